Context: an optimization exercise on an open-source flow, tuned for small area and a short achievable clock period. The choices shown serve that exercise and are no tape-out recipe. Where RTL was checked, it was by simulation tests only, not by an equivalence proof against the original. Order is by start time. A run may have started before the one above it ended, and the first run may already hold edits. Not every run is shown, and edits may drop behaviour that the tests do not exercise. Function not checked in runs 2, 3, 7, 9 to 14 and 18: the RTL went through the layout flow alone.

`run.sh`:
```
#!/bin/bash
# synth_recipe.tcl (not shown) runs the flow's synth.tcl, then flattens the netlist and writes it again
# the make line also repeats each setting of config.mk as NAME=value (left out here)
make -C /OpenROAD-flow-scripts/flow DESIGN_CONFIG=/design/flow/config.mk WORK_HOME=/design/flow/orfs CLKGATE_MAP_FILE= SYNTH_SCRIPT=/design/flow/synth_recipe.tcl finish
```
`config.mk`:
```
export PLATFORM = sky130hd
export DESIGN_NAME = kalman_range
export DESIGN_NICKNAME = kalman_range
export VERILOG_FILES = /design/flow/design.v
export SDC_FILE = /design/flow/constraint.sdc
export NUM_CORES = 4
export LEC_CHECK = 0
export CAP_MARGIN = 20
export CORE_MARGIN = 2
export CORE_UTILIZATION = 40
export PLACE_DENSITY = 0.6
export SLEW_MARGIN = 20
```
`constraint.sdc`:
```
create_clock -name core_clock -period 140.0 [get_ports {clk}]
set_input_delay 28.0000 -clock core_clock [delete_from_list [all_inputs] [get_ports {clk}]]
set_output_delay 28.0000 -clock core_clock [all_outputs]
set_load 0.01 [all_outputs]
```
`design.v`:
```
module kalman_filter(
input				clk,
input				rst_n,
input		[18:0]	data_in,
input		[13:0]	kg,
output	reg	[18:0]	data_out
);
wire	[19:0]	diff	= {1'b0, data_in} - {1'b0, data_out};
wire			neg		= diff[19];
wire signed	[14:0]	kg_s	= {1'b0, kg};
wire signed	[19:0]	diff_s	= diff;
wire signed	[34:0]	prod	= kg_s * diff_s;
wire	[34:0]	sum		= {data_out, 16'd0} + prod + {19'd0, {16{neg}}};
always @(posedge clk or negedge rst_n) begin
	if(~rst_n)
		data_out	<= 19'd0;
	else
		data_out	<= sum[34:16];
end
endmodule
module seg_driver(
		input	wire		clk		,
		input	wire		rst_n	,
		input	wire		alive	,	 
		input	wire [12:0]	q_in	,
		input	wire [6:0]	r_in	,
		output	wire [6:0]	hex1	,
		output	wire [6:0]	hex2	,
		output	wire [6:0]	hex3	,
		output	wire [6:0]	hex4	,
		output	wire [6:0]	hex5	,
		output	wire [6:0]	hex6	,
		output	wire [6:0]	hex7	,
		output	wire [6:0]	hex8
	);
		reg		[12:0]	q1;
		reg		[6:0]	r1;
		always @(posedge clk) begin
			q1 <= q_in;
			r1 <= r_in;
		end
		wire	[27:0]	q10_w	= q1 * 15'd3277;				 
		wire	[9:0]	q10		= q10_w[24:15];
		wire	[17:0]	q100_w	= q10 * 8'd205;				 
		wire	[6:0]	q100	= q100_w[17:11];
		wire	[14:0]	q1000_w	= q100 * 8'd205;
		wire	[2:0]	q1000	= q1000_w[13:11];
		wire	[3:0]	d_h		= q1 - q10 * 4'd10;
		wire	[3:0]	d_th	= q10 - q100 * 4'd10;
		wire	[3:0]	d_tth	= q100 - q1000 * 4'd10;
		wire	[14:0]	r10_w	= r1 * 8'd205;
		wire	[3:0]	r10		= r10_w[14:11];			 
		wire	[3:0]	d_o		= r1 - r10 * 4'd10;
		reg		[3:0]	point_3, point_2, point_1, cm_unit, cm_ten, cm_hund;
		always @(posedge clk or negedge rst_n) begin
			if(!rst_n)begin
				point_3	<= 4'd8;
				point_2	<= 4'd8;
				point_1	<= 4'd8;
				cm_unit	<= 4'd8;
				cm_ten	<= 4'd8;
				cm_hund	<= 4'd8;
			end
			else begin
				point_3	<= d_o;
				point_2	<= r10;
				point_1	<= d_h;
				cm_unit	<= d_th;
				cm_ten	<= d_tth;
				cm_hund	<= {1'b0, q1000};
			end
		end
		assign hex1 = hex_data(point_3);
		assign hex2 = hex_data(point_2);
		assign hex3 = hex_data(point_1);
		assign hex4 = {1'b0, {6{alive}}};
		assign hex5 = hex_data(cm_unit);
		assign hex6 = hex_data(cm_ten);
		assign hex7 = hex_data(cm_hund);
		assign hex8 = {7{alive}};
		function  [6:0]	hex_data;
			input   [3:0]	data_i;
			begin
				case(data_i)
					4'd0:hex_data = 7'b1000000;
					4'd1:hex_data = 7'b1111001;
					4'd2:hex_data = 7'b0100100;
					4'd3:hex_data = 7'b0110000;
					4'd4:hex_data = 7'b0011001;
					4'd5:hex_data = 7'b0010010;
					4'd6:hex_data = 7'b0000010;
					4'd7:hex_data = 7'b1111000;
					4'd9:hex_data = 7'b0010000;
					default:hex_data = 7'b0000000;
				endcase
			end
		endfunction
	endmodule
module kalman_range (
    input               clk,
    input               rst_n,
    input       [18:0]  f_data_in,
    input       [18:0]  b_data_in,
    output      [6:0]   hex1,
    output      [6:0]   hex2,
    output      [6:0]   hex3,
    output      [6:0]   hex4,
    output      [6:0]   hex5,
    output      [6:0]   hex6,
    output      [6:0]   hex7,
    output      [6:0]   hex8,
    output      [12:0]  distance_data_f,
    output      [12:0]  distance_data_b
);
    reg     [2:0]   step;
    always @(posedge clk or negedge rst_n) begin
        if (!rst_n)
            step <= 3'd0;
        else if (step != 3'd5)
            step <= step + 3'd1;
    end
    reg     [13:0]  kg;
    always @(*) begin
        case (step)
            3'd0:    kg = 14'd5538;
            3'd1:    kg = 14'd9485;
            3'd2:    kg = 14'd12288;
            3'd3:    kg = 14'd14212;
            3'd4:    kg = 14'd15420;
            default: kg = 14'd16002;
        endcase
    end
    wire    [18:0]  filter_data_f;
    wire    [18:0]  filter_data_b;
    kalman_filter   f_kalman_filter(
        .clk        (clk),
        .rst_n      (rst_n),
        .data_in    (f_data_in),
        .kg         (kg),
        .data_out   (filter_data_f)
    );
    kalman_filter   b_kalman_filter(
        .clk        (clk),
        .rst_n      (rst_n),
        .data_in    (b_data_in),
        .kg         (kg),
        .data_out   (filter_data_b)
    );
    wire    [34:0]  qf_w = filter_data_f * 35'd41943 + 35'd20968;
    wire    [34:0]  qb_w = filter_data_b * 35'd41943 + 35'd20968;
    assign distance_data_f = qf_w[34:22];
    assign distance_data_b = qb_w[34:22];
    wire    [6:0]   rf = filter_data_f[6:0] - distance_data_f[6:0] * 7'd100;
    seg_driver u_seg_driver(
        .clk        (clk),
        .rst_n      (rst_n),
        .alive      (step != 3'd0),
        .q_in       (distance_data_f),
        .r_in       (rf),
        .hex1       (hex1),
        .hex2       (hex2),
        .hex3       (hex3),
        .hex4       (hex4),
        .hex5       (hex5),
        .hex6       (hex6),
        .hex7       (hex7),
        .hex8       (hex8)
    );
endmodule
```
==> results.cfg, run 1 <==
[status]
outcome = timing/DRC/antenna clean

[sta]
tightest_slew_ps = 1120
max_freq_mhz = 27.1
clock-skew-final_ps = 19.8
slew_headroom = 0.251
report.final.slew_viol_count = 0
rsz0062_at_grt = no
tns_ps = 0
finalHoldViolations = 0
layout_min_cycle_time_ps = 36900
final-setup-viol-count = 0
period_share = 0.264

[setup_path]
startpoint_type = input port
crit_top_cell = fa_1
cp_num_cells = 27
cp_max_fo = 8
crit_buf_inv = 4
rr_worst_depth = 50
critPathKind = input port to register
cp_slowest_stage_delay_ps = 710
cp.required_ps = 140270
endpoint_kind = register
slowest_stage = a2111oi_0
cp_top_family = compound AO/OA/AOI/OAI gates
worst-endpoint-arrival_ps = 37170

[clock_network]
cts_tree = yes
clk_pin_slew_worst_paths_ps = 90
root_buffer = clkbuf_16
clk_path_buf_depth = 2
cts_max_level = 3
postCtsSetupBuffers = 0
clkLatencyLatePin_ps = 400
ctsResizeCount = 0
numCtsBuffers = 9
cts.sinks = 85
hold_buffers = 0

[drt]
vias = 29749
wire_per_inst_um = 17.4
drt_wl_total_um = 104000
vias_per_cell = 4.95
drt-pass1-iter-count = 5
post-route-drc-count = 0
ant_nets = 0
dr.first_iter.drc_count = 1425

[floorplan]
std_cell_rows = 120
fp.dieW_um = 332
die_area_um2 = 110000
fp.dieH_um = 332
io_pins = 122
core_um2 = 107000
initial_core_util = 0.403

[run]
drv_cap = 0

[global_routing]
track_usage = 0.197
grt_max_degree = 66
grt_pass1_wl_um = 172000
grt_pass1_vias = 31993
antenna_found_initial = 1
grt.overflow.total = 0

[cells_and_area]
syn_to_final_growth_pct = 7.51
multi_input_area_um2 = 36400
fillers = 10490
finalNonFillerCells = 6005
drive_gt1_frac = 0.0219
final_common_cell = inv_1
final_cell_mix = 1166 x inv_1, 889 x fa_1, 810 x ha_1
final-seq-area_um2 = 2030
nNetsFinal = 6336
antennaDiodeCount = 0

[logic_synthesis]
ys_types = 79
yosysSeqAreaShare = 0.0472
ys_seq_elements = 85
synth_top_family_by_area = adder cells
avgSynthCellArea_um2 = 9.55
synth_warnings = 3
synthesis.area_um2 = 43100
synth_flop_cell = dfrtp_1
synth_edf_count = 0
synth_xor_xnor_area_share = 0.0439
synth_compound_area_frac = 0.0661
synthArstFlopShare = 0.765
synth-simple-area-share = 0.0831
synthAdderAreaFrac = 0.647
muxShareOfSynthArea = 0.00235
synth_cells = 4515

[placement]
placed_cells = 5988
dp_hpwl_um = 89600
place.gp.congestion = 0.888
io_buffers = 120

[min_path]
hold_depth = 0
min_path_type = register to register
final cells by class:
cell class              count  share of cell area
multi-input cells        3183               0.786
inverters                1169              0.0946
flip-flops and latches     85              0.0439
well taps                1403              0.0378
repair buffers            149              0.0310
clock buffers               9             0.00486
clock inverters             7             0.00224
Yosys cell counts (50+ instances only):
cell type  number  share of area
a21o_1         71          0.012
a21oi_1       135          0.016
clkbuf_1       57         0.0050
dfrtp_1        59          0.034
fa_1          889           0.41
ha_1          810           0.23
inv_1        1166           0.10
nand2_1       282          0.025
nor2_1        377          0.033
o21ai_0        50         0.0058
xnor2_1       140          0.028
xor2_1         68          0.014
flip-flops by register name, summed over array words and instances, names as in the netlist:
signal                    cells
u_seg_driver.q1              13
b_kalman_filter.data_out     19
u_seg_driver.point_2          4
u_seg_driver.point_3          4
u_seg_driver.cm_unit          4
u_seg_driver.cm_ten           4
f_kalman_filter.data_out     19
u_seg_driver.point_1          4
u_seg_driver.cm_hund          4
u_seg_driver.r1               7
step                          3
stage by stage:
step           area (µm²)  setup slack [ps]  utilization  hold slack, ps
2_1_floorplan       43100            104120            -             399
3_3_place_gp        46000            102870        0.430             456
3_5_place_dp        46000            102820        0.430             463
4_1_cts             46300            103230        0.433             475
5_1_grt             46400            102610        0.433             484
6_report            46400            103100        0.433             463
logic make-up (layout without fill, tap and decap cells):
family,Yosys count,count (layout)
compound gates,423,423
xor+xnor,212,212
fa+ha+maj,1699,1699
buf+inv,1248,1334
flops,85,85
mux,10,10
other cells,1,2
simple gates,837,837
metal layers:
metal,GRT usage,vias to the layer above,share of wire
li1,-,14030,-
met1,0.274,14973,0.45
met2,0.324,631,0.47
met3,0.0315,113,0.059
met4,0.0413,2,0.020
met5,0,-,0.00012
path summary, 6_finish.rpt:
kind	from	endpoint	slack [ps]
max	b_data_in[6]	b_kalman_filter.data_out[12]$_DFF_PN0_	103100
min	u_seg_driver.r1[0]$_DFF_P_	u_seg_driver.point_3[0]$_DFF_PN0_	460
max reg2reg	u_seg_driver.q1[2]$_DFF_P_	u_seg_driver.cm_ten[3]$_DFF_PN1_	127160
min reg2reg	u_seg_driver.r1[0]$_DFF_P_	u_seg_driver.point_3[0]$_DFF_PN0_	460
max in group asynchronous	rst_n	u_seg_driver.point_2[3]$_DFF_PN1_	111880
min in group asynchronous	rst_n	u_seg_driver.cm_ten[0]$_DFF_PN0_	27480
Power of run 1 is left out: the tool's default activity adds up to more than one toggle a clock period on the data nets, which glitch-free logic cannot reach.
==> run 2: changes to the inputs <==
==> design.v (replaced) <==
module kalman_filter(
input				clk,
input				rst_n,
input		[18:0]	data_in,
input		[17:0]	bsel,
output	reg	[18:0]	data_out
);
    wire n0 = ~data_out[0];
    wire n1 = ~data_out[1];
    wire n2 = ~data_out[2];
    wire n3 = ~data_out[3];
    wire n4 = ~data_out[4];
    wire n5 = ~data_out[5];
    wire n6 = ~data_out[6];
    wire n7 = ~data_out[7];
    wire n8 = ~data_out[8];
    wire n9 = ~data_out[9];
    wire n10 = ~data_out[10];
    wire n11 = ~data_out[11];
    wire n12 = ~data_out[12];
    wire n13 = ~data_out[13];
    wire n14 = ~data_out[14];
    wire n15 = ~data_out[15];
    wire n16 = ~data_out[16];
    wire n17 = ~data_out[17];
    wire n18 = ~data_out[18];
    wire n19 = data_in[0] & n0;
    wire n20 = data_in[0] ^ n0;
    wire n21 = data_in[1] & n1;
    wire n22 = data_in[1] ^ n1;
    wire n23 = data_in[2] & n2;
    wire n24 = data_in[2] ^ n2;
    wire n25 = data_in[3] & n3;
    wire n26 = data_in[3] ^ n3;
    wire n27 = data_in[4] & n4;
    wire n28 = data_in[4] ^ n4;
    wire n29 = data_in[5] & n5;
    wire n30 = data_in[5] ^ n5;
    wire n31 = data_in[6] & n6;
    wire n32 = data_in[6] ^ n6;
    wire n33 = data_in[7] & n7;
    wire n34 = data_in[7] ^ n7;
    wire n35 = data_in[8] & n8;
    wire n36 = data_in[8] ^ n8;
    wire n37 = data_in[9] & n9;
    wire n38 = data_in[9] ^ n9;
    wire n39 = data_in[10] & n10;
    wire n40 = data_in[10] ^ n10;
    wire n41 = data_in[11] & n11;
    wire n42 = data_in[11] ^ n11;
    wire n43 = data_in[12] & n12;
    wire n44 = data_in[12] ^ n12;
    wire n45 = data_in[13] & n13;
    wire n46 = data_in[13] ^ n13;
    wire n47 = data_in[14] & n14;
    wire n48 = data_in[14] ^ n14;
    wire n49 = data_in[15] & n15;
    wire n50 = data_in[15] ^ n15;
    wire n51 = data_in[16] & n16;
    wire n52 = data_in[16] ^ n16;
    wire n53 = data_in[17] & n17;
    wire n54 = data_in[17] ^ n17;
    wire n55 = data_in[18] & n18;
    wire n56 = data_in[18] ^ n18;
    wire n57 = n19 | n20;
    wire n58 = n21 | (n22 & n57);
    wire n59 = n22 & n20;
    wire n60 = n25 | (n26 & n23);
    wire n61 = n26 & n24;
    wire n62 = n29 | (n30 & n27);
    wire n63 = n30 & n28;
    wire n64 = n33 | (n34 & n31);
    wire n65 = n34 & n32;
    wire n66 = n37 | (n38 & n35);
    wire n67 = n38 & n36;
    wire n68 = n41 | (n42 & n39);
    wire n69 = n42 & n40;
    wire n70 = n45 | (n46 & n43);
    wire n71 = n46 & n44;
    wire n72 = n49 | (n50 & n47);
    wire n73 = n50 & n48;
    wire n74 = n53 | (n54 & n51);
    wire n75 = n54 & n52;
    wire n76 = n23 | (n24 & n58);
    wire n77 = n24 & n59;
    wire n78 = n60 | (n61 & n58);
    wire n79 = n61 & n59;
    wire n80 = n31 | (n32 & n62);
    wire n81 = n32 & n63;
    wire n82 = n64 | (n65 & n62);
    wire n83 = n65 & n63;
    wire n84 = n39 | (n40 & n66);
    wire n85 = n40 & n67;
    wire n86 = n68 | (n69 & n66);
    wire n87 = n69 & n67;
    wire n88 = n47 | (n48 & n70);
    wire n89 = n48 & n71;
    wire n90 = n72 | (n73 & n70);
    wire n91 = n73 & n71;
    wire n92 = n55 | (n56 & n74);
    wire n93 = n56 & n75;
    wire n94 = n55 | (n56 & n74);
    wire n95 = n56 & n75;
    wire n96 = n27 | (n28 & n78);
    wire n97 = n28 & n79;
    wire n98 = n62 | (n63 & n78);
    wire n99 = n63 & n79;
    wire n100 = n80 | (n81 & n78);
    wire n101 = n81 & n79;
    wire n102 = n82 | (n83 & n78);
    wire n103 = n83 & n79;
    wire n104 = n43 | (n44 & n86);
    wire n105 = n44 & n87;
    wire n106 = n70 | (n71 & n86);
    wire n107 = n71 & n87;
    wire n108 = n88 | (n89 & n86);
    wire n109 = n89 & n87;
    wire n110 = n90 | (n91 & n86);
    wire n111 = n91 & n87;
    wire n112 = n35 | (n36 & n102);
    wire n113 = n36 & n103;
    wire n114 = n66 | (n67 & n102);
    wire n115 = n67 & n103;
    wire n116 = n84 | (n85 & n102);
    wire n117 = n85 & n103;
    wire n118 = n86 | (n87 & n102);
    wire n119 = n87 & n103;
    wire n120 = n104 | (n105 & n102);
    wire n121 = n105 & n103;
    wire n122 = n106 | (n107 & n102);
    wire n123 = n107 & n103;
    wire n124 = n108 | (n109 & n102);
    wire n125 = n109 & n103;
    wire n126 = n110 | (n111 & n102);
    wire n127 = n111 & n103;
    wire n128 = n51 | (n52 & n126);
    wire n129 = n52 & n127;
    wire n130 = n74 | (n75 & n126);
    wire n131 = n75 & n127;
    wire n132 = n92 | (n93 & n126);
    wire n133 = n93 & n127;
    wire n134 = n94 | (n95 & n126);
    wire n135 = n95 & n127;
    wire n136 = ~n20;
    wire n137 = n22 ^ n57;
    wire n138 = n24 ^ n58;
    wire n139 = n26 ^ n76;
    wire n140 = n28 ^ n78;
    wire n141 = n30 ^ n96;
    wire n142 = n32 ^ n98;
    wire n143 = n34 ^ n100;
    wire n144 = n36 ^ n102;
    wire n145 = n38 ^ n112;
    wire n146 = n40 ^ n114;
    wire n147 = n42 ^ n116;
    wire n148 = n44 ^ n118;
    wire n149 = n46 ^ n120;
    wire n150 = n48 ^ n122;
    wire n151 = n50 ^ n124;
    wire n152 = n52 ^ n126;
    wire n153 = n54 ^ n128;
    wire n154 = n56 ^ n130;
    wire n155 = ~n132;
    wire n156 = bsel[0] & n136;
    wire n157 = bsel[0] & n137;
    wire n158 = bsel[1] & n136;
    wire n159 = n157 | n158;
    wire n160 = bsel[0] & n138;
    wire n161 = bsel[1] & n137;
    wire n162 = n160 | n161;
    wire n163 = bsel[0] & n139;
    wire n164 = bsel[1] & n138;
    wire n165 = n163 | n164;
    wire n166 = bsel[0] & n140;
    wire n167 = bsel[1] & n139;
    wire n168 = n166 | n167;
    wire n169 = bsel[0] & n141;
    wire n170 = bsel[1] & n140;
    wire n171 = n169 | n170;
    wire n172 = bsel[0] & n142;
    wire n173 = bsel[1] & n141;
    wire n174 = n172 | n173;
    wire n175 = bsel[0] & n143;
    wire n176 = bsel[1] & n142;
    wire n177 = n175 | n176;
    wire n178 = bsel[0] & n144;
    wire n179 = bsel[1] & n143;
    wire n180 = n178 | n179;
    wire n181 = bsel[0] & n145;
    wire n182 = bsel[1] & n144;
    wire n183 = n181 | n182;
    wire n184 = bsel[0] & n146;
    wire n185 = bsel[1] & n145;
    wire n186 = n184 | n185;
    wire n187 = bsel[0] & n147;
    wire n188 = bsel[1] & n146;
    wire n189 = n187 | n188;
    wire n190 = bsel[0] & n148;
    wire n191 = bsel[1] & n147;
    wire n192 = n190 | n191;
    wire n193 = bsel[0] & n149;
    wire n194 = bsel[1] & n148;
    wire n195 = n193 | n194;
    wire n196 = bsel[0] & n150;
    wire n197 = bsel[1] & n149;
    wire n198 = n196 | n197;
    wire n199 = bsel[0] & n151;
    wire n200 = bsel[1] & n150;
    wire n201 = n199 | n200;
    wire n202 = bsel[0] & n152;
    wire n203 = bsel[1] & n151;
    wire n204 = n202 | n203;
    wire n205 = bsel[0] & n153;
    wire n206 = bsel[1] & n152;
    wire n207 = n205 | n206;
    wire n208 = bsel[0] & n154;
    wire n209 = bsel[1] & n153;
    wire n210 = n208 | n209;
    wire n211 = bsel[0] & n155;
    wire n212 = bsel[1] & n154;
    wire n213 = n211 | n212;
    wire n214 = bsel[0] & n155;
    wire n215 = bsel[1] & n155;
    wire n216 = n214 | n215;
    wire n217 = ~n216;
    wire n218 = bsel[2] & n136;
    wire n219 = n218 ^ bsel[3];
    wire n220 = bsel[2] & n137;
    wire n221 = n220 ^ bsel[3];
    wire n222 = bsel[2] & n138;
    wire n223 = n222 ^ bsel[3];
    wire n224 = bsel[2] & n139;
    wire n225 = n224 ^ bsel[3];
    wire n226 = bsel[2] & n140;
    wire n227 = n226 ^ bsel[3];
    wire n228 = bsel[2] & n141;
    wire n229 = n228 ^ bsel[3];
    wire n230 = bsel[2] & n142;
    wire n231 = n230 ^ bsel[3];
    wire n232 = bsel[2] & n143;
    wire n233 = n232 ^ bsel[3];
    wire n234 = bsel[2] & n144;
    wire n235 = n234 ^ bsel[3];
    wire n236 = bsel[2] & n145;
    wire n237 = n236 ^ bsel[3];
    wire n238 = bsel[2] & n146;
    wire n239 = n238 ^ bsel[3];
    wire n240 = bsel[2] & n147;
    wire n241 = n240 ^ bsel[3];
    wire n242 = bsel[2] & n148;
    wire n243 = n242 ^ bsel[3];
    wire n244 = bsel[2] & n149;
    wire n245 = n244 ^ bsel[3];
    wire n246 = bsel[2] & n150;
    wire n247 = n246 ^ bsel[3];
    wire n248 = bsel[2] & n151;
    wire n249 = n248 ^ bsel[3];
    wire n250 = bsel[2] & n152;
    wire n251 = n250 ^ bsel[3];
    wire n252 = bsel[2] & n153;
    wire n253 = n252 ^ bsel[3];
    wire n254 = bsel[2] & n154;
    wire n255 = n254 ^ bsel[3];
    wire n256 = bsel[2] & n155;
    wire n257 = n256 ^ bsel[3];
    wire n258 = bsel[2] & n155;
    wire n259 = n258 ^ bsel[3];
    wire n260 = ~n259;
    wire n261 = bsel[4] & n136;
    wire n262 = bsel[4] & n137;
    wire n263 = bsel[5] & n136;
    wire n264 = n262 | n263;
    wire n265 = bsel[4] & n138;
    wire n266 = bsel[5] & n137;
    wire n267 = n265 | n266;
    wire n268 = bsel[4] & n139;
    wire n269 = bsel[5] & n138;
    wire n270 = n268 | n269;
    wire n271 = bsel[4] & n140;
    wire n272 = bsel[5] & n139;
    wire n273 = n271 | n272;
    wire n274 = bsel[4] & n141;
    wire n275 = bsel[5] & n140;
    wire n276 = n274 | n275;
    wire n277 = bsel[4] & n142;
    wire n278 = bsel[5] & n141;
    wire n279 = n277 | n278;
    wire n280 = bsel[4] & n143;
    wire n281 = bsel[5] & n142;
    wire n282 = n280 | n281;
    wire n283 = bsel[4] & n144;
    wire n284 = bsel[5] & n143;
    wire n285 = n283 | n284;
    wire n286 = bsel[4] & n145;
    wire n287 = bsel[5] & n144;
    wire n288 = n286 | n287;
    wire n289 = bsel[4] & n146;
    wire n290 = bsel[5] & n145;
    wire n291 = n289 | n290;
    wire n292 = bsel[4] & n147;
    wire n293 = bsel[5] & n146;
    wire n294 = n292 | n293;
    wire n295 = bsel[4] & n148;
    wire n296 = bsel[5] & n147;
    wire n297 = n295 | n296;
    wire n298 = bsel[4] & n149;
    wire n299 = bsel[5] & n148;
    wire n300 = n298 | n299;
    wire n301 = bsel[4] & n150;
    wire n302 = bsel[5] & n149;
    wire n303 = n301 | n302;
    wire n304 = bsel[4] & n151;
    wire n305 = bsel[5] & n150;
    wire n306 = n304 | n305;
    wire n307 = bsel[4] & n152;
    wire n308 = bsel[5] & n151;
    wire n309 = n307 | n308;
    wire n310 = bsel[4] & n153;
    wire n311 = bsel[5] & n152;
    wire n312 = n310 | n311;
    wire n313 = bsel[4] & n154;
    wire n314 = bsel[5] & n153;
    wire n315 = n313 | n314;
    wire n316 = bsel[4] & n155;
    wire n317 = bsel[5] & n154;
    wire n318 = n316 | n317;
    wire n319 = bsel[4] & n155;
    wire n320 = bsel[5] & n155;
    wire n321 = n319 | n320;
    wire n322 = ~n321;
    wire n323 = bsel[6] & n136;
    wire n324 = n323 ^ bsel[8];
    wire n325 = bsel[6] & n137;
    wire n326 = bsel[7] & n136;
    wire n327 = n325 | n326;
    wire n328 = n327 ^ bsel[8];
    wire n329 = bsel[6] & n138;
    wire n330 = bsel[7] & n137;
    wire n331 = n329 | n330;
    wire n332 = n331 ^ bsel[8];
    wire n333 = bsel[6] & n139;
    wire n334 = bsel[7] & n138;
    wire n335 = n333 | n334;
    wire n336 = n335 ^ bsel[8];
    wire n337 = bsel[6] & n140;
    wire n338 = bsel[7] & n139;
    wire n339 = n337 | n338;
    wire n340 = n339 ^ bsel[8];
    wire n341 = bsel[6] & n141;
    wire n342 = bsel[7] & n140;
    wire n343 = n341 | n342;
    wire n344 = n343 ^ bsel[8];
    wire n345 = bsel[6] & n142;
    wire n346 = bsel[7] & n141;
    wire n347 = n345 | n346;
    wire n348 = n347 ^ bsel[8];
    wire n349 = bsel[6] & n143;
    wire n350 = bsel[7] & n142;
    wire n351 = n349 | n350;
    wire n352 = n351 ^ bsel[8];
    wire n353 = bsel[6] & n144;
    wire n354 = bsel[7] & n143;
    wire n355 = n353 | n354;
    wire n356 = n355 ^ bsel[8];
    wire n357 = bsel[6] & n145;
    wire n358 = bsel[7] & n144;
    wire n359 = n357 | n358;
    wire n360 = n359 ^ bsel[8];
    wire n361 = bsel[6] & n146;
    wire n362 = bsel[7] & n145;
    wire n363 = n361 | n362;
    wire n364 = n363 ^ bsel[8];
    wire n365 = bsel[6] & n147;
    wire n366 = bsel[7] & n146;
    wire n367 = n365 | n366;
    wire n368 = n367 ^ bsel[8];
    wire n369 = bsel[6] & n148;
    wire n370 = bsel[7] & n147;
    wire n371 = n369 | n370;
    wire n372 = n371 ^ bsel[8];
    wire n373 = bsel[6] & n149;
    wire n374 = bsel[7] & n148;
    wire n375 = n373 | n374;
    wire n376 = n375 ^ bsel[8];
    wire n377 = bsel[6] & n150;
    wire n378 = bsel[7] & n149;
    wire n379 = n377 | n378;
    wire n380 = n379 ^ bsel[8];
    wire n381 = bsel[6] & n151;
    wire n382 = bsel[7] & n150;
    wire n383 = n381 | n382;
    wire n384 = n383 ^ bsel[8];
    wire n385 = bsel[6] & n152;
    wire n386 = bsel[7] & n151;
    wire n387 = n385 | n386;
    wire n388 = n387 ^ bsel[8];
    wire n389 = bsel[6] & n153;
    wire n390 = bsel[7] & n152;
    wire n391 = n389 | n390;
    wire n392 = n391 ^ bsel[8];
    wire n393 = bsel[6] & n154;
    wire n394 = bsel[7] & n153;
    wire n395 = n393 | n394;
    wire n396 = n395 ^ bsel[8];
    wire n397 = bsel[6] & n155;
    wire n398 = bsel[7] & n154;
    wire n399 = n397 | n398;
    wire n400 = n399 ^ bsel[8];
    wire n401 = bsel[6] & n155;
    wire n402 = bsel[7] & n155;
    wire n403 = n401 | n402;
    wire n404 = n403 ^ bsel[8];
    wire n405 = ~n404;
    wire n406 = bsel[9] & n136;
    wire n407 = n406 ^ bsel[11];
    wire n408 = bsel[9] & n137;
    wire n409 = bsel[10] & n136;
    wire n410 = n408 | n409;
    wire n411 = n410 ^ bsel[11];
    wire n412 = bsel[9] & n138;
    wire n413 = bsel[10] & n137;
    wire n414 = n412 | n413;
    wire n415 = n414 ^ bsel[11];
    wire n416 = bsel[9] & n139;
    wire n417 = bsel[10] & n138;
    wire n418 = n416 | n417;
    wire n419 = n418 ^ bsel[11];
    wire n420 = bsel[9] & n140;
    wire n421 = bsel[10] & n139;
    wire n422 = n420 | n421;
    wire n423 = n422 ^ bsel[11];
    wire n424 = bsel[9] & n141;
    wire n425 = bsel[10] & n140;
    wire n426 = n424 | n425;
    wire n427 = n426 ^ bsel[11];
    wire n428 = bsel[9] & n142;
    wire n429 = bsel[10] & n141;
    wire n430 = n428 | n429;
    wire n431 = n430 ^ bsel[11];
    wire n432 = bsel[9] & n143;
    wire n433 = bsel[10] & n142;
    wire n434 = n432 | n433;
    wire n435 = n434 ^ bsel[11];
    wire n436 = bsel[9] & n144;
    wire n437 = bsel[10] & n143;
    wire n438 = n436 | n437;
    wire n439 = n438 ^ bsel[11];
    wire n440 = bsel[9] & n145;
    wire n441 = bsel[10] & n144;
    wire n442 = n440 | n441;
    wire n443 = n442 ^ bsel[11];
    wire n444 = bsel[9] & n146;
    wire n445 = bsel[10] & n145;
    wire n446 = n444 | n445;
    wire n447 = n446 ^ bsel[11];
    wire n448 = bsel[9] & n147;
    wire n449 = bsel[10] & n146;
    wire n450 = n448 | n449;
    wire n451 = n450 ^ bsel[11];
    wire n452 = bsel[9] & n148;
    wire n453 = bsel[10] & n147;
    wire n454 = n452 | n453;
    wire n455 = n454 ^ bsel[11];
    wire n456 = bsel[9] & n149;
    wire n457 = bsel[10] & n148;
    wire n458 = n456 | n457;
    wire n459 = n458 ^ bsel[11];
    wire n460 = bsel[9] & n150;
    wire n461 = bsel[10] & n149;
    wire n462 = n460 | n461;
    wire n463 = n462 ^ bsel[11];
    wire n464 = bsel[9] & n151;
    wire n465 = bsel[10] & n150;
    wire n466 = n464 | n465;
    wire n467 = n466 ^ bsel[11];
    wire n468 = bsel[9] & n152;
    wire n469 = bsel[10] & n151;
    wire n470 = n468 | n469;
    wire n471 = n470 ^ bsel[11];
    wire n472 = bsel[9] & n153;
    wire n473 = bsel[10] & n152;
    wire n474 = n472 | n473;
    wire n475 = n474 ^ bsel[11];
    wire n476 = bsel[9] & n154;
    wire n477 = bsel[10] & n153;
    wire n478 = n476 | n477;
    wire n479 = n478 ^ bsel[11];
    wire n480 = bsel[9] & n155;
    wire n481 = bsel[10] & n154;
    wire n482 = n480 | n481;
    wire n483 = n482 ^ bsel[11];
    wire n484 = bsel[9] & n155;
    wire n485 = bsel[10] & n155;
    wire n486 = n484 | n485;
    wire n487 = n486 ^ bsel[11];
    wire n488 = ~n487;
    wire n489 = bsel[12] & n136;
    wire n490 = n489 ^ bsel[14];
    wire n491 = bsel[12] & n137;
    wire n492 = bsel[13] & n136;
    wire n493 = n491 | n492;
    wire n494 = n493 ^ bsel[14];
    wire n495 = bsel[12] & n138;
    wire n496 = bsel[13] & n137;
    wire n497 = n495 | n496;
    wire n498 = n497 ^ bsel[14];
    wire n499 = bsel[12] & n139;
    wire n500 = bsel[13] & n138;
    wire n501 = n499 | n500;
    wire n502 = n501 ^ bsel[14];
    wire n503 = bsel[12] & n140;
    wire n504 = bsel[13] & n139;
    wire n505 = n503 | n504;
    wire n506 = n505 ^ bsel[14];
    wire n507 = bsel[12] & n141;
    wire n508 = bsel[13] & n140;
    wire n509 = n507 | n508;
    wire n510 = n509 ^ bsel[14];
    wire n511 = bsel[12] & n142;
    wire n512 = bsel[13] & n141;
    wire n513 = n511 | n512;
    wire n514 = n513 ^ bsel[14];
    wire n515 = bsel[12] & n143;
    wire n516 = bsel[13] & n142;
    wire n517 = n515 | n516;
    wire n518 = n517 ^ bsel[14];
    wire n519 = bsel[12] & n144;
    wire n520 = bsel[13] & n143;
    wire n521 = n519 | n520;
    wire n522 = n521 ^ bsel[14];
    wire n523 = bsel[12] & n145;
    wire n524 = bsel[13] & n144;
    wire n525 = n523 | n524;
    wire n526 = n525 ^ bsel[14];
    wire n527 = bsel[12] & n146;
    wire n528 = bsel[13] & n145;
    wire n529 = n527 | n528;
    wire n530 = n529 ^ bsel[14];
    wire n531 = bsel[12] & n147;
    wire n532 = bsel[13] & n146;
    wire n533 = n531 | n532;
    wire n534 = n533 ^ bsel[14];
    wire n535 = bsel[12] & n148;
    wire n536 = bsel[13] & n147;
    wire n537 = n535 | n536;
    wire n538 = n537 ^ bsel[14];
    wire n539 = bsel[12] & n149;
    wire n540 = bsel[13] & n148;
    wire n541 = n539 | n540;
    wire n542 = n541 ^ bsel[14];
    wire n543 = bsel[12] & n150;
    wire n544 = bsel[13] & n149;
    wire n545 = n543 | n544;
    wire n546 = n545 ^ bsel[14];
    wire n547 = bsel[12] & n151;
    wire n548 = bsel[13] & n150;
    wire n549 = n547 | n548;
    wire n550 = n549 ^ bsel[14];
    wire n551 = bsel[12] & n152;
    wire n552 = bsel[13] & n151;
    wire n553 = n551 | n552;
    wire n554 = n553 ^ bsel[14];
    wire n555 = bsel[12] & n153;
    wire n556 = bsel[13] & n152;
    wire n557 = n555 | n556;
    wire n558 = n557 ^ bsel[14];
    wire n559 = bsel[12] & n154;
    wire n560 = bsel[13] & n153;
    wire n561 = n559 | n560;
    wire n562 = n561 ^ bsel[14];
    wire n563 = bsel[12] & n155;
    wire n564 = bsel[13] & n154;
    wire n565 = n563 | n564;
    wire n566 = n565 ^ bsel[14];
    wire n567 = bsel[12] & n155;
    wire n568 = bsel[13] & n155;
    wire n569 = n567 | n568;
    wire n570 = n569 ^ bsel[14];
    wire n571 = ~n570;
    wire n572 = bsel[15] & n136;
    wire n573 = n572 ^ bsel[17];
    wire n574 = bsel[15] & n137;
    wire n575 = bsel[16] & n136;
    wire n576 = n574 | n575;
    wire n577 = n576 ^ bsel[17];
    wire n578 = bsel[15] & n138;
    wire n579 = bsel[16] & n137;
    wire n580 = n578 | n579;
    wire n581 = n580 ^ bsel[17];
    wire n582 = bsel[15] & n139;
    wire n583 = bsel[16] & n138;
    wire n584 = n582 | n583;
    wire n585 = n584 ^ bsel[17];
    wire n586 = bsel[15] & n140;
    wire n587 = bsel[16] & n139;
    wire n588 = n586 | n587;
    wire n589 = n588 ^ bsel[17];
    wire n590 = bsel[15] & n141;
    wire n591 = bsel[16] & n140;
    wire n592 = n590 | n591;
    wire n593 = n592 ^ bsel[17];
    wire n594 = bsel[15] & n142;
    wire n595 = bsel[16] & n141;
    wire n596 = n594 | n595;
    wire n597 = n596 ^ bsel[17];
    wire n598 = bsel[15] & n143;
    wire n599 = bsel[16] & n142;
    wire n600 = n598 | n599;
    wire n601 = n600 ^ bsel[17];
    wire n602 = bsel[15] & n144;
    wire n603 = bsel[16] & n143;
    wire n604 = n602 | n603;
    wire n605 = n604 ^ bsel[17];
    wire n606 = bsel[15] & n145;
    wire n607 = bsel[16] & n144;
    wire n608 = n606 | n607;
    wire n609 = n608 ^ bsel[17];
    wire n610 = bsel[15] & n146;
    wire n611 = bsel[16] & n145;
    wire n612 = n610 | n611;
    wire n613 = n612 ^ bsel[17];
    wire n614 = bsel[15] & n147;
    wire n615 = bsel[16] & n146;
    wire n616 = n614 | n615;
    wire n617 = n616 ^ bsel[17];
    wire n618 = bsel[15] & n148;
    wire n619 = bsel[16] & n147;
    wire n620 = n618 | n619;
    wire n621 = n620 ^ bsel[17];
    wire n622 = bsel[15] & n149;
    wire n623 = bsel[16] & n148;
    wire n624 = n622 | n623;
    wire n625 = n624 ^ bsel[17];
    wire n626 = bsel[15] & n150;
    wire n627 = bsel[16] & n149;
    wire n628 = n626 | n627;
    wire n629 = n628 ^ bsel[17];
    wire n630 = bsel[15] & n151;
    wire n631 = bsel[16] & n150;
    wire n632 = n630 | n631;
    wire n633 = n632 ^ bsel[17];
    wire n634 = bsel[15] & n152;
    wire n635 = bsel[16] & n151;
    wire n636 = n634 | n635;
    wire n637 = n636 ^ bsel[17];
    wire n638 = bsel[15] & n153;
    wire n639 = bsel[16] & n152;
    wire n640 = n638 | n639;
    wire n641 = n640 ^ bsel[17];
    wire n642 = bsel[15] & n154;
    wire n643 = bsel[16] & n153;
    wire n644 = n642 | n643;
    wire n645 = n644 ^ bsel[17];
    wire n646 = bsel[15] & n155;
    wire n647 = bsel[16] & n154;
    wire n648 = n646 | n647;
    wire n649 = n648 ^ bsel[17];
    wire n650 = bsel[15] & n155;
    wire n651 = bsel[16] & n155;
    wire n652 = n650 | n651;
    wire n653 = n652 ^ bsel[17];
    wire n654 = ~n653;
    wire n655 = ~n155;
    wire n656 = bsel[3] ^ n219 ^ n162;
    wire n657 = (bsel[3] & n219) | (bsel[3] & n162) | (n219 & n162);
    wire n658 = n221 ^ n155 ^ n165;
    wire n659 = (n221 & n155) | (n221 & n165) | (n155 & n165);
    wire n660 = n261 ^ n223 ^ n155;
    wire n661 = (n261 & n223) | (n261 & n155) | (n223 & n155);
    wire n662 = n168 ^ n659;
    wire n663 = n168 & n659;
    wire n664 = n264 ^ n155 ^ n225;
    wire n665 = (n264 & n155) | (n264 & n225) | (n155 & n225);
    wire n666 = n171 ^ n661 ^ n664;
    wire n667 = (n171 & n661) | (n171 & n664) | (n661 & n664);
    wire n668 = bsel[8] ^ n324 ^ n267;
    wire n669 = (bsel[8] & n324) | (bsel[8] & n267) | (n324 & n267);
    wire n670 = n155 ^ n227 ^ n174;
    wire n671 = (n155 & n227) | (n155 & n174) | (n227 & n174);
    wire n672 = n668 ^ n665 ^ n670;
    wire n673 = (n668 & n665) | (n668 & n670) | (n665 & n670);
    wire n674 = n328 ^ n155 ^ n270;
    wire n675 = (n328 & n155) | (n328 & n270) | (n155 & n270);
    wire n676 = n177 ^ n669 ^ n229;
    wire n677 = (n177 & n669) | (n177 & n229) | (n669 & n229);
    wire n678 = n674 ^ n671 ^ n676;
    wire n679 = (n674 & n671) | (n674 & n676) | (n671 & n676);
    wire n680 = bsel[11] ^ n407 ^ n155;
    wire n681 = (bsel[11] & n407) | (bsel[11] & n155) | (n407 & n155);
    wire n682 = n273 ^ n332 ^ n180;
    wire n683 = (n273 & n332) | (n273 & n180) | (n332 & n180);
    wire n684 = n231 ^ n675 ^ n680;
    wire n685 = (n231 & n675) | (n231 & n680) | (n675 & n680);
    wire n686 = n677 ^ n682 ^ n684;
    wire n687 = (n677 & n682) | (n677 & n684) | (n682 & n684);
    wire n688 = n411 ^ n155 ^ n276;
    wire n689 = (n411 & n155) | (n411 & n276) | (n155 & n276);
    wire n690 = n233 ^ n336 ^ n681;
    wire n691 = (n233 & n336) | (n233 & n681) | (n336 & n681);
    wire n692 = n183 ^ n683 ^ n688;
    wire n693 = (n183 & n683) | (n183 & n688) | (n683 & n688);
    wire n694 = n685 ^ n690 ^ n692;
    wire n695 = (n685 & n690) | (n685 & n692) | (n690 & n692);
    wire n696 = bsel[14] ^ n490 ^ n155;
    wire n697 = (bsel[14] & n490) | (bsel[14] & n155) | (n490 & n155);
    wire n698 = n415 ^ n279 ^ n235;
    wire n699 = (n415 & n279) | (n415 & n235) | (n279 & n235);
    wire n700 = n340 ^ n186 ^ n696;
    wire n701 = (n340 & n186) | (n340 & n696) | (n186 & n696);
    wire n702 = n689 ^ n691 ^ n698;
    wire n703 = (n689 & n691) | (n689 & n698) | (n691 & n698);
    wire n704 = n700 ^ n693 ^ n702;
    wire n705 = (n700 & n693) | (n700 & n702) | (n693 & n702);
    wire n706 = n494 ^ n155 ^ n282;
    wire n707 = (n494 & n155) | (n494 & n282) | (n155 & n282);
    wire n708 = n419 ^ n697 ^ n189;
    wire n709 = (n419 & n697) | (n419 & n189) | (n697 & n189);
    wire n710 = n237 ^ n344 ^ n699;
    wire n711 = (n237 & n344) | (n237 & n699) | (n344 & n699);
    wire n712 = n706 ^ n701 ^ n708;
    wire n713 = (n706 & n701) | (n706 & n708) | (n701 & n708);
    wire n714 = n703 ^ n710 ^ n712;
    wire n715 = (n703 & n710) | (n703 & n712) | (n710 & n712);
    wire n716 = bsel[17] ^ n573 ^ n155;
    wire n717 = (bsel[17] & n573) | (bsel[17] & n155) | (n573 & n155);
    wire n718 = n498 ^ n285 ^ n423;
    wire n719 = (n498 & n285) | (n498 & n423) | (n285 & n423);
    wire n720 = n192 ^ n716 ^ n239;
    wire n721 = (n192 & n716) | (n192 & n239) | (n716 & n239);
    wire n722 = n348 ^ n707 ^ n709;
    wire n723 = (n348 & n707) | (n348 & n709) | (n707 & n709);
    wire n724 = n718 ^ n720 ^ n711;
    wire n725 = (n718 & n720) | (n718 & n711) | (n720 & n711);
    wire n726 = n713 ^ n722 ^ n724;
    wire n727 = (n713 & n722) | (n713 & n724) | (n722 & n724);
    wire n728 = n577 ^ n155 ^ n502;
    wire n729 = (n577 & n155) | (n577 & n502) | (n155 & n502);
    wire n730 = n717 ^ n195 ^ n288;
    wire n731 = (n717 & n195) | (n717 & n288) | (n195 & n288);
    wire n732 = n241 ^ n352 ^ n427;
    wire n733 = (n241 & n352) | (n241 & n427) | (n352 & n427);
    wire n734 = n719 ^ n728 ^ n721;
    wire n735 = (n719 & n728) | (n719 & n721) | (n728 & n721);
    wire n736 = n730 ^ n732 ^ n723;
    wire n737 = (n730 & n732) | (n730 & n723) | (n732 & n723);
    wire n738 = n734 ^ n725 ^ n736;
    wire n739 = (n734 & n725) | (n734 & n736) | (n725 & n736);
    wire n740 = n136 ^ n155 ^ n581;
    wire n741 = (n136 & n155) | (n136 & n581) | (n155 & n581);
    wire n742 = n506 ^ n198 ^ n291;
    wire n743 = (n506 & n198) | (n506 & n291) | (n198 & n291);
    wire n744 = n243 ^ n356 ^ n431;
    wire n745 = (n243 & n356) | (n243 & n431) | (n356 & n431);
    wire n746 = n740 ^ n729 ^ n731;
    wire n747 = (n740 & n729) | (n740 & n731) | (n729 & n731);
    wire n748 = n733 ^ n742 ^ n744;
    wire n749 = (n733 & n742) | (n733 & n744) | (n742 & n744);
    wire n750 = n735 ^ n746 ^ n748;
    wire n751 = (n735 & n746) | (n735 & n748) | (n746 & n748);
    wire n752 = n737 ^ n750;
    wire n753 = n737 & n750;
    wire n754 = n137 ^ n155 ^ n585;
    wire n755 = (n137 & n155) | (n137 & n585) | (n155 & n585);
    wire n756 = n201 ^ n294 ^ n245;
    wire n757 = (n201 & n294) | (n201 & n245) | (n294 & n245);
    wire n758 = n435 ^ n510 ^ n741;
    wire n759 = (n435 & n510) | (n435 & n741) | (n510 & n741);
    wire n760 = n360 ^ n743 ^ n754;
    wire n761 = (n360 & n743) | (n360 & n754) | (n743 & n754);
    wire n762 = n745 ^ n756 ^ n758;
    wire n763 = (n745 & n756) | (n745 & n758) | (n756 & n758);
    wire n764 = n747 ^ n760 ^ n749;
    wire n765 = (n747 & n760) | (n747 & n749) | (n760 & n749);
    wire n766 = n762 ^ n751 ^ n764;
    wire n767 = (n762 & n751) | (n762 & n764) | (n751 & n764);
    wire n768 = data_out[0] ^ n138 ^ n589;
    wire n769 = (data_out[0] & n138) | (data_out[0] & n589) | (n138 & n589);
    wire n770 = n204 ^ n297 ^ n247;
    wire n771 = (n204 & n297) | (n204 & n247) | (n297 & n247);
    wire n772 = n439 ^ n514 ^ n364;
    wire n773 = (n439 & n514) | (n439 & n364) | (n514 & n364);
    wire n774 = n755 ^ n768 ^ n757;
    wire n775 = (n755 & n768) | (n755 & n757) | (n768 & n757);
    wire n776 = n759 ^ n770 ^ n761;
    wire n777 = (n759 & n770) | (n759 & n761) | (n770 & n761);
    wire n778 = n772 ^ n774 ^ n763;
    wire n779 = (n772 & n774) | (n772 & n763) | (n774 & n763);
    wire n780 = n776 ^ n765 ^ n778;
    wire n781 = (n776 & n765) | (n776 & n778) | (n765 & n778);
    wire n782 = data_out[1] ^ n139 ^ n300;
    wire n783 = (data_out[1] & n139) | (data_out[1] & n300) | (n139 & n300);
    wire n784 = n249 ^ n518 ^ n593;
    wire n785 = (n249 & n518) | (n249 & n593) | (n518 & n593);
    wire n786 = n207 ^ n368 ^ n443;
    wire n787 = (n207 & n368) | (n207 & n443) | (n368 & n443);
    wire n788 = n769 ^ n771 ^ n782;
    wire n789 = (n769 & n771) | (n769 & n782) | (n771 & n782);
    wire n790 = n784 ^ n773 ^ n786;
    wire n791 = (n784 & n773) | (n784 & n786) | (n773 & n786);
    wire n792 = n775 ^ n788 ^ n777;
    wire n793 = (n775 & n788) | (n775 & n777) | (n788 & n777);
    wire n794 = n790 ^ n779 ^ n792;
    wire n795 = (n790 & n779) | (n790 & n792) | (n779 & n792);
    wire n796 = data_out[2] ^ n140 ^ n303;
    wire n797 = (data_out[2] & n140) | (data_out[2] & n303) | (n140 & n303);
    wire n798 = n251 ^ n522 ^ n597;
    wire n799 = (n251 & n522) | (n251 & n597) | (n522 & n597);
    wire n800 = n210 ^ n372 ^ n447;
    wire n801 = (n210 & n372) | (n210 & n447) | (n372 & n447);
    wire n802 = n783 ^ n785 ^ n796;
    wire n803 = (n783 & n785) | (n783 & n796) | (n785 & n796);
    wire n804 = n798 ^ n787 ^ n800;
    wire n805 = (n798 & n787) | (n798 & n800) | (n787 & n800);
    wire n806 = n789 ^ n802 ^ n791;
    wire n807 = (n789 & n802) | (n789 & n791) | (n802 & n791);
    wire n808 = n804 ^ n793 ^ n806;
    wire n809 = (n804 & n793) | (n804 & n806) | (n793 & n806);
    wire n810 = data_out[3] ^ n141 ^ n306;
    wire n811 = (data_out[3] & n141) | (data_out[3] & n306) | (n141 & n306);
    wire n812 = n601 ^ n213 ^ n253;
    wire n813 = (n601 & n213) | (n601 & n253) | (n213 & n253);
    wire n814 = n376 ^ n451 ^ n526;
    wire n815 = (n376 & n451) | (n376 & n526) | (n451 & n526);
    wire n816 = n797 ^ n799 ^ n810;
    wire n817 = (n797 & n799) | (n797 & n810) | (n799 & n810);
    wire n818 = n801 ^ n812 ^ n814;
    wire n819 = (n801 & n812) | (n801 & n814) | (n812 & n814);
    wire n820 = n803 ^ n816 ^ n805;
    wire n821 = (n803 & n816) | (n803 & n805) | (n816 & n805);
    wire n822 = n818 ^ n807 ^ n820;
    wire n823 = (n818 & n807) | (n818 & n820) | (n807 & n820);
    wire n824 = data_out[4] ^ n142;
    wire n825 = ~n824;
    wire n826 = data_out[4] | n142;
    wire n827 = n825 ^ n217 ^ n309;
    wire n828 = (n825 & n217) | (n825 & n309) | (n217 & n309);
    wire n829 = n605 ^ n255 ^ n380;
    wire n830 = (n605 & n255) | (n605 & n380) | (n255 & n380);
    wire n831 = n455 ^ n530 ^ n811;
    wire n832 = (n455 & n530) | (n455 & n811) | (n530 & n811);
    wire n833 = n827 ^ n813 ^ n815;
    wire n834 = (n827 & n813) | (n827 & n815) | (n813 & n815);
    wire n835 = n829 ^ n817 ^ n831;
    wire n836 = (n829 & n817) | (n829 & n831) | (n817 & n831);
    wire n837 = n819 ^ n833 ^ n835;
    wire n838 = (n819 & n833) | (n819 & n835) | (n833 & n835);
    wire n839 = n821 ^ n837;
    wire n840 = n821 & n837;
    wire n841 = data_out[5] ^ n143;
    wire n842 = ~n841;
    wire n843 = data_out[5] | n143;
    wire n844 = n826 ^ n842 ^ n257;
    wire n845 = (n826 & n842) | (n826 & n257) | (n842 & n257);
    wire n846 = n312 ^ n384 ^ n459;
    wire n847 = (n312 & n384) | (n312 & n459) | (n384 & n459);
    wire n848 = n534 ^ n609 ^ n828;
    wire n849 = (n534 & n609) | (n534 & n828) | (n609 & n828);
    wire n850 = n844 ^ n830 ^ n832;
    wire n851 = (n844 & n830) | (n844 & n832) | (n830 & n832);
    wire n852 = n846 ^ n848 ^ n834;
    wire n853 = (n846 & n848) | (n846 & n834) | (n848 & n834);
    wire n854 = n836 ^ n850 ^ n852;
    wire n855 = (n836 & n850) | (n836 & n852) | (n850 & n852);
    wire n856 = n838 ^ n854;
    wire n857 = n838 & n854;
    wire n858 = data_out[6] ^ n144 ^ n843;
    wire n859 = (data_out[6] & n144) | (data_out[6] & n843) | (n144 & n843);
    wire n860 = n260 ^ n858 ^ n315;
    wire n861 = (n260 & n858) | (n260 & n315) | (n858 & n315);
    wire n862 = n388 ^ n463 ^ n538;
    wire n863 = (n388 & n463) | (n388 & n538) | (n463 & n538);
    wire n864 = n613 ^ n845 ^ n847;
    wire n865 = (n613 & n845) | (n613 & n847) | (n845 & n847);
    wire n866 = n860 ^ n849 ^ n862;
    wire n867 = (n860 & n849) | (n860 & n862) | (n849 & n862);
    wire n868 = n851 ^ n864 ^ n866;
    wire n869 = (n851 & n864) | (n851 & n866) | (n864 & n866);
    wire n870 = n853 ^ n868 ^ n855;
    wire n871 = (n853 & n868) | (n853 & n855) | (n868 & n855);
    wire n872 = data_out[7] ^ n145;
    wire n873 = ~n872;
    wire n874 = data_out[7] | n145;
    wire n875 = n873 ^ n859 ^ n318;
    wire n876 = (n873 & n859) | (n873 & n318) | (n859 & n318);
    wire n877 = n467 ^ n542 ^ n617;
    wire n878 = (n467 & n542) | (n467 & n617) | (n542 & n617);
    wire n879 = n392 ^ n861 ^ n863;
    wire n880 = (n392 & n861) | (n392 & n863) | (n861 & n863);
    wire n881 = n875 ^ n877 ^ n865;
    wire n882 = (n875 & n877) | (n875 & n865) | (n877 & n865);
    wire n883 = n867 ^ n879 ^ n881;
    wire n884 = (n867 & n879) | (n867 & n881) | (n879 & n881);
    wire n885 = n869 ^ n883;
    wire n886 = n869 & n883;
    wire n887 = data_out[8] ^ n146 ^ n874;
    wire n888 = (data_out[8] & n146) | (data_out[8] & n874) | (n146 & n874);
    wire n889 = n322 ^ n471 ^ n546;
    wire n890 = (n322 & n471) | (n322 & n546) | (n471 & n546);
    wire n891 = n621 ^ n887 ^ n396;
    wire n892 = (n621 & n887) | (n621 & n396) | (n887 & n396);
    wire n893 = n876 ^ n878 ^ n889;
    wire n894 = (n876 & n878) | (n876 & n889) | (n878 & n889);
    wire n895 = n891 ^ n880 ^ n893;
    wire n896 = (n891 & n880) | (n891 & n893) | (n880 & n893);
    wire n897 = n882 ^ n895 ^ n884;
    wire n898 = (n882 & n895) | (n882 & n884) | (n895 & n884);
    wire n899 = data_out[9] ^ n147;
    wire n900 = ~n899;
    wire n901 = data_out[9] | n147;
    wire n902 = n900 ^ n888 ^ n550;
    wire n903 = (n900 & n888) | (n900 & n550) | (n888 & n550);
    wire n904 = n625 ^ n400 ^ n475;
    wire n905 = (n625 & n400) | (n625 & n475) | (n400 & n475);
    wire n906 = n890 ^ n902 ^ n892;
    wire n907 = (n890 & n902) | (n890 & n892) | (n902 & n892);
    wire n908 = n904 ^ n894 ^ n906;
    wire n909 = (n904 & n894) | (n904 & n906) | (n894 & n906);
    wire n910 = n896 ^ n908;
    wire n911 = n896 & n908;
    wire n912 = data_out[10] ^ n148 ^ n901;
    wire n913 = (data_out[10] & n148) | (data_out[10] & n901) | (n148 & n901);
    wire n914 = n405 ^ n554 ^ n629;
    wire n915 = (n405 & n554) | (n405 & n629) | (n554 & n629);
    wire n916 = n912 ^ n479 ^ n903;
    wire n917 = (n912 & n479) | (n912 & n903) | (n479 & n903);
    wire n918 = n914 ^ n905 ^ n916;
    wire n919 = (n914 & n905) | (n914 & n916) | (n905 & n916);
    wire n920 = n907 ^ n918 ^ n909;
    wire n921 = (n907 & n918) | (n907 & n909) | (n918 & n909);
    wire n922 = data_out[11] ^ n149;
    wire n923 = ~n922;
    wire n924 = data_out[11] | n149;
    wire n925 = n923 ^ n913 ^ n633;
    wire n926 = (n923 & n913) | (n923 & n633) | (n913 & n633);
    wire n927 = n483 ^ n558 ^ n915;
    wire n928 = (n483 & n558) | (n483 & n915) | (n558 & n915);
    wire n929 = n925 ^ n917 ^ n927;
    wire n930 = (n925 & n917) | (n925 & n927) | (n917 & n927);
    wire n931 = n919 ^ n929;
    wire n932 = n919 & n929;
    wire n933 = data_out[12] ^ n150 ^ n924;
    wire n934 = (data_out[12] & n150) | (data_out[12] & n924) | (n150 & n924);
    wire n935 = n488 ^ n637 ^ n933;
    wire n936 = (n488 & n637) | (n488 & n933) | (n637 & n933);
    wire n937 = n562 ^ n926 ^ n935;
    wire n938 = (n562 & n926) | (n562 & n935) | (n926 & n935);
    wire n939 = n928 ^ n937 ^ n930;
    wire n940 = (n928 & n937) | (n928 & n930) | (n937 & n930);
    wire n941 = data_out[13] ^ n151;
    wire n942 = ~n941;
    wire n943 = data_out[13] | n151;
    wire n944 = n942 ^ n934 ^ n566;
    wire n945 = (n942 & n934) | (n942 & n566) | (n934 & n566);
    wire n946 = n641 ^ n936 ^ n944;
    wire n947 = (n641 & n936) | (n641 & n944) | (n936 & n944);
    wire n948 = n938 ^ n946;
    wire n949 = n938 & n946;
    wire n950 = data_out[14] ^ n152 ^ n943;
    wire n951 = (data_out[14] & n152) | (data_out[14] & n943) | (n152 & n943);
    wire n952 = n571 ^ n950 ^ n645;
    wire n953 = (n571 & n950) | (n571 & n645) | (n950 & n645);
    wire n954 = n945 ^ n952 ^ n947;
    wire n955 = (n945 & n952) | (n945 & n947) | (n952 & n947);
    wire n956 = data_out[15] ^ n153;
    wire n957 = ~n956;
    wire n958 = data_out[15] | n153;
    wire n959 = n957 ^ n951 ^ n649;
    wire n960 = (n957 & n951) | (n957 & n649) | (n951 & n649);
    wire n961 = n953 ^ n959;
    wire n962 = n953 & n959;
    wire n963 = data_out[16] ^ n154 ^ n958;
    wire n964 = (data_out[16] & n154) | (data_out[16] & n958) | (n154 & n958);
    wire n965 = n654 ^ n963 ^ n960;
    wire n966 = (n654 & n963) | (n654 & n960) | (n963 & n960);
    wire n967 = data_out[17] ^ n155;
    wire n968 = ~n967;
    wire n969 = data_out[17] | n155;
    wire n970 = n968 ^ n964;
    wire n971 = n968 & n964;
    wire n972 = data_out[18] ^ n655 ^ n969;
    wire n973 = (data_out[18] & n655) | (data_out[18] & n969) | (n655 & n969);
    wire n974 = n156 & n155;
    wire n975 = n156 ^ n155;
    wire n976 = n159 & n155;
    wire n977 = n159 ^ n155;
    wire n978 = n155 & n656;
    wire n979 = n155 ^ n656;
    wire n980 = n657 & n658;
    wire n981 = n657 ^ n658;
    wire n982 = n660 & n662;
    wire n983 = n660 ^ n662;
    wire n984 = n663 & n666;
    wire n985 = n663 ^ n666;
    wire n986 = n667 & n672;
    wire n987 = n667 ^ n672;
    wire n988 = n673 & n678;
    wire n989 = n673 ^ n678;
    wire n990 = n679 & n686;
    wire n991 = n679 ^ n686;
    wire n992 = n687 & n694;
    wire n993 = n687 ^ n694;
    wire n994 = n695 & n704;
    wire n995 = n695 ^ n704;
    wire n996 = n705 & n714;
    wire n997 = n705 ^ n714;
    wire n998 = n715 & n726;
    wire n999 = n715 ^ n726;
    wire n1000 = n727 & n738;
    wire n1001 = n727 ^ n738;
    wire n1002 = n739 & n752;
    wire n1003 = n739 ^ n752;
    wire n1004 = n753 & n766;
    wire n1005 = n753 ^ n766;
    wire n1006 = n767 & n780;
    wire n1007 = n767 ^ n780;
    wire n1008 = n781 & n794;
    wire n1009 = n781 ^ n794;
    wire n1010 = n795 & n808;
    wire n1011 = n795 ^ n808;
    wire n1012 = n809 & n822;
    wire n1013 = n809 ^ n822;
    wire n1014 = n823 & n839;
    wire n1015 = n823 ^ n839;
    wire n1016 = n840 & n856;
    wire n1017 = n840 ^ n856;
    wire n1018 = n857 & n870;
    wire n1019 = n857 ^ n870;
    wire n1020 = n871 & n885;
    wire n1021 = n871 ^ n885;
    wire n1022 = n886 & n897;
    wire n1023 = n886 ^ n897;
    wire n1024 = n898 & n910;
    wire n1025 = n898 ^ n910;
    wire n1026 = n911 & n920;
    wire n1027 = n911 ^ n920;
    wire n1028 = n921 & n931;
    wire n1029 = n921 ^ n931;
    wire n1030 = n932 & n939;
    wire n1031 = n932 ^ n939;
    wire n1032 = n940 & n948;
    wire n1033 = n940 ^ n948;
    wire n1034 = n949 & n954;
    wire n1035 = n949 ^ n954;
    wire n1036 = n955 & n961;
    wire n1037 = n955 ^ n961;
    wire n1038 = n962 & n965;
    wire n1039 = n962 ^ n965;
    wire n1040 = n966 & n970;
    wire n1041 = n966 ^ n970;
    wire n1042 = n971 & n972;
    wire n1043 = n971 ^ n972;
    wire n1044 = n976 | (n977 & n974);
    wire n1045 = n977 & n975;
    wire n1046 = n980 | (n981 & n978);
    wire n1047 = n981 & n979;
    wire n1048 = n984 | (n985 & n982);
    wire n1049 = n985 & n983;
    wire n1050 = n988 | (n989 & n986);
    wire n1051 = n989 & n987;
    wire n1052 = n992 | (n993 & n990);
    wire n1053 = n993 & n991;
    wire n1054 = n996 | (n997 & n994);
    wire n1055 = n997 & n995;
    wire n1056 = n1000 | (n1001 & n998);
    wire n1057 = n1001 & n999;
    wire n1058 = n1004 | (n1005 & n1002);
    wire n1059 = n1005 & n1003;
    wire n1060 = n1008 | (n1009 & n1006);
    wire n1061 = n1009 & n1007;
    wire n1062 = n1012 | (n1013 & n1010);
    wire n1063 = n1013 & n1011;
    wire n1064 = n1016 | (n1017 & n1014);
    wire n1065 = n1017 & n1015;
    wire n1066 = n1020 | (n1021 & n1018);
    wire n1067 = n1021 & n1019;
    wire n1068 = n1024 | (n1025 & n1022);
    wire n1069 = n1025 & n1023;
    wire n1070 = n1028 | (n1029 & n1026);
    wire n1071 = n1029 & n1027;
    wire n1072 = n1032 | (n1033 & n1030);
    wire n1073 = n1033 & n1031;
    wire n1074 = n1036 | (n1037 & n1034);
    wire n1075 = n1037 & n1035;
    wire n1076 = n1040 | (n1041 & n1038);
    wire n1077 = n1041 & n1039;
    wire n1078 = n978 | (n979 & n1044);
    wire n1079 = n979 & n1045;
    wire n1080 = n1046 | (n1047 & n1044);
    wire n1081 = n1047 & n1045;
    wire n1082 = n986 | (n987 & n1048);
    wire n1083 = n987 & n1049;
    wire n1084 = n1050 | (n1051 & n1048);
    wire n1085 = n1051 & n1049;
    wire n1086 = n994 | (n995 & n1052);
    wire n1087 = n995 & n1053;
    wire n1088 = n1054 | (n1055 & n1052);
    wire n1089 = n1055 & n1053;
    wire n1090 = n1002 | (n1003 & n1056);
    wire n1091 = n1003 & n1057;
    wire n1092 = n1058 | (n1059 & n1056);
    wire n1093 = n1059 & n1057;
    wire n1094 = n1010 | (n1011 & n1060);
    wire n1095 = n1011 & n1061;
    wire n1096 = n1062 | (n1063 & n1060);
    wire n1097 = n1063 & n1061;
    wire n1098 = n1018 | (n1019 & n1064);
    wire n1099 = n1019 & n1065;
    wire n1100 = n1066 | (n1067 & n1064);
    wire n1101 = n1067 & n1065;
    wire n1102 = n1026 | (n1027 & n1068);
    wire n1103 = n1027 & n1069;
    wire n1104 = n1070 | (n1071 & n1068);
    wire n1105 = n1071 & n1069;
    wire n1106 = n1034 | (n1035 & n1072);
    wire n1107 = n1035 & n1073;
    wire n1108 = n1074 | (n1075 & n1072);
    wire n1109 = n1075 & n1073;
    wire n1110 = n1042 | (n1043 & n1076);
    wire n1111 = n1043 & n1077;
    wire n1112 = n982 | (n983 & n1080);
    wire n1113 = n983 & n1081;
    wire n1114 = n1048 | (n1049 & n1080);
    wire n1115 = n1049 & n1081;
    wire n1116 = n1082 | (n1083 & n1080);
    wire n1117 = n1083 & n1081;
    wire n1118 = n1084 | (n1085 & n1080);
    wire n1119 = n1085 & n1081;
    wire n1120 = n998 | (n999 & n1088);
    wire n1121 = n999 & n1089;
    wire n1122 = n1056 | (n1057 & n1088);
    wire n1123 = n1057 & n1089;
    wire n1124 = n1090 | (n1091 & n1088);
    wire n1125 = n1091 & n1089;
    wire n1126 = n1092 | (n1093 & n1088);
    wire n1127 = n1093 & n1089;
    wire n1128 = n1014 | (n1015 & n1096);
    wire n1129 = n1015 & n1097;
    wire n1130 = n1064 | (n1065 & n1096);
    wire n1131 = n1065 & n1097;
    wire n1132 = n1098 | (n1099 & n1096);
    wire n1133 = n1099 & n1097;
    wire n1134 = n1100 | (n1101 & n1096);
    wire n1135 = n1101 & n1097;
    wire n1136 = n1030 | (n1031 & n1104);
    wire n1137 = n1031 & n1105;
    wire n1138 = n1072 | (n1073 & n1104);
    wire n1139 = n1073 & n1105;
    wire n1140 = n1106 | (n1107 & n1104);
    wire n1141 = n1107 & n1105;
    wire n1142 = n1108 | (n1109 & n1104);
    wire n1143 = n1109 & n1105;
    wire n1144 = n990 | (n991 & n1118);
    wire n1145 = n991 & n1119;
    wire n1146 = n1052 | (n1053 & n1118);
    wire n1147 = n1053 & n1119;
    wire n1148 = n1086 | (n1087 & n1118);
    wire n1149 = n1087 & n1119;
    wire n1150 = n1088 | (n1089 & n1118);
    wire n1151 = n1089 & n1119;
    wire n1152 = n1120 | (n1121 & n1118);
    wire n1153 = n1121 & n1119;
    wire n1154 = n1122 | (n1123 & n1118);
    wire n1155 = n1123 & n1119;
    wire n1156 = n1124 | (n1125 & n1118);
    wire n1157 = n1125 & n1119;
    wire n1158 = n1126 | (n1127 & n1118);
    wire n1159 = n1127 & n1119;
    wire n1160 = n1022 | (n1023 & n1134);
    wire n1161 = n1023 & n1135;
    wire n1162 = n1068 | (n1069 & n1134);
    wire n1163 = n1069 & n1135;
    wire n1164 = n1102 | (n1103 & n1134);
    wire n1165 = n1103 & n1135;
    wire n1166 = n1104 | (n1105 & n1134);
    wire n1167 = n1105 & n1135;
    wire n1168 = n1136 | (n1137 & n1134);
    wire n1169 = n1137 & n1135;
    wire n1170 = n1138 | (n1139 & n1134);
    wire n1171 = n1139 & n1135;
    wire n1172 = n1140 | (n1141 & n1134);
    wire n1173 = n1141 & n1135;
    wire n1174 = n1142 | (n1143 & n1134);
    wire n1175 = n1143 & n1135;
    wire n1176 = n1006 | (n1007 & n1158);
    wire n1177 = n1007 & n1159;
    wire n1178 = n1060 | (n1061 & n1158);
    wire n1179 = n1061 & n1159;
    wire n1180 = n1094 | (n1095 & n1158);
    wire n1181 = n1095 & n1159;
    wire n1182 = n1096 | (n1097 & n1158);
    wire n1183 = n1097 & n1159;
    wire n1184 = n1128 | (n1129 & n1158);
    wire n1185 = n1129 & n1159;
    wire n1186 = n1130 | (n1131 & n1158);
    wire n1187 = n1131 & n1159;
    wire n1188 = n1132 | (n1133 & n1158);
    wire n1189 = n1133 & n1159;
    wire n1190 = n1134 | (n1135 & n1158);
    wire n1191 = n1135 & n1159;
    wire n1192 = n1160 | (n1161 & n1158);
    wire n1193 = n1161 & n1159;
    wire n1194 = n1162 | (n1163 & n1158);
    wire n1195 = n1163 & n1159;
    wire n1196 = n1164 | (n1165 & n1158);
    wire n1197 = n1165 & n1159;
    wire n1198 = n1166 | (n1167 & n1158);
    wire n1199 = n1167 & n1159;
    wire n1200 = n1168 | (n1169 & n1158);
    wire n1201 = n1169 & n1159;
    wire n1202 = n1170 | (n1171 & n1158);
    wire n1203 = n1171 & n1159;
    wire n1204 = n1172 | (n1173 & n1158);
    wire n1205 = n1173 & n1159;
    wire n1206 = n1174 | (n1175 & n1158);
    wire n1207 = n1175 & n1159;
    wire n1208 = n1038 | (n1039 & n1206);
    wire n1209 = n1039 & n1207;
    wire n1210 = n1076 | (n1077 & n1206);
    wire n1211 = n1077 & n1207;
    wire n1212 = n1110 | (n1111 & n1206);
    wire n1213 = n1111 & n1207;
    wire n1214 = n1007 ^ n1158;
    wire n1215 = n1009 ^ n1176;
    wire n1216 = n1011 ^ n1178;
    wire n1217 = n1013 ^ n1180;
    wire n1218 = n1015 ^ n1182;
    wire n1219 = n1017 ^ n1184;
    wire n1220 = n1019 ^ n1186;
    wire n1221 = n1021 ^ n1188;
    wire n1222 = n1023 ^ n1190;
    wire n1223 = n1025 ^ n1192;
    wire n1224 = n1027 ^ n1194;
    wire n1225 = n1029 ^ n1196;
    wire n1226 = n1031 ^ n1198;
    wire n1227 = n1033 ^ n1200;
    wire n1228 = n1035 ^ n1202;
    wire n1229 = n1037 ^ n1204;
    wire n1230 = n1039 ^ n1206;
    wire n1231 = n1041 ^ n1208;
    wire n1232 = n1043 ^ n1210;
    wire [18:0] next_out = {n1232, n1231, n1230, n1229, n1228, n1227, n1226, n1225, n1224, n1223, n1222, n1221, n1220, n1219, n1218, n1217, n1216, n1215, n1214};
always @(posedge clk or negedge rst_n) begin
	if(~rst_n)
		data_out	<= 19'd0;
	else
		data_out	<= next_out;
end
endmodule
module seg_driver(
		input	wire		clk		,
		input	wire		rst_n	,
		input	wire		alive	,	 
		input	wire [12:0]	q_in	,
		input	wire [6:0]	r_in	,
		output	wire [6:0]	hex1	,
		output	wire [6:0]	hex2	,
		output	wire [6:0]	hex3	,
		output	wire [6:0]	hex4	,
		output	wire [6:0]	hex5	,
		output	wire [6:0]	hex6	,
		output	wire [6:0]	hex7	,
		output	wire [6:0]	hex8
	);
		reg		[12:0]	q1;
		reg		[6:0]	r1;
		always @(posedge clk) begin
			q1 <= q_in;
			r1 <= r_in;
		end
		function [3:0] add3;
			input [3:0] d;
			case (d)
				4'd5:    add3 = 4'd8;
				4'd6:    add3 = 4'd9;
				4'd7:    add3 = 4'd10;
				4'd8:    add3 = 4'd11;
				4'd9:    add3 = 4'd12;
				default: add3 = d;
			endcase
		endfunction
		reg		[28:0]	sq;
		reg		[14:0]	sr;
		integer			i;
		always @(*) begin
			sq = {16'd0, q1};
			for (i = 0; i < 13; i = i + 1) begin
				sq[16:13] = add3(sq[16:13]);
				sq[20:17] = add3(sq[20:17]);
				sq[24:21] = add3(sq[24:21]);
				sq = sq << 1;
			end
			sr = {8'd0, r1};
			for (i = 0; i < 7; i = i + 1) begin
				sr[10:7]  = add3(sr[10:7]);
				sr = sr << 1;
			end
		end
		reg		[3:0]	point_3, point_2, point_1, cm_unit, cm_ten;
		reg		[2:0]	cm_hund;
		always @(posedge clk or negedge rst_n) begin
			if(!rst_n)begin
				point_3	<= 4'd8;
				point_2	<= 4'd8;
				point_1	<= 4'd8;
				cm_unit	<= 4'd8;
				cm_ten	<= 4'd8;
				cm_hund	<= 3'd7;
			end
			else begin
				point_3	<= sr[10:7];
				point_2	<= sr[14:11];
				point_1	<= sq[16:13];
				cm_unit	<= sq[20:17];
				cm_ten	<= sq[24:21];
				cm_hund	<= sq[27:25];
			end
		end
		assign hex1 = hex_data(point_3);
		assign hex2 = hex_data(point_2);
		assign hex3 = hex_data(point_1);
		assign hex4 = {1'b0, {6{alive}}};
		assign hex5 = hex_data(cm_unit);
		assign hex6 = hex_data(cm_ten);
		assign hex7 = hex_data({cm_hund[2] & cm_hund[1] ? 4'd8 : {1'b0, cm_hund}});
		assign hex8 = {7{alive}};
		function  [6:0]	hex_data;
			input   [3:0]	data_i;
			begin
				case(data_i)
					4'd0:hex_data = 7'b1000000;
					4'd1:hex_data = 7'b1111001;
					4'd2:hex_data = 7'b0100100;
					4'd3:hex_data = 7'b0110000;
					4'd4:hex_data = 7'b0011001;
					4'd5:hex_data = 7'b0010010;
					4'd6:hex_data = 7'b0000010;
					4'd7:hex_data = 7'b1111000;
					4'd9:hex_data = 7'b0010000;
					default:hex_data = 7'b0000000;
				endcase
			end
		endfunction
	endmodule
module kalman_range (
    input               clk,
    input               rst_n,
    input       [18:0]  f_data_in,
    input       [18:0]  b_data_in,
    output      [6:0]   hex1,
    output      [6:0]   hex2,
    output      [6:0]   hex3,
    output      [6:0]   hex4,
    output      [6:0]   hex5,
    output      [6:0]   hex6,
    output      [6:0]   hex7,
    output      [6:0]   hex8,
    output      [12:0]  distance_data_f,
    output      [12:0]  distance_data_b
);
    reg     [2:0]   step;
    always @(posedge clk or negedge rst_n) begin
        if (!rst_n)
            step <= 3'd0;
        else if (step != 3'd5)
            step <= step + 3'd1;
    end
    reg     [17:0]   bsel;
    always @(*) begin
        case (step)
            3'd0: bsel = 18'b110110110110100010;    
            3'd1: bsel = 18'b110001001000011101;    
            3'd2: bsel = 18'b101000000000000000;    
            3'd3: bsel = 18'b101010101010000100;    
            3'd4: bsel = 18'b000101000001001100;    
            default: bsel = 18'b000101010010000010;    
        endcase
    end
    wire    [18:0]  filter_data_f;
    wire    [18:0]  filter_data_b;
    kalman_filter   f_kalman_filter(
        .clk        (clk),
        .rst_n      (rst_n),
        .data_in    (f_data_in),
        .bsel       (bsel),
        .data_out   (filter_data_f)
    );
    kalman_filter   b_kalman_filter(
        .clk        (clk),
        .rst_n      (rst_n),
        .data_in    (b_data_in),
        .bsel       (bsel),
        .data_out   (filter_data_b)
    );
    div100  f_div (.x(filter_data_f), .q(distance_data_f));
    div100  b_div (.x(filter_data_b), .q(distance_data_b));
    wire    [6:0]   rf;
    mod100  f_mod (.x(filter_data_f), .q(distance_data_f), .r(rf));
    seg_driver u_seg_driver(
        .clk        (clk),
        .rst_n      (rst_n),
        .alive      (step != 3'd0),
        .q_in       (distance_data_f),
        .r_in       (rf),
        .hex1       (hex1),
        .hex2       (hex2),
        .hex3       (hex3),
        .hex4       (hex4),
        .hex5       (hex5),
        .hex6       (hex6),
        .hex7       (hex7),
        .hex8       (hex8)
    );
endmodule
module div100(
    input   [18:0]  x,
    output  [12:0]  q
);
    wire d0 = ~x[0];
    wire d1 = ~x[1];
    wire d2 = ~x[2];
    wire d3 = ~x[3];
    wire d4 = ~x[4];
    wire d5 = ~x[5];
    wire d6 = ~x[6];
    wire d7 = ~x[7];
    wire d8 = ~x[8];
    wire d9 = ~x[9];
    wire d10 = ~x[10];
    wire d11 = ~x[11];
    wire d12 = ~x[12];
    wire d13 = ~x[13];
    wire d14 = ~x[14];
    wire d15 = ~x[15];
    wire d16 = ~x[16];
    wire d17 = ~x[17];
    wire d18 = ~x[18];
    wire d19 = d0 ^ d2;
    wire d20 = d0 & d2;
    wire d21 = d1 ^ d3 ^ d6;
    wire d22 = (d1 & d3) | (d1 & d6) | (d3 & d6);
    wire d23 = d2 ^ d4 ^ d7;
    wire d24 = (d2 & d4) | (d2 & d7) | (d4 & d7);
    wire d25 = d3 ^ d5 ^ d8;
    wire d26 = (d3 & d5) | (d3 & d8) | (d5 & d8);
    wire d27 = d4 ^ d6 ^ d9;
    wire d28 = (d4 & d6) | (d4 & d9) | (d6 & d9);
    wire d29 = x[0] ^ d5 ^ d7;
    wire d30 = (x[0] & d5) | (x[0] & d7) | (d5 & d7);
    wire d31 = d10 ^ d28;
    wire d32 = d10 & d28;
    wire d33 = x[1] ^ d6 ^ d8;
    wire d34 = (x[1] & d6) | (x[1] & d8) | (d6 & d8);
    wire d35 = d11 ^ d30 ^ d33;
    wire d36 = (d11 & d30) | (d11 & d33) | (d30 & d33);
    wire d37 = x[2] ^ d7 ^ d9;
    wire d38 = (x[2] & d7) | (x[2] & d9) | (d7 & d9);
    wire d39 = d12 ^ d34 ^ d37;
    wire d40 = (d12 & d34) | (d12 & d37) | (d34 & d37);
    wire d41 = x[0] ^ x[3] ^ d8;
    wire d42 = (x[0] & x[3]) | (x[0] & d8) | (x[3] & d8);
    wire d43 = d10 ^ d13 ^ d38;
    wire d44 = (d10 & d13) | (d10 & d38) | (d13 & d38);
    wire d45 = d41 ^ d43;
    wire d46 = d41 & d43;
    wire d47 = x[1] ^ x[4] ^ d9;
    wire d48 = (x[1] & x[4]) | (x[1] & d9) | (x[4] & d9);
    wire d49 = d11 ^ d14 ^ d42;
    wire d50 = (d11 & d14) | (d11 & d42) | (d14 & d42);
    wire d51 = d47 ^ d44 ^ d49;
    wire d52 = (d47 & d44) | (d47 & d49) | (d44 & d49);
    wire d53 = x[0] ^ x[2];
    wire d54 = ~d53;
    wire d55 = x[0] | x[2];
    wire d56 = x[5] ^ d10 ^ d12;
    wire d57 = (x[5] & d10) | (x[5] & d12) | (d10 & d12);
    wire d58 = d15 ^ d54 ^ d48;
    wire d59 = (d15 & d54) | (d15 & d48) | (d54 & d48);
    wire d60 = d56 ^ d50 ^ d58;
    wire d61 = (d56 & d50) | (d56 & d58) | (d50 & d58);
    wire d62 = x[1] ^ x[3] ^ x[6];
    wire d63 = (x[1] & x[3]) | (x[1] & x[6]) | (x[3] & x[6]);
    wire d64 = d11 ^ d13 ^ d16;
    wire d65 = (d11 & d13) | (d11 & d16) | (d13 & d16);
    wire d66 = d55 ^ d57 ^ d62;
    wire d67 = (d55 & d57) | (d55 & d62) | (d57 & d62);
    wire d68 = d64 ^ d59 ^ d66;
    wire d69 = (d64 & d59) | (d64 & d66) | (d59 & d66);
    wire d70 = x[2] ^ x[4] ^ x[7];
    wire d71 = (x[2] & x[4]) | (x[2] & x[7]) | (x[4] & x[7]);
    wire d72 = d12 ^ d14 ^ d17;
    wire d73 = (d12 & d14) | (d12 & d17) | (d14 & d17);
    wire d74 = d63 ^ d65 ^ d70;
    wire d75 = (d63 & d65) | (d63 & d70) | (d65 & d70);
    wire d76 = d72 ^ d67 ^ d74;
    wire d77 = (d72 & d67) | (d72 & d74) | (d67 & d74);
    wire d78 = x[3] ^ x[5] ^ x[8];
    wire d79 = (x[3] & x[5]) | (x[3] & x[8]) | (x[5] & x[8]);
    wire d80 = d13 ^ d15 ^ d18;
    wire d81 = (d13 & d15) | (d13 & d18) | (d15 & d18);
    wire d82 = d71 ^ d73 ^ d78;
    wire d83 = (d71 & d73) | (d71 & d78) | (d73 & d78);
    wire d84 = d80 ^ d75 ^ d82;
    wire d85 = (d80 & d75) | (d80 & d82) | (d75 & d82);
    wire d86 = x[4] ^ x[6];
    wire d87 = ~d86;
    wire d88 = x[4] | x[6];
    wire d89 = x[9] ^ d14 ^ d16;
    wire d90 = (x[9] & d14) | (x[9] & d16) | (d14 & d16);
    wire d91 = d87 ^ d79 ^ d81;
    wire d92 = (d87 & d79) | (d87 & d81) | (d79 & d81);
    wire d93 = d89 ^ d83 ^ d91;
    wire d94 = (d89 & d83) | (d89 & d91) | (d83 & d91);
    wire d95 = x[5] ^ x[7];
    wire d96 = ~d95;
    wire d97 = x[5] | x[7];
    wire d98 = x[10] ^ d15 ^ d17;
    wire d99 = (x[10] & d15) | (x[10] & d17) | (d15 & d17);
    wire d100 = d88 ^ d96 ^ d90;
    wire d101 = (d88 & d96) | (d88 & d90) | (d96 & d90);
    wire d102 = d98 ^ d92 ^ d100;
    wire d103 = (d98 & d92) | (d98 & d100) | (d92 & d100);
    wire d104 = x[6] ^ x[8];
    wire d105 = ~d104;
    wire d106 = x[6] | x[8];
    wire d107 = x[11] ^ d16 ^ d18;
    wire d108 = (x[11] & d16) | (x[11] & d18) | (d16 & d18);
    wire d109 = d97 ^ d105 ^ d99;
    wire d110 = (d97 & d105) | (d97 & d99) | (d105 & d99);
    wire d111 = d107 ^ d101 ^ d109;
    wire d112 = (d107 & d101) | (d107 & d109) | (d101 & d109);
    wire d113 = x[7] ^ x[9] ^ x[12];
    wire d114 = (x[7] & x[9]) | (x[7] & x[12]) | (x[9] & x[12]);
    wire d115 = d17 ^ d106 ^ d108;
    wire d116 = (d17 & d106) | (d17 & d108) | (d106 & d108);
    wire d117 = d113 ^ d110 ^ d115;
    wire d118 = (d113 & d110) | (d113 & d115) | (d110 & d115);
    wire d119 = x[8] ^ x[10];
    wire d120 = ~d119;
    wire d121 = x[8] | x[10];
    wire d122 = x[13] ^ d18 ^ d120;
    wire d123 = (x[13] & d18) | (x[13] & d120) | (d18 & d120);
    wire d124 = d114 ^ d116 ^ d122;
    wire d125 = (d114 & d116) | (d114 & d122) | (d116 & d122);
    wire d126 = x[9] ^ x[11] ^ x[14];
    wire d127 = (x[9] & x[11]) | (x[9] & x[14]) | (x[11] & x[14]);
    wire d128 = d121 ^ d126 ^ d123;
    wire d129 = (d121 & d126) | (d121 & d123) | (d126 & d123);
    wire d130 = x[10] ^ x[12];
    wire d131 = ~d130;
    wire d132 = x[10] | x[12];
    wire d133 = x[15] ^ d131 ^ d127;
    wire d134 = (x[15] & d131) | (x[15] & d127) | (d131 & d127);
    wire d135 = x[11] ^ x[13];
    wire d136 = ~d135;
    wire d137 = x[11] | x[13];
    wire d138 = x[16] ^ d132 ^ d136;
    wire d139 = (x[16] & d132) | (x[16] & d136) | (d132 & d136);
    wire d140 = x[12] ^ x[14];
    wire d141 = ~d140;
    wire d142 = x[12] | x[14];
    wire d143 = x[17] ^ d137 ^ d141;
    wire d144 = (x[17] & d137) | (x[17] & d141) | (d137 & d141);
    wire d145 = x[13] ^ x[15];
    wire d146 = ~d145;
    wire d147 = x[13] | x[15];
    wire d148 = x[18] ^ d142 ^ d146;
    wire d149 = (x[18] & d142) | (x[18] & d146) | (d142 & d146);
    wire d150 = x[14] ^ x[16];
    wire d151 = ~d150;
    wire d152 = x[14] | x[16];
    wire d153 = d147 ^ d151;
    wire d154 = d147 & d151;
    wire d155 = x[15] ^ x[17];
    wire d156 = ~d155;
    wire d157 = x[15] | x[17];
    wire d158 = d152 ^ d156;
    wire d159 = d152 & d156;
    wire d160 = x[16] ^ x[18];
    wire d161 = ~d160;
    wire d162 = x[16] | x[18];
    wire d163 = d157 ^ d161;
    wire d164 = d157 & d161;
    wire d165 = x[17] ^ d162;
    wire d166 = ~d165;
    wire d167 = x[17] | d162;
    wire d168 = ~x[18];
    wire d169 = d0 & d3;
    wire d170 = d0 ^ d3;
    wire d171 = d1 & d4;
    wire d172 = d1 ^ d4;
    wire d173 = d5 & d19;
    wire d174 = d5 ^ d19;
    wire d175 = d20 & d21;
    wire d176 = d20 ^ d21;
    wire d177 = d22 & d23;
    wire d178 = d22 ^ d23;
    wire d179 = d24 & d25;
    wire d180 = d24 ^ d25;
    wire d181 = d26 & d27;
    wire d182 = d26 ^ d27;
    wire d183 = d29 & d31;
    wire d184 = d29 ^ d31;
    wire d185 = d32 & d35;
    wire d186 = d32 ^ d35;
    wire d187 = d36 & d39;
    wire d188 = d36 ^ d39;
    wire d189 = d40 & d45;
    wire d190 = d40 ^ d45;
    wire d191 = d46 & d51;
    wire d192 = d46 ^ d51;
    wire d193 = d52 & d60;
    wire d194 = d52 ^ d60;
    wire d195 = d61 & d68;
    wire d196 = d61 ^ d68;
    wire d197 = d69 & d76;
    wire d198 = d69 ^ d76;
    wire d199 = d77 & d84;
    wire d200 = d77 ^ d84;
    wire d201 = d85 & d93;
    wire d202 = d85 ^ d93;
    wire d203 = d94 & d102;
    wire d204 = d94 ^ d102;
    wire d205 = d103 & d111;
    wire d206 = d103 ^ d111;
    wire d207 = d112 & d117;
    wire d208 = d112 ^ d117;
    wire d209 = d118 & d124;
    wire d210 = d118 ^ d124;
    wire d211 = d125 & d128;
    wire d212 = d125 ^ d128;
    wire d213 = d129 & d133;
    wire d214 = d129 ^ d133;
    wire d215 = d134 & d138;
    wire d216 = d134 ^ d138;
    wire d217 = d139 & d143;
    wire d218 = d139 ^ d143;
    wire d219 = d144 & d148;
    wire d220 = d144 ^ d148;
    wire d221 = d149 & d153;
    wire d222 = d149 ^ d153;
    wire d223 = d154 & d158;
    wire d224 = d154 ^ d158;
    wire d225 = d159 & d163;
    wire d226 = d159 ^ d163;
    wire d227 = d164 & d166;
    wire d228 = d164 ^ d166;
    wire d229 = d167 & d168;
    wire d230 = d167 ^ d168;
    wire d231 = ~x[18];
    wire d232 = d1 & d0;
    wire d233 = d170 & d2;
    wire d234 = d173 | (d174 & d171);
    wire d235 = d174 & d172;
    wire d236 = d177 | (d178 & d175);
    wire d237 = d178 & d176;
    wire d238 = d181 | (d182 & d179);
    wire d239 = d182 & d180;
    wire d240 = d185 | (d186 & d183);
    wire d241 = d186 & d184;
    wire d242 = d189 | (d190 & d187);
    wire d243 = d190 & d188;
    wire d244 = d193 | (d194 & d191);
    wire d245 = d194 & d192;
    wire d246 = d197 | (d198 & d195);
    wire d247 = d198 & d196;
    wire d248 = d201 | (d202 & d199);
    wire d249 = d202 & d200;
    wire d250 = d205 | (d206 & d203);
    wire d251 = d206 & d204;
    wire d252 = d209 | (d210 & d207);
    wire d253 = d210 & d208;
    wire d254 = d213 | (d214 & d211);
    wire d255 = d214 & d212;
    wire d256 = d217 | (d218 & d215);
    wire d257 = d218 & d216;
    wire d258 = d221 | (d222 & d219);
    wire d259 = d222 & d220;
    wire d260 = d225 | (d226 & d223);
    wire d261 = d226 & d224;
    wire d262 = d229 | (d230 & d227);
    wire d263 = d230 & d228;
    wire d264 = d2 & d232;
    wire d265 = d233 & d232;
    wire d266 = d175 | (d176 & d234);
    wire d267 = d176 & d235;
    wire d268 = d236 | (d237 & d234);
    wire d269 = d237 & d235;
    wire d270 = d183 | (d184 & d238);
    wire d271 = d184 & d239;
    wire d272 = d240 | (d241 & d238);
    wire d273 = d241 & d239;
    wire d274 = d191 | (d192 & d242);
    wire d275 = d192 & d243;
    wire d276 = d244 | (d245 & d242);
    wire d277 = d245 & d243;
    wire d278 = d199 | (d200 & d246);
    wire d279 = d200 & d247;
    wire d280 = d248 | (d249 & d246);
    wire d281 = d249 & d247;
    wire d282 = d207 | (d208 & d250);
    wire d283 = d208 & d251;
    wire d284 = d252 | (d253 & d250);
    wire d285 = d253 & d251;
    wire d286 = d215 | (d216 & d254);
    wire d287 = d216 & d255;
    wire d288 = d256 | (d257 & d254);
    wire d289 = d257 & d255;
    wire d290 = d223 | (d224 & d258);
    wire d291 = d224 & d259;
    wire d292 = d260 | (d261 & d258);
    wire d293 = d261 & d259;
    wire d294 = x[18] | (d231 & d262);
    wire d295 = d231 & d263;
    wire d296 = d171 | (d172 & d169);
    wire d297 = d172 & d265;
    wire d298 = d234 | (d235 & d169);
    wire d299 = d235 & d265;
    wire d300 = d266 | (d267 & d169);
    wire d301 = d267 & d265;
    wire d302 = d268 | (d269 & d169);
    wire d303 = d269 & d265;
    wire d304 = d187 | (d188 & d272);
    wire d305 = d188 & d273;
    wire d306 = d242 | (d243 & d272);
    wire d307 = d243 & d273;
    wire d308 = d274 | (d275 & d272);
    wire d309 = d275 & d273;
    wire d310 = d276 | (d277 & d272);
    wire d311 = d277 & d273;
    wire d312 = d203 | (d204 & d280);
    wire d313 = d204 & d281;
    wire d314 = d250 | (d251 & d280);
    wire d315 = d251 & d281;
    wire d316 = d282 | (d283 & d280);
    wire d317 = d283 & d281;
    wire d318 = d284 | (d285 & d280);
    wire d319 = d285 & d281;
    wire d320 = d219 | (d220 & d288);
    wire d321 = d220 & d289;
    wire d322 = d258 | (d259 & d288);
    wire d323 = d259 & d289;
    wire d324 = d290 | (d291 & d288);
    wire d325 = d291 & d289;
    wire d326 = d292 | (d293 & d288);
    wire d327 = d293 & d289;
    wire d328 = d179 | (d180 & d302);
    wire d329 = d180 & d303;
    wire d330 = d238 | (d239 & d302);
    wire d331 = d239 & d303;
    wire d332 = d270 | (d271 & d302);
    wire d333 = d271 & d303;
    wire d334 = d272 | (d273 & d302);
    wire d335 = d273 & d303;
    wire d336 = d304 | (d305 & d302);
    wire d337 = d305 & d303;
    wire d338 = d306 | (d307 & d302);
    wire d339 = d307 & d303;
    wire d340 = d308 | (d309 & d302);
    wire d341 = d309 & d303;
    wire d342 = d310 | (d311 & d302);
    wire d343 = d311 & d303;
    wire d344 = d211 | (d212 & d318);
    wire d345 = d212 & d319;
    wire d346 = d254 | (d255 & d318);
    wire d347 = d255 & d319;
    wire d348 = d286 | (d287 & d318);
    wire d349 = d287 & d319;
    wire d350 = d288 | (d289 & d318);
    wire d351 = d289 & d319;
    wire d352 = d320 | (d321 & d318);
    wire d353 = d321 & d319;
    wire d354 = d322 | (d323 & d318);
    wire d355 = d323 & d319;
    wire d356 = d324 | (d325 & d318);
    wire d357 = d325 & d319;
    wire d358 = d326 | (d327 & d318);
    wire d359 = d327 & d319;
    wire d360 = d195 | (d196 & d342);
    wire d361 = d196 & d343;
    wire d362 = d246 | (d247 & d342);
    wire d363 = d247 & d343;
    wire d364 = d278 | (d279 & d342);
    wire d365 = d279 & d343;
    wire d366 = d280 | (d281 & d342);
    wire d367 = d281 & d343;
    wire d368 = d312 | (d313 & d342);
    wire d369 = d313 & d343;
    wire d370 = d314 | (d315 & d342);
    wire d371 = d315 & d343;
    wire d372 = d316 | (d317 & d342);
    wire d373 = d317 & d343;
    wire d374 = d318 | (d319 & d342);
    wire d375 = d319 & d343;
    wire d376 = d344 | (d345 & d342);
    wire d377 = d345 & d343;
    wire d378 = d346 | (d347 & d342);
    wire d379 = d347 & d343;
    wire d380 = d348 | (d349 & d342);
    wire d381 = d349 & d343;
    wire d382 = d350 | (d351 & d342);
    wire d383 = d351 & d343;
    wire d384 = d352 | (d353 & d342);
    wire d385 = d353 & d343;
    wire d386 = d354 | (d355 & d342);
    wire d387 = d355 & d343;
    wire d388 = d356 | (d357 & d342);
    wire d389 = d357 & d343;
    wire d390 = d358 | (d359 & d342);
    wire d391 = d359 & d343;
    wire d392 = d227 | (d228 & d390);
    wire d393 = d228 & d391;
    wire d394 = d262 | (d263 & d390);
    wire d395 = d263 & d391;
    wire d396 = d294 | (d295 & d390);
    wire d397 = d295 & d391;
    wire d398 = d208 ^ d370;
    wire d399 = d210 ^ d372;
    wire d400 = d212 ^ d374;
    wire d401 = d214 ^ d376;
    wire d402 = d216 ^ d378;
    wire d403 = d218 ^ d380;
    wire d404 = d220 ^ d382;
    wire d405 = d222 ^ d384;
    wire d406 = d224 ^ d386;
    wire d407 = d226 ^ d388;
    wire d408 = d228 ^ d390;
    wire d409 = d230 ^ d392;
    wire d410 = d231 ^ d394;
    assign q = {d410, d409, d408, d407, d406, d405, d404, d403, d402, d401, d400, d399, d398};
endmodule
module mod100(
    input   [18:0]  x,
    input   [12:0]  q,
    output  [6:0]   r
);
    wire m0 = ~q[0];
    wire m1 = ~q[0];
    wire m2 = ~q[1];
    wire m3 = ~q[0];
    wire m4 = ~q[1];
    wire m5 = ~q[2];
    wire m6 = ~q[3];
    wire m7 = ~q[4];
    wire m8 = ~x[2];
    wire m9 = x[3] ^ x[2];
    wire m10 = x[3] & x[2];
    wire m11 = x[4] ^ m5;
    wire m12 = x[4] & m5;
    wire m13 = x[5] ^ m1;
    wire m14 = ~m13;
    wire m15 = x[5] | m1;
    wire m16 = m6 ^ m12;
    wire m17 = m6 & m12;
    wire m18 = x[6] ^ m0;
    wire m19 = ~m18;
    wire m20 = x[6] | m0;
    wire m21 = m2 ^ m7 ^ m15;
    wire m22 = (m2 & m7) | (m2 & m15) | (m7 & m15);
    wire m23 = m19 ^ m17;
    wire m24 = m19 & m17;
    wire m25 = m3 & m8;
    wire m26 = m3 ^ m8;
    wire m27 = m4 & m9;
    wire m28 = m4 ^ m9;
    wire m29 = m10 & m11;
    wire m30 = m10 ^ m11;
    wire m31 = m14 & m16;
    wire m32 = m14 ^ m16;
    wire m33 = m21 & m23;
    wire m34 = m21 ^ m23;
    wire m35 = m27 | (m28 & m25);
    wire m36 = m29 | (m30 & m35);
    wire m37 = m31 | (m32 & m36);
    wire m38 = m33 | (m34 & m37);
    wire m39 = m28 ^ m25;
    wire m40 = m30 ^ m35;
    wire m41 = m32 ^ m36;
    wire m42 = m34 ^ m37;
    assign r = {m42, m41, m40, m39, m26, x[1], x[0]};
endmodule
==> run 2 against run 1 <==
Net effect:
- still clean
- clock-buffer cell count rose by 1
- via count fell by 27%
- synthesized area fell by 41%
- register-to-register slack improved by 3100 ps
- non-clock buffer count rose by 21
- critical path depth rose by 9
- clock skew rose by 2.7 ps
- setup slack got worse by 320 ps
- core utilization rose by 0.26 points
- critical endpoint is now f_kalman_filter.data_out[17]$_DFF_PN0_
- largest cell class unchanged
- highest routed layer is now met4
==> results.cfg, run 2 <==
[logic_synthesis]
synth_top_family_by_area = adder cells
synth_warnings = 3
synth_edf_count = 0
synthesis.area_um2 = 25300
ys_types = 97
yosysSeqAreaShare = 0.0796
synthArstFlopShare = 0.762
synthMostInstantiatedCell = inv_1
synthAdderAreaFrac = 0.432
synth_flop_cell = dfrtp_1
muxShareOfSynthArea = 0.0131
synth_xor_xnor_area_share = 0.0631
synthTopCellsByCount = 530 x inv_1, 373 x fa_1, 276 x ha_1
synth_largest_area_cell = fa_1
avgSynthCellArea_um2 = 8.39
ys_seq_elements = 84
synth_cells = 3014
synth-simple-area-share = 0.106
synth_compound_area_frac = 0.189
synth_top_area_frac = 0.295
synth_area_leaders = fa_1 30%, ha_1 14%, inv_1 7.9%

[setup_path]
endpoint_kind = register
worst-endpoint-arrival_ps = 37510
critPathKind = input port to register
cp_max_fo = 12
rr_worst_depth = 34
cp_slowest_stage_delay_ps = 800
cp.required_ps = 140290
startpoint_type = input port
slowest_stage = xnor2_1
rrSetupSlack_ps = 130250
crit_top_cell = fa_1

[sta]
finalHoldViolations = 0
period_share = 0.266
max_freq_mhz = 26.9
final-setup-viol-count = 0
tns_ps = 0
slew_headroom = 0.255
report.final.slew_viol_count = 0
rsz0062_at_grt = no
tightest_slew_ps = 1120
clock-skew-final_ps = 22.5
layout_min_cycle_time_ps = 37220

[clock_network]
numCtsBuffers = 9
hold_buffers = 0
postCtsSetupBuffers = 0
root_buffer = clkbuf_16
clk_path_buf_depth = 2
cts_max_level = 3
clk_pin_slew_worst_paths_ps = 80
cts_tree = yes
cts.sinks = 84
ctsResizeCount = 0
clkLatencyLatePin_ps = 400

[min_path]
hold_depth = 0
min_path_type = register to register

[global_routing]
antenna_found_initial = 0
grt_pass1_vias = 22519
grt_max_degree = 50
track_usage = 0.240
grt.overflow.total = 0
grt_pass1_wl_um = 125000

[cells_and_area]
final_common_cell = inv_1
top_regs = b_kalman_filter.data_out x19, f_kalman_filter.data_out x19, u_seg_driver.q1 x13
final_cell_mix = 530 x inv_1, 373 x fa_1, 276 x ha_1
nNetsFinal = 3692
drive_gt1_frac = 0.0382
syn_to_final_growth_pct = 8.19

[floorplan]
io_pins = 122
std_cell_rows = 92
fp.dieW_um = 255
die_area_um2 = 65200
core_um2 = 62700
fp.dieH_um = 255
initial_core_util = 0.403

[placement]
place.gp.congestion = 0.918
dp_hpwl_um = 60200
io_buffers = 120

[status]
outcome = timing/DRC/antenna clean

[run]
drv_cap = 0

[drt]
drt_wl_total_um = 78200
drt-pass1-iter-count = 6
ant_nets = 0
vias = 21670
dr.first_iter.drc_count = 1984
wire_per_inst_um = 20.3
vias_per_cell = 5.62
post-route-drc-count = 0
run 2: cell types whose count changed in the layout (fill, tap and decap cells not counted), moves of 25 or more:
cell     previous run  this run
a21o_1             70        45
a21oi_1           133       178
a22oi_1             1        50
fa_1              889       373
ha_1              810       276
inv_1            1166       530
nand2_1           282       183
nor2_1            375       178
o21ai_0            48       185
o22ai_1             3       103
run 2: worst max-delay path: cells and delay by family:
kind | cells | cell delay [ps]
buffers and inverters | 5 | 880
AND/OR/NAND/NOR | 4 | 450
adder cells (fa/ha/maj) | 8 | 3150
XOR/XNOR | 2 | 940
AO/OA/AOI/OAI | 17 | 4050
run 2: cells by family after synthesis:
family	count (synthesis)
simple gates	576
xor+xnor	182
compound gates	755
mux	32
flops	84
buf+inv	735
other cells	1
fa+ha+maj	649
run 2: layout make-up:
class	count	area, µm²
antenna	1	2.50
fill	6111	35400
inverter	543	2040
clock inverter	6	55.1
timing repair buffer	170	1570
multi-input combinational	2195	20400
tap	846	1060
sequential	84	2010
clock buffer	10	250
run 2: metrics by stage:
stage / cells / hold WS, ps / setup slack, ps / instance area [µm²] / utilization
after floorplan: 3014 / 316 / 104350 / 25300 / -
final: 3855 / 329 / 102780 / 27300 / 0.436
after global placement: 3838 / 322 / 102810 / 27000 / 0.431
after global routing: 3854 / 338 / 102160 / 27300 / 0.436
after detailed placement: 3838 / 320 / 102510 / 27000 / 0.431
after CTS: 3854 / 331 / 102910 / 27300 / 0.436
run 2: path summary, 6_finish.rpt:
kind                                                  startpoint                                endpoint
setup reg to reg           f_kalman_filter.data_out[0]$_DFF_PN0_  f_kalman_filter.data_out[17]$_DFF_PN0_
max in group asynchronous                                  rst_n  b_kalman_filter.data_out[17]$_DFF_PN0_
setup / recovery                                    f_data_in[0]  f_kalman_filter.data_out[17]$_DFF_PN0_
hold / removal                        u_seg_driver.q1[0]$_DFF_P_       u_seg_driver.point_1[0]$_DFF_PN0_
min in group asynchronous                                  rst_n       u_seg_driver.point_3[2]$_DFF_PN0_
hold reg to reg                       u_seg_driver.q1[0]$_DFF_P_       u_seg_driver.point_1[0]$_DFF_PN0_
run 2: routing by layer:
layer,vias up,routed length (µm),GRT usage
met5,-,0,0
met4,0,2280,0.0804
met3,156,5920,0.0377
met2,964,36900,0.399
met1,10616,33100,0.318
li1,9934,-,-
Power of run 2 is left out for the same reason.
==> run 3: changes to the inputs <==
--- a/design.v
+++ b/design.v
@@ -661,324 +661,324 @@
     wire n653 = n652 ^ bsel[17];
     wire n654 = ~n653;
     wire n655 = ~n155;
-    wire n656 = bsel[3] ^ n219 ^ n162;
-    wire n657 = (bsel[3] & n219) | (bsel[3] & n162) | (n219 & n162);
-    wire n658 = n221 ^ n155 ^ n165;
-    wire n659 = (n221 & n155) | (n221 & n165) | (n155 & n165);
-    wire n660 = n261 ^ n223 ^ n155;
-    wire n661 = (n261 & n223) | (n261 & n155) | (n223 & n155);
-    wire n662 = n168 ^ n659;
-    wire n663 = n168 & n659;
-    wire n664 = n264 ^ n155 ^ n225;
-    wire n665 = (n264 & n155) | (n264 & n225) | (n155 & n225);
-    wire n666 = n171 ^ n661 ^ n664;
-    wire n667 = (n171 & n661) | (n171 & n664) | (n661 & n664);
-    wire n668 = bsel[8] ^ n324 ^ n267;
-    wire n669 = (bsel[8] & n324) | (bsel[8] & n267) | (n324 & n267);
-    wire n670 = n155 ^ n227 ^ n174;
-    wire n671 = (n155 & n227) | (n155 & n174) | (n227 & n174);
-    wire n672 = n668 ^ n665 ^ n670;
-    wire n673 = (n668 & n665) | (n668 & n670) | (n665 & n670);
-    wire n674 = n328 ^ n155 ^ n270;
-    wire n675 = (n328 & n155) | (n328 & n270) | (n155 & n270);
-    wire n676 = n177 ^ n669 ^ n229;
-    wire n677 = (n177 & n669) | (n177 & n229) | (n669 & n229);
-    wire n678 = n674 ^ n671 ^ n676;
-    wire n679 = (n674 & n671) | (n674 & n676) | (n671 & n676);
-    wire n680 = bsel[11] ^ n407 ^ n155;
-    wire n681 = (bsel[11] & n407) | (bsel[11] & n155) | (n407 & n155);
-    wire n682 = n273 ^ n332 ^ n180;
-    wire n683 = (n273 & n332) | (n273 & n180) | (n332 & n180);
-    wire n684 = n231 ^ n675 ^ n680;
-    wire n685 = (n231 & n675) | (n231 & n680) | (n675 & n680);
-    wire n686 = n677 ^ n682 ^ n684;
-    wire n687 = (n677 & n682) | (n677 & n684) | (n682 & n684);
-    wire n688 = n411 ^ n155 ^ n276;
-    wire n689 = (n411 & n155) | (n411 & n276) | (n155 & n276);
-    wire n690 = n233 ^ n336 ^ n681;
-    wire n691 = (n233 & n336) | (n233 & n681) | (n336 & n681);
-    wire n692 = n183 ^ n683 ^ n688;
-    wire n693 = (n183 & n683) | (n183 & n688) | (n683 & n688);
-    wire n694 = n685 ^ n690 ^ n692;
-    wire n695 = (n685 & n690) | (n685 & n692) | (n690 & n692);
-    wire n696 = bsel[14] ^ n490 ^ n155;
-    wire n697 = (bsel[14] & n490) | (bsel[14] & n155) | (n490 & n155);
-    wire n698 = n415 ^ n279 ^ n235;
-    wire n699 = (n415 & n279) | (n415 & n235) | (n279 & n235);
-    wire n700 = n340 ^ n186 ^ n696;
-    wire n701 = (n340 & n186) | (n340 & n696) | (n186 & n696);
-    wire n702 = n689 ^ n691 ^ n698;
-    wire n703 = (n689 & n691) | (n689 & n698) | (n691 & n698);
-    wire n704 = n700 ^ n693 ^ n702;
-    wire n705 = (n700 & n693) | (n700 & n702) | (n693 & n702);
-    wire n706 = n494 ^ n155 ^ n282;
-    wire n707 = (n494 & n155) | (n494 & n282) | (n155 & n282);
-    wire n708 = n419 ^ n697 ^ n189;
-    wire n709 = (n419 & n697) | (n419 & n189) | (n697 & n189);
-    wire n710 = n237 ^ n344 ^ n699;
-    wire n711 = (n237 & n344) | (n237 & n699) | (n344 & n699);
-    wire n712 = n706 ^ n701 ^ n708;
-    wire n713 = (n706 & n701) | (n706 & n708) | (n701 & n708);
-    wire n714 = n703 ^ n710 ^ n712;
-    wire n715 = (n703 & n710) | (n703 & n712) | (n710 & n712);
-    wire n716 = bsel[17] ^ n573 ^ n155;
-    wire n717 = (bsel[17] & n573) | (bsel[17] & n155) | (n573 & n155);
-    wire n718 = n498 ^ n285 ^ n423;
-    wire n719 = (n498 & n285) | (n498 & n423) | (n285 & n423);
-    wire n720 = n192 ^ n716 ^ n239;
-    wire n721 = (n192 & n716) | (n192 & n239) | (n716 & n239);
-    wire n722 = n348 ^ n707 ^ n709;
-    wire n723 = (n348 & n707) | (n348 & n709) | (n707 & n709);
-    wire n724 = n718 ^ n720 ^ n711;
-    wire n725 = (n718 & n720) | (n718 & n711) | (n720 & n711);
-    wire n726 = n713 ^ n722 ^ n724;
-    wire n727 = (n713 & n722) | (n713 & n724) | (n722 & n724);
-    wire n728 = n577 ^ n155 ^ n502;
-    wire n729 = (n577 & n155) | (n577 & n502) | (n155 & n502);
-    wire n730 = n717 ^ n195 ^ n288;
-    wire n731 = (n717 & n195) | (n717 & n288) | (n195 & n288);
-    wire n732 = n241 ^ n352 ^ n427;
-    wire n733 = (n241 & n352) | (n241 & n427) | (n352 & n427);
-    wire n734 = n719 ^ n728 ^ n721;
-    wire n735 = (n719 & n728) | (n719 & n721) | (n728 & n721);
-    wire n736 = n730 ^ n732 ^ n723;
-    wire n737 = (n730 & n732) | (n730 & n723) | (n732 & n723);
-    wire n738 = n734 ^ n725 ^ n736;
-    wire n739 = (n734 & n725) | (n734 & n736) | (n725 & n736);
-    wire n740 = n136 ^ n155 ^ n581;
-    wire n741 = (n136 & n155) | (n136 & n581) | (n155 & n581);
-    wire n742 = n506 ^ n198 ^ n291;
-    wire n743 = (n506 & n198) | (n506 & n291) | (n198 & n291);
-    wire n744 = n243 ^ n356 ^ n431;
-    wire n745 = (n243 & n356) | (n243 & n431) | (n356 & n431);
-    wire n746 = n740 ^ n729 ^ n731;
-    wire n747 = (n740 & n729) | (n740 & n731) | (n729 & n731);
-    wire n748 = n733 ^ n742 ^ n744;
-    wire n749 = (n733 & n742) | (n733 & n744) | (n742 & n744);
-    wire n750 = n735 ^ n746 ^ n748;
-    wire n751 = (n735 & n746) | (n735 & n748) | (n746 & n748);
-    wire n752 = n737 ^ n750;
-    wire n753 = n737 & n750;
-    wire n754 = n137 ^ n155 ^ n585;
-    wire n755 = (n137 & n155) | (n137 & n585) | (n155 & n585);
-    wire n756 = n201 ^ n294 ^ n245;
-    wire n757 = (n201 & n294) | (n201 & n245) | (n294 & n245);
-    wire n758 = n435 ^ n510 ^ n741;
-    wire n759 = (n435 & n510) | (n435 & n741) | (n510 & n741);
-    wire n760 = n360 ^ n743 ^ n754;
-    wire n761 = (n360 & n743) | (n360 & n754) | (n743 & n754);
-    wire n762 = n745 ^ n756 ^ n758;
-    wire n763 = (n745 & n756) | (n745 & n758) | (n756 & n758);
-    wire n764 = n747 ^ n760 ^ n749;
-    wire n765 = (n747 & n760) | (n747 & n749) | (n760 & n749);
-    wire n766 = n762 ^ n751 ^ n764;
-    wire n767 = (n762 & n751) | (n762 & n764) | (n751 & n764);
-    wire n768 = data_out[0] ^ n138 ^ n589;
-    wire n769 = (data_out[0] & n138) | (data_out[0] & n589) | (n138 & n589);
-    wire n770 = n204 ^ n297 ^ n247;
-    wire n771 = (n204 & n297) | (n204 & n247) | (n297 & n247);
-    wire n772 = n439 ^ n514 ^ n364;
-    wire n773 = (n439 & n514) | (n439 & n364) | (n514 & n364);
-    wire n774 = n755 ^ n768 ^ n757;
-    wire n775 = (n755 & n768) | (n755 & n757) | (n768 & n757);
-    wire n776 = n759 ^ n770 ^ n761;
-    wire n777 = (n759 & n770) | (n759 & n761) | (n770 & n761);
-    wire n778 = n772 ^ n774 ^ n763;
-    wire n779 = (n772 & n774) | (n772 & n763) | (n774 & n763);
-    wire n780 = n776 ^ n765 ^ n778;
-    wire n781 = (n776 & n765) | (n776 & n778) | (n765 & n778);
-    wire n782 = data_out[1] ^ n139 ^ n300;
-    wire n783 = (data_out[1] & n139) | (data_out[1] & n300) | (n139 & n300);
-    wire n784 = n249 ^ n518 ^ n593;
-    wire n785 = (n249 & n518) | (n249 & n593) | (n518 & n593);
-    wire n786 = n207 ^ n368 ^ n443;
-    wire n787 = (n207 & n368) | (n207 & n443) | (n368 & n443);
-    wire n788 = n769 ^ n771 ^ n782;
-    wire n789 = (n769 & n771) | (n769 & n782) | (n771 & n782);
-    wire n790 = n784 ^ n773 ^ n786;
-    wire n791 = (n784 & n773) | (n784 & n786) | (n773 & n786);
-    wire n792 = n775 ^ n788 ^ n777;
-    wire n793 = (n775 & n788) | (n775 & n777) | (n788 & n777);
-    wire n794 = n790 ^ n779 ^ n792;
-    wire n795 = (n790 & n779) | (n790 & n792) | (n779 & n792);
-    wire n796 = data_out[2] ^ n140 ^ n303;
-    wire n797 = (data_out[2] & n140) | (data_out[2] & n303) | (n140 & n303);
-    wire n798 = n251 ^ n522 ^ n597;
-    wire n799 = (n251 & n522) | (n251 & n597) | (n522 & n597);
-    wire n800 = n210 ^ n372 ^ n447;
-    wire n801 = (n210 & n372) | (n210 & n447) | (n372 & n447);
-    wire n802 = n783 ^ n785 ^ n796;
-    wire n803 = (n783 & n785) | (n783 & n796) | (n785 & n796);
-    wire n804 = n798 ^ n787 ^ n800;
-    wire n805 = (n798 & n787) | (n798 & n800) | (n787 & n800);
-    wire n806 = n789 ^ n802 ^ n791;
-    wire n807 = (n789 & n802) | (n789 & n791) | (n802 & n791);
-    wire n808 = n804 ^ n793 ^ n806;
-    wire n809 = (n804 & n793) | (n804 & n806) | (n793 & n806);
-    wire n810 = data_out[3] ^ n141 ^ n306;
-    wire n811 = (data_out[3] & n141) | (data_out[3] & n306) | (n141 & n306);
-    wire n812 = n601 ^ n213 ^ n253;
-    wire n813 = (n601 & n213) | (n601 & n253) | (n213 & n253);
-    wire n814 = n376 ^ n451 ^ n526;
-    wire n815 = (n376 & n451) | (n376 & n526) | (n451 & n526);
-    wire n816 = n797 ^ n799 ^ n810;
-    wire n817 = (n797 & n799) | (n797 & n810) | (n799 & n810);
-    wire n818 = n801 ^ n812 ^ n814;
-    wire n819 = (n801 & n812) | (n801 & n814) | (n812 & n814);
-    wire n820 = n803 ^ n816 ^ n805;
-    wire n821 = (n803 & n816) | (n803 & n805) | (n816 & n805);
-    wire n822 = n818 ^ n807 ^ n820;
-    wire n823 = (n818 & n807) | (n818 & n820) | (n807 & n820);
+    wire n656, n657;
+    add_fa nu0 (.a(bsel[3]), .b(n219), .c(n162), .s(n656), .co(n657));
+    wire n658, n659;
+    add_fa nu1 (.a(n221), .b(n155), .c(n165), .s(n658), .co(n659));
+    wire n660, n661;
+    add_fa nu2 (.a(n261), .b(n223), .c(n155), .s(n660), .co(n661));
+    wire n662, n663;
+    add_ha nu3 (.a(n168), .b(n659), .s(n662), .co(n663));
+    wire n664, n665;
+    add_fa nu4 (.a(n264), .b(n155), .c(n225), .s(n664), .co(n665));
+    wire n666, n667;
+    add_fa nu5 (.a(n171), .b(n661), .c(n664), .s(n666), .co(n667));
+    wire n668, n669;
+    add_fa nu6 (.a(bsel[8]), .b(n324), .c(n267), .s(n668), .co(n669));
+    wire n670, n671;
+    add_fa nu7 (.a(n155), .b(n227), .c(n174), .s(n670), .co(n671));
+    wire n672, n673;
+    add_fa nu8 (.a(n668), .b(n665), .c(n670), .s(n672), .co(n673));
+    wire n674, n675;
+    add_fa nu9 (.a(n328), .b(n155), .c(n270), .s(n674), .co(n675));
+    wire n676, n677;
+    add_fa nu10 (.a(n177), .b(n669), .c(n229), .s(n676), .co(n677));
+    wire n678, n679;
+    add_fa nu11 (.a(n674), .b(n671), .c(n676), .s(n678), .co(n679));
+    wire n680, n681;
+    add_fa nu12 (.a(bsel[11]), .b(n407), .c(n155), .s(n680), .co(n681));
+    wire n682, n683;
+    add_fa nu13 (.a(n273), .b(n332), .c(n180), .s(n682), .co(n683));
+    wire n684, n685;
+    add_fa nu14 (.a(n231), .b(n675), .c(n680), .s(n684), .co(n685));
+    wire n686, n687;
+    add_fa nu15 (.a(n677), .b(n682), .c(n684), .s(n686), .co(n687));
+    wire n688, n689;
+    add_fa nu16 (.a(n411), .b(n155), .c(n276), .s(n688), .co(n689));
+    wire n690, n691;
+    add_fa nu17 (.a(n233), .b(n336), .c(n681), .s(n690), .co(n691));
+    wire n692, n693;
+    add_fa nu18 (.a(n183), .b(n683), .c(n688), .s(n692), .co(n693));
+    wire n694, n695;
+    add_fa nu19 (.a(n685), .b(n690), .c(n692), .s(n694), .co(n695));
+    wire n696, n697;
+    add_fa nu20 (.a(bsel[14]), .b(n490), .c(n155), .s(n696), .co(n697));
+    wire n698, n699;
+    add_fa nu21 (.a(n415), .b(n279), .c(n235), .s(n698), .co(n699));
+    wire n700, n701;
+    add_fa nu22 (.a(n340), .b(n186), .c(n696), .s(n700), .co(n701));
+    wire n702, n703;
+    add_fa nu23 (.a(n689), .b(n691), .c(n698), .s(n702), .co(n703));
+    wire n704, n705;
+    add_fa nu24 (.a(n700), .b(n693), .c(n702), .s(n704), .co(n705));
+    wire n706, n707;
+    add_fa nu25 (.a(n494), .b(n155), .c(n282), .s(n706), .co(n707));
+    wire n708, n709;
+    add_fa nu26 (.a(n419), .b(n697), .c(n189), .s(n708), .co(n709));
+    wire n710, n711;
+    add_fa nu27 (.a(n237), .b(n344), .c(n699), .s(n710), .co(n711));
+    wire n712, n713;
+    add_fa nu28 (.a(n706), .b(n701), .c(n708), .s(n712), .co(n713));
+    wire n714, n715;
+    add_fa nu29 (.a(n703), .b(n710), .c(n712), .s(n714), .co(n715));
+    wire n716, n717;
+    add_fa nu30 (.a(bsel[17]), .b(n573), .c(n155), .s(n716), .co(n717));
+    wire n718, n719;
+    add_fa nu31 (.a(n498), .b(n285), .c(n423), .s(n718), .co(n719));
+    wire n720, n721;
+    add_fa nu32 (.a(n192), .b(n716), .c(n239), .s(n720), .co(n721));
+    wire n722, n723;
+    add_fa nu33 (.a(n348), .b(n707), .c(n709), .s(n722), .co(n723));
+    wire n724, n725;
+    add_fa nu34 (.a(n718), .b(n720), .c(n711), .s(n724), .co(n725));
+    wire n726, n727;
+    add_fa nu35 (.a(n713), .b(n722), .c(n724), .s(n726), .co(n727));
+    wire n728, n729;
+    add_fa nu36 (.a(n577), .b(n155), .c(n502), .s(n728), .co(n729));
+    wire n730, n731;
+    add_fa nu37 (.a(n717), .b(n195), .c(n288), .s(n730), .co(n731));
+    wire n732, n733;
+    add_fa nu38 (.a(n241), .b(n352), .c(n427), .s(n732), .co(n733));
+    wire n734, n735;
+    add_fa nu39 (.a(n719), .b(n728), .c(n721), .s(n734), .co(n735));
+    wire n736, n737;
+    add_fa nu40 (.a(n730), .b(n732), .c(n723), .s(n736), .co(n737));
+    wire n738, n739;
+    add_fa nu41 (.a(n734), .b(n725), .c(n736), .s(n738), .co(n739));
+    wire n740, n741;
+    add_fa nu42 (.a(n136), .b(n155), .c(n581), .s(n740), .co(n741));
+    wire n742, n743;
+    add_fa nu43 (.a(n506), .b(n198), .c(n291), .s(n742), .co(n743));
+    wire n744, n745;
+    add_fa nu44 (.a(n243), .b(n356), .c(n431), .s(n744), .co(n745));
+    wire n746, n747;
+    add_fa nu45 (.a(n740), .b(n729), .c(n731), .s(n746), .co(n747));
+    wire n748, n749;
+    add_fa nu46 (.a(n733), .b(n742), .c(n744), .s(n748), .co(n749));
+    wire n750, n751;
+    add_fa nu47 (.a(n735), .b(n746), .c(n748), .s(n750), .co(n751));
+    wire n752, n753;
+    add_ha nu48 (.a(n737), .b(n750), .s(n752), .co(n753));
+    wire n754, n755;
+    add_fa nu49 (.a(n137), .b(n155), .c(n585), .s(n754), .co(n755));
+    wire n756, n757;
+    add_fa nu50 (.a(n201), .b(n294), .c(n245), .s(n756), .co(n757));
+    wire n758, n759;
+    add_fa nu51 (.a(n435), .b(n510), .c(n741), .s(n758), .co(n759));
+    wire n760, n761;
+    add_fa nu52 (.a(n360), .b(n743), .c(n754), .s(n760), .co(n761));
+    wire n762, n763;
+    add_fa nu53 (.a(n745), .b(n756), .c(n758), .s(n762), .co(n763));
+    wire n764, n765;
+    add_fa nu54 (.a(n747), .b(n760), .c(n749), .s(n764), .co(n765));
+    wire n766, n767;
+    add_fa nu55 (.a(n762), .b(n751), .c(n764), .s(n766), .co(n767));
+    wire n768, n769;
+    add_fa nu56 (.a(data_out[0]), .b(n138), .c(n589), .s(n768), .co(n769));
+    wire n770, n771;
+    add_fa nu57 (.a(n204), .b(n297), .c(n247), .s(n770), .co(n771));
+    wire n772, n773;
+    add_fa nu58 (.a(n439), .b(n514), .c(n364), .s(n772), .co(n773));
+    wire n774, n775;
+    add_fa nu59 (.a(n755), .b(n768), .c(n757), .s(n774), .co(n775));
+    wire n776, n777;
+    add_fa nu60 (.a(n759), .b(n770), .c(n761), .s(n776), .co(n777));
+    wire n778, n779;
+    add_fa nu61 (.a(n772), .b(n774), .c(n763), .s(n778), .co(n779));
+    wire n780, n781;
+    add_fa nu62 (.a(n776), .b(n765), .c(n778), .s(n780), .co(n781));
+    wire n782, n783;
+    add_fa nu63 (.a(data_out[1]), .b(n139), .c(n300), .s(n782), .co(n783));
+    wire n784, n785;
+    add_fa nu64 (.a(n249), .b(n518), .c(n593), .s(n784), .co(n785));
+    wire n786, n787;
+    add_fa nu65 (.a(n207), .b(n368), .c(n443), .s(n786), .co(n787));
+    wire n788, n789;
+    add_fa nu66 (.a(n769), .b(n771), .c(n782), .s(n788), .co(n789));
+    wire n790, n791;
+    add_fa nu67 (.a(n784), .b(n773), .c(n786), .s(n790), .co(n791));
+    wire n792, n793;
+    add_fa nu68 (.a(n775), .b(n788), .c(n777), .s(n792), .co(n793));
+    wire n794, n795;
+    add_fa nu69 (.a(n790), .b(n779), .c(n792), .s(n794), .co(n795));
+    wire n796, n797;
+    add_fa nu70 (.a(data_out[2]), .b(n140), .c(n303), .s(n796), .co(n797));
+    wire n798, n799;
+    add_fa nu71 (.a(n251), .b(n522), .c(n597), .s(n798), .co(n799));
+    wire n800, n801;
+    add_fa nu72 (.a(n210), .b(n372), .c(n447), .s(n800), .co(n801));
+    wire n802, n803;
+    add_fa nu73 (.a(n783), .b(n785), .c(n796), .s(n802), .co(n803));
+    wire n804, n805;
+    add_fa nu74 (.a(n798), .b(n787), .c(n800), .s(n804), .co(n805));
+    wire n806, n807;
+    add_fa nu75 (.a(n789), .b(n802), .c(n791), .s(n806), .co(n807));
+    wire n808, n809;
+    add_fa nu76 (.a(n804), .b(n793), .c(n806), .s(n808), .co(n809));
+    wire n810, n811;
+    add_fa nu77 (.a(data_out[3]), .b(n141), .c(n306), .s(n810), .co(n811));
+    wire n812, n813;
+    add_fa nu78 (.a(n601), .b(n213), .c(n253), .s(n812), .co(n813));
+    wire n814, n815;
+    add_fa nu79 (.a(n376), .b(n451), .c(n526), .s(n814), .co(n815));
+    wire n816, n817;
+    add_fa nu80 (.a(n797), .b(n799), .c(n810), .s(n816), .co(n817));
+    wire n818, n819;
+    add_fa nu81 (.a(n801), .b(n812), .c(n814), .s(n818), .co(n819));
+    wire n820, n821;
+    add_fa nu82 (.a(n803), .b(n816), .c(n805), .s(n820), .co(n821));
+    wire n822, n823;
+    add_fa nu83 (.a(n818), .b(n807), .c(n820), .s(n822), .co(n823));
     wire n824 = data_out[4] ^ n142;
     wire n825 = ~n824;
     wire n826 = data_out[4] | n142;
-    wire n827 = n825 ^ n217 ^ n309;
-    wire n828 = (n825 & n217) | (n825 & n309) | (n217 & n309);
-    wire n829 = n605 ^ n255 ^ n380;
-    wire n830 = (n605 & n255) | (n605 & n380) | (n255 & n380);
-    wire n831 = n455 ^ n530 ^ n811;
-    wire n832 = (n455 & n530) | (n455 & n811) | (n530 & n811);
-    wire n833 = n827 ^ n813 ^ n815;
-    wire n834 = (n827 & n813) | (n827 & n815) | (n813 & n815);
-    wire n835 = n829 ^ n817 ^ n831;
-    wire n836 = (n829 & n817) | (n829 & n831) | (n817 & n831);
-    wire n837 = n819 ^ n833 ^ n835;
-    wire n838 = (n819 & n833) | (n819 & n835) | (n833 & n835);
-    wire n839 = n821 ^ n837;
-    wire n840 = n821 & n837;
+    wire n827, n828;
+    add_fa nu84 (.a(n825), .b(n217), .c(n309), .s(n827), .co(n828));
+    wire n829, n830;
+    add_fa nu85 (.a(n605), .b(n255), .c(n380), .s(n829), .co(n830));
+    wire n831, n832;
+    add_fa nu86 (.a(n455), .b(n530), .c(n811), .s(n831), .co(n832));
+    wire n833, n834;
+    add_fa nu87 (.a(n827), .b(n813), .c(n815), .s(n833), .co(n834));
+    wire n835, n836;
+    add_fa nu88 (.a(n829), .b(n817), .c(n831), .s(n835), .co(n836));
+    wire n837, n838;
+    add_fa nu89 (.a(n819), .b(n833), .c(n835), .s(n837), .co(n838));
+    wire n839, n840;
+    add_ha nu90 (.a(n821), .b(n837), .s(n839), .co(n840));
     wire n841 = data_out[5] ^ n143;
     wire n842 = ~n841;
     wire n843 = data_out[5] | n143;
-    wire n844 = n826 ^ n842 ^ n257;
-    wire n845 = (n826 & n842) | (n826 & n257) | (n842 & n257);
-    wire n846 = n312 ^ n384 ^ n459;
-    wire n847 = (n312 & n384) | (n312 & n459) | (n384 & n459);
-    wire n848 = n534 ^ n609 ^ n828;
-    wire n849 = (n534 & n609) | (n534 & n828) | (n609 & n828);
-    wire n850 = n844 ^ n830 ^ n832;
-    wire n851 = (n844 & n830) | (n844 & n832) | (n830 & n832);
-    wire n852 = n846 ^ n848 ^ n834;
-    wire n853 = (n846 & n848) | (n846 & n834) | (n848 & n834);
-    wire n854 = n836 ^ n850 ^ n852;
-    wire n855 = (n836 & n850) | (n836 & n852) | (n850 & n852);
-    wire n856 = n838 ^ n854;
-    wire n857 = n838 & n854;
-    wire n858 = data_out[6] ^ n144 ^ n843;
-    wire n859 = (data_out[6] & n144) | (data_out[6] & n843) | (n144 & n843);
-    wire n860 = n260 ^ n858 ^ n315;
-    wire n861 = (n260 & n858) | (n260 & n315) | (n858 & n315);
-    wire n862 = n388 ^ n463 ^ n538;
-    wire n863 = (n388 & n463) | (n388 & n538) | (n463 & n538);
-    wire n864 = n613 ^ n845 ^ n847;
-    wire n865 = (n613 & n845) | (n613 & n847) | (n845 & n847);
-    wire n866 = n860 ^ n849 ^ n862;
-    wire n867 = (n860 & n849) | (n860 & n862) | (n849 & n862);
-    wire n868 = n851 ^ n864 ^ n866;
-    wire n869 = (n851 & n864) | (n851 & n866) | (n864 & n866);
-    wire n870 = n853 ^ n868 ^ n855;
-    wire n871 = (n853 & n868) | (n853 & n855) | (n868 & n855);
+    wire n844, n845;
+    add_fa nu91 (.a(n826), .b(n842), .c(n257), .s(n844), .co(n845));
+    wire n846, n847;
+    add_fa nu92 (.a(n312), .b(n384), .c(n459), .s(n846), .co(n847));
+    wire n848, n849;
+    add_fa nu93 (.a(n534), .b(n609), .c(n828), .s(n848), .co(n849));
+    wire n850, n851;
+    add_fa nu94 (.a(n844), .b(n830), .c(n832), .s(n850), .co(n851));
+    wire n852, n853;
+    add_fa nu95 (.a(n846), .b(n848), .c(n834), .s(n852), .co(n853));
+    wire n854, n855;
+    add_fa nu96 (.a(n836), .b(n850), .c(n852), .s(n854), .co(n855));
+    wire n856, n857;
+    add_ha nu97 (.a(n838), .b(n854), .s(n856), .co(n857));
+    wire n858, n859;
+    add_fa nu98 (.a(data_out[6]), .b(n144), .c(n843), .s(n858), .co(n859));
+    wire n860, n861;
+    add_fa nu99 (.a(n260), .b(n858), .c(n315), .s(n860), .co(n861));
+    wire n862, n863;
+    add_fa nu100 (.a(n388), .b(n463), .c(n538), .s(n862), .co(n863));
+    wire n864, n865;
+    add_fa nu101 (.a(n613), .b(n845), .c(n847), .s(n864), .co(n865));
+    wire n866, n867;
+    add_fa nu102 (.a(n860), .b(n849), .c(n862), .s(n866), .co(n867));
+    wire n868, n869;
+    add_fa nu103 (.a(n851), .b(n864), .c(n866), .s(n868), .co(n869));
+    wire n870, n871;
+    add_fa nu104 (.a(n853), .b(n868), .c(n855), .s(n870), .co(n871));
     wire n872 = data_out[7] ^ n145;
     wire n873 = ~n872;
     wire n874 = data_out[7] | n145;
-    wire n875 = n873 ^ n859 ^ n318;
-    wire n876 = (n873 & n859) | (n873 & n318) | (n859 & n318);
-    wire n877 = n467 ^ n542 ^ n617;
-    wire n878 = (n467 & n542) | (n467 & n617) | (n542 & n617);
-    wire n879 = n392 ^ n861 ^ n863;
-    wire n880 = (n392 & n861) | (n392 & n863) | (n861 & n863);
-    wire n881 = n875 ^ n877 ^ n865;
-    wire n882 = (n875 & n877) | (n875 & n865) | (n877 & n865);
-    wire n883 = n867 ^ n879 ^ n881;
-    wire n884 = (n867 & n879) | (n867 & n881) | (n879 & n881);
-    wire n885 = n869 ^ n883;
-    wire n886 = n869 & n883;
-    wire n887 = data_out[8] ^ n146 ^ n874;
-    wire n888 = (data_out[8] & n146) | (data_out[8] & n874) | (n146 & n874);
-    wire n889 = n322 ^ n471 ^ n546;
-    wire n890 = (n322 & n471) | (n322 & n546) | (n471 & n546);
-    wire n891 = n621 ^ n887 ^ n396;
-    wire n892 = (n621 & n887) | (n621 & n396) | (n887 & n396);
-    wire n893 = n876 ^ n878 ^ n889;
-    wire n894 = (n876 & n878) | (n876 & n889) | (n878 & n889);
-    wire n895 = n891 ^ n880 ^ n893;
-    wire n896 = (n891 & n880) | (n891 & n893) | (n880 & n893);
-    wire n897 = n882 ^ n895 ^ n884;
-    wire n898 = (n882 & n895) | (n882 & n884) | (n895 & n884);
+    wire n875, n876;
+    add_fa nu105 (.a(n873), .b(n859), .c(n318), .s(n875), .co(n876));
+    wire n877, n878;
+    add_fa nu106 (.a(n467), .b(n542), .c(n617), .s(n877), .co(n878));
+    wire n879, n880;
+    add_fa nu107 (.a(n392), .b(n861), .c(n863), .s(n879), .co(n880));
+    wire n881, n882;
+    add_fa nu108 (.a(n875), .b(n877), .c(n865), .s(n881), .co(n882));
+    wire n883, n884;
+    add_fa nu109 (.a(n867), .b(n879), .c(n881), .s(n883), .co(n884));
+    wire n885, n886;
+    add_ha nu110 (.a(n869), .b(n883), .s(n885), .co(n886));
+    wire n887, n888;
+    add_fa nu111 (.a(data_out[8]), .b(n146), .c(n874), .s(n887), .co(n888));
+    wire n889, n890;
+    add_fa nu112 (.a(n322), .b(n471), .c(n546), .s(n889), .co(n890));
+    wire n891, n892;
+    add_fa nu113 (.a(n621), .b(n887), .c(n396), .s(n891), .co(n892));
+    wire n893, n894;
+    add_fa nu114 (.a(n876), .b(n878), .c(n889), .s(n893), .co(n894));
+    wire n895, n896;
+    add_fa nu115 (.a(n891), .b(n880), .c(n893), .s(n895), .co(n896));
+    wire n897, n898;
+    add_fa nu116 (.a(n882), .b(n895), .c(n884), .s(n897), .co(n898));
     wire n899 = data_out[9] ^ n147;
     wire n900 = ~n899;
     wire n901 = data_out[9] | n147;
-    wire n902 = n900 ^ n888 ^ n550;
-    wire n903 = (n900 & n888) | (n900 & n550) | (n888 & n550);
-    wire n904 = n625 ^ n400 ^ n475;
-    wire n905 = (n625 & n400) | (n625 & n475) | (n400 & n475);
-    wire n906 = n890 ^ n902 ^ n892;
-    wire n907 = (n890 & n902) | (n890 & n892) | (n902 & n892);
-    wire n908 = n904 ^ n894 ^ n906;
-    wire n909 = (n904 & n894) | (n904 & n906) | (n894 & n906);
-    wire n910 = n896 ^ n908;
-    wire n911 = n896 & n908;
-    wire n912 = data_out[10] ^ n148 ^ n901;
-    wire n913 = (data_out[10] & n148) | (data_out[10] & n901) | (n148 & n901);
-    wire n914 = n405 ^ n554 ^ n629;
-    wire n915 = (n405 & n554) | (n405 & n629) | (n554 & n629);
-    wire n916 = n912 ^ n479 ^ n903;
-    wire n917 = (n912 & n479) | (n912 & n903) | (n479 & n903);
-    wire n918 = n914 ^ n905 ^ n916;
-    wire n919 = (n914 & n905) | (n914 & n916) | (n905 & n916);
-    wire n920 = n907 ^ n918 ^ n909;
-    wire n921 = (n907 & n918) | (n907 & n909) | (n918 & n909);
+    wire n902, n903;
+    add_fa nu117 (.a(n900), .b(n888), .c(n550), .s(n902), .co(n903));
+    wire n904, n905;
+    add_fa nu118 (.a(n625), .b(n400), .c(n475), .s(n904), .co(n905));
+    wire n906, n907;
+    add_fa nu119 (.a(n890), .b(n902), .c(n892), .s(n906), .co(n907));
+    wire n908, n909;
+    add_fa nu120 (.a(n904), .b(n894), .c(n906), .s(n908), .co(n909));
+    wire n910, n911;
+    add_ha nu121 (.a(n896), .b(n908), .s(n910), .co(n911));
+    wire n912, n913;
+    add_fa nu122 (.a(data_out[10]), .b(n148), .c(n901), .s(n912), .co(n913));
+    wire n914, n915;
+    add_fa nu123 (.a(n405), .b(n554), .c(n629), .s(n914), .co(n915));
+    wire n916, n917;
+    add_fa nu124 (.a(n912), .b(n479), .c(n903), .s(n916), .co(n917));
+    wire n918, n919;
+    add_fa nu125 (.a(n914), .b(n905), .c(n916), .s(n918), .co(n919));
+    wire n920, n921;
+    add_fa nu126 (.a(n907), .b(n918), .c(n909), .s(n920), .co(n921));
     wire n922 = data_out[11] ^ n149;
     wire n923 = ~n922;
     wire n924 = data_out[11] | n149;
-    wire n925 = n923 ^ n913 ^ n633;
-    wire n926 = (n923 & n913) | (n923 & n633) | (n913 & n633);
-    wire n927 = n483 ^ n558 ^ n915;
-    wire n928 = (n483 & n558) | (n483 & n915) | (n558 & n915);
-    wire n929 = n925 ^ n917 ^ n927;
-    wire n930 = (n925 & n917) | (n925 & n927) | (n917 & n927);
-    wire n931 = n919 ^ n929;
-    wire n932 = n919 & n929;
-    wire n933 = data_out[12] ^ n150 ^ n924;
-    wire n934 = (data_out[12] & n150) | (data_out[12] & n924) | (n150 & n924);
-    wire n935 = n488 ^ n637 ^ n933;
-    wire n936 = (n488 & n637) | (n488 & n933) | (n637 & n933);
-    wire n937 = n562 ^ n926 ^ n935;
-    wire n938 = (n562 & n926) | (n562 & n935) | (n926 & n935);
-    wire n939 = n928 ^ n937 ^ n930;
-    wire n940 = (n928 & n937) | (n928 & n930) | (n937 & n930);
+    wire n925, n926;
+    add_fa nu127 (.a(n923), .b(n913), .c(n633), .s(n925), .co(n926));
+    wire n927, n928;
+    add_fa nu128 (.a(n483), .b(n558), .c(n915), .s(n927), .co(n928));
+    wire n929, n930;
+    add_fa nu129 (.a(n925), .b(n917), .c(n927), .s(n929), .co(n930));
+    wire n931, n932;
+    add_ha nu130 (.a(n919), .b(n929), .s(n931), .co(n932));
+    wire n933, n934;
+    add_fa nu131 (.a(data_out[12]), .b(n150), .c(n924), .s(n933), .co(n934));
+    wire n935, n936;
+    add_fa nu132 (.a(n488), .b(n637), .c(n933), .s(n935), .co(n936));
+    wire n937, n938;
+    add_fa nu133 (.a(n562), .b(n926), .c(n935), .s(n937), .co(n938));
+    wire n939, n940;
+    add_fa nu134 (.a(n928), .b(n937), .c(n930), .s(n939), .co(n940));
     wire n941 = data_out[13] ^ n151;
     wire n942 = ~n941;
     wire n943 = data_out[13] | n151;
-    wire n944 = n942 ^ n934 ^ n566;
-    wire n945 = (n942 & n934) | (n942 & n566) | (n934 & n566);
-    wire n946 = n641 ^ n936 ^ n944;
-    wire n947 = (n641 & n936) | (n641 & n944) | (n936 & n944);
-    wire n948 = n938 ^ n946;
-    wire n949 = n938 & n946;
-    wire n950 = data_out[14] ^ n152 ^ n943;
-    wire n951 = (data_out[14] & n152) | (data_out[14] & n943) | (n152 & n943);
-    wire n952 = n571 ^ n950 ^ n645;
-    wire n953 = (n571 & n950) | (n571 & n645) | (n950 & n645);
-    wire n954 = n945 ^ n952 ^ n947;
-    wire n955 = (n945 & n952) | (n945 & n947) | (n952 & n947);
+    wire n944, n945;
+    add_fa nu135 (.a(n942), .b(n934), .c(n566), .s(n944), .co(n945));
+    wire n946, n947;
+    add_fa nu136 (.a(n641), .b(n936), .c(n944), .s(n946), .co(n947));
+    wire n948, n949;
+    add_ha nu137 (.a(n938), .b(n946), .s(n948), .co(n949));
+    wire n950, n951;
+    add_fa nu138 (.a(data_out[14]), .b(n152), .c(n943), .s(n950), .co(n951));
+    wire n952, n953;
+    add_fa nu139 (.a(n571), .b(n950), .c(n645), .s(n952), .co(n953));
+    wire n954, n955;
+    add_fa nu140 (.a(n945), .b(n952), .c(n947), .s(n954), .co(n955));
     wire n956 = data_out[15] ^ n153;
     wire n957 = ~n956;
     wire n958 = data_out[15] | n153;
-    wire n959 = n957 ^ n951 ^ n649;
-    wire n960 = (n957 & n951) | (n957 & n649) | (n951 & n649);
-    wire n961 = n953 ^ n959;
-    wire n962 = n953 & n959;
-    wire n963 = data_out[16] ^ n154 ^ n958;
-    wire n964 = (data_out[16] & n154) | (data_out[16] & n958) | (n154 & n958);
-    wire n965 = n654 ^ n963 ^ n960;
-    wire n966 = (n654 & n963) | (n654 & n960) | (n963 & n960);
+    wire n959, n960;
+    add_fa nu141 (.a(n957), .b(n951), .c(n649), .s(n959), .co(n960));
+    wire n961, n962;
+    add_ha nu142 (.a(n953), .b(n959), .s(n961), .co(n962));
+    wire n963, n964;
+    add_fa nu143 (.a(data_out[16]), .b(n154), .c(n958), .s(n963), .co(n964));
+    wire n965, n966;
+    add_fa nu144 (.a(n654), .b(n963), .c(n960), .s(n965), .co(n966));
     wire n967 = data_out[17] ^ n155;
     wire n968 = ~n967;
     wire n969 = data_out[17] | n155;
-    wire n970 = n968 ^ n964;
-    wire n971 = n968 & n964;
-    wire n972 = data_out[18] ^ n655 ^ n969;
-    wire n973 = (data_out[18] & n655) | (data_out[18] & n969) | (n655 & n969);
+    wire n970, n971;
+    add_ha nu145 (.a(n968), .b(n964), .s(n970), .co(n971));
+    wire n972, n973;
+    add_fa nu146 (.a(data_out[18]), .b(n655), .c(n969), .s(n972), .co(n973));
     wire n974 = n156 & n155;
     wire n975 = n156 ^ n155;
     wire n976 = n159 & n155;
@@ -1434,152 +1434,152 @@
     wire d16 = ~x[16];
     wire d17 = ~x[17];
     wire d18 = ~x[18];
-    wire d19 = d0 ^ d2;
-    wire d20 = d0 & d2;
-    wire d21 = d1 ^ d3 ^ d6;
-    wire d22 = (d1 & d3) | (d1 & d6) | (d3 & d6);
-    wire d23 = d2 ^ d4 ^ d7;
-    wire d24 = (d2 & d4) | (d2 & d7) | (d4 & d7);
-    wire d25 = d3 ^ d5 ^ d8;
-    wire d26 = (d3 & d5) | (d3 & d8) | (d5 & d8);
-    wire d27 = d4 ^ d6 ^ d9;
-    wire d28 = (d4 & d6) | (d4 & d9) | (d6 & d9);
-    wire d29 = x[0] ^ d5 ^ d7;
-    wire d30 = (x[0] & d5) | (x[0] & d7) | (d5 & d7);
-    wire d31 = d10 ^ d28;
-    wire d32 = d10 & d28;
-    wire d33 = x[1] ^ d6 ^ d8;
-    wire d34 = (x[1] & d6) | (x[1] & d8) | (d6 & d8);
-    wire d35 = d11 ^ d30 ^ d33;
-    wire d36 = (d11 & d30) | (d11 & d33) | (d30 & d33);
-    wire d37 = x[2] ^ d7 ^ d9;
-    wire d38 = (x[2] & d7) | (x[2] & d9) | (d7 & d9);
-    wire d39 = d12 ^ d34 ^ d37;
-    wire d40 = (d12 & d34) | (d12 & d37) | (d34 & d37);
-    wire d41 = x[0] ^ x[3] ^ d8;
-    wire d42 = (x[0] & x[3]) | (x[0] & d8) | (x[3] & d8);
-    wire d43 = d10 ^ d13 ^ d38;
-    wire d44 = (d10 & d13) | (d10 & d38) | (d13 & d38);
-    wire d45 = d41 ^ d43;
-    wire d46 = d41 & d43;
-    wire d47 = x[1] ^ x[4] ^ d9;
-    wire d48 = (x[1] & x[4]) | (x[1] & d9) | (x[4] & d9);
-    wire d49 = d11 ^ d14 ^ d42;
-    wire d50 = (d11 & d14) | (d11 & d42) | (d14 & d42);
-    wire d51 = d47 ^ d44 ^ d49;
-    wire d52 = (d47 & d44) | (d47 & d49) | (d44 & d49);
+    wire d19, d20;
+    add_ha du0 (.a(d0), .b(d2), .s(d19), .co(d20));
+    wire d21, d22;
+    add_fa du1 (.a(d1), .b(d3), .c(d6), .s(d21), .co(d22));
+    wire d23, d24;
+    add_fa du2 (.a(d2), .b(d4), .c(d7), .s(d23), .co(d24));
+    wire d25, d26;
+    add_fa du3 (.a(d3), .b(d5), .c(d8), .s(d25), .co(d26));
+    wire d27, d28;
+    add_fa du4 (.a(d4), .b(d6), .c(d9), .s(d27), .co(d28));
+    wire d29, d30;
+    add_fa du5 (.a(x[0]), .b(d5), .c(d7), .s(d29), .co(d30));
+    wire d31, d32;
+    add_ha du6 (.a(d10), .b(d28), .s(d31), .co(d32));
+    wire d33, d34;
+    add_fa du7 (.a(x[1]), .b(d6), .c(d8), .s(d33), .co(d34));
+    wire d35, d36;
+    add_fa du8 (.a(d11), .b(d30), .c(d33), .s(d35), .co(d36));
+    wire d37, d38;
+    add_fa du9 (.a(x[2]), .b(d7), .c(d9), .s(d37), .co(d38));
+    wire d39, d40;
+    add_fa du10 (.a(d12), .b(d34), .c(d37), .s(d39), .co(d40));
+    wire d41, d42;
+    add_fa du11 (.a(x[0]), .b(x[3]), .c(d8), .s(d41), .co(d42));
+    wire d43, d44;
+    add_fa du12 (.a(d10), .b(d13), .c(d38), .s(d43), .co(d44));
+    wire d45, d46;
+    add_ha du13 (.a(d41), .b(d43), .s(d45), .co(d46));
+    wire d47, d48;
+    add_fa du14 (.a(x[1]), .b(x[4]), .c(d9), .s(d47), .co(d48));
+    wire d49, d50;
+    add_fa du15 (.a(d11), .b(d14), .c(d42), .s(d49), .co(d50));
+    wire d51, d52;
+    add_fa du16 (.a(d47), .b(d44), .c(d49), .s(d51), .co(d52));
     wire d53 = x[0] ^ x[2];
     wire d54 = ~d53;
     wire d55 = x[0] | x[2];
-    wire d56 = x[5] ^ d10 ^ d12;
-    wire d57 = (x[5] & d10) | (x[5] & d12) | (d10 & d12);
-    wire d58 = d15 ^ d54 ^ d48;
-    wire d59 = (d15 & d54) | (d15 & d48) | (d54 & d48);
-    wire d60 = d56 ^ d50 ^ d58;
-    wire d61 = (d56 & d50) | (d56 & d58) | (d50 & d58);
-    wire d62 = x[1] ^ x[3] ^ x[6];
-    wire d63 = (x[1] & x[3]) | (x[1] & x[6]) | (x[3] & x[6]);
-    wire d64 = d11 ^ d13 ^ d16;
-    wire d65 = (d11 & d13) | (d11 & d16) | (d13 & d16);
-    wire d66 = d55 ^ d57 ^ d62;
-    wire d67 = (d55 & d57) | (d55 & d62) | (d57 & d62);
-    wire d68 = d64 ^ d59 ^ d66;
-    wire d69 = (d64 & d59) | (d64 & d66) | (d59 & d66);
-    wire d70 = x[2] ^ x[4] ^ x[7];
-    wire d71 = (x[2] & x[4]) | (x[2] & x[7]) | (x[4] & x[7]);
-    wire d72 = d12 ^ d14 ^ d17;
-    wire d73 = (d12 & d14) | (d12 & d17) | (d14 & d17);
-    wire d74 = d63 ^ d65 ^ d70;
-    wire d75 = (d63 & d65) | (d63 & d70) | (d65 & d70);
-    wire d76 = d72 ^ d67 ^ d74;
-    wire d77 = (d72 & d67) | (d72 & d74) | (d67 & d74);
-    wire d78 = x[3] ^ x[5] ^ x[8];
-    wire d79 = (x[3] & x[5]) | (x[3] & x[8]) | (x[5] & x[8]);
-    wire d80 = d13 ^ d15 ^ d18;
-    wire d81 = (d13 & d15) | (d13 & d18) | (d15 & d18);
-    wire d82 = d71 ^ d73 ^ d78;
-    wire d83 = (d71 & d73) | (d71 & d78) | (d73 & d78);
-    wire d84 = d80 ^ d75 ^ d82;
-    wire d85 = (d80 & d75) | (d80 & d82) | (d75 & d82);
+    wire d56, d57;
+    add_fa du17 (.a(x[5]), .b(d10), .c(d12), .s(d56), .co(d57));
+    wire d58, d59;
+    add_fa du18 (.a(d15), .b(d54), .c(d48), .s(d58), .co(d59));
+    wire d60, d61;
+    add_fa du19 (.a(d56), .b(d50), .c(d58), .s(d60), .co(d61));
+    wire d62, d63;
+    add_fa du20 (.a(x[1]), .b(x[3]), .c(x[6]), .s(d62), .co(d63));
+    wire d64, d65;
+    add_fa du21 (.a(d11), .b(d13), .c(d16), .s(d64), .co(d65));
+    wire d66, d67;
+    add_fa du22 (.a(d55), .b(d57), .c(d62), .s(d66), .co(d67));
+    wire d68, d69;
+    add_fa du23 (.a(d64), .b(d59), .c(d66), .s(d68), .co(d69));
+    wire d70, d71;
+    add_fa du24 (.a(x[2]), .b(x[4]), .c(x[7]), .s(d70), .co(d71));
+    wire d72, d73;
+    add_fa du25 (.a(d12), .b(d14), .c(d17), .s(d72), .co(d73));
+    wire d74, d75;
+    add_fa du26 (.a(d63), .b(d65), .c(d70), .s(d74), .co(d75));
+    wire d76, d77;
+    add_fa du27 (.a(d72), .b(d67), .c(d74), .s(d76), .co(d77));
+    wire d78, d79;
+    add_fa du28 (.a(x[3]), .b(x[5]), .c(x[8]), .s(d78), .co(d79));
+    wire d80, d81;
+    add_fa du29 (.a(d13), .b(d15), .c(d18), .s(d80), .co(d81));
+    wire d82, d83;
+    add_fa du30 (.a(d71), .b(d73), .c(d78), .s(d82), .co(d83));
+    wire d84, d85;
+    add_fa du31 (.a(d80), .b(d75), .c(d82), .s(d84), .co(d85));
     wire d86 = x[4] ^ x[6];
     wire d87 = ~d86;
     wire d88 = x[4] | x[6];
-    wire d89 = x[9] ^ d14 ^ d16;
-    wire d90 = (x[9] & d14) | (x[9] & d16) | (d14 & d16);
-    wire d91 = d87 ^ d79 ^ d81;
-    wire d92 = (d87 & d79) | (d87 & d81) | (d79 & d81);
-    wire d93 = d89 ^ d83 ^ d91;
-    wire d94 = (d89 & d83) | (d89 & d91) | (d83 & d91);
+    wire d89, d90;
+    add_fa du32 (.a(x[9]), .b(d14), .c(d16), .s(d89), .co(d90));
+    wire d91, d92;
+    add_fa du33 (.a(d87), .b(d79), .c(d81), .s(d91), .co(d92));
+    wire d93, d94;
+    add_fa du34 (.a(d89), .b(d83), .c(d91), .s(d93), .co(d94));
     wire d95 = x[5] ^ x[7];
     wire d96 = ~d95;
     wire d97 = x[5] | x[7];
-    wire d98 = x[10] ^ d15 ^ d17;
-    wire d99 = (x[10] & d15) | (x[10] & d17) | (d15 & d17);
-    wire d100 = d88 ^ d96 ^ d90;
-    wire d101 = (d88 & d96) | (d88 & d90) | (d96 & d90);
-    wire d102 = d98 ^ d92 ^ d100;
-    wire d103 = (d98 & d92) | (d98 & d100) | (d92 & d100);
+    wire d98, d99;
+    add_fa du35 (.a(x[10]), .b(d15), .c(d17), .s(d98), .co(d99));
+    wire d100, d101;
+    add_fa du36 (.a(d88), .b(d96), .c(d90), .s(d100), .co(d101));
+    wire d102, d103;
+    add_fa du37 (.a(d98), .b(d92), .c(d100), .s(d102), .co(d103));
     wire d104 = x[6] ^ x[8];
     wire d105 = ~d104;
     wire d106 = x[6] | x[8];
-    wire d107 = x[11] ^ d16 ^ d18;
-    wire d108 = (x[11] & d16) | (x[11] & d18) | (d16 & d18);
-    wire d109 = d97 ^ d105 ^ d99;
-    wire d110 = (d97 & d105) | (d97 & d99) | (d105 & d99);
-    wire d111 = d107 ^ d101 ^ d109;
-    wire d112 = (d107 & d101) | (d107 & d109) | (d101 & d109);
-    wire d113 = x[7] ^ x[9] ^ x[12];
-    wire d114 = (x[7] & x[9]) | (x[7] & x[12]) | (x[9] & x[12]);
-    wire d115 = d17 ^ d106 ^ d108;
-    wire d116 = (d17 & d106) | (d17 & d108) | (d106 & d108);
-    wire d117 = d113 ^ d110 ^ d115;
-    wire d118 = (d113 & d110) | (d113 & d115) | (d110 & d115);
+    wire d107, d108;
+    add_fa du38 (.a(x[11]), .b(d16), .c(d18), .s(d107), .co(d108));
+    wire d109, d110;
+    add_fa du39 (.a(d97), .b(d105), .c(d99), .s(d109), .co(d110));
+    wire d111, d112;
+    add_fa du40 (.a(d107), .b(d101), .c(d109), .s(d111), .co(d112));
+    wire d113, d114;
+    add_fa du41 (.a(x[7]), .b(x[9]), .c(x[12]), .s(d113), .co(d114));
+    wire d115, d116;
+    add_fa du42 (.a(d17), .b(d106), .c(d108), .s(d115), .co(d116));
+    wire d117, d118;
+    add_fa du43 (.a(d113), .b(d110), .c(d115), .s(d117), .co(d118));
     wire d119 = x[8] ^ x[10];
     wire d120 = ~d119;
     wire d121 = x[8] | x[10];
-    wire d122 = x[13] ^ d18 ^ d120;
-    wire d123 = (x[13] & d18) | (x[13] & d120) | (d18 & d120);
-    wire d124 = d114 ^ d116 ^ d122;
-    wire d125 = (d114 & d116) | (d114 & d122) | (d116 & d122);
-    wire d126 = x[9] ^ x[11] ^ x[14];
-    wire d127 = (x[9] & x[11]) | (x[9] & x[14]) | (x[11] & x[14]);
-    wire d128 = d121 ^ d126 ^ d123;
-    wire d129 = (d121 & d126) | (d121 & d123) | (d126 & d123);
+    wire d122, d123;
+    add_fa du44 (.a(x[13]), .b(d18), .c(d120), .s(d122), .co(d123));
+    wire d124, d125;
+    add_fa du45 (.a(d114), .b(d116), .c(d122), .s(d124), .co(d125));
+    wire d126, d127;
+    add_fa du46 (.a(x[9]), .b(x[11]), .c(x[14]), .s(d126), .co(d127));
+    wire d128, d129;
+    add_fa du47 (.a(d121), .b(d126), .c(d123), .s(d128), .co(d129));
     wire d130 = x[10] ^ x[12];
     wire d131 = ~d130;
     wire d132 = x[10] | x[12];
-    wire d133 = x[15] ^ d131 ^ d127;
-    wire d134 = (x[15] & d131) | (x[15] & d127) | (d131 & d127);
+    wire d133, d134;
+    add_fa du48 (.a(x[15]), .b(d131), .c(d127), .s(d133), .co(d134));
     wire d135 = x[11] ^ x[13];
     wire d136 = ~d135;
     wire d137 = x[11] | x[13];
-    wire d138 = x[16] ^ d132 ^ d136;
-    wire d139 = (x[16] & d132) | (x[16] & d136) | (d132 & d136);
+    wire d138, d139;
+    add_fa du49 (.a(x[16]), .b(d132), .c(d136), .s(d138), .co(d139));
     wire d140 = x[12] ^ x[14];
     wire d141 = ~d140;
     wire d142 = x[12] | x[14];
-    wire d143 = x[17] ^ d137 ^ d141;
-    wire d144 = (x[17] & d137) | (x[17] & d141) | (d137 & d141);
+    wire d143, d144;
+    add_fa du50 (.a(x[17]), .b(d137), .c(d141), .s(d143), .co(d144));
     wire d145 = x[13] ^ x[15];
     wire d146 = ~d145;
     wire d147 = x[13] | x[15];
-    wire d148 = x[18] ^ d142 ^ d146;
-    wire d149 = (x[18] & d142) | (x[18] & d146) | (d142 & d146);
+    wire d148, d149;
+    add_fa du51 (.a(x[18]), .b(d142), .c(d146), .s(d148), .co(d149));
     wire d150 = x[14] ^ x[16];
     wire d151 = ~d150;
     wire d152 = x[14] | x[16];
-    wire d153 = d147 ^ d151;
-    wire d154 = d147 & d151;
+    wire d153, d154;
+    add_ha du52 (.a(d147), .b(d151), .s(d153), .co(d154));
     wire d155 = x[15] ^ x[17];
     wire d156 = ~d155;
     wire d157 = x[15] | x[17];
-    wire d158 = d152 ^ d156;
-    wire d159 = d152 & d156;
+    wire d158, d159;
+    add_ha du53 (.a(d152), .b(d156), .s(d158), .co(d159));
     wire d160 = x[16] ^ x[18];
     wire d161 = ~d160;
     wire d162 = x[16] | x[18];
-    wire d163 = d157 ^ d161;
-    wire d164 = d157 & d161;
+    wire d163, d164;
+    add_ha du54 (.a(d157), .b(d161), .s(d163), .co(d164));
     wire d165 = x[17] ^ d162;
     wire d166 = ~d165;
     wire d167 = x[17] | d162;
@@ -1842,22 +1842,22 @@
     wire m6 = ~q[3];
     wire m7 = ~q[4];
     wire m8 = ~x[2];
-    wire m9 = x[3] ^ x[2];
-    wire m10 = x[3] & x[2];
-    wire m11 = x[4] ^ m5;
-    wire m12 = x[4] & m5;
+    wire m9, m10;
+    add_ha mu0 (.a(x[3]), .b(x[2]), .s(m9), .co(m10));
+    wire m11, m12;
+    add_ha mu1 (.a(x[4]), .b(m5), .s(m11), .co(m12));
     wire m13 = x[5] ^ m1;
     wire m14 = ~m13;
     wire m15 = x[5] | m1;
-    wire m16 = m6 ^ m12;
-    wire m17 = m6 & m12;
+    wire m16, m17;
+    add_ha mu2 (.a(m6), .b(m12), .s(m16), .co(m17));
     wire m18 = x[6] ^ m0;
     wire m19 = ~m18;
     wire m20 = x[6] | m0;
-    wire m21 = m2 ^ m7 ^ m15;
-    wire m22 = (m2 & m7) | (m2 & m15) | (m7 & m15);
-    wire m23 = m19 ^ m17;
-    wire m24 = m19 & m17;
+    wire m21, m22;
+    add_fa mu3 (.a(m2), .b(m7), .c(m15), .s(m21), .co(m22));
+    wire m23, m24;
+    add_ha mu4 (.a(m19), .b(m17), .s(m23), .co(m24));
     wire m25 = m3 & m8;
     wire m26 = m3 ^ m8;
     wire m27 = m4 & m9;
@@ -1878,3 +1878,11 @@
     wire m42 = m34 ^ m37;
     assign r = {m42, m41, m40, m39, m26, x[1], x[0]};
 endmodule
+module add_fa(input a, input b, input c, output s, output co);
+    assign s  = a ^ b ^ c;
+    assign co = (a & b) | (a & c) | (b & c);
+endmodule
+module add_ha(input a, input b, output s, output co);
+    assign s  = a ^ b;
+    assign co = a & b;
+endmodule
--- a/config.mk
+++ b/config.mk
@@ -10,3 +10,5 @@
 export CORE_UTILIZATION = 40
 export PLACE_DENSITY = 0.6
 export SLEW_MARGIN = 20
+export SYNTH_HIERARCHICAL = 1
+export SYNTH_MINIMUM_KEEP_SIZE = 0
==> run 3 against run 2 <==
Net effect:
- non-clock buffer count decreased by 6
- synthesized cell count decreased by 8.7%
- flip-flop and latch count unchanged
- critical path type unchanged
==> results.cfg, run 3 <==
[sta]
max_freq_mhz = 28.2
report.final.slew_viol_count = 0
layout_min_cycle_time_ps = 35520
period_share = 0.254
finalHoldViolations = 0
slew_headroom = 0.300
tns_ps = 0
final-setup-viol-count = 0
tightest_slew_ps = 1050
rsz0062_at_grt = no
clock-skew-final_ps = 14.5

[setup_path]
rr_worst_depth = 27
worst-endpoint-arrival_ps = 35780
critPathKind = input port to register
startpoint = f_data_in[0]
crit_top_cell = fa_1
r2r_end = f_kalman_filter.data_out[17]$_DFF_PN0_
rrSetupSlack_ps = 131770
cp.required_ps = 140250
endpoint_kind = register
startpoint_type = input port
cp_slowest_stage_delay_ps = 570
cp_max_fo = 10
endpoint = f_kalman_filter.data_out[17]$_DFF_PN0_
reg2reg_from = f_kalman_filter.data_out[0]$_DFF_PN0_
slowest_stage = fa_1

[logic_synthesis]
ys_seq_elements = 84
yosysSeqAreaShare = 0.0783
avgSynthCellArea_um2 = 9.33
synthArstFlopShare = 0.762
synth_cells = 2752
synthesis.area_um2 = 25700
synth_largest_area_cell = fa_1
synth_edf_count = 0
synth_flop_cell = dfrtp_1
synthTopCellsByCount = 392 x fa_1, 277 x ha_1, 259 x inv_1
synth_warnings = 9
ys_types = 116
synth_area_leaders = fa_1 31%, ha_1 13%, xnor2_1 8.6%
synth_top_area_frac = 0.305
synthMostInstantiatedCell = fa_1

[cells_and_area]
nNetsFinal = 3441
final_common_cell = fa_1
fillers = 6063
syn_to_final_growth_pct = 7.58
top_regs = b_kalman_filter.data_out x19, f_kalman_filter.data_out x19, u_seg_driver.q1 x13
drive_gt1_frac = 0.0632
final-seq-area_um2 = 2010
final_cell_mix = 392 x fa_1, 277 x ha_1, 259 x inv_1
antennaDiodeCount = 0
multi_input_area_um2 = 21800

[drt]
vias_per_cell = 5.72
drt-pass1-iter-count = 6
post-route-drc-count = 0
drt_wl_total_um = 73700
vias = 20500
ant_nets = 0
wire_per_inst_um = 20.6
dr.first_iter.drc_count = 1858

[min_path]
min_path_type = register to register

[global_routing]
track_usage = 0.223
grtUsageMet1 = 0.299
grtUsageMet2 = 0.373
grt_max_degree = 65
grt_pass1_wl_um = 118000
antenna_found_initial = 0
grt.overflow.total = 0
grtUsageMet3 = 0.0326
grt.busiest_layer = met2
grt_pass1_vias = 21197

[placement]
place.gp.congestion = 0.929
io_buffers = 120
dp_hpwl_um = 57200

[clock_network]
clk_pin_slew_worst_paths_ps = 70
cts_tree = yes
cts_max_level = 3
cts.sinks = 84
root_buffer = clkbuf_16
clkLatencyLatePin_ps = 370
numCtsBuffers = 9
ctsResizeCount = 0
hold_buffers = 0
clk_path_buf_depth = 2
postCtsSetupBuffers = 0

[floorplan]
fp.dieW_um = 257
io_pins = 122
fp.dieH_um = 257
core_um2 = 63300
std_cell_rows = 92
die_area_um2 = 66300
initial_core_util = 0.406

[status]
outcome = timing/DRC/antenna clean

[run]
drv_cap = 0
## run 3: cell count changes after synthesis, moves of 12 or more
cell      previous run  this run
xnor2_1            130       253
mux2i_1             27        12
o21ai_0            185       121
a21oi_1            180       108
o21ai_1              7        19
o22ai_1            103        22
fa_1               373       392
clkbuf_1           123       103
nand2_1            183       218
nor2_1             179        96
inv_1              530       259
a22oi_1             50       154
## run 3: modules after synthesis, one instance, submodules excluded
module / cell area [µm²] / times used
kalman_filter: 4770 / 2
add_ha: 12.5 / 36
kalman_range: 359 / 1
div100: 1380 / 2
mod100: 219 / 1
seg_driver: 4900 / 1
add_fa: 20.0 / 373
## run 3: kinds of logic (layout without fill, tap and decap cells)
group	after synthesis	in the layout	share of synthesized area
buffers and inverters	464	449	0.0785
AND/OR/NAND/NOR	535	535	0.103
other	1	1	0.000146
flip-flops	84	84	0.0783
multiplexers	14	14	0.00555
XOR/XNOR	305	305	0.106
adder cells (fa/ha/maj)	672	672	0.442
AO/OA/AOI/OAI	677	677	0.187
## run 3: worst min path at each step
stage,slack (ps),from,cells after the start,end
global placement,340,u_seg_driver.r1[0]$_DFF_P_,0,u_seg_driver.point_3[0]$_DFF_PN0_
finish,360,u_seg_driver.r1[0]$_DFF_P_,0,u_seg_driver.point_3[0]$_DFF_PN0_
floorplan,320,u_seg_driver.q1[0]$_DFF_P_,0,u_seg_driver.point_1[0]$_DFF_PN0_
detailed placement,340,u_seg_driver.r1[0]$_DFF_P_,0,u_seg_driver.point_3[0]$_DFF_PN0_
global route,360,u_seg_driver.r1[0]$_DFF_P_,0,u_seg_driver.point_3[0]$_DFF_PN0_
CTS,350,u_seg_driver.r1[0]$_DFF_P_,0,u_seg_driver.point_3[0]$_DFF_PN0_
## run 3: routing by layer
metal  part of all wire  vias up  wire length [µm]
met3              0.070      133              5150
met1               0.43    10225             31400
met4              0.026        0              1880
met5                  0        -                 0
met2               0.48      807             35300
li1                   -     9335                 -
## run 3: critical path, delay by kind of cell
kind                       cells  cell delay [ps]
and+or+nand+nor                3              290
buffers and inverters          4              740
adders and majority gates     10             4020
AOI/OAI and AO/OA             10             2330
xor gates and xnor gates       2              370
## run 3: final cells by class
class / instances / share of cell area
tap: 846 / 0.0383
clock inverter: 6 / 0.00154
timing repair buffer: 164 / 0.0553
clock buffer: 10 / 0.00829
sequential: 84 / 0.0728
multi-input combinational: 2204 / 0.787
inverter: 269 / 0.0365
## run 3: metrics by stage
stage	utilization	instance area [µm²]	setup slack (ps)	hold slack, ps	std cells
finish	0.437	27600	104480	358	3583
global route	0.437	27600	104120	360	3583
CTS	0.436	27600	104480	355	3583
detailed placement	0.432	27400	104120	345	3567
global placement	0.432	27400	104270	338	3567
floorplan	-	25700	105240	316	2752
Power of run 3 is left out for the same reason.
==> run 4: changes to the inputs <==
--- a/design.v
+++ b/design.v
@@ -1269,14 +1269,10 @@
 		end
 		function [3:0] add3;
 			input [3:0] d;
-			case (d)
-				4'd5:    add3 = 4'd8;
-				4'd6:    add3 = 4'd9;
-				4'd7:    add3 = 4'd10;
-				4'd8:    add3 = 4'd11;
-				4'd9:    add3 = 4'd12;
-				default: add3 = d;
-			endcase
+			add3 = {d[3] | d[2] & (d[1] | d[0]),
+			        d[3] & d[0] | d[2] & ~d[1] & ~d[0],
+			        d[3] & ~d[0] | ~d[2] & d[1] | d[1] & d[0],
+			        d[3] & ~d[0] | ~d[3] & ~d[2] & d[0] | d[2] & d[1] & ~d[0]};
 		endfunction
 		reg		[28:0]	sq;
 		reg		[14:0]	sr;
@@ -1321,24 +1317,29 @@
 		assign hex4 = {1'b0, {6{alive}}};
 		assign hex5 = hex_data(cm_unit);
 		assign hex6 = hex_data(cm_ten);
-		assign hex7 = hex_data({cm_hund[2] & cm_hund[1] ? 4'd8 : {1'b0, cm_hund}});
+		assign hex7 = hex_hund(cm_hund);
 		assign hex8 = {7{alive}};
 		function  [6:0]	hex_data;
-			input   [3:0]	data_i;
-			begin
-				case(data_i)
-					4'd0:hex_data = 7'b1000000;
-					4'd1:hex_data = 7'b1111001;
-					4'd2:hex_data = 7'b0100100;
-					4'd3:hex_data = 7'b0110000;
-					4'd4:hex_data = 7'b0011001;
-					4'd5:hex_data = 7'b0010010;
-					4'd6:hex_data = 7'b0000010;
-					4'd7:hex_data = 7'b1111000;
-					4'd9:hex_data = 7'b0010000;
-					default:hex_data = 7'b0000000;
-				endcase
-			end
+			input   [3:0]	d;
+			hex_data = ~{d[3] | d[2] ^ d[1] | d[1] & ~d[0],						 
+			             d[3] | ~d[1] & ~d[0] | d[2] & ~d[1] | d[2] & ~d[0],	 
+			             ~d[2] & ~d[0] | d[1] & ~d[0],							 
+			             d[3] | ~d[2] & ~d[0] | ~d[2] & d[1] | d[1] & ~d[0] | d[2] & ~d[1] & d[0],	 
+			             d[2] | ~d[1] | d[0],									 
+			             ~d[2] | ~d[1] & ~d[0] | d[1] & d[0],					 
+			             d[3] | d[1] | d[2] & d[0] | ~d[2] & ~d[0]};			 
+		endfunction
+		function  [6:0]	hex_hund;
+			input   [2:0]	d;
+			case (d)
+				3'd0:    hex_hund = 7'b1000000;
+				3'd1:    hex_hund = 7'b1111001;
+				3'd2:    hex_hund = 7'b0100100;
+				3'd3:    hex_hund = 7'b0110000;
+				3'd4:    hex_hund = 7'b0011001;
+				3'd5:    hex_hund = 7'b0010010;
+				default: hex_hund = 7'b0000000;
+			endcase
 		endfunction
 	endmodule
 module kalman_range (
==> run 4 against run 3 <==
Net effect:
- still clean
- worst hold slack lost 26 ps
- clock skew grew 16 ps
- setup slack lost 340 ps
- clock-buffer cell count is the same
- critical endpoint is now b_kalman_filter.data_out[17]$_DFF_PN0_
==> results.cfg, run 4 <==
[logic_synthesis]
synth_top_area_frac = 0.304
synth_cells = 2769
synthesis.area_um2 = 25800
synthArstFlopShare = 0.762
ys_types = 126
synthMostInstantiatedCell = fa_1
synthTopCellsByCount = 392 x fa_1, 265 x inv_1, 258 x ha_1
avgSynthCellArea_um2 = 9.33
ys_seq_elements = 84
synth_area_leaders = fa_1 30%, ha_1 12%, xnor2_1 8.6%
synth_edf_count = 0
yosysSeqAreaShare = 0.0779
synth_warnings = 9
synth_flop_cell = dfrtp_1
synth_largest_area_cell = fa_1

[global_routing]
grt_pass1_vias = 21763
antenna_found_initial = 1
track_usage = 0.234
grt_max_degree = 65
grt.overflow.total = 0
grt_pass1_wl_um = 123000

[setup_path]
startpoint_type = input port
crit_top_cell = fa_1
worst-endpoint-arrival_ps = 36120
critPathKind = input port to register
cp_max_fo = 10
slowest_stage = xor2_1
endpoint_kind = register
rr_worst_depth = 26
reg2reg_from = f_kalman_filter.data_out[0]$_DFF_PN0_
rrSetupSlack_ps = 131440
r2r_end = f_kalman_filter.data_out[17]$_DFF_PN0_
cp.required_ps = 140260
startpoint = b_data_in[0]
cp_slowest_stage_delay_ps = 770

[placement]
dp_hpwl_um = 59200
place.gp.congestion = 0.930
io_buffers = 120
placed_area_um2 = 27500

[status]
outcome = timing/DRC/antenna clean

[floorplan]
std_cell_rows = 93
die_area_um2 = 66600
fp.dieW_um = 258
core_um2 = 64100
initial_core_util = 0.403
io_pins = 122
fp.dieH_um = 258

[cells_and_area]
fillers = 6142
nNetsFinal = 3429
top_regs = b_kalman_filter.data_out x19, f_kalman_filter.data_out x19, u_seg_driver.q1 x13
final_cell_mix = 392 x fa_1, 264 x inv_1, 258 x ha_1
finalInstanceArea_um2 = 27800
drive_gt1_frac = 0.0605
syn_to_final_growth_pct = 7.53
antennaDiodeCount = 0
final_common_cell = fa_1

[clock_network]
cts_max_level = 3
clk_pin_slew_worst_paths_ps = 60
cts_tree = yes
root_buffer = clkbuf_16
clk_path_buf_depth = 2
clkLatencyLatePin_ps = 400
ctsResizeCount = 0
hold_buffers = 0
postCtsSetupBuffers = 0
numCtsBuffers = 9
cts.sinks = 84

[min_path]
min_path_type = register to register
min_from = u_seg_driver.r1[0]$_DFF_P_
hold_depth = 0
hold_end = u_seg_driver.point_3[0]$_DFF_PN0_

[sta]
report.final.slew_viol_count = 0
period_share = 0.256
final-setup-viol-count = 0
tns_ps = 0
finalHoldViolations = 0
max_freq_mhz = 27.9
rsz0062_at_grt = no
layout_min_cycle_time_ps = 35860
slew_headroom = 0.220
tightest_slew_ps = 1160
clock-skew-final_ps = 30.3

[drt]
dr.first_iter.drc_count = 1568
post-route-drc-count = 0
wire_per_inst_um = 21.4
drt_wl_total_um = 77000
vias_per_cell = 5.80
ant_nets = 0
drt-pass1-iter-count = 6
vias = 20883

[run]
drv_cap = 0
run 4: worst max-delay path by stage:
stage | to | depth (start not counted)
6_report | b_kalman_filter.data_out[17]$_DFF_PN0_ | 27
5_1_grt | f_kalman_filter.data_out[17]$_DFF_PN0_ | 28
4_1_cts | b_kalman_filter.data_out[17]$_DFF_PN0_ | 31
3_5_place_dp | b_kalman_filter.data_out[17]$_DFF_PN0_ | 31
3_3_place_gp | f_kalman_filter.data_out[17]$_DFF_PN0_ | 31
2_1_floorplan | f_kalman_filter.data_out[17]$_DFF_PN0_ | 27
run 4: worst max-delay path: cells and delay by family:
kind	cells	cell delay, ps
adders and majority gates	9	3790
AOI/OAI and AO/OA	7	1580
and+or+nand+nor	5	960
xor gates and xnor gates	2	940
buffers and inverters	4	850
run 4: final cells by class:
type / instances / area (µm²) / area share
Multi-Input combinational cell: 2211 / 21900 / 0.788
Sequential cell: 84 / 2010 / 0.0724
Timing Repair Buffer: 160 / 1500 / 0.0539
Tap cell: 855 / 1070 / 0.0385
Inverter: 273 / 1020 / 0.0369
Clock buffer: 10 / 250 / 0.00901
Clock inverter: 6 / 42.5 / 0.00153
run 4: layer usage:
| metal | part of all wire | GRT usage | wire length [µm] | vias to the layer above |
|---|---|---|---|---|
| met4 | 0.027 | 0.0774 | 2120 | 0 |
| met2 | 0.48 | 0.391 | 36700 | 758 |
| li1 | - | - | - | 9524 |
| met3 | 0.067 | 0.0385 | 5190 | 127 |
| met1 | 0.43 | 0.307 | 33000 | 10474 |
| met5 | 0 | 0 | 0 | - |
run 4: metrics by stage:
step	utilization	hold slack, ps	instances	setup slack [ps]
4_1_cts	0.433	333	3599	103880
2_1_floorplan	-	316	2769	104560
6_report	0.433	333	3599	104140
5_1_grt	0.433	336	3599	103740
3_5_place_dp	0.429	324	3583	103490
3_3_place_gp	0.429	319	3583	103520
run 4: cell families after synthesis:
group	synth area share
muxes	0.00557
AOI/OAI and AO/OA	0.195
and+or+nand+nor	0.110
other	0.000145
buffers and inverters	0.0785
adders and majority gates	0.431
DFF	0.0779
xor gates and xnor gates	0.103
run 4: per-module statistics from Yosys (local to each module, per instance):
| module | flip-flops and latches | times used |
|---|---|---|
| kalman_range | 3 | 1 |
| div100 | 0 | 2 |
| mod100 | 0 | 1 |
| add_fa | 0 | 373 |
| kalman_filter | 19 | 2 |
| add_ha | 0 | 36 |
| seg_driver | 43 | 1 |
Power of run 4 is left out for the same reason.
==> run 5: changes to the inputs <==
--- a/config.mk
+++ b/config.mk
@@ -5,6 +5,7 @@
 export SDC_FILE = /design/flow/constraint.sdc
 export NUM_CORES = 4
 export LEC_CHECK = 0
+export ABC_AREA = 1
 export CAP_MARGIN = 20
 export CORE_MARGIN = 2
 export CORE_UTILIZATION = 40
==> run 5 against run 4 <==
Net effect:
- still clean
- global-route usage down 2.9 points
- register-to-register slack better by 480 ps
- flip-flop and latch count unchanged
- largest cell class unchanged
- highest routed layer unchanged
==> results.cfg, run 5 <==
[sta]
layout_min_cycle_time_ps = 35280
finalHoldViolations = 0
max_freq_mhz = 28.3
tightest_slew_ps = 1040
tns_ps = 0
hold_slack_ps = 352
final-setup-viol-count = 0
period_share = 0.252
clock-skew-final_ps = 15.4
rsz0062_at_grt = no
report.final.slew_viol_count = 0
slew_headroom = 0.307

[setup_path]
rrSetupSlack_ps = 131920
slowest_stage = inv_1
startpoint_type = input port
reg2reg_from = f_kalman_filter.data_out[0]$_DFF_PN0_
endpoint_kind = register
cp.required_ps = 140280
cp_slowest_stage_delay_ps = 850
crit_top_cell = fa_1
cp_max_fo = 18
rr_worst_depth = 33
worst-endpoint-arrival_ps = 35560
critPathKind = input port to register
startpoint = f_data_in[0]

[cells_and_area]
drive_gt1_frac = 0.0843
final_common_cell = nand2_1
post-route-util = 0.432
final_cell_mix = 561 x nand2_1, 483 x inv_1, 392 x fa_1
top_regs = b_kalman_filter.data_out x19, f_kalman_filter.data_out x19, u_seg_driver.q1 x13
syn_to_final_growth_pct = 7.45
nNetsFinal = 3745

[drt]
ant_nets = 0
vias_per_cell = 5.10
drt-pass1-iter-count = 7
wire_per_inst_um = 16.6
drt_wl_total_um = 64800
dr.first_iter.drc_count = 1371
vias = 19919
post-route-drc-count = 0

[global_routing]
antenna_found_initial = 0
grt_pass1_vias = 19909
grt.busiest_layer = met2
grtUsageMet1 = 0.289
track_usage = 0.205
grt_pass1_wl_um = 105000
grtUsageMet2 = 0.331
grt.overflow.total = 0
grt_max_degree = 65
grtUsageMet3 = 0.0254

[logic_synthesis]
ys_types = 52
ys_seq_elements = 84
synthArstFlopShare = 0.762
synth_warnings = 9
synth_flop_cell = dfrtp_1
synth_top_area_frac = 0.311
synth_cells = 3064
synthMostInstantiatedCell = nand2_1
synth_edf_count = 0
synth_area_leaders = fa_1 31%, ha_1 13%, nand2_1 8.4%
yosysSeqAreaShare = 0.0797
synthTopCellsByCount = 563 x nand2_1, 484 x inv_1, 392 x fa_1
avgSynthCellArea_um2 = 8.24
synthesis.area_um2 = 25200
synth_largest_area_cell = fa_1

[run]
drv_cap = 0

[floorplan]
core_um2 = 62700
die_area_um2 = 65100
fp.dieW_um = 255
std_cell_rows = 92
fp.dieH_um = 255
initial_core_util = 0.402
io_pins = 122

[clock_network]
clk_pin_slew_worst_paths_ps = 80
postCtsSetupBuffers = 0
hold_buffers = 0
cts_tree = yes
cts.sinks = 84
root_buffer = clkbuf_16
clkLatencyLatePin_ps = 390
numCtsBuffers = 9
clk_path_buf_depth = 2
ctsResizeCount = 0
cts_max_level = 3

[placement]
io_buffers = 120
dp_hpwl_um = 50800
place.gp.congestion = 0.860

[min_path]
min_from = u_seg_driver.q1[0]$_DFF_P_
min_path_type = register to register
hold_depth = 0

[status]
outcome = timing/DRC/antenna clean
run 5: changes by cell type after synthesis, sizes merged, moves of 28 or more:
cell	change
nand2	+489
o211ai	-30
o21ai	-95
a22oi	-142
inv	+239
nor3	-51
o22ai	+211
nor2	+72
xnor2	-242
nand3	+72
xor2	+182
a21o	-28
clkbuf	-33
run 5: stage by stage:
| stage | cell area, µm² | setup slack (ps) | cells |
|---|---|---|---|
| 2_1_floorplan | 25200 | 105690 | 3064 |
| 5_1_grt | 27100 | 104130 | 3906 |
| 4_1_cts | 27100 | 104480 | 3905 |
| 3_3_place_gp | 26800 | 104190 | 3889 |
| 3_5_place_dp | 26800 | 104080 | 3889 |
| 6_report | 27100 | 104720 | 3907 |
run 5: critical path, delay by kind of cell:
kind / cells / cell delay (ps)
adder cells (fa/ha/maj): 9 / 3340
buffers and inverters: 7 / 1610
AND/OR/NAND/NOR: 10 / 1180
AO/OA/AOI/OAI: 7 / 940
XOR/XNOR: 2 / 450
run 5: modules after synthesis (local to each module, per instance):
module	cells inside	flops+latches
add_fa	1	0
add_ha	1	0
div100	267	0
kalman_filter	728	19
kalman_range	42	3
mod100	35	0
seg_driver	588	43
run 5: worst paths after layout:
kind | to
min reg2reg | u_seg_driver.point_1[0]$_DFF_PN0_
max in group asynchronous | u_seg_driver.cm_ten[0]$_DFF_PN0_
max reg2reg | f_kalman_filter.data_out[17]$_DFF_PN0_
max | f_kalman_filter.data_out[17]$_DFF_PN0_
min | u_seg_driver.point_1[0]$_DFF_PN0_
min in group asynchronous | b_kalman_filter.data_out[18]$_DFF_PN0_
run 5: cells by family (layout without fill, tap and decap cells):
kind of cell	count (synthesis)	after routing	share of synthesized area
buffers and inverters	670	666	0.110
adders and majority gates	650	650	0.439
AOI/OAI and AO/OA	405	405	0.105
and+or+nand+nor	1014	1014	0.183
xor gates and xnor gates	240	240	0.0839
DFF	84	84	0.0797
other	1	2	0.000149
run 5: layer usage:
layer,part of all wire,vias to the layer above
met5,0,-
met4,0.020,0
met3,0.060,75
met2,0.46,649
met1,0.46,9548
li1,-,9647
run 5: layout make-up:
type | instances | area (µm²)
tap | 846 | 1060
clock inverter | 7 | 86.3
sequential | 84 | 2010
fill | 6225 | 35600
multi-input combinational | 2310 | 20500
inverter | 514 | 1930
antenna | 1 | 2.50
clock buffer | 9 | 225
timing repair buffer | 136 | 1330
Power of run 5 is left out for the same reason.
==> run 6: changes to the inputs <==
--- a/design.v
+++ b/design.v
@@ -1435,399 +1435,293 @@
     wire d16 = ~x[16];
     wire d17 = ~x[17];
     wire d18 = ~x[18];
-    wire d19, d20;
-    add_ha du0 (.a(d0), .b(d2), .s(d19), .co(d20));
-    wire d21, d22;
-    add_fa du1 (.a(d1), .b(d3), .c(d6), .s(d21), .co(d22));
-    wire d23, d24;
-    add_fa du2 (.a(d2), .b(d4), .c(d7), .s(d23), .co(d24));
-    wire d25, d26;
-    add_fa du3 (.a(d3), .b(d5), .c(d8), .s(d25), .co(d26));
-    wire d27, d28;
-    add_fa du4 (.a(d4), .b(d6), .c(d9), .s(d27), .co(d28));
-    wire d29, d30;
-    add_fa du5 (.a(x[0]), .b(d5), .c(d7), .s(d29), .co(d30));
-    wire d31, d32;
-    add_ha du6 (.a(d10), .b(d28), .s(d31), .co(d32));
-    wire d33, d34;
-    add_fa du7 (.a(x[1]), .b(d6), .c(d8), .s(d33), .co(d34));
-    wire d35, d36;
-    add_fa du8 (.a(d11), .b(d30), .c(d33), .s(d35), .co(d36));
-    wire d37, d38;
-    add_fa du9 (.a(x[2]), .b(d7), .c(d9), .s(d37), .co(d38));
+    wire d19 = x[2] ^ d7;
+    wire d20 = ~d19;
+    wire d21 = x[2] | d7;
+    wire d22, d23;
+    add_ha du0 (.a(d9), .b(d12), .s(d22), .co(d23));
+    wire d24, d25;
+    add_fa du1 (.a(x[0]), .b(x[3]), .c(d8), .s(d24), .co(d25));
+    wire d26, d27;
+    add_fa du2 (.a(d10), .b(d13), .c(d21), .s(d26), .co(d27));
+    wire d28, d29;
+    add_ha du3 (.a(d23), .b(d24), .s(d28), .co(d29));
+    wire d30, d31;
+    add_fa du4 (.a(x[1]), .b(x[4]), .c(d9), .s(d30), .co(d31));
+    wire d32, d33;
+    add_fa du5 (.a(d11), .b(d14), .c(d25), .s(d32), .co(d33));
+    wire d34, d35;
+    add_fa du6 (.a(d30), .b(d27), .c(d29), .s(d34), .co(d35));
+    wire d36 = x[0] ^ x[2];
+    wire d37 = ~d36;
+    wire d38 = x[0] | x[2];
     wire d39, d40;
-    add_fa du10 (.a(d12), .b(d34), .c(d37), .s(d39), .co(d40));
+    add_fa du7 (.a(x[5]), .b(d10), .c(d12), .s(d39), .co(d40));
     wire d41, d42;
-    add_fa du11 (.a(x[0]), .b(x[3]), .c(d8), .s(d41), .co(d42));
+    add_fa du8 (.a(d15), .b(d37), .c(d31), .s(d41), .co(d42));
     wire d43, d44;
-    add_fa du12 (.a(d10), .b(d13), .c(d38), .s(d43), .co(d44));
+    add_fa du9 (.a(d39), .b(d33), .c(d41), .s(d43), .co(d44));
     wire d45, d46;
-    add_ha du13 (.a(d41), .b(d43), .s(d45), .co(d46));
+    add_fa du10 (.a(x[1]), .b(x[3]), .c(x[6]), .s(d45), .co(d46));
     wire d47, d48;
-    add_fa du14 (.a(x[1]), .b(x[4]), .c(d9), .s(d47), .co(d48));
+    add_fa du11 (.a(d11), .b(d13), .c(d16), .s(d47), .co(d48));
     wire d49, d50;
-    add_fa du15 (.a(d11), .b(d14), .c(d42), .s(d49), .co(d50));
+    add_fa du12 (.a(d38), .b(d40), .c(d45), .s(d49), .co(d50));
     wire d51, d52;
-    add_fa du16 (.a(d47), .b(d44), .c(d49), .s(d51), .co(d52));
-    wire d53 = x[0] ^ x[2];
-    wire d54 = ~d53;
-    wire d55 = x[0] | x[2];
-    wire d56, d57;
-    add_fa du17 (.a(x[5]), .b(d10), .c(d12), .s(d56), .co(d57));
-    wire d58, d59;
-    add_fa du18 (.a(d15), .b(d54), .c(d48), .s(d58), .co(d59));
-    wire d60, d61;
-    add_fa du19 (.a(d56), .b(d50), .c(d58), .s(d60), .co(d61));
-    wire d62, d63;
-    add_fa du20 (.a(x[1]), .b(x[3]), .c(x[6]), .s(d62), .co(d63));
-    wire d64, d65;
-    add_fa du21 (.a(d11), .b(d13), .c(d16), .s(d64), .co(d65));
-    wire d66, d67;
-    add_fa du22 (.a(d55), .b(d57), .c(d62), .s(d66), .co(d67));
-    wire d68, d69;
-    add_fa du23 (.a(d64), .b(d59), .c(d66), .s(d68), .co(d69));
-    wire d70, d71;
-    add_fa du24 (.a(x[2]), .b(x[4]), .c(x[7]), .s(d70), .co(d71));
+    add_fa du13 (.a(d47), .b(d42), .c(d49), .s(d51), .co(d52));
+    wire d53, d54;
+    add_fa du14 (.a(x[2]), .b(x[4]), .c(x[7]), .s(d53), .co(d54));
+    wire d55, d56;
+    add_fa du15 (.a(d12), .b(d14), .c(d17), .s(d55), .co(d56));
+    wire d57, d58;
+    add_fa du16 (.a(d46), .b(d48), .c(d53), .s(d57), .co(d58));
+    wire d59, d60;
+    add_fa du17 (.a(d55), .b(d50), .c(d57), .s(d59), .co(d60));
+    wire d61, d62;
+    add_fa du18 (.a(x[3]), .b(x[5]), .c(x[8]), .s(d61), .co(d62));
+    wire d63, d64;
+    add_fa du19 (.a(d13), .b(d15), .c(d18), .s(d63), .co(d64));
+    wire d65, d66;
+    add_fa du20 (.a(d54), .b(d56), .c(d61), .s(d65), .co(d66));
+    wire d67, d68;
+    add_fa du21 (.a(d63), .b(d58), .c(d65), .s(d67), .co(d68));
+    wire d69 = x[4] ^ x[6];
+    wire d70 = ~d69;
+    wire d71 = x[4] | x[6];
     wire d72, d73;
-    add_fa du25 (.a(d12), .b(d14), .c(d17), .s(d72), .co(d73));
+    add_fa du22 (.a(x[9]), .b(d14), .c(d16), .s(d72), .co(d73));
     wire d74, d75;
-    add_fa du26 (.a(d63), .b(d65), .c(d70), .s(d74), .co(d75));
+    add_fa du23 (.a(d70), .b(d62), .c(d64), .s(d74), .co(d75));
     wire d76, d77;
-    add_fa du27 (.a(d72), .b(d67), .c(d74), .s(d76), .co(d77));
-    wire d78, d79;
-    add_fa du28 (.a(x[3]), .b(x[5]), .c(x[8]), .s(d78), .co(d79));
-    wire d80, d81;
-    add_fa du29 (.a(d13), .b(d15), .c(d18), .s(d80), .co(d81));
-    wire d82, d83;
-    add_fa du30 (.a(d71), .b(d73), .c(d78), .s(d82), .co(d83));
-    wire d84, d85;
-    add_fa du31 (.a(d80), .b(d75), .c(d82), .s(d84), .co(d85));
-    wire d86 = x[4] ^ x[6];
-    wire d87 = ~d86;
-    wire d88 = x[4] | x[6];
-    wire d89, d90;
-    add_fa du32 (.a(x[9]), .b(d14), .c(d16), .s(d89), .co(d90));
-    wire d91, d92;
-    add_fa du33 (.a(d87), .b(d79), .c(d81), .s(d91), .co(d92));
-    wire d93, d94;
-    add_fa du34 (.a(d89), .b(d83), .c(d91), .s(d93), .co(d94));
-    wire d95 = x[5] ^ x[7];
-    wire d96 = ~d95;
-    wire d97 = x[5] | x[7];
+    add_fa du24 (.a(d72), .b(d66), .c(d74), .s(d76), .co(d77));
+    wire d78 = x[5] ^ x[7];
+    wire d79 = ~d78;
+    wire d80 = x[5] | x[7];
+    wire d81, d82;
+    add_fa du25 (.a(x[10]), .b(d15), .c(d17), .s(d81), .co(d82));
+    wire d83, d84;
+    add_fa du26 (.a(d71), .b(d79), .c(d73), .s(d83), .co(d84));
+    wire d85, d86;
+    add_fa du27 (.a(d81), .b(d75), .c(d83), .s(d85), .co(d86));
+    wire d87 = x[6] ^ x[8];
+    wire d88 = ~d87;
+    wire d89 = x[6] | x[8];
+    wire d90, d91;
+    add_fa du28 (.a(x[11]), .b(d16), .c(d18), .s(d90), .co(d91));
+    wire d92, d93;
+    add_fa du29 (.a(d80), .b(d88), .c(d82), .s(d92), .co(d93));
+    wire d94, d95;
+    add_fa du30 (.a(d90), .b(d84), .c(d92), .s(d94), .co(d95));
+    wire d96, d97;
+    add_fa du31 (.a(x[7]), .b(x[9]), .c(x[12]), .s(d96), .co(d97));
     wire d98, d99;
-    add_fa du35 (.a(x[10]), .b(d15), .c(d17), .s(d98), .co(d99));
+    add_fa du32 (.a(d17), .b(d89), .c(d91), .s(d98), .co(d99));
     wire d100, d101;
-    add_fa du36 (.a(d88), .b(d96), .c(d90), .s(d100), .co(d101));
-    wire d102, d103;
-    add_fa du37 (.a(d98), .b(d92), .c(d100), .s(d102), .co(d103));
-    wire d104 = x[6] ^ x[8];
-    wire d105 = ~d104;
-    wire d106 = x[6] | x[8];
+    add_fa du33 (.a(d96), .b(d93), .c(d98), .s(d100), .co(d101));
+    wire d102 = x[8] ^ x[10];
+    wire d103 = ~d102;
+    wire d104 = x[8] | x[10];
+    wire d105, d106;
+    add_fa du34 (.a(x[13]), .b(d18), .c(d103), .s(d105), .co(d106));
     wire d107, d108;
-    add_fa du38 (.a(x[11]), .b(d16), .c(d18), .s(d107), .co(d108));
+    add_fa du35 (.a(d97), .b(d99), .c(d105), .s(d107), .co(d108));
     wire d109, d110;
-    add_fa du39 (.a(d97), .b(d105), .c(d99), .s(d109), .co(d110));
+    add_fa du36 (.a(x[9]), .b(x[11]), .c(x[14]), .s(d109), .co(d110));
     wire d111, d112;
-    add_fa du40 (.a(d107), .b(d101), .c(d109), .s(d111), .co(d112));
-    wire d113, d114;
-    add_fa du41 (.a(x[7]), .b(x[9]), .c(x[12]), .s(d113), .co(d114));
-    wire d115, d116;
-    add_fa du42 (.a(d17), .b(d106), .c(d108), .s(d115), .co(d116));
-    wire d117, d118;
-    add_fa du43 (.a(d113), .b(d110), .c(d115), .s(d117), .co(d118));
-    wire d119 = x[8] ^ x[10];
-    wire d120 = ~d119;
-    wire d121 = x[8] | x[10];
-    wire d122, d123;
-    add_fa du44 (.a(x[13]), .b(d18), .c(d120), .s(d122), .co(d123));
-    wire d124, d125;
-    add_fa du45 (.a(d114), .b(d116), .c(d122), .s(d124), .co(d125));
+    add_fa du37 (.a(d104), .b(d109), .c(d106), .s(d111), .co(d112));
+    wire d113 = x[10] ^ x[12];
+    wire d114 = ~d113;
+    wire d115 = x[10] | x[12];
+    wire d116, d117;
+    add_fa du38 (.a(x[15]), .b(d114), .c(d110), .s(d116), .co(d117));
+    wire d118 = x[11] ^ x[13];
+    wire d119 = ~d118;
+    wire d120 = x[11] | x[13];
+    wire d121, d122;
+    add_fa du39 (.a(x[16]), .b(d115), .c(d119), .s(d121), .co(d122));
+    wire d123 = x[12] ^ x[14];
+    wire d124 = ~d123;
+    wire d125 = x[12] | x[14];
     wire d126, d127;
-    add_fa du46 (.a(x[9]), .b(x[11]), .c(x[14]), .s(d126), .co(d127));
-    wire d128, d129;
-    add_fa du47 (.a(d121), .b(d126), .c(d123), .s(d128), .co(d129));
-    wire d130 = x[10] ^ x[12];
-    wire d131 = ~d130;
-    wire d132 = x[10] | x[12];
-    wire d133, d134;
-    add_fa du48 (.a(x[15]), .b(d131), .c(d127), .s(d133), .co(d134));
-    wire d135 = x[11] ^ x[13];
-    wire d136 = ~d135;
-    wire d137 = x[11] | x[13];
-    wire d138, d139;
-    add_fa du49 (.a(x[16]), .b(d132), .c(d136), .s(d138), .co(d139));
-    wire d140 = x[12] ^ x[14];
-    wire d141 = ~d140;
-    wire d142 = x[12] | x[14];
-    wire d143, d144;
-    add_fa du50 (.a(x[17]), .b(d137), .c(d141), .s(d143), .co(d144));
-    wire d145 = x[13] ^ x[15];
-    wire d146 = ~d145;
-    wire d147 = x[13] | x[15];
-    wire d148, d149;
-    add_fa du51 (.a(x[18]), .b(d142), .c(d146), .s(d148), .co(d149));
-    wire d150 = x[14] ^ x[16];
-    wire d151 = ~d150;
-    wire d152 = x[14] | x[16];
-    wire d153, d154;
-    add_ha du52 (.a(d147), .b(d151), .s(d153), .co(d154));
-    wire d155 = x[15] ^ x[17];
-    wire d156 = ~d155;
-    wire d157 = x[15] | x[17];
-    wire d158, d159;
-    add_ha du53 (.a(d152), .b(d156), .s(d158), .co(d159));
-    wire d160 = x[16] ^ x[18];
-    wire d161 = ~d160;
-    wire d162 = x[16] | x[18];
-    wire d163, d164;
-    add_ha du54 (.a(d157), .b(d161), .s(d163), .co(d164));
-    wire d165 = x[17] ^ d162;
-    wire d166 = ~d165;
-    wire d167 = x[17] | d162;
-    wire d168 = ~x[18];
-    wire d169 = d0 & d3;
-    wire d170 = d0 ^ d3;
-    wire d171 = d1 & d4;
-    wire d172 = d1 ^ d4;
-    wire d173 = d5 & d19;
-    wire d174 = d5 ^ d19;
-    wire d175 = d20 & d21;
-    wire d176 = d20 ^ d21;
-    wire d177 = d22 & d23;
-    wire d178 = d22 ^ d23;
-    wire d179 = d24 & d25;
-    wire d180 = d24 ^ d25;
-    wire d181 = d26 & d27;
-    wire d182 = d26 ^ d27;
-    wire d183 = d29 & d31;
-    wire d184 = d29 ^ d31;
-    wire d185 = d32 & d35;
-    wire d186 = d32 ^ d35;
-    wire d187 = d36 & d39;
-    wire d188 = d36 ^ d39;
-    wire d189 = d40 & d45;
-    wire d190 = d40 ^ d45;
-    wire d191 = d46 & d51;
-    wire d192 = d46 ^ d51;
-    wire d193 = d52 & d60;
-    wire d194 = d52 ^ d60;
-    wire d195 = d61 & d68;
-    wire d196 = d61 ^ d68;
-    wire d197 = d69 & d76;
-    wire d198 = d69 ^ d76;
-    wire d199 = d77 & d84;
-    wire d200 = d77 ^ d84;
-    wire d201 = d85 & d93;
-    wire d202 = d85 ^ d93;
-    wire d203 = d94 & d102;
-    wire d204 = d94 ^ d102;
-    wire d205 = d103 & d111;
-    wire d206 = d103 ^ d111;
-    wire d207 = d112 & d117;
-    wire d208 = d112 ^ d117;
-    wire d209 = d118 & d124;
-    wire d210 = d118 ^ d124;
-    wire d211 = d125 & d128;
-    wire d212 = d125 ^ d128;
-    wire d213 = d129 & d133;
-    wire d214 = d129 ^ d133;
-    wire d215 = d134 & d138;
-    wire d216 = d134 ^ d138;
-    wire d217 = d139 & d143;
-    wire d218 = d139 ^ d143;
-    wire d219 = d144 & d148;
-    wire d220 = d144 ^ d148;
-    wire d221 = d149 & d153;
-    wire d222 = d149 ^ d153;
-    wire d223 = d154 & d158;
-    wire d224 = d154 ^ d158;
-    wire d225 = d159 & d163;
-    wire d226 = d159 ^ d163;
-    wire d227 = d164 & d166;
-    wire d228 = d164 ^ d166;
-    wire d229 = d167 & d168;
-    wire d230 = d167 ^ d168;
-    wire d231 = ~x[18];
-    wire d232 = d1 & d0;
-    wire d233 = d170 & d2;
-    wire d234 = d173 | (d174 & d171);
-    wire d235 = d174 & d172;
-    wire d236 = d177 | (d178 & d175);
-    wire d237 = d178 & d176;
-    wire d238 = d181 | (d182 & d179);
-    wire d239 = d182 & d180;
-    wire d240 = d185 | (d186 & d183);
-    wire d241 = d186 & d184;
-    wire d242 = d189 | (d190 & d187);
-    wire d243 = d190 & d188;
-    wire d244 = d193 | (d194 & d191);
-    wire d245 = d194 & d192;
-    wire d246 = d197 | (d198 & d195);
-    wire d247 = d198 & d196;
-    wire d248 = d201 | (d202 & d199);
-    wire d249 = d202 & d200;
-    wire d250 = d205 | (d206 & d203);
-    wire d251 = d206 & d204;
-    wire d252 = d209 | (d210 & d207);
-    wire d253 = d210 & d208;
-    wire d254 = d213 | (d214 & d211);
-    wire d255 = d214 & d212;
-    wire d256 = d217 | (d218 & d215);
-    wire d257 = d218 & d216;
-    wire d258 = d221 | (d222 & d219);
-    wire d259 = d222 & d220;
-    wire d260 = d225 | (d226 & d223);
-    wire d261 = d226 & d224;
-    wire d262 = d229 | (d230 & d227);
-    wire d263 = d230 & d228;
-    wire d264 = d2 & d232;
-    wire d265 = d233 & d232;
-    wire d266 = d175 | (d176 & d234);
-    wire d267 = d176 & d235;
-    wire d268 = d236 | (d237 & d234);
-    wire d269 = d237 & d235;
-    wire d270 = d183 | (d184 & d238);
-    wire d271 = d184 & d239;
-    wire d272 = d240 | (d241 & d238);
-    wire d273 = d241 & d239;
-    wire d274 = d191 | (d192 & d242);
-    wire d275 = d192 & d243;
-    wire d276 = d244 | (d245 & d242);
-    wire d277 = d245 & d243;
-    wire d278 = d199 | (d200 & d246);
-    wire d279 = d200 & d247;
-    wire d280 = d248 | (d249 & d246);
-    wire d281 = d249 & d247;
-    wire d282 = d207 | (d208 & d250);
-    wire d283 = d208 & d251;
-    wire d284 = d252 | (d253 & d250);
-    wire d285 = d253 & d251;
-    wire d286 = d215 | (d216 & d254);
-    wire d287 = d216 & d255;
-    wire d288 = d256 | (d257 & d254);
-    wire d289 = d257 & d255;
-    wire d290 = d223 | (d224 & d258);
-    wire d291 = d224 & d259;
-    wire d292 = d260 | (d261 & d258);
-    wire d293 = d261 & d259;
-    wire d294 = x[18] | (d231 & d262);
-    wire d295 = d231 & d263;
-    wire d296 = d171 | (d172 & d169);
-    wire d297 = d172 & d265;
-    wire d298 = d234 | (d235 & d169);
-    wire d299 = d235 & d265;
-    wire d300 = d266 | (d267 & d169);
-    wire d301 = d267 & d265;
-    wire d302 = d268 | (d269 & d169);
-    wire d303 = d269 & d265;
-    wire d304 = d187 | (d188 & d272);
-    wire d305 = d188 & d273;
-    wire d306 = d242 | (d243 & d272);
-    wire d307 = d243 & d273;
-    wire d308 = d274 | (d275 & d272);
-    wire d309 = d275 & d273;
-    wire d310 = d276 | (d277 & d272);
-    wire d311 = d277 & d273;
-    wire d312 = d203 | (d204 & d280);
-    wire d313 = d204 & d281;
-    wire d314 = d250 | (d251 & d280);
-    wire d315 = d251 & d281;
-    wire d316 = d282 | (d283 & d280);
-    wire d317 = d283 & d281;
-    wire d318 = d284 | (d285 & d280);
-    wire d319 = d285 & d281;
-    wire d320 = d219 | (d220 & d288);
-    wire d321 = d220 & d289;
-    wire d322 = d258 | (d259 & d288);
-    wire d323 = d259 & d289;
-    wire d324 = d290 | (d291 & d288);
-    wire d325 = d291 & d289;
-    wire d326 = d292 | (d293 & d288);
-    wire d327 = d293 & d289;
-    wire d328 = d179 | (d180 & d302);
-    wire d329 = d180 & d303;
-    wire d330 = d238 | (d239 & d302);
-    wire d331 = d239 & d303;
-    wire d332 = d270 | (d271 & d302);
-    wire d333 = d271 & d303;
-    wire d334 = d272 | (d273 & d302);
-    wire d335 = d273 & d303;
-    wire d336 = d304 | (d305 & d302);
-    wire d337 = d305 & d303;
-    wire d338 = d306 | (d307 & d302);
-    wire d339 = d307 & d303;
-    wire d340 = d308 | (d309 & d302);
-    wire d341 = d309 & d303;
-    wire d342 = d310 | (d311 & d302);
-    wire d343 = d311 & d303;
-    wire d344 = d211 | (d212 & d318);
-    wire d345 = d212 & d319;
-    wire d346 = d254 | (d255 & d318);
-    wire d347 = d255 & d319;
-    wire d348 = d286 | (d287 & d318);
-    wire d349 = d287 & d319;
-    wire d350 = d288 | (d289 & d318);
-    wire d351 = d289 & d319;
-    wire d352 = d320 | (d321 & d318);
-    wire d353 = d321 & d319;
-    wire d354 = d322 | (d323 & d318);
-    wire d355 = d323 & d319;
-    wire d356 = d324 | (d325 & d318);
-    wire d357 = d325 & d319;
-    wire d358 = d326 | (d327 & d318);
-    wire d359 = d327 & d319;
-    wire d360 = d195 | (d196 & d342);
-    wire d361 = d196 & d343;
-    wire d362 = d246 | (d247 & d342);
-    wire d363 = d247 & d343;
-    wire d364 = d278 | (d279 & d342);
-    wire d365 = d279 & d343;
-    wire d366 = d280 | (d281 & d342);
-    wire d367 = d281 & d343;
-    wire d368 = d312 | (d313 & d342);
-    wire d369 = d313 & d343;
-    wire d370 = d314 | (d315 & d342);
-    wire d371 = d315 & d343;
-    wire d372 = d316 | (d317 & d342);
-    wire d373 = d317 & d343;
-    wire d374 = d318 | (d319 & d342);
-    wire d375 = d319 & d343;
-    wire d376 = d344 | (d345 & d342);
-    wire d377 = d345 & d343;
-    wire d378 = d346 | (d347 & d342);
-    wire d379 = d347 & d343;
-    wire d380 = d348 | (d349 & d342);
-    wire d381 = d349 & d343;
-    wire d382 = d350 | (d351 & d342);
-    wire d383 = d351 & d343;
-    wire d384 = d352 | (d353 & d342);
-    wire d385 = d353 & d343;
-    wire d386 = d354 | (d355 & d342);
-    wire d387 = d355 & d343;
-    wire d388 = d356 | (d357 & d342);
-    wire d389 = d357 & d343;
-    wire d390 = d358 | (d359 & d342);
-    wire d391 = d359 & d343;
-    wire d392 = d227 | (d228 & d390);
-    wire d393 = d228 & d391;
-    wire d394 = d262 | (d263 & d390);
-    wire d395 = d263 & d391;
-    wire d396 = d294 | (d295 & d390);
-    wire d397 = d295 & d391;
-    wire d398 = d208 ^ d370;
-    wire d399 = d210 ^ d372;
-    wire d400 = d212 ^ d374;
-    wire d401 = d214 ^ d376;
-    wire d402 = d216 ^ d378;
-    wire d403 = d218 ^ d380;
-    wire d404 = d220 ^ d382;
-    wire d405 = d222 ^ d384;
-    wire d406 = d224 ^ d386;
-    wire d407 = d226 ^ d388;
-    wire d408 = d228 ^ d390;
-    wire d409 = d230 ^ d392;
-    wire d410 = d231 ^ d394;
-    assign q = {d410, d409, d408, d407, d406, d405, d404, d403, d402, d401, d400, d399, d398};
+    add_fa du40 (.a(x[17]), .b(d120), .c(d124), .s(d126), .co(d127));
+    wire d128 = x[13] ^ x[15];
+    wire d129 = ~d128;
+    wire d130 = x[13] | x[15];
+    wire d131, d132;
+    add_fa du41 (.a(x[18]), .b(d125), .c(d129), .s(d131), .co(d132));
+    wire d133 = x[14] ^ x[16];
+    wire d134 = ~d133;
+    wire d135 = x[14] | x[16];
+    wire d136, d137;
+    add_ha du42 (.a(d130), .b(d134), .s(d136), .co(d137));
+    wire d138 = x[15] ^ x[17];
+    wire d139 = ~d138;
+    wire d140 = x[15] | x[17];
+    wire d141, d142;
+    add_ha du43 (.a(d135), .b(d139), .s(d141), .co(d142));
+    wire d143 = x[16] ^ x[18];
+    wire d144 = ~d143;
+    wire d145 = x[16] | x[18];
+    wire d146, d147;
+    add_ha du44 (.a(d140), .b(d144), .s(d146), .co(d147));
+    wire d148 = x[17] ^ d145;
+    wire d149 = ~d148;
+    wire d150 = x[17] | d145;
+    wire d151 = ~x[18];
+    wire d152 = d20 & d22;
+    wire d153 = d20 ^ d22;
+    wire d154 = d26 & d28;
+    wire d155 = d26 ^ d28;
+    wire d156 = d32 & d34;
+    wire d157 = d32 ^ d34;
+    wire d158 = d35 & d43;
+    wire d159 = d35 ^ d43;
+    wire d160 = d44 & d51;
+    wire d161 = d44 ^ d51;
+    wire d162 = d52 & d59;
+    wire d163 = d52 ^ d59;
+    wire d164 = d60 & d67;
+    wire d165 = d60 ^ d67;
+    wire d166 = d68 & d76;
+    wire d167 = d68 ^ d76;
+    wire d168 = d77 & d85;
+    wire d169 = d77 ^ d85;
+    wire d170 = d86 & d94;
+    wire d171 = d86 ^ d94;
+    wire d172 = d95 & d100;
+    wire d173 = d95 ^ d100;
+    wire d174 = d101 & d107;
+    wire d175 = d101 ^ d107;
+    wire d176 = d108 & d111;
+    wire d177 = d108 ^ d111;
+    wire d178 = d112 & d116;
+    wire d179 = d112 ^ d116;
+    wire d180 = d117 & d121;
+    wire d181 = d117 ^ d121;
+    wire d182 = d122 & d126;
+    wire d183 = d122 ^ d126;
+    wire d184 = d127 & d131;
+    wire d185 = d127 ^ d131;
+    wire d186 = d132 & d136;
+    wire d187 = d132 ^ d136;
+    wire d188 = d137 & d141;
+    wire d189 = d137 ^ d141;
+    wire d190 = d142 & d146;
+    wire d191 = d142 ^ d146;
+    wire d192 = d147 & d149;
+    wire d193 = d147 ^ d149;
+    wire d194 = d150 & d151;
+    wire d195 = d150 ^ d151;
+    wire d196 = ~x[18];
+    wire d197 = d154 | (d155 & d152);
+    wire d198 = d155 & d153;
+    wire d199 = d158 | (d159 & d156);
+    wire d200 = d159 & d157;
+    wire d201 = d162 | (d163 & d160);
+    wire d202 = d163 & d161;
+    wire d203 = d166 | (d167 & d164);
+    wire d204 = d167 & d165;
+    wire d205 = d170 | (d171 & d168);
+    wire d206 = d171 & d169;
+    wire d207 = d174 | (d175 & d172);
+    wire d208 = d175 & d173;
+    wire d209 = d178 | (d179 & d176);
+    wire d210 = d179 & d177;
+    wire d211 = d182 | (d183 & d180);
+    wire d212 = d183 & d181;
+    wire d213 = d186 | (d187 & d184);
+    wire d214 = d187 & d185;
+    wire d215 = d190 | (d191 & d188);
+    wire d216 = d191 & d189;
+    wire d217 = d194 | (d195 & d192);
+    wire d218 = d195 & d193;
+    wire d219 = d156 | (d157 & d197);
+    wire d220 = d157 & d198;
+    wire d221 = d199 | (d200 & d197);
+    wire d222 = d200 & d198;
+    wire d223 = d164 | (d165 & d201);
+    wire d224 = d165 & d202;
+    wire d225 = d203 | (d204 & d201);
+    wire d226 = d204 & d202;
+    wire d227 = d172 | (d173 & d205);
+    wire d228 = d173 & d206;
+    wire d229 = d207 | (d208 & d205);
+    wire d230 = d208 & d206;
+    wire d231 = d180 | (d181 & d209);
+    wire d232 = d181 & d210;
+    wire d233 = d211 | (d212 & d209);
+    wire d234 = d212 & d210;
+    wire d235 = d188 | (d189 & d213);
+    wire d236 = d189 & d214;
+    wire d237 = d215 | (d216 & d213);
+    wire d238 = d216 & d214;
+    wire d239 = x[18] | (d196 & d217);
+    wire d240 = d196 & d218;
+    wire d241 = d168 | (d169 & d225);
+    wire d242 = d169 & d226;
+    wire d243 = d205 | (d206 & d225);
+    wire d244 = d206 & d226;
+    wire d245 = d227 | (d228 & d225);
+    wire d246 = d228 & d226;
+    wire d247 = d229 | (d230 & d225);
+    wire d248 = d230 & d226;
+    wire d249 = d184 | (d185 & d233);
+    wire d250 = d185 & d234;
+    wire d251 = d213 | (d214 & d233);
+    wire d252 = d214 & d234;
+    wire d253 = d235 | (d236 & d233);
+    wire d254 = d236 & d234;
+    wire d255 = d237 | (d238 & d233);
+    wire d256 = d238 & d234;
+    wire d257 = d176 | (d177 & d247);
+    wire d258 = d177 & d248;
+    wire d259 = d209 | (d210 & d247);
+    wire d260 = d210 & d248;
+    wire d261 = d231 | (d232 & d247);
+    wire d262 = d232 & d248;
+    wire d263 = d233 | (d234 & d247);
+    wire d264 = d234 & d248;
+    wire d265 = d249 | (d250 & d247);
+    wire d266 = d250 & d248;
+    wire d267 = d251 | (d252 & d247);
+    wire d268 = d252 & d248;
+    wire d269 = d253 | (d254 & d247);
+    wire d270 = d254 & d248;
+    wire d271 = d255 | (d256 & d247);
+    wire d272 = d256 & d248;
+    wire d273 = d160 | (d161 & d221);
+    wire d274 = d201 | (d202 & d221);
+    wire d275 = d223 | (d224 & d221);
+    wire d276 = d225 | (d226 & d221);
+    wire d277 = d241 | (d242 & d221);
+    wire d278 = d243 | (d244 & d221);
+    wire d279 = d245 | (d246 & d221);
+    wire d280 = d247 | (d248 & d221);
+    wire d281 = d257 | (d258 & d221);
+    wire d282 = d259 | (d260 & d221);
+    wire d283 = d261 | (d262 & d221);
+    wire d284 = d263 | (d264 & d221);
+    wire d285 = d265 | (d266 & d221);
+    wire d286 = d267 | (d268 & d221);
+    wire d287 = d269 | (d270 & d221);
+    wire d288 = d271 | (d272 & d221);
+    wire d289 = d192 | (d193 & d288);
+    wire d290 = d217 | (d218 & d288);
+    wire d291 = d239 | (d240 & d288);
+    wire d292 = d173 ^ d278;
+    wire d293 = d175 ^ d279;
+    wire d294 = d177 ^ d280;
+    wire d295 = d179 ^ d281;
+    wire d296 = d181 ^ d282;
+    wire d297 = d183 ^ d283;
+    wire d298 = d185 ^ d284;
+    wire d299 = d187 ^ d285;
+    wire d300 = d189 ^ d286;
+    wire d301 = d191 ^ d287;
+    wire d302 = d193 ^ d288;
+    wire d303 = d195 ^ d289;
+    wire d304 = d196 ^ d290;
+    assign q = {d304, d303, d302, d301, d300, d299, d298, d297, d296, d295, d294, d293, d292};
 endmodule
 module mod100(
     input   [18:0]  x,
==> run 6 against run 5 <==
Net effect:
- clock-buffer cell count unchanged
- synthesized cell count decreased by 3.7%
- final area decreased by 3.0%
- clock skew about the same
- synthesized area decreased by 2.9%
- maximum frequency decreased by 1.4%
- core utilization increased by 0.26 points
- wire length increased by 1.2%
- global-route usage increased by 0.67 points
- first-iteration DRC count decreased by 9.8%
- highest routed layer unchanged
==> results.cfg, run 6 <==
[status]
outcome = timing/DRC/antenna clean

[clock_network]
postCtsSetupBuffers = 0
cts_max_level = 3
cts.sinks = 84
root_buffer = clkbuf_16
clk_pin_slew_worst_paths_ps = 80
clk_path_buf_depth = 2
cts_tree = yes
hold_buffers = 0
ctsResizeCount = 0
numCtsBuffers = 9
clkLatencyLatePin_ps = 390

[floorplan]
initial_core_util = 0.405
io_pins = 122
fp.dieH_um = 252
fp.dieW_um = 252
core_um2 = 60500
std_cell_rows = 90
die_area_um2 = 63300

[drt]
dr.first_iter.drc_count = 1237
post-route-drc-count = 0
wire_per_inst_um = 17.6
ant_nets = 0
vias_per_cell = 5.28
drt-pass1-iter-count = 5
vias = 19708
wl_met2_um = 31200
m1WireLength_um = 28900
met3_length_um = 3820
top_layer = met4
drt_wl_total_um = 65600

[logic_synthesis]
synth_warnings = 9
synth_edf_count = 0
synth_cells = 2952
muxShareOfSynthArea = 0
synth_area_leaders = fa_1 31%, ha_1 12%, xor2_1 8.5%
synth_compound_area_frac = 0.108
synthesis.area_um2 = 24500
synth_xor_xnor_area_share = 0.0899
synth-simple-area-share = 0.182
synth_top_family_by_area = adder cells
synthTopCellsByCount = 499 x nand2_1, 458 x inv_1, 374 x fa_1
avgSynthCellArea_um2 = 8.30
ys_seq_elements = 84
yosysSeqAreaShare = 0.0821
synthMostInstantiatedCell = nand2_1
synth_flop_cell = dfrtp_1
ys_types = 52
synthArstFlopShare = 0.762
synth_largest_area_cell = fa_1
synthAdderAreaFrac = 0.428
synth_top_area_frac = 0.305

[global_routing]
grt_pass1_vias = 20420
antenna_found_initial = 0
grt_pass1_wl_um = 107000
grt.overflow.total = 0
grt_max_degree = 65
track_usage = 0.211

[sta]
finalHoldViolations = 0
max_freq_mhz = 27.9
tightest_slew_ps = 1020
slew_headroom = 0.319
clock-skew-final_ps = 15.4
tns_ps = 0
final-setup-viol-count = 0
layout_min_cycle_time_ps = 35800
period_share = 0.256
rsz0062_at_grt = no
report.final.slew_viol_count = 0

[setup_path]
cp_slowest_stage_delay_ps = 980
crit_top_cell = fa_1
cp_max_fo = 18
worst-endpoint-arrival_ps = 36050
endpoint_kind = register
startpoint_type = input port
slowest_stage = clkinv_1
critPathKind = input port to register
cp.required_ps = 140260

[cells_and_area]
antennaDiodeCount = 0
final_cell_mix = 497 x nand2_1, 456 x inv_1, 374 x fa_1
drive_gt1_frac = 0.0922
final_common_cell = nand2_1
syn_to_final_growth_pct = 7.28
nNetsFinal = 3598
top_regs = b_kalman_filter.data_out x19, f_kalman_filter.data_out x19, u_seg_driver.q1 x13
finalInstanceArea_um2 = 26300

[placement]
placed_area_um2 = 26000
dp_hpwl_um = 51800
io_buffers = 120
place.gp.congestion = 0.928

[run]
drv_cap = 0

[min_path]
min_path_type = register to register
run 6: critical path, delay by kind of cell:
family / cells / cell delay, ps
AOI/OAI and AO/OA: 7 / 1010
xor gates and xnor gates: 2 / 460
adders and majority gates: 9 / 3230
buffers and inverters: 7 / 1810
and+or+nand+nor: 10 / 1500
run 6: final cells by class:
type	count	area, µm²
Tap cell	782	978
Inverter	494	1850
Clock inverter	7	86.3
Fill cell	5825	34200
Sequential cell	84	2010
Timing Repair Buffer	137	1330
Clock buffer	9	225
Multi-Input combinational cell	2218	19800
run 6: cell families (layout without fill, tap and decap cells):
family | Yosys count | count (layout)
AND/OR/NAND/NOR | 948 | 948
XOR/XNOR | 250 | 250
flip-flops | 84 | 84
buffers and inverters | 650 | 647
other | 1 | 1
adder cells (fa/ha/maj) | 614 | 614
AO/OA/AOI/OAI | 405 | 405
run 6: stage by stage:
stage / hold slack, ps / setup WS [ps] / std cells / utilization
final: 337 / 104210 / 3731 / 0.435
after global routing: 345 / 103580 / 3731 / 0.435
after CTS: 338 / 104410 / 3731 / 0.435
after detailed placement: 326 / 104020 / 3715 / 0.430
after global placement: 324 / 104240 / 3715 / 0.430
after floorplan: 316 / 105690 / 2952 / -
run 6: path summary, 6_finish.rpt:
kind                                                             from  slack [ps]  depth (start not counted)                                      to
worst max-delay path                                     b_data_in[0]      104210                         35  b_kalman_filter.data_out[17]$_DFF_PN0_
worst min-delay path                       u_seg_driver.r1[0]$_DFF_P_         340                          0       u_seg_driver.point_3[0]$_DFF_PN0_
worst max register to register  b_kalman_filter.data_out[9]$_DFF_PN0_      131640                         32  b_kalman_filter.data_out[17]$_DFF_PN0_
worst min register to register             u_seg_driver.r1[0]$_DFF_P_         340                          0       u_seg_driver.point_3[0]$_DFF_PN0_
max in group asynchronous                                       rst_n      111660                          1   f_kalman_filter.data_out[6]$_DFF_PN0_
min in group asynchronous                                       rst_n       27750                          1  b_kalman_filter.data_out[18]$_DFF_PN0_
run 6: routing by layer:
layer / vias to the layer above / track usage
met5: - / 0
met4: 0 / 0.0680
met3: 104 / 0.0270
met2: 699 / 0.355
met1: 9573 / 0.282
li1: 9332 / -
run 6: per-module statistics from Yosys, one instance, submodules excluded:
module         flip-flops and latches  cells
add_fa                              0      1
seg_driver                         43    588
add_ha                              0      1
kalman_filter                      19    728
mod100                              0     35
kalman_range                        3     42
div100                              0    221
Power of run 6 is left out for the same reason.
==> run 7: too many edits to list; what changed since run 6 <==
design.v: 1783 -> 1762 lines; modules unchanged: 3
  kalman_filter: edited, 1248 -> 1232 lines, shown in part
  seg_driver: edited, 96 -> 158 lines
  bcd_add3: new, 6 lines
  kalman_range: edited, 70 -> 70 lines
  div100: edited, 311 -> 238 lines
==> module kalman_filter as of run 7, first 60 of 1232 lines <==
module kalman_filter(
input				clk,
input				rst_n,
input		[18:0]	data_in,
input		[15:0]	bsel,
output	reg	[18:0]	data_out
);
    wire n0 = ~data_out[0];
    wire n1 = ~data_out[1];
    wire n2 = ~data_out[2];
    wire n3 = ~data_out[3];
    wire n4 = ~data_out[4];
    wire n5 = ~data_out[5];
    wire n6 = ~data_out[6];
    wire n7 = ~data_out[7];
    wire n8 = ~data_out[8];
    wire n9 = ~data_out[9];
    wire n10 = ~data_out[10];
    wire n11 = ~data_out[11];
    wire n12 = ~data_out[12];
    wire n13 = ~data_out[13];
    wire n14 = ~data_out[14];
    wire n15 = ~data_out[15];
    wire n16 = ~data_out[16];
    wire n17 = ~data_out[17];
    wire n18 = ~data_out[18];
    wire n19 = data_in[0] & n0;
    wire n20 = data_in[0] ^ n0;
    wire n21 = data_in[1] & n1;
    wire n22 = data_in[1] ^ n1;
    wire n23 = data_in[2] & n2;
    wire n24 = data_in[2] ^ n2;
    wire n25 = data_in[3] & n3;
    wire n26 = data_in[3] ^ n3;
    wire n27 = data_in[4] & n4;
    wire n28 = data_in[4] ^ n4;
    wire n29 = data_in[5] & n5;
    wire n30 = data_in[5] ^ n5;
    wire n31 = data_in[6] & n6;
    wire n32 = data_in[6] ^ n6;
    wire n33 = data_in[7] & n7;
    wire n34 = data_in[7] ^ n7;
    wire n35 = data_in[8] & n8;
    wire n36 = data_in[8] ^ n8;
    wire n37 = data_in[9] & n9;
    wire n38 = data_in[9] ^ n9;
    wire n39 = data_in[10] & n10;
    wire n40 = data_in[10] ^ n10;
    wire n41 = data_in[11] & n11;
    wire n42 = data_in[11] ^ n11;
    wire n43 = data_in[12] & n12;
    wire n44 = data_in[12] ^ n12;
    wire n45 = data_in[13] & n13;
    wire n46 = data_in[13] ^ n13;
    wire n47 = data_in[14] & n14;
    wire n48 = data_in[14] ^ n14;
    wire n49 = data_in[15] & n15;
    wire n50 = data_in[15] ^ n15;
    wire n51 = data_in[16] & n16;
    wire n52 = data_in[16] ^ n16;
==> module seg_driver as of run 7 <==
module seg_driver(
		input	wire		clk		,
		input	wire		rst_n	,
		input	wire		alive	,	 
		input	wire [12:0]	q_in	,
		input	wire [6:0]	r_in	,
		output	wire [6:0]	hex1	,
		output	wire [6:0]	hex2	,
		output	wire [6:0]	hex3	,
		output	wire [6:0]	hex4	,
		output	wire [6:0]	hex5	,
		output	wire [6:0]	hex6	,
		output	wire [6:0]	hex7	,
		output	wire [6:0]	hex8
	);
		reg		[12:0]	q1;
		reg		[6:0]	r1;
		always @(posedge clk) begin
			q1 <= q_in;
			r1 <= r_in;
		end
		wire	[28:0]	q_s3 = {16'd0, q1} << 3;
		wire	[28:0]	q_c3;
		wire	[3:0]	qa0;
		bcd_add3 u_qa0 (.d(q_s3[16:13]), .o(qa0));
		assign q_c3 = {q_s3[28:17], qa0, q_s3[12:0]};
		wire	[28:0]	q_s4 = q_c3 << 1;
		wire	[28:0]	q_c4;
		wire	[3:0]	qa1;
		bcd_add3 u_qa1 (.d(q_s4[16:13]), .o(qa1));
		assign q_c4 = {q_s4[28:17], qa1, q_s4[12:0]};
		wire	[28:0]	q_s5 = q_c4 << 1;
		wire	[28:0]	q_c5;
		wire	[3:0]	qa2;
		bcd_add3 u_qa2 (.d(q_s5[16:13]), .o(qa2));
		assign q_c5 = {q_s5[28:17], qa2, q_s5[12:0]};
		wire	[28:0]	q_s6 = q_c5 << 1;
		wire	[28:0]	q_c6;
		wire	[3:0]	qa3;
		bcd_add3 u_qa3 (.d(q_s6[20:17]), .o(qa3));
		wire	[3:0]	qa4;
		bcd_add3 u_qa4 (.d(q_s6[16:13]), .o(qa4));
		assign q_c6 = {q_s6[28:21], qa3, qa4, q_s6[12:0]};
		wire	[28:0]	q_s7 = q_c6 << 1;
		wire	[28:0]	q_c7;
		wire	[3:0]	qa5;
		bcd_add3 u_qa5 (.d(q_s7[20:17]), .o(qa5));
		wire	[3:0]	qa6;
		bcd_add3 u_qa6 (.d(q_s7[16:13]), .o(qa6));
		assign q_c7 = {q_s7[28:21], qa5, qa6, q_s7[12:0]};
		wire	[28:0]	q_s8 = q_c7 << 1;
		wire	[28:0]	q_c8;
		wire	[3:0]	qa7;
		bcd_add3 u_qa7 (.d(q_s8[20:17]), .o(qa7));
		wire	[3:0]	qa8;
		bcd_add3 u_qa8 (.d(q_s8[16:13]), .o(qa8));
		assign q_c8 = {q_s8[28:21], qa7, qa8, q_s8[12:0]};
		wire	[28:0]	q_s9 = q_c8 << 1;
		wire	[28:0]	q_c9;
		wire	[3:0]	qa9;
		bcd_add3 u_qa9 (.d(q_s9[24:21]), .o(qa9));
		wire	[3:0]	qa10;
		bcd_add3 u_qa10 (.d(q_s9[20:17]), .o(qa10));
		wire	[3:0]	qa11;
		bcd_add3 u_qa11 (.d(q_s9[16:13]), .o(qa11));
		assign q_c9 = {q_s9[28:25], qa9, qa10, qa11, q_s9[12:0]};
		wire	[28:0]	q_s10 = q_c9 << 1;
		wire	[28:0]	q_c10;
		wire	[3:0]	qa12;
		bcd_add3 u_qa12 (.d(q_s10[24:21]), .o(qa12));
		wire	[3:0]	qa13;
		bcd_add3 u_qa13 (.d(q_s10[20:17]), .o(qa13));
		wire	[3:0]	qa14;
		bcd_add3 u_qa14 (.d(q_s10[16:13]), .o(qa14));
		assign q_c10 = {q_s10[28:25], qa12, qa13, qa14, q_s10[12:0]};
		wire	[28:0]	q_s11 = q_c10 << 1;
		wire	[28:0]	q_c11;
		wire	[3:0]	qa15;
		bcd_add3 u_qa15 (.d(q_s11[24:21]), .o(qa15));
		wire	[3:0]	qa16;
		bcd_add3 u_qa16 (.d(q_s11[20:17]), .o(qa16));
		wire	[3:0]	qa17;
		bcd_add3 u_qa17 (.d(q_s11[16:13]), .o(qa17));
		assign q_c11 = {q_s11[28:25], qa15, qa16, qa17, q_s11[12:0]};
		wire	[28:0]	q_s12 = q_c11 << 1;
		wire	[28:0]	q_c12;
		wire	[3:0]	qa18;
		bcd_add3 u_qa18 (.d(q_s12[24:21]), .o(qa18));
		wire	[3:0]	qa19;
		bcd_add3 u_qa19 (.d(q_s12[20:17]), .o(qa19));
		wire	[3:0]	qa20;
		bcd_add3 u_qa20 (.d(q_s12[16:13]), .o(qa20));
		assign q_c12 = {q_s12[28:25], qa18, qa19, qa20, q_s12[12:0]};
		wire	[28:0]	q_s13 = q_c12 << 1;
		wire	[14:0]	r_s3 = {8'd0, r1} << 3;
		wire	[3:0]	ra3;
		bcd_add3 u_ra3 (.d(r_s3[10:7]), .o(ra3));
		wire	[14:0]	r_s4 = {r_s3[13:11], ra3, r_s3[6:0], 1'b0};
		wire	[3:0]	ra4;
		bcd_add3 u_ra4 (.d(r_s4[10:7]), .o(ra4));
		wire	[14:0]	r_s5 = {r_s4[13:11], ra4, r_s4[6:0], 1'b0};
		wire	[3:0]	ra5;
		bcd_add3 u_ra5 (.d(r_s5[10:7]), .o(ra5));
		wire	[14:0]	r_s6 = {r_s5[13:11], ra5, r_s5[6:0], 1'b0};
		wire	[3:0]	ra6;
		bcd_add3 u_ra6 (.d(r_s6[10:7]), .o(ra6));
		wire	[14:0]	r_s7 = {r_s6[13:11], ra6, r_s6[6:0], 1'b0};
		reg		[3:0]	point_3, point_2, point_1, cm_unit, cm_ten;
		reg		[2:0]	cm_hund;
		always @(posedge clk or negedge rst_n) begin
			if(!rst_n)begin
				point_3	<= 4'd8;
				point_2	<= 4'd8;
				point_1	<= 4'd8;
				cm_unit	<= 4'd8;
				cm_ten	<= 4'd8;
				cm_hund	<= 3'd7;
			end
			else begin
				point_3	<= r_s7[10:7];
				point_2	<= r_s7[14:11];
				point_1	<= q_s13[16:13];
				cm_unit	<= q_s13[20:17];
				cm_ten	<= q_s13[24:21];
				cm_hund	<= q_s13[27:25];
			end
		end
		assign hex1 = hex_data(point_3);
		assign hex2 = hex_data(point_2);
		assign hex3 = hex_data(point_1);
		assign hex4 = {1'b0, {6{alive}}};
		assign hex5 = hex_data(cm_unit);
		assign hex6 = hex_data(cm_ten);
		assign hex7 = hex_hund(cm_hund);
		assign hex8 = {7{alive}};
		function  [6:0]	hex_data;
			input   [3:0]	d;
			hex_data = ~{d[3] | d[2] ^ d[1] | d[1] & ~d[0],						 
			             d[3] | ~d[1] & ~d[0] | d[2] & ~d[1] | d[2] & ~d[0],	 
			             ~d[2] & ~d[0] | d[1] & ~d[0],							 
			             d[3] | ~d[2] & ~d[0] | ~d[2] & d[1] | d[1] & ~d[0] | d[2] & ~d[1] & d[0],	 
			             d[2] | ~d[1] | d[0],									 
			             ~d[2] | ~d[1] & ~d[0] | d[1] & d[0],					 
			             d[3] | d[1] | d[2] & d[0] | ~d[2] & ~d[0]};			 
		endfunction
		function  [6:0]	hex_hund;
			input   [2:0]	d;
			case (d)
				3'd0:    hex_hund = 7'b1000000;
				3'd1:    hex_hund = 7'b1111001;
				3'd2:    hex_hund = 7'b0100100;
				3'd3:    hex_hund = 7'b0110000;
				3'd4:    hex_hund = 7'b0011001;
				3'd5:    hex_hund = 7'b0010010;
				default: hex_hund = 7'b0000000;
			endcase
		endfunction
	endmodule
==> module bcd_add3 as of run 7 <==
module bcd_add3(input [3:0] d, output [3:0] o);
	assign o = {d[3] | d[2] & (d[1] | d[0]),
	            d[3] & d[0] | d[2] & ~d[1] & ~d[0],
	            d[3] & ~d[0] | ~d[2] & d[1] | d[1] & d[0],
	            d[3] & ~d[0] | ~d[3] & ~d[2] & d[0] | d[2] & d[1] & ~d[0]};
endmodule
==> module kalman_range, changes in run 7 <==
@@ -21,15 +21,15 @@
         else if (step != 3'd5)
             step <= step + 3'd1;
     end
-    reg     [17:0]   bsel;
+    reg     [15:0]   bsel;
     always @(*) begin
         case (step)
-            3'd0: bsel = 18'b110110110110100010;    
-            3'd1: bsel = 18'b110001001000011101;    
-            3'd2: bsel = 18'b101000000000000000;    
-            3'd3: bsel = 18'b101010101010000100;    
-            3'd4: bsel = 18'b000101000001001100;    
-            default: bsel = 18'b000101010010000010;    
+            3'd0: bsel = 16'b0100101001100010;    
+            3'd1: bsel = 16'b0110010000010101;    
+            3'd2: bsel = 16'b1000000000000000;    
+            3'd3: bsel = 16'b0000100001001000;    
+            3'd4: bsel = 16'b0001000010000100;    
+            default: bsel = 16'b0000001100000010;    
         endcase
     end
     wire    [18:0]  filter_data_f;
==> module div100, changes in run 7 <==
@@ -200,112 +200,39 @@
     wire d195 = d150 ^ d151;
     wire d196 = ~x[18];
     wire d197 = d154 | (d155 & d152);
-    wire d198 = d155 & d153;
-    wire d199 = d158 | (d159 & d156);
-    wire d200 = d159 & d157;
-    wire d201 = d162 | (d163 & d160);
-    wire d202 = d163 & d161;
-    wire d203 = d166 | (d167 & d164);
-    wire d204 = d167 & d165;
-    wire d205 = d170 | (d171 & d168);
-    wire d206 = d171 & d169;
-    wire d207 = d174 | (d175 & d172);
-    wire d208 = d175 & d173;
-    wire d209 = d178 | (d179 & d176);
-    wire d210 = d179 & d177;
-    wire d211 = d182 | (d183 & d180);
-    wire d212 = d183 & d181;
-    wire d213 = d186 | (d187 & d184);
-    wire d214 = d187 & d185;
-    wire d215 = d190 | (d191 & d188);
-    wire d216 = d191 & d189;
-    wire d217 = d194 | (d195 & d192);
-    wire d218 = d195 & d193;
-    wire d219 = d156 | (d157 & d197);
-    wire d220 = d157 & d198;
-    wire d221 = d199 | (d200 & d197);
-    wire d222 = d200 & d198;
-    wire d223 = d164 | (d165 & d201);
-    wire d224 = d165 & d202;
-    wire d225 = d203 | (d204 & d201);
-    wire d226 = d204 & d202;
-    wire d227 = d172 | (d173 & d205);
-    wire d228 = d173 & d206;
-    wire d229 = d207 | (d208 & d205);
-    wire d230 = d208 & d206;
-    wire d231 = d180 | (d181 & d209);
-    wire d232 = d181 & d210;
-    wire d233 = d211 | (d212 & d209);
-    wire d234 = d212 & d210;
-    wire d235 = d188 | (d189 & d213);
-    wire d236 = d189 & d214;
-    wire d237 = d215 | (d216 & d213);
-    wire d238 = d216 & d214;
-    wire d239 = x[18] | (d196 & d217);
-    wire d240 = d196 & d218;
-    wire d241 = d168 | (d169 & d225);
-    wire d242 = d169 & d226;
-    wire d243 = d205 | (d206 & d225);
-    wire d244 = d206 & d226;
-    wire d245 = d227 | (d228 & d225);
-    wire d246 = d228 & d226;
-    wire d247 = d229 | (d230 & d225);
-    wire d248 = d230 & d226;
-    wire d249 = d184 | (d185 & d233);
-    wire d250 = d185 & d234;
-    wire d251 = d213 | (d214 & d233);
-    wire d252 = d214 & d234;
-    wire d253 = d235 | (d236 & d233);
-    wire d254 = d236 & d234;
-    wire d255 = d237 | (d238 & d233);
-    wire d256 = d238 & d234;
-    wire d257 = d176 | (d177 & d247);
-    wire d258 = d177 & d248;
-    wire d259 = d209 | (d210 & d247);
-    wire d260 = d210 & d248;
-    wire d261 = d231 | (d232 & d247);
-    wire d262 = d232 & d248;
-    wire d263 = d233 | (d234 & d247);
-    wire d264 = d234 & d248;
-    wire d265 = d249 | (d250 & d247);
-    wire d266 = d250 & d248;
-    wire d267 = d251 | (d252 & d247);
-    wire d268 = d252 & d248;
-    wire d269 = d253 | (d254 & d247);
-    wire d270 = d254 & d248;
-    wire d271 = d255 | (d256 & d247);
-    wire d272 = d256 & d248;
-    wire d273 = d160 | (d161 & d221);
-    wire d274 = d201 | (d202 & d221);
-    wire d275 = d223 | (d224 & d221);
-    wire d276 = d225 | (d226 & d221);
-    wire d277 = d241 | (d242 & d221);
-    wire d278 = d243 | (d244 & d221);
-    wire d279 = d245 | (d246 & d221);
-    wire d280 = d247 | (d248 & d221);
-    wire d281 = d257 | (d258 & d221);
-    wire d282 = d259 | (d260 & d221);
-    wire d283 = d261 | (d262 & d221);
-    wire d284 = d263 | (d264 & d221);
-    wire d285 = d265 | (d266 & d221);
-    wire d286 = d267 | (d268 & d221);
-    wire d287 = d269 | (d270 & d221);
-    wire d288 = d271 | (d272 & d221);
-    wire d289 = d192 | (d193 & d288);
-    wire d290 = d217 | (d218 & d288);
-    wire d291 = d239 | (d240 & d288);
-    wire d292 = d173 ^ d278;
-    wire d293 = d175 ^ d279;
-    wire d294 = d177 ^ d280;
-    wire d295 = d179 ^ d281;
-    wire d296 = d181 ^ d282;
-    wire d297 = d183 ^ d283;
-    wire d298 = d185 ^ d284;
-    wire d299 = d187 ^ d285;
-    wire d300 = d189 ^ d286;
-    wire d301 = d191 ^ d287;
-    wire d302 = d193 ^ d288;
-    wire d303 = d195 ^ d289;
-    wire d304 = d196 ^ d290;
-    assign q = {d304, d303, d302, d301, d300, d299, d298, d297, d296, d295, d294, d293, d292};
+    wire d198 = d156 | (d157 & d197);
+    wire d199 = d158 | (d159 & d198);
+    wire d200 = d160 | (d161 & d199);
+    wire d201 = d162 | (d163 & d200);
+    wire d202 = d164 | (d165 & d201);
+    wire d203 = d166 | (d167 & d202);
+    wire d204 = d168 | (d169 & d203);
+    wire d205 = d170 | (d171 & d204);
+    wire d206 = d172 | (d173 & d205);
+    wire d207 = d174 | (d175 & d206);
+    wire d208 = d176 | (d177 & d207);
+    wire d209 = d178 | (d179 & d208);
+    wire d210 = d180 | (d181 & d209);
+    wire d211 = d182 | (d183 & d210);
+    wire d212 = d184 | (d185 & d211);
+    wire d213 = d186 | (d187 & d212);
+    wire d214 = d188 | (d189 & d213);
+    wire d215 = d190 | (d191 & d214);
+    wire d216 = d192 | (d193 & d215);
+    wire d217 = d194 | (d195 & d216);
+    wire d218 = x[18] | (d196 & d217);
+    wire d219 = d173 ^ d205;
+    wire d220 = d175 ^ d206;
+    wire d221 = d177 ^ d207;
+    wire d222 = d179 ^ d208;
+    wire d223 = d181 ^ d209;
+    wire d224 = d183 ^ d210;
+    wire d225 = d185 ^ d211;
+    wire d226 = d187 ^ d212;
+    wire d227 = d189 ^ d213;
+    wire d228 = d191 ^ d214;
+    wire d229 = d193 ^ d215;
+    wire d230 = d195 ^ d216;
+    wire d231 = d196 ^ d217;
+    assign q = {d231, d230, d229, d228, d227, d226, d225, d224, d223, d222, d221, d220, d219};
 endmodule
==> run 7 against run 6 <==
Net effect:
- still clean on timing, DRC and antenna
- via count is 12% lower
- synthesized cell count is 16% lower
- die area is 12% lower
- worst hold slack better by 1.5 ps
- critical path type is now register to output pin
==> results.cfg, run 7 <==
[status]
outcome = timing/DRC/antenna clean

[floorplan]
die_area_um2 = 55400
io_pins = 122
initial_core_util = 0.406
core_um2 = 52800
fp.dieH_um = 235
std_cell_rows = 84
fp.dieW_um = 235

[clock_network]
clkLatencyLatePin_ps = 370
numCtsBuffers = 9
postCtsSetupBuffers = 0
cts_tree = yes
root_buffer = clkbuf_16
clk_path_buf_depth = 2
cts.sinks = 84
clk_pin_slew_worst_paths_ps = 70
hold_buffers = 0
cts_max_level = 3
ctsResizeCount = 0

[setup_path]
crit_buf_inv = 2
cp_slowest_stage_delay_ps = 560
cp.required_ps = 112000
slowest_stage = clkdlybuf4s50_1
crit_top_cell = fa_1
startpoint_type = register
worst-endpoint-arrival_ps = 8820
endpoint_kind = output pin
cp_max_fo = 5
cp_top_family = adder cells
rrSetupSlack_ps = 131960
critPathKind = register to output pin

[logic_synthesis]
synth_cells = 2486
avgSynthCellArea_um2 = 8.61
synthesis.area_um2 = 21400
synth_warnings = 9

[placement]
dp_hpwl_um = 49300
place.gp.congestion = 0.929
io_buffers = 120

[sta]
max_freq_mhz = 27.2
rsz0062_at_grt = no
report.final.slew_viol_count = 0
tns_ps = 0
clock-skew-final_ps = 16.6
final-setup-viol-count = 0
period_share = 0.263
finalHoldViolations = 0
tightest_slew_ps = 838
layout_min_cycle_time_ps = 36820
slew_headroom = 0.440

[cells_and_area]
top_regs = b_kalman_filter.data_out x19, f_kalman_filter.data_out x19, u_seg_driver.q1 x13
drive_gt1_frac = 0.0550
antennaDiodeCount = 0
final_cell_mix = 493 x nand2_1, 420 x fa_1, 378 x inv_1
final_common_cell = nand2_1
nNetsFinal = 3178
fillers = 5126
syn_to_final_growth_pct = 8.66

[min_path]
min_path_type = register to register

[drt]
drt_wl_total_um = 60000
drt-pass1-iter-count = 6
dr.first_iter.drc_count = 1490
vias = 17361
vias_per_cell = 5.43
post-route-drc-count = 0
ant_nets = 0
wire_per_inst_um = 18.8

[global_routing]
grt_pass1_vias = 18231
antenna_found_initial = 0
track_usage = 0.221
grt.overflow.total = 0
grt_max_degree = 56
grt_pass1_wl_um = 97600

[run]
drv_cap = 0
run 7: metrics by stage:
stage | setup WS [ps] | hold slack (ps) | std cells | cell area [µm²] | utilization
after global placement | 103710 | 324 | 3182 | 22900 | 0.434
after CTS | 103090 | 344 | 3198 | 23300 | 0.441
after detailed placement | 103520 | 326 | 3182 | 22900 | 0.434
after global routing | 102750 | 351 | 3198 | 23300 | 0.441
after floorplan | 104470 | 316 | 2498 | 21500 | -
final | 103180 | 338 | 3198 | 23300 | 0.441
run 7: metal layers:
metal	routed length, µm	vias to the layer above	share of wire	GRT usage
met5	0	-	0	0
met4	1620	0	0.027	0.0714
met3	4390	103	0.073	0.0371
met2	27700	718	0.46	0.358
met1	26300	8506	0.44	0.303
li1	-	8034	-	-
run 7: cell type report:
class / instances / area, µm² / area share
multi-input combinational: 1854 / 17200 / 0.738
sequential: 84 / 2010 / 0.0865
inverter: 424 / 1590 / 0.0684
timing repair buffer: 132 / 1290 / 0.0554
tap: 688 / 861 / 0.0370
clock buffer: 11 / 264 / 0.0113
clock inverter: 5 / 88.8 / 0.00382
run 7: final timing paths:
check	start	endpoint	cells past startpoint
max	b_kalman_filter.data_out[9]$_DFF_PN0_	distance_data_b[12]	33
min	u_seg_driver.r1[0]$_DFF_P_	u_seg_driver.point_3[0]$_DFF_PN0_	0
max in group asynchronous	rst_n	u_seg_driver.cm_ten[1]$_DFF_PN0_	2
min reg2reg	u_seg_driver.r1[0]$_DFF_P_	u_seg_driver.point_3[0]$_DFF_PN0_	0
min in group asynchronous	rst_n	f_kalman_filter.data_out[18]$_DFF_PN0_	1
max reg2reg	f_kalman_filter.data_out[0]$_DFF_PN0_	f_kalman_filter.data_out[15]$_DFF_PN0_	31
Power of run 7 is left out for the same reason.
==> run 8: too many edits to list; what changed since run 7 <==
design.v: 1762 -> 1897 lines; modules unchanged: 6
  kalman_filter: edited, 1232 -> 1294 lines, shown in part
  div100: edited, 238 -> 311 lines
==> module kalman_filter as of run 8, first 60 of 1294 lines <==
module kalman_filter(
input				clk,
input				rst_n,
input		[18:0]	data_in,
input		[15:0]	bsel,
output	reg	[18:0]	data_out
);
    wire n0 = ~data_out[0];
    wire n1 = ~data_out[1];
    wire n2 = ~data_out[2];
    wire n3 = ~data_out[3];
    wire n4 = ~data_out[4];
    wire n5 = ~data_out[5];
    wire n6 = ~data_out[6];
    wire n7 = ~data_out[7];
    wire n8 = ~data_out[8];
    wire n9 = ~data_out[9];
    wire n10 = ~data_out[10];
    wire n11 = ~data_out[11];
    wire n12 = ~data_out[12];
    wire n13 = ~data_out[13];
    wire n14 = ~data_out[14];
    wire n15 = ~data_out[15];
    wire n16 = ~data_out[16];
    wire n17 = ~data_out[17];
    wire n18 = ~data_out[18];
    wire n19 = data_in[0] & n0;
    wire n20 = data_in[0] ^ n0;
    wire n21 = data_in[1] & n1;
    wire n22 = data_in[1] ^ n1;
    wire n23 = data_in[2] & n2;
    wire n24 = data_in[2] ^ n2;
    wire n25 = data_in[3] & n3;
    wire n26 = data_in[3] ^ n3;
    wire n27 = data_in[4] & n4;
    wire n28 = data_in[4] ^ n4;
    wire n29 = data_in[5] & n5;
    wire n30 = data_in[5] ^ n5;
    wire n31 = data_in[6] & n6;
    wire n32 = data_in[6] ^ n6;
    wire n33 = data_in[7] & n7;
    wire n34 = data_in[7] ^ n7;
    wire n35 = data_in[8] & n8;
    wire n36 = data_in[8] ^ n8;
    wire n37 = data_in[9] & n9;
    wire n38 = data_in[9] ^ n9;
    wire n39 = data_in[10] & n10;
    wire n40 = data_in[10] ^ n10;
    wire n41 = data_in[11] & n11;
    wire n42 = data_in[11] ^ n11;
    wire n43 = data_in[12] & n12;
    wire n44 = data_in[12] ^ n12;
    wire n45 = data_in[13] & n13;
    wire n46 = data_in[13] ^ n13;
    wire n47 = data_in[14] & n14;
    wire n48 = data_in[14] ^ n14;
    wire n49 = data_in[15] & n15;
    wire n50 = data_in[15] ^ n15;
    wire n51 = data_in[16] & n16;
    wire n52 = data_in[16] ^ n16;
==> module div100, changes in run 8 <==
@@ -200,39 +200,112 @@
     wire d195 = d150 ^ d151;
     wire d196 = ~x[18];
     wire d197 = d154 | (d155 & d152);
-    wire d198 = d156 | (d157 & d197);
-    wire d199 = d158 | (d159 & d198);
-    wire d200 = d160 | (d161 & d199);
-    wire d201 = d162 | (d163 & d200);
-    wire d202 = d164 | (d165 & d201);
-    wire d203 = d166 | (d167 & d202);
-    wire d204 = d168 | (d169 & d203);
-    wire d205 = d170 | (d171 & d204);
-    wire d206 = d172 | (d173 & d205);
-    wire d207 = d174 | (d175 & d206);
-    wire d208 = d176 | (d177 & d207);
-    wire d209 = d178 | (d179 & d208);
-    wire d210 = d180 | (d181 & d209);
-    wire d211 = d182 | (d183 & d210);
-    wire d212 = d184 | (d185 & d211);
-    wire d213 = d186 | (d187 & d212);
-    wire d214 = d188 | (d189 & d213);
-    wire d215 = d190 | (d191 & d214);
-    wire d216 = d192 | (d193 & d215);
-    wire d217 = d194 | (d195 & d216);
-    wire d218 = x[18] | (d196 & d217);
-    wire d219 = d173 ^ d205;
-    wire d220 = d175 ^ d206;
-    wire d221 = d177 ^ d207;
-    wire d222 = d179 ^ d208;
-    wire d223 = d181 ^ d209;
-    wire d224 = d183 ^ d210;
-    wire d225 = d185 ^ d211;
-    wire d226 = d187 ^ d212;
-    wire d227 = d189 ^ d213;
-    wire d228 = d191 ^ d214;
-    wire d229 = d193 ^ d215;
-    wire d230 = d195 ^ d216;
-    wire d231 = d196 ^ d217;
-    assign q = {d231, d230, d229, d228, d227, d226, d225, d224, d223, d222, d221, d220, d219};
+    wire d198 = d155 & d153;
+    wire d199 = d158 | (d159 & d156);
+    wire d200 = d159 & d157;
+    wire d201 = d162 | (d163 & d160);
+    wire d202 = d163 & d161;
+    wire d203 = d166 | (d167 & d164);
+    wire d204 = d167 & d165;
+    wire d205 = d170 | (d171 & d168);
+    wire d206 = d171 & d169;
+    wire d207 = d174 | (d175 & d172);
+    wire d208 = d175 & d173;
+    wire d209 = d178 | (d179 & d176);
+    wire d210 = d179 & d177;
+    wire d211 = d182 | (d183 & d180);
+    wire d212 = d183 & d181;
+    wire d213 = d186 | (d187 & d184);
+    wire d214 = d187 & d185;
+    wire d215 = d190 | (d191 & d188);
+    wire d216 = d191 & d189;
+    wire d217 = d194 | (d195 & d192);
+    wire d218 = d195 & d193;
+    wire d219 = d156 | (d157 & d197);
+    wire d220 = d157 & d198;
+    wire d221 = d199 | (d200 & d197);
+    wire d222 = d200 & d198;
+    wire d223 = d164 | (d165 & d201);
+    wire d224 = d165 & d202;
+    wire d225 = d203 | (d204 & d201);
+    wire d226 = d204 & d202;
+    wire d227 = d172 | (d173 & d205);
+    wire d228 = d173 & d206;
+    wire d229 = d207 | (d208 & d205);
+    wire d230 = d208 & d206;
+    wire d231 = d180 | (d181 & d209);
+    wire d232 = d181 & d210;
+    wire d233 = d211 | (d212 & d209);
+    wire d234 = d212 & d210;
+    wire d235 = d188 | (d189 & d213);
+    wire d236 = d189 & d214;
+    wire d237 = d215 | (d216 & d213);
+    wire d238 = d216 & d214;
+    wire d239 = x[18] | (d196 & d217);
+    wire d240 = d196 & d218;
+    wire d241 = d168 | (d169 & d225);
+    wire d242 = d169 & d226;
+    wire d243 = d205 | (d206 & d225);
+    wire d244 = d206 & d226;
+    wire d245 = d227 | (d228 & d225);
+    wire d246 = d228 & d226;
+    wire d247 = d229 | (d230 & d225);
+    wire d248 = d230 & d226;
+    wire d249 = d184 | (d185 & d233);
+    wire d250 = d185 & d234;
+    wire d251 = d213 | (d214 & d233);
+    wire d252 = d214 & d234;
+    wire d253 = d235 | (d236 & d233);
+    wire d254 = d236 & d234;
+    wire d255 = d237 | (d238 & d233);
+    wire d256 = d238 & d234;
+    wire d257 = d176 | (d177 & d247);
+    wire d258 = d177 & d248;
+    wire d259 = d209 | (d210 & d247);
+    wire d260 = d210 & d248;
+    wire d261 = d231 | (d232 & d247);
+    wire d262 = d232 & d248;
+    wire d263 = d233 | (d234 & d247);
+    wire d264 = d234 & d248;
+    wire d265 = d249 | (d250 & d247);
+    wire d266 = d250 & d248;
+    wire d267 = d251 | (d252 & d247);
+    wire d268 = d252 & d248;
+    wire d269 = d253 | (d254 & d247);
+    wire d270 = d254 & d248;
+    wire d271 = d255 | (d256 & d247);
+    wire d272 = d256 & d248;
+    wire d273 = d160 | (d161 & d221);
+    wire d274 = d201 | (d202 & d221);
+    wire d275 = d223 | (d224 & d221);
+    wire d276 = d225 | (d226 & d221);
+    wire d277 = d241 | (d242 & d221);
+    wire d278 = d243 | (d244 & d221);
+    wire d279 = d245 | (d246 & d221);
+    wire d280 = d247 | (d248 & d221);
+    wire d281 = d257 | (d258 & d221);
+    wire d282 = d259 | (d260 & d221);
+    wire d283 = d261 | (d262 & d221);
+    wire d284 = d263 | (d264 & d221);
+    wire d285 = d265 | (d266 & d221);
+    wire d286 = d267 | (d268 & d221);
+    wire d287 = d269 | (d270 & d221);
+    wire d288 = d271 | (d272 & d221);
+    wire d289 = d192 | (d193 & d288);
+    wire d290 = d217 | (d218 & d288);
+    wire d291 = d239 | (d240 & d288);
+    wire d292 = d173 ^ d278;
+    wire d293 = d175 ^ d279;
+    wire d294 = d177 ^ d280;
+    wire d295 = d179 ^ d281;
+    wire d296 = d181 ^ d282;
+    wire d297 = d183 ^ d283;
+    wire d298 = d185 ^ d284;
+    wire d299 = d187 ^ d285;
+    wire d300 = d189 ^ d286;
+    wire d301 = d191 ^ d287;
+    wire d302 = d193 ^ d288;
+    wire d303 = d195 ^ d289;
+    wire d304 = d196 ^ d290;
+    assign q = {d304, d303, d302, d301, d300, d299, d298, d297, d296, d295, d294, d293, d292};
 endmodule
==> run 8 against run 7 <==
Net effect:
- still clean on timing, DRC and antenna
- register-to-register slack better by 520 ps
- global-route usage down 0.84 points
- worst hold slack better by 15 ps
- cell count up 12%
- critical endpoint is now b_kalman_filter.data_out[17]$_DFF_PN0_
==> results.cfg, run 8 <==
[floorplan]
initial_core_util = 0.403
core_um2 = 56300
fp.dieW_um = 242
io_pins = 122
fp.dieH_um = 242
die_area_um2 = 58700
std_cell_rows = 87

[clock_network]
numCtsBuffers = 9
root_buffer = clkbuf_16
ctsResizeCount = 0
cts_tree = yes
postCtsSetupBuffers = 0
hold_buffers = 0
cts_max_level = 3
clkLatencyLatePin_ps = 360
cts.sinks = 84
clk_pin_slew_worst_paths_ps = 70
clk_path_buf_depth = 2

[sta]
period_share = 0.250
clock-skew-final_ps = 12.5
fin_ws_ps = 105020
layout_min_cycle_time_ps = 34990
final-setup-viol-count = 0
finalHoldViolations = 0
slew_headroom = 0.375
tns_ps = 0
max_freq_mhz = 28.6
report.final.slew_viol_count = 0
rsz0062_at_grt = no
tightest_slew_ps = 937

[drt]
wire_per_inst_um = 17.2
post-route-drc-count = 0
drt_wl_total_um = 61900
vias = 19301
top_layer = met4
m1WireLength_um = 26300
ant_nets = 0
drt-pass1-iter-count = 9
wl_met2_um = 28800
dr.first_iter.drc_count = 1813
vias_per_cell = 5.37
met3_length_um = 4860

[logic_synthesis]
synth_cells = 2822
avgSynthCellArea_um2 = 8.04
synthesis.area_um2 = 22700
synth_warnings = 9

[global_routing]
grt_pass1_wl_um = 101000
grt_max_degree = 65
antenna_found_initial = 0
track_usage = 0.213
grt.overflow.total = 0
grt_pass1_vias = 19373

[cells_and_area]
drive_gt1_frac = 0.0648
final_cell_mix = 619 x nand2_1, 406 x inv_1, 374 x fa_1
antennaDiodeCount = 0
final_common_cell = nand2_1
top_regs = b_kalman_filter.data_out x19, f_kalman_filter.data_out x19, u_seg_driver.q1 x13
syn_to_final_growth_pct = 7.91
fillers = 5583
nNetsFinal = 3489

[status]
outcome = timing/DRC/antenna clean

[run]
drv_cap = 0

[setup_path]
worst-endpoint-arrival_ps = 35220
endpoint_kind = register
crit_top_cell = fa_1
slowest_stage = nand2_1
critPathKind = input port to register
cp_max_fo = 15
cp_slowest_stage_delay_ps = 480
cp.required_ps = 140230
startpoint_type = input port

[placement]
dpl_worst_slack_ps = 104720
place.gp.congestion = 0.942
io_buffers = 120
dp_hpwl_um = 51000

[min_path]
min_path_type = register to register
[run 8: cell types whose count changed in the layout (fill, tap and decap cells not counted), moves of 13 or more]
| cell | delta |
|---|---|
| nand3_1 | +26 |
| a21oi_1 | +42 |
| xor2_1 | +30 |
| ha_1 | +26 |
| nand2_1 | +126 |
| inv_1 | +28 |
| fa_1 | -46 |
| nand2_2 | +22 |
| nor2_1 | +13 |
[run 8: routing by layer]
layer	track usage	vias up
met5	0	-
met4	0.0730	0
met3	0.0431	136
met2	0.350	786
met1	0.279	9241
li1	-	9138
[run 8: path summary, 6_finish.rpt]
check | startpoint | to | slack, ps | depth (start not counted)
worst min-delay path | u_seg_driver.r1[0]$_DFF_P_ | u_seg_driver.point_3[0]$_DFF_PN0_ | 350 | 0
max in group asynchronous | rst_n | f_kalman_filter.data_out[11]$_DFF_PN0_ | 111710 | 1
worst min register to register | u_seg_driver.r1[0]$_DFF_P_ | u_seg_driver.point_3[0]$_DFF_PN0_ | 350 | 0
worst max-delay path | b_data_in[0] | b_kalman_filter.data_out[17]$_DFF_PN0_ | 105020 | 30
worst max register to register | f_kalman_filter.data_out[0]$_DFF_PN0_ | f_kalman_filter.data_out[17]$_DFF_PN0_ | 132480 | 28
min in group asynchronous | rst_n | b_kalman_filter.data_out[0]$_DFF_PN0_ | 27720 | 1
[run 8: per-stage QoR]
stage / instance area [µm²] / cells / util / hold WS [ps]
2_1_floorplan: 22700 / 2834 / - / 316
3_3_place_gp: 24200 / 3581 / 0.430 / 337
3_5_place_dp: 24200 / 3581 / 0.430 / 336
4_1_cts: 24500 / 3597 / 0.435 / 356
5_1_grt: 24500 / 3597 / 0.435 / 359
6_report: 24500 / 3597 / 0.435 / 353
[run 8: layout make-up]
type / instances / area (µm²) / share of cell area
timing repair buffer: 127 / 1250 / 0.0511
tap: 756 / 946 / 0.0386
multi-input combinational: 2156 / 18300 / 0.746
inverter: 458 / 1720 / 0.0702
clock inverter: 6 / 41.3 / 0.00169
sequential: 84 / 2010 / 0.0821
clock buffer: 10 / 250 / 0.0102
[run 8: critical path: cells and delay by family]
kind	cells	cell delay [ps]
buffers and inverters	4	670
AOI/OAI and AO/OA	8	1300
adders and majority gates	10	3820
xor gates and xnor gates	1	170
and+or+nand+nor	7	1250
Power of run 8 is left out for the same reason.
## Run 9: large edit since run 8, in outline
design.v: 1897 -> 1835 lines; modules unchanged: 7
  kalman_filter: edited, 1294 -> 1232 lines, shown in part
==> module kalman_filter as of run 9, first 60 of 1232 lines <==
module kalman_filter(
input				clk,
input				rst_n,
input		[18:0]	data_in,
input		[15:0]	bsel,
output	reg	[18:0]	data_out
);
    wire n0 = ~data_out[0];
    wire n1 = ~data_out[1];
    wire n2 = ~data_out[2];
    wire n3 = ~data_out[3];
    wire n4 = ~data_out[4];
    wire n5 = ~data_out[5];
    wire n6 = ~data_out[6];
    wire n7 = ~data_out[7];
    wire n8 = ~data_out[8];
    wire n9 = ~data_out[9];
    wire n10 = ~data_out[10];
    wire n11 = ~data_out[11];
    wire n12 = ~data_out[12];
    wire n13 = ~data_out[13];
    wire n14 = ~data_out[14];
    wire n15 = ~data_out[15];
    wire n16 = ~data_out[16];
    wire n17 = ~data_out[17];
    wire n18 = ~data_out[18];
    wire n19 = data_in[0] & n0;
    wire n20 = data_in[0] ^ n0;
    wire n21 = data_in[1] & n1;
    wire n22 = data_in[1] ^ n1;
    wire n23 = data_in[2] & n2;
    wire n24 = data_in[2] ^ n2;
    wire n25 = data_in[3] & n3;
    wire n26 = data_in[3] ^ n3;
    wire n27 = data_in[4] & n4;
    wire n28 = data_in[4] ^ n4;
    wire n29 = data_in[5] & n5;
    wire n30 = data_in[5] ^ n5;
    wire n31 = data_in[6] & n6;
    wire n32 = data_in[6] ^ n6;
    wire n33 = data_in[7] & n7;
    wire n34 = data_in[7] ^ n7;
    wire n35 = data_in[8] & n8;
    wire n36 = data_in[8] ^ n8;
    wire n37 = data_in[9] & n9;
    wire n38 = data_in[9] ^ n9;
    wire n39 = data_in[10] & n10;
    wire n40 = data_in[10] ^ n10;
    wire n41 = data_in[11] & n11;
    wire n42 = data_in[11] ^ n11;
    wire n43 = data_in[12] & n12;
    wire n44 = data_in[12] ^ n12;
    wire n45 = data_in[13] & n13;
    wire n46 = data_in[13] ^ n13;
    wire n47 = data_in[14] & n14;
    wire n48 = data_in[14] ^ n14;
    wire n49 = data_in[15] & n15;
    wire n50 = data_in[15] ^ n15;
    wire n51 = data_in[16] & n16;
    wire n52 = data_in[16] ^ n16;
==> run 9 against run 8 <==
Net effect:
- still clean on timing, DRC and antenna
- worst hold slack got worse by 22 ps
- die area decreased by 1.5%
- non-clock buffer count increased by 2
- maximum frequency decreased by 0.24%
- critical path depth increased by 2
- largest cell class unchanged
- highest routed layer unchanged
==> results.cfg, run 9 <==
[clock_network]
ctsResizeCount = 0
postCtsSetupBuffers = 0
hold_buffers = 0
cts_max_level = 3
cts.sinks = 84
clk_path_buf_depth = 2
root_buffer = clkbuf_16
clk_pin_slew_worst_paths_ps = 80
cts_tree = yes
clkLatencyLatePin_ps = 360
numCtsBuffers = 9

[drt]
wire_per_inst_um = 18.4
drt_wl_total_um = 63600
ant_nets = 0
vias = 18574
dr.first_iter.drc_count = 1420
post-route-drc-count = 0
drt-pass1-iter-count = 6
vias_per_cell = 5.37

[logic_synthesis]
synth_cells = 2690
synth_warnings = 9
avgSynthCellArea_um2 = 8.31
synthesis.area_um2 = 22400

[cells_and_area]
drive_gt1_frac = 0.0623
top_regs = b_kalman_filter.data_out x19, f_kalman_filter.data_out x19, u_seg_driver.q1 x13
final_cell_mix = 553 x nand2_1, 398 x fa_1, 396 x inv_1
nNetsFinal = 3381
final_common_cell = nand2_1
syn_to_final_growth_pct = 8.33

[global_routing]
grt_max_degree = 53
antenna_found_initial = 0
grt_pass1_wl_um = 103000
grt_pass1_vias = 19145
track_usage = 0.226
grt.overflow.total = 0

[floorplan]
fp.dieW_um = 240
io_pins = 122
die_area_um2 = 57800
std_cell_rows = 86
fp.dieH_um = 240
core_um2 = 55200
initial_core_util = 0.405

[setup_path]
crit_top_cell = fa_1
worst-endpoint-arrival_ps = 35320
critPathKind = input port to register
startpoint_type = input port
crit_buf_inv = 3
cp_max_fo = 14
cp.required_ps = 140250
cp_top_family = adder cells
endpoint_kind = register
cp_slowest_stage_delay_ps = 490
slowest_stage = fa_1

[sta]
slew_headroom = 0.405
max_freq_mhz = 28.5
rsz0062_at_grt = no
clock-skew-final_ps = 15.4
tightest_slew_ps = 892
layout_min_cycle_time_ps = 35070
tns_ps = 0
period_share = 0.250
finalHoldViolations = 0
report.final.slew_viol_count = 0
final-setup-viol-count = 0

[placement]
dp_hpwl_um = 52200
io_buffers = 120
place.gp.congestion = 0.972

[min_path]
min_path_type = register to register

[status]
outcome = timing/DRC/antenna clean

[run]
drv_cap = 0
-- run 9: worst paths after layout --
kind | from | endpoint | slack, ps | cells past startpoint
min | u_seg_driver.r1[0]$_DFF_P_ | u_seg_driver.point_3[0]$_DFF_PN0_ | 330 | 0
max | f_data_in[0] | f_kalman_filter.data_out[17]$_DFF_PN0_ | 104930 | 32
max in group asynchronous | rst_n | b_kalman_filter.data_out[0]$_DFF_PN0_ | 111500 | 2
min reg2reg | u_seg_driver.r1[0]$_DFF_P_ | u_seg_driver.point_3[0]$_DFF_PN0_ | 330 | 0
max reg2reg | f_kalman_filter.data_out[0]$_DFF_PN0_ | f_kalman_filter.data_out[17]$_DFF_PN0_ | 132320 | 30
min in group asynchronous | rst_n | f_kalman_filter.data_out[15]$_DFF_PN0_ | 27490 | 1
-- run 9: layout make-up --
cell class	count	area [µm²]
clock inverter	3	23.8
inverter	448	1680
fill	5403	31000
tap	748	936
clock buffer	13	283
timing repair buffer	129	1270
sequential	84	2010
antenna	1	2.50
multi-input combinational	2034	18000
-- run 9: through the flow --
stage / util / cell area (µm²) / hold WS [ps] / worst slack [ps] / instances
floorplan: - / 22400 / 316 / 105480 / 2702
global placement: 0.433 / 23900 / 325 / 104670 / 3443
detailed placement: 0.433 / 23900 / 332 / 104600 / 3443
CTS: 0.439 / 24200 / 336 / 104940 / 3459
global route: 0.439 / 24200 / 348 / 104380 / 3459
finish: 0.439 / 24200 / 331 / 104930 / 3460
-- run 9: worst reg2reg max path: cells and delay by family (launching register included) --
kind | cells | cell delay [ps]
DFF | 1 | 630
and+or+nand+nor | 13 | 1900
xor gates and xnor gates | 1 | 170
AOI/OAI and AO/OA | 5 | 800
adders and majority gates | 10 | 4040
buffers and inverters | 1 | 50
-- run 9: routing by layer --
layer / vias to the layer above / global-route usage / routed length [µm]
met1: 9084 / 0.309 / 27800
met5: - / 0 / 0
met4: 0 / 0.0687 / 1500
met3: 85 / 0.0292 / 4430
met2: 679 / 0.371 / 29800
li1: 8726 / - / -
Power of run 9 is left out for the same reason.
==> run 10: changes to the inputs <==
--- a/config.mk
+++ b/config.mk
@@ -8,8 +8,8 @@
 export ABC_AREA = 1
 export CAP_MARGIN = 20
 export CORE_MARGIN = 2
-export CORE_UTILIZATION = 40
-export PLACE_DENSITY = 0.6
+export CORE_UTILIZATION = 65
+export PLACE_DENSITY = 0.75
 export SLEW_MARGIN = 20
 export SYNTH_HIERARCHICAL = 1
 export SYNTH_MINIMUM_KEEP_SIZE = 0
==> run 10 against run 9 <==
Net effect:
- final area fell by 1.6%
- sequential share of layout area rose by 0.14 points
- core utilization rose by 27 points
- critical path depth rose by 1
- global-route usage rose by 12 points
- setup slack got worse by 61 ps
- non-clock buffer count fell by 1
- first-iteration DRC count rose by 37%
- register-to-register slack barely moved
- clock-buffer cell count fell by 4
- clock skew rose by 7.7 ps
==> results.cfg, run 10 <==
[drt]
drt_wl_total_um = 59600
vias_per_cell = 6.05
vias = 19104
drt-pass1-iter-count = 6
ant_nets = 0
wire_per_inst_um = 18.9
dr.first_iter.drc_count = 1950
post-route-drc-count = 0

[clock_network]
clkLatencyLatePin_ps = 380
cts.sinks = 84
postCtsSetupBuffers = 0
cts_tree = yes
cts_max_level = 3
numCtsBuffers = 9
root_buffer = clkbuf_16
ctsResizeCount = 0
clk_path_buf_depth = 2
hold_buffers = 0
clk_pin_slew_worst_paths_ps = 70

[min_path]
hold_depth = 0
min_path_type = register to register
min_from = u_seg_driver.q1[0]$_DFF_P_
hold_end = u_seg_driver.point_1[0]$_DFF_PN0_

[setup_path]
cp.required_ps = 140260
endpoint_kind = register
startpoint_type = input port
cp_max_fo = 14
rr_worst_depth = 31
rrSetupSlack_ps = 132310
r2r_end = f_kalman_filter.data_out[15]$_DFF_PN0_
worst-endpoint-arrival_ps = 35390
critPathKind = input port to register
cp_slowest_stage_delay_ps = 510
slowest_stage = fa_1
reg2reg_from = f_kalman_filter.data_out[0]$_DFF_PN0_
crit_top_cell = fa_1

[floorplan]
core_um2 = 33700
fp.dieH_um = 189
io_pins = 122
die_area_um2 = 35900
fp.dieW_um = 189
std_cell_rows = 67
initial_core_util = 0.664

[sta]
final-setup-viol-count = 0
max_freq_mhz = 28.5
report.final.slew_viol_count = 0
tns_ps = 0
slew_headroom = 0.407
rsz0062_at_grt = no
clock-skew-final_ps = 23.1
period_share = 0.251
tightest_slew_ps = 889
layout_min_cycle_time_ps = 35130
finalHoldViolations = 0

[global_routing]
track_usage = 0.347
grt_pass1_wl_um = 98600
antenna_found_initial = 1
grt_max_degree = 65
grt_pass1_vias = 19414
grt.overflow.total = 0

[run]
drv_cap = 0

[placement]
place.gp.congestion = 0.984
io_buffers = 120
dp_hpwl_um = 48400

[logic_synthesis]
synthesis.area_um2 = 22400
avgSynthCellArea_um2 = 8.31
synth_warnings = 9
synth_cells = 2690

[cells_and_area]
final-seq-area_um2 = 2010
syn_to_final_growth_pct = 6.56
final_common_cell = nand2_1
top_regs = b_kalman_filter.data_out x19, f_kalman_filter.data_out x19, u_seg_driver.q1 x13
drive_gt1_frac = 0.0627
final_cell_mix = 553 x nand2_1, 398 x fa_1, 396 x inv_1
antennaDiodeCount = 0
multi_input_area_um2 = 18000
fillers = 2682
nNetsFinal = 3380

[status]
outcome = timing/DRC/antenna clean
-- run 10: changes by cell type in the layout (fill, tap and decap cells not counted), sizes merged --
cell,delta
bufinv,+1
diode,-1
buf,-1
clkbuf,-4
inv,+3
-- run 10: worst max-delay path, delay by kind of cell --
| family | cells | cell delay (ps) |
|---|---|---|
| compound gates | 5 | 910 |
| fa+ha+maj | 10 | 4010 |
| buf+inv | 5 | 750 |
| xor+xnor | 1 | 170 |
| simple gates | 12 | 1520 |
-- run 10: per-layer routing --
| metal | GRT usage | wire (µm) | share of wire |
|---|---|---|---|
| met1 | 0.485 | 25100 | 0.42 |
| met2 | 0.545 | 26700 | 0.45 |
| met3 | 0.0686 | 5850 | 0.098 |
| met4 | 0.117 | 1910 | 0.032 |
| met5 | 0 | 0 | 0 |
-- run 10: worst max path at each step --
| stage | startpoint | endpoint | slack, ps | cells after the start |
|---|---|---|---|---|
| 6_report | f_data_in[0] | f_kalman_filter.data_out[15]$_DFF_PN0_ | 104870 | 33 |
| 5_1_grt | f_data_in[0] | f_kalman_filter.data_out[15]$_DFF_PN0_ | 104450 | 35 |
| 4_1_cts | b_data_in[0] | b_kalman_filter.data_out[15]$_DFF_PN0_ | 104960 | 35 |
| 3_5_place_dp | f_data_in[0] | f_kalman_filter.data_out[15]$_DFF_PN0_ | 104570 | 33 |
| 3_3_place_gp | b_data_in[0] | b_kalman_filter.data_out[15]$_DFF_PN0_ | 104690 | 33 |
| 2_1_floorplan | f_data_in[0] | f_kalman_filter.data_out[15]$_DFF_PN0_ | 105480 | 33 |
-- run 10: through the flow --
stage	instance area (µm²)	instances	setup slack, ps	util	hold WS, ps
CTS	23800	3158	104960	0.707	331
finish	23800	3158	104870	0.707	330
global route	23800	3158	104450	0.707	333
detailed placement	23500	3142	104570	0.698	322
global placement	23500	3142	104690	0.698	320
floorplan	22400	2702	105480	-	316
-- run 10: layout make-up --
type,count,area share
clock buffers,9,0.00945
clock inverters,7,0.00331
inverters,448,0.0706
multi-input cells,2034,0.756
flip-flops and latches,84,0.0844
well taps,448,0.0235
repair buffers,128,0.0528
Power of run 10 is left out for the same reason.
==> run 11: changes to the inputs <==
==> flow/run.sh (new file) <==
#!/bin/bash
# The standard layout (standard.sh: ORFS with the standard synthesis),
# with the port buffers that global placement inserts made buf_1 cells instead
# of the delay buffers buffer_ports picks on its own. Every port still gets
# its own buffer. ORFS writes each step's full log under orfs/logs; make's own
# output goes to flow_make.log here.
set -euo pipefail
export BUFFER_PORTS_ARGS="-buffer_cell sky130_fd_sc_hd__buf_1"
bash standard.sh finish > flow_make.log 2>&1
==> standard.sh (new file) <==
#!/bin/bash
# synth_recipe.tcl (not shown) runs the flow's synth.tcl, then flattens the netlist and writes it again
# the make line also repeats each setting of config.mk as NAME=value (left out here)
make -C /OpenROAD-flow-scripts/flow DESIGN_CONFIG=/design/flow/config.mk WORK_HOME=/design/flow/orfs CLKGATE_MAP_FILE= SYNTH_SCRIPT=/design/flow/synth_recipe.tcl "${@:-finish}"
--- a/config.mk
+++ b/config.mk
@@ -8,8 +8,8 @@
 export ABC_AREA = 1
 export CAP_MARGIN = 20
 export CORE_MARGIN = 2
-export CORE_UTILIZATION = 65
-export PLACE_DENSITY = 0.75
+export CORE_UTILIZATION = 40
+export PLACE_DENSITY = 0.6
 export SLEW_MARGIN = 20
 export SYNTH_HIERARCHICAL = 1
 export SYNTH_MINIMUM_KEEP_SIZE = 0
removed: run.sh
==> run 11 against run 10 <==
Net effect:
- largest cell class unchanged
- clock-buffer cell count unchanged
- first-iteration DRC count is 26% lower
- setup slack better by 390 ps
- synthesized area stayed put
- core utilization decreased by 28 points
- register-to-register slack lost 60 ps
- still clean on timing, DRC and antenna
- clock skew down 9.1 ps
- wire length up 4.5%
- die area up 61%
- cell count up 9.5%
- via count decreased by 2.4%
- highest routed layer unchanged
==> results.cfg, run 11 <==
[status]
outcome = timing/DRC/antenna clean

[sta]
clock-skew-final_ps = 14.0
tns_ps = 0
period_share = 0.248
final-setup-viol-count = 0
layout_min_cycle_time_ps = 34740
tightest_slew_ps = 911
rsz0062_at_grt = no
max_freq_mhz = 28.8
report.final.slew_viol_count = 0
slew_headroom = 0.392
finalHoldViolations = 0

[floorplan]
std_cell_rows = 86
fp.dieW_um = 240
initial_core_util = 0.405
core_um2 = 55200
io_pins = 122
die_area_um2 = 57800
fp.dieH_um = 240

[clock_network]
cts_max_level = 3
root_buffer = clkbuf_16
cts_tree = yes
clk_pin_slew_worst_paths_ps = 80
ctsResizeCount = 0
postCtsSetupBuffers = 0
hold_buffers = 0
cts.sinks = 84
clk_path_buf_depth = 2
clkLatencyLatePin_ps = 390
numCtsBuffers = 9

[run]
drv_cap = 0

[logic_synthesis]
avgSynthCellArea_um2 = 8.31
synthesis.area_um2 = 22400
synth_cells = 2690
synth_warnings = 9

[setup_path]
worst-endpoint-arrival_ps = 35020
cp_max_fo = 14
slowest_stage = fa_1
crit_buf_inv = 5
critPathKind = input port to register
cp.required_ps = 140280
cp_slowest_stage_delay_ps = 510
cp_top_family = adder cells
startpoint_type = input port
crit_top_cell = fa_1
endpoint_kind = register

[drt]
vias_per_cell = 5.39
post-route-drc-count = 0
wire_per_inst_um = 18.0
drt-pass1-iter-count = 6
ant_nets = 0
vias = 18636
drt_wl_total_um = 62300
dr.first_iter.drc_count = 1445

[cells_and_area]
final_common_cell = nand2_1
drive_gt1_frac = 0.0627
final_cell_mix = 553 x nand2_1, 398 x fa_1, 396 x inv_1
nNetsFinal = 3380
finalNonFillerCells = 3458
syn_to_final_growth_pct = 5.14
finalInstanceArea_um2 = 23500
top_regs = b_kalman_filter.data_out x19, f_kalman_filter.data_out x19, u_seg_driver.q1 x13
antennaDiodeCount = 0
fillers = 5461

[global_routing]
grt_pass1_vias = 18862
grtUsageMet3 = 0.0350
grtUsageMet2 = 0.362
grtUsageMet1 = 0.302
track_usage = 0.221
antenna_found_initial = 0
grt.overflow.total = 0
grt_pass1_wl_um = 100000
grt_max_degree = 65
grt.busiest_layer = met2

[min_path]
min_path_type = register to register

[placement]
placed_cells = 3441
io_buffers = 120
dp_hpwl_um = 50800
placed_area_um2 = 23200
place.gp.congestion = 0.962
-- run 11: worst reg2reg max path, delay by kind of cell (launching register included) --
family	cells	cell delay [ps]
fa+ha+maj	10	4100
simple gates	12	1580
compound gates	5	810
flops	1	640
buf+inv	3	320
xor+xnor	1	170
-- run 11: layout make-up --
cell class / instances / area (µm²) / area share
sequential: 84 / 2010 / 0.0856
multi-input combinational: 2034 / 18000 / 0.766
tap: 748 / 936 / 0.0398
clock buffer: 9 / 225 / 0.00958
timing repair buffer: 128 / 534 / 0.0227
clock inverter: 7 / 103 / 0.00436
inverter: 448 / 1680 / 0.0715
-- run 11: worst paths after layout --
check	from	to	slack, ps	cells after the start
max	f_data_in[0]	f_kalman_filter.data_out[15]$_DFF_PN0_	105260	33
min in group asynchronous	rst_n	f_kalman_filter.data_out[15]$_DFF_PN0_	27520	1
min	u_seg_driver.r1[0]$_DFF_P_	u_seg_driver.point_3[0]$_DFF_PN0_	340	0
max reg2reg	f_kalman_filter.data_out[0]$_DFF_PN0_	f_kalman_filter.data_out[15]$_DFF_PN0_	132250	31
min reg2reg	u_seg_driver.r1[0]$_DFF_P_	u_seg_driver.point_3[0]$_DFF_PN0_	340	0
max in group asynchronous	rst_n	u_seg_driver.cm_ten[3]$_DFF_PN1_	111850	2
-- run 11: stage by stage --
stage / util / hold WS [ps] / setup WS [ps]
global route: 0.426 / 340 / 104910
floorplan: - / 316 / 105480
detailed placement: 0.419 / 322 / 104880
global placement: 0.419 / 318 / 105050
CTS: 0.425 / 339 / 105300
finish: 0.426 / 338 / 105260
-- run 11: metal layers --
metal	up-vias	wire [µm]
met2	778	29100
li1	8707	-
met5	-	0
met1	9062	27000
met3	89	4770
met4	0	1410
Power of run 11 is left out for the same reason.
## Run 12: large edit since run 11, in outline
design.v: 1835 -> 1849 lines; modules unchanged: 7
  kalman_filter: edited, 1232 -> 1246 lines, shown in part
==> module kalman_filter as of run 12, first 60 of 1246 lines <==
module kalman_filter(
input				clk,
input				rst_n,
input		[18:0]	data_in,
input		[15:0]	bsel,
output	reg	[18:0]	data_out
);
    wire n0 = ~data_out[0];
    wire n1 = ~data_out[1];
    wire n2 = ~data_out[2];
    wire n3 = ~data_out[3];
    wire n4 = ~data_out[4];
    wire n5 = ~data_out[5];
    wire n6 = ~data_out[6];
    wire n7 = ~data_out[7];
    wire n8 = ~data_out[8];
    wire n9 = ~data_out[9];
    wire n10 = ~data_out[10];
    wire n11 = ~data_out[11];
    wire n12 = ~data_out[12];
    wire n13 = ~data_out[13];
    wire n14 = ~data_out[14];
    wire n15 = ~data_out[15];
    wire n16 = ~data_out[16];
    wire n17 = ~data_out[17];
    wire n18 = ~data_out[18];
    wire n19 = data_in[0] & n0;
    wire n20 = data_in[0] ^ n0;
    wire n21 = data_in[1] & n1;
    wire n22 = data_in[1] ^ n1;
    wire n23 = data_in[2] & n2;
    wire n24 = data_in[2] ^ n2;
    wire n25 = data_in[3] & n3;
    wire n26 = data_in[3] ^ n3;
    wire n27 = data_in[4] & n4;
    wire n28 = data_in[4] ^ n4;
    wire n29 = data_in[5] & n5;
    wire n30 = data_in[5] ^ n5;
    wire n31 = data_in[6] & n6;
    wire n32 = data_in[6] ^ n6;
    wire n33 = data_in[7] & n7;
    wire n34 = data_in[7] ^ n7;
    wire n35 = data_in[8] & n8;
    wire n36 = data_in[8] ^ n8;
    wire n37 = data_in[9] & n9;
    wire n38 = data_in[9] ^ n9;
    wire n39 = data_in[10] & n10;
    wire n40 = data_in[10] ^ n10;
    wire n41 = data_in[11] & n11;
    wire n42 = data_in[11] ^ n11;
    wire n43 = data_in[12] & n12;
    wire n44 = data_in[12] ^ n12;
    wire n45 = data_in[13] & n13;
    wire n46 = data_in[13] ^ n13;
    wire n47 = data_in[14] & n14;
    wire n48 = data_in[14] ^ n14;
    wire n49 = data_in[15] & n15;
    wire n50 = data_in[15] ^ n15;
    wire n51 = data_in[16] & n16;
    wire n52 = data_in[16] ^ n16;
==> run 12 against run 11 <==
Net effect:
- critical path depth decreased by 3
- maximum frequency increased by 1.2%
- die area increased by 1.5%
- final area increased by 1.0%
- first-iteration DRC count increased by 19%
- clock-buffer cell count unchanged
- still clean
- critical path type unchanged
- core utilization decreased by 0.38 points
- setup slack improved by 400 ps
- wire length decreased by 2.7%
- register-to-register slack improved by 530 ps
==> results.cfg, run 12 <==
[status]
outcome = timing/DRC/antenna clean

[clock_network]
postCtsSetupBuffers = 0
cts_max_level = 3
hold_buffers = 0
numCtsBuffers = 9
ctsResizeCount = 0
root_buffer = clkbuf_16
clkLatencyLatePin_ps = 370
cts.sinks = 84
cts_tree = yes
clk_pin_slew_worst_paths_ps = 70
clk_path_buf_depth = 2

[global_routing]
grtUsageMet3 = 0.0311
grt.overflow.total = 0
grtUsageMet2 = 0.344
grt.busiest_layer = met2
grt_pass1_wl_um = 99100
grtUsageMet1 = 0.284
antenna_found_initial = 2
grt_max_degree = 65
track_usage = 0.208
grt_pass1_vias = 18941

[sta]
tightest_slew_ps = 960
max_freq_mhz = 29.1
rsz0062_at_grt = no
finalHoldViolations = 0
report.final.slew_viol_count = 0
slew_headroom = 0.358
final-setup-viol-count = 0
tns_ps = 0
layout_min_cycle_time_ps = 34340
period_share = 0.245
clock-skew-final_ps = 12.4
fin_ws_ps = 105660

[placement]
io_buffers = 120
dpl_worst_slack_ps = 105370
dp_hpwl_um = 50300
placed_area_um2 = 23500
place.gp.congestion = 0.935

[floorplan]
die_area_um2 = 58700
initial_core_util = 0.403
fp.dieH_um = 242
fp.dieW_um = 242
core_um2 = 56300
std_cell_rows = 87
io_pins = 122

[cells_and_area]
final_common_cell = nand2_1
antennaDiodeCount = 0
finalInstanceArea_um2 = 23800
fillers = 5611
top_regs = b_kalman_filter.data_out x19, f_kalman_filter.data_out x19, u_seg_driver.q1 x13
post-route-util = 0.422
final_cell_mix = 587 x nand2_1, 400 x inv_1, 388 x fa_1
nNetsFinal = 3440
syn_to_final_growth_pct = 4.63
drive_gt1_frac = 0.0781
final-seq-area_um2 = 2010
multi_input_area_um2 = 18300

[drt]
vias_per_cell = 5.32
dr.first_iter.drc_count = 1718
ant_nets = 0
wire_per_inst_um = 17.1
post-route-drc-count = 0
vias = 18796
drt-pass1-iter-count = 7
drt_wl_total_um = 60600

[setup_path]
crit_top_cell = fa_1
critPathKind = input port to register
worst-endpoint-arrival_ps = 34600
endpoint_kind = register
startpoint_type = input port
rr_worst_depth = 31
cp_slowest_stage_delay_ps = 530
slowest_stage = fa_1
cp_max_fo = 15
cp.required_ps = 140250

[run]
drv_cap = 0

[logic_synthesis]
synthesis.area_um2 = 22700
synth_cells = 2756
avgSynthCellArea_um2 = 8.24
synth_warnings = 9

[min_path]
min_path_type = register to register
hold_depth = 0
-- run 12: area by class of cell --
type                       count  share of cell area
timing repair buffer         128              0.0216
inverter                     458              0.0724
clock inverter                 7             0.00305
clock buffer                   9             0.00948
sequential                    84              0.0847
tap                          756              0.0398
multi-input combinational   2092               0.769
-- run 12: per-stage QoR --
stage / hold slack [ps] / instances
after floorplan: 316 / 2768
after global placement: 335 / 3518
after detailed placement: 323 / 3518
after CTS: 331 / 3534
after global routing: 337 / 3534
final: 330 / 3534
-- run 12: path summary, 6_finish.rpt --
| path | slack [ps] | end | startpoint |
|---|---|---|---|
| setup reg to reg | 132780 | f_kalman_filter.data_out[15]$_DFF_PN0_ | f_kalman_filter.data_out[3]$_DFF_PN0_ |
| hold / removal | 330 | u_seg_driver.point_3[0]$_DFF_PN0_ | u_seg_driver.r1[0]$_DFF_P_ |
| min in group asynchronous | 27770 | b_kalman_filter.data_out[0]$_DFF_PN0_ | rst_n |
| hold reg to reg | 330 | u_seg_driver.point_3[0]$_DFF_PN0_ | u_seg_driver.r1[0]$_DFF_P_ |
| max in group asynchronous | 111590 | u_seg_driver.cm_unit[2]$_DFF_PN0_ | rst_n |
| setup / recovery | 105660 | b_kalman_filter.data_out[17]$_DFF_PN0_ | b_data_in[0] |
-- run 12: worst max-delay path, delay by kind of cell --
| family | cells | cell delay, ps |
|---|---|---|
| xor gates and xnor gates | 1 | 150 |
| buffers and inverters | 4 | 230 |
| adders and majority gates | 10 | 3820 |
| and+or+nand+nor | 10 | 1440 |
| AOI/OAI and AO/OA | 5 | 980 |
-- run 12: routing by layer --
metal / up-vias / share of wire
li1: 8916 / -
met1: 9122 / 0.44
met2: 661 / 0.47
met3: 93 / 0.065
met4: 4 / 0.022
met5: - / 0.00031
Power of run 12 is left out for the same reason.
==> run 13: changes to the inputs <==
==> flow/run.sh (replaced) <==
#!/bin/bash
# The standard layout (standard.sh: ORFS with the standard synthesis),
# with two changes to how it is made, none to the constraints:
# - the port buffers that global placement inserts are buf_1 cells instead of
#   the delay buffers buffer_ports picks on its own (every port still gets its
#   own buffer);
# - ORFS's timing repair aims for 106.5 ns of setup slack instead of 0, so it
#   sizes up the gates of the paths that set the achieved period.
# ORFS writes each step's full log under orfs/logs; make's own output goes to
# flow_make.log here.
set -euo pipefail
export BUFFER_PORTS_ARGS="-buffer_cell sky130_fd_sc_hd__buf_1"
export SETUP_SLACK_MARGIN=106.5
bash standard.sh finish > flow_make.log 2>&1
==> run 13 against run 12 <==
Net effect:
- via count grew 4.4%
- flip-flop and latch count is the same
- synthesized cell count did not move
- sequential share of layout area fell by 0.78 points
- synthesized area is the same
- core utilization up 4.3 points
- register-to-register slack improved by 290 ps
- clock-buffer cell count increased by 3
- die area unchanged
- critical path type unchanged
==> results.cfg, run 13 <==
[setup_path]
cp_top_family = adder cells
cp_slowest_stage_delay_ps = 570
critPathKind = input port to register
slowest_stage = fa_1
startpoint_type = input port
cp_max_fo = 3
endpoint_kind = register
crit_buf_inv = 5
cp.required_ps = 140250
worst-endpoint-arrival_ps = 33870

[cells_and_area]
nNetsFinal = 3555
final_cell_mix = 539 x nand2_1, 378 x inv_1, 330 x fa_1
antennaDiodeCount = 0
drive_gt1_frac = 0.190
syn_to_final_growth_pct = 15.3
final_common_cell = nand2_1
top_regs = b_kalman_filter.data_out x19, f_kalman_filter.data_out x19, u_seg_driver.q1 x13

[floorplan]
std_cell_rows = 87
core_um2 = 56300
io_pins = 122
die_area_um2 = 58700
fp.dieH_um = 242
initial_core_util = 0.403
fp.dieW_um = 242

[clock_network]
root_buffer = clkbuf_16
cts_tree = yes
cts.sinks = 84
clk_path_buf_depth = 2
clkLatencyLatePin_ps = 370
numCtsBuffers = 9
hold_buffers = 0
cts_max_level = 3
clk_pin_slew_worst_paths_ps = 60

[logic_synthesis]
synth_cells = 2756
synthesis.area_um2 = 22700
avgSynthCellArea_um2 = 8.24
synth_warnings = 9

[sta]
layout_min_cycle_time_ps = 33620
rsz0062_at_grt = yes
tns_ps = 0
period_share = 0.240
slew_headroom = 0.345
final-setup-viol-count = 0
report.final.slew_viol_count = 0
tightest_slew_ps = 981
clock-skew-final_ps = 15.4
finalHoldViolations = 0
max_freq_mhz = 29.7
hold_slack_ps = 335

[placement]
place.gp.congestion = 0.938
io_buffers = 120
dp_hpwl_um = 50600

[drt]
drt-pass1-iter-count = 8
dr.first_iter.drc_count = 1867
vias = 19631
drt_wl_total_um = 64000
vias_per_cell = 5.38
post-route-drc-count = 0
wire_per_inst_um = 17.5
ant_nets = 0

[status]
outcome = timing/DRC/antenna clean

[global_routing]
grt_max_degree = 65
grt_pass1_vias = 19341
grt_pass1_wl_um = 101000
track_usage = 0.213
antenna_found_initial = 1
grt.overflow.total = 0

[run]
drv_cap = 0

[min_path]
min_path_type = register to register
==> run 13: path summary, 6_finish.rpt <==
kind / startpoint / endpoint / slack [ps] / cells past startpoint
worst min-delay path: u_seg_driver.r1[0]$_DFF_P_ / u_seg_driver.point_3[0]$_DFF_PN0_ / 340 / 0
worst max register to register: step[1]$_DFFE_PN0P_ / f_kalman_filter.data_out[17]$_DFF_PN0_ / 133070 / 22
min in group asynchronous: rst_n / b_kalman_filter.data_out[3]$_DFF_PN0_ / 27750 / 1
worst min register to register: u_seg_driver.r1[0]$_DFF_P_ / u_seg_driver.point_3[0]$_DFF_PN0_ / 340 / 0
worst max-delay path: b_data_in[0] / b_kalman_filter.data_out[17]$_DFF_PN0_ / 106380 / 30
max in group asynchronous: rst_n / f_kalman_filter.data_out[13]$_DFF_PN0_ / 111620 / 1
==> run 13: timing repair <==
action                                  CTS  global route
buffers inserted                         63            53
endpoints found under the setup margin   38            38
cloned                                    1             1
gates resized for setup                 119           153
pin swaps                                76            98
==> run 13: per-layer routing <==
metal	wire (µm)	track usage	vias up	share of wire
li1	-	-	9156	-
met1	26900	0.284	9422	0.42
met2	30300	0.355	904	0.47
met3	4840	0.0342	147	0.076
met4	1960	0.0681	2	0.031
met5	13	0	-	0.00020
==> run 13: stage by stage <==
step                      utilization  cells  setup WS, ps  instance area (µm²)
after floorplan                     -   2768        106340                23000
after global placement          0.420   3515        105550                23600
after detailed placement        0.420   3515        105390                23600
after CTS                       0.443   3595        106350                25000
after global routing            0.465   3649        106170                26200
final                           0.465   3649        106380                26200
==> run 13: area by class of cell <==
type | instances | area, µm²
clock buffers | 12 | 268
clock inverters | 4 | 26.3
fillers | 5337 | 30100
inverters | 458 | 1820
multi-input cells | 2092 | 19600
flip-flops and latches | 84 | 2010
well taps | 756 | 946
repair buffers | 241 | 1510
repair inverters | 2 | 17.5
Power of run 13 is left out for the same reason.
==> run 14: changes to the inputs <==
--- a/design.v
+++ b/design.v
@@ -1096,22 +1096,22 @@
     wire n1088 = n1017 & n1018;
     wire n1089 = n1017 ^ n1018;
     wire n1090 = n1022 | (n1023 & n1020);
-    wire n1091 = n1023 & n1021;
-    wire n1092 = n1026 | (n1027 & n1024);
-    wire n1093 = n1027 & n1025;
-    wire n1094 = n1030 | (n1031 & n1028);
-    wire n1095 = n1031 & n1029;
-    wire n1096 = n1034 | (n1035 & n1032);
-    wire n1097 = n1035 & n1033;
-    wire n1098 = n1038 | (n1039 & n1036);
-    wire n1099 = n1039 & n1037;
-    wire n1100 = n1042 | (n1043 & n1040);
-    wire n1101 = n1043 & n1041;
-    wire n1102 = n1046 | (n1047 & n1044);
-    wire n1103 = n1047 & n1045;
-    wire n1104 = n1050 | (n1051 & n1048);
-    wire n1105 = n1051 & n1049;
-    wire n1106 = n1054 | (n1055 & n1052);
+    wire n1091 = n1024 | (n1025 & n1090);
+    wire n1092 = n1026 | (n1027 & n1091);
+    wire n1093 = n1028 | (n1029 & n1092);
+    wire n1094 = n1030 | (n1031 & n1093);
+    wire n1095 = n1032 | (n1033 & n1094);
+    wire n1096 = n1034 | (n1035 & n1095);
+    wire n1097 = n1036 | (n1037 & n1096);
+    wire n1098 = n1038 | (n1039 & n1097);
+    wire n1099 = n1040 | (n1041 & n1098);
+    wire n1100 = n1042 | (n1043 & n1099);
+    wire n1101 = n1044 | (n1045 & n1100);
+    wire n1102 = n1046 | (n1047 & n1101);
+    wire n1103 = n1048 | (n1049 & n1102);
+    wire n1104 = n1050 | (n1051 & n1103);
+    wire n1105 = n1052 | (n1053 & n1104);
+    wire n1106 = n1054 | (n1055 & n1105);
     wire n1107 = n1055 & n1053;
     wire n1108 = n1058 | (n1059 & n1056);
     wire n1109 = n1059 & n1057;
@@ -1129,114 +1129,82 @@
     wire n1121 = n1083 & n1081;
     wire n1122 = n1086 | (n1087 & n1084);
     wire n1123 = n1087 & n1085;
-    wire n1124 = n1092 | (n1093 & n1090);
-    wire n1125 = n1093 & n1091;
-    wire n1126 = n1096 | (n1097 & n1094);
-    wire n1127 = n1097 & n1095;
-    wire n1128 = n1100 | (n1101 & n1098);
-    wire n1129 = n1101 & n1099;
-    wire n1130 = n1104 | (n1105 & n1102);
-    wire n1131 = n1105 & n1103;
-    wire n1132 = n1108 | (n1109 & n1106);
-    wire n1133 = n1109 & n1107;
-    wire n1134 = n1112 | (n1113 & n1110);
-    wire n1135 = n1113 & n1111;
-    wire n1136 = n1116 | (n1117 & n1114);
-    wire n1137 = n1117 & n1115;
+    wire n1124 = n1056 | (n1057 & n1106);
+    wire n1125 = n1057 & n1107;
+    wire n1126 = n1108 | (n1109 & n1106);
+    wire n1127 = n1109 & n1107;
+    wire n1128 = n1064 | (n1065 & n1110);
+    wire n1129 = n1065 & n1111;
+    wire n1130 = n1112 | (n1113 & n1110);
+    wire n1131 = n1113 & n1111;
+    wire n1132 = n1072 | (n1073 & n1114);
+    wire n1133 = n1073 & n1115;
+    wire n1134 = n1116 | (n1117 & n1114);
+    wire n1135 = n1117 & n1115;
+    wire n1136 = n1080 | (n1081 & n1118);
+    wire n1137 = n1081 & n1119;
     wire n1138 = n1120 | (n1121 & n1118);
     wire n1139 = n1121 & n1119;
-    wire n1140 = n1126 | (n1127 & n1124);
-    wire n1141 = n1127 & n1125;
-    wire n1142 = n1130 | (n1131 & n1128);
-    wire n1143 = n1131 & n1129;
-    wire n1144 = n1134 | (n1135 & n1132);
-    wire n1145 = n1135 & n1133;
-    wire n1146 = n1138 | (n1139 & n1136);
-    wire n1147 = n1139 & n1137;
-    wire n1148 = n1142 | (n1143 & n1140);
-    wire n1149 = n1143 & n1141;
-    wire n1150 = n1146 | (n1147 & n1144);
-    wire n1151 = n1147 & n1145;
-    wire n1152 = n1150 | (n1151 & n1148);
-    wire n1153 = n1151 & n1149;
-    wire n1154 = n1144 | (n1145 & n1148);
-    wire n1155 = n1145 & n1149;
-    wire n1156 = n1128 | (n1129 & n1140);
-    wire n1157 = n1129 & n1141;
-    wire n1158 = n1132 | (n1133 & n1148);
-    wire n1159 = n1133 & n1149;
-    wire n1160 = n1136 | (n1137 & n1154);
-    wire n1161 = n1137 & n1155;
-    wire n1162 = n1094 | (n1095 & n1124);
-    wire n1163 = n1095 & n1125;
-    wire n1164 = n1098 | (n1099 & n1140);
-    wire n1165 = n1099 & n1141;
-    wire n1166 = n1102 | (n1103 & n1156);
-    wire n1167 = n1103 & n1157;
-    wire n1168 = n1106 | (n1107 & n1148);
-    wire n1169 = n1107 & n1149;
-    wire n1170 = n1110 | (n1111 & n1158);
-    wire n1171 = n1111 & n1159;
-    wire n1172 = n1114 | (n1115 & n1154);
-    wire n1173 = n1115 & n1155;
-    wire n1174 = n1118 | (n1119 & n1160);
-    wire n1175 = n1119 & n1161;
-    wire n1176 = n1122 | (n1123 & n1152);
-    wire n1177 = n1123 & n1153;
-    wire n1178 = n1024 | (n1025 & n1090);
-    wire n1179 = n1025 & n1091;
-    wire n1180 = n1028 | (n1029 & n1124);
-    wire n1181 = n1029 & n1125;
-    wire n1182 = n1032 | (n1033 & n1162);
-    wire n1183 = n1033 & n1163;
-    wire n1184 = n1036 | (n1037 & n1140);
-    wire n1185 = n1037 & n1141;
-    wire n1186 = n1040 | (n1041 & n1164);
-    wire n1187 = n1041 & n1165;
-    wire n1188 = n1044 | (n1045 & n1156);
-    wire n1189 = n1045 & n1157;
-    wire n1190 = n1048 | (n1049 & n1166);
-    wire n1191 = n1049 & n1167;
-    wire n1192 = n1052 | (n1053 & n1148);
-    wire n1193 = n1053 & n1149;
-    wire n1194 = n1056 | (n1057 & n1168);
-    wire n1195 = n1057 & n1169;
-    wire n1196 = n1060 | (n1061 & n1158);
-    wire n1197 = n1061 & n1159;
-    wire n1198 = n1064 | (n1065 & n1170);
-    wire n1199 = n1065 & n1171;
-    wire n1200 = n1068 | (n1069 & n1154);
-    wire n1201 = n1069 & n1155;
-    wire n1202 = n1072 | (n1073 & n1172);
-    wire n1203 = n1073 & n1173;
-    wire n1204 = n1076 | (n1077 & n1160);
-    wire n1205 = n1077 & n1161;
-    wire n1206 = n1080 | (n1081 & n1174);
-    wire n1207 = n1081 & n1175;
-    wire n1208 = n1084 | (n1085 & n1152);
-    wire n1209 = n1085 & n1153;
-    wire n1210 = n1088 | (n1089 & n1176);
-    wire n1211 = n1089 & n1177;
-    wire n1212 = n1053 ^ n1148;
-    wire n1213 = n1055 ^ n1192;
-    wire n1214 = n1057 ^ n1168;
-    wire n1215 = n1059 ^ n1194;
-    wire n1216 = n1061 ^ n1158;
-    wire n1217 = n1063 ^ n1196;
-    wire n1218 = n1065 ^ n1170;
-    wire n1219 = n1067 ^ n1198;
-    wire n1220 = n1069 ^ n1154;
-    wire n1221 = n1071 ^ n1200;
-    wire n1222 = n1073 ^ n1172;
-    wire n1223 = n1075 ^ n1202;
-    wire n1224 = n1077 ^ n1160;
-    wire n1225 = n1079 ^ n1204;
-    wire n1226 = n1081 ^ n1174;
-    wire n1227 = n1083 ^ n1206;
-    wire n1228 = n1085 ^ n1152;
-    wire n1229 = n1087 ^ n1208;
-    wire n1230 = n1089 ^ n1176;
-    wire [18:0] next_out = {n1230, n1229, n1228, n1227, n1226, n1225, n1224, n1223, n1222, n1221, n1220, n1219, n1218, n1217, n1216, n1215, n1214, n1213, n1212};
+    wire n1140 = n1088 | (n1089 & n1122);
+    wire n1141 = n1089 & n1123;
+    wire n1142 = n1060 | (n1061 & n1126);
+    wire n1143 = n1061 & n1127;
+    wire n1144 = n1110 | (n1111 & n1126);
+    wire n1145 = n1111 & n1127;
+    wire n1146 = n1128 | (n1129 & n1126);
+    wire n1147 = n1129 & n1127;
+    wire n1148 = n1130 | (n1131 & n1126);
+    wire n1149 = n1131 & n1127;
+    wire n1150 = n1076 | (n1077 & n1134);
+    wire n1151 = n1077 & n1135;
+    wire n1152 = n1118 | (n1119 & n1134);
+    wire n1153 = n1119 & n1135;
+    wire n1154 = n1136 | (n1137 & n1134);
+    wire n1155 = n1137 & n1135;
+    wire n1156 = n1138 | (n1139 & n1134);
+    wire n1157 = n1139 & n1135;
+    wire n1158 = n1068 | (n1069 & n1148);
+    wire n1159 = n1069 & n1149;
+    wire n1160 = n1114 | (n1115 & n1148);
+    wire n1161 = n1115 & n1149;
+    wire n1162 = n1132 | (n1133 & n1148);
+    wire n1163 = n1133 & n1149;
+    wire n1164 = n1134 | (n1135 & n1148);
+    wire n1165 = n1135 & n1149;
+    wire n1166 = n1150 | (n1151 & n1148);
+    wire n1167 = n1151 & n1149;
+    wire n1168 = n1152 | (n1153 & n1148);
+    wire n1169 = n1153 & n1149;
+    wire n1170 = n1154 | (n1155 & n1148);
+    wire n1171 = n1155 & n1149;
+    wire n1172 = n1156 | (n1157 & n1148);
+    wire n1173 = n1157 & n1149;
+    wire n1174 = n1084 | (n1085 & n1172);
+    wire n1175 = n1085 & n1173;
+    wire n1176 = n1122 | (n1123 & n1172);
+    wire n1177 = n1123 & n1173;
+    wire n1178 = n1140 | (n1141 & n1172);
+    wire n1179 = n1141 & n1173;
+    wire n1180 = n1053 ^ n1104;
+    wire n1181 = n1055 ^ n1105;
+    wire n1182 = n1057 ^ n1106;
+    wire n1183 = n1059 ^ n1124;
+    wire n1184 = n1061 ^ n1126;
+    wire n1185 = n1063 ^ n1142;
+    wire n1186 = n1065 ^ n1144;
+    wire n1187 = n1067 ^ n1146;
+    wire n1188 = n1069 ^ n1148;
+    wire n1189 = n1071 ^ n1158;
+    wire n1190 = n1073 ^ n1160;
+    wire n1191 = n1075 ^ n1162;
+    wire n1192 = n1077 ^ n1164;
+    wire n1193 = n1079 ^ n1166;
+    wire n1194 = n1081 ^ n1168;
+    wire n1195 = n1083 ^ n1170;
+    wire n1196 = n1085 ^ n1172;
+    wire n1197 = n1087 ^ n1174;
+    wire n1198 = n1089 ^ n1176;
+    wire [18:0] next_out = {n1198, n1197, n1196, n1195, n1194, n1193, n1192, n1191, n1190, n1189, n1188, n1187, n1186, n1185, n1184, n1183, n1182, n1181, n1180};
 always @(posedge clk or negedge rst_n) begin
 	if(~rst_n)
 		data_out	<= 19'd0;
@@ -1680,16 +1648,16 @@
     wire d195 = d150 ^ d151;
     wire d196 = ~x[18];
     wire d197 = d154 | (d155 & d152);
-    wire d198 = d155 & d153;
-    wire d199 = d158 | (d159 & d156);
-    wire d200 = d159 & d157;
-    wire d201 = d162 | (d163 & d160);
-    wire d202 = d163 & d161;
-    wire d203 = d166 | (d167 & d164);
-    wire d204 = d167 & d165;
-    wire d205 = d170 | (d171 & d168);
-    wire d206 = d171 & d169;
-    wire d207 = d174 | (d175 & d172);
+    wire d198 = d156 | (d157 & d197);
+    wire d199 = d158 | (d159 & d198);
+    wire d200 = d160 | (d161 & d199);
+    wire d201 = d162 | (d163 & d200);
+    wire d202 = d164 | (d165 & d201);
+    wire d203 = d166 | (d167 & d202);
+    wire d204 = d168 | (d169 & d203);
+    wire d205 = d170 | (d171 & d204);
+    wire d206 = d172 | (d173 & d205);
+    wire d207 = d174 | (d175 & d206);
     wire d208 = d175 & d173;
     wire d209 = d178 | (d179 & d176);
     wire d210 = d179 & d177;
@@ -1701,93 +1669,52 @@
     wire d216 = d191 & d189;
     wire d217 = d194 | (d195 & d192);
     wire d218 = d195 & d193;
-    wire d219 = d156 | (d157 & d197);
-    wire d220 = d157 & d198;
-    wire d221 = d199 | (d200 & d197);
-    wire d222 = d200 & d198;
-    wire d223 = d164 | (d165 & d201);
-    wire d224 = d165 & d202;
-    wire d225 = d203 | (d204 & d201);
-    wire d226 = d204 & d202;
-    wire d227 = d172 | (d173 & d205);
-    wire d228 = d173 & d206;
-    wire d229 = d207 | (d208 & d205);
-    wire d230 = d208 & d206;
-    wire d231 = d180 | (d181 & d209);
-    wire d232 = d181 & d210;
-    wire d233 = d211 | (d212 & d209);
-    wire d234 = d212 & d210;
-    wire d235 = d188 | (d189 & d213);
-    wire d236 = d189 & d214;
-    wire d237 = d215 | (d216 & d213);
-    wire d238 = d216 & d214;
-    wire d239 = x[18] | (d196 & d217);
-    wire d240 = d196 & d218;
-    wire d241 = d168 | (d169 & d225);
-    wire d242 = d169 & d226;
-    wire d243 = d205 | (d206 & d225);
-    wire d244 = d206 & d226;
-    wire d245 = d227 | (d228 & d225);
-    wire d246 = d228 & d226;
-    wire d247 = d229 | (d230 & d225);
-    wire d248 = d230 & d226;
-    wire d249 = d184 | (d185 & d233);
-    wire d250 = d185 & d234;
-    wire d251 = d213 | (d214 & d233);
-    wire d252 = d214 & d234;
-    wire d253 = d235 | (d236 & d233);
-    wire d254 = d236 & d234;
-    wire d255 = d237 | (d238 & d233);
-    wire d256 = d238 & d234;
-    wire d257 = d176 | (d177 & d247);
-    wire d258 = d177 & d248;
-    wire d259 = d209 | (d210 & d247);
-    wire d260 = d210 & d248;
-    wire d261 = d231 | (d232 & d247);
-    wire d262 = d232 & d248;
-    wire d263 = d233 | (d234 & d247);
-    wire d264 = d234 & d248;
-    wire d265 = d249 | (d250 & d247);
-    wire d266 = d250 & d248;
-    wire d267 = d251 | (d252 & d247);
-    wire d268 = d252 & d248;
-    wire d269 = d253 | (d254 & d247);
-    wire d270 = d254 & d248;
-    wire d271 = d255 | (d256 & d247);
-    wire d272 = d256 & d248;
-    wire d273 = d160 | (d161 & d221);
-    wire d274 = d201 | (d202 & d221);
-    wire d275 = d223 | (d224 & d221);
-    wire d276 = d225 | (d226 & d221);
-    wire d277 = d241 | (d242 & d221);
-    wire d278 = d243 | (d244 & d221);
-    wire d279 = d245 | (d246 & d221);
-    wire d280 = d247 | (d248 & d221);
-    wire d281 = d257 | (d258 & d221);
-    wire d282 = d259 | (d260 & d221);
-    wire d283 = d261 | (d262 & d221);
-    wire d284 = d263 | (d264 & d221);
-    wire d285 = d265 | (d266 & d221);
-    wire d286 = d267 | (d268 & d221);
-    wire d287 = d269 | (d270 & d221);
-    wire d288 = d271 | (d272 & d221);
-    wire d289 = d192 | (d193 & d288);
-    wire d290 = d217 | (d218 & d288);
-    wire d291 = d239 | (d240 & d288);
-    wire d292 = d173 ^ d278;
-    wire d293 = d175 ^ d279;
-    wire d294 = d177 ^ d280;
-    wire d295 = d179 ^ d281;
-    wire d296 = d181 ^ d282;
-    wire d297 = d183 ^ d283;
-    wire d298 = d185 ^ d284;
-    wire d299 = d187 ^ d285;
-    wire d300 = d189 ^ d286;
-    wire d301 = d191 ^ d287;
-    wire d302 = d193 ^ d288;
-    wire d303 = d195 ^ d289;
-    wire d304 = d196 ^ d290;
-    assign q = {d304, d303, d302, d301, d300, d299, d298, d297, d296, d295, d294, d293, d292};
+    wire d219 = d176 | (d177 & d207);
+    wire d220 = d177 & d208;
+    wire d221 = d209 | (d210 & d207);
+    wire d222 = d210 & d208;
+    wire d223 = d184 | (d185 & d211);
+    wire d224 = d185 & d212;
+    wire d225 = d213 | (d214 & d211);
+    wire d226 = d214 & d212;
+    wire d227 = d192 | (d193 & d215);
+    wire d228 = d193 & d216;
+    wire d229 = d217 | (d218 & d215);
+    wire d230 = d218 & d216;
+    wire d231 = d180 | (d181 & d221);
+    wire d232 = d181 & d222;
+    wire d233 = d211 | (d212 & d221);
+    wire d234 = d212 & d222;
+    wire d235 = d223 | (d224 & d221);
+    wire d236 = d224 & d222;
+    wire d237 = d225 | (d226 & d221);
+    wire d238 = d226 & d222;
+    wire d239 = x[18] | (d196 & d229);
+    wire d240 = d196 & d230;
+    wire d241 = d188 | (d189 & d237);
+    wire d242 = d189 & d238;
+    wire d243 = d215 | (d216 & d237);
+    wire d244 = d216 & d238;
+    wire d245 = d227 | (d228 & d237);
+    wire d246 = d228 & d238;
+    wire d247 = d229 | (d230 & d237);
+    wire d248 = d230 & d238;
+    wire d249 = d239 | (d240 & d237);
+    wire d250 = d240 & d238;
+    wire d251 = d173 ^ d205;
+    wire d252 = d175 ^ d206;
+    wire d253 = d177 ^ d207;
+    wire d254 = d179 ^ d219;
+    wire d255 = d181 ^ d221;
+    wire d256 = d183 ^ d231;
+    wire d257 = d185 ^ d233;
+    wire d258 = d187 ^ d235;
+    wire d259 = d189 ^ d237;
+    wire d260 = d191 ^ d241;
+    wire d261 = d193 ^ d243;
+    wire d262 = d195 ^ d245;
+    wire d263 = d196 ^ d247;
+    assign q = {d263, d262, d261, d260, d259, d258, d257, d256, d255, d254, d253, d252, d251};
 endmodule
 module mod100(
     input   [18:0]  x,
==> flow/run.sh (replaced) <==
#!/bin/bash
# The standard layout (standard.sh: ORFS with the standard synthesis),
# with the port buffers that global placement inserts made buf_1 cells instead
# of the delay buffers buffer_ports picks on its own. Every port still gets
# its own buffer. ORFS writes each step's full log under orfs/logs; make's own
# output goes to flow_make.log here.
set -euo pipefail
export BUFFER_PORTS_ARGS="-buffer_cell sky130_fd_sc_hd__buf_1"
bash standard.sh finish > flow_make.log 2>&1
==> run 14 against run 13 <==
Net effect:
- synthesized area fell by 4.2%
- final area down 13%
- global-route usage fell by 0.14 points
- via count down 9.3%
- core utilization shrank 4.1 points
- worst hold slack got worse by 7.5 ps
- wire length is 9.9% lower
- critical path depth increased by 11
- critical path type unchanged
- largest cell class unchanged
==> results.cfg, run 14 <==
[status]
outcome = timing/DRC/antenna clean

[global_routing]
grt.overflow.total = 0
grt_max_degree = 65
grtUsageMet1 = 0.286
track_usage = 0.212
antenna_found_initial = 1
grtUsageMet3 = 0.0324
grt_pass1_vias = 18191
grtUsageMet2 = 0.349
grt.busiest_layer = met2
grt_pass1_wl_um = 95600

[clock_network]
root_buffer = clkbuf_16
clkLatencyLatePin_ps = 360
clk_path_buf_depth = 2
cts_tree = yes
cts_max_level = 3
clk_pin_slew_worst_paths_ps = 70
ctsResizeCount = 0
hold_buffers = 0
postCtsSetupBuffers = 0
numCtsBuffers = 9
cts.sinks = 84

[drt]
vias_per_cell = 5.34
vias = 17806
post-route-drc-count = 0
ant_nets = 0
wire_per_inst_um = 17.3
dr.first_iter.drc_count = 1366
drt-pass1-iter-count = 7
drt_wl_total_um = 57700

[sta]
finalHoldViolations = 0
layout_min_cycle_time_ps = 36450
rsz0062_at_grt = no
max_freq_mhz = 27.4
final-setup-viol-count = 0
report.final.slew_viol_count = 0
slew_headroom = 0.342
tns_ps = 0
clock-skew-final_ps = 12.2
period_share = 0.260
tightest_slew_ps = 987

[floorplan]
core_um2 = 53800
io_pins = 122
die_area_um2 = 56300
std_cell_rows = 85
initial_core_util = 0.404
fp.dieH_um = 237
fp.dieW_um = 237

[cells_and_area]
antennaDiodeCount = 0
top_regs = b_kalman_filter.data_out x19, f_kalman_filter.data_out x19, u_seg_driver.q1 x13
syn_to_final_growth_pct = 4.90
final_cell_mix = 571 x nand2_1, 398 x inv_1, 390 x fa_1
finalInstanceArea_um2 = 22800
final_common_cell = nand2_1
nNetsFinal = 3292
drive_gt1_frac = 0.0740

[setup_path]
rrSetupSlack_ps = 130630
cp_slowest_stage_delay_ps = 580
reg2reg_from = f_kalman_filter.data_out[3]$_DFF_PN0_
cp.required_ps = 140250
endpoint_kind = register
rr_worst_depth = 37
worst-endpoint-arrival_ps = 36700
cp_max_fo = 14
slowest_stage = fa_1
crit_top_cell = fa_1
r2r_end = f_kalman_filter.data_out[17]$_DFF_PN0_
critPathKind = input port to register
startpoint_type = input port

[logic_synthesis]
avgSynthCellArea_um2 = 8.34
synth_warnings = 9
synthesis.area_um2 = 21800
synth_cells = 2610

[min_path]
hold_end = u_seg_driver.point_1[0]$_DFF_PN0_
min_from = u_seg_driver.q1[0]$_DFF_P_
min_path_type = register to register
hold_depth = 0

[placement]
dp_hpwl_um = 47000
place.gp.congestion = 0.912
placed_area_um2 = 22500
io_buffers = 120

[run]
drv_cap = 0
-- run 14: through the flow --
step                      worst slack [ps]  hold slack [ps]  utilization  std cells
after global routing                102950              337        0.424       3332
after floorplan                     104020              316            -       2622
after detailed placement            103130              320        0.419       3316
after CTS                           103500              329        0.424       3332
final                               103550              328        0.424       3332
after global placement              103390              317        0.419       3316
-- run 14: cell type report --
| cell class | count | area (µm²) |
|---|---|---|
| Timing Repair Buffer | 132 | 544 |
| Fill cell | 5355 | 31000 |
| Inverter | 468 | 1760 |
| Sequential cell | 84 | 2010 |
| Clock buffer | 12 | 258 |
| Multi-Input combinational cell | 1936 | 17400 |
| Clock inverter | 4 | 31.3 |
| Tap cell | 696 | 871 |
-- run 14: worst max-delay path: cells and delay by family --
| kind | cells | cell delay (ps) |
|---|---|---|
| compound gates | 10 | 1770 |
| buf+inv | 8 | 1280 |
| fa+ha+maj | 11 | 4330 |
| simple gates | 11 | 1130 |
| xor+xnor | 1 | 170 |
-- run 14: layer usage --
layer | wire length [µm] | part of all wire | up-vias
li1 | - | - | 8339
met1 | 24700 | 0.43 | 8633
met2 | 27100 | 0.47 | 715
met3 | 4280 | 0.074 | 117
met4 | 1580 | 0.027 | 2
met5 | 13 | 0.00023 | -
-- run 14: how the worst max path moves through the flow --
stage / from / endpoint / slack, ps / depth (start not counted)
final: f_data_in[0] / f_kalman_filter.data_out[17]$_DFF_PN0_ / 103550 / 41
after global routing: f_data_in[0] / f_kalman_filter.data_out[17]$_DFF_PN0_ / 102950 / 41
after CTS: f_data_in[0] / f_kalman_filter.data_out[17]$_DFF_PN0_ / 103500 / 41
after detailed placement: f_data_in[0] / f_kalman_filter.data_out[17]$_DFF_PN0_ / 103130 / 41
after global placement: f_data_in[0] / f_kalman_filter.data_out[17]$_DFF_PN0_ / 103390 / 41
after floorplan: b_data_in[0] / b_kalman_filter.data_out[17]$_DFF_PN0_ / 104020 / 39
Power of run 14 is left out for the same reason.
==> run 15: changes to the inputs <==
--- a/design.v
+++ b/design.v
@@ -1096,22 +1096,22 @@
     wire n1088 = n1017 & n1018;
     wire n1089 = n1017 ^ n1018;
     wire n1090 = n1022 | (n1023 & n1020);
-    wire n1091 = n1024 | (n1025 & n1090);
-    wire n1092 = n1026 | (n1027 & n1091);
-    wire n1093 = n1028 | (n1029 & n1092);
-    wire n1094 = n1030 | (n1031 & n1093);
-    wire n1095 = n1032 | (n1033 & n1094);
-    wire n1096 = n1034 | (n1035 & n1095);
-    wire n1097 = n1036 | (n1037 & n1096);
-    wire n1098 = n1038 | (n1039 & n1097);
-    wire n1099 = n1040 | (n1041 & n1098);
-    wire n1100 = n1042 | (n1043 & n1099);
-    wire n1101 = n1044 | (n1045 & n1100);
-    wire n1102 = n1046 | (n1047 & n1101);
-    wire n1103 = n1048 | (n1049 & n1102);
-    wire n1104 = n1050 | (n1051 & n1103);
-    wire n1105 = n1052 | (n1053 & n1104);
-    wire n1106 = n1054 | (n1055 & n1105);
+    wire n1091 = n1023 & n1021;
+    wire n1092 = n1026 | (n1027 & n1024);
+    wire n1093 = n1027 & n1025;
+    wire n1094 = n1030 | (n1031 & n1028);
+    wire n1095 = n1031 & n1029;
+    wire n1096 = n1034 | (n1035 & n1032);
+    wire n1097 = n1035 & n1033;
+    wire n1098 = n1038 | (n1039 & n1036);
+    wire n1099 = n1039 & n1037;
+    wire n1100 = n1042 | (n1043 & n1040);
+    wire n1101 = n1043 & n1041;
+    wire n1102 = n1046 | (n1047 & n1044);
+    wire n1103 = n1047 & n1045;
+    wire n1104 = n1050 | (n1051 & n1048);
+    wire n1105 = n1051 & n1049;
+    wire n1106 = n1054 | (n1055 & n1052);
     wire n1107 = n1055 & n1053;
     wire n1108 = n1058 | (n1059 & n1056);
     wire n1109 = n1059 & n1057;
@@ -1129,82 +1129,114 @@
     wire n1121 = n1083 & n1081;
     wire n1122 = n1086 | (n1087 & n1084);
     wire n1123 = n1087 & n1085;
-    wire n1124 = n1056 | (n1057 & n1106);
-    wire n1125 = n1057 & n1107;
-    wire n1126 = n1108 | (n1109 & n1106);
-    wire n1127 = n1109 & n1107;
-    wire n1128 = n1064 | (n1065 & n1110);
-    wire n1129 = n1065 & n1111;
-    wire n1130 = n1112 | (n1113 & n1110);
-    wire n1131 = n1113 & n1111;
-    wire n1132 = n1072 | (n1073 & n1114);
-    wire n1133 = n1073 & n1115;
-    wire n1134 = n1116 | (n1117 & n1114);
-    wire n1135 = n1117 & n1115;
-    wire n1136 = n1080 | (n1081 & n1118);
-    wire n1137 = n1081 & n1119;
+    wire n1124 = n1092 | (n1093 & n1090);
+    wire n1125 = n1093 & n1091;
+    wire n1126 = n1096 | (n1097 & n1094);
+    wire n1127 = n1097 & n1095;
+    wire n1128 = n1100 | (n1101 & n1098);
+    wire n1129 = n1101 & n1099;
+    wire n1130 = n1104 | (n1105 & n1102);
+    wire n1131 = n1105 & n1103;
+    wire n1132 = n1108 | (n1109 & n1106);
+    wire n1133 = n1109 & n1107;
+    wire n1134 = n1112 | (n1113 & n1110);
+    wire n1135 = n1113 & n1111;
+    wire n1136 = n1116 | (n1117 & n1114);
+    wire n1137 = n1117 & n1115;
     wire n1138 = n1120 | (n1121 & n1118);
     wire n1139 = n1121 & n1119;
-    wire n1140 = n1088 | (n1089 & n1122);
-    wire n1141 = n1089 & n1123;
-    wire n1142 = n1060 | (n1061 & n1126);
-    wire n1143 = n1061 & n1127;
-    wire n1144 = n1110 | (n1111 & n1126);
-    wire n1145 = n1111 & n1127;
-    wire n1146 = n1128 | (n1129 & n1126);
-    wire n1147 = n1129 & n1127;
-    wire n1148 = n1130 | (n1131 & n1126);
-    wire n1149 = n1131 & n1127;
-    wire n1150 = n1076 | (n1077 & n1134);
-    wire n1151 = n1077 & n1135;
-    wire n1152 = n1118 | (n1119 & n1134);
-    wire n1153 = n1119 & n1135;
-    wire n1154 = n1136 | (n1137 & n1134);
-    wire n1155 = n1137 & n1135;
-    wire n1156 = n1138 | (n1139 & n1134);
-    wire n1157 = n1139 & n1135;
-    wire n1158 = n1068 | (n1069 & n1148);
-    wire n1159 = n1069 & n1149;
-    wire n1160 = n1114 | (n1115 & n1148);
-    wire n1161 = n1115 & n1149;
-    wire n1162 = n1132 | (n1133 & n1148);
-    wire n1163 = n1133 & n1149;
-    wire n1164 = n1134 | (n1135 & n1148);
-    wire n1165 = n1135 & n1149;
-    wire n1166 = n1150 | (n1151 & n1148);
-    wire n1167 = n1151 & n1149;
-    wire n1168 = n1152 | (n1153 & n1148);
-    wire n1169 = n1153 & n1149;
-    wire n1170 = n1154 | (n1155 & n1148);
-    wire n1171 = n1155 & n1149;
-    wire n1172 = n1156 | (n1157 & n1148);
-    wire n1173 = n1157 & n1149;
-    wire n1174 = n1084 | (n1085 & n1172);
-    wire n1175 = n1085 & n1173;
-    wire n1176 = n1122 | (n1123 & n1172);
-    wire n1177 = n1123 & n1173;
-    wire n1178 = n1140 | (n1141 & n1172);
-    wire n1179 = n1141 & n1173;
-    wire n1180 = n1053 ^ n1104;
-    wire n1181 = n1055 ^ n1105;
-    wire n1182 = n1057 ^ n1106;
-    wire n1183 = n1059 ^ n1124;
-    wire n1184 = n1061 ^ n1126;
-    wire n1185 = n1063 ^ n1142;
-    wire n1186 = n1065 ^ n1144;
-    wire n1187 = n1067 ^ n1146;
-    wire n1188 = n1069 ^ n1148;
-    wire n1189 = n1071 ^ n1158;
-    wire n1190 = n1073 ^ n1160;
-    wire n1191 = n1075 ^ n1162;
-    wire n1192 = n1077 ^ n1164;
-    wire n1193 = n1079 ^ n1166;
-    wire n1194 = n1081 ^ n1168;
-    wire n1195 = n1083 ^ n1170;
-    wire n1196 = n1085 ^ n1172;
-    wire n1197 = n1087 ^ n1174;
-    wire n1198 = n1089 ^ n1176;
-    wire [18:0] next_out = {n1198, n1197, n1196, n1195, n1194, n1193, n1192, n1191, n1190, n1189, n1188, n1187, n1186, n1185, n1184, n1183, n1182, n1181, n1180};
+    wire n1140 = n1126 | (n1127 & n1124);
+    wire n1141 = n1127 & n1125;
+    wire n1142 = n1130 | (n1131 & n1128);
+    wire n1143 = n1131 & n1129;
+    wire n1144 = n1134 | (n1135 & n1132);
+    wire n1145 = n1135 & n1133;
+    wire n1146 = n1138 | (n1139 & n1136);
+    wire n1147 = n1139 & n1137;
+    wire n1148 = n1142 | (n1143 & n1140);
+    wire n1149 = n1143 & n1141;
+    wire n1150 = n1146 | (n1147 & n1144);
+    wire n1151 = n1147 & n1145;
+    wire n1152 = n1150 | (n1151 & n1148);
+    wire n1153 = n1151 & n1149;
+    wire n1154 = n1144 | (n1145 & n1148);
+    wire n1155 = n1145 & n1149;
+    wire n1156 = n1128 | (n1129 & n1140);
+    wire n1157 = n1129 & n1141;
+    wire n1158 = n1132 | (n1133 & n1148);
+    wire n1159 = n1133 & n1149;
+    wire n1160 = n1136 | (n1137 & n1154);
+    wire n1161 = n1137 & n1155;
+    wire n1162 = n1094 | (n1095 & n1124);
+    wire n1163 = n1095 & n1125;
+    wire n1164 = n1098 | (n1099 & n1140);
+    wire n1165 = n1099 & n1141;
+    wire n1166 = n1102 | (n1103 & n1156);
+    wire n1167 = n1103 & n1157;
+    wire n1168 = n1106 | (n1107 & n1148);
+    wire n1169 = n1107 & n1149;
+    wire n1170 = n1110 | (n1111 & n1158);
+    wire n1171 = n1111 & n1159;
+    wire n1172 = n1114 | (n1115 & n1154);
+    wire n1173 = n1115 & n1155;
+    wire n1174 = n1118 | (n1119 & n1160);
+    wire n1175 = n1119 & n1161;
+    wire n1176 = n1122 | (n1123 & n1152);
+    wire n1177 = n1123 & n1153;
+    wire n1178 = n1024 | (n1025 & n1090);
+    wire n1179 = n1025 & n1091;
+    wire n1180 = n1028 | (n1029 & n1124);
+    wire n1181 = n1029 & n1125;
+    wire n1182 = n1032 | (n1033 & n1162);
+    wire n1183 = n1033 & n1163;
+    wire n1184 = n1036 | (n1037 & n1140);
+    wire n1185 = n1037 & n1141;
+    wire n1186 = n1040 | (n1041 & n1164);
+    wire n1187 = n1041 & n1165;
+    wire n1188 = n1044 | (n1045 & n1156);
+    wire n1189 = n1045 & n1157;
+    wire n1190 = n1048 | (n1049 & n1166);
+    wire n1191 = n1049 & n1167;
+    wire n1192 = n1052 | (n1053 & n1148);
+    wire n1193 = n1053 & n1149;
+    wire n1194 = n1056 | (n1057 & n1168);
+    wire n1195 = n1057 & n1169;
+    wire n1196 = n1060 | (n1061 & n1158);
+    wire n1197 = n1061 & n1159;
+    wire n1198 = n1064 | (n1065 & n1170);
+    wire n1199 = n1065 & n1171;
+    wire n1200 = n1068 | (n1069 & n1154);
+    wire n1201 = n1069 & n1155;
+    wire n1202 = n1072 | (n1073 & n1172);
+    wire n1203 = n1073 & n1173;
+    wire n1204 = n1076 | (n1077 & n1160);
+    wire n1205 = n1077 & n1161;
+    wire n1206 = n1080 | (n1081 & n1174);
+    wire n1207 = n1081 & n1175;
+    wire n1208 = n1084 | (n1085 & n1152);
+    wire n1209 = n1085 & n1153;
+    wire n1210 = n1088 | (n1089 & n1176);
+    wire n1211 = n1089 & n1177;
+    wire n1212 = n1053 ^ n1148;
+    wire n1213 = n1055 ^ n1192;
+    wire n1214 = n1057 ^ n1168;
+    wire n1215 = n1059 ^ n1194;
+    wire n1216 = n1061 ^ n1158;
+    wire n1217 = n1063 ^ n1196;
+    wire n1218 = n1065 ^ n1170;
+    wire n1219 = n1067 ^ n1198;
+    wire n1220 = n1069 ^ n1154;
+    wire n1221 = n1071 ^ n1200;
+    wire n1222 = n1073 ^ n1172;
+    wire n1223 = n1075 ^ n1202;
+    wire n1224 = n1077 ^ n1160;
+    wire n1225 = n1079 ^ n1204;
+    wire n1226 = n1081 ^ n1174;
+    wire n1227 = n1083 ^ n1206;
+    wire n1228 = n1085 ^ n1152;
+    wire n1229 = n1087 ^ n1208;
+    wire n1230 = n1089 ^ n1176;
+    wire [18:0] next_out = {n1230, n1229, n1228, n1227, n1226, n1225, n1224, n1223, n1222, n1221, n1220, n1219, n1218, n1217, n1216, n1215, n1214, n1213, n1212};
 always @(posedge clk or negedge rst_n) begin
 	if(~rst_n)
 		data_out	<= 19'd0;
--- a/config.mk
+++ b/config.mk
@@ -9,6 +9,7 @@
 export CAP_MARGIN = 20
 export CORE_MARGIN = 2
 export CORE_UTILIZATION = 40
+export CTS_BUF_LIST = sky130_fd_sc_hd__clkbuf_8
 export PLACE_DENSITY = 0.6
 export SLEW_MARGIN = 20
 export SYNTH_HIERARCHICAL = 1
==> run 15 against run 14 <==
Net effect:
- cell count increased by 2.6%
- critical path type unchanged
- synthesized area increased by 2.1%
- clock-buffer cell count decreased by 3
- final area increased by 1.6%
- core utilization decreased by 0.22 points
- largest cell class unchanged
==> results.cfg, run 15 <==
[status]
outcome = timing/DRC/antenna clean

[setup_path]
endpoint_kind = register
r2r_end = f_kalman_filter.data_out[17]$_DFF_PN0_
startpoint_type = input port
crit_buf_inv = 3
cp_num_cells = 30
rr_worst_depth = 28
rrSetupSlack_ps = 132660
critPathKind = input port to register
cp_top_family = adder cells
cp_max_fo = 15
reg2reg_from = f_kalman_filter.data_out[0]$_DFF_PN0_
slowest_stage = fa_1
cp_slowest_stage_delay_ps = 520
cp.required_ps = 140300
crit_top_cell = fa_1
worst-endpoint-arrival_ps = 34630

[cells_and_area]
nNetsFinal = 3336
syn_to_final_growth_pct = 4.39
drive_gt1_frac = 0.0787
top_regs = b_kalman_filter.data_out x19, f_kalman_filter.data_out x19, u_seg_driver.q1 x13
final_cell_mix = 541 x nand2_1, 399 x inv_1, 396 x fa_1
finalInstanceArea_um2 = 23200
final_common_cell = nand2_1

[clock_network]
clk_path_buf_depth = 2
cts.sinks = 84
cts_tree = yes
clk_pin_slew_worst_paths_ps = 100
cts_max_level = 3
numCtsBuffers = 9
postCtsSetupBuffers = 0
hold_buffers = 0
root_buffer = clkbuf_8
ctsResizeCount = 0
clkLatencyLatePin_ps = 410

[floorplan]
initial_core_util = 0.404
io_pins = 122
fp.dieW_um = 240
std_cell_rows = 86
die_area_um2 = 57500
core_um2 = 55000
fp.dieH_um = 240

[drt]
drt-pass1-iter-count = 9
ant_nets = 0
post-route-drc-count = 0
dr.first_iter.drc_count = 1525
vias_per_cell = 5.29
wire_per_inst_um = 17.0
drt_wl_total_um = 58100
vias = 18084

[global_routing]
grt.overflow.total = 0
grt_pass1_vias = 18426
antenna_found_initial = 2
grt_max_degree = 65
track_usage = 0.209
grt_pass1_wl_um = 95800

[placement]
io_buffers = 120
placed_area_um2 = 23000
dp_hpwl_um = 48400
place.gp.congestion = 0.924

[run]
drv_cap = 0

[min_path]
min_path_type = register to register
hold_depth = 0
hold_end = u_seg_driver.point_1[0]$_DFF_PN0_
min_from = u_seg_driver.q1[0]$_DFF_P_

[logic_synthesis]
synthesis.area_um2 = 22200
synth_cells = 2646
avgSynthCellArea_um2 = 8.40
synth_warnings = 9

[sta]
report.final.slew_viol_count = 0
tightest_slew_ps = 922
rsz0062_at_grt = no
period_share = 0.245
clock-skew-final_ps = 17.5
finalHoldViolations = 0
layout_min_cycle_time_ps = 34330
slew_headroom = 0.385
max_freq_mhz = 29.1
tns_ps = 0
final-setup-viol-count = 0
-- run 15: cell types whose count changed in the layout (fill, tap and decap cells not counted), moves of 8 or more --
cell	change
a21oi_1	+20
a21oi_2	-12
clkbuf_16	-10
clkbuf_8	+9
nand2_1	-30
nand2_2	+30
nand3_1	+10
nor2_1	+8
nor3_1	+8
o221ai_1	-10
o221ai_2	+10
-- run 15: per-layer routing --
metal | vias up | GRT usage | part of all wire
met1 | 8701 | 0.289 | 0.44
met3 | 128 | 0.0320 | 0.074
met2 | 748 | 0.335 | 0.46
met5 | - | 0 | 0.00022
li1 | 8505 | - | -
met4 | 2 | 0.0720 | 0.028
-- run 15: worst reg2reg max path, delay by kind of cell (launching register included) --
| kind | cells | cell delay (ps) |
|---|---|---|
| flip-flops | 1 | 640 |
| AO/OA/AOI/OAI | 5 | 910 |
| adder cells (fa/ha/maj) | 10 | 3920 |
| buffers and inverters | 1 | 50 |
| XOR/XNOR | 1 | 150 |
| AND/OR/NAND/NOR | 11 | 1570 |
-- run 15: how the worst max path moves through the flow --
stage,start,to
floorplan,b_data_in[0],b_kalman_filter.data_out[17]$_DFF_PN0_
global placement,f_data_in[0],f_kalman_filter.data_out[17]$_DFF_PN0_
detailed placement,f_data_in[0],f_kalman_filter.data_out[15]$_DFF_PN0_
CTS,b_data_in[0],b_kalman_filter.data_out[17]$_DFF_PN0_
global route,f_data_in[0],f_kalman_filter.data_out[17]$_DFF_PN0_
finish,f_data_in[0],f_kalman_filter.data_out[17]$_DFF_PN0_
-- run 15: layout make-up --
cell class                      count  area, µm²
Fill cell                        5447      31800
Multi-Input combinational cell   1976      17800
Sequential cell                    84       2010
Inverter                          464       1740
Tap cell                          748        936
Timing Repair Buffer              130        529
Clock buffer                        9        124
Clock inverter                      7       91.3
Antenna cell                        1       2.50
-- run 15: metrics by stage --
step	instances	worst slack, ps	util	hold WS (ps)
5_1_grt	3419	105310	0.422	342
4_1_cts	3418	105720	0.422	340
6_report	3419	105670	0.422	336
2_1_floorplan	2658	105920	-	316
3_5_place_dp	3402	105280	0.418	329
3_3_place_gp	3402	105340	0.418	329
Power of run 15 is left out for the same reason.
==> run 16: changes to the inputs <==
--- a/config.mk
+++ b/config.mk
@@ -9,7 +9,6 @@
 export CAP_MARGIN = 20
 export CORE_MARGIN = 2
 export CORE_UTILIZATION = 40
-export CTS_BUF_LIST = sky130_fd_sc_hd__clkbuf_8
 export PLACE_DENSITY = 0.6
 export SLEW_MARGIN = 20
 export SYNTH_HIERARCHICAL = 1
==> run 16 against run 15 <==
Net effect:
- still clean
- critical path depth did not move
- maximum frequency fell by 0.19%
- register-to-register slack barely moved
- sequential share of layout area barely moved
- worst hold slack got worse by 3.0 ps
- cell count barely moved
- synthesized cell count did not move
- via count fell by 0.29%
- clock skew fell by 6.2 ps
- global-route usage barely moved
==> results.cfg, run 16 <==
[setup_path]
slowest_stage = fa_1
startpoint = f_data_in[0]
cp.required_ps = 140250
r2r_end = f_kalman_filter.data_out[17]$_DFF_PN0_
cp_max_fo = 15
critPathKind = input port to register
crit_top_cell = fa_1
endpoint_kind = register
worst-endpoint-arrival_ps = 34640
rrSetupSlack_ps = 132650
endpoint = f_kalman_filter.data_out[17]$_DFF_PN0_
reg2reg_from = f_kalman_filter.data_out[0]$_DFF_PN0_
cp_slowest_stage_delay_ps = 520
startpoint_type = input port
rr_worst_depth = 28

[global_routing]
grt_pass1_wl_um = 95900
antenna_found_initial = 1
track_usage = 0.209
grt_pass1_vias = 18465
grt.overflow.total = 0
grt_max_degree = 65

[sta]
hold_slack_ps = 333
tns_ps = 0
slew_headroom = 0.378
tightest_slew_ps = 932
period_share = 0.246
max_freq_mhz = 29.1
clock-skew-final_ps = 11.3
layout_min_cycle_time_ps = 34390
report.final.slew_viol_count = 0
rsz0062_at_grt = no
finalHoldViolations = 0
final-setup-viol-count = 0

[cells_and_area]
fillers = 5430
top_regs = b_kalman_filter.data_out x19, f_kalman_filter.data_out x19, u_seg_driver.q1 x13
final_common_cell = nand2_1
final_cell_mix = 541 x nand2_1, 398 x inv_1, 396 x fa_1
drive_gt1_frac = 0.0787
antennaDiodeCount = 0
finalInstanceArea_um2 = 23300
nNetsFinal = 3336
syn_to_final_growth_pct = 4.84

[floorplan]
initial_core_util = 0.404
fp.dieW_um = 240
std_cell_rows = 86
io_pins = 122
die_area_um2 = 57500
core_um2 = 55000
fp.dieH_um = 240

[drt]
vias_per_cell = 5.28
ant_nets = 0
vias = 18032
post-route-drc-count = 0
drt-pass1-iter-count = 6
dr.first_iter.drc_count = 1577
drt_wl_total_um = 58100
wire_per_inst_um = 17.0

[clock_network]
cts.sinks = 84
cts_max_level = 3
hold_buffers = 0
root_buffer = clkbuf_16
cts_tree = yes
clk_pin_slew_worst_paths_ps = 70
ctsResizeCount = 0
clkLatencyLatePin_ps = 360
clk_path_buf_depth = 2
numCtsBuffers = 9
postCtsSetupBuffers = 0

[placement]
place.gp.congestion = 0.924
dp_hpwl_um = 48400
placed_area_um2 = 23000
io_buffers = 120

[logic_synthesis]
synth_warnings = 9
synthesis.area_um2 = 22200
synth_cells = 2646
avgSynthCellArea_um2 = 8.40

[run]
drv_cap = 0

[min_path]
min_path_type = register to register
hold_depth = 0

[status]
outcome = timing/DRC/antenna clean
## run 16: changes by cell type in the layout (fill, tap and decap cells not counted), sizes merged
cell    before  now
clkbuf      10   11
inv        452  451
diode        1    0
## run 16: metal layers
| layer | global-route usage | wire length (µm) | share of wire |
|---|---|---|---|
| met5 | 0 | 13 | 0.00022 |
| met4 | 0.0682 | 1550 | 0.027 |
| met3 | 0.0323 | 4220 | 0.073 |
| met2 | 0.336 | 26600 | 0.46 |
| met1 | 0.289 | 25700 | 0.44 |
## run 16: cell type report
class / count / area [µm²] / share of cell area
multi-input cells: 1976 / 17800 / 0.762
flip-flops and latches: 84 / 2010 / 0.0863
inverters: 464 / 1740 / 0.0747
well taps: 748 / 936 / 0.0402
repair buffers: 130 / 529 / 0.0227
clock buffers: 10 / 229 / 0.00983
clock inverters: 6 / 87.6 / 0.00376
## run 16: how the worst min path moves through the flow
stage	start	endpoint	slack, ps
floorplan	u_seg_driver.q1[0]$_DFF_P_	u_seg_driver.point_1[0]$_DFF_PN0_	320
global placement	u_seg_driver.q1[0]$_DFF_P_	u_seg_driver.point_1[0]$_DFF_PN0_	330
detailed placement	u_seg_driver.q1[0]$_DFF_P_	u_seg_driver.point_1[0]$_DFF_PN0_	330
CTS	u_seg_driver.r1[0]$_DFF_P_	u_seg_driver.point_3[0]$_DFF_PN0_	340
global route	u_seg_driver.r1[0]$_DFF_P_	u_seg_driver.point_3[0]$_DFF_PN0_	340
finish	u_seg_driver.q1[0]$_DFF_P_	u_seg_driver.point_1[0]$_DFF_PN0_	330
## run 16: per-stage QoR
| step | worst slack, ps | utilization | instances |
|---|---|---|---|
| after detailed placement | 105280 | 0.418 | 3402 |
| after global placement | 105340 | 0.418 | 3402 |
| final | 105610 | 0.424 | 3418 |
| after floorplan | 105920 | - | 2658 |
| after CTS | 105660 | 0.424 | 3418 |
| after global routing | 105240 | 0.424 | 3418 |
## run 16: worst max-delay path: cells and delay by family
family / cells / cell delay [ps]
adders and majority gates: 10 / 3810
and+or+nand+nor: 11 / 1560
AOI/OAI and AO/OA: 5 / 930
xor gates and xnor gates: 1 / 150
buffers and inverters: 3 / 170
Power of run 16 is left out for the same reason.
==> run 17: changes to the inputs <==
--- a/design.v
+++ b/design.v
@@ -1268,7 +1268,7 @@
 		wire	[28:0]	q_s3 = {16'd0, q1} << 3;
 		wire	[28:0]	q_c3;
 		wire	[3:0]	qa0;
-		bcd_add3 u_qa0 (.d(q_s3[16:13]), .o(qa0));
+		bcd_add3s u_qa0 (.d(q_s3[15:13]), .o(qa0));
 		assign q_c3 = {q_s3[28:17], qa0, q_s3[12:0]};
 		wire	[28:0]	q_s4 = q_c3 << 1;
 		wire	[28:0]	q_c4;
@@ -1283,7 +1283,7 @@
 		wire	[28:0]	q_s6 = q_c5 << 1;
 		wire	[28:0]	q_c6;
 		wire	[3:0]	qa3;
-		bcd_add3 u_qa3 (.d(q_s6[20:17]), .o(qa3));
+		bcd_add3s u_qa3 (.d(q_s6[19:17]), .o(qa3));
 		wire	[3:0]	qa4;
 		bcd_add3 u_qa4 (.d(q_s6[16:13]), .o(qa4));
 		assign q_c6 = {q_s6[28:21], qa3, qa4, q_s6[12:0]};
@@ -1304,7 +1304,7 @@
 		wire	[28:0]	q_s9 = q_c8 << 1;
 		wire	[28:0]	q_c9;
 		wire	[3:0]	qa9;
-		bcd_add3 u_qa9 (.d(q_s9[24:21]), .o(qa9));
+		bcd_add3s u_qa9 (.d(q_s9[23:21]), .o(qa9));
 		wire	[3:0]	qa10;
 		bcd_add3 u_qa10 (.d(q_s9[20:17]), .o(qa10));
 		wire	[3:0]	qa11;
@@ -1340,7 +1340,7 @@
 		wire	[28:0]	q_s13 = q_c12 << 1;
 		wire	[14:0]	r_s3 = {8'd0, r1} << 3;
 		wire	[3:0]	ra3;
-		bcd_add3 u_ra3 (.d(r_s3[10:7]), .o(ra3));
+		bcd_add3s u_ra3 (.d(r_s3[9:7]), .o(ra3));
 		wire	[14:0]	r_s4 = {r_s3[13:11], ra3, r_s3[6:0], 1'b0};
 		wire	[3:0]	ra4;
 		bcd_add3 u_ra4 (.d(r_s4[10:7]), .o(ra4));
@@ -1408,6 +1408,12 @@
 	            d[3] & ~d[0] | ~d[2] & d[1] | d[1] & d[0],
 	            d[3] & ~d[0] | ~d[3] & ~d[2] & d[0] | d[2] & d[1] & ~d[0]};
 endmodule
+module bcd_add3s(input [2:0] d, output [3:0] o);
+	assign o = {d[2] & (d[1] | d[0]),
+	            d[2] & ~d[1] & ~d[0],
+	            ~d[2] & d[1] | d[1] & d[0],
+	            ~d[2] & d[0] | d[2] & d[1] & ~d[0]};
+endmodule
 module kalman_range (
     input               clk,
     input               rst_n,
--- a/config.mk
+++ b/config.mk
@@ -9,6 +9,7 @@
 export CAP_MARGIN = 20
 export CORE_MARGIN = 2
 export CORE_UTILIZATION = 40
+export CTS_BUF_LIST = sky130_fd_sc_hd__clkbuf_8
 export PLACE_DENSITY = 0.6
 export SLEW_MARGIN = 20
 export SYNTH_HIERARCHICAL = 1
==> run 17 against run 16 <==
Net effect:
- clock skew grew 9.1 ps
- clock-buffer cell count grew 1
- global-route usage grew 0.058 points
- wire length grew 0.21%
- highest routed layer is now met4
- sequential share of layout area grew 0.11 points
- register-to-register slack lost 40 ps
- synthesized cell count shrank 0.98%
- still clean
- non-clock buffer count shrank 2
==> results.cfg, run 17 <==
[status]
outcome = timing/DRC/antenna clean

[global_routing]
grt_pass1_vias = 18329
grtUsageMet1 = 0.289
grt_pass1_wl_um = 95700
grtUsageMet3 = 0.0348
grt.overflow.total = 0
track_usage = 0.210
grtUsageMet2 = 0.341
grt_max_degree = 65
antenna_found_initial = 1
grt.busiest_layer = met2

[setup_path]
rr_worst_depth = 29
reg2reg_from = f_kalman_filter.data_out[7]$_DFF_PN0_
startpoint = f_data_in[0]
critPathKind = input port to register
slowest_stage = clkinv_1
rrSetupSlack_ps = 132610
cp.required_ps = 140310
cp_max_fo = 14
worst-endpoint-arrival_ps = 34720
endpoint_kind = register
crit_top_cell = fa_1
r2r_end = f_kalman_filter.data_out[17]$_DFF_PN0_
cp_slowest_stage_delay_ps = 550
startpoint_type = input port
endpoint = f_kalman_filter.data_out[17]$_DFF_PN0_

[placement]
placed_cells = 3318
io_buffers = 120
dp_hpwl_um = 48500
place.gp.congestion = 0.921

[cells_and_area]
drive_gt1_frac = 0.0779
fillers = 5482
nNetsFinal = 3296
final_common_cell = nand2_1
syn_to_final_growth_pct = 3.97
final_cell_mix = 520 x nand2_1, 400 x inv_1, 396 x fa_1
post-route-util = 0.419
top_regs = b_kalman_filter.data_out x19, f_kalman_filter.data_out x19, u_seg_driver.q1 x13
finalNonFillerCells = 3335

[floorplan]
std_cell_rows = 86
fp.dieW_um = 239
io_pins = 122
initial_core_util = 0.403
fp.dieH_um = 239
die_area_um2 = 57200
core_um2 = 54900

[min_path]
min_path_type = register to register
min_from = u_seg_driver.q1[0]$_DFF_P_

[clock_network]
clk_pin_slew_worst_paths_ps = 100
ctsResizeCount = 0
clk_path_buf_depth = 2
numCtsBuffers = 9
cts_max_level = 3
cts_tree = yes
root_buffer = clkbuf_8
clkLatencyLatePin_ps = 410
postCtsSetupBuffers = 0
hold_buffers = 0
cts.sinks = 84

[sta]
final-setup-viol-count = 0
clock-skew-final_ps = 20.4
tightest_slew_ps = 958
period_share = 0.246
layout_min_cycle_time_ps = 34410
slew_headroom = 0.361
rsz0062_at_grt = no
hold_slack_ps = 337
tns_ps = 0
report.final.slew_viol_count = 0
max_freq_mhz = 29.1
finalHoldViolations = 0

[drt]
drt_wl_total_um = 58200
drt-pass1-iter-count = 6
ant_nets = 0
post-route-drc-count = 0
vias = 17994
wire_per_inst_um = 17.4
vias_per_cell = 5.40
dr.first_iter.drc_count = 1654

[logic_synthesis]
synth_cells = 2620
avgSynthCellArea_um2 = 8.45
synth_warnings = 9
synthesis.area_um2 = 22100

[run]
drv_cap = 0
[run 17: how the worst min path moves through the flow]
stage / slack [ps] / cells after the start / to
CTS: 340 / 0 / u_seg_driver.point_3[0]$_DFF_PN0_
finish: 340 / 0 / u_seg_driver.point_1[0]$_DFF_PN0_
floorplan: 320 / 0 / u_seg_driver.point_1[0]$_DFF_PN0_
detailed placement: 330 / 0 / u_seg_driver.point_1[0]$_DFF_PN0_
global placement: 320 / 0 / u_seg_driver.point_1[0]$_DFF_PN0_
global route: 350 / 0 / u_seg_driver.point_3[0]$_DFF_PN0_
[run 17: routing by layer]
metal  vias up  wire (µm)
met5         -          0
met3        89       4320
met2       733      27000
met4         0       1150
li1       8427          -
met1      8745      25700
[run 17: critical path: cells and delay by family]
kind / cells / cell delay (ps)
AO/OA/AOI/OAI: 5 / 820
AND/OR/NAND/NOR: 11 / 1230
XOR/XNOR: 1 / 150
buffers and inverters: 6 / 1230
adder cells (fa/ha/maj): 9 / 3280
[run 17: final cells by class]
type                       count  area, µm²  area share
tap                          704        881      0.0383
clock inverter                 5       82.6     0.00359
antenna                        1       2.50    0.000109
inverter                     462       1730      0.0754
multi-input combinational   1940      17600       0.766
clock buffer                  11        151     0.00658
timing repair buffer         128        514      0.0223
sequential                    84       2010      0.0874
[run 17: stage by stage]
step | worst slack, ps | area, µm²
floorplan | 105920 | 22100
global placement | 105330 | 22800
detailed placement | 105250 | 22800
CTS | 105670 | 23000
global route | 105210 | 23000
finish | 105590 | 23000
Power of run 17 is left out for the same reason.
==> run 18: changes to the inputs <==
--- a/design.v
+++ b/design.v
@@ -707,536 +707,548 @@
     wire n699 = ~n698;
     wire n700 = bsel[15] | bsel[14];
     wire n701 = ~n155;
-    wire n702, n703;
-    add_fa nu0 (.a(bsel[2]), .b(n241), .c(n183), .s(n702), .co(n703));
-    wire n704, n705;
-    add_fa nu1 (.a(n244), .b(n155), .c(n186), .s(n704), .co(n705));
-    wire n706, n707;
-    add_fa nu2 (.a(n303), .b(n247), .c(n155), .s(n706), .co(n707));
-    wire n708, n709;
-    add_ha nu3 (.a(n189), .b(n705), .s(n708), .co(n709));
-    wire n710, n711;
-    add_fa nu4 (.a(n306), .b(n155), .c(n250), .s(n710), .co(n711));
-    wire n712, n713;
-    add_fa nu5 (.a(n192), .b(n707), .c(n710), .s(n712), .co(n713));
-    wire n714, n715;
-    add_fa nu6 (.a(bsel[6]), .b(n366), .c(n309), .s(n714), .co(n715));
-    wire n716, n717;
-    add_fa nu7 (.a(n155), .b(n253), .c(n195), .s(n716), .co(n717));
-    wire n718, n719;
-    add_fa nu8 (.a(n714), .b(n711), .c(n716), .s(n718), .co(n719));
-    wire n720, n721;
-    add_fa nu9 (.a(n371), .b(n155), .c(n312), .s(n720), .co(n721));
-    wire n722, n723;
-    add_fa nu10 (.a(n198), .b(n715), .c(n256), .s(n722), .co(n723));
-    wire n724, n725;
-    add_fa nu11 (.a(n720), .b(n717), .c(n722), .s(n724), .co(n725));
-    wire n726, n727;
-    add_fa nu12 (.a(bsel[9]), .b(n469), .c(n155), .s(n726), .co(n727));
-    wire n728, n729;
-    add_fa nu13 (.a(n315), .b(n376), .c(n201), .s(n728), .co(n729));
-    wire n730, n731;
-    add_fa nu14 (.a(n259), .b(n721), .c(n726), .s(n730), .co(n731));
-    wire n732, n733;
-    add_fa nu15 (.a(n723), .b(n728), .c(n730), .s(n732), .co(n733));
-    wire n734, n735;
-    add_fa nu16 (.a(n472), .b(n155), .c(n318), .s(n734), .co(n735));
-    wire n736, n737;
-    add_fa nu17 (.a(n381), .b(n262), .c(n727), .s(n736), .co(n737));
+    wire n702 = ~data_out[4];
+    wire n703 = ~data_out[5];
+    wire n704 = ~data_out[7];
+    wire n705 = ~data_out[9];
+    wire n706 = ~data_out[11];
+    wire n707 = ~data_out[13];
+    wire n708 = ~data_out[15];
+    wire n709 = ~data_out[17];
+    wire n710 = data_out[5] | (n703 & data_out[4]);
+    wire n711 = data_out[6] & n710;
+    wire n712 = data_out[7] | (n704 & n711);
+    wire n713 = data_out[8] & n712;
+    wire n714 = data_out[9] | (n705 & n713);
+    wire n715 = data_out[10] & n714;
+    wire n716 = data_out[11] | (n706 & n715);
+    wire n717 = data_out[12] & n716;
+    wire n718 = data_out[13] | (n707 & n717);
+    wire n719 = data_out[14] & n718;
+    wire n720 = data_out[15] | (n708 & n719);
+    wire n721 = data_out[16] & n720;
+    wire n722 = data_out[17] | (n709 & n721);
+    wire n723 = data_out[18] & n722;
+    wire n724 = n703 ^ data_out[4];
+    wire n725 = data_out[6] ^ n710;
+    wire n726 = n704 ^ n711;
+    wire n727 = data_out[8] ^ n712;
+    wire n728 = n705 ^ n713;
+    wire n729 = data_out[10] ^ n714;
+    wire n730 = n706 ^ n715;
+    wire n731 = data_out[12] ^ n716;
+    wire n732 = n707 ^ n717;
+    wire n733 = data_out[14] ^ n718;
+    wire n734 = n708 ^ n719;
+    wire n735 = data_out[16] ^ n720;
+    wire n736 = n709 ^ n721;
+    wire n737 = data_out[18] ^ n722;
     wire n738, n739;
-    add_fa nu18 (.a(n204), .b(n729), .c(n734), .s(n738), .co(n739));
+    add_fa nu0 (.a(bsel[2]), .b(n241), .c(n183), .s(n738), .co(n739));
     wire n740, n741;
-    add_fa nu19 (.a(n731), .b(n736), .c(n738), .s(n740), .co(n741));
+    add_fa nu1 (.a(n244), .b(n155), .c(n186), .s(n740), .co(n741));
     wire n742, n743;
-    add_fa nu20 (.a(n636), .b(n534), .c(n475), .s(n742), .co(n743));
+    add_fa nu2 (.a(n303), .b(n247), .c(n155), .s(n742), .co(n743));
     wire n744, n745;
-    add_fa nu21 (.a(n155), .b(n321), .c(n386), .s(n744), .co(n745));
+    add_ha nu3 (.a(n189), .b(n741), .s(n744), .co(n745));
     wire n746, n747;
-    add_fa nu22 (.a(n265), .b(n742), .c(n207), .s(n746), .co(n747));
+    add_fa nu4 (.a(n306), .b(n155), .c(n250), .s(n746), .co(n747));
     wire n748, n749;
-    add_fa nu23 (.a(n735), .b(n744), .c(n737), .s(n748), .co(n749));
+    add_fa nu5 (.a(n192), .b(n743), .c(n746), .s(n748), .co(n749));
     wire n750, n751;
-    add_fa nu24 (.a(n746), .b(n739), .c(n748), .s(n750), .co(n751));
+    add_fa nu6 (.a(bsel[6]), .b(n366), .c(n309), .s(n750), .co(n751));
     wire n752, n753;
-    add_fa nu25 (.a(n539), .b(n155), .c(n478), .s(n752), .co(n753));
+    add_fa nu7 (.a(n155), .b(n253), .c(n195), .s(n752), .co(n753));
     wire n754, n755;
-    add_fa nu26 (.a(n324), .b(n743), .c(n210), .s(n754), .co(n755));
+    add_fa nu8 (.a(n750), .b(n747), .c(n752), .s(n754), .co(n755));
     wire n756, n757;
-    add_fa nu27 (.a(n391), .b(n268), .c(n752), .s(n756), .co(n757));
+    add_fa nu9 (.a(n371), .b(n155), .c(n312), .s(n756), .co(n757));
     wire n758, n759;
-    add_fa nu28 (.a(n745), .b(n747), .c(n754), .s(n758), .co(n759));
+    add_fa nu10 (.a(n198), .b(n751), .c(n256), .s(n758), .co(n759));
     wire n760, n761;
-    add_fa nu29 (.a(n756), .b(n749), .c(n758), .s(n760), .co(n761));
+    add_fa nu11 (.a(n756), .b(n753), .c(n758), .s(n760), .co(n761));
     wire n762, n763;
-    add_fa nu30 (.a(n700), .b(n638), .c(n155), .s(n762), .co(n763));
+    add_fa nu12 (.a(bsel[9]), .b(n469), .c(n155), .s(n762), .co(n763));
     wire n764, n765;
-    add_fa nu31 (.a(n544), .b(n481), .c(n327), .s(n764), .co(n765));
+    add_fa nu13 (.a(n315), .b(n376), .c(n201), .s(n764), .co(n765));
     wire n766, n767;
-    add_fa nu32 (.a(n213), .b(n396), .c(n753), .s(n766), .co(n767));
+    add_fa nu14 (.a(n259), .b(n757), .c(n762), .s(n766), .co(n767));
     wire n768, n769;
-    add_fa nu33 (.a(n271), .b(n762), .c(n764), .s(n768), .co(n769));
+    add_fa nu15 (.a(n759), .b(n764), .c(n766), .s(n768), .co(n769));
     wire n770, n771;
-    add_fa nu34 (.a(n755), .b(n757), .c(n766), .s(n770), .co(n771));
+    add_fa nu16 (.a(n472), .b(n155), .c(n318), .s(n770), .co(n771));
     wire n772, n773;
-    add_fa nu35 (.a(n768), .b(n759), .c(n770), .s(n772), .co(n773));
+    add_fa nu17 (.a(n381), .b(n262), .c(n763), .s(n772), .co(n773));
     wire n774, n775;
-    add_fa nu36 (.a(n641), .b(n155), .c(n484), .s(n774), .co(n775));
+    add_fa nu18 (.a(n204), .b(n765), .c(n770), .s(n774), .co(n775));
     wire n776, n777;
-    add_fa nu37 (.a(n549), .b(n763), .c(n216), .s(n776), .co(n777));
+    add_fa nu19 (.a(n767), .b(n772), .c(n774), .s(n776), .co(n777));
     wire n778, n779;
-    add_fa nu38 (.a(n330), .b(n401), .c(n274), .s(n778), .co(n779));
+    add_fa nu20 (.a(n636), .b(n534), .c(n475), .s(n778), .co(n779));
     wire n780, n781;
-    add_fa nu39 (.a(n765), .b(n774), .c(n767), .s(n780), .co(n781));
+    add_fa nu21 (.a(n155), .b(n321), .c(n386), .s(n780), .co(n781));
     wire n782, n783;
-    add_fa nu40 (.a(n776), .b(n778), .c(n769), .s(n782), .co(n783));
+    add_fa nu22 (.a(n265), .b(n778), .c(n207), .s(n782), .co(n783));
     wire n784, n785;
-    add_fa nu41 (.a(n771), .b(n780), .c(n782), .s(n784), .co(n785));
+    add_fa nu23 (.a(n771), .b(n780), .c(n773), .s(n784), .co(n785));
     wire n786, n787;
-    add_fa nu42 (.a(n136), .b(n644), .c(n155), .s(n786), .co(n787));
+    add_fa nu24 (.a(n782), .b(n775), .c(n784), .s(n786), .co(n787));
     wire n788, n789;
-    add_fa nu43 (.a(n487), .b(n554), .c(n219), .s(n788), .co(n789));
+    add_fa nu25 (.a(n539), .b(n155), .c(n478), .s(n788), .co(n789));
     wire n790, n791;
-    add_fa nu44 (.a(n333), .b(n406), .c(n277), .s(n790), .co(n791));
+    add_fa nu26 (.a(n324), .b(n779), .c(n210), .s(n790), .co(n791));
     wire n792, n793;
-    add_fa nu45 (.a(n786), .b(n775), .c(n777), .s(n792), .co(n793));
+    add_fa nu27 (.a(n391), .b(n268), .c(n788), .s(n792), .co(n793));
     wire n794, n795;
-    add_fa nu46 (.a(n779), .b(n788), .c(n790), .s(n794), .co(n795));
+    add_fa nu28 (.a(n781), .b(n783), .c(n790), .s(n794), .co(n795));
     wire n796, n797;
-    add_fa nu47 (.a(n781), .b(n792), .c(n794), .s(n796), .co(n797));
+    add_fa nu29 (.a(n792), .b(n785), .c(n794), .s(n796), .co(n797));
     wire n798, n799;
-    add_ha nu48 (.a(n783), .b(n796), .s(n798), .co(n799));
+    add_fa nu30 (.a(n700), .b(n638), .c(n155), .s(n798), .co(n799));
     wire n800, n801;
-    add_fa nu49 (.a(n137), .b(n155), .c(n647), .s(n800), .co(n801));
+    add_fa nu31 (.a(n544), .b(n481), .c(n327), .s(n800), .co(n801));
     wire n802, n803;
-    add_fa nu50 (.a(n490), .b(n787), .c(n222), .s(n802), .co(n803));
+    add_fa nu32 (.a(n213), .b(n396), .c(n789), .s(n802), .co(n803));
     wire n804, n805;
-    add_fa nu51 (.a(n336), .b(n280), .c(n559), .s(n804), .co(n805));
+    add_fa nu33 (.a(n271), .b(n798), .c(n800), .s(n804), .co(n805));
     wire n806, n807;
-    add_fa nu52 (.a(n800), .b(n411), .c(n789), .s(n806), .co(n807));
+    add_fa nu34 (.a(n791), .b(n793), .c(n802), .s(n806), .co(n807));
     wire n808, n809;
-    add_fa nu53 (.a(n791), .b(n802), .c(n804), .s(n808), .co(n809));
+    add_fa nu35 (.a(n804), .b(n795), .c(n806), .s(n808), .co(n809));
     wire n810, n811;
-    add_fa nu54 (.a(n793), .b(n806), .c(n795), .s(n810), .co(n811));
+    add_fa nu36 (.a(n641), .b(n155), .c(n484), .s(n810), .co(n811));
     wire n812, n813;
-    add_fa nu55 (.a(n808), .b(n797), .c(n810), .s(n812), .co(n813));
+    add_fa nu37 (.a(n549), .b(n799), .c(n216), .s(n812), .co(n813));
     wire n814, n815;
-    add_fa nu56 (.a(data_out[0]), .b(n138), .c(n650), .s(n814), .co(n815));
+    add_fa nu38 (.a(n330), .b(n401), .c(n274), .s(n814), .co(n815));
     wire n816, n817;
-    add_fa nu57 (.a(n493), .b(n225), .c(n339), .s(n816), .co(n817));
+    add_fa nu39 (.a(n801), .b(n810), .c(n803), .s(n816), .co(n817));
     wire n818, n819;
-    add_fa nu58 (.a(n283), .b(n564), .c(n801), .s(n818), .co(n819));
+    add_fa nu40 (.a(n812), .b(n814), .c(n805), .s(n818), .co(n819));
     wire n820, n821;
-    add_fa nu59 (.a(n814), .b(n416), .c(n803), .s(n820), .co(n821));
+    add_fa nu41 (.a(n807), .b(n816), .c(n818), .s(n820), .co(n821));
     wire n822, n823;
-    add_fa nu60 (.a(n805), .b(n816), .c(n818), .s(n822), .co(n823));
+    add_fa nu42 (.a(n136), .b(n644), .c(n155), .s(n822), .co(n823));
     wire n824, n825;
-    add_fa nu61 (.a(n807), .b(n820), .c(n809), .s(n824), .co(n825));
+    add_fa nu43 (.a(n487), .b(n554), .c(n219), .s(n824), .co(n825));
     wire n826, n827;
-    add_fa nu62 (.a(n822), .b(n811), .c(n824), .s(n826), .co(n827));
+    add_fa nu44 (.a(n333), .b(n406), .c(n277), .s(n826), .co(n827));
     wire n828, n829;
-    add_fa nu63 (.a(data_out[1]), .b(n139), .c(n653), .s(n828), .co(n829));
+    add_fa nu45 (.a(n822), .b(n811), .c(n813), .s(n828), .co(n829));
     wire n830, n831;
-    add_fa nu64 (.a(n342), .b(n496), .c(n286), .s(n830), .co(n831));
+    add_fa nu46 (.a(n815), .b(n824), .c(n826), .s(n830), .co(n831));
     wire n832, n833;
-    add_fa nu65 (.a(n569), .b(n815), .c(n228), .s(n832), .co(n833));
+    add_fa nu47 (.a(n817), .b(n828), .c(n830), .s(n832), .co(n833));
     wire n834, n835;
-    add_fa nu66 (.a(n421), .b(n828), .c(n817), .s(n834), .co(n835));
+    add_ha nu48 (.a(n819), .b(n832), .s(n834), .co(n835));
     wire n836, n837;
-    add_fa nu67 (.a(n819), .b(n830), .c(n832), .s(n836), .co(n837));
+    add_fa nu49 (.a(n137), .b(n155), .c(n647), .s(n836), .co(n837));
     wire n838, n839;
-    add_fa nu68 (.a(n821), .b(n834), .c(n823), .s(n838), .co(n839));
+    add_fa nu50 (.a(n490), .b(n823), .c(n222), .s(n838), .co(n839));
     wire n840, n841;
-    add_fa nu69 (.a(n836), .b(n825), .c(n838), .s(n840), .co(n841));
+    add_fa nu51 (.a(n336), .b(n280), .c(n559), .s(n840), .co(n841));
     wire n842, n843;
-    add_fa nu70 (.a(data_out[2]), .b(n140), .c(n656), .s(n842), .co(n843));
+    add_fa nu52 (.a(n836), .b(n411), .c(n825), .s(n842), .co(n843));
     wire n844, n845;
-    add_fa nu71 (.a(n345), .b(n289), .c(n499), .s(n844), .co(n845));
+    add_fa nu53 (.a(n827), .b(n838), .c(n840), .s(n844), .co(n845));
     wire n846, n847;
-    add_fa nu72 (.a(n574), .b(n231), .c(n426), .s(n846), .co(n847));
+    add_fa nu54 (.a(n829), .b(n842), .c(n831), .s(n846), .co(n847));
     wire n848, n849;
-    add_fa nu73 (.a(n829), .b(n842), .c(n831), .s(n848), .co(n849));
+    add_fa nu55 (.a(n844), .b(n833), .c(n846), .s(n848), .co(n849));
     wire n850, n851;
-    add_fa nu74 (.a(n844), .b(n833), .c(n846), .s(n850), .co(n851));
+    add_fa nu56 (.a(data_out[0]), .b(n138), .c(n650), .s(n850), .co(n851));
     wire n852, n853;
-    add_fa nu75 (.a(n835), .b(n848), .c(n837), .s(n852), .co(n853));
+    add_fa nu57 (.a(n493), .b(n225), .c(n339), .s(n852), .co(n853));
     wire n854, n855;
-    add_fa nu76 (.a(n850), .b(n839), .c(n852), .s(n854), .co(n855));
+    add_fa nu58 (.a(n283), .b(n564), .c(n837), .s(n854), .co(n855));
     wire n856, n857;
-    add_fa nu77 (.a(data_out[3]), .b(n141), .c(n659), .s(n856), .co(n857));
+    add_fa nu59 (.a(n850), .b(n416), .c(n839), .s(n856), .co(n857));
     wire n858, n859;
-    add_fa nu78 (.a(n348), .b(n502), .c(n234), .s(n858), .co(n859));
+    add_fa nu60 (.a(n841), .b(n852), .c(n854), .s(n858), .co(n859));
     wire n860, n861;
-    add_fa nu79 (.a(n431), .b(n292), .c(n579), .s(n860), .co(n861));
+    add_fa nu61 (.a(n843), .b(n856), .c(n845), .s(n860), .co(n861));
     wire n862, n863;
-    add_fa nu80 (.a(n843), .b(n856), .c(n845), .s(n862), .co(n863));
+    add_fa nu62 (.a(n858), .b(n847), .c(n860), .s(n862), .co(n863));
     wire n864, n865;
-    add_fa nu81 (.a(n847), .b(n858), .c(n860), .s(n864), .co(n865));
+    add_fa nu63 (.a(data_out[1]), .b(n139), .c(n653), .s(n864), .co(n865));
     wire n866, n867;
-    add_fa nu82 (.a(n849), .b(n862), .c(n851), .s(n866), .co(n867));
+    add_fa nu64 (.a(n342), .b(n496), .c(n286), .s(n866), .co(n867));
     wire n868, n869;
-    add_fa nu83 (.a(n864), .b(n853), .c(n866), .s(n868), .co(n869));
-    wire n870 = data_out[4] ^ n142;
-    wire n871 = ~n870;
-    wire n872 = data_out[4] | n142;
-    wire n873, n874;
-    add_fa nu84 (.a(n871), .b(n662), .c(n238), .s(n873), .co(n874));
-    wire n875, n876;
-    add_fa nu85 (.a(n351), .b(n505), .c(n436), .s(n875), .co(n876));
-    wire n877, n878;
-    add_fa nu86 (.a(n295), .b(n584), .c(n857), .s(n877), .co(n878));
-    wire n879, n880;
-    add_fa nu87 (.a(n873), .b(n859), .c(n861), .s(n879), .co(n880));
-    wire n881, n882;
-    add_fa nu88 (.a(n875), .b(n877), .c(n863), .s(n881), .co(n882));
-    wire n883, n884;
-    add_fa nu89 (.a(n865), .b(n879), .c(n881), .s(n883), .co(n884));
-    wire n885, n886;
-    add_ha nu90 (.a(n867), .b(n883), .s(n885), .co(n886));
-    wire n887 = data_out[5] ^ n143;
-    wire n888 = ~n887;
-    wire n889 = data_out[5] | n143;
+    add_fa nu65 (.a(n569), .b(n851), .c(n228), .s(n868), .co(n869));
+    wire n870, n871;
+    add_fa nu66 (.a(n421), .b(n864), .c(n853), .s(n870), .co(n871));
+    wire n872, n873;
+    add_fa nu67 (.a(n855), .b(n866), .c(n868), .s(n872), .co(n873));
+    wire n874, n875;
+    add_fa nu68 (.a(n857), .b(n870), .c(n859), .s(n874), .co(n875));
+    wire n876, n877;
+    add_fa nu69 (.a(n872), .b(n861), .c(n874), .s(n876), .co(n877));
+    wire n878, n879;
+    add_fa nu70 (.a(data_out[2]), .b(n140), .c(n656), .s(n878), .co(n879));
+    wire n880, n881;
+    add_fa nu71 (.a(n345), .b(n289), .c(n499), .s(n880), .co(n881));
+    wire n882, n883;
+    add_fa nu72 (.a(n574), .b(n231), .c(n426), .s(n882), .co(n883));
+    wire n884, n885;
+    add_fa nu73 (.a(n865), .b(n878), .c(n867), .s(n884), .co(n885));
+    wire n886, n887;
+    add_fa nu74 (.a(n880), .b(n869), .c(n882), .s(n886), .co(n887));
+    wire n888, n889;
+    add_fa nu75 (.a(n871), .b(n884), .c(n873), .s(n888), .co(n889));
     wire n890, n891;
-    add_fa nu91 (.a(n872), .b(n888), .c(n298), .s(n890), .co(n891));
+    add_fa nu76 (.a(n886), .b(n875), .c(n888), .s(n890), .co(n891));
     wire n892, n893;
-    add_fa nu92 (.a(n508), .b(n665), .c(n354), .s(n892), .co(n893));
+    add_fa nu77 (.a(data_out[3]), .b(n141), .c(n659), .s(n892), .co(n893));
     wire n894, n895;
-    add_fa nu93 (.a(n441), .b(n589), .c(n874), .s(n894), .co(n895));
+    add_fa nu78 (.a(n348), .b(n502), .c(n234), .s(n894), .co(n895));
     wire n896, n897;
-    add_fa nu94 (.a(n890), .b(n876), .c(n878), .s(n896), .co(n897));
+    add_fa nu79 (.a(n431), .b(n292), .c(n579), .s(n896), .co(n897));
     wire n898, n899;
-    add_fa nu95 (.a(n892), .b(n894), .c(n880), .s(n898), .co(n899));
+    add_fa nu80 (.a(n879), .b(n892), .c(n881), .s(n898), .co(n899));
     wire n900, n901;
-    add_fa nu96 (.a(n896), .b(n882), .c(n898), .s(n900), .co(n901));
+    add_fa nu81 (.a(n883), .b(n894), .c(n896), .s(n900), .co(n901));
     wire n902, n903;
-    add_ha nu97 (.a(n884), .b(n900), .s(n902), .co(n903));
+    add_fa nu82 (.a(n885), .b(n898), .c(n887), .s(n902), .co(n903));
     wire n904, n905;
-    add_fa nu98 (.a(data_out[6]), .b(n144), .c(n889), .s(n904), .co(n905));
+    add_fa nu83 (.a(n900), .b(n889), .c(n902), .s(n904), .co(n905));
     wire n906, n907;
-    add_fa nu99 (.a(n302), .b(n511), .c(n668), .s(n906), .co(n907));
+    add_fa nu84 (.a(n702), .b(n142), .c(n662), .s(n906), .co(n907));
     wire n908, n909;
-    add_fa nu100 (.a(n904), .b(n357), .c(n446), .s(n908), .co(n909));
+    add_fa nu85 (.a(n238), .b(n351), .c(n505), .s(n908), .co(n909));
     wire n910, n911;
-    add_fa nu101 (.a(n594), .b(n891), .c(n906), .s(n910), .co(n911));
+    add_fa nu86 (.a(n436), .b(n295), .c(n584), .s(n910), .co(n911));
     wire n912, n913;
-    add_fa nu102 (.a(n893), .b(n908), .c(n895), .s(n912), .co(n913));
+    add_fa nu87 (.a(n893), .b(n906), .c(n908), .s(n912), .co(n913));
     wire n914, n915;
-    add_fa nu103 (.a(n897), .b(n910), .c(n912), .s(n914), .co(n915));
+    add_fa nu88 (.a(n895), .b(n897), .c(n910), .s(n914), .co(n915));
     wire n916, n917;
-    add_fa nu104 (.a(n899), .b(n914), .c(n901), .s(n916), .co(n917));
-    wire n918 = data_out[7] ^ n145;
-    wire n919 = ~n918;
-    wire n920 = data_out[7] | n145;
-    wire n921, n922;
-    add_fa nu105 (.a(n919), .b(n905), .c(n514), .s(n921), .co(n922));
-    wire n923, n924;
-    add_fa nu106 (.a(n671), .b(n360), .c(n599), .s(n923), .co(n924));
-    wire n925, n926;
-    add_fa nu107 (.a(n451), .b(n907), .c(n921), .s(n925), .co(n926));
-    wire n927, n928;
-    add_fa nu108 (.a(n909), .b(n923), .c(n911), .s(n927), .co(n928));
-    wire n929, n930;
-    add_fa nu109 (.a(n925), .b(n913), .c(n927), .s(n929), .co(n930));
-    wire n931, n932;
-    add_ha nu110 (.a(n915), .b(n929), .s(n931), .co(n932));
-    wire n933, n934;
-    add_fa nu111 (.a(data_out[8]), .b(n146), .c(n920), .s(n933), .co(n934));
-    wire n935, n936;
-    add_fa nu112 (.a(n364), .b(n517), .c(n674), .s(n935), .co(n936));
-    wire n937, n938;
-    add_fa nu113 (.a(n604), .b(n933), .c(n456), .s(n937), .co(n938));
-    wire n939, n940;
-    add_fa nu114 (.a(n922), .b(n935), .c(n924), .s(n939), .co(n940));
-    wire n941, n942;
-    add_fa nu115 (.a(n937), .b(n926), .c(n939), .s(n941), .co(n942));
-    wire n943, n944;
-    add_fa nu116 (.a(n928), .b(n941), .c(n930), .s(n943), .co(n944));
-    wire n945 = data_out[9] ^ n147;
-    wire n946 = ~n945;
-    wire n947 = data_out[9] | n147;
+    add_fa nu89 (.a(n899), .b(n912), .c(n901), .s(n916), .co(n917));
+    wire n918, n919;
+    add_fa nu90 (.a(n914), .b(n903), .c(n916), .s(n918), .co(n919));
+    wire n920, n921;
+    add_fa nu91 (.a(n724), .b(n143), .c(n298), .s(n920), .co(n921));
+    wire n922, n923;
+    add_fa nu92 (.a(n508), .b(n665), .c(n354), .s(n922), .co(n923));
+    wire n924, n925;
+    add_fa nu93 (.a(n441), .b(n589), .c(n907), .s(n924), .co(n925));
+    wire n926, n927;
+    add_fa nu94 (.a(n909), .b(n920), .c(n911), .s(n926), .co(n927));
+    wire n928, n929;
+    add_fa nu95 (.a(n922), .b(n924), .c(n913), .s(n928), .co(n929));
+    wire n930, n931;
+    add_fa nu96 (.a(n915), .b(n926), .c(n928), .s(n930), .co(n931));
+    wire n932, n933;
+    add_ha nu97 (.a(n917), .b(n930), .s(n932), .co(n933));
+    wire n934, n935;
+    add_fa nu98 (.a(n725), .b(n144), .c(n302), .s(n934), .co(n935));
+    wire n936, n937;
+    add_fa nu99 (.a(n511), .b(n668), .c(n357), .s(n936), .co(n937));
+    wire n938, n939;
+    add_fa nu100 (.a(n446), .b(n594), .c(n921), .s(n938), .co(n939));
+    wire n940, n941;
+    add_fa nu101 (.a(n934), .b(n923), .c(n925), .s(n940), .co(n941));
+    wire n942, n943;
+    add_fa nu102 (.a(n936), .b(n938), .c(n927), .s(n942), .co(n943));
+    wire n944, n945;
+    add_fa nu103 (.a(n940), .b(n929), .c(n942), .s(n944), .co(n945));
+    wire n946, n947;
+    add_ha nu104 (.a(n931), .b(n944), .s(n946), .co(n947));
     wire n948, n949;
-    add_fa nu117 (.a(n946), .b(n677), .c(n520), .s(n948), .co(n949));
+    add_fa nu105 (.a(n726), .b(n145), .c(n514), .s(n948), .co(n949));
     wire n950, n951;
-    add_fa nu118 (.a(n934), .b(n609), .c(n461), .s(n950), .co(n951));
+    add_fa nu106 (.a(n671), .b(n360), .c(n599), .s(n950), .co(n951));
     wire n952, n953;
-    add_fa nu119 (.a(n936), .b(n948), .c(n938), .s(n952), .co(n953));
+    add_fa nu107 (.a(n451), .b(n935), .c(n948), .s(n952), .co(n953));
     wire n954, n955;
-    add_fa nu120 (.a(n950), .b(n940), .c(n952), .s(n954), .co(n955));
+    add_fa nu108 (.a(n937), .b(n950), .c(n939), .s(n954), .co(n955));
     wire n956, n957;
-    add_ha nu121 (.a(n942), .b(n954), .s(n956), .co(n957));
+    add_fa nu109 (.a(n941), .b(n952), .c(n954), .s(n956), .co(n957));
     wire n958, n959;
-    add_fa nu122 (.a(data_out[10]), .b(n148), .c(n947), .s(n958), .co(n959));
+    add_fa nu110 (.a(n943), .b(n956), .c(n945), .s(n958), .co(n959));
     wire n960, n961;
-    add_fa nu123 (.a(n680), .b(n467), .c(n523), .s(n960), .co(n961));
+    add_fa nu111 (.a(n727), .b(n146), .c(n364), .s(n960), .co(n961));
     wire n962, n963;
-    add_fa nu124 (.a(n614), .b(n958), .c(n949), .s(n962), .co(n963));
+    add_fa nu112 (.a(n517), .b(n674), .c(n604), .s(n962), .co(n963));
     wire n964, n965;
-    add_fa nu125 (.a(n960), .b(n951), .c(n962), .s(n964), .co(n965));
+    add_fa nu113 (.a(n456), .b(n949), .c(n960), .s(n964), .co(n965));
     wire n966, n967;
-    add_fa nu126 (.a(n953), .b(n964), .c(n955), .s(n966), .co(n967));
-    wire n968 = data_out[11] ^ n149;
-    wire n969 = ~n968;
-    wire n970 = data_out[11] | n149;
-    wire n971, n972;
-    add_fa nu127 (.a(n969), .b(n683), .c(n959), .s(n971), .co(n972));
-    wire n973, n974;
-    add_fa nu128 (.a(n526), .b(n619), .c(n961), .s(n973), .co(n974));
-    wire n975, n976;
-    add_fa nu129 (.a(n971), .b(n963), .c(n973), .s(n975), .co(n976));
-    wire n977, n978;
-    add_ha nu130 (.a(n965), .b(n975), .s(n977), .co(n978));
-    wire n979, n980;
-    add_fa nu131 (.a(data_out[12]), .b(n150), .c(n970), .s(n979), .co(n980));
-    wire n981, n982;
-    add_fa nu132 (.a(n530), .b(n686), .c(n979), .s(n981), .co(n982));
-    wire n983, n984;
-    add_fa nu133 (.a(n624), .b(n972), .c(n981), .s(n983), .co(n984));
-    wire n985, n986;
-    add_fa nu134 (.a(n974), .b(n983), .c(n976), .s(n985), .co(n986));
-    wire n987 = data_out[13] ^ n151;
-    wire n988 = ~n987;
-    wire n989 = data_out[13] | n151;
+    add_fa nu114 (.a(n951), .b(n962), .c(n953), .s(n966), .co(n967));
+    wire n968, n969;
+    add_fa nu115 (.a(n964), .b(n955), .c(n966), .s(n968), .co(n969));
+    wire n970, n971;
+    add_ha nu116 (.a(n957), .b(n968), .s(n970), .co(n971));
+    wire n972, n973;
+    add_fa nu117 (.a(n728), .b(n147), .c(n677), .s(n972), .co(n973));
+    wire n974, n975;
+    add_fa nu118 (.a(n520), .b(n609), .c(n461), .s(n974), .co(n975));
+    wire n976, n977;
+    add_fa nu119 (.a(n961), .b(n972), .c(n963), .s(n976), .co(n977));
+    wire n978, n979;
+    add_fa nu120 (.a(n965), .b(n974), .c(n976), .s(n978), .co(n979));
+    wire n980, n981;
+    add_fa nu121 (.a(n967), .b(n978), .c(n969), .s(n980), .co(n981));
+    wire n982, n983;
+    add_fa nu122 (.a(n729), .b(n148), .c(n680), .s(n982), .co(n983));
+    wire n984, n985;
+    add_fa nu123 (.a(n467), .b(n523), .c(n614), .s(n984), .co(n985));
+    wire n986, n987;
+    add_fa nu124 (.a(n973), .b(n982), .c(n984), .s(n986), .co(n987));
+    wire n988, n989;
+    add_fa nu125 (.a(n975), .b(n977), .c(n986), .s(n988), .co(n989));
     wire n990, n991;
-    add_fa nu135 (.a(n988), .b(n980), .c(n629), .s(n990), .co(n991));
+    add_ha nu126 (.a(n979), .b(n988), .s(n990), .co(n991));
     wire n992, n993;
-    add_fa nu136 (.a(n689), .b(n982), .c(n990), .s(n992), .co(n993));
+    add_fa nu127 (.a(n730), .b(n149), .c(n683), .s(n992), .co(n993));
     wire n994, n995;
-    add_ha nu137 (.a(n984), .b(n992), .s(n994), .co(n995));
+    add_fa nu128 (.a(n526), .b(n983), .c(n619), .s(n994), .co(n995));
     wire n996, n997;
-    add_fa nu138 (.a(data_out[14]), .b(n152), .c(n989), .s(n996), .co(n997));
+    add_fa nu129 (.a(n992), .b(n985), .c(n994), .s(n996), .co(n997));
     wire n998, n999;
-    add_fa nu139 (.a(n635), .b(n692), .c(n996), .s(n998), .co(n999));
+    add_fa nu130 (.a(n987), .b(n996), .c(n989), .s(n998), .co(n999));
     wire n1000, n1001;
-    add_fa nu140 (.a(n991), .b(n998), .c(n993), .s(n1000), .co(n1001));
-    wire n1002 = data_out[15] ^ n153;
-    wire n1003 = ~n1002;
-    wire n1004 = data_out[15] | n153;
-    wire n1005, n1006;
-    add_fa nu141 (.a(n1003), .b(n997), .c(n695), .s(n1005), .co(n1006));
-    wire n1007, n1008;
-    add_ha nu142 (.a(n999), .b(n1005), .s(n1007), .co(n1008));
-    wire n1009, n1010;
-    add_fa nu143 (.a(data_out[16]), .b(n154), .c(n1004), .s(n1009), .co(n1010));
-    wire n1011, n1012;
-    add_fa nu144 (.a(n699), .b(n1009), .c(n1006), .s(n1011), .co(n1012));
-    wire n1013 = data_out[17] ^ n155;
-    wire n1014 = ~n1013;
-    wire n1015 = data_out[17] | n155;
+    add_fa nu131 (.a(n731), .b(n150), .c(n530), .s(n1000), .co(n1001));
+    wire n1002, n1003;
+    add_fa nu132 (.a(n686), .b(n993), .c(n624), .s(n1002), .co(n1003));
+    wire n1004, n1005;
+    add_fa nu133 (.a(n1000), .b(n995), .c(n1002), .s(n1004), .co(n1005));
+    wire n1006, n1007;
+    add_ha nu134 (.a(n997), .b(n1004), .s(n1006), .co(n1007));
+    wire n1008, n1009;
+    add_fa nu135 (.a(n732), .b(n151), .c(n629), .s(n1008), .co(n1009));
+    wire n1010, n1011;
+    add_fa nu136 (.a(n689), .b(n1001), .c(n1008), .s(n1010), .co(n1011));
+    wire n1012, n1013;
+    add_fa nu137 (.a(n1003), .b(n1010), .c(n1005), .s(n1012), .co(n1013));
+    wire n1014, n1015;
+    add_fa nu138 (.a(n733), .b(n152), .c(n635), .s(n1014), .co(n1015));
     wire n1016, n1017;
-    add_ha nu145 (.a(n1014), .b(n1010), .s(n1016), .co(n1017));
+    add_fa nu139 (.a(n692), .b(n1009), .c(n1014), .s(n1016), .co(n1017));
     wire n1018, n1019;
-    add_fa nu146 (.a(data_out[18]), .b(n701), .c(n1015), .s(n1018), .co(n1019));
-    wire n1020 = n177 & n155;
-    wire n1021 = n177 ^ n155;
-    wire n1022 = n180 & n155;
-    wire n1023 = n180 ^ n155;
-    wire n1024 = n155 & n702;
-    wire n1025 = n155 ^ n702;
-    wire n1026 = n703 & n704;
-    wire n1027 = n703 ^ n704;
-    wire n1028 = n706 & n708;
-    wire n1029 = n706 ^ n708;
-    wire n1030 = n709 & n712;
-    wire n1031 = n709 ^ n712;
-    wire n1032 = n713 & n718;
-    wire n1033 = n713 ^ n718;
-    wire n1034 = n719 & n724;
-    wire n1035 = n719 ^ n724;
-    wire n1036 = n725 & n732;
-    wire n1037 = n725 ^ n732;
-    wire n1038 = n733 & n740;
-    wire n1039 = n733 ^ n740;
-    wire n1040 = n741 & n750;
-    wire n1041 = n741 ^ n750;
-    wire n1042 = n751 & n760;
-    wire n1043 = n751 ^ n760;
-    wire n1044 = n761 & n772;
-    wire n1045 = n761 ^ n772;
-    wire n1046 = n773 & n784;
-    wire n1047 = n773 ^ n784;
-    wire n1048 = n785 & n798;
-    wire n1049 = n785 ^ n798;
-    wire n1050 = n799 & n812;
-    wire n1051 = n799 ^ n812;
-    wire n1052 = n813 & n826;
-    wire n1053 = n813 ^ n826;
-    wire n1054 = n827 & n840;
-    wire n1055 = n827 ^ n840;
-    wire n1056 = n841 & n854;
-    wire n1057 = n841 ^ n854;
-    wire n1058 = n855 & n868;
-    wire n1059 = n855 ^ n868;
-    wire n1060 = n869 & n885;
-    wire n1061 = n869 ^ n885;
-    wire n1062 = n886 & n902;
-    wire n1063 = n886 ^ n902;
-    wire n1064 = n903 & n916;
-    wire n1065 = n903 ^ n916;
-    wire n1066 = n917 & n931;
-    wire n1067 = n917 ^ n931;
-    wire n1068 = n932 & n943;
-    wire n1069 = n932 ^ n943;
-    wire n1070 = n944 & n956;
-    wire n1071 = n944 ^ n956;
-    wire n1072 = n957 & n966;
-    wire n1073 = n957 ^ n966;
-    wire n1074 = n967 & n977;
-    wire n1075 = n967 ^ n977;
-    wire n1076 = n978 & n985;
-    wire n1077 = n978 ^ n985;
-    wire n1078 = n986 & n994;
-    wire n1079 = n986 ^ n994;
-    wire n1080 = n995 & n1000;
-    wire n1081 = n995 ^ n1000;
-    wire n1082 = n1001 & n1007;
-    wire n1083 = n1001 ^ n1007;
-    wire n1084 = n1008 & n1011;
-    wire n1085 = n1008 ^ n1011;
-    wire n1086 = n1012 & n1016;
-    wire n1087 = n1012 ^ n1016;
-    wire n1088 = n1017 & n1018;
-    wire n1089 = n1017 ^ n1018;
-    wire n1090 = n1022 | (n1023 & n1020);
-    wire n1091 = n1023 & n1021;
-    wire n1092 = n1026 | (n1027 & n1024);
-    wire n1093 = n1027 & n1025;
-    wire n1094 = n1030 | (n1031 & n1028);
-    wire n1095 = n1031 & n1029;
-    wire n1096 = n1034 | (n1035 & n1032);
-    wire n1097 = n1035 & n1033;
-    wire n1098 = n1038 | (n1039 & n1036);
-    wire n1099 = n1039 & n1037;
-    wire n1100 = n1042 | (n1043 & n1040);
-    wire n1101 = n1043 & n1041;
-    wire n1102 = n1046 | (n1047 & n1044);
-    wire n1103 = n1047 & n1045;
-    wire n1104 = n1050 | (n1051 & n1048);
-    wire n1105 = n1051 & n1049;
-    wire n1106 = n1054 | (n1055 & n1052);
-    wire n1107 = n1055 & n1053;
-    wire n1108 = n1058 | (n1059 & n1056);
-    wire n1109 = n1059 & n1057;
-    wire n1110 = n1062 | (n1063 & n1060);
-    wire n1111 = n1063 & n1061;
-    wire n1112 = n1066 | (n1067 & n1064);
-    wire n1113 = n1067 & n1065;
-    wire n1114 = n1070 | (n1071 & n1068);
-    wire n1115 = n1071 & n1069;
-    wire n1116 = n1074 | (n1075 & n1072);
-    wire n1117 = n1075 & n1073;
-    wire n1118 = n1078 | (n1079 & n1076);
-    wire n1119 = n1079 & n1077;
-    wire n1120 = n1082 | (n1083 & n1080);
-    wire n1121 = n1083 & n1081;
-    wire n1122 = n1086 | (n1087 & n1084);
-    wire n1123 = n1087 & n1085;
-    wire n1124 = n1092 | (n1093 & n1090);
-    wire n1125 = n1093 & n1091;
-    wire n1126 = n1096 | (n1097 & n1094);
-    wire n1127 = n1097 & n1095;
-    wire n1128 = n1100 | (n1101 & n1098);
-    wire n1129 = n1101 & n1099;
-    wire n1130 = n1104 | (n1105 & n1102);
-    wire n1131 = n1105 & n1103;
-    wire n1132 = n1108 | (n1109 & n1106);
-    wire n1133 = n1109 & n1107;
-    wire n1134 = n1112 | (n1113 & n1110);
-    wire n1135 = n1113 & n1111;
-    wire n1136 = n1116 | (n1117 & n1114);
-    wire n1137 = n1117 & n1115;
-    wire n1138 = n1120 | (n1121 & n1118);
-    wire n1139 = n1121 & n1119;
-    wire n1140 = n1126 | (n1127 & n1124);
-    wire n1141 = n1127 & n1125;
-    wire n1142 = n1130 | (n1131 & n1128);
-    wire n1143 = n1131 & n1129;
-    wire n1144 = n1134 | (n1135 & n1132);
-    wire n1145 = n1135 & n1133;
-    wire n1146 = n1138 | (n1139 & n1136);
-    wire n1147 = n1139 & n1137;
-    wire n1148 = n1142 | (n1143 & n1140);
-    wire n1149 = n1143 & n1141;
-    wire n1150 = n1146 | (n1147 & n1144);
-    wire n1151 = n1147 & n1145;
-    wire n1152 = n1150 | (n1151 & n1148);
-    wire n1153 = n1151 & n1149;
-    wire n1154 = n1144 | (n1145 & n1148);
-    wire n1155 = n1145 & n1149;
-    wire n1156 = n1128 | (n1129 & n1140);
-    wire n1157 = n1129 & n1141;
-    wire n1158 = n1132 | (n1133 & n1148);
-    wire n1159 = n1133 & n1149;
-    wire n1160 = n1136 | (n1137 & n1154);
-    wire n1161 = n1137 & n1155;
-    wire n1162 = n1094 | (n1095 & n1124);
-    wire n1163 = n1095 & n1125;
-    wire n1164 = n1098 | (n1099 & n1140);
-    wire n1165 = n1099 & n1141;
-    wire n1166 = n1102 | (n1103 & n1156);
-    wire n1167 = n1103 & n1157;
-    wire n1168 = n1106 | (n1107 & n1148);
-    wire n1169 = n1107 & n1149;
-    wire n1170 = n1110 | (n1111 & n1158);
-    wire n1171 = n1111 & n1159;
-    wire n1172 = n1114 | (n1115 & n1154);
-    wire n1173 = n1115 & n1155;
-    wire n1174 = n1118 | (n1119 & n1160);
-    wire n1175 = n1119 & n1161;
-    wire n1176 = n1122 | (n1123 & n1152);
-    wire n1177 = n1123 & n1153;
-    wire n1178 = n1024 | (n1025 & n1090);
-    wire n1179 = n1025 & n1091;
-    wire n1180 = n1028 | (n1029 & n1124);
-    wire n1181 = n1029 & n1125;
-    wire n1182 = n1032 | (n1033 & n1162);
-    wire n1183 = n1033 & n1163;
-    wire n1184 = n1036 | (n1037 & n1140);
-    wire n1185 = n1037 & n1141;
-    wire n1186 = n1040 | (n1041 & n1164);
-    wire n1187 = n1041 & n1165;
-    wire n1188 = n1044 | (n1045 & n1156);
-    wire n1189 = n1045 & n1157;
-    wire n1190 = n1048 | (n1049 & n1166);
-    wire n1191 = n1049 & n1167;
-    wire n1192 = n1052 | (n1053 & n1148);
-    wire n1193 = n1053 & n1149;
-    wire n1194 = n1056 | (n1057 & n1168);
-    wire n1195 = n1057 & n1169;
-    wire n1196 = n1060 | (n1061 & n1158);
-    wire n1197 = n1061 & n1159;
-    wire n1198 = n1064 | (n1065 & n1170);
-    wire n1199 = n1065 & n1171;
-    wire n1200 = n1068 | (n1069 & n1154);
-    wire n1201 = n1069 & n1155;
-    wire n1202 = n1072 | (n1073 & n1172);
-    wire n1203 = n1073 & n1173;
-    wire n1204 = n1076 | (n1077 & n1160);
-    wire n1205 = n1077 & n1161;
-    wire n1206 = n1080 | (n1081 & n1174);
-    wire n1207 = n1081 & n1175;
-    wire n1208 = n1084 | (n1085 & n1152);
-    wire n1209 = n1085 & n1153;
-    wire n1210 = n1088 | (n1089 & n1176);
-    wire n1211 = n1089 & n1177;
-    wire n1212 = n1053 ^ n1148;
-    wire n1213 = n1055 ^ n1192;
-    wire n1214 = n1057 ^ n1168;
-    wire n1215 = n1059 ^ n1194;
-    wire n1216 = n1061 ^ n1158;
-    wire n1217 = n1063 ^ n1196;
-    wire n1218 = n1065 ^ n1170;
-    wire n1219 = n1067 ^ n1198;
-    wire n1220 = n1069 ^ n1154;
-    wire n1221 = n1071 ^ n1200;
-    wire n1222 = n1073 ^ n1172;
-    wire n1223 = n1075 ^ n1202;
-    wire n1224 = n1077 ^ n1160;
-    wire n1225 = n1079 ^ n1204;
-    wire n1226 = n1081 ^ n1174;
-    wire n1227 = n1083 ^ n1206;
-    wire n1228 = n1085 ^ n1152;
-    wire n1229 = n1087 ^ n1208;
-    wire n1230 = n1089 ^ n1176;
-    wire [18:0] next_out = {n1230, n1229, n1228, n1227, n1226, n1225, n1224, n1223, n1222, n1221, n1220, n1219, n1218, n1217, n1216, n1215, n1214, n1213, n1212};
+    add_ha nu140 (.a(n1011), .b(n1016), .s(n1018), .co(n1019));
+    wire n1020, n1021;
+    add_fa nu141 (.a(n734), .b(n153), .c(n695), .s(n1020), .co(n1021));
+    wire n1022, n1023;
+    add_fa nu142 (.a(n1015), .b(n1020), .c(n1017), .s(n1022), .co(n1023));
+    wire n1024, n1025;
+    add_fa nu143 (.a(n735), .b(n154), .c(n699), .s(n1024), .co(n1025));
+    wire n1026, n1027;
+    add_ha nu144 (.a(n1024), .b(n1021), .s(n1026), .co(n1027));
+    wire n1028, n1029;
+    add_fa nu145 (.a(n736), .b(n155), .c(n1025), .s(n1028), .co(n1029));
+    wire n1030, n1031;
+    add_ha nu146 (.a(n737), .b(n701), .s(n1030), .co(n1031));
+    wire n1032 = n177 & n155;
+    wire n1033 = n177 ^ n155;
+    wire n1034 = n180 & n155;
+    wire n1035 = n180 ^ n155;
+    wire n1036 = n155 & n738;
+    wire n1037 = n155 ^ n738;
+    wire n1038 = n739 & n740;
+    wire n1039 = n739 ^ n740;
+    wire n1040 = n742 & n744;
+    wire n1041 = n742 ^ n744;
+    wire n1042 = n745 & n748;
+    wire n1043 = n745 ^ n748;
+    wire n1044 = n749 & n754;
+    wire n1045 = n749 ^ n754;
+    wire n1046 = n755 & n760;
+    wire n1047 = n755 ^ n760;
+    wire n1048 = n761 & n768;
+    wire n1049 = n761 ^ n768;
+    wire n1050 = n769 & n776;
+    wire n1051 = n769 ^ n776;
+    wire n1052 = n777 & n786;
+    wire n1053 = n777 ^ n786;
+    wire n1054 = n787 & n796;
+    wire n1055 = n787 ^ n796;
+    wire n1056 = n797 & n808;
+    wire n1057 = n797 ^ n808;
+    wire n1058 = n809 & n820;
+    wire n1059 = n809 ^ n820;
+    wire n1060 = n821 & n834;
+    wire n1061 = n821 ^ n834;
+    wire n1062 = n835 & n848;
+    wire n1063 = n835 ^ n848;
+    wire n1064 = n849 & n862;
+    wire n1065 = n849 ^ n862;
+    wire n1066 = n863 & n876;
+    wire n1067 = n863 ^ n876;
+    wire n1068 = n877 & n890;
+    wire n1069 = n877 ^ n890;
+    wire n1070 = n891 & n904;
+    wire n1071 = n891 ^ n904;
+    wire n1072 = n905 & n918;
+    wire n1073 = n905 ^ n918;
+    wire n1074 = n919 & n932;
+    wire n1075 = n919 ^ n932;
+    wire n1076 = n933 & n946;
+    wire n1077 = n933 ^ n946;
+    wire n1078 = n947 & n958;
+    wire n1079 = n947 ^ n958;
+    wire n1080 = n959 & n970;
+    wire n1081 = n959 ^ n970;
+    wire n1082 = n971 & n980;
+    wire n1083 = n971 ^ n980;
+    wire n1084 = n981 & n990;
+    wire n1085 = n981 ^ n990;
+    wire n1086 = n991 & n998;
+    wire n1087 = n991 ^ n998;
+    wire n1088 = n999 & n1006;
+    wire n1089 = n999 ^ n1006;
+    wire n1090 = n1007 & n1012;
+    wire n1091 = n1007 ^ n1012;
+    wire n1092 = n1013 & n1018;
+    wire n1093 = n1013 ^ n1018;
+    wire n1094 = n1019 & n1022;
+    wire n1095 = n1019 ^ n1022;
+    wire n1096 = n1023 & n1026;
+    wire n1097 = n1023 ^ n1026;
+    wire n1098 = n1027 & n1028;
+    wire n1099 = n1027 ^ n1028;
+    wire n1100 = n1029 & n1030;
+    wire n1101 = n1029 ^ n1030;
+    wire n1102 = n1034 | (n1035 & n1032);
+    wire n1103 = n1035 & n1033;
+    wire n1104 = n1038 | (n1039 & n1036);
+    wire n1105 = n1039 & n1037;
+    wire n1106 = n1042 | (n1043 & n1040);
+    wire n1107 = n1043 & n1041;
+    wire n1108 = n1046 | (n1047 & n1044);
+    wire n1109 = n1047 & n1045;
+    wire n1110 = n1050 | (n1051 & n1048);
+    wire n1111 = n1051 & n1049;
+    wire n1112 = n1054 | (n1055 & n1052);
+    wire n1113 = n1055 & n1053;
+    wire n1114 = n1058 | (n1059 & n1056);
+    wire n1115 = n1059 & n1057;
+    wire n1116 = n1062 | (n1063 & n1060);
+    wire n1117 = n1063 & n1061;
+    wire n1118 = n1066 | (n1067 & n1064);
+    wire n1119 = n1067 & n1065;
+    wire n1120 = n1070 | (n1071 & n1068);
+    wire n1121 = n1071 & n1069;
+    wire n1122 = n1074 | (n1075 & n1072);
+    wire n1123 = n1075 & n1073;
+    wire n1124 = n1078 | (n1079 & n1076);
+    wire n1125 = n1079 & n1077;
+    wire n1126 = n1082 | (n1083 & n1080);
+    wire n1127 = n1083 & n1081;
+    wire n1128 = n1086 | (n1087 & n1084);
+    wire n1129 = n1087 & n1085;
+    wire n1130 = n1090 | (n1091 & n1088);
+    wire n1131 = n1091 & n1089;
+    wire n1132 = n1094 | (n1095 & n1092);
+    wire n1133 = n1095 & n1093;
+    wire n1134 = n1098 | (n1099 & n1096);
+    wire n1135 = n1099 & n1097;
+    wire n1136 = n1104 | (n1105 & n1102);
+    wire n1137 = n1105 & n1103;
+    wire n1138 = n1108 | (n1109 & n1106);
+    wire n1139 = n1109 & n1107;
+    wire n1140 = n1112 | (n1113 & n1110);
+    wire n1141 = n1113 & n1111;
+    wire n1142 = n1116 | (n1117 & n1114);
+    wire n1143 = n1117 & n1115;
+    wire n1144 = n1120 | (n1121 & n1118);
+    wire n1145 = n1121 & n1119;
+    wire n1146 = n1124 | (n1125 & n1122);
+    wire n1147 = n1125 & n1123;
+    wire n1148 = n1128 | (n1129 & n1126);
+    wire n1149 = n1129 & n1127;
+    wire n1150 = n1132 | (n1133 & n1130);
+    wire n1151 = n1133 & n1131;
+    wire n1152 = n1138 | (n1139 & n1136);
+    wire n1153 = n1139 & n1137;
+    wire n1154 = n1142 | (n1143 & n1140);
+    wire n1155 = n1143 & n1141;
+    wire n1156 = n1146 | (n1147 & n1144);
+    wire n1157 = n1147 & n1145;
+    wire n1158 = n1150 | (n1151 & n1148);
+    wire n1159 = n1151 & n1149;
+    wire n1160 = n1154 | (n1155 & n1152);
+    wire n1161 = n1155 & n1153;
+    wire n1162 = n1158 | (n1159 & n1156);
+    wire n1163 = n1159 & n1157;
+    wire n1164 = n1162 | (n1163 & n1160);
+    wire n1165 = n1163 & n1161;
+    wire n1166 = n1156 | (n1157 & n1160);
+    wire n1167 = n1157 & n1161;
+    wire n1168 = n1140 | (n1141 & n1152);
+    wire n1169 = n1141 & n1153;
+    wire n1170 = n1144 | (n1145 & n1160);
+    wire n1171 = n1145 & n1161;
+    wire n1172 = n1148 | (n1149 & n1166);
+    wire n1173 = n1149 & n1167;
+    wire n1174 = n1106 | (n1107 & n1136);
+    wire n1175 = n1107 & n1137;
+    wire n1176 = n1110 | (n1111 & n1152);
+    wire n1177 = n1111 & n1153;
+    wire n1178 = n1114 | (n1115 & n1168);
+    wire n1179 = n1115 & n1169;
+    wire n1180 = n1118 | (n1119 & n1160);
+    wire n1181 = n1119 & n1161;
+    wire n1182 = n1122 | (n1123 & n1170);
+    wire n1183 = n1123 & n1171;
+    wire n1184 = n1126 | (n1127 & n1166);
+    wire n1185 = n1127 & n1167;
+    wire n1186 = n1130 | (n1131 & n1172);
+    wire n1187 = n1131 & n1173;
+    wire n1188 = n1134 | (n1135 & n1164);
+    wire n1189 = n1135 & n1165;
+    wire n1190 = n1036 | (n1037 & n1102);
+    wire n1191 = n1037 & n1103;
+    wire n1192 = n1040 | (n1041 & n1136);
+    wire n1193 = n1041 & n1137;
+    wire n1194 = n1044 | (n1045 & n1174);
+    wire n1195 = n1045 & n1175;
+    wire n1196 = n1048 | (n1049 & n1152);
+    wire n1197 = n1049 & n1153;
+    wire n1198 = n1052 | (n1053 & n1176);
+    wire n1199 = n1053 & n1177;
+    wire n1200 = n1056 | (n1057 & n1168);
+    wire n1201 = n1057 & n1169;
+    wire n1202 = n1060 | (n1061 & n1178);
+    wire n1203 = n1061 & n1179;
+    wire n1204 = n1064 | (n1065 & n1160);
+    wire n1205 = n1065 & n1161;
+    wire n1206 = n1068 | (n1069 & n1180);
+    wire n1207 = n1069 & n1181;
+    wire n1208 = n1072 | (n1073 & n1170);
+    wire n1209 = n1073 & n1171;
+    wire n1210 = n1076 | (n1077 & n1182);
+    wire n1211 = n1077 & n1183;
+    wire n1212 = n1080 | (n1081 & n1166);
+    wire n1213 = n1081 & n1167;
+    wire n1214 = n1084 | (n1085 & n1184);
+    wire n1215 = n1085 & n1185;
+    wire n1216 = n1088 | (n1089 & n1172);
+    wire n1217 = n1089 & n1173;
+    wire n1218 = n1092 | (n1093 & n1186);
+    wire n1219 = n1093 & n1187;
+    wire n1220 = n1096 | (n1097 & n1164);
+    wire n1221 = n1097 & n1165;
+    wire n1222 = n1100 | (n1101 & n1188);
+    wire n1223 = n1101 & n1189;
+    wire n1224 = n1065 ^ n1160;
+    wire n1225 = n1067 ^ n1204;
+    wire n1226 = n1069 ^ n1180;
+    wire n1227 = n1071 ^ n1206;
+    wire n1228 = n1073 ^ n1170;
+    wire n1229 = n1075 ^ n1208;
+    wire n1230 = n1077 ^ n1182;
+    wire n1231 = n1079 ^ n1210;
+    wire n1232 = n1081 ^ n1166;
+    wire n1233 = n1083 ^ n1212;
+    wire n1234 = n1085 ^ n1184;
+    wire n1235 = n1087 ^ n1214;
+    wire n1236 = n1089 ^ n1172;
+    wire n1237 = n1091 ^ n1216;
+    wire n1238 = n1093 ^ n1186;
+    wire n1239 = n1095 ^ n1218;
+    wire n1240 = n1097 ^ n1164;
+    wire n1241 = n1099 ^ n1220;
+    wire n1242 = n1101 ^ n1188;
+    wire [18:0] next_out = {n1242, n1241, n1240, n1239, n1238, n1237, n1236, n1235, n1234, n1233, n1232, n1231, n1230, n1229, n1228, n1227, n1226, n1225, n1224};
 always @(posedge clk or negedge rst_n) begin
 	if(~rst_n)
 		data_out	<= 19'd0;
==> run 18 against run 17 <==
Net effect:
- critical path type unchanged
- critical endpoint is now f_kalman_filter.data_out[15]$_DFF_PN0_
- global-route usage up 0.60 points
- synthesized cell count up 0.61%
- critical path depth decreased by 1
- via count increased by 0.87%
- sequential share of layout area shrank 0.062 points
- first-iteration DRC count down 8.9%
- maximum frequency about the same
==> results.cfg, run 18 <==
[placement]
place.gp.congestion = 0.921
dpl_worst_slack_ps = 105180
dp_hpwl_um = 49600
io_buffers = 120
placed_area_um2 = 23000

[sta]
max_freq_mhz = 29.1
report.final.slew_viol_count = 0
slew_headroom = 0.369
final-setup-viol-count = 0
finalHoldViolations = 0
rsz0062_at_grt = no
tns_ps = 0
tightest_slew_ps = 944
period_share = 0.246
fin_ws_ps = 105610
clock-skew-final_ps = 18.3
layout_min_cycle_time_ps = 34390

[clock_network]
ctsResizeCount = 0
cts_tree = yes
cts_max_level = 3
postCtsSetupBuffers = 0
numCtsBuffers = 9
cts.sinks = 84
clk_path_buf_depth = 2
clk_pin_slew_worst_paths_ps = 110
root_buffer = clkbuf_8
hold_buffers = 0
clkLatencyLatePin_ps = 430

[drt]
vias_per_cell = 5.34
vias = 18151
drt-pass1-iter-count = 7
ant_nets = 0
dr.first_iter.drc_count = 1506
post-route-drc-count = 0
wire_per_inst_um = 17.6
drt_wl_total_um = 59900

[global_routing]
grt_pass1_vias = 18371
antenna_found_initial = 0
grt_pass1_wl_um = 97400
grt_max_degree = 60
grt.overflow.total = 0
track_usage = 0.216

[cells_and_area]
nNetsFinal = 3323
top_regs = b_kalman_filter.data_out x19, f_kalman_filter.data_out x19, u_seg_driver.q1 x13
final_cell_mix = 526 x nand2_1, 402 x inv_1, 396 x fa_1
final_common_cell = nand2_1
drive_gt1_frac = 0.0756
post-route-util = 0.422
syn_to_final_growth_pct = 4.28
finalInstanceArea_um2 = 23200

[logic_synthesis]
avgSynthCellArea_um2 = 8.43
synth_cells = 2636
synthesis.area_um2 = 22200
synth_warnings = 9

[setup_path]
slowest_stage = clkinv_1
startpoint_type = input port
worst-endpoint-arrival_ps = 34720
cp.required_ps = 140330
cp_max_fo = 15
crit_top_cell = nand2_1
cp_slowest_stage_delay_ps = 610
endpoint_kind = register
critPathKind = input port to register

[min_path]
min_path_type = register to register

[floorplan]
die_area_um2 = 57500
initial_core_util = 0.404
fp.dieH_um = 240
std_cell_rows = 86
core_um2 = 55000
fp.dieW_um = 240
io_pins = 122

[run]
drv_cap = 0

[status]
outcome = timing/DRC/antenna clean
-- run 18: through the flow --
stage | cells | hold WS [ps]
6_report | 3396 | 351
3_5_place_dp | 3379 | 347
5_1_grt | 3395 | 373
4_1_cts | 3395 | 362
3_3_place_gp | 3379 | 348
2_1_floorplan | 2636 | 316
-- run 18: worst paths after layout --
path,depth (start not counted),slack (ps),startpoint,end
worst min-delay path,0,350,u_seg_driver.q1[0]$_DFF_P_,u_seg_driver.point_1[0]$_DFF_PN0_
max in group asynchronous,2,111570,rst_n,b_kalman_filter.data_out[0]$_DFF_PN0_
worst min register to register,0,350,u_seg_driver.q1[0]$_DFF_P_,u_seg_driver.point_1[0]$_DFF_PN0_
min in group asynchronous,1,27380,rst_n,f_kalman_filter.data_out[17]$_DFF_PN0_
worst max register to register,30,132640,f_kalman_filter.data_out[3]$_DFF_PN0_,f_kalman_filter.data_out[15]$_DFF_PN0_
worst max-delay path,31,105610,f_data_in[6],f_kalman_filter.data_out[15]$_DFF_PN0_
-- run 18: final cells by class --
| type | instances | area (µm²) |
|---|---|---|
| Tap cell | 748 | 936 |
| Sequential cell | 84 | 2010 |
| Antenna cell | 1 | 2.50 |
| Multi-Input combinational cell | 1954 | 17700 |
| Clock inverter | 7 | 103 |
| Fill cell | 5410 | 31800 |
| Inverter | 464 | 1740 |
| Timing Repair Buffer | 129 | 522 |
| Clock buffer | 9 | 124 |
-- run 18: metal layers --
metal	GRT usage	part of all wire	vias to the layer above
met5	0	0	-
met4	0.0670	0.028	0
met3	0.0545	0.090	115
met2	0.344	0.46	767
met1	0.288	0.43	8786
li1	-	-	8483
-- run 18: critical path: cells and delay by family --
family	cells	cell delay, ps
adder cells (fa/ha/maj)	8	3400
XOR/XNOR	1	170
AND/OR/NAND/NOR	16	1480
AO/OA/AOI/OAI	2	300
buffers and inverters	4	1340
Power of run 18 is left out for the same reason.
==> run 19: changes to the inputs <==
==> design.v: back to that of run 17 <==
--- a/config.mk
+++ b/config.mk
@@ -10,6 +10,8 @@
 export CORE_MARGIN = 2
 export CORE_UTILIZATION = 40
 export CTS_BUF_LIST = sky130_fd_sc_hd__clkbuf_8
+export CTS_CLUSTER_DIAMETER = 150
+export CTS_CLUSTER_SIZE = 40
 export PLACE_DENSITY = 0.6
 export SLEW_MARGIN = 20
 export SYNTH_HIERARCHICAL = 1
==> run 19 against run 18 <==
Net effect:
- wire length down 2.9%
- critical path type unchanged
- flip-flop and latch count unchanged
- sequential share of layout area up 0.062 points
- highest routed layer unchanged
- core utilization down 0.22 points
- still clean
- via count down 0.86%
==> results.cfg, run 19 <==
[status]
outcome = timing/DRC/antenna clean

[drt]
post-route-drc-count = 0
wl_met2_um = 27000
wire_per_inst_um = 17.4
ant_nets = 0
top_layer = met4
dr.first_iter.drc_count = 1654
vias = 17994
drt-pass1-iter-count = 6
m1WireLength_um = 25700
drt_wl_total_um = 58200
vias_per_cell = 5.40
met3_length_um = 4320

[logic_synthesis]
synth_warnings = 9
avgSynthCellArea_um2 = 8.45
synthesis.area_um2 = 22100
synth_cells = 2620

[placement]
io_buffers = 120
place.gp.congestion = 0.921
dp_hpwl_um = 48500
placed_area_um2 = 22800

[setup_path]
worst-endpoint-arrival_ps = 34720
cp_max_fo = 14
cp_slowest_stage_delay_ps = 550
rr_worst_depth = 29
cp.required_ps = 140310
critPathKind = input port to register
endpoint_kind = register
slowest_stage = clkinv_1
crit_top_cell = fa_1
startpoint_type = input port

[cells_and_area]
post-route-util = 0.419
drive_gt1_frac = 0.0779
final_cell_mix = 520 x nand2_1, 400 x inv_1, 396 x fa_1
final_common_cell = nand2_1
fillers = 5482
top_regs = b_kalman_filter.data_out x19, f_kalman_filter.data_out x19, u_seg_driver.q1 x13
finalInstanceArea_um2 = 23000
syn_to_final_growth_pct = 3.97
nNetsFinal = 3296

[sta]
clock-skew-final_ps = 20.4
hold_slack_ps = 337
finalHoldViolations = 0
layout_min_cycle_time_ps = 34410
period_share = 0.246
rsz0062_at_grt = no
max_freq_mhz = 29.1
tns_ps = 0
report.final.slew_viol_count = 0
tightest_slew_ps = 958
slew_headroom = 0.361
final-setup-viol-count = 0

[clock_network]
cts.sinks = 84
hold_buffers = 0
root_buffer = clkbuf_8
numCtsBuffers = 9
postCtsSetupBuffers = 0
clkLatencyLatePin_ps = 410
cts_tree = yes
clk_path_buf_depth = 2
ctsResizeCount = 0
clk_pin_slew_worst_paths_ps = 100
cts_max_level = 3

[floorplan]
io_pins = 122
fp.dieW_um = 239
initial_core_util = 0.403
die_area_um2 = 57200
core_um2 = 54900
std_cell_rows = 86
fp.dieH_um = 239

[run]
drv_cap = 0

[global_routing]
grt_max_degree = 65
grt.overflow.total = 0
track_usage = 0.210
grt_pass1_wl_um = 95700
grt_pass1_vias = 18329
antenna_found_initial = 1

[min_path]
hold_depth = 0
min_path_type = register to register
## run 19: critical path: cells and delay by family
family                     cells  cell delay, ps
AOI/OAI and AO/OA              5             820
xor gates and xnor gates       1             150
adders and majority gates      9            3280
buffers and inverters          6            1230
and+or+nand+nor               11            1230
## run 19: layer usage
metal / up-vias / track usage
met1: 8745 / 0.289
met4: 0 / 0.0591
li1: 8427 / -
met3: 89 / 0.0348
met5: - / 0
met2: 733 / 0.341
## run 19: final timing paths
| check | startpoint | to | slack [ps] |
|---|---|---|---|
| min reg2reg | u_seg_driver.q1[0]$_DFF_P_ | u_seg_driver.point_1[0]$_DFF_PN0_ | 340 |
| max | f_data_in[0] | f_kalman_filter.data_out[17]$_DFF_PN0_ | 105590 |
| min | u_seg_driver.q1[0]$_DFF_P_ | u_seg_driver.point_1[0]$_DFF_PN0_ | 340 |
| min in group asynchronous | rst_n | f_kalman_filter.data_out[18]$_DFF_PN0_ | 27690 |
| max in group asynchronous | rst_n | u_seg_driver.point_1[2]$_DFF_PN0_ | 111670 |
| max reg2reg | f_kalman_filter.data_out[7]$_DFF_PN0_ | f_kalman_filter.data_out[17]$_DFF_PN0_ | 132610 |
## run 19: area by class of cell
class	count	area [µm²]	area share
clock buffers	11	151	0.00658
flip-flops and latches	84	2010	0.0874
well taps	704	881	0.0383
repair buffers	128	514	0.0223
multi-input cells	1940	17600	0.766
clock inverters	5	82.6	0.00359
diodes	1	2.50	0.000109
inverters	462	1730	0.0754
## run 19: per-stage QoR
step | worst slack, ps | std cells
finish | 105590 | 3335
global route | 105210 | 3335
CTS | 105670 | 3334
detailed placement | 105250 | 3318
global placement | 105330 | 3318
floorplan | 105920 | 2620
Power of run 19 is left out for the same reason.

## separate check: timing with driven ports
No port has a modelled driver above. Below, the same layouts with a new extraction and two added sets of constraints.
Step 1, drivers: a clkbuf_16 drives clk and a buf_2 each remaining input, both assumed.
Step 2 times the ports against the registers' clock, not the clock port: input delays grow and output delays shrink by t, the midpoint of the rising clock arrivals with the driver on.
Slacks: ideal / step 1 / step 2; pairs: ideal / step 1.
run | shift t [ns] | setup slack, ns | worst setup path at the end | clock arrival spread, ns | slew at the worst register clock pin (ns)
run 1 | 0.450 | 103.096 / 103.136 / 102.687 | input to register | 0.020 / 0.021 | 0.09 / 0.09
run 2 | 0.447 | 102.776 / 102.808 / 102.361 | input to register | 0.023 / 0.023 | 0.09 / 0.09
run 3 | 0.425 | 104.479 / 104.513 / 104.088 | input to register | 0.014 / 0.014 | 0.07 / 0.07
run 4 | 0.447 | 104.138 / 104.175 / 103.728 | input to register | 0.030 / 0.030 | 0.09 / 0.09
run 5 | 0.437 | 104.724 / 104.756 / 104.319 | input to register | 0.018 / 0.018 | 0.08 / 0.08
run 6 | 0.439 | 104.205 / 104.230 / 103.791 | input to register | 0.017 / 0.017 | 0.08 / 0.08
run 7 | 0.422 | 103.182 / 103.121 / 103.543 | register to output | 0.017 / 0.017 | 0.08 / 0.08
run 8 | 0.412 | 105.015 / 105.049 / 104.637 | input to register | 0.014 / 0.014 | 0.07 / 0.07
run 9 | 0.407 | 104.932 / 104.963 / 104.556 | input to register | 0.015 / 0.016 | 0.08 / 0.08
run 10 | 0.426 | 104.871 / 104.906 / 104.480 | input to register | 0.023 / 0.023 | 0.09 / 0.09
run 11 | 0.432 | 105.257 / 105.289 / 104.856 | input to register | 0.016 / 0.017 | 0.08 / 0.08
run 12 | 0.412 | 105.659 / 105.689 / 105.277 | input to register | 0.013 / 0.013 | 0.07 / 0.07
run 13 | 0.412 | 106.377 / 106.383 / 105.971 | input to register | 0.017 / 0.017 | 0.07 / 0.07
run 14 | 0.412 | 103.551 / 103.580 / 103.168 | input to register | 0.012 / 0.012 | 0.07 / 0.07
run 15 | 0.445 | 105.674 / 105.703 / 105.259 | input to register | 0.021 / 0.021 | 0.10 / 0.10
run 16 | 0.407 | 105.610 / 105.642 / 105.235 | input to register | 0.012 / 0.012 | 0.07 / 0.07
run 17 | 0.451 | 105.586 / 105.613 / 105.162 | input to register | 0.021 / 0.020 | 0.10 / 0.10
run 18 | 0.470 | 105.607 / 105.631 / 105.161 | input to register | 0.022 / 0.022 | 0.11 / 0.11
run 19 | 0.451 | 105.586 / 105.613 / 105.162 | input to register | 0.021 / 0.020 | 0.10 / 0.10
After both steps every run listed still meets setup and hold. For run 18, which loses most, drivers alone change the setup slack by +0.024 ns; drivers and shift together by -0.446 ns.
